Source: an optimization exercise on an open RTL-to-GDS flow (aim: small area). Production flows keep margins and buffers that such runs may drop. Where RTL was checked, it was by simulation tests only, not by an equivalence proof against the original. The runs stand in the order in which they began. Some may have run side by side, so a run need not build on the results above it, and the first need not be the original design. Not every run is shown, and edits may drop behaviour that the tests do not exercise. The RTL of runs 1 and 23 was laid out without a check of its function. No driver is modelled on the clock port, so clocking that relies on it looks cheaper here than on a real chip.

`flow/config.mk`:
```
export PLATFORM = sky130hd
export DESIGN_NAME = game_core
export DESIGN_NICKNAME = game_core
export VERILOG_FILES = /design/flow/design.v
export SDC_FILE = /design/flow/constraint.sdc
export NUM_CORES = 4
export LEC_CHECK = 0
export CAP_MARGIN = 20
export CORE_MARGIN = 2
export CORE_UTILIZATION = 40
export SLEW_MARGIN = 20
```
`flow/constraint.sdc`:
```
create_clock -name core_clock -period 12.0 [get_ports {clk}]
set_input_delay 2.4000 -clock core_clock [delete_from_list [all_inputs] [get_ports {clk}]]
set_output_delay 2.4000 -clock core_clock [all_outputs]
set_load 0.01 [all_outputs]
```
`flow/design.v`:
```
module bullet(
				input logic Clk, Reset, frame_clk, 
				input logic [15:0] keycode,
				input logic [9:0] Char_X, Char_Y, Monster_X, Monster_Y, Monster2_X, Monster2_Y,
				output logic [9:0] bullet_X, bullet_Y,
				output logic hit,
				output logic hit2
);
	parameter [9:0] bullet_X_Min = 10'd40;        
	parameter [9:0] bullet_X_Max = 10'd599;      
	parameter [9:0] bullet_Y_Min = 10'd40;        
	parameter [9:0] bullet_Y_Max = 10'd439;      
	parameter [9:0] bullet_X_Step = 10'd4;     
	parameter [9:0] bullet_Y_Step = 10'd4;       
	parameter [9:0] bullet_X_Size = 10'd5; 
	parameter [9:0] bullet_Y_Size = 10'd5;
	parameter [9:0] monster_X_Size = 10'd40;
	parameter [9:0] monster_Y_Size = 10'd40;
	parameter [9:0] bullet_start = 10'd20;
    logic frame_clk_delayed, frame_clk_rising_edge;
    always_ff @ (posedge Clk) begin
        frame_clk_delayed <= frame_clk;
        frame_clk_rising_edge <= (frame_clk == 1'b1) && (frame_clk_delayed == 1'b0);
    end
	logic [9:0] bullet_X_Pos, bullet_X_Motion, bullet_Y_Pos, bullet_Y_Motion;
	logic [9:0] bullet_X_Pos_in, bullet_X_Motion_in, bullet_Y_Pos_in, bullet_Y_Motion_in;
	logic proceed, miss;
	enum logic [4:0] {Start, Up, Right, Down, Left} State, Next_state;
	assign bullet_X = bullet_X_Pos;
	assign bullet_Y = bullet_Y_Pos;
	always_ff @(posedge Clk) begin
		if(Reset|(~proceed)|hit|miss|hit2) begin
			bullet_X_Pos <= Char_X + bullet_start;
			bullet_Y_Pos <= Char_Y + bullet_start;
			bullet_X_Motion <= 10'd0;
			bullet_Y_Motion <= 10'd0;
		end
		else begin
			bullet_X_Pos <= bullet_X_Pos_in;
			bullet_Y_Pos <= bullet_Y_Pos_in;
			bullet_X_Motion <= bullet_X_Motion_in;
			bullet_Y_Motion <= bullet_Y_Motion_in;
		end
	end
	always_ff @(posedge Clk) begin
		if(Reset)
			State <= Start;
		else
			State <= Next_state;
	end
	always_comb begin
		bullet_Y_Motion_in = bullet_Y_Motion;
		bullet_X_Motion_in = bullet_X_Motion;
		bullet_X_Pos_in = bullet_X_Pos;
		bullet_Y_Pos_in = bullet_Y_Pos;
		proceed = 1'b1;
		Next_state = State;
		case(State)
			Start:
			begin
			if (keycode[7:0] == 8'h52)
				Next_state = Up;
			else if (keycode[7:0] == 8'h51)
				Next_state = Down;
			else if (keycode[7:0] == 8'h50)
				Next_state = Left;
			else if (keycode[7:0] == 8'h4f)
				Next_state = Right;
			end
			Up, Down, Left, Right:
			begin
				if (hit|miss|hit2)
					Next_state = Start;
			end
			default:Next_state = State;
		endcase
		if (frame_clk_rising_edge) begin
		unique case(State)
			Start:	
				proceed = 1'b0;
			Up: 
			begin
				bullet_Y_Motion_in = (~(bullet_Y_Step) + 1'b1);
			end
			Down: 
			begin
				bullet_Y_Motion_in = bullet_Y_Step;
			end
			Left: 
			begin
				bullet_X_Motion_in = (~(bullet_X_Step) + 1'b1);
			end
			Right: 
			begin
				bullet_X_Motion_in = bullet_X_Step;
			end
		endcase
		bullet_X_Pos_in = bullet_X_Pos + bullet_X_Motion;
		bullet_Y_Pos_in = bullet_Y_Pos + bullet_Y_Motion;
		end
	end
	always_comb begin
		miss = 1'b0;
		hit = 1'b0;
		hit2 = 1'b0;
		if (State != Start) begin
			if (bullet_Y_Pos_in <= bullet_Y_Min || (bullet_Y_Pos_in + bullet_Y_Size) >= bullet_Y_Max)
				miss = 1'b1;
			else if (bullet_X_Pos_in <= bullet_X_Min || (bullet_X_Pos_in + bullet_X_Size) >= bullet_X_Max)
				miss = 1'b1;
			else if (bullet_X_Pos_in <= (Monster_X + monster_X_Size) && bullet_X_Pos_in >= (Monster_X) && bullet_Y_Pos_in <= (Monster_Y + monster_Y_Size) && bullet_Y_Pos_in >= (Monster_Y))
				hit = 1'b1;
			else if (bullet_X_Pos_in <= (Monster2_X + monster_X_Size) && bullet_X_Pos_in >= (Monster2_X) && bullet_Y_Pos_in <= (Monster2_Y + monster_Y_Size) && bullet_Y_Pos_in >= (Monster2_Y))
				hit2 = 1'b1;
		end
	end
endmodule
module monster(
				input logic Clk, Reset, frame_clk, hit,
				input logic [9:0]		Char_X, Char_Y,
				output logic [9:0]	Monster_X, Monster_Y,
				output logic [9:0]	monster_bullet_X_L, monster_bullet_Y_L, 
											monster_bullet_X_R, monster_bullet_Y_R, 
											monster_bullet_X_U, monster_bullet_Y_U,
											monster_bullet_X_D, monster_bullet_Y_D,
				output logic 	hit_char	
);
	parameter [9:0] monster_X_top = 10'd320;   
	parameter [9:0] monster_Y_top = 10'd240; 
	parameter [9:0] monster_X_Min = 10'd40;        
	parameter [9:0] monster_X_Max = 10'd599;      
	parameter [9:0] monster_Y_Min = 10'd40;        
	parameter [9:0] monster_Y_Max = 10'd439;      
	parameter [9:0] monster_X_Step = 10'd1;     
	parameter [9:0] monster_Y_Step = 10'd1;       
	parameter [9:0] monster_X_Size = 10'd20;
	parameter [9:0] monster_Y_Size = 10'd20;
	parameter [1:0] initial_health = 2'b11;
	parameter [9:0] count_Mid = 10'd120;
	parameter [9:0] count_Max = 10'd240;
    logic frame_clk_delayed, frame_clk_rising_edge;
    always_ff @ (posedge Clk) begin
        frame_clk_delayed <= frame_clk;
        frame_clk_rising_edge <= (frame_clk == 1'b1) && (frame_clk_delayed == 1'b0);
    end
	logic [1:0] health;
	logic [9:0] monster_X_Pos, monster_X_Motion, monster_Y_Pos, monster_Y_Motion;
	logic [9:0] monster_X_Pos_in, monster_X_Motion_in, monster_Y_Pos_in, monster_Y_Motion_in;
	logic L_hit, R_hit, U_hit, D_hit;
	logic L_hit2, R_hit2, U_hit2, D_hit2;
	logic [9:0] count, count_in;
	logic [1:0] dir_mon;
	assign hit_char = L_hit | R_hit | U_hit | D_hit;
	always_ff @(posedge Clk) begin
		if (Reset) begin
			health <= initial_health;
			monster_X_Pos <= monster_X_top;
			monster_Y_Pos <= monster_Y_top;
			monster_X_Motion <= 10'd0;
			monster_Y_Motion <= 10'd0;
			count <= 10'd0;
		end
		else begin
			monster_X_Pos <= monster_X_Pos_in;
			monster_Y_Pos <= monster_Y_Pos_in;
			monster_X_Motion <= monster_X_Motion_in;
			monster_Y_Motion <= monster_Y_Motion_in;
			count <= count_in;
		end
		if(count > count_Max) begin
			count <= 10'b0;
		end
		if(monster_X_Pos > Char_X)begin
			dir_mon <= 2'b01;
		end else if (monster_Y_Pos > Char_Y)begin
			dir_mon <= 2'b00;
		end else if (monster_X_Pos <= Char_X)begin
			dir_mon <= 2'b11;
		end else begin
			dir_mon <= 2'b10;
		end
		if (hit)
			health <= health - 1'b1;
		if (health == 2'b00) begin
			monster_X_Pos <= 10'b0;
			monster_Y_Pos <= 10'b0;
		end
	end
	always_comb
    begin
        monster_X_Pos_in = monster_X_Pos;
        monster_Y_Pos_in = monster_Y_Pos;
		  count_in = count;
		  if(count < count_Mid)begin
		  		monster_X_Motion_in = monster_X_Motion;
				monster_Y_Motion_in = monster_Y_Motion;
		  end else begin
				monster_X_Motion_in = 10'b0;
				monster_Y_Motion_in = 10'b0;
		  end
        if (frame_clk_rising_edge)
        begin
				count_in = count + 10'd1;
				if(dir_mon == 2'b00) begin  
					monster_Y_Motion_in = (~(monster_Y_Step) + 1'b1);
					monster_X_Motion_in = 10'b0;
				end else if(dir_mon == 2'b01) begin  
					monster_X_Motion_in = (~(monster_X_Step) + 1'b1);
					monster_Y_Motion_in = 10'b0;
				end else if(dir_mon == 2'b10) begin  
					monster_Y_Motion_in = monster_Y_Step;
					monster_X_Motion_in = 10'b0;
				end else if(dir_mon == 2'b11) begin  
					monster_X_Motion_in = monster_X_Step;
					monster_Y_Motion_in = 10'b0;
				end 
				if( monster_Y_Pos + monster_Y_Size >= monster_Y_Max && dir_mon == 2'b10)  
				begin
                monster_Y_Motion_in = 10'd0;
				end
            if ( monster_Y_Pos <= monster_Y_Min && dir_mon == 2'b00)   
				begin
                monster_Y_Motion_in = 10'd0;
				end
				if( monster_X_Pos + monster_X_Size >= monster_X_Max && dir_mon == 2'b11)   
				begin
                monster_X_Motion_in = 10'd0;
				end
            if ( monster_X_Pos <= monster_X_Min && dir_mon == 2'b10)   
				begin
                monster_X_Motion_in = 10'd0;   
				end
            monster_X_Pos_in = monster_X_Pos + monster_X_Motion;
            monster_Y_Pos_in = monster_Y_Pos + monster_Y_Motion;
        end
	end
	always_comb begin
		Monster_X = monster_X_Pos;
		Monster_Y = monster_Y_Pos;
	end
	bullet bullet_left (
						.keycode(8'h0050),
						.Char_X(monster_X_Pos),
						.Char_Y(monster_Y_Pos),
						.Monster_X(Char_X),
						.Monster_Y(Char_Y),
						.Monster2_X(10'b0),
						.Monster2_Y(10'b0),
						.bullet_X(monster_bullet_X_L),
						.bullet_Y(monster_bullet_Y_L),
						.hit(L_hit),
						.hit2(L_hit2),
						.*
	);
	bullet bullet_right (
						.keycode(8'h004f),
						.Char_X(monster_X_Pos),
						.Char_Y(monster_Y_Pos),
						.Monster_X(Char_X),
						.Monster_Y(Char_Y),
						.Monster2_X(10'b0),
						.Monster2_Y(10'b0),
						.bullet_X(monster_bullet_X_R),
						.bullet_Y(monster_bullet_Y_R),
						.hit(R_hit),
						.hit2(R_hit2),
						.*
	);
	bullet bullet_down (
						.keycode(8'h0051),
						.Char_X(monster_X_Pos),
						.Char_Y(monster_Y_Pos),
						.Monster_X(Char_X),
						.Monster_Y(Char_Y),
						.Monster2_X(10'b0),
						.Monster2_Y(10'b0),
						.bullet_X(monster_bullet_X_D),
						.bullet_Y(monster_bullet_Y_D),
						.hit(D_hit),
						.hit2(D_hit2),
						.*
	);
	bullet bullet_up (
						.keycode(8'h0052),
						.Char_X(monster_X_Pos),
						.Char_Y(monster_Y_Pos),
						.Monster_X(Char_X),
						.Monster_Y(Char_Y),
						.Monster2_X(10'b0),
						.Monster2_Y(10'b0),
						.bullet_X(monster_bullet_X_U),
						.bullet_Y(monster_bullet_Y_U),
						.hit(U_hit),
						.hit2(U_hit2),
						.*
	);
endmodule
module monster2(
				input logic Clk, Reset, frame_clk, hit,
				input logic [9:0]		Char_X, Char_Y,
				output logic [9:0]	Monster_X_2, Monster_Y_2,
				output logic 	hit_char
);
	parameter [9:0] monster_X_top = 10'd200;   
	parameter [9:0] monster_Y_top = 10'd300; 
	parameter [9:0] monster_X_Min = 10'd40;        
	parameter [9:0] monster_X_Max = 10'd599;      
	parameter [9:0] monster_Y_Min = 10'd40;        
	parameter [9:0] monster_Y_Max = 10'd439;      
	parameter [9:0] monster_X_Step = 10'd3;     
	parameter [9:0] monster_Y_Step = 10'd3;       
	parameter [9:0] monster_X_Size = 10'd20;
	parameter [9:0] monster_Y_Size = 10'd20;
	parameter [1:0] initial_health = 2'b11;
	parameter [9:0] count_Mid = 10'd80;
	parameter [9:0] count_Max = 10'd160;
    logic frame_clk_delayed, frame_clk_rising_edge;
    always_ff @ (posedge Clk) begin
        frame_clk_delayed <= frame_clk;
        frame_clk_rising_edge <= (frame_clk == 1'b1) && (frame_clk_delayed == 1'b0);
    end
	logic [1:0] health;
	logic [9:0] monster_X_Pos, monster_X_Motion, monster_Y_Pos, monster_Y_Motion;
	logic [9:0] monster_X_Pos_in, monster_X_Motion_in, monster_Y_Pos_in, monster_Y_Motion_in;
	logic [9:0] count, count_in;
	logic [1:0] dir_mon;
	always_ff @(posedge Clk) begin
		if (Reset) begin
			health <= initial_health;
			monster_X_Pos <= monster_X_top;
			monster_Y_Pos <= monster_Y_top;
			monster_X_Motion <= 10'd0;
			monster_Y_Motion <= 10'd0;
			count <= 10'd0;
		end
		else begin
			monster_X_Pos <= monster_X_Pos_in;
			monster_Y_Pos <= monster_Y_Pos_in;
			monster_X_Motion <= monster_X_Motion_in;
			monster_Y_Motion <= monster_Y_Motion_in;
			count <= count_in;
		end
		if(count > count_Max) begin
			count <= 10'b0;
		end
		if(monster_X_Pos >= Char_X) begin
			if(monster_Y_Pos >= Char_Y) begin
				if((monster_X_Pos - Char_X) >= (monster_Y_Pos - Char_Y)) begin
					dir_mon <= 2'b01; 
				end 
				else begin
					dir_mon <= 2'b00; 
				end
			end
			else begin
				if((monster_X_Pos - Char_X) >= (Char_Y - monster_Y_Pos)) begin
					dir_mon <= 2'b01; 
				end 
				else begin
					dir_mon <= 2'b10; 
				end
			end
		end
		else begin
			if(monster_Y_Pos >= Char_Y) begin
				if((Char_X - monster_X_Pos) >= (monster_Y_Pos - Char_Y)) begin
					dir_mon <= 2'b11; 
				end 
				else begin
					dir_mon <= 2'b00; 
				end
			end
			else begin
				if((Char_X - monster_X_Pos) >= (Char_Y - monster_Y_Pos)) begin
					dir_mon <= 2'b11; 
				end 
				else begin
					dir_mon <= 2'b10; 
				end
			end
		end
		if (hit)
			health <= health - 1'b1;
		if (health == 2'b00) begin
			monster_X_Pos <= 10'b0;
			monster_Y_Pos <= 10'b0;
		end
	end
	always_comb
    begin
        monster_X_Pos_in = monster_X_Pos;
        monster_Y_Pos_in = monster_Y_Pos;
		  count_in = count;
		  if(count > count_Mid)begin
		  		monster_X_Motion_in = monster_X_Motion;
				monster_Y_Motion_in = monster_Y_Motion;
		  end else begin
				monster_X_Motion_in = 10'b0;
				monster_Y_Motion_in = 10'b0;
		  end
        if (frame_clk_rising_edge)
        begin
				count_in = count + 10'd1;
				if(dir_mon == 2'b00) begin  
					monster_Y_Motion_in = (~(monster_Y_Step) + 1'b1);
					monster_X_Motion_in = 10'b0;
				end else if(dir_mon == 2'b01) begin  
					monster_X_Motion_in = (~(monster_X_Step) + 1'b1);
					monster_Y_Motion_in = 10'b0;
				end else if(dir_mon == 2'b10) begin  
					monster_Y_Motion_in = monster_Y_Step;
					monster_X_Motion_in = 10'b0;
				end else if(dir_mon == 2'b11) begin  
					monster_X_Motion_in = monster_X_Step;
					monster_Y_Motion_in = 10'b0;
				end 
				if( monster_Y_Pos + monster_Y_Size >= monster_Y_Max && dir_mon == 2'b10)  
				begin
                monster_Y_Motion_in = 10'd0;
				end
            if ( monster_Y_Pos <= monster_Y_Min && dir_mon == 2'b00)   
				begin
                monster_Y_Motion_in = 10'd0;
				end
				if( monster_X_Pos + monster_X_Size >= monster_X_Max && dir_mon == 2'b11)   
				begin
                monster_X_Motion_in = 10'd0;
				end
            if ( monster_X_Pos <= monster_X_Min && dir_mon == 2'b10)   
				begin
                monster_X_Motion_in = 10'd0;   
				end
            monster_X_Pos_in = monster_X_Pos + monster_X_Motion;
            monster_Y_Pos_in = monster_Y_Pos + monster_Y_Motion;
        end
	end
	always_comb begin
		Monster_X_2 = monster_X_Pos;
		Monster_Y_2 = monster_Y_Pos;
	end
	always_comb begin
		hit_char = 1'b0;
		if (Char_X <= (Monster_X_2 + monster_X_Size) && Char_X >= (Monster_X_2) && Char_Y <= (Monster_Y_2 + monster_Y_Size) && Char_Y >= (Monster_Y_2))begin
			hit_char = 1'b1;
		end
	end
endmodule
module level(
            input logic          Clk, Reset, frame_clk,
            input logic [9:0]    Char_X, Char_Y,
            input logic [15:0]   keycode,
            output logic         finish,
				output logic 			hited,
            output logic [9:0]	Monster_X, Monster_Y,
				output logic [9:0]   Monster_X_2, Monster_Y_2,
				output logic [9:0]	monster_bullet_X_L, monster_bullet_Y_L, 
											monster_bullet_X_R, monster_bullet_Y_R, 
											monster_bullet_X_U, monster_bullet_Y_U,
											monster_bullet_X_D, monster_bullet_Y_D,
            output logic [9:0]   bullet_X, bullet_Y
);
logic hit_by_bullet, hit_by_monster, hit_by_bullet_2, hit_by_monster_2;
assign hited = hit_by_monster| hit_by_monster_2;
always_comb begin
    finish = 1'b0;
    if((Monster_X == 10'b0) && (Monster_Y == 10'b0) && (Monster_X_2 == 10'b0) && (Monster_Y_2 == 10'b0))
        finish = 1'b1;
end
monster monster_1 (
                .hit(hit_by_bullet),
                .hit_char(hit_by_monster),
                .*
);
monster2 monster_2 (.hit(hit_by_bullet_2),
						  .hit_char(hit_by_monster_2),
						  .*);
bullet bullet_1(
                .hit(hit_by_bullet),
					 .hit2(hit_by_bullet_2),
					 .Monster2_X(Monster_X_2),
					 .Monster2_Y(Monster_Y_2),
                .*
);
endmodule
module master_state_controller(
							input Clk, Reset,
							input [15:0] keycode,
							input [9:0] Char_X, Char_Y,
							input finish_1, finish_2, finish_3, Die,
							output logic active_1, active_2, active_3, initial_frame, 
							output logic final_frame, game_over, soft_reset, active_key,
							output logic active_4, active_5, active_6, active_7
);
enum logic [4:0] {Start, L1, Wait1, Wait2, L2, L3, End, Game_Over} State, Next_state;
always_ff @(posedge Clk) begin
	if (Reset)begin
		State <= Start;
		F1 <= 1'b0;
		F2 <= 1'b0;
		F3 <= 1'b0;
		Fkey <= 1'b0;
		N1 <= 1'b0;
		N2 <= 1'b0;
		N3 <= 1'b0;
		active_key <= 1'b0;
   end
	else begin
		State <= Next_state;
		F1 <= F1_in;
		F2 <= F2_in;
		F3 <= F3_in;
		Fkey <= Fkey_in;
		N1 <= N1_in;
		N2 <= N2_in;
		N3 <= N3_in;
		active_key <= active_key_in;
	end
end
logic N1, N2, N3;
logic N1_in, N2_in, N3_in;
logic F1, F2, F3, Fkey;
logic F1_in, F2_in, F3_in, Fkey_in;
logic active_key_in;
always_comb begin
	initial_frame = 1'b0;
	final_frame = 1'b0;
	active_1 = 1'b0;
	active_2 = 1'b0;
	active_3 = 1'b0;
	active_4 = 1'b0;
	active_5 = 1'b0;
	active_6 = 1'b0;
	active_7 = 1'b0;
	game_over = 1'b0;
	soft_reset = 1'b0;
	active_key_in = active_key;
	N1_in = N1;
	N2_in = N2;
	N3_in = N3;
	F1_in = F1;
	F2_in = F2;
	F3_in = F3;
	Fkey_in = Fkey;
	Next_state = State;
		case(State)
			Start:begin
					if(keycode == 16'h0028)begin
						Next_state = L1;
						soft_reset = 1'b1;
						Fkey_in = 1'b0;
						active_key_in = 1'b0;
					end
					end
			L1: begin
					soft_reset = 1'b0;
					if(finish_1)begin
						F1_in = 1'b1;
					end
					else if((F1 == 1'b1 && Char_X >= 10'd540 && Char_Y >= 10'd220 && Char_Y <= 10'd260) || keycode == 16'd0044)begin
						N2_in = 1'b1;
						Next_state = Wait1;
					end else if((F1 == 1'b1 && Char_X >= 10'd300 && Char_X <= 10'd330 && Char_Y <= 10'd60))begin
						N3_in = 1'b1;
						Next_state = Wait1;
					end else if(Die)
						Next_state = Game_Over;	
				 end
			Wait1:begin
						Next_state = Wait2;
						soft_reset = 1'b1;
					end
			Wait2:begin
						if(N2)begin
							Next_state = L2;
							N2_in = 1'b0;
						end else if(N3)begin
							Next_state = L3;
							N3_in = 1'b0;
						end else begin
							Next_state = L1;
							N1_in = 1'b0;
						end
						soft_reset = 1'b1;
					end
			L2: begin
					soft_reset = 1'b0;
					if(finish_2 && F2 == 1'b0)begin
						active_key_in = 1'b1;
						F2_in = 1'b1;
					end else if(active_key == 1'b1 && Char_X >= 10'd300 && Char_X <= 10'd330 && Char_Y >= 10'd210 && Char_Y <= 10'd230)begin
						active_key_in = 1'b0;
						Fkey_in = 1'b1;
					end else if(F2 == 1'b1 && Fkey == 1'b1 && Char_Y >= 10'd210 && Char_Y <= 10'd230 && Char_X <= 10'd60)begin
						N1_in = 1'b1;
						Next_state = Wait1;
					end else if(Die)begin
						Next_state = Game_Over;
					end
				 end
			L3: begin
					soft_reset = 1'b0;
					if(finish_3)begin
						F3_in = 1'b1;
					end
					else if((F3 == 1'b1 && Char_X >= 10'd300 && Char_X <= 10'd330 && Char_Y >= 10'd380))begin
						Next_state = Wait1;
						N1_in = 1'b1;
					end else if(Die)begin
						Next_state = Game_Over;	
					end else if(F3 == 1'b1 && Fkey == 1'b1 && Char_X >= 10'd300 && 
									Char_X <= 10'd330 && Char_Y >= 10'd210 && Char_Y <= 10'd230)begin
						Next_state = End;
					end
				 end
			End, Game_Over: begin
						soft_reset = 1'b1;
						if(keycode == 16'h0029)begin
							F1_in = 1'b0;
							F2_in = 1'b0;
							F3_in = 1'b0;
							Next_state = Start;
						end
					end
			default:;
		endcase
	case(State)
		Start: initial_frame = 1'b1;
		L1:begin
				if(F1 == 1'b0)
					active_1 = 1'b1;
				else
					active_4 = 1'b1;
			end
		L2:begin
				if(F2 == 1'b0)
					active_2 = 1'b1;
				else
					active_5 = 1'b1;
			end
		L3:begin
				if(F3 == 1'b0)
					active_3 = 1'b1;
				else
					active_6 = 1'b1;
			end
		Wait1, Wait2: 
			begin
				active_7 = 1'b1;
			end
		End: final_frame = 1'b1;
		Game_Over: game_over = 1'b1;
	endcase
end
endmodule
module partial_top_level(
                        input logic Clk, Reset, frame_clk,
                        input logic [15:0] keycode,
                        input logic [9:0]     Char_X, Char_Y,
                        output logic [9:0]	Monster_X, Monster_Y,
								output logic [9:0]	Monster_X_2, Monster_Y_2,
 								output logic [9:0]	monster_bullet_X_L, monster_bullet_Y_L, 
															monster_bullet_X_R, monster_bullet_Y_R, 
															monster_bullet_X_U, monster_bullet_Y_U,
															monster_bullet_X_D, monster_bullet_Y_D,
                        output logic [9:0]   bullet_X, bullet_Y,
								output logic [2:0]   Health,
								output logic dungeon_frame1, dungeon_frame2, dungeon_frame3, 
								output logic initial_frame, final_frame, game_over, 
								output logic soft_reset, active_key
);
logic finish_1, finish_2, finish_3, Die, die_1, die_2, die_3;
logic hit1, hit2, hit3;
logic active_1, active_2,active_3, active_4, active_5, active_6, active_7;
logic [2:0] hit_count1, hitcount_2, hit_count3;
logic [2:0] health, health_in;
logic [9:0] Monster_X_1, Monster_Y_1, monster_bullet_X_L_1, monster_bullet_Y_L_1, 
            monster_bullet_X_R_1, monster_bullet_Y_R_1, monster_bullet_X_U_1, monster_bullet_Y_U_1,
				monster_bullet_X_D_1, monster_bullet_Y_D_1, bullet_X_1, bullet_Y_1,
            Monster_X__2, Monster_Y__2, monster_bullet_X_L_2, monster_bullet_Y_L_2, 
            monster_bullet_X_R_2, monster_bullet_Y_R_2, monster_bullet_X_U_2, monster_bullet_Y_U_2,
				monster_bullet_X_D_2, monster_bullet_Y_D_2, bullet_X_2, bullet_Y_2,
				Monster_X_3, Monster_Y_3, monster_bullet_X_L_3, monster_bullet_Y_L_3, 
            monster_bullet_X_R_3, monster_bullet_Y_R_3, monster_bullet_X_U_3, monster_bullet_Y_U_3,
				monster_bullet_X_D_3, monster_bullet_Y_D_3, bullet_X_3, bullet_Y_3;
logic [9:0] Monster_X_1_2, Monster_Y_1_2, Monster_X_2_2, Monster_Y_2_2, Monster_X_3_2, Monster_Y_3_2;
assign dungeon_frame1 = active_1 || active_4;
assign dungeon_frame2 = active_2 || active_5;
assign dungeon_frame3 = active_3 || active_6;
assign Health = health;
always_ff @(posedge Clk) begin
    if(Reset)
        health <= 3'b111;
    else
        health <= health_in;
end
always_comb begin
	 health_in = health;
	 Die = 1'b0;
    if(active_1 == 1'b1) begin
        Monster_X = Monster_X_1; 
        Monster_Y = Monster_Y_1;
		  if(hit1)
			health_in = health - 1'b1;
		  Monster_X_2 = Monster_X_1_2;
		  Monster_Y_2 = Monster_Y_1_2;
        monster_bullet_X_L = monster_bullet_X_L_1;
        monster_bullet_Y_L = monster_bullet_Y_L_1; 
		  monster_bullet_X_R = monster_bullet_X_R_1;
        monster_bullet_Y_R = monster_bullet_Y_R_1;
	     monster_bullet_X_U = monster_bullet_X_U_1; 
        monster_bullet_Y_U = monster_bullet_Y_U_1;
		  monster_bullet_X_D = monster_bullet_X_D_1; 
        monster_bullet_Y_D = monster_bullet_Y_D_1;
        bullet_X = bullet_X_1; 
        bullet_Y = bullet_Y_1;
    end
    else if (active_2 == 1'b1) begin
        Monster_X = Monster_X__2; 
        Monster_Y = Monster_Y__2;
		  if(hit2)
			health_in = health - 1'b1;
		  Monster_X_2 = Monster_X_2_2;
		  Monster_Y_2 = Monster_Y_2_2;
        monster_bullet_X_L = monster_bullet_X_L_2;
        monster_bullet_Y_L = monster_bullet_Y_L_2; 
		  monster_bullet_X_R = monster_bullet_X_R_2;
        monster_bullet_Y_R = monster_bullet_Y_R_2;
	     monster_bullet_X_U = monster_bullet_X_U_2; 
        monster_bullet_Y_U = monster_bullet_Y_U_2;
		  monster_bullet_X_D = monster_bullet_X_D_2; 
        monster_bullet_Y_D = monster_bullet_Y_D_2;
        bullet_X = bullet_X_2; 
        bullet_Y = bullet_Y_2;
    end else if (active_3 == 1'b1) begin
		  Monster_X = Monster_X_3; 
        Monster_Y = Monster_Y_3;
		  Monster_X_2 = Monster_X_3_2;
		  Monster_Y_2 = Monster_Y_3_2;		
		  if(hit3)
			health_in = health - 1'b1;
        monster_bullet_X_L = monster_bullet_X_L_3;
        monster_bullet_Y_L = monster_bullet_Y_L_3; 
		  monster_bullet_X_R = monster_bullet_X_R_3;
        monster_bullet_Y_R = monster_bullet_Y_R_3;
	     monster_bullet_X_U = monster_bullet_X_U_3; 
        monster_bullet_Y_U = monster_bullet_Y_U_3;
		  monster_bullet_X_D = monster_bullet_X_D_3; 
        monster_bullet_Y_D = monster_bullet_Y_D_3;
        bullet_X = bullet_X_3; 
        bullet_Y = bullet_Y_3;
    end else if(active_4 || active_5 || active_6 || active_7)begin
		  Monster_X = 10'b0; 
        Monster_Y = 10'b0;
		  Monster_X_2 = 10'b0;
		  Monster_Y_2 = 10'b0;
        monster_bullet_X_L = 10'b0;
        monster_bullet_Y_L = 10'b0; 
		  monster_bullet_X_R = 10'b0;
        monster_bullet_Y_R = 10'b0;
	     monster_bullet_X_U = 10'b0; 
        monster_bullet_Y_U = 10'b0;
		  monster_bullet_X_D = 10'b0; 
        monster_bullet_Y_D = 10'b0;
        bullet_X = 10'b0; 
        bullet_Y = 10'b0;
	 end else begin
        Monster_X = 10'b0; 
        Monster_Y = 10'b0;
		  Monster_X_2 = 10'b0;
		  Monster_Y_2 = 10'b0;
		  health_in = 3'b111;
        monster_bullet_X_L = 10'b0;
        monster_bullet_Y_L = 10'b0; 
		  monster_bullet_X_R = 10'b0;
        monster_bullet_Y_R = 10'b0;
	     monster_bullet_X_U = 10'b0; 
        monster_bullet_Y_U = 10'b0;
		  monster_bullet_X_D = 10'b0; 
        monster_bullet_Y_D = 10'b0;
        bullet_X = 10'b0; 
        bullet_Y = 10'b0;
    end
	 if(health == 3'b0)
		Die = 1'b1;
end
master_state_controller MSC(.*);
level level_1(
            .Reset(~active_1),
            .finish(finish_1),
				.hited(hit1),
            .Monster_X(Monster_X_1),
            .Monster_Y(Monster_Y_1),
				.Monster_X_2(Monster_X_1_2),
				.Monster_Y_2(Monster_Y_1_2),
				.monster_bullet_X_L(monster_bullet_X_L_1), 
            .monster_bullet_Y_L(monster_bullet_Y_L_1), 
				.monster_bullet_X_R(monster_bullet_X_R_1), 
            .monster_bullet_Y_R(monster_bullet_Y_R_1), 
				.monster_bullet_X_U(monster_bullet_X_U_1), 
            .monster_bullet_Y_U(monster_bullet_Y_U_1),
				.monster_bullet_X_D(monster_bullet_X_D_1), 
            .monster_bullet_Y_D(monster_bullet_Y_D_1),
            .bullet_X(bullet_X_1), 
            .bullet_Y(bullet_Y_1),
            .*
);
level level_2(
            .Reset(~active_2),
            .finish(finish_2),
				.hited(hit2),
            .Monster_X(Monster_X__2),
            .Monster_Y(Monster_Y__2),
				.Monster_X_2(Monster_X_2_2),
				.Monster_Y_2(Monster_Y_2_2),
				.monster_bullet_X_L(monster_bullet_X_L_2), 
            .monster_bullet_Y_L(monster_bullet_Y_L_2), 
				.monster_bullet_X_R(monster_bullet_X_R_2), 
            .monster_bullet_Y_R(monster_bullet_Y_R_2), 
				.monster_bullet_X_U(monster_bullet_X_U_2), 
            .monster_bullet_Y_U(monster_bullet_Y_U_2),
				.monster_bullet_X_D(monster_bullet_X_D_2), 
            .monster_bullet_Y_D(monster_bullet_Y_D_2),
            .bullet_X(bullet_X_2), 
            .bullet_Y(bullet_Y_2),
            .*
);
level level_3(
            .Reset(~active_3),
            .finish(finish_3),
				.hited(hit3),
            .Monster_X(Monster_X_3),
            .Monster_Y(Monster_Y_3),
				.Monster_X_2(Monster_X_3_2),
				.Monster_Y_2(Monster_Y_3_2),
				.monster_bullet_X_L(monster_bullet_X_L_3), 
            .monster_bullet_Y_L(monster_bullet_Y_L_3), 
				.monster_bullet_X_R(monster_bullet_X_R_3), 
            .monster_bullet_Y_R(monster_bullet_Y_R_3), 
				.monster_bullet_X_U(monster_bullet_X_U_3), 
            .monster_bullet_Y_U(monster_bullet_Y_U_3),
				.monster_bullet_X_D(monster_bullet_X_D_3), 
            .monster_bullet_Y_D(monster_bullet_Y_D_3),
            .bullet_X(bullet_X_3), 
            .bullet_Y(bullet_Y_3),
            .*
);
endmodule
module  character( input         Clk,                 
                             Reset,               
                             frame_clk,           
									  soft_reset,
					input logic [15:0] keycode,
               input [9:0]   DrawX, DrawY,        
					input initial_frame, final_frame, game_over,
               output logic  is_character,              
					output logic character_frame,
					output logic [9:0] charX, charY,
					output logic [9:0] char_frame_X, char_frame_Y
              );
    parameter [9:0] char_X_top = 10'd50;   
    parameter [9:0] char_Y_top = 10'd50;   
    parameter [9:0] char_X_Min = 10'd40;        
    parameter [9:0] char_X_Max = 10'd599;      
    parameter [9:0] char_Y_Min = 10'd40;        
    parameter [9:0] char_Y_Max = 10'd439;      
    parameter [9:0] char_X_Step = 10'd2;     
    parameter [9:0] char_Y_Step = 10'd2;       
	 parameter [9:0] char_X_Size = 10'd42; 
	 parameter [9:0] char_Y_Size = 10'd50; 
    logic [9:0] char_X_Pos, char_X_Motion, char_Y_Pos, char_Y_Motion;
    logic [9:0] char_X_Pos_in, char_X_Motion_in, char_Y_Pos_in, char_Y_Motion_in;
    logic char_pic, char_pic_in;
    logic frame_clk_delayed, frame_clk_rising_edge;
    always_ff @ (posedge Clk) begin
        frame_clk_delayed <= frame_clk;
        frame_clk_rising_edge <= (frame_clk == 1'b1) && (frame_clk_delayed == 1'b0);
    end
    always_ff @ (posedge Clk)
    begin
        if (Reset || soft_reset)
        begin
            char_X_Pos <= char_X_top;
            char_Y_Pos <= char_Y_top;
            char_X_Motion <= 10'd0;
            char_Y_Motion <= 10'd0;
				char_pic <= 1'b0;
        end
        else
        begin
            char_X_Pos <= char_X_Pos_in;
            char_Y_Pos <= char_Y_Pos_in;
            char_X_Motion <= char_X_Motion_in;
            char_Y_Motion <= char_Y_Motion_in;
				char_pic <= char_pic_in;
        end
    end
    always_comb
    begin
        char_X_Pos_in = char_X_Pos;
        char_Y_Pos_in = char_Y_Pos;
		  if(keycode == 16'b0)begin
				char_X_Motion_in = 10'd0;
				char_Y_Motion_in = 10'd0;
		  end
		  else begin
				char_X_Motion_in = char_X_Motion;
				char_Y_Motion_in = char_Y_Motion;
		  end
		  char_pic_in = char_pic;
        if (frame_clk_rising_edge)
        begin
				if(keycode == 16'h001a)  
				begin
					char_Y_Motion_in = (~(char_Y_Step) + 1'b1);
					char_X_Motion_in = 10'd0;
				end
				else if(keycode == 16'h0004)  
				begin
					char_X_Motion_in = (~(char_X_Step) + 1'b1);
					char_Y_Motion_in = 10'd0;
					char_pic_in = 1'b1;
				end
				else if(keycode == 16'h0016)  
				begin
					char_Y_Motion_in = char_Y_Step;
					char_X_Motion_in = 10'd0;
				end
				else if(keycode == 16'h0007)  
				begin
					char_X_Motion_in = char_X_Step;
					char_Y_Motion_in = 10'd0;
					char_pic_in = 1'b0;
				end else if(keycode == 16'h1a04 || keycode == 16'h041a)  
				begin
					char_X_Motion_in = (~(char_X_Step) + 1'b1);
					char_Y_Motion_in = (~(char_Y_Step) + 1'b1);
					char_pic_in = 1'b1;
				end else if(keycode == 16'h1a07 || keycode == 16'h071a)  
				begin
					char_X_Motion_in = char_X_Step;;
					char_Y_Motion_in = (~(char_Y_Step) + 1'b1);
					char_pic_in = 1'b0;
				end else if(keycode == 16'h0416 ||keycode == 16'h1604)  
				begin
					char_X_Motion_in = (~(char_X_Step) + 1'b1);
					char_Y_Motion_in = char_Y_Step;
					char_pic_in = 1'b1;
				end else if(keycode == 16'h1607 || keycode == 16'h0716)  
				begin
					char_X_Motion_in = char_X_Step;
					char_Y_Motion_in = char_Y_Step;
					char_pic_in = 1'b0;
				end
				if( char_Y_Pos + char_Y_Size >= char_Y_Max && (keycode[7:0] == 8'h16 || keycode[15:8] == 8'h16))   
				begin
                char_Y_Motion_in = 10'd0;
				end
            else if ( char_Y_Pos <= char_Y_Min && (keycode[7:0] == 8'h1a || keycode[15:8] == 8'h1a))   
				begin
                char_Y_Motion_in = 10'd0;
				end
				if( char_X_Pos + char_X_Size >= char_X_Max && keycode[7:0] == 8'b00000111)   
				begin
                char_X_Motion_in = 10'd0;   
					 if(char_Y_Pos <= char_Y_Min || char_Y_Pos + char_Y_Size >= char_Y_Max)
							char_Y_Motion_in = 10'd0;
				end
            else if ( char_X_Pos <= char_X_Min && keycode[7:0] == 8'b00000100)   
				begin
                char_X_Motion_in = 10'd0;   
					 if(char_Y_Pos <= char_Y_Min || char_Y_Pos + char_Y_Size >= char_Y_Max)
							char_Y_Motion_in = 10'd0;
				end
            char_X_Pos_in = char_X_Pos + char_X_Motion;
            char_Y_Pos_in = char_Y_Pos + char_Y_Motion;
        end
    end
    int DistX, DistY, X, Y, X_size, Y_size, X_start, Y_start;
    assign X_start = char_X_Pos;
	 assign Y_start = char_Y_Pos;
    assign DistX = DrawX;
	 assign DistY = DrawY;
	 assign X_size = char_X_Size;
	 assign Y_size = char_Y_Size;
    always_comb begin
		  character_frame = char_pic;
		  char_frame_X = char_X_Pos;
		  char_frame_Y = char_Y_Pos;
        if ( (DistX >= X_start) && (DistX < X_start + X_size) && (DistY >= Y_start) && (DistY < Y_start + Y_size))
		  begin
				charX = DistX - char_X_Pos_in;
				charY = DistY - char_Y_Pos_in;
				if(initial_frame == 0 && final_frame == 0 && game_over == 0)begin
					is_character = 1'b1;
				end else begin
					is_character = 1'b0;
				end
		  end
        else
		  begin
            is_character = 1'b0;
				charX = 10'b0;
				charY = 10'b0;
		  end
    end
endmodule
module BM_decider
(input logic [9:0] monster_bullet_X_L, monster_bullet_Y_L,
						 monster_bullet_X_R, monster_bullet_Y_R,
						 monster_bullet_X_U, monster_bullet_Y_U,
						 monster_bullet_X_D, monster_bullet_Y_D,
 input logic 		 dungeon_frame1, dungeon_frame2, dungeon_frame3, active_key,
 input logic [9:0] DrawX, DrawY,
 input logic [2:0] Health,
 input logic [9:0] Monster_X, Monster_Y, Monster_X_2, Monster_Y_2, bullet_X, bullet_Y,
 output logic 		 is_bullet, is_bullet_l, is_bullet_r, is_bullet_u, is_bullet_d,  is_monster1, is_monster2, is_monster3,
 output logic 		 is_heart, is_key,
 output logic [9:0] m1_idx_x, m1_idx_y, b_idx_x, b_idx_y, m2_idx_x, m2_idx_y,
						  bl_idx_x, bl_idx_y, br_idx_x, br_idx_y, 
					     bu_idx_x, bu_idx_y, bd_idx_x, bd_idx_y, key_idx_x, key_idx_y
);
parameter [9:0] monster_width = 10'd42;
parameter [9:0] monster_height = 10'd50;
parameter [9:0] bullet_height = 10'd5;
parameter [9:0] bullet_width= 10'd5;
parameter [9:0] heart_width = 10'd20;
parameter [9:0] bullet_start = 10'd20;
parameter [9:0] key_min_x = 10'd300;
parameter [9:0] key_min_y = 10'd210;
logic is_Mons1, is_Mons2, is_Mons3;
int heart_max;
assign is_monster1 = is_Mons1;
assign is_monster2 = is_Mons2;
assign is_monster3 = is_Mons3;
assign heart_max = Health * heart_width;
	always_comb begin
		if(DrawX < heart_max && DrawX >= 10'd0 && DrawY < 10'd20 && DrawY >= 10'd0 && 
										(dungeon_frame1 || dungeon_frame2 || dungeon_frame3))begin
			is_heart = 1'b1;
		end else begin
			is_heart = 1'b0;
		end
		if(active_key && DrawX >= 10'd300 && DrawX < 10'd360 && DrawY >= 10'd210 && DrawY < 10'd245)begin
			is_key = 1'b1;
			key_idx_x = DrawX - key_min_x;
			key_idx_y = DrawY - key_min_y;
		end else begin
			is_key = 1'b0;
			key_idx_x = 10'b0;
			key_idx_y = 10'b0;
		end
		is_Mons1 = 1'b0;
		is_Mons2 = 1'b0;
		is_Mons3 = 1'b0;
		m1_idx_x = 1'b0;
		m1_idx_y = 1'b0;
		m2_idx_x = 1'b0;
		m2_idx_y = 1'b0;
		if(Monster_X > 10'b0 && (DrawX < Monster_X + monster_width) && (DrawX >= Monster_X) 
						  && (DrawY < Monster_Y + monster_height) && (DrawY >= Monster_Y))begin 
			if (dungeon_frame1) begin
				is_Mons1 = 1'b1;
				is_Mons2 = 1'b0;
			end else if (dungeon_frame2 || dungeon_frame3) begin
				is_Mons1 = 1'b0;
				is_Mons2 = 1'b1;
			end else begin
				is_Mons1 = 1'b0;
				is_Mons2 = 1'b0;
			end
			m1_idx_x =  DrawX - Monster_X;
			m1_idx_y = DrawY - Monster_Y;
		end 
		if(Monster_X_2 > 10'b0 && (DrawX < Monster_X_2 + monster_width) && (DrawX >= Monster_X_2) 
						  && (DrawY < Monster_Y_2 + monster_height) && (DrawY >= Monster_Y_2))begin 
			if (dungeon_frame1 || dungeon_frame2 || dungeon_frame3) begin
				is_Mons3 = 1'b1;
			end
			m2_idx_x =  DrawX - Monster_X_2;
			m2_idx_y = DrawY - Monster_Y_2;
		end 
		if(monster_bullet_X_L > bullet_start && monster_bullet_Y_L > bullet_start && (DrawX < monster_bullet_X_L + bullet_width) && (DrawX >= monster_bullet_X_L) 
						  && (DrawY < monster_bullet_Y_L + bullet_height) && (DrawY >= monster_bullet_Y_L) )begin
			is_bullet_l = 1'b1;
			bl_idx_x = DrawX - monster_bullet_X_L;
			bl_idx_y = DrawY - monster_bullet_Y_L;
		end else begin
			is_bullet_l = 1'b0;
			bl_idx_x = 10'b0;
			bl_idx_y = 10'b0;
		end
		if(monster_bullet_X_R > bullet_start && monster_bullet_Y_R > bullet_start && (DrawX < monster_bullet_X_R + bullet_width) && (DrawX >= monster_bullet_X_R) 
						  && (DrawY < monster_bullet_Y_R + bullet_height) && (DrawY >= monster_bullet_Y_R) )begin
			is_bullet_r = 1'b1;
			br_idx_x = DrawX - monster_bullet_X_R;
			br_idx_y = DrawY - monster_bullet_Y_R;
		end else begin
			is_bullet_r = 1'b0;
			br_idx_x = 10'b0;
			br_idx_y = 10'b0;
		end
		if(monster_bullet_X_U > bullet_start && monster_bullet_Y_U > bullet_start && (DrawX < monster_bullet_X_U + bullet_width) && (DrawX >= monster_bullet_X_U) 
						  && (DrawY < monster_bullet_Y_U + bullet_height) && (DrawY >= monster_bullet_Y_U) )begin
			is_bullet_u = 1'b1;
			bu_idx_x = DrawX - monster_bullet_X_U;
			bu_idx_y = DrawY - monster_bullet_Y_U;
		end else begin
			is_bullet_u = 1'b0;
			bu_idx_x = 10'b0;
			bu_idx_y = 10'b0;
		end
		if(monster_bullet_X_D > bullet_start && monster_bullet_Y_D > bullet_start && (DrawX < monster_bullet_X_D + bullet_width) && (DrawX >= monster_bullet_X_D) 
						  && (DrawY < monster_bullet_Y_D + bullet_height) && (DrawY >= monster_bullet_Y_D) )begin
			is_bullet_d = 1'b1;
			bd_idx_x = DrawX - monster_bullet_X_D;
			bd_idx_y = DrawY - monster_bullet_Y_D;
		end else begin
			is_bullet_d = 1'b0;
			bd_idx_x = 10'b0;
			bd_idx_y = 10'b0;
		end
		if(bullet_X != 1'b0 && bullet_Y != 1'b0 && (DrawX < bullet_X + bullet_width) && (DrawX >= bullet_X) 
						  && (DrawY < bullet_Y + bullet_height) && (DrawY >= bullet_Y) )begin
			is_bullet = 1'b1;
			b_idx_x =  DrawX - bullet_X;
			b_idx_y = DrawY - bullet_Y;
		end else begin
			is_bullet = 1'b0;
			b_idx_x = 10'b0;
			b_idx_y = 10'b0;
		end
	end
endmodule
module idx_decider(input logic is_character, is_monster1, is_monster2, is_bullet, is_monster3,
						 input logic is_bullet_l, is_bullet_r, is_bullet_u, is_bullet_d,
						 input logic is_heart, is_key,
						 input logic [9:0] DrawX, DrawY,
						 input logic [9:0] charX, charY,
						 input logic [9:0] m1_idx_x, m1_idx_y, b_idx_x, b_idx_y, m2_idx_x, m2_idx_y,
												 bl_idx_x, bl_idx_y, br_idx_x, br_idx_y, 
												 bu_idx_x, bu_idx_y, bd_idx_x, bd_idx_y, key_idx_x, key_idx_y,
						 output logic [18:0] char_ra, background_ra, monster1_ra, monster2_ra, monster3_ra,
						 output logic [18:0] bullet_ra,
						 output logic [18:0] bullet_l_ra, bullet_r_ra, bullet_u_ra, bullet_d_ra,
						 output logic [18:0] heart_ra, key_ra
						);
	parameter [9:0] char_X_Size = 10'd42;
	parameter [9:0] mon_X_Size = 10'd42;
	parameter [9:0] bul_X_Size = 10'd5;
	parameter [9:0] back_X_Size = 10'd320;
	parameter [9:0] heart_X_Size = 10'd140;
	parameter [9:0] key_X_Size = 10'd60;
	always_comb
	begin
		background_ra = (DrawY >> 1)* back_X_Size + (DrawX >> 1);
	   char_ra= 19'b0;
		bullet_ra = 19'b0;
		monster1_ra = 19'b0;
		monster2_ra = 19'b0;
		monster3_ra = 19'b0;
		bullet_l_ra = 19'b0;			
		bullet_r_ra = 19'b0;
		bullet_u_ra = 19'b0;
		bullet_d_ra = 19'b0;
		heart_ra = 19'b0;
		key_ra = 19'b0;
		if(is_key == 1'b1)begin
			key_ra = key_idx_y * key_X_Size + key_idx_x;
		end
		if(is_heart == 1'b1)begin
			heart_ra = DrawY * heart_X_Size + DrawX;
		end
		if(is_character == 1'b1) begin
			char_ra = charY * char_X_Size + charX;
		end
		if (is_monster1 == 1'b1) begin
			monster1_ra = m1_idx_y * mon_X_Size + m1_idx_x;
		end
		if (is_monster2 == 1'b1) begin
			monster2_ra = m1_idx_y * mon_X_Size + m1_idx_x;
		end
		if (is_monster3 == 1'b1) begin
			monster3_ra = m2_idx_y * mon_X_Size + m2_idx_x;
		end
		if (is_bullet == 1'b1) begin
			bullet_ra = b_idx_y * bul_X_Size + b_idx_x;
		end
		if (is_bullet_l == 1'b1) begin
			bullet_l_ra = bl_idx_y * bul_X_Size + bl_idx_x;
		end
		if (is_bullet_r == 1'b1) begin
			bullet_r_ra = br_idx_y * bul_X_Size + br_idx_x;
		end
		if (is_bullet_u == 1'b1) begin
			bullet_u_ra = bu_idx_y * bul_X_Size + bu_idx_x;
		end
		if (is_bullet_d == 1'b1) begin
			bullet_d_ra = bd_idx_y * bul_X_Size + bd_idx_x;
		end
	end
endmodule
module game_core(
    input  logic        clk,
    input  logic        reset,           
    input  logic        frame_clk,       
    input  logic [15:0] keycode,
    input  logic [9:0]  DrawX, DrawY,    
    output logic [2:0]  Health,
    output logic        active_key,
    output logic        dungeon_frame1, dungeon_frame2, dungeon_frame3,
    output logic        initial_frame, final_frame, game_over,
    output logic [9:0]  Monster_X, Monster_Y, Monster_X_2, Monster_Y_2,
    output logic [9:0]  monster_bullet_X_L, monster_bullet_Y_L,
                        monster_bullet_X_R, monster_bullet_Y_R,
                        monster_bullet_X_U, monster_bullet_Y_U,
                        monster_bullet_X_D, monster_bullet_Y_D,
    output logic [9:0]  bullet_X, bullet_Y,
    output logic [9:0]  char_frame_X, char_frame_Y,
    output logic        character_frame,
    output logic        is_character, is_monster1, is_monster2, is_monster3,
    output logic        is_bullet, is_bullet_l, is_bullet_r, is_bullet_u, is_bullet_d,
    output logic        is_heart, is_key,
    output logic [18:0] char_ra, background_ra, monster1_ra, monster2_ra, monster3_ra,
    output logic [18:0] bullet_ra, bullet_l_ra, bullet_r_ra, bullet_u_ra, bullet_d_ra,
    output logic [18:0] heart_ra, key_ra
);
    logic soft_reset;
    logic [9:0] charX, charY;
    logic [9:0] m1_idx_x, m1_idx_y, b_idx_x, b_idx_y, m2_idx_x, m2_idx_y,
                bl_idx_x, bl_idx_y, br_idx_x, br_idx_y,
                bu_idx_x, bu_idx_y, bd_idx_x, bd_idx_y, key_idx_x, key_idx_y;
    partial_top_level ptl_instance(
        .Clk(clk), .Reset(reset), .frame_clk(frame_clk),
        .keycode(keycode),
        .Char_X(char_frame_X), .Char_Y(char_frame_Y),
        .Monster_X(Monster_X), .Monster_Y(Monster_Y),
        .Monster_X_2(Monster_X_2), .Monster_Y_2(Monster_Y_2),
        .monster_bullet_X_L(monster_bullet_X_L), .monster_bullet_Y_L(monster_bullet_Y_L),
        .monster_bullet_X_R(monster_bullet_X_R), .monster_bullet_Y_R(monster_bullet_Y_R),
        .monster_bullet_X_U(monster_bullet_X_U), .monster_bullet_Y_U(monster_bullet_Y_U),
        .monster_bullet_X_D(monster_bullet_X_D), .monster_bullet_Y_D(monster_bullet_Y_D),
        .bullet_X(bullet_X), .bullet_Y(bullet_Y),
        .Health(Health),
        .dungeon_frame1(dungeon_frame1), .dungeon_frame2(dungeon_frame2),
        .dungeon_frame3(dungeon_frame3),
        .initial_frame(initial_frame), .final_frame(final_frame), .game_over(game_over),
        .soft_reset(soft_reset), .active_key(active_key)
    );
    character character_instance(
        .Clk(clk), .Reset(reset), .frame_clk(frame_clk), .soft_reset(soft_reset),
        .keycode(keycode), .DrawX(DrawX), .DrawY(DrawY),
        .initial_frame(initial_frame), .final_frame(final_frame), .game_over(game_over),
        .is_character(is_character), .character_frame(character_frame),
        .charX(charX), .charY(charY),
        .char_frame_X(char_frame_X), .char_frame_Y(char_frame_Y)
    );
    BM_decider BM_ins(
        .monster_bullet_X_L(monster_bullet_X_L), .monster_bullet_Y_L(monster_bullet_Y_L),
        .monster_bullet_X_R(monster_bullet_X_R), .monster_bullet_Y_R(monster_bullet_Y_R),
        .monster_bullet_X_U(monster_bullet_X_U), .monster_bullet_Y_U(monster_bullet_Y_U),
        .monster_bullet_X_D(monster_bullet_X_D), .monster_bullet_Y_D(monster_bullet_Y_D),
        .dungeon_frame1(dungeon_frame1), .dungeon_frame2(dungeon_frame2),
        .dungeon_frame3(dungeon_frame3), .active_key(active_key),
        .DrawX(DrawX), .DrawY(DrawY), .Health(Health),
        .Monster_X(Monster_X), .Monster_Y(Monster_Y),
        .Monster_X_2(Monster_X_2), .Monster_Y_2(Monster_Y_2),
        .bullet_X(bullet_X), .bullet_Y(bullet_Y),
        .is_bullet(is_bullet), .is_bullet_l(is_bullet_l), .is_bullet_r(is_bullet_r),
        .is_bullet_u(is_bullet_u), .is_bullet_d(is_bullet_d),
        .is_monster1(is_monster1), .is_monster2(is_monster2), .is_monster3(is_monster3),
        .is_heart(is_heart), .is_key(is_key),
        .m1_idx_x(m1_idx_x), .m1_idx_y(m1_idx_y), .b_idx_x(b_idx_x), .b_idx_y(b_idx_y),
        .m2_idx_x(m2_idx_x), .m2_idx_y(m2_idx_y),
        .bl_idx_x(bl_idx_x), .bl_idx_y(bl_idx_y), .br_idx_x(br_idx_x), .br_idx_y(br_idx_y),
        .bu_idx_x(bu_idx_x), .bu_idx_y(bu_idx_y), .bd_idx_x(bd_idx_x), .bd_idx_y(bd_idx_y),
        .key_idx_x(key_idx_x), .key_idx_y(key_idx_y)
    );
    idx_decider idx_des_ins(
        .is_character(is_character), .is_monster1(is_monster1), .is_monster2(is_monster2),
        .is_bullet(is_bullet), .is_monster3(is_monster3),
        .is_bullet_l(is_bullet_l), .is_bullet_r(is_bullet_r),
        .is_bullet_u(is_bullet_u), .is_bullet_d(is_bullet_d),
        .is_heart(is_heart), .is_key(is_key),
        .DrawX(DrawX), .DrawY(DrawY), .charX(charX), .charY(charY),
        .m1_idx_x(m1_idx_x), .m1_idx_y(m1_idx_y), .b_idx_x(b_idx_x), .b_idx_y(b_idx_y),
        .m2_idx_x(m2_idx_x), .m2_idx_y(m2_idx_y),
        .bl_idx_x(bl_idx_x), .bl_idx_y(bl_idx_y), .br_idx_x(br_idx_x), .br_idx_y(br_idx_y),
        .bu_idx_x(bu_idx_x), .bu_idx_y(bu_idx_y), .bd_idx_x(bd_idx_x), .bd_idx_y(bd_idx_y),
        .key_idx_x(key_idx_x), .key_idx_y(key_idx_y),
        .char_ra(char_ra), .background_ra(background_ra), .monster1_ra(monster1_ra),
        .monster2_ra(monster2_ra), .monster3_ra(monster3_ra), .bullet_ra(bullet_ra),
        .bullet_l_ra(bullet_l_ra), .bullet_r_ra(bullet_r_ra),
        .bullet_u_ra(bullet_u_ra), .bullet_d_ra(bullet_d_ra),
        .heart_ra(heart_ra), .key_ra(key_ra)
    );
endmodule
```
`flow/run.sh`:
```
#!/bin/bash
# synth_recipe.tcl (not shown) runs the flow's synth.tcl, then flattens the netlist and writes it again
# the make line also repeats each setting of config.mk as NAME=value (left out here)
make -C /OpenROAD-flow-scripts/flow DESIGN_CONFIG=/design/flow/config.mk WORK_HOME=/design/flow/orfs CLKGATE_MAP_FILE= SYNTH_SCRIPT=/design/flow/synth_recipe.tcl finish
```
==> results.txt, run 1 <==
CTS tree -> built
Layout cells sized above 1 -> 6.29%
First-pass GRT wire length -> 625 mm
Die Y-Extent -> 499 microns
Critical path type -> in2out
GRT Overall Usage -> 33.8%
Status -> finished clean
Vias in the first global route -> 92600
Worst-case clock skew -> 0.0551 ns
Worst-path clk slew -> 0.06 ns
Placed cell area -> 107000 sq um
Syn Inst Count -> 12100
Number of routed nets with antenna violations -> 0
Ports -> 449
Vias -> 97000
Area grow syn2layout -> 13.2%
Final wirelength -> 440 mm
Hold Fails Final Rpt -> 0
Worst-margin pin slew -> 1.33 ns
Routability Congestion -> 1.02
Synth top area share -> 25.3%
Synth top cells by count -> ha_1, inv_1, a21oi_1, nor2_1, nand2_1
Standard-cell rows -> 181
Core ar. -> 243000 sq um
Initial Utilization -> 40.2%
WHS Path Cells -> 1
Area contributors post-synth -> ha_1, dfxtp_1, xnor2_1
DR pass1 iterations -> 7
Final-report setup violation count -> 0
Final Cell Area -> 111000 sq um
Die width -> 499 microns
TritonCTS Sinks -> 733
Register area share after synthesis -> 16.5%
Flops & latches, synth -> 733
Full die area -> 249000 sq um
Reg2reg path depth -> 19
Netlist Area Pre-Place -> 97800 sq um
Met2 Track Usage GR -> 53.1%
Reg-to-reg slack, setup -> 4.76 ns
DP Cell Count -> 15700
Hold Path Origin -> character_instance.frame_clk_delayed$_DFF_P_
# H-tree levels -> 3
Total gr overflow -> 0
Reg2reg end -> ptl_instance.health[2]$_SDFFE_PP1P_
Pin count of the biggest net entering global routing -> 126
Fin crit period -> 11.67 ns
CTS root buf -> clkbuf_16
Final Cycle Share -> 97.2%
Hold_buf cts -> 0
Count leader, synth -> ha_1
Post-synth EDFFs -> 150
Cell variety after synth -> 125
M3 GR Usage -> 6.42%
Max stage delay on crit path -> 0.60 ns
Syn Area/Cell -> 8.07 sq um
Grt met1 use -> 41.6%
Port Buffers -> 407
Vias/cell -> 6.09
Antenna violations before repair -> 39
Max-slew violation count -> 0
Synth Flop Type -> dfxtp_1
Max_slew headroom -> 10.8%
DRC viols -> 0
Nets@finish -> 14800
Crit path capture type -> primary output
Total CTS buffers -> 94
Most Crowded Layer GR -> met2
Synth area leader -> ha_1
Number of DRC markers in iteration 0 -> 9563
Fmax -> 0.0857 GHz
Hold/Removal Path Class -> reg2reg
Critical path data required time -> 9.60 ns
Drt wl/cell -> 27.6 microns
Setup TNS Final -> 0 ns
Clock Path Buffers -> 3
Synth warn -> 9
CP startpoint kind -> input port
WP data arrival -> 9.27 ns
Non-Filler Instances -> 15900
Post-DP HPWL -> 348 mm
Slowest-stage cell, CP -> or4b_2
Asr flop ratio synth -> 0%
# Max-Cap Violations -> 0
Worst skew pair latency -> 0.77 ns
Max Fanout on Critical Path -> 7
-- per-stage QoR --
step                      hold WS [ns]  utilization (%)  setup WS [ns]
after detailed placement         0.378             44.1         -0.102
after global placement           0.366             44.1         -0.130
final                            0.386             45.5          0.331
after global routing             0.412             45.5        -0.0173
after CTS                        0.388             45.4         0.0197
after floorplan                  0.367                -           1.06
-- worst max-delay path, delay by kind of cell --
family	cells	cell delay, ns
AOI/OAI and AO/OA	8	1.25
adders and majority gates	7	2.17
buffers and inverters	10	1.91
and+or+nand+nor	6	1.52
-- logic make-up after synthesis --
family | share of synthesized area, %
fa+ha+maj | 27.9
compound gates | 22.6
xor+xnor | 7.46
buf+inv | 6.12
other cells | 0.00383
flops | 16.5
mux | 2.73
simple gates | 16.7
-- worst max path at each step --
stage	end	start	cells after the start	slack, ns
floorplan	monster3_ra[15]	DrawX[0]	27	1.06
detailed placement	monster3_ra[15]	DrawX[0]	29	-0.10
global placement	monster3_ra[15]	DrawX[0]	29	-0.13
finish	monster3_ra[15]	DrawX[0]	31	0.33
global route	monster3_ra[15]	ptl_instance.MSC.F2$_SDFFE_PP0P_	37	-0.02
CTS	monster1_ra[15]	ptl_instance.MSC.State[2]$_SDFFE_PP0P_	33	0.02
-- placed cells by master, fill, tap and decap left out, types with 327 or more instances in the layout --
| cell type | instances |
|---|---|
| ha_1 | 1980 |
| a21o_1 | 453 |
| o21ai_0 | 624 |
| xnor2_1 | 578 |
| nand2_1 | 744 |
| a21oi_1 | 1047 |
| inv_1 | 1057 |
| dfxtp_1 | 574 |
| clkdlybuf4s50_1 | 389 |
| buf_4 | 327 |
| nor2_1 | 991 |
-- final cells by class --
cell class | instances | area (sq um)
Clock inverter | 55 | 639
Antenna cell | 28 | 70.1
Fill cell | 23900 | 132000
Tap cell | 3202 | 4010
Sequential cell | 733 | 16200
Clock buffer | 119 | 2570
Inverter | 1072 | 4030
Timing Repair Buffer | 762 | 6990
Multi-Input combinational cell | 9952 | 76300
-- repair_timing --
| item | CTS | global route |
|---|---|---|
| pin swaps | 1 | 6 |
| gates cloned | 0 | 2 |
| setup buffers | 2 | 17 |
| setup endpoints to repair | 20 | 47 |
| gates resized for setup | 2 | 49 |
-- routing by layer --
layer | part of all wire (%) | up-vias
met5 | 0.023 | -
met4 | 8.5 | 16
met3 | 8.4 | 1176
met2 | 43 | 4394
met1 | 40 | 46700
li1 | - | 44800
Power of run 1 is not shown: the default activity estimate is doubtful for this run.
==> run 2, diff against run 1 <==
==> flow/design.v (replaced) <==
module mbullet #(parameter int DIR = 0)    
(
    input  logic       clk, rst, hard, fe,
    input  logic [9:0] px, py,             
    input  logic [9:0] cx, cy,             
    output logic [9:0] bx, by,
    output logic       hit
);
    logic st, mv;                          
    logic [9:0] xin, yin;
    logic miss, inbox;
    always_comb begin
        xin = bx;
        yin = by;
        if (fe && mv) begin
            case (DIR)
                0: xin = bx - 10'd4;
                1: xin = bx + 10'd4;
                2: yin = by - 10'd4;
                default: yin = by + 10'd4;
            endcase
        end
    end
    wire [10:0] hx = {1'b0, xin} - {1'b0, cx};
    wire [10:0] hy = {1'b0, yin} - {1'b0, cy};
    assign miss  = (yin <= 10'd40) || (yin >= 10'd434 && yin <= 10'd1018) ||
                   (xin <= 10'd40) || (xin >= 10'd594 && xin <= 10'd1018);
    assign inbox = !hx[10] && hx[9:0] <= 10'd40 && cx <= 10'd983 &&
                   !hy[10] && hy[9:0] <= 10'd40 && cy <= 10'd983;
    assign hit   = !st && !miss && inbox;
    always_ff @(posedge clk) begin
        if (hard) begin
            bx <= 10'd340;
            by <= 10'd260;
            mv <= 1'b0;
        end else if (rst || (fe && st) || (!st && (miss || inbox))) begin
            bx <= px + 10'd20;
            by <= py + 10'd20;
            mv <= 1'b0;
        end else begin
            bx <= xin;
            by <= yin;
            mv <= mv | fe;
        end
        if (rst)
            st <= 1'b1;
        else if (st)
            st <= 1'b0;
        else
            st <= miss || inbox;
    end
endmodule
module game_core(
    input  logic        clk,
    input  logic        reset,           
    input  logic        frame_clk,       
    input  logic [15:0] keycode,
    input  logic [9:0]  DrawX, DrawY,    
    output logic [2:0]  Health,
    output logic        active_key,
    output logic        dungeon_frame1, dungeon_frame2, dungeon_frame3,
    output logic        initial_frame, final_frame, game_over,
    output logic [9:0]  Monster_X, Monster_Y, Monster_X_2, Monster_Y_2,
    output logic [9:0]  monster_bullet_X_L, monster_bullet_Y_L,
                        monster_bullet_X_R, monster_bullet_Y_R,
                        monster_bullet_X_U, monster_bullet_Y_U,
                        monster_bullet_X_D, monster_bullet_Y_D,
    output logic [9:0]  bullet_X, bullet_Y,
    output logic [9:0]  char_frame_X, char_frame_Y,
    output logic        character_frame,
    output logic        is_character, is_monster1, is_monster2, is_monster3,
    output logic        is_bullet, is_bullet_l, is_bullet_r, is_bullet_u, is_bullet_d,
    output logic        is_heart, is_key,
    output logic [18:0] char_ra, background_ra, monster1_ra, monster2_ra, monster3_ra,
    output logic [18:0] bullet_ra, bullet_l_ra, bullet_r_ra, bullet_u_ra, bullet_d_ra,
    output logic [18:0] heart_ra, key_ra
);
    logic fdly, fe;
    always_ff @(posedge clk) begin
        fdly <= frame_clk;
        fe   <= frame_clk & ~fdly;
    end
    localparam logic [2:0] S_START = 3'd0, S_L1 = 3'd1, S_W1 = 3'd2, S_W2 = 3'd3,
                           S_L2 = 3'd4, S_L3 = 3'd5, S_END = 3'd6, S_GO = 3'd7;
    logic [2:0] st, st_n;
    logic F1, F2, F3, Fkey, N2, N3, akey;
    logic F1_n, F2_n, F3_n, Fkey_n, N2_n, N3_n, akey_n;
    logic soft_reset;
    logic [2:0] health;
    logic [9:0] cx, cy;                   
    logic eng_finish, eng_hit;
    logic [1:0] last;                     
    wire inL1 = st == S_L1;
    wire inL2 = st == S_L2;
    wire inL3 = st == S_L3;
    wire act  = (inL1 & ~F1) | (inL2 & ~F2) | (inL3 & ~F3);
    wire [1:0] lvl = inL1 ? 2'd1 : inL2 ? 2'd2 : 2'd3;
    wire fin  = eng_finish & (act | (last == lvl));
    wire die  = health == 3'd0;
    wire k28 = keycode == 16'h0028;
    wire k29 = keycode == 16'h0029;
    wire k44 = keycode == 16'd44;
    wire cx_300_330 = cx >= 10'd300 && cx <= 10'd330;
    wire cy_210_230 = cy >= 10'd210 && cy <= 10'd230;
    always_comb begin
        st_n = st;
        F1_n = F1; F2_n = F2; F3_n = F3;
        Fkey_n = Fkey; N2_n = N2; N3_n = N3; akey_n = akey;
        soft_reset = 1'b0;
        case (st)
            S_START:
                if (k28) begin
                    st_n = S_L1;
                    soft_reset = 1'b1;
                    Fkey_n = 1'b0;
                    akey_n = 1'b0;
                end
            S_L1:
                if (fin)
                    F1_n = 1'b1;
                else if ((F1 && cx >= 10'd540 && cy >= 10'd220 && cy <= 10'd260) || k44) begin
                    N2_n = 1'b1;
                    st_n = S_W1;
                end else if (F1 && cx_300_330 && cy <= 10'd60) begin
                    N3_n = 1'b1;
                    st_n = S_W1;
                end else if (die)
                    st_n = S_GO;
            S_W1: begin
                st_n = S_W2;
                soft_reset = 1'b1;
            end
            S_W2: begin
                soft_reset = 1'b1;
                if (N2) begin
                    st_n = S_L2;
                    N2_n = 1'b0;
                end else if (N3) begin
                    st_n = S_L3;
                    N3_n = 1'b0;
                end else
                    st_n = S_L1;
            end
            S_L2:
                if (fin && !F2) begin
                    akey_n = 1'b1;
                    F2_n = 1'b1;
                end else if (akey && cx_300_330 && cy_210_230) begin
                    akey_n = 1'b0;
                    Fkey_n = 1'b1;
                end else if (F2 && Fkey && cy_210_230 && cx <= 10'd60)
                    st_n = S_W1;
                else if (die)
                    st_n = S_GO;
            S_L3:
                if (fin)
                    F3_n = 1'b1;
                else if (F3 && cx_300_330 && cy >= 10'd380)
                    st_n = S_W1;
                else if (die)
                    st_n = S_GO;
                else if (F3 && Fkey && cx_300_330 && cy_210_230)
                    st_n = S_END;
            default: begin        
                soft_reset = 1'b1;
                if (k29) begin
                    F1_n = 1'b0; F2_n = 1'b0; F3_n = 1'b0;
                    st_n = S_START;
                end
            end
        endcase
    end
    always_ff @(posedge clk) begin
        if (reset) begin
            st <= S_START;
            F1 <= 1'b0; F2 <= 1'b0; F3 <= 1'b0;
            Fkey <= 1'b0; N2 <= 1'b0; N3 <= 1'b0; akey <= 1'b0;
        end else begin
            st <= st_n;
            F1 <= F1_n; F2 <= F2_n; F3 <= F3_n;
            Fkey <= Fkey_n; N2 <= N2_n; N3 <= N3_n; akey <= akey_n;
        end
    end
    always_ff @(posedge clk) begin
        if (reset)
            health <= 3'b111;
        else if (act) begin
            if (eng_hit)
                health <= health - 3'd1;
        end else if (!(inL1 | inL2 | inL3 | st == S_W1 | st == S_W2))
            health <= 3'b111;
    end
    always_ff @(posedge clk)
        if (act)
            last <= lvl;
    logic nact;
    logic [1:0] nlvl;
    always_comb begin
        nact = 1'b0;
        nlvl = 2'd1;
        if (st == S_START)
            nact = k28 & ~F1;
        else if (st == S_W2) begin
            if (N2) begin
                nlvl = 2'd2;
                nact = ~F2;
            end else if (N3) begin
                nlvl = 2'd3;
                nact = ~F3;
            end else
                nact = ~F1;
        end
    end
    wire hard = nact & ~reset & (last != nlvl);
    wire erst = ~act;
    assign Health = health;
    assign active_key = akey;
    assign dungeon_frame1 = inL1;
    assign dungeon_frame2 = inL2;
    assign dungeon_frame3 = inL3;
    assign initial_frame = st == S_START;
    assign final_frame = st == S_END;
    assign game_over = st == S_GO;
    logic [1:0] cxm, cym;      
    logic [1:0] cxm_n, cym_n;
    logic cpic, cpic_n;
    wire [7:0] klo = keycode[7:0];
    wire [7:0] khi = keycode[15:8];
    wire cy_top = cy <= 10'd40;
    wire cy_bot = cy >= 10'd389 && cy <= 10'd973;
    wire cx_rgt = cx >= 10'd557 && cx <= 10'd981;
    wire cx_lft = cx <= 10'd40;
    wire [9:0] cxd = cxm[0] ? 10'h3fe : 10'd2;
    wire [9:0] cyd = cym[0] ? 10'h3fe : 10'd2;
    wire [9:0] cx_in = (fe && cxm[1]) ? cx + cxd : cx;
    wire [9:0] cy_in = (fe && cym[1]) ? cy + cyd : cy;
    always_comb begin
        cxm_n = (keycode == 16'd0) ? 2'b00 : cxm;
        cym_n = (keycode == 16'd0) ? 2'b00 : cym;
        cpic_n = cpic;
        if (fe) begin
            case (keycode)
                16'h001a: begin cym_n = 2'b11; cxm_n = 2'b00; end
                16'h0004: begin cxm_n = 2'b11; cym_n = 2'b00; cpic_n = 1'b1; end
                16'h0016: begin cym_n = 2'b10; cxm_n = 2'b00; end
                16'h0007: begin cxm_n = 2'b10; cym_n = 2'b00; cpic_n = 1'b0; end
                16'h1a04, 16'h041a: begin cxm_n = 2'b11; cym_n = 2'b11; cpic_n = 1'b1; end
                16'h1a07, 16'h071a: begin cxm_n = 2'b10; cym_n = 2'b11; cpic_n = 1'b0; end
                16'h0416, 16'h1604: begin cxm_n = 2'b11; cym_n = 2'b10; cpic_n = 1'b1; end
                16'h1607, 16'h0716: begin cxm_n = 2'b10; cym_n = 2'b10; cpic_n = 1'b0; end
                default: ;
            endcase
            if (cy_bot && (klo == 8'h16 || khi == 8'h16))
                cym_n = 2'b00;
            else if (cy_top && (klo == 8'h1a || khi == 8'h1a))
                cym_n = 2'b00;
            if (cx_rgt && klo == 8'h07) begin
                cxm_n = 2'b00;
                if (cy_top || cy_bot)
                    cym_n = 2'b00;
            end else if (cx_lft && klo == 8'h04) begin
                cxm_n = 2'b00;
                if (cy_top || cy_bot)
                    cym_n = 2'b00;
            end
        end
    end
    always_ff @(posedge clk) begin
        if (reset || soft_reset) begin
            cx <= 10'd50;
            cy <= 10'd50;
            cxm <= 2'b00;
            cym <= 2'b00;
            cpic <= 1'b0;
        end else begin
            cx <= cx_in;
            cy <= cy_in;
            cxm <= cxm_n;
            cym <= cym_n;
            cpic <= cpic_n;
        end
    end
    assign char_frame_X = cx;
    assign char_frame_Y = cy;
    assign character_frame = cpic;
    logic [1:0] h1;
    logic [9:0] p1x, p1y;
    logic [7:0] c1;
    logic [1:0] d1;            
    logic [1:0] m1;            
    logic [1:0] m1_n;
    logic pb_hit1, pb_hit2;    
    wire [9:0] q1x = hard ? 10'd320 : p1x;
    wire [9:0] q1y = hard ? 10'd240 : p1y;
    always_comb begin
        m1_n = (c1 < 8'd120) ? m1 : 2'd0;
        if (fe) begin
            if (d1 == 2'b00)
                m1_n = (p1y <= 10'd40) ? 2'd0 : 2'd3;
            else if (d1 == 2'b01)
                m1_n = 2'd1;
            else
                m1_n = (p1x >= 10'd579 && p1x <= 10'd1003) ? 2'd0 : 2'd2;
        end
    end
    always_ff @(posedge clk) begin
        if (hard) begin
            h1 <= 2'd3;
            p1x <= 10'd320;
            p1y <= 10'd240;
            m1 <= 2'd0;
            c1 <= 8'd0;
        end else begin
            if (pb_hit1)
                h1 <= h1 - 2'd1;
            else if (erst)
                h1 <= 2'd3;
            if (h1 == 2'd0) begin
                p1x <= 10'd0;
                p1y <= 10'd0;
            end else if (erst) begin
                p1x <= 10'd320;
                p1y <= 10'd240;
            end else if (fe) begin
                case (m1)
                    2'd1: p1x <= p1x - 10'd1;
                    2'd2: p1x <= p1x + 10'd1;
                    2'd3: p1y <= p1y - 10'd1;
                    default: ;
                endcase
            end
            m1 <= erst ? 2'd0 : m1_n;
            if (c1 > 8'd240 || erst)
                c1 <= 8'd0;
            else if (fe)
                c1 <= c1 + 8'd1;
        end
        if (q1x > cx)
            d1 <= 2'b01;
        else if (q1y > cy)
            d1 <= 2'b00;
        else
            d1 <= 2'b11;
    end
    logic [1:0] h2;
    logic [9:0] p2x, p2y;
    logic [7:0] c2;
    logic [1:0] d2;            
    logic [2:0] m2;            
    logic [2:0] m2_n;
    wire [9:0] q2x = hard ? 10'd200 : p2x;
    wire [9:0] q2y = hard ? 10'd300 : p2y;
    wire [10:0] ex = {1'b0, q2x} - {1'b0, cx};
    wire [10:0] ey = {1'b0, q2y} - {1'b0, cy};
    wire [9:0] ax = ex[10] ? (10'd0 - ex[9:0]) : ex[9:0];
    wire [9:0] ay = ey[10] ? (10'd0 - ey[9:0]) : ey[9:0];
    wire [1:0] d2_n = (ax >= ay) ? (ex[10] ? 2'b11 : 2'b01) : (ey[10] ? 2'b10 : 2'b00);
    always_comb begin
        m2_n = (c2 > 8'd80) ? m2 : 3'd0;
        if (fe) begin
            case (d2)
                2'b00: m2_n = (p2y <= 10'd40) ? 3'd0 : 3'b100;
                2'b01: m2_n = 3'b101;
                2'b10: m2_n = (p2y >= 10'd419 && p2y <= 10'd1003) ? 3'd0 : 3'b110;
                default: m2_n = (p2x >= 10'd579 && p2x <= 10'd1003) ? 3'd0 : 3'b111;
            endcase
        end
    end
    always_ff @(posedge clk) begin
        if (hard) begin
            h2 <= 2'd3;
            p2x <= 10'd200;
            p2y <= 10'd300;
            m2 <= 3'd0;
            c2 <= 8'd0;
        end else begin
            if (pb_hit2)
                h2 <= h2 - 2'd1;
            else if (erst)
                h2 <= 2'd3;
            if (h2 == 2'd0) begin
                p2x <= 10'd0;
                p2y <= 10'd0;
            end else if (erst) begin
                p2x <= 10'd200;
                p2y <= 10'd300;
            end else if (fe && m2[2]) begin
                case (m2[1:0])
                    2'b00: p2y <= p2y - 10'd3;
                    2'b01: p2x <= p2x - 10'd3;
                    2'b10: p2y <= p2y + 10'd3;
                    default: p2x <= p2x + 10'd3;
                endcase
            end
            m2 <= erst ? 3'd0 : m2_n;
            if (c2 > 8'd160 || erst)
                c2 <= 8'd0;
            else if (fe)
                c2 <= c2 + 8'd1;
        end
        d2 <= d2_n;
    end
    wire [10:0] tx = {1'b0, cx} - {1'b0, p2x};
    wire [10:0] ty = {1'b0, cy} - {1'b0, p2y};
    wire m2_touch = !tx[10] && tx[9:0] <= 10'd20 && p2x <= 10'd1003 &&
                    !ty[10] && ty[9:0] <= 10'd20 && p2y <= 10'd1003;
    logic [9:0] blx, bly, brx, bry, bux, buy, bdx, bdy;
    logic bl_hit, br_hit, bu_hit, bd_hit;
    mbullet #(.DIR(0)) mb_l(.clk(clk), .rst(erst), .hard(hard), .fe(fe), .px(p1x), .py(p1y),
                            .cx(cx), .cy(cy), .bx(blx), .by(bly), .hit(bl_hit));
    mbullet #(.DIR(1)) mb_r(.clk(clk), .rst(erst), .hard(hard), .fe(fe), .px(p1x), .py(p1y),
                            .cx(cx), .cy(cy), .bx(brx), .by(bry), .hit(br_hit));
    mbullet #(.DIR(2)) mb_u(.clk(clk), .rst(erst), .hard(hard), .fe(fe), .px(p1x), .py(p1y),
                            .cx(cx), .cy(cy), .bx(bux), .by(buy), .hit(bu_hit));
    mbullet #(.DIR(3)) mb_d(.clk(clk), .rst(erst), .hard(hard), .fe(fe), .px(p1x), .py(p1y),
                            .cx(cx), .cy(cy), .bx(bdx), .by(bdy), .hit(bd_hit));
    logic pst;                 
    logic [1:0] pdir;          
    logic pmv;
    logic [9:0] pbx, pby;
    logic [9:0] pxin, pyin;
    always_comb begin
        pxin = pbx;
        pyin = pby;
        if (fe && pmv && !pst) begin
            case (pdir)
                2'd0: pyin = pby - 10'd4;
                2'd1: pxin = pbx + 10'd4;
                2'd2: pyin = pby + 10'd4;
                default: pxin = pbx - 10'd4;
            endcase
        end
    end
    wire pmiss = (pyin <= 10'd40) || (pyin >= 10'd434 && pyin <= 10'd1018) ||
                 (pxin <= 10'd40) || (pxin >= 10'd594 && pxin <= 10'd1018);
    wire [10:0] g1x = {1'b0, pxin} - {1'b0, p1x};
    wire [10:0] g1y = {1'b0, pyin} - {1'b0, p1y};
    wire [10:0] g2x = {1'b0, pxin} - {1'b0, p2x};
    wire [10:0] g2y = {1'b0, pyin} - {1'b0, p2y};
    wire pbox1 = !g1x[10] && g1x[9:0] <= 10'd40 && p1x <= 10'd983 &&
                 !g1y[10] && g1y[9:0] <= 10'd40 && p1y <= 10'd983;
    wire pbox2 = !g2x[10] && g2x[9:0] <= 10'd40 && p2x <= 10'd983 &&
                 !g2y[10] && g2y[9:0] <= 10'd40 && p2y <= 10'd983;
    assign pb_hit1 = !pst && !pmiss && pbox1;
    assign pb_hit2 = !pst && !pmiss && !pbox1 && pbox2;
    wire pend = !pst && (pmiss || pbox1 || pbox2);
    always_ff @(posedge clk) begin
        if (erst || (fe && pst) || pend) begin
            pbx <= cx + 10'd20;
            pby <= cy + 10'd20;
            pmv <= 1'b0;
        end else begin
            pbx <= pxin;
            pby <= pyin;
            pmv <= pmv | fe;
        end
        if (erst)
            pst <= 1'b1;
        else if (pst) begin
            if (klo == 8'h52) begin
                pst <= 1'b0; pdir <= 2'd0;
            end else if (klo == 8'h51) begin
                pst <= 1'b0; pdir <= 2'd2;
            end else if (klo == 8'h50) begin
                pst <= 1'b0; pdir <= 2'd3;
            end else if (klo == 8'h4f) begin
                pst <= 1'b0; pdir <= 2'd1;
            end
        end else if (pend)
            pst <= 1'b1;
    end
    assign eng_finish = p1x == 10'd0 && p1y == 10'd0 && p2x == 10'd0 && p2y == 10'd0;
    assign eng_hit = bl_hit | br_hit | bu_hit | bd_hit | m2_touch;
    assign Monster_X = act ? p1x : 10'd0;
    assign Monster_Y = act ? p1y : 10'd0;
    assign Monster_X_2 = act ? p2x : 10'd0;
    assign Monster_Y_2 = act ? p2y : 10'd0;
    assign monster_bullet_X_L = act ? blx : 10'd0;
    assign monster_bullet_Y_L = act ? bly : 10'd0;
    assign monster_bullet_X_R = act ? brx : 10'd0;
    assign monster_bullet_Y_R = act ? bry : 10'd0;
    assign monster_bullet_X_U = act ? bux : 10'd0;
    assign monster_bullet_Y_U = act ? buy : 10'd0;
    assign monster_bullet_X_D = act ? bdx : 10'd0;
    assign monster_bullet_Y_D = act ? bdy : 10'd0;
    assign bullet_X = act ? pbx : 10'd0;
    assign bullet_Y = act ? pby : 10'd0;
    wire anydf = inL1 | inL2 | inL3;
    wire [10:0] chx = {1'b0, DrawX} - {1'b0, cx};
    wire [10:0] chy = {1'b0, DrawY} - {1'b0, cy};
    wire cbox = !chx[10] && chx[9:0] < 10'd42 && !chy[10] && chy[9:0] < 10'd50;
    assign is_character = cbox && !(initial_frame || final_frame || game_over);
    wire [9:0] charX = chx[9:0] - ((fe && cxm[1]) ? cxd : 10'd0);
    wire [9:0] charY = chy[9:0] - ((fe && cym[1]) ? cyd : 10'd0);
    assign char_ra = is_character ? (19'(charY) * 19'd42 + 19'(charX)) : 19'd0;
    wire [10:0] s1x = {1'b0, DrawX} - {1'b0, Monster_X};
    wire [10:0] s1y = {1'b0, DrawY} - {1'b0, Monster_Y};
    wire mbox1 = Monster_X != 10'd0 && !s1x[10] && s1x[9:0] < 10'd42 && Monster_X <= 10'd981 &&
                 !s1y[10] && s1y[9:0] < 10'd50 && Monster_Y <= 10'd973;
    assign is_monster1 = mbox1 && dungeon_frame1;
    assign is_monster2 = mbox1 && !dungeon_frame1 && (dungeon_frame2 || dungeon_frame3);
    wire [18:0] m1ra = 19'(s1y[5:0]) * 19'd42 + 19'(s1x[5:0]);
    assign monster1_ra = is_monster1 ? m1ra : 19'd0;
    assign monster2_ra = is_monster2 ? m1ra : 19'd0;
    wire [10:0] s2x = {1'b0, DrawX} - {1'b0, Monster_X_2};
    wire [10:0] s2y = {1'b0, DrawY} - {1'b0, Monster_Y_2};
    wire mbox2 = Monster_X_2 != 10'd0 && !s2x[10] && s2x[9:0] < 10'd42 && Monster_X_2 <= 10'd981 &&
                 !s2y[10] && s2y[9:0] < 10'd50 && Monster_Y_2 <= 10'd973;
    assign is_monster3 = mbox2 && anydf;
    assign monster3_ra = is_monster3 ? (19'(s2y[5:0]) * 19'd42 + 19'(s2x[5:0])) : 19'd0;
    function automatic logic [5:0] bbox(input logic [9:0] dx, input logic [9:0] dy,
                                        input logic [9:0] bx, input logic [9:0] by);
        logic [10:0] sx, sy;
        sx = {1'b0, dx} - {1'b0, bx};
        sy = {1'b0, dy} - {1'b0, by};
        bbox[0] = !sx[10] && sx[9:0] < 10'd5 && bx <= 10'd1018 &&
                  !sy[10] && sy[9:0] < 10'd5 && by <= 10'd1018;
        bbox[5:1] = 5'(sy[2:0]) * 5'd5 + 5'(sx[2:0]);
    endfunction
    wire [5:0] bl = bbox(DrawX, DrawY, monster_bullet_X_L, monster_bullet_Y_L);
    wire [5:0] br = bbox(DrawX, DrawY, monster_bullet_X_R, monster_bullet_Y_R);
    wire [5:0] bu = bbox(DrawX, DrawY, monster_bullet_X_U, monster_bullet_Y_U);
    wire [5:0] bd = bbox(DrawX, DrawY, monster_bullet_X_D, monster_bullet_Y_D);
    wire [5:0] bp = bbox(DrawX, DrawY, bullet_X, bullet_Y);
    assign is_bullet_l = bl[0] && monster_bullet_X_L > 10'd20 && monster_bullet_Y_L > 10'd20;
    assign is_bullet_r = br[0] && monster_bullet_X_R > 10'd20 && monster_bullet_Y_R > 10'd20;
    assign is_bullet_u = bu[0] && monster_bullet_X_U > 10'd20 && monster_bullet_Y_U > 10'd20;
    assign is_bullet_d = bd[0] && monster_bullet_X_D > 10'd20 && monster_bullet_Y_D > 10'd20;
    assign is_bullet   = bp[0] && bullet_X != 10'd0 && bullet_Y != 10'd0;
    assign bullet_l_ra = is_bullet_l ? 19'(bl[5:1]) : 19'd0;
    assign bullet_r_ra = is_bullet_r ? 19'(br[5:1]) : 19'd0;
    assign bullet_u_ra = is_bullet_u ? 19'(bu[5:1]) : 19'd0;
    assign bullet_d_ra = is_bullet_d ? 19'(bd[5:1]) : 19'd0;
    assign bullet_ra   = is_bullet   ? 19'(bp[5:1]) : 19'd0;
    wire [7:0] hmax = {health, 4'b0} + {health, 2'b0};
    assign is_heart = DrawX < {2'b0, hmax} && DrawY < 10'd20 && anydf;
    assign heart_ra = is_heart ? (19'(DrawY[4:0]) * 19'd140 + 19'(DrawX[7:0])) : 19'd0;
    assign is_key = akey && DrawX >= 10'd300 && DrawX < 10'd360 && DrawY >= 10'd210 && DrawY < 10'd245;
    wire [5:0] kx = DrawX[5:0] - 6'd44;       
    wire [5:0] ky = DrawY[5:0] - 6'd18;       
    assign key_ra = is_key ? (19'(ky) * 19'd60 + 19'(kx)) : 19'd0;
    assign background_ra = 19'(DrawY[9:1]) * 19'd320 + 19'(DrawX[9:1]);
endmodule
==> results.txt, run 2 <==
Status -> finished clean
Area grow syn2layout -> 14.9%
Cell variety after synth -> 106 (-15%)
Full die area -> 95200 sq um (-62%)
Grt met1 use -> 41.5% (-0.097 points)
Netlist Area Pre-Place -> 37100 sq um (-62%)
Vias -> 37500 (-61%)
Crit path capture type -> primary output
Worst-path clk slew -> 0.06 ns (about the same)
Count leader, synth -> ha_1
Unrepaired setup endpoints after global routing -> false
Synth Flop Type -> dfxtp_1
Most Crowded Layer GR -> met2
M3 GR Usage -> 4.37% (-2.0 points)
Hold_buf cts -> 0 (unchanged)
Die width -> 309 microns (-38%)
GRT Overall Usage -> 29.7% (-4.1 points)
Fin crit period -> 11.28 ns (-0.389 ns)
CTS root buf -> clkbuf_16
Pin count of the biggest net entering global routing -> 65 (-48%)
Port Buffers -> 342 (-16%)
Clock Path Buffers -> 3 (unchanged)
Hold Fails Final Rpt -> 0 (unchanged)
CTS resizes -> 0 (-2)
Standard-cell rows -> 111 (-39%)
Post-synthesis compound-gate area fraction -> 21.4% (-1.2 points)
Final Cycle Share -> 94.0% (-3.2 points)
Setup TNS Final -> 0 ns (unchanged)
Register area share after synthesis -> 12.0% (-4.6 points)
Post-synthesis mux area share -> 3.41% (+0.69 points)
Number of fill cells in the layout -> 9295 (-61%)
Routability Congestion -> 0.952 (-6.3%)
Number of routed nets with antenna violations -> 0 (unchanged)
Initial Utilization -> 40.4% (+0.18 points)
Ports -> 449 (unchanged)
Max-slew violation count -> 0 (unchanged)
Max stage delay on crit path -> 0.55 ns (-0.05 ns)
Fmax -> 0.0887 GHz (+3.5%)
WP data arrival -> 8.88 ns (-0.39 ns)
Total gr overflow -> 0 (unchanged)
Syn Inst Count -> 4965 (-59%)
CTS tree -> built
Post-Synth Simple-Gate Area -> 20.7% (+4.1 points)
Max_slew headroom -> 18.3% (+7.4 points)
Layout cells sized above 1 -> 4.03% (-2.3 points)
Asr flop ratio synth -> 0% (unchanged)
# H-tree levels -> 1 (-2)
DRC viols -> 0 (unchanged)
Worst-margin pin slew -> 1.22 ns (-0.114 ns)
Synth warn -> 5 (-4)
Critical path's top delay family -> compound AO/OA/AOI/OAI gates
Synth area leader -> ha_1
# Max-Cap Violations -> 0 (unchanged)
Slowest-stage cell, CP -> clkdlybuf4s50_1
Commonest non-fill, non-tap cell in the layout -> ha_1
Post-CTS setup buffers -> 0 (-2)
Worst skew pair latency -> 0.62 ns (-0.15 ns)
Synth top cells by count -> ha_1, inv_1, nor2_1, nand2_1, a21oi_1
Final-report setup violation count -> 0 (unchanged)
Total CTS buffers -> 30 (-68%)
Nets@finish -> 5995 (-59%)
Critical path data required time -> 9.60 ns (about the same)
Commonest cells after routing, fill and taps aside -> ha_1, inv_1, nor2_1, nand2_1, clkdlybuf4s50_1
First-pass GRT wire length -> 215 mm (-66%)
Syn Area/Cell -> 7.47 sq um (-7.4%)
Final wirelength -> 146 mm (-67%)
Die Y-Extent -> 309 microns (-38%)
Post-synth EDFFs -> 6 (-96%)
Post-Synth XOR/XNOR Area -> 8.62% (+1.2 points)
Hold/Removal Path Class -> reg2reg
Buf+Inv Stages, Crit Path -> 5 (-5)
Vias/cell -> 5.74 (-5.8%)
CP most frequent cell -> ha_1
Number of DRC markers in iteration 0 -> 3379 (-65%)
Flops & latches, synth -> 219 (-70%)
Core ar. -> 91800 sq um (-62%)
Area contributors post-synth -> ha_1, dfxtp_1, xnor2_1
Largest family of logic cells by synthesized area -> adder cells
Adder-cell share of the synthesized area -> 24.5% (-3.4 points)
CP startpoint kind -> input port
Synth top area share -> 21.1% (-4.2 points)
Max Fanout on Critical Path -> 3 (-4)
Vias in the first global route -> 34400 (-63%)
TritonCTS Sinks -> 219 (-70%)
Met2 Track Usage GR -> 45.6% (-7.5 points)
Critical path type -> in2out
Post-DP HPWL -> 113 mm (-68%)
Worst-case clock skew -> 0.0174 ns (-0.0378 ns)
Drt wl/cell -> 22.3 microns (-19%)
Antenna violations before repair -> 11 (-72%)
DR pass1 iterations -> 5 (-2)
-- run 2: cell types whose count changed after synthesis, moves of 106 or more --
cell / previous run / this run
o21ai_0: 639 / 236
inv_1: 1061 / 536
clkbuf_1: 236 / 111
ha_1: 1980 / 627
nor2_1: 994 / 426
nor3_1: 257 / 128
a21oi_1: 1052 / 331
nand2_1: 747 / 383
xnor2_1: 604 / 241
a21o_1: 453 / 116
nand2b_1: 167 / 61
edfxtp_1: 150 / 6
dfxtp_1: 583 / 213
nor2b_1: 208 / 86
-- run 2: kinds of logic after synthesis --
family / Yosys count
xor+xnor: 365
flops: 219
buf+inv: 794
fa+ha+maj: 689
simple gates: 1564
compound gates: 1211
other cells: 1
mux: 122
-- run 2: worst reg2reg max path, cell delays in order, from the launching register on --
cell	delay, ns
dfxtp_1	0.59
clkinv_1	0.42
nor3_1	0.55
nand3_1	0.14
a21oi_1	0.16
o21ai_0	0.14
nand3_2	0.41
buf_4	0.63
nand2_1	0.14
ha_1	0.36
o21ai_0	0.15
a21boi_0	0.29
o21a_1	0.15
nor2_1	0.06
o21ai_0	0.31
buf_2	0.27
nand2_1	0.08
o21ai_0	0.10
ha_1	0.28
a21o_1	0.16
a21o_1	0.18
a21o_1	0.18
a21oi_1	0.14
nor2b_1	0.06
o21ai_0	0.14
o2bb2ai_1	0.13
o21ai_0	0.20
mux2i_1	0.18
-- run 2: worst paths after layout --
| kind | from | end | slack (ns) | cells past startpoint |
|---|---|---|---|---|
| hold reg to reg | fdly$_DFF_P_ | fe$_DFF_P_ | 0.38 | 1 |
| setup / recovery | DrawY[3] | char_ra[15] | 0.72 | 26 |
| hold / removal | fdly$_DFF_P_ | fe$_DFF_P_ | 0.38 | 1 |
| setup reg to reg | st[0]$_SDFFE_PP0P_ | d2[1]$_DFF_P_ | 5.30 | 27 |
-- run 2: layer usage --
layer,vias up,routed length (microns),part of all wire (%)
met5,-,47,0.032
met1,17700,64500,44
met3,255,13200,9.1
met2,1599,61900,42
li1,18000,-,-
met4,8,6300,4.3
-- run 2: layout make-up --
| class | count | area [sq um] | share of cell area (%) |
|---|---|---|---|
| clock inverter | 14 | 180 | 0.423 |
| antenna | 4 | 10.0 | 0.0235 |
| sequential | 219 | 4450 | 10.4 |
| clock buffer | 41 | 842 | 1.98 |
| tap | 1243 | 1560 | 3.65 |
| timing repair buffer | 417 | 3960 | 9.29 |
| multi-input combinational | 4057 | 29600 | 69.4 |
| inverter | 542 | 2040 | 4.78 |
-- run 2: metrics by stage --
| stage | hold slack [ns] | cells | util (%) | setup WS, ns | cell area [sq um] |
|---|---|---|---|---|---|
| finish | 0.382 | 6537 | 46.4 | 0.721 | 42600 |
| CTS | 0.387 | 6531 | 46.4 | 0.788 | 42600 |
| floorplan | 0.367 | 5070 | - | 2.14 | 37500 |
| global route | 0.396 | 6533 | 46.4 | 0.249 | 42600 |
| global placement | 0.375 | 6476 | 45.3 | 0.873 | 41600 |
| detailed placement | 0.377 | 6476 | 45.3 | 0.827 | 41600 |
Power of run 2 is not shown: the default activity estimate is doubtful for this run.
==> run 3, diff against run 2 <==
--- a/flow/design.v
+++ b/flow/design.v
@@ -8,2 +8,25 @@
 );
+    function automatic logic [10:0] sub10(input logic [9:0] a, input logic [9:0] b);
+        logic c;
+        c = 1'b1;
+        for (int i = 0; i < 10; i++) begin
+            sub10[i] = a[i] ^ ~b[i] ^ c;
+            c = (a[i] & ~b[i]) | (a[i] & c) | (~b[i] & c);
+        end
+        sub10[10] = ~c;
+    endfunction
+    function automatic logic ge10(input logic [9:0] a, input logic [9:0] b);
+        logic g;
+        g = 1'b1;
+        for (int i = 0; i < 10; i++)
+            g = (a[i] & ~b[i]) | (a[i] & g) | (~b[i] & g);
+        ge10 = g;
+    endfunction
+    function automatic logic ge8(input logic [7:0] a, input logic [7:0] b);
+        logic g;
+        g = 1'b1;
+        for (int i = 0; i < 8; i++)
+            g = (a[i] & ~b[i]) | (a[i] & g) | (~b[i] & g);
+        ge8 = g;
+    endfunction
     logic st, mv;                          
@@ -23,8 +46,8 @@
     end
-    wire [10:0] hx = {1'b0, xin} - {1'b0, cx};
-    wire [10:0] hy = {1'b0, yin} - {1'b0, cy};
-    assign miss  = (yin <= 10'd40) || (yin >= 10'd434 && yin <= 10'd1018) ||
-                   (xin <= 10'd40) || (xin >= 10'd594 && xin <= 10'd1018);
-    assign inbox = !hx[10] && hx[9:0] <= 10'd40 && cx <= 10'd983 &&
-                   !hy[10] && hy[9:0] <= 10'd40 && cy <= 10'd983;
+    wire [10:0] hx = sub10(xin, cx);
+    wire [10:0] hy = sub10(yin, cy);
+    assign miss  = (ge10(10'd40, yin)) || (ge10(yin, 10'd434) && ge10(10'd1018, yin)) ||
+                   (ge10(10'd40, xin)) || (ge10(xin, 10'd594) && ge10(10'd1018, xin));
+    assign inbox = !hx[10] && ge10(10'd40, hx[9:0]) && ge10(10'd983, cx) &&
+                   !hy[10] && ge10(10'd40, hy[9:0]) && cy <= 10'd983;
     assign hit   = !st && !miss && inbox;
@@ -77,2 +100,25 @@
 );
+    function automatic logic [10:0] sub10(input logic [9:0] a, input logic [9:0] b);
+        logic c;
+        c = 1'b1;
+        for (int i = 0; i < 10; i++) begin
+            sub10[i] = a[i] ^ ~b[i] ^ c;
+            c = (a[i] & ~b[i]) | (a[i] & c) | (~b[i] & c);
+        end
+        sub10[10] = ~c;
+    endfunction
+    function automatic logic ge10(input logic [9:0] a, input logic [9:0] b);
+        logic g;
+        g = 1'b1;
+        for (int i = 0; i < 10; i++)
+            g = (a[i] & ~b[i]) | (a[i] & g) | (~b[i] & g);
+        ge10 = g;
+    endfunction
+    function automatic logic ge8(input logic [7:0] a, input logic [7:0] b);
+        logic g;
+        g = 1'b1;
+        for (int i = 0; i < 8; i++)
+            g = (a[i] & ~b[i]) | (a[i] & g) | (~b[i] & g);
+        ge8 = g;
+    endfunction
     logic fdly, fe;
@@ -102,4 +148,4 @@
     wire k44 = keycode == 16'd44;
-    wire cx_300_330 = cx >= 10'd300 && cx <= 10'd330;
-    wire cy_210_230 = cy >= 10'd210 && cy <= 10'd230;
+    wire cx_300_330 = ge10(cx, 10'd300) && cx <= 10'd330;
+    wire cy_210_230 = ge10(cy, 10'd210) && cy <= 10'd230;
     always_comb begin
@@ -120,6 +166,6 @@
                     F1_n = 1'b1;
-                else if ((F1 && cx >= 10'd540 && cy >= 10'd220 && cy <= 10'd260) || k44) begin
+                else if ((F1 && ge10(cx, 10'd540) && ge10(cy, 10'd220) && ge10(10'd260, cy)) || k44) begin
                     N2_n = 1'b1;
                     st_n = S_W1;
-                end else if (F1 && cx_300_330 && cy <= 10'd60) begin
+                end else if (F1 && cx_300_330 && ge10(10'd60, cy)) begin
                     N3_n = 1'b1;
@@ -150,3 +196,3 @@
                     Fkey_n = 1'b1;
-                end else if (F2 && Fkey && cy_210_230 && cx <= 10'd60)
+                end else if (F2 && Fkey && cy_210_230 && ge10(10'd60, cx))
                     st_n = S_W1;
@@ -157,3 +203,3 @@
                     F3_n = 1'b1;
-                else if (F3 && cx_300_330 && cy >= 10'd380)
+                else if (F3 && cx_300_330 && ge10(cy, 10'd380))
                     st_n = S_W1;
@@ -229,4 +275,4 @@
     wire cy_top = cy <= 10'd40;
-    wire cy_bot = cy >= 10'd389 && cy <= 10'd973;
-    wire cx_rgt = cx >= 10'd557 && cx <= 10'd981;
+    wire cy_bot = ge10(cy, 10'd389) && cy <= 10'd973;
+    wire cx_rgt = ge10(cx, 10'd557) && cx <= 10'd981;
     wire cx_lft = cx <= 10'd40;
@@ -295,6 +341,6 @@
     always_comb begin
-        m1_n = (c1 < 8'd120) ? m1 : 2'd0;
+        m1_n = (!ge8(c1, 8'd120)) ? m1 : 2'd0;
         if (fe) begin
             if (d1 == 2'b00)
-                m1_n = (p1y <= 10'd40) ? 2'd0 : 2'd3;
+                m1_n = (ge10(10'd40, p1y)) ? 2'd0 : 2'd3;
             else if (d1 == 2'b01)
@@ -302,3 +348,3 @@
             else
-                m1_n = (p1x >= 10'd579 && p1x <= 10'd1003) ? 2'd0 : 2'd2;
+                m1_n = (ge10(p1x, 10'd579) && ge10(10'd1003, p1x)) ? 2'd0 : 2'd2;
         end
@@ -332,3 +378,3 @@
             m1 <= erst ? 2'd0 : m1_n;
-            if (c1 > 8'd240 || erst)
+            if (!ge8(8'd240, c1) || erst)
                 c1 <= 8'd0;
@@ -337,5 +383,5 @@
         end
-        if (q1x > cx)
+        if (!ge10(cx, q1x))
             d1 <= 2'b01;
-        else if (q1y > cy)
+        else if (!ge10(cy, q1y))
             d1 <= 2'b00;
@@ -352,15 +398,15 @@
     wire [9:0] q2y = hard ? 10'd300 : p2y;
-    wire [10:0] ex = {1'b0, q2x} - {1'b0, cx};
-    wire [10:0] ey = {1'b0, q2y} - {1'b0, cy};
+    wire [10:0] ex = sub10(q2x, cx);
+    wire [10:0] ey = sub10(q2y, cy);
     wire [9:0] ax = ex[10] ? (10'd0 - ex[9:0]) : ex[9:0];
     wire [9:0] ay = ey[10] ? (10'd0 - ey[9:0]) : ey[9:0];
-    wire [1:0] d2_n = (ax >= ay) ? (ex[10] ? 2'b11 : 2'b01) : (ey[10] ? 2'b10 : 2'b00);
+    wire [1:0] d2_n = ge10(ax, ay) ? (ex[10] ? 2'b11 : 2'b01) : (ey[10] ? 2'b10 : 2'b00);
     always_comb begin
-        m2_n = (c2 > 8'd80) ? m2 : 3'd0;
+        m2_n = (!ge8(8'd80, c2)) ? m2 : 3'd0;
         if (fe) begin
             case (d2)
-                2'b00: m2_n = (p2y <= 10'd40) ? 3'd0 : 3'b100;
+                2'b00: m2_n = (ge10(10'd40, p2y)) ? 3'd0 : 3'b100;
                 2'b01: m2_n = 3'b101;
-                2'b10: m2_n = (p2y >= 10'd419 && p2y <= 10'd1003) ? 3'd0 : 3'b110;
-                default: m2_n = (p2x >= 10'd579 && p2x <= 10'd1003) ? 3'd0 : 3'b111;
+                2'b10: m2_n = (ge10(p2y, 10'd419) && ge10(10'd1003, p2y)) ? 3'd0 : 3'b110;
+                default: m2_n = (ge10(p2x, 10'd579) && ge10(10'd1003, p2x)) ? 3'd0 : 3'b111;
             endcase
@@ -395,3 +441,3 @@
             m2 <= erst ? 3'd0 : m2_n;
-            if (c2 > 8'd160 || erst)
+            if (!ge8(8'd160, c2) || erst)
                 c2 <= 8'd0;
@@ -402,6 +448,6 @@
     end
-    wire [10:0] tx = {1'b0, cx} - {1'b0, p2x};
-    wire [10:0] ty = {1'b0, cy} - {1'b0, p2y};
-    wire m2_touch = !tx[10] && tx[9:0] <= 10'd20 && p2x <= 10'd1003 &&
-                    !ty[10] && ty[9:0] <= 10'd20 && p2y <= 10'd1003;
+    wire [10:0] tx = sub10(cx, p2x);
+    wire [10:0] ty = sub10(cy, p2y);
+    wire m2_touch = !tx[10] && ge10(10'd20, tx[9:0]) && ge10(10'd1003, p2x) &&
+                    !ty[10] && ge10(10'd20, ty[9:0]) && p2y <= 10'd1003;
     logic [9:0] blx, bly, brx, bry, bux, buy, bdx, bdy;
@@ -433,12 +479,12 @@
     end
-    wire pmiss = (pyin <= 10'd40) || (pyin >= 10'd434 && pyin <= 10'd1018) ||
-                 (pxin <= 10'd40) || (pxin >= 10'd594 && pxin <= 10'd1018);
-    wire [10:0] g1x = {1'b0, pxin} - {1'b0, p1x};
-    wire [10:0] g1y = {1'b0, pyin} - {1'b0, p1y};
-    wire [10:0] g2x = {1'b0, pxin} - {1'b0, p2x};
-    wire [10:0] g2y = {1'b0, pyin} - {1'b0, p2y};
-    wire pbox1 = !g1x[10] && g1x[9:0] <= 10'd40 && p1x <= 10'd983 &&
-                 !g1y[10] && g1y[9:0] <= 10'd40 && p1y <= 10'd983;
-    wire pbox2 = !g2x[10] && g2x[9:0] <= 10'd40 && p2x <= 10'd983 &&
-                 !g2y[10] && g2y[9:0] <= 10'd40 && p2y <= 10'd983;
+    wire pmiss = (ge10(10'd40, pyin)) || (ge10(pyin, 10'd434) && ge10(10'd1018, pyin)) ||
+                 (ge10(10'd40, pxin)) || (ge10(pxin, 10'd594) && ge10(10'd1018, pxin));
+    wire [10:0] g1x = sub10(pxin, p1x);
+    wire [10:0] g1y = sub10(pyin, p1y);
+    wire [10:0] g2x = sub10(pxin, p2x);
+    wire [10:0] g2y = sub10(pyin, p2y);
+    wire pbox1 = !g1x[10] && ge10(10'd40, g1x[9:0]) && ge10(10'd983, p1x) &&
+                 !g1y[10] && ge10(10'd40, g1y[9:0]) && p1y <= 10'd983;
+    wire pbox2 = !g2x[10] && ge10(10'd40, g2x[9:0]) && ge10(10'd983, p2x) &&
+                 !g2y[10] && ge10(10'd40, g2y[9:0]) && p2y <= 10'd983;
     assign pb_hit1 = !pst && !pmiss && pbox1;
@@ -488,5 +534,5 @@
     wire anydf = inL1 | inL2 | inL3;
-    wire [10:0] chx = {1'b0, DrawX} - {1'b0, cx};
-    wire [10:0] chy = {1'b0, DrawY} - {1'b0, cy};
-    wire cbox = !chx[10] && chx[9:0] < 10'd42 && !chy[10] && chy[9:0] < 10'd50;
+    wire [10:0] chx = sub10(DrawX, cx);
+    wire [10:0] chy = sub10(DrawY, cy);
+    wire cbox = !chx[10] && !ge10(chx[9:0], 10'd42) && !chy[10] && chy[9:0] < 10'd50;
     assign is_character = cbox && !(initial_frame || final_frame || game_over);
@@ -495,6 +541,6 @@
     assign char_ra = is_character ? (19'(charY) * 19'd42 + 19'(charX)) : 19'd0;
-    wire [10:0] s1x = {1'b0, DrawX} - {1'b0, Monster_X};
-    wire [10:0] s1y = {1'b0, DrawY} - {1'b0, Monster_Y};
-    wire mbox1 = Monster_X != 10'd0 && !s1x[10] && s1x[9:0] < 10'd42 && Monster_X <= 10'd981 &&
-                 !s1y[10] && s1y[9:0] < 10'd50 && Monster_Y <= 10'd973;
+    wire [10:0] s1x = sub10(DrawX, Monster_X);
+    wire [10:0] s1y = sub10(DrawY, Monster_Y);
+    wire mbox1 = Monster_X != 10'd0 && !s1x[10] && !ge10(s1x[9:0], 10'd42) && ge10(10'd981, Monster_X) &&
+                 !s1y[10] && !ge10(s1y[9:0], 10'd50) && Monster_Y <= 10'd973;
     assign is_monster1 = mbox1 && dungeon_frame1;
@@ -504,6 +550,6 @@
     assign monster2_ra = is_monster2 ? m1ra : 19'd0;
-    wire [10:0] s2x = {1'b0, DrawX} - {1'b0, Monster_X_2};
-    wire [10:0] s2y = {1'b0, DrawY} - {1'b0, Monster_Y_2};
-    wire mbox2 = Monster_X_2 != 10'd0 && !s2x[10] && s2x[9:0] < 10'd42 && Monster_X_2 <= 10'd981 &&
-                 !s2y[10] && s2y[9:0] < 10'd50 && Monster_Y_2 <= 10'd973;
+    wire [10:0] s2x = sub10(DrawX, Monster_X_2);
+    wire [10:0] s2y = sub10(DrawY, Monster_Y_2);
+    wire mbox2 = Monster_X_2 != 10'd0 && !s2x[10] && !ge10(s2x[9:0], 10'd42) && ge10(10'd981, Monster_X_2) &&
+                 !s2y[10] && !ge10(s2y[9:0], 10'd50) && Monster_Y_2 <= 10'd973;
     assign is_monster3 = mbox2 && anydf;
@@ -513,6 +559,6 @@
         logic [10:0] sx, sy;
-        sx = {1'b0, dx} - {1'b0, bx};
-        sy = {1'b0, dy} - {1'b0, by};
-        bbox[0] = !sx[10] && sx[9:0] < 10'd5 && bx <= 10'd1018 &&
-                  !sy[10] && sy[9:0] < 10'd5 && by <= 10'd1018;
+        sx = sub10(dx, bx);
+        sy = sub10(dy, by);
+        bbox[0] = !sx[10] && !ge10(sx[9:0], 10'd5) && ge10(10'd1018, bx) &&
+                  !sy[10] && !ge10(sy[9:0], 10'd5) && by <= 10'd1018;
         bbox[5:1] = 5'(sy[2:0]) * 5'd5 + 5'(sx[2:0]);
@@ -524,6 +570,6 @@
     wire [5:0] bp = bbox(DrawX, DrawY, bullet_X, bullet_Y);
-    assign is_bullet_l = bl[0] && monster_bullet_X_L > 10'd20 && monster_bullet_Y_L > 10'd20;
-    assign is_bullet_r = br[0] && monster_bullet_X_R > 10'd20 && monster_bullet_Y_R > 10'd20;
-    assign is_bullet_u = bu[0] && monster_bullet_X_U > 10'd20 && monster_bullet_Y_U > 10'd20;
-    assign is_bullet_d = bd[0] && monster_bullet_X_D > 10'd20 && monster_bullet_Y_D > 10'd20;
+    assign is_bullet_l = bl[0] && !ge10(10'd20, monster_bullet_X_L) && monster_bullet_Y_L > 10'd20;
+    assign is_bullet_r = br[0] && !ge10(10'd20, monster_bullet_X_R) && monster_bullet_Y_R > 10'd20;
+    assign is_bullet_u = bu[0] && !ge10(10'd20, monster_bullet_X_U) && monster_bullet_Y_U > 10'd20;
+    assign is_bullet_d = bd[0] && !ge10(10'd20, monster_bullet_X_D) && monster_bullet_Y_D > 10'd20;
     assign is_bullet   = bp[0] && bullet_X != 10'd0 && bullet_Y != 10'd0;
@@ -535,5 +581,5 @@
     wire [7:0] hmax = {health, 4'b0} + {health, 2'b0};
-    assign is_heart = DrawX < {2'b0, hmax} && DrawY < 10'd20 && anydf;
+    assign is_heart = !ge10(DrawX, {2'b0, hmax}) && !ge10(DrawY, 10'd20) && anydf;
     assign heart_ra = is_heart ? (19'(DrawY[4:0]) * 19'd140 + 19'(DrawX[7:0])) : 19'd0;
-    assign is_key = akey && DrawX >= 10'd300 && DrawX < 10'd360 && DrawY >= 10'd210 && DrawY < 10'd245;
+    assign is_key = akey && ge10(DrawX, 10'd300) && !ge10(DrawX, 10'd360) && ge10(DrawY, 10'd210) && DrawY < 10'd245;
     wire [5:0] kx = DrawX[5:0] - 6'd44;       
==> results.txt, run 3 <==
Max_slew headroom -> 13.2% (-5.0 points)
Vias/cell -> 5.50 (-4.2%)
Post-synth EDFFs -> 6 (unchanged)
Die width -> 282 microns (-8.5%)
Worst-path clk slew -> 0.06 ns (about the same)
First-pass GRT wire length -> 174 mm (-19%)
CP startpoint kind -> input port
WP data arrival -> 9.12 ns (+0.24 ns)
Hold Fails Final Rpt -> 0 (unchanged)
Layout Utilization -> 47.5% (+1.0 points)
Hold/Removal Path Class -> reg2reg
DRC viols -> 0 (unchanged)
Area grow syn2layout -> 18.0%
Clock Path Buffers -> 3 (unchanged)
Ports -> 449 (unchanged)
Number of DRC markers in iteration 0 -> 2652 (-22%)
Asr flop ratio synth -> 0% (unchanged)
Count leader, synth -> nor2_1
Final wirelength -> 119 mm (-18%)
Full die area -> 79700 sq um (-16%)
Max Fanout on Critical Path -> 3 (unchanged)
Commonest non-fill, non-tap cell in the layout -> nor2_1
Standard-cell rows -> 102 (-8.1%)
Critical path type -> in2out
Worst-margin pin slew -> 1.29 ns (+0.0748 ns)
Reg-to-reg slack, setup -> 4.13 ns (-1.17 ns)
# H-tree levels -> 1 (unchanged)
Port Buffers -> 342 (unchanged)
Synth top area share -> 19.6% (-1.5 points)
Fin crit period -> 11.52 ns (+0.240 ns)
Synth Flop Type -> dfxtp_1
Syn Area/Cell -> 8.22 sq um (+10%)
Worst skew pair latency -> 0.61 ns (about the same)
Final-report setup violation count -> 0 (unchanged)
Drt wl/cell -> 23.0 microns (+3.1%)
Vias in the first global route -> 26600 (-23%)
DR pass1 iterations -> 5 (unchanged)
Register area share after synthesis -> 14.3% (+2.4 points)
Pin count of the biggest net entering global routing -> 73 (+12%)
Fmax -> 0.0868 GHz (-2.1%)
Area contributors post-synth -> fa_1, dfxtp_1, ha_1
Non-Filler Instances -> 5185 (-21%)
Routability Congestion -> 0.987 (+3.7%)
Total CTS buffers -> 28 (-6.7%)
# Max-Cap Violations -> 0 (unchanged)
CTS root buf -> clkbuf_16
Critical path data required time -> 9.60 ns (about the same)
Max-slew violation count -> 0 (unchanged)
Flops & latches, synth -> 219 (unchanged)
Layout cells sized above 1 -> 4.83% (+0.80 points)
Crit path capture type -> primary output
Initial Utilization -> 40.2% (-0.19 points)
Status -> finished clean
Nets@finish -> 4790 (-20%)
GRT Overall Usage -> 29.4% (-0.25 points)
Unrepaired setup endpoints after global routing -> false
Vias -> 28500 (-24%)
CTS tree -> built
Commonest cells after routing, fill and taps aside -> nor2_1, inv_1, clkdlybuf4s50_1, ha_1, fa_1
Hold_buf cts -> 0 (unchanged)
Final Cycle Share -> 96.0% (+2.0 points)
Netlist Area Pre-Place -> 31000 sq um (-16%)
Total gr overflow -> 0 (unchanged)
Cell variety after synth -> 85 (-20%)
Syn Inst Count -> 3773 (-24%)
Post-DP HPWL -> 95.8 mm (-15%)
Number of routed nets with antenna violations -> 0 (unchanged)
DP Cell Count -> 5130 (-21%)
Synth warn -> 5 (unchanged)
Die Y-Extent -> 282 microns (-8.5%)
Worst-case clock skew -> 0.0422 ns (+0.0248 ns)
Antenna violations before repair -> 2 (-9)
Core ar. -> 77100 sq um (-16%)
Synth area leader -> fa_1
TritonCTS Sinks -> 219 (unchanged)
Synth top cells by count -> nor2_1, inv_1, ha_1, fa_1, nand2_1
-- run 3: cell types whose count changed after synthesis, sizes merged, moves of 46 or more --
| cell | before | now |
|---|---|---|
| nor3 | 129 | 68 |
| nand2 | 384 | 241 |
| xnor2 | 241 | 176 |
| a21o | 116 | 51 |
| ha | 627 | 325 |
| nor2b | 86 | 36 |
| o21a | 63 | 16 |
| inv | 539 | 436 |
| fa | 62 | 304 |
| xor2 | 124 | 77 |
| o21ai | 253 | 149 |
| a21oi | 333 | 215 |
| nor4 | 83 | 37 |
-- run 3: logic make-up after synthesis --
family,count (synthesis),share of synthesized area [%]
XOR/XNOR,253,7.15
adder cells (fa/ha/maj),642,33.2
buffers and inverters,671,9.59
multiplexers,86,2.82
flip-flops,219,14.3
AND/OR/NAND/NOR,1220,19.1
other,1,0.0121
AO/OA/AOI/OAI,681,13.9
-- run 3: critical path: stages --
cell             delay, ns
clkdlybuf4s50_1       0.47
fa_2                  0.46
fa_2                  0.45
fa_1                  0.39
fa_2                  0.35
fa_2                  0.34
fa_1                  0.39
fa_2                  0.36
fa_2                  0.59
xnor2_2               0.09
xnor2_2               0.15
ha_1                  0.30
ha_1                  0.30
ha_1                  0.32
ha_2                  0.19
inv_1                 0.06
nand2_1               0.07
a2111o_1              0.38
o211ai_1              0.14
nand4_1               0.17
nand3b_1              0.23
nor4_1                0.21
dlygate4sd2_1         0.31
-- run 3: path summary, 6_finish.rpt --
check                           start              to  depth (start not counted)
setup / recovery             DrawY[2]     char_ra[16]                         23
hold / removal           fdly$_DFF_P_      fe$_DFF_P_                          1
setup reg to reg  p1y[0]$_SDFFE_PP0P_  pbx[3]$_DFF_P_                         25
hold reg to reg          fdly$_DFF_P_      fe$_DFF_P_                          1
-- run 3: final cells by class --
class                           instances  area [sq um]
Fill cell                            7666         40500
Multi-Input combinational cell       2988         24000
Sequential cell                       219          4450
Timing Repair Buffer                  444          4190
Inverter                              441          1660
Tap cell                             1040          1300
Clock buffer                           38           788
Clock inverter                         13           175
Antenna cell                            2          5.00
-- run 3: timing repair --
item	4_1_cts	5_1_grt
pin swaps	1	6
endpoints found under the setup margin	4	4
gates resized for setup	7	9
gates cloned	0	0
setup buffers	0	1
-- run 3: stage by stage --
step | hold WS (ns) | setup WS [ns] | cell area (sq um) | TNS, ns
finish | 0.378 | 0.480 | 36600 | 0
global route | 0.424 | 0.229 | 36600 | 0
CTS | 0.385 | -0.0538 | 36500 | -0.0538
detailed placement | 0.368 | -0.349 | 35600 | -1.24
global placement | 0.363 | -0.292 | 35600 | -1.01
floorplan | 0.367 | 0.905 | 31400 | 0
-- run 3: metal layers --
layer	track usage [%]	share of wire (%)
met2	45.7	44
met1	40.0	42
met4	10.4	3.9
met5	0	0
met3	6.86	9.9
Power of run 3 is not shown: the default activity estimate is doubtful for this run.
==> run 4, diff against run 3 <==
--- a/flow/design.v
+++ b/flow/design.v
@@ -3,4 +3,6 @@
     input  logic       clk, rst, hard, fe,
-    input  logic [9:0] px, py,             
+    input  logic [9:0] px20, py20,         
     input  logic [9:0] cx, cy,             
+    input  logic [9:0] cx40, cy40,         
+    input  logic       cxok, cyok,         
     output logic [9:0] bx, by,
@@ -8,11 +10,2 @@
 );
-    function automatic logic [10:0] sub10(input logic [9:0] a, input logic [9:0] b);
-        logic c;
-        c = 1'b1;
-        for (int i = 0; i < 10; i++) begin
-            sub10[i] = a[i] ^ ~b[i] ^ c;
-            c = (a[i] & ~b[i]) | (a[i] & c) | (~b[i] & c);
-        end
-        sub10[10] = ~c;
-    endfunction
     function automatic logic ge10(input logic [9:0] a, input logic [9:0] b);
@@ -24,8 +17,9 @@
     endfunction
-    function automatic logic ge8(input logic [7:0] a, input logic [7:0] b);
-        logic g;
-        g = 1'b1;
-        for (int i = 0; i < 8; i++)
-            g = (a[i] & ~b[i]) | (a[i] & g) | (~b[i] & g);
-        ge8 = g;
+    function automatic logic [9:0] add10(input logic [9:0] a, input logic [9:0] b);
+        logic c;
+        c = 1'b0;
+        for (int i = 0; i < 10; i++) begin
+            add10[i] = a[i] ^ b[i] ^ c;
+            c = (a[i] & b[i]) | (a[i] & c) | (b[i] & c);
+        end
     endfunction
@@ -34,2 +28,3 @@
     logic miss, inbox;
+    wire m = fe & mv;
     always_comb begin
@@ -37,17 +32,13 @@
         yin = by;
-        if (fe && mv) begin
-            case (DIR)
-                0: xin = bx - 10'd4;
-                1: xin = bx + 10'd4;
-                2: yin = by - 10'd4;
-                default: yin = by + 10'd4;
-            endcase
-        end
+        case (DIR)
+            0: xin = add10(bx, {{8{m}}, 2'b00});
+            1: xin = add10(bx, {7'd0, m, 2'b00});
+            2: yin = add10(by, {{8{m}}, 2'b00});
+            default: yin = add10(by, {7'd0, m, 2'b00});
+        endcase
     end
-    wire [10:0] hx = sub10(xin, cx);
-    wire [10:0] hy = sub10(yin, cy);
-    assign miss  = (ge10(10'd40, yin)) || (ge10(yin, 10'd434) && ge10(10'd1018, yin)) ||
-                   (ge10(10'd40, xin)) || (ge10(xin, 10'd594) && ge10(10'd1018, xin));
-    assign inbox = !hx[10] && ge10(10'd40, hx[9:0]) && ge10(10'd983, cx) &&
-                   !hy[10] && ge10(10'd40, hy[9:0]) && cy <= 10'd983;
+    assign miss  = ge10(10'd40, yin) || (ge10(yin, 10'd434) && ge10(10'd1018, yin)) ||
+                   ge10(10'd40, xin) || (ge10(xin, 10'd594) && ge10(10'd1018, xin));
+    assign inbox = ge10(xin, cx) && ge10(cx40, xin) && cxok &&
+                   ge10(yin, cy) && ge10(cy40, yin) && cyok;
     assign hit   = !st && !miss && inbox;
@@ -59,4 +50,4 @@
         end else if (rst || (fe && st) || (!st && (miss || inbox))) begin
-            bx <= px + 10'd20;
-            by <= py + 10'd20;
+            bx <= px20;
+            by <= py20;
             mv <= 1'b0;
@@ -123,2 +114,26 @@
     endfunction
+    function automatic logic [9:0] add10(input logic [9:0] a, input logic [9:0] b);
+        logic c;
+        c = 1'b0;
+        for (int i = 0; i < 10; i++) begin
+            add10[i] = a[i] ^ b[i] ^ c;
+            c = (a[i] & b[i]) | (a[i] & c) | (b[i] & c);
+        end
+    endfunction
+    function automatic logic [15:0] add16(input logic [15:0] a, input logic [15:0] b,
+                                          input logic cin);
+        logic c;
+        c = cin;
+        for (int i = 0; i < 16; i++) begin
+            add16[i] = a[i] ^ b[i] ^ c;
+            c = (a[i] & b[i]) | (a[i] & c) | (b[i] & c);
+        end
+    endfunction
+    function automatic logic [11:0] mul42(input logic [5:0] y, input logic [5:0] x);
+        logic [15:0] y5, s;
+        y5 = add16({8'd0, y, 2'b00}, {10'd0, y}, 1'b0);                    
+        s  = add16({5'd0, y, 5'd0}, {10'd0, x}, 1'b0);                     
+        s  = add16(s, {y5[14:0], 1'b0}, 1'b0);                             
+        mul42 = s[11:0];
+    endfunction
     logic fdly, fe;
@@ -148,4 +163,4 @@
     wire k44 = keycode == 16'd44;
-    wire cx_300_330 = ge10(cx, 10'd300) && cx <= 10'd330;
-    wire cy_210_230 = ge10(cy, 10'd210) && cy <= 10'd230;
+    wire cx_300_330 = ge10(cx, 10'd300) && ge10(10'd330, cx);
+    wire cy_210_230 = ge10(cy, 10'd210) && ge10(10'd230, cy);
     always_comb begin
@@ -274,10 +289,10 @@
     wire [7:0] khi = keycode[15:8];
-    wire cy_top = cy <= 10'd40;
-    wire cy_bot = ge10(cy, 10'd389) && cy <= 10'd973;
-    wire cx_rgt = ge10(cx, 10'd557) && cx <= 10'd981;
-    wire cx_lft = cx <= 10'd40;
-    wire [9:0] cxd = cxm[0] ? 10'h3fe : 10'd2;
-    wire [9:0] cyd = cym[0] ? 10'h3fe : 10'd2;
-    wire [9:0] cx_in = (fe && cxm[1]) ? cx + cxd : cx;
-    wire [9:0] cy_in = (fe && cym[1]) ? cy + cyd : cy;
+    wire cy_top = ge10(10'd40, cy);
+    wire cy_bot = ge10(cy, 10'd389) && ge10(10'd973, cy);
+    wire cx_rgt = ge10(cx, 10'd557) && ge10(10'd981, cx);
+    wire cx_lft = ge10(10'd40, cx);
+    wire xmv = fe & cxm[1];
+    wire ymv = fe & cym[1];
+    wire [9:0] cx_in = add10(cx, {{8{xmv & cxm[0]}}, xmv, 1'b0});
+    wire [9:0] cy_in = add10(cy, {{8{ymv & cym[0]}}, ymv, 1'b0});
     always_comb begin
@@ -341,6 +356,6 @@
     always_comb begin
-        m1_n = (!ge8(c1, 8'd120)) ? m1 : 2'd0;
+        m1_n = ge8(c1, 8'd120) ? 2'd0 : m1;
         if (fe) begin
             if (d1 == 2'b00)
-                m1_n = (ge10(10'd40, p1y)) ? 2'd0 : 2'd3;
+                m1_n = ge10(10'd40, p1y) ? 2'd0 : 2'd3;
             else if (d1 == 2'b01)
@@ -351,2 +366,8 @@
     end
+    wire m1l = fe & (m1 == 2'd1);
+    wire m1r = fe & (m1 == 2'd2);
+    wire m1u = fe & (m1 == 2'd3);
+    wire [9:0] p1x_mv = add10(p1x, {{9{m1l}}, m1l | m1r});
+    wire [9:0] p1y_mv = add10(p1y, {10{m1u}});
+    wire [7:0] c1_inc = 8'(add10({2'b0, c1}, {9'd0, fe}));
     always_ff @(posedge clk) begin
@@ -369,9 +390,5 @@
                 p1y <= 10'd240;
-            end else if (fe) begin
-                case (m1)
-                    2'd1: p1x <= p1x - 10'd1;
-                    2'd2: p1x <= p1x + 10'd1;
-                    2'd3: p1y <= p1y - 10'd1;
-                    default: ;
-                endcase
+            end else begin
+                p1x <= p1x_mv;
+                p1y <= p1y_mv;
             end
@@ -380,4 +397,4 @@
                 c1 <= 8'd0;
-            else if (fe)
-                c1 <= c1 + 8'd1;
+            else
+                c1 <= c1_inc;
         end
@@ -400,10 +417,12 @@
     wire [10:0] ey = sub10(q2y, cy);
-    wire [9:0] ax = ex[10] ? (10'd0 - ex[9:0]) : ex[9:0];
-    wire [9:0] ay = ey[10] ? (10'd0 - ey[9:0]) : ey[9:0];
-    wire [1:0] d2_n = ge10(ax, ay) ? (ex[10] ? 2'b11 : 2'b01) : (ey[10] ? 2'b10 : 2'b00);
+    wire sx = ex[10];
+    wire sy = ey[10];
+    wire [15:0] es = add16({{5{sx}}, ex}, {{5{sy}}, ey} ^ {16{sx ~^ sy}}, sx ~^ sy);
+    wire ahor = sx ? (es[15] | (es == 16'd0)) : !es[15];
+    wire [1:0] d2_n = ahor ? (sx ? 2'b11 : 2'b01) : (sy ? 2'b10 : 2'b00);
     always_comb begin
-        m2_n = (!ge8(8'd80, c2)) ? m2 : 3'd0;
+        m2_n = ge8(8'd80, c2) ? 3'd0 : m2;
         if (fe) begin
             case (d2)
-                2'b00: m2_n = (ge10(10'd40, p2y)) ? 3'd0 : 3'b100;
+                2'b00: m2_n = ge10(10'd40, p2y) ? 3'd0 : 3'b100;
                 2'b01: m2_n = 3'b101;
@@ -414,2 +433,9 @@
     end
+    wire m2u = fe & (m2 == 3'b100);
+    wire m2l = fe & (m2 == 3'b101);
+    wire m2d = fe & (m2 == 3'b110);
+    wire m2r = fe & (m2 == 3'b111);
+    wire [9:0] p2x_mv = add10(p2x, {{8{m2l}}, m2r, m2l | m2r});
+    wire [9:0] p2y_mv = add10(p2y, {{8{m2u}}, m2d, m2u | m2d});
+    wire [7:0] c2_inc = 8'(add10({2'b0, c2}, {9'd0, fe}));
     always_ff @(posedge clk) begin
@@ -432,9 +458,5 @@
                 p2y <= 10'd300;
-            end else if (fe && m2[2]) begin
-                case (m2[1:0])
-                    2'b00: p2y <= p2y - 10'd3;
-                    2'b01: p2x <= p2x - 10'd3;
-                    2'b10: p2y <= p2y + 10'd3;
-                    default: p2x <= p2x + 10'd3;
-                endcase
+            end else begin
+                p2x <= p2x_mv;
+                p2y <= p2y_mv;
             end
@@ -443,4 +465,4 @@
                 c2 <= 8'd0;
-            else if (fe)
-                c2 <= c2 + 8'd1;
+            else
+                c2 <= c2_inc;
         end
@@ -451,13 +473,23 @@
     wire m2_touch = !tx[10] && ge10(10'd20, tx[9:0]) && ge10(10'd1003, p2x) &&
-                    !ty[10] && ge10(10'd20, ty[9:0]) && p2y <= 10'd1003;
+                    !ty[10] && ge10(10'd20, ty[9:0]) && ge10(10'd1003, p2y);
+    wire [9:0] p1x20 = add10(p1x, 10'd20);
+    wire [9:0] p1y20 = add10(p1y, 10'd20);
+    wire [9:0] cx40 = add10(cx, 10'd40);
+    wire [9:0] cy40 = add10(cy, 10'd40);
+    wire cxok = ge10(10'd983, cx);
+    wire cyok = ge10(10'd983, cy);
     logic [9:0] blx, bly, brx, bry, bux, buy, bdx, bdy;
     logic bl_hit, br_hit, bu_hit, bd_hit;
-    mbullet #(.DIR(0)) mb_l(.clk(clk), .rst(erst), .hard(hard), .fe(fe), .px(p1x), .py(p1y),
-                            .cx(cx), .cy(cy), .bx(blx), .by(bly), .hit(bl_hit));
-    mbullet #(.DIR(1)) mb_r(.clk(clk), .rst(erst), .hard(hard), .fe(fe), .px(p1x), .py(p1y),
-                            .cx(cx), .cy(cy), .bx(brx), .by(bry), .hit(br_hit));
-    mbullet #(.DIR(2)) mb_u(.clk(clk), .rst(erst), .hard(hard), .fe(fe), .px(p1x), .py(p1y),
-                            .cx(cx), .cy(cy), .bx(bux), .by(buy), .hit(bu_hit));
-    mbullet #(.DIR(3)) mb_d(.clk(clk), .rst(erst), .hard(hard), .fe(fe), .px(p1x), .py(p1y),
-                            .cx(cx), .cy(cy), .bx(bdx), .by(bdy), .hit(bd_hit));
+    mbullet #(.DIR(0)) mb_l(.clk(clk), .rst(erst), .hard(hard), .fe(fe), .px20(p1x20), .py20(p1y20),
+                            .cx(cx), .cy(cy), .cx40(cx40), .cy40(cy40), .cxok(cxok), .cyok(cyok),
+                            .bx(blx), .by(bly), .hit(bl_hit));
+    mbullet #(.DIR(1)) mb_r(.clk(clk), .rst(erst), .hard(hard), .fe(fe), .px20(p1x20), .py20(p1y20),
+                            .cx(cx), .cy(cy), .cx40(cx40), .cy40(cy40), .cxok(cxok), .cyok(cyok),
+                            .bx(brx), .by(bry), .hit(br_hit));
+    mbullet #(.DIR(2)) mb_u(.clk(clk), .rst(erst), .hard(hard), .fe(fe), .px20(p1x20), .py20(p1y20),
+                            .cx(cx), .cy(cy), .cx40(cx40), .cy40(cy40), .cxok(cxok), .cyok(cyok),
+                            .bx(bux), .by(buy), .hit(bu_hit));
+    mbullet #(.DIR(3)) mb_d(.clk(clk), .rst(erst), .hard(hard), .fe(fe), .px20(p1x20), .py20(p1y20),
+                            .cx(cx), .cy(cy), .cx40(cx40), .cy40(cy40), .cxok(cxok), .cyok(cyok),
+                            .bx(bdx), .by(bdy), .hit(bd_hit));
     logic pst;                 
@@ -466,17 +498,11 @@
     logic [9:0] pbx, pby;
-    logic [9:0] pxin, pyin;
-    always_comb begin
-        pxin = pbx;
-        pyin = pby;
-        if (fe && pmv && !pst) begin
-            case (pdir)
-                2'd0: pyin = pby - 10'd4;
-                2'd1: pxin = pbx + 10'd4;
-                2'd2: pyin = pby + 10'd4;
-                default: pxin = pbx - 10'd4;
-            endcase
-        end
-    end
-    wire pmiss = (ge10(10'd40, pyin)) || (ge10(pyin, 10'd434) && ge10(10'd1018, pyin)) ||
-                 (ge10(10'd40, pxin)) || (ge10(pxin, 10'd594) && ge10(10'd1018, pxin));
+    wire pm = fe & pmv & ~pst;
+    wire pmu = pm & (pdir == 2'd0);
+    wire pmr = pm & (pdir == 2'd1);
+    wire pmd = pm & (pdir == 2'd2);
+    wire pml = pm & (pdir == 2'd3);
+    wire [9:0] pxin = add10(pbx, {{7{pml}}, pml | pmr, 2'b00});
+    wire [9:0] pyin = add10(pby, {{7{pmu}}, pmu | pmd, 2'b00});
+    wire pmiss = ge10(10'd40, pyin) || (ge10(pyin, 10'd434) && ge10(10'd1018, pyin)) ||
+                 ge10(10'd40, pxin) || (ge10(pxin, 10'd594) && ge10(10'd1018, pxin));
     wire [10:0] g1x = sub10(pxin, p1x);
@@ -486,5 +512,5 @@
     wire pbox1 = !g1x[10] && ge10(10'd40, g1x[9:0]) && ge10(10'd983, p1x) &&
-                 !g1y[10] && ge10(10'd40, g1y[9:0]) && p1y <= 10'd983;
+                 !g1y[10] && ge10(10'd40, g1y[9:0]) && ge10(10'd983, p1y);
     wire pbox2 = !g2x[10] && ge10(10'd40, g2x[9:0]) && ge10(10'd983, p2x) &&
-                 !g2y[10] && ge10(10'd40, g2y[9:0]) && p2y <= 10'd983;
+                 !g2y[10] && ge10(10'd40, g2y[9:0]) && ge10(10'd983, p2y);
     assign pb_hit1 = !pst && !pmiss && pbox1;
@@ -494,4 +520,4 @@
         if (erst || (fe && pst) || pend) begin
-            pbx <= cx + 10'd20;
-            pby <= cy + 10'd20;
+            pbx <= add10(cx, 10'd20);
+            pby <= add10(cy, 10'd20);
             pmv <= 1'b0;
@@ -536,7 +562,14 @@
     wire [10:0] chy = sub10(DrawY, cy);
-    wire cbox = !chx[10] && !ge10(chx[9:0], 10'd42) && !chy[10] && chy[9:0] < 10'd50;
+    wire cbox = !chx[10] && !ge10(chx[9:0], 10'd42) && !chy[10] && !ge10(chy[9:0], 10'd50);
     assign is_character = cbox && !(initial_frame || final_frame || game_over);
-    wire [9:0] charX = chx[9:0] - ((fe && cxm[1]) ? cxd : 10'd0);
-    wire [9:0] charY = chy[9:0] - ((fe && cym[1]) ? cyd : 10'd0);
-    assign char_ra = is_character ? (19'(charY) * 19'd42 + 19'(charX)) : 19'd0;
+    wire xpos = xmv & ~cxm[0];
+    wire ypos = ymv & ~cym[0];
+    wire [5:0] lx = 6'(add10({4'd0, chx[5:0]}, {4'd0, {4{xpos}}, xmv, 1'b0}));
+    wire [5:0] ly = 6'(add10({4'd0, chy[5:0]}, {4'd0, {4{ypos}}, ymv, 1'b0}));
+    wire wx = xpos & (chx[5:1] == 5'd0);
+    wire wy = ypos & (chy[5:1] == 5'd0);
+    wire [11:0] cra = mul42(ly, lx);
+    wire [9:0] kcr = wy ? (wx ? 10'd645 : 10'd630) : (wx ? 10'd15 : 10'd0);
+    wire [9:0] cra_hi = add10({4'd0, cra[11:6]}, kcr);
+    assign char_ra = is_character ? {3'd0, cra_hi, cra[5:0]} : 19'd0;
     wire [10:0] s1x = sub10(DrawX, Monster_X);
@@ -544,8 +577,8 @@
     wire mbox1 = Monster_X != 10'd0 && !s1x[10] && !ge10(s1x[9:0], 10'd42) && ge10(10'd981, Monster_X) &&
-                 !s1y[10] && !ge10(s1y[9:0], 10'd50) && Monster_Y <= 10'd973;
+                 !s1y[10] && !ge10(s1y[9:0], 10'd50) && ge10(10'd973, Monster_Y);
     assign is_monster1 = mbox1 && dungeon_frame1;
     assign is_monster2 = mbox1 && !dungeon_frame1 && (dungeon_frame2 || dungeon_frame3);
-    wire [18:0] m1ra = 19'(s1y[5:0]) * 19'd42 + 19'(s1x[5:0]);
-    assign monster1_ra = is_monster1 ? m1ra : 19'd0;
-    assign monster2_ra = is_monster2 ? m1ra : 19'd0;
+    wire [11:0] m1ra = mul42(s1y[5:0], s1x[5:0]);
+    assign monster1_ra = is_monster1 ? {7'd0, m1ra} : 19'd0;
+    assign monster2_ra = is_monster2 ? {7'd0, m1ra} : 19'd0;
     wire [10:0] s2x = sub10(DrawX, Monster_X_2);
@@ -553,5 +586,6 @@
     wire mbox2 = Monster_X_2 != 10'd0 && !s2x[10] && !ge10(s2x[9:0], 10'd42) && ge10(10'd981, Monster_X_2) &&
-                 !s2y[10] && !ge10(s2y[9:0], 10'd50) && Monster_Y_2 <= 10'd973;
+                 !s2y[10] && !ge10(s2y[9:0], 10'd50) && ge10(10'd973, Monster_Y_2);
     assign is_monster3 = mbox2 && anydf;
-    assign monster3_ra = is_monster3 ? (19'(s2y[5:0]) * 19'd42 + 19'(s2x[5:0])) : 19'd0;
+    wire [11:0] m3ra = mul42(s2y[5:0], s2x[5:0]);
+    assign monster3_ra = is_monster3 ? {7'd0, m3ra} : 19'd0;
     function automatic logic [5:0] bbox(input logic [9:0] dx, input logic [9:0] dy,
@@ -559,7 +593,10 @@
         logic [10:0] sx, sy;
+        logic [15:0] t;
         sx = sub10(dx, bx);
         sy = sub10(dy, by);
-        bbox[0] = !sx[10] && !ge10(sx[9:0], 10'd5) && ge10(10'd1018, bx) &&
-                  !sy[10] && !ge10(sy[9:0], 10'd5) && by <= 10'd1018;
-        bbox[5:1] = 5'(sy[2:0]) * 5'd5 + 5'(sx[2:0]);
+        bbox[0] = !sx[10] && sx[9:3] == 7'd0 && !ge10({7'd0, sx[2:0]}, 10'd5) && ge10(10'd1018, bx) &&
+                  !sy[10] && sy[9:3] == 7'd0 && !ge10({7'd0, sy[2:0]}, 10'd5) && ge10(10'd1018, by);
+        t = add16({11'd0, sy[2:0], 2'b00}, {13'd0, sy[2:0]}, 1'b0);
+        t = add16(t, {13'd0, sx[2:0]}, 1'b0);
+        bbox[5:1] = t[4:0];
     endfunction
@@ -570,6 +607,6 @@
     wire [5:0] bp = bbox(DrawX, DrawY, bullet_X, bullet_Y);
-    assign is_bullet_l = bl[0] && !ge10(10'd20, monster_bullet_X_L) && monster_bullet_Y_L > 10'd20;
-    assign is_bullet_r = br[0] && !ge10(10'd20, monster_bullet_X_R) && monster_bullet_Y_R > 10'd20;
-    assign is_bullet_u = bu[0] && !ge10(10'd20, monster_bullet_X_U) && monster_bullet_Y_U > 10'd20;
-    assign is_bullet_d = bd[0] && !ge10(10'd20, monster_bullet_X_D) && monster_bullet_Y_D > 10'd20;
+    assign is_bullet_l = bl[0] && !ge10(10'd20, monster_bullet_X_L) && !ge10(10'd20, monster_bullet_Y_L);
+    assign is_bullet_r = br[0] && !ge10(10'd20, monster_bullet_X_R) && !ge10(10'd20, monster_bullet_Y_R);
+    assign is_bullet_u = bu[0] && !ge10(10'd20, monster_bullet_X_U) && !ge10(10'd20, monster_bullet_Y_U);
+    assign is_bullet_d = bd[0] && !ge10(10'd20, monster_bullet_X_D) && !ge10(10'd20, monster_bullet_Y_D);
     assign is_bullet   = bp[0] && bullet_X != 10'd0 && bullet_Y != 10'd0;
@@ -580,10 +617,17 @@
     assign bullet_ra   = is_bullet   ? 19'(bp[5:1]) : 19'd0;
-    wire [7:0] hmax = {health, 4'b0} + {health, 2'b0};
-    assign is_heart = !ge10(DrawX, {2'b0, hmax}) && !ge10(DrawY, 10'd20) && anydf;
-    assign heart_ra = is_heart ? (19'(DrawY[4:0]) * 19'd140 + 19'(DrawX[7:0])) : 19'd0;
-    assign is_key = akey && ge10(DrawX, 10'd300) && !ge10(DrawX, 10'd360) && ge10(DrawY, 10'd210) && DrawY < 10'd245;
-    wire [5:0] kx = DrawX[5:0] - 6'd44;       
-    wire [5:0] ky = DrawY[5:0] - 6'd18;       
-    assign key_ra = is_key ? (19'(ky) * 19'd60 + 19'(kx)) : 19'd0;
-    assign background_ra = 19'(DrawY[9:1]) * 19'd320 + 19'(DrawX[9:1]);
+    wire [15:0] hmax = add16({9'd0, health, 4'b0}, {11'd0, health, 2'b0}, 1'b0);
+    assign is_heart = !ge10(DrawX, hmax[9:0]) && !ge10(DrawY, 10'd20) && anydf;
+    wire [15:0] h3 = add16({10'd0, DrawY[4:0], 1'b0}, {11'd0, DrawY[4:0]}, 1'b0);
+    wire [15:0] hx4 = add16({h3[13:0], 2'b00}, {8'd0, DrawX[7:0]}, 1'b0);
+    wire [15:0] hra = add16(hx4, {4'd0, DrawY[4:0], 7'd0}, 1'b0);
+    assign heart_ra = is_heart ? {7'd0, hra[11:0]} : 19'd0;
+    assign is_key = akey && ge10(DrawX, 10'd300) && !ge10(DrawX, 10'd360) &&
+                    ge10(DrawY, 10'd210) && !ge10(DrawY, 10'd245);
+    wire [5:0] kx = 6'(add10({4'd0, DrawX[5:0]}, 10'd20));    
+    wire [5:0] ky = 6'(add10({4'd0, DrawY[5:0]}, 10'd46));    
+    wire [15:0] kra = add16({4'd0, ky, kx}, ~{8'd0, ky, 2'b00}, 1'b1);
+    assign key_ra = is_key ? {7'd0, kra[11:0]} : 19'd0;
+    wire [15:0] bg5 = add16({5'd0, DrawY[9:1], 2'b00}, {7'd0, DrawY[9:1]}, 1'b0);
+    wire [15:0] bgh = add16(bg5, {13'd0, DrawX[9:7]}, 1'b0);
+    assign background_ra = {bgh[12:0], DrawX[6:1]};
 endmodule
==> results.txt, run 4 <==
Status -> finished clean
Final Cycle Share -> 98.2% (+2.2 points)
Synth top cells by count -> inv_1, fa_1, nor2_1, dfxtp_1, ha_1
Diode count -> 0 (-2)
Hold_buf cts -> 0 (unchanged)
Post-synth EDFFs -> 6 (unchanged)
Most Crowded Layer GR -> met2
Worst skew pair latency -> 0.58 ns (-0.03 ns)
Synth area leader -> fa_1
M3 GR Usage -> 8.41% (+1.5 points)
# Max-Cap Violations -> 0 (unchanged)
Grt met1 use -> 39.7% (-0.32 points)
Final wirelength -> 106 mm (-11%)
Die width -> 265 microns (-6.2%)
Met2 Track Usage GR -> 45.8% (+0.12 points)
Critical path data required time -> 9.60 ns (about the same)
Commonest cells after routing, fill and taps aside -> inv_1, fa_1, clkdlybuf4s50_1, nor2_1, dfxtp_1
Full die area -> 70100 sq um (-12%)
Vias in the first global route -> 23400 (-12%)
TritonCTS Sinks -> 219 (unchanged)
Drt wl/cell -> 24.3 microns (+5.6%)
Worst-margin pin slew -> 1.14 ns (-0.150 ns)
Cell variety after synth -> 85 (unchanged)
Synth Flop Type -> dfxtp_1
GRT Overall Usage -> 29.8% (+0.38 points)
Count leader, synth -> inv_1
Area grow syn2layout -> 19.0%
Asr flop ratio synth -> 0% (unchanged)
Fmax -> 0.0849 GHz (-2.2%)
Worst path cell trace -> dlygate4sd2_1 > inv_4 > ha_1 > inv_1 > fa_1 > fa_2 > fa_1 > fa_1 > inv_1 > fa_1 > fa_1 > fa_1 > inv_1 > fa_1 > fa_2 > fa_1 > fa_1 > fa_2 > fa_1 > ha_1 > ha_1 > and2_1 > dlygate4sd2_1
Hold Fails Final Rpt -> 0 (unchanged)
Syn Area/Cell -> 8.66 sq um (+5.4%)
Worst-case clock skew -> 0.0279 ns (-0.0143 ns)
Core ar. -> 67300 sq um (-13%)
Max-slew violation count -> 0 (unchanged)
Post-DP HPWL -> 86.7 mm (-9.5%)
CP startpoint kind -> input port
Buf+Inv Stages, Crit Path -> 6 (+3)
Critical path type -> in2out
Vias/cell -> 5.59 (+1.6%)
# H-tree levels -> 1 (unchanged)
Worst-path clk slew -> 0.06 ns (about the same)
Final hold slack -> 0.381 ns (+0.00230 ns)
Fin crit period -> 11.78 ns (+0.260 ns)
Final-report setup violation count -> 0 (unchanged)
DRC viols -> 0 (unchanged)
Pin count of the biggest net entering global routing -> 61 (-16%)
Antenna violations before repair -> 0 (-2)
WP data arrival -> 9.38 ns (+0.26 ns)
Area contributors post-synth -> fa_1, dfxtp_1, ha_1
First-pass GRT wire length -> 156 mm (-11%)
Final Cell Area -> 32400 sq um (-12%)
Vias -> 24400 (-15%)
Total CTS buffers -> 27 (-3.6%)
Ports -> 449 (unchanged)
Layout cells sized above 1 -> 5.19% (+0.36 points)
Layout Utilization -> 48.1% (+0.66 points)
Syn Inst Count -> 3144 (-17%)
Commonest non-fill, non-tap cell in the layout -> inv_1
Flops & latches, synth -> 219 (unchanged)
Critical path's top delay family -> adder cells
Initial Utilization -> 40.5% (+0.24 points)
Max stage delay on crit path -> 0.58 ns (about the same)
Clock Path Buffers -> 3 (unchanged)
CTS tree -> built
Number of routed nets with antenna violations -> 0 (unchanged)
Setup TNS Final -> 0 ns (unchanged)
Slowest-stage cell, CP -> fa_1
Max_slew headroom -> 23.7% (+11 points)
Hold/Removal Path Class -> reg2reg
CTS root buf -> clkbuf_16
Synth warn -> 5 (unchanged)
Number of DRC markers in iteration 0 -> 2480 (-6.5%)
Die Y-Extent -> 265 microns (-6.2%)
Nets@finish -> 4076 (-15%)
Register area share after synthesis -> 16.3% (+2.0 points)
Netlist Area Pre-Place -> 27200 sq um (-12%)
Standard-cell rows -> 95 (-6.9%)
Max Fanout on Critical Path -> 2 (-1)
Port Buffers -> 336 (-1.8%)
DR pass1 iterations -> 6 (+1)
Unrepaired setup endpoints after global routing -> false
Crit path capture type -> primary output
Placed cell area -> 31400 sq um (-12%)
Total gr overflow -> 0 (unchanged)
CP most frequent cell -> fa_1
Routability Congestion -> 0.971 (-1.6%)
Synth top area share -> 26.6% (+7.0 points)
[run 4: cell types whose count changed in the layout (fill, tap and decap cells not counted), sizes merged, moves of 18 or more]
cell    change
and2       +51
inv        +18
a211oi     -21
nor2      -160
mux2i      -25
nand2      -41
ha        -119
a21o       -39
xnor2     -135
maj3       +20
a21oi     -117
o21bai     -31
fa         +58
xor2       -47
[run 4: area by class of cell]
cell class	count	area [sq um]
Clock buffer	37	806
Inverter	453	1700
Tap cell	873	1090
Timing Repair Buffer	420	4010
Fill cell	6539	34900
Sequential cell	219	4440
Multi-Input combinational cell	2348	20200
Clock inverter	12	101
[run 4: final timing paths]
path / start / end / slack [ns] / cells after the start
worst max register to register: st[1]$_SDFFE_PP0P_ / d2[0]$_DFF_P_ / 2.32 / 34
worst min-delay path: fdly$_DFF_P_ / fe$_DFF_P_ / 0.38 / 1
worst max-delay path: DrawY[1] / char_ra[13] / 0.22 / 23
worst min register to register: fdly$_DFF_P_ / fe$_DFF_P_ / 0.38 / 1
[run 4: stage by stage]
| stage | instances | setup WS [ns] |
|---|---|---|
| CTS | 4360 | -0.00120 |
| global route | 4362 | 0.00846 |
| detailed placement | 4311 | -0.420 |
| finish | 4362 | 0.221 |
| floorplan | 3255 | 0.00190 |
| global placement | 4311 | -0.423 |
[run 4: logic make-up after synthesis]
kind of cell             Yosys count  share of synthesized area, %
AO/OA/AOI/OAI                    486                          11.8
XOR/XNOR                          71                          2.29
adder cells (fa/ha/maj)          601                          37.3
buffers and inverters            688                          11.3
flip-flops                       219                          16.3
multiplexers                      57                          2.12
other                              1                        0.0138
AND/OR/NAND/NOR                 1021                          18.9
[run 4: worst reg2reg max path, delay by kind of cell, from the launching register on]
family / cells / cell delay (ns)
compound gates: 4 / 0.76
flops: 1 / 0.78
fa+ha+maj: 20 / 6.76
xor+xnor: 2 / 0.34
buf+inv: 5 / 0.33
simple gates: 3 / 0.61
[run 4: metal layers]
metal  routed length (microns)  vias up
li1                          -    10900
met1                     43200    11900
met2                     46800     1332
met3                     11200      219
met4                      4830        0
met5                         0        -
[run 4: timing repair]
action	CTS	global route
endpoints found under the setup margin	4	4
pin swaps	0	6
buffers inserted	0	1
gates resized for setup	7	11
Power of run 4 is not shown: the default activity estimate is doubtful for this run.
==> run 5, diff against run 4 <==
--- a/flow/config.mk
+++ b/flow/config.mk
@@ -10,2 +10,3 @@
 export CORE_UTILIZATION = 40
+export CTS_BUF_LIST = sky130_fd_sc_hd__clkbuf_2 sky130_fd_sc_hd__clkbuf_4
 export SLEW_MARGIN = 20
==> results.txt, run 5 <==
Worst flop-to-flop path startpoint -> st[1]$_SDFFE_PP0P_
Number of fill cells in the layout -> 6582 (+0.66%)
Max-slew violation count -> 0 (unchanged)
# H-tree levels -> 2 (+1)
Cell variety after synth -> 85 (unchanged)
Met2 Track Usage GR -> 46.1% (+0.26 points)
Final wirelength -> 106 mm (+0.34%)
Synth warn -> 5 (unchanged)
Vias/cell -> 5.56 (-0.40%)
WP data arrival -> 9.37 ns (about the same)
Standard-cell rows -> 95 (unchanged)
Worst-margin pin slew -> 1.07 ns (-0.0762 ns)
Total gr overflow -> 0 (unchanged)
Final-report setup violation count -> 0 (unchanged)
CTS root buf -> clkbuf_4
Die width -> 265 microns (unchanged)
M3 GR Usage -> 7.74% (-0.67 points)
Count leader, synth -> inv_1
First-pass GRT wire length -> 157 mm (+0.48%)
DR pass1 iterations -> 6 (unchanged)
Syn Inst Count -> 3144 (unchanged)
Max_slew headroom -> 28.8% (+5.1 points)
Core ar. -> 67300 sq um (unchanged)
Reg-to-reg slack, setup -> 2.25 ns (-0.07 ns)
Post-synth EDFFs -> 6 (unchanged)
Hold/Removal Path Class -> reg2reg
Antenna violations before repair -> 2 (+2)
Hold Path Origin -> fdly$_DFF_P_
Worst-path clk slew -> 0.06 ns (about the same)
Routability Congestion -> 0.971 (unchanged)
Area contributors post-synth -> fa_1, dfxtp_1, ha_1
Fin worst setup slack -> 0.225 ns (+0.00442 ns)
DRC viols -> 0 (unchanged)
# Max-Cap Violations -> 0 (unchanged)
GRT Overall Usage -> 30.1% (+0.24 points)
Number of DRC markers in iteration 0 -> 2629 (+6.0%)
Syn Area/Cell -> 8.66 sq um (unchanged)
Nets@finish -> 4109 (+0.81%)
Asr flop ratio synth -> 0% (unchanged)
Hold EP -> fe$_DFF_P_
Slowest-stage cell, CP -> fa_1
Pin count of the biggest net entering global routing -> 61 (unchanged)
Hold_buf cts -> 0 (unchanged)
Synth Flop Type -> dfxtp_1
Full die area -> 70100 sq um (unchanged)
Fin crit period -> 11.77 ns (-0.00442 ns)
Register area share after synthesis -> 16.3% (unchanged)
Area grow syn2layout -> 18.5%
Layout cells sized above 1 -> 6.40% (+1.2 points)
Max stage delay on crit path -> 0.58 ns (about the same)
Placed cell area -> 31400 sq um (unchanged)
Grt met1 use -> 40.2% (+0.54 points)
Ports -> 449 (unchanged)
WHS Path Cells -> 1 (unchanged)
Final hold slack -> 0.382 ns (+0.00118 ns)
Final Cell Area -> 32300 sq um (-0.38%)
Most Crowded Layer GR -> met2
Final Cycle Share -> 98.1% (about the same)
Worst-case clock skew -> 0.0985 ns (+0.0706 ns)
Initial Utilization -> 40.5% (unchanged)
Commonest cells after routing, fill and taps aside -> inv_1, fa_1, clkdlybuf4s50_1, nor2_1, dfxtp_1
Unrepaired setup endpoints after global routing -> false
Place WS -> -0.420 ns (unchanged)
Die Y-Extent -> 265 microns (unchanged)
Drt wl/cell -> 24.1 microns (-1.0%)
Synth top cells by count -> inv_1, fa_1, nor2_1, dfxtp_1, ha_1
Total CTS buffers -> 60 (+120%)
Clock Path Buffers -> 3 (unchanged)
TritonCTS Sinks -> 219 (unchanged)
Port Buffers -> 336 (unchanged)
Synth top area share -> 26.6% (unchanged)
Max Fanout on Critical Path -> 2 (unchanged)
Worst skew pair latency -> 0.90 ns (+0.32 ns)
Crit path launch -> DrawY[1]
Number of routed nets with antenna violations -> 0 (unchanged)
Hold Fails Final Rpt -> 0 (unchanged)
Crit path capture type -> primary output
CTS tree -> built
Vias -> 24600 (+0.99%)
CP most frequent cell -> fa_1
Vias in the first global route -> 23600 (+0.90%)
Worst path cell trace -> dlygate4sd2_1 > inv_4 > ha_1 > inv_1 > fa_1 > fa_2 > fa_1 > fa_1 > inv_1 > fa_1 > fa_1 > fa_1 > inv_1 > fa_1 > fa_2 > fa_1 > fa_2 > fa_2 > fa_1 > ha_1 > ha_1 > and2_1 > dlygate4sd2_1
CP startpoint kind -> input port
Reg2reg path depth -> 34 (unchanged)
Reg2reg end -> d2[0]$_DFF_P_
Flops & latches, synth -> 219 (unchanged)
Synth area leader -> fa_1
Post-DP HPWL -> 86.7 mm (unchanged)
Fmax -> 0.0849 GHz (about the same)
Critical path type -> in2out
Status -> finished clean
Critical path data required time -> 9.60 ns (about the same)
Commonest non-fill, non-tap cell in the layout -> inv_1
Netlist Area Pre-Place -> 27200 sq um (unchanged)
## run 5: changes by cell type in the layout (fill, tap and decap cells not counted), moves of 3 or more
cell and delta:
clkbuf_1 -3, clkbuf_16 -29, clkbuf_4 +83, clkbuf_8 -5, clkinv_1 +16, diode_2 +3, inv_6 -3
## run 5: through the flow
step / TNS (ns) / instances / util, %
4_1_cts: -0.00120 / 4418 / 47.8
6_report: 0 / 4423 / 47.9
3_5_place_dp: -1.11 / 4311 / 46.7
3_3_place_gp: -1.14 / 4311 / 46.7
5_1_grt: 0 / 4423 / 47.9
2_1_floorplan: 0 / 3255 / -
## run 5: worst max path at each step
| stage | end | slack, ns | cells after the start |
|---|---|---|---|
| floorplan | d2[0]$_DFF_P_ | 0.002 | 38 |
| finish | char_ra[13] | 0.23 | 23 |
| CTS | char_ra[13] | -0.001 | 27 |
| global route | char_ra[13] | 0.009 | 27 |
| detailed placement | char_ra[13] | -0.42 | 27 |
| global placement | char_ra[13] | -0.42 | 27 |
## run 5: kinds of logic (layout without fill, tap and decap cells)
logic type	count (synthesis)	after routing	share of synthesized area [%]
xor+xnor	71	71	2.29
fa+ha+maj	601	601	37.3
simple gates	1021	1021	18.9
mux	57	57	2.12
other cells	1	115	0.0138
flops	219	219	16.3
compound gates	486	486	11.8
buf+inv	688	980	11.3
## run 5: timing repair
action | CTS | global route
buffers inserted | 0 | 1
pin swaps | 0 | 6
setup endpoints to repair | 4 | 4
gates resized for setup | 7 | 11
endpoints found under the hold margin | 0 | 0
gates cloned | 0 | 0
## run 5: routing by layer
layer  part of all wire (%)  wire length (microns)  vias to the layer above
li1                       -                      -                    11000
met1                     41                  43400                    12100
met2                     44                  47100                     1335
met3                     10                  11000                      228
met4                    4.6                   4900                        0
met5                      0                      0                        -
## run 5: critical path, delay by kind of cell
family,cells,cell delay [ns]
and+or+nand+nor,1,0.13
adders and majority gates,16,5.99
buffers and inverters,6,0.82
## run 5: area by class of cell
class,count,area [sq um],share of cell area [%]
inverter,453,1700,5.28
timing repair buffer,420,4010,12.4
multi-input combinational,2348,20200,62.7
tap,873,1090,3.39
antenna,3,7.51,0.0233
clock buffer,83,623,1.93
sequential,219,4440,13.8
clock inverter,24,153,0.473
Power of run 5 is not shown: the default activity estimate is doubtful for this run.
==> run 6, diff against run 5 <==
--- a/flow/design.v
+++ b/flow/design.v
@@ -2,6 +2,6 @@
 (
-    input  logic       clk, rst, hard, fe,
+    input  logic       clk, rst, fe,
+    input  logic       keep,               
     input  logic [9:0] px20, py20,         
     input  logic [9:0] cx, cy,             
-    input  logic [9:0] cx40, cy40,         
     input  logic       cxok, cyok,         
@@ -41,11 +41,18 @@
                    ge10(10'd40, xin) || (ge10(xin, 10'd594) && ge10(10'd1018, xin));
-    assign inbox = ge10(xin, cx) && ge10(cx40, xin) && cxok &&
-                   ge10(yin, cy) && ge10(cy40, yin) && cyok;
+    function automatic logic [10:0] sub10(input logic [9:0] a, input logic [9:0] b);
+        logic c;
+        c = 1'b1;
+        for (int i = 0; i < 10; i++) begin
+            sub10[i] = a[i] ^ ~b[i] ^ c;
+            c = (a[i] & ~b[i]) | (a[i] & c) | (~b[i] & c);
+        end
+        sub10[10] = ~c;
+    endfunction
+    wire [10:0] hx = sub10(xin, cx);
+    wire [10:0] hy = sub10(yin, cy);
+    assign inbox = !hx[10] && ge10(10'd40, hx[9:0]) && cxok &&
+                   !hy[10] && ge10(10'd40, hy[9:0]) && cyok;
     assign hit   = !st && !miss && inbox;
     always_ff @(posedge clk) begin
-        if (hard) begin
-            bx <= 10'd340;
-            by <= 10'd260;
-            mv <= 1'b0;
-        end else if (rst || (fe && st) || (!st && (miss || inbox))) begin
+        if (rst || !keep || (fe && st) || (!st && (miss || inbox))) begin
             bx <= px20;
@@ -276,2 +283,3 @@
     wire erst = ~act;
+    wire keep = ~reset & ((st_n == S_L1 & ~F1_n) | (st_n == S_L2 & ~F2_n) | (st_n == S_L3 & ~F3_n));
     assign Health = health;
@@ -373,10 +381,4 @@
     always_ff @(posedge clk) begin
-        if (hard) begin
-            h1 <= 2'd3;
-            p1x <= 10'd320;
-            p1y <= 10'd240;
-            m1 <= 2'd0;
-            c1 <= 8'd0;
-        end else begin
-            if (pb_hit1)
+        begin
+            if (pb_hit1 && !hard)
                 h1 <= h1 - 2'd1;
@@ -384,3 +386,3 @@
                 h1 <= 2'd3;
-            if (h1 == 2'd0) begin
+            if (h1 == 2'd0 && !hard) begin
                 p1x <= 10'd0;
@@ -441,10 +443,4 @@
     always_ff @(posedge clk) begin
-        if (hard) begin
-            h2 <= 2'd3;
-            p2x <= 10'd200;
-            p2y <= 10'd300;
-            m2 <= 3'd0;
-            c2 <= 8'd0;
-        end else begin
-            if (pb_hit2)
+        begin
+            if (pb_hit2 && !hard)
                 h2 <= h2 - 2'd1;
@@ -452,3 +448,3 @@
                 h2 <= 2'd3;
-            if (h2 == 2'd0) begin
+            if (h2 == 2'd0 && !hard) begin
                 p2x <= 10'd0;
@@ -474,6 +470,4 @@
                     !ty[10] && ge10(10'd20, ty[9:0]) && ge10(10'd1003, p2y);
-    wire [9:0] p1x20 = add10(p1x, 10'd20);
-    wire [9:0] p1y20 = add10(p1y, 10'd20);
-    wire [9:0] cx40 = add10(cx, 10'd40);
-    wire [9:0] cy40 = add10(cy, 10'd40);
+    wire [9:0] p1x20 = keep ? (hard ? 10'd340 : add10(p1x, 10'd20)) : 10'd0;
+    wire [9:0] p1y20 = keep ? (hard ? 10'd260 : add10(p1y, 10'd20)) : 10'd0;
     wire cxok = ge10(10'd983, cx);
@@ -482,13 +476,13 @@
     logic bl_hit, br_hit, bu_hit, bd_hit;
-    mbullet #(.DIR(0)) mb_l(.clk(clk), .rst(erst), .hard(hard), .fe(fe), .px20(p1x20), .py20(p1y20),
-                            .cx(cx), .cy(cy), .cx40(cx40), .cy40(cy40), .cxok(cxok), .cyok(cyok),
+    mbullet #(.DIR(0)) mb_l(.clk(clk), .rst(erst), .fe(fe), .keep(keep), .px20(p1x20), .py20(p1y20),
+                            .cx(cx), .cy(cy), .cxok(cxok), .cyok(cyok),
                             .bx(blx), .by(bly), .hit(bl_hit));
-    mbullet #(.DIR(1)) mb_r(.clk(clk), .rst(erst), .hard(hard), .fe(fe), .px20(p1x20), .py20(p1y20),
-                            .cx(cx), .cy(cy), .cx40(cx40), .cy40(cy40), .cxok(cxok), .cyok(cyok),
+    mbullet #(.DIR(1)) mb_r(.clk(clk), .rst(erst), .fe(fe), .keep(keep), .px20(p1x20), .py20(p1y20),
+                            .cx(cx), .cy(cy), .cxok(cxok), .cyok(cyok),
                             .bx(brx), .by(bry), .hit(br_hit));
-    mbullet #(.DIR(2)) mb_u(.clk(clk), .rst(erst), .hard(hard), .fe(fe), .px20(p1x20), .py20(p1y20),
-                            .cx(cx), .cy(cy), .cx40(cx40), .cy40(cy40), .cxok(cxok), .cyok(cyok),
+    mbullet #(.DIR(2)) mb_u(.clk(clk), .rst(erst), .fe(fe), .keep(keep), .px20(p1x20), .py20(p1y20),
+                            .cx(cx), .cy(cy), .cxok(cxok), .cyok(cyok),
                             .bx(bux), .by(buy), .hit(bu_hit));
-    mbullet #(.DIR(3)) mb_d(.clk(clk), .rst(erst), .hard(hard), .fe(fe), .px20(p1x20), .py20(p1y20),
-                            .cx(cx), .cy(cy), .cx40(cx40), .cy40(cy40), .cxok(cxok), .cyok(cyok),
+    mbullet #(.DIR(3)) mb_d(.clk(clk), .rst(erst), .fe(fe), .keep(keep), .px20(p1x20), .py20(p1y20),
+                            .cx(cx), .cy(cy), .cxok(cxok), .cyok(cyok),
                             .bx(bdx), .by(bdy), .hit(bd_hit));
@@ -549,10 +543,10 @@
     assign Monster_Y_2 = act ? p2y : 10'd0;
-    assign monster_bullet_X_L = act ? blx : 10'd0;
-    assign monster_bullet_Y_L = act ? bly : 10'd0;
-    assign monster_bullet_X_R = act ? brx : 10'd0;
-    assign monster_bullet_Y_R = act ? bry : 10'd0;
-    assign monster_bullet_X_U = act ? bux : 10'd0;
-    assign monster_bullet_Y_U = act ? buy : 10'd0;
-    assign monster_bullet_X_D = act ? bdx : 10'd0;
-    assign monster_bullet_Y_D = act ? bdy : 10'd0;
+    assign monster_bullet_X_L = blx;
+    assign monster_bullet_Y_L = bly;
+    assign monster_bullet_X_R = brx;
+    assign monster_bullet_Y_R = bry;
+    assign monster_bullet_X_U = bux;
+    assign monster_bullet_Y_U = buy;
+    assign monster_bullet_X_D = bdx;
+    assign monster_bullet_Y_D = bdy;
     assign bullet_X = act ? pbx : 10'd0;
==> flow/flow/run.sh (new file) <==
#!/bin/bash
# Standard layout, except that the port buffers are the platform's smallest
# buffer (buf_1) instead of the default pick. Every tool's output is kept in
# a log file in the work folder.
set -euo pipefail
bash standard.sh BUFFER_PORTS_ARGS="-buffer_cell sky130_fd_sc_hd__buf_1" finish > standard_flow.log 2>&1
==> flow/standard.sh (new file) <==
#!/bin/bash
# synth_recipe.tcl (not shown) runs the flow's synth.tcl, then flattens the netlist and writes it again
# the make line also repeats each setting of config.mk as NAME=value (left out here)
make -C /OpenROAD-flow-scripts/flow DESIGN_CONFIG=/design/flow/config.mk WORK_HOME=/design/flow/orfs CLKGATE_MAP_FILE= SYNTH_SCRIPT=/design/flow/synth_recipe.tcl "${@:-finish}"
--- a/flow/config.mk
+++ b/flow/config.mk
@@ -10,3 +10,2 @@
 export CORE_UTILIZATION = 40
-export CTS_BUF_LIST = sky130_fd_sc_hd__clkbuf_2 sky130_fd_sc_hd__clkbuf_4
 export SLEW_MARGIN = 20
removed: flow/run.sh
==> results.txt, run 6 <==
Number of DRC markers in iteration 0 -> 1885 (-28%)
Syn Inst Count -> 2793 (-11%)
Status -> finished clean
Hold EP -> fe$_DFF_P_
Layout cells sized above 1 -> 5.25% (-1.1 points)
Final wirelength -> 103 mm (-3.2%)
Layout Utilization -> 45.3% (-2.7 points)
Worst-path clk slew -> 0.06 ns (about the same)
Max Fanout on Critical Path -> 3 (+1)
Number of fill cells in the layout -> 6595 (+0.20%)
Vias in the first global route -> 21700 (-7.9%)
Area grow syn2layout -> 11.5%
Crit path capture type -> primary output
DRC viols -> 0 (unchanged)
Diode count -> 0 (-3)
TritonCTS Sinks -> 219 (unchanged)
Total CTS buffers -> 27 (-55%)
Worst skew pair latency -> 0.57 ns (-0.33 ns)
Drt wl/cell -> 25.5 microns (+5.9%)
Reg2reg path depth -> 36 (+5.9%)
Post-synth EDFFs -> 58 (+52)
Count leader, synth -> inv_1
Die Y-Extent -> 263 microns (-0.78%)
CP startpoint kind -> input port
DP Cell Count -> 3996 (-7.3%)
Synth top cells by count -> inv_1, fa_1, ha_1, nor2_1, dfxtp_1
GRT Overall Usage -> 29.5% (-0.54 points)
Adder-cell share of the synthesized area -> 41.5% (+4.2 points)
Fin crit period -> 11.67 ns (-0.105 ns)
Commonest non-fill, non-tap cell in the layout -> inv_1
Standard-cell rows -> 94 (-1.1%)
Full die area -> 69100 sq um (-1.5%)
Reg area -> 4960 sq um (+12%)
Routability Congestion -> 1.02 (+5.1%)
Hold Path Origin -> fdly$_DFF_P_
First-pass GRT wire length -> 148 mm (-5.2%)
Area contributors post-synth -> fa_1, dfxtp_1, ha_1
Antenna violations before repair -> 2 (unchanged)
WP data arrival -> 9.27 ns (-0.10 ns)
Max-slew violation count -> 0 (unchanged)
# Max-Cap Violations -> 0 (unchanged)
Flops & latches, synth -> 219 (unchanged)
Die width -> 263 microns (-0.78%)
Fmax -> 0.0857 GHz (+0.90%)
Post-synthesis compound-gate area fraction -> 9.58% (-2.2 points)
Hold/Removal Path Class -> reg2reg
Register area share after synthesis -> 18.5% (+2.2 points)
Core ar. -> 66000 sq um (-1.9%)
Synth Flop Type -> dfxtp_1
Post-synthesis mux area share -> 2.16% (+0.039 points)
Reg2reg end -> d2[0]$_DFF_P_
Final-report setup violation count -> 0 (unchanged)
# H-tree levels -> 1 (-1)
Unrepaired setup endpoints after global routing -> false
Multi-input gate area -> 19300 sq um (-4.4%)
Clock Path Buffers -> 3 (unchanged)
Post-Synth Simple-Gate Area -> 15.2% (-3.7 points)
Netlist Area Pre-Place -> 26800 sq um (-1.6%)
Port Buffers -> 336 (unchanged)
Critical path data required time -> 9.60 ns (about the same)
Cell variety after synth -> 83 (-2.4%)
Non-Filler Instances -> 4044 (-8.6%)
Vias -> 22300 (-9.5%)
Initial Utilization -> 40.6% (+0.15 points)
Max_slew headroom -> 23.3% (-5.5 points)
Vias/cell -> 5.51 (-1.0%)
Post-DP HPWL -> 82.8 mm (-4.5%)
CTS root buf -> clkbuf_16
DR pass1 iterations -> 5 (-1)
Pin count of the biggest net entering global routing -> 61 (unchanged)
Worst flop-to-flop path startpoint -> st[2]$_SDFF_PP0_
Ports -> 449 (unchanged)
WHS Path Cells -> 1 (unchanged)
Final Cycle Share -> 97.2% (-0.88 points)
Number of routed nets with antenna violations -> 0 (unchanged)
Worst-case clock skew -> 0.0172 ns (-0.0813 ns)
Post-Synth XOR/XNOR Area -> 1.99% (-0.29 points)
Asr flop ratio synth -> 0% (unchanged)
Synth area leader -> fa_1
Nets@finish -> 3827 (-6.9%)
Total gr overflow -> 0 (unchanged)
Commonest cells after routing, fill and taps aside -> inv_1, fa_1, buf_1, ha_1, nor2_1
Largest family of logic cells by synthesized area -> adder cells
Reg-to-reg slack, setup -> 2.16 ns (-0.09 ns)
Synth top area share -> 31.8% (+5.2 points)
CTS tree -> built
Syn Area/Cell -> 9.59 sq um (+11%)
Post-CTS setup buffers -> 0 (unchanged)
Critical path type -> in2out
Hold Fails Final Rpt -> 0 (unchanged)
Synth warn -> 5 (unchanged)
Worst-margin pin slew -> 1.15 ns (+0.0818 ns)
-- run 6: cells by family after synthesis --
kind of cell | count (synthesis)
other | 1
flip-flops | 219
adder cells (fa/ha/maj) | 635
buffers and inverters | 662
XOR/XNOR | 61
AND/OR/NAND/NOR | 767
AO/OA/AOI/OAI | 393
multiplexers | 55
-- run 6: stage by stage --
| stage | setup TNS [ns] | area [sq um] | setup slack (ns) | hold WS, ns |
|---|---|---|---|---|
| floorplan | 0 | 27200 | 0.0625 | 0.367 |
| global placement | 0 | 29000 | 0.0979 | 0.373 |
| detailed placement | -0.0856 | 29000 | -0.0429 | 0.380 |
| CTS | 0 | 29800 | 0.296 | 0.389 |
| global route | 0 | 29900 | 0.0309 | 0.415 |
| finish | 0 | 29900 | 0.330 | 0.386 |
-- run 6: routing by layer --
metal	wire length, microns	vias to the layer above	track usage (%)	share of wire [%]
li1	-	9749	-	-
met4	4820	2	12.3	4.7
met2	45200	1191	44.8	44
met1	40000	11100	37.5	39
met5	12	-	0	0.012
met3	12900	196	11.5	13
-- run 6: critical path: stages --
cell and delay, ns:
buf_1 0.22, inv_1 0.16, ha_1 0.15, inv_1 0.05
fa_1 0.49, inv_1 0.06, fa_1 0.41, inv_1 0.07
fa_1 0.47, fa_1 0.56, inv_1 0.06, fa_1 0.40
fa_1 0.41, fa_1 0.37, inv_1 0.07, fa_1 0.40
inv_1 0.09, fa_1 0.16, inv_1 0.05, fa_1 0.37
fa_1 0.38, fa_1 0.38, fa_1 0.37, ha_1 0.19
ha_1 0.26, and2_1 0.10, buf_1 0.15
-- run 6: what timing repair did --
item / in CTS / in global routing
resized for setup: 0 / 2
setup endpoints to repair: 0 / 2
endpoints found under the hold margin: 0 / 0
hold buffers: 0 / 0
-- run 6: cell type report --
cell class,count,area share (%)
inverter,475,5.97
sequential,219,16.6
clock inverter,7,0.218
clock buffer,41,2.64
multi-input combinational,2023,64.7
timing repair buffer,415,6.22
tap,864,3.62
-- run 6: worst max path at each step --
stage	startpoint	to	slack, ns	cells past startpoint
after global placement	keycode[4]	d2[0]$_DFF_P_	0.1	37
after detailed placement	keycode[4]	d2[1]$_DFF_P_	-0.04	37
after global routing	DrawY[1]	char_ra[13]	0.03	27
after floorplan	keycode[13]	d2[0]$_DFF_P_	0.06	38
final	DrawY[1]	char_ra[13]	0.33	27
after CTS	DrawY[1]	char_ra[13]	0.30	27
Power of run 6 is not shown: the default activity estimate is doubtful for this run.
==> run 7, diff against run 6 <==
==> flow/run.sh (new file) <==
#!/bin/bash
# synth_recipe.tcl (not shown) runs the flow's synth.tcl, then flattens the netlist and writes it again
# the make line also repeats each setting of config.mk as NAME=value (left out here)
make -C /OpenROAD-flow-scripts/flow DESIGN_CONFIG=/design/flow/config.mk WORK_HOME=/design/flow/orfs CLKGATE_MAP_FILE= SYNTH_SCRIPT=/design/flow/synth_recipe.tcl finish
removed: flow/flow/run.sh
removed: flow/standard.sh
==> results.txt, run 7 <==
CTS tree -> built
CTS root buf -> clkbuf_16
Final wirelength -> 111 mm (+7.9%)
Crit path capture type -> primary output
Layout cells sized above 1 -> 6.73% (+1.5 points)
Die width -> 263 microns (unchanged)
Initial Utilization -> 40.6% (unchanged)
DRC viols -> 0 (unchanged)
Final Cell Area -> 32400 sq um (+8.6%)
CP startpoint kind -> input port
Count leader, synth -> inv_1
Vias -> 22700 (+2.1%)
Final Cycle Share -> 98.1% (+0.88 points)
Max-slew violation count -> 0 (unchanged)
Full die area -> 69100 sq um (unchanged)
Commonest cells after routing, fill and taps aside -> inv_1, fa_1, clkdlybuf4s50_1, ha_1, nor2_1
Syn Area/Cell -> 9.59 sq um (unchanged)
Hold/Removal Path Class -> reg2reg
Drt wl/cell -> 27.3 microns (+7.1%)
Fmax -> 0.0849 GHz (-0.89%)
Die Y-Extent -> 263 microns (unchanged)
Clock Path Buffers -> 3 (unchanged)
Multi-input gate area -> 19300 sq um (about the same)
WP data arrival -> 9.37 ns (+0.10 ns)
Cell variety after synth -> 83 (unchanged)
Max Fanout on Critical Path -> 2 (-1)
DR pass1 iterations -> 6 (+1)
Area grow syn2layout -> 21.1%
Vias in the first global route -> 23200 (+6.8%)
Antenna violations before repair -> 4 (+2)
Routability Congestion -> 1.02 (+0.38%)
Worst skew pair latency -> 0.61 ns (+0.04 ns)
# H-tree levels -> 1 (unchanged)
Final-report setup violation count -> 0 (unchanged)
Pin count of the biggest net entering global routing -> 61 (unchanged)
# Max-Cap Violations -> 0 (unchanged)
Syn Inst Count -> 2793 (unchanged)
Synth top cells by count -> inv_1, fa_1, ha_1, nor2_1, dfxtp_1
Max_slew headroom -> 22.2% (-1.1 points)
Asr flop ratio synth -> 0% (unchanged)
Number of fill cells in the layout -> 6138 (-6.9%)
Post-synth EDFFs -> 58 (unchanged)
Netlist Area Pre-Place -> 26800 sq um (unchanged)
Worst-margin pin slew -> 1.15 ns (+0.00475 ns)
Standard-cell rows -> 94 (unchanged)
Worst-path clk slew -> 0.06 ns (about the same)
Port Buffers -> 336 (unchanged)
Fin crit period -> 11.77 ns (+0.105 ns)
Synth Flop Type -> dfxtp_1
Vias/cell -> 5.58 (+1.4%)
Number of routed nets with antenna violations -> 0 (unchanged)
Total CTS buffers -> 29 (+7.4%)
TritonCTS Sinks -> 219 (unchanged)
Number of DRC markers in iteration 0 -> 1985 (+5.3%)
Nets@finish -> 3852 (+0.65%)
Final hold slack -> 0.406 ns (+0.0196 ns)
Flops & latches, synth -> 219 (unchanged)
Total gr overflow -> 0 (unchanged)
Reg area -> 4960 sq um (unchanged)
Commonest non-fill, non-tap cell in the layout -> inv_1
Critical path data required time -> 9.60 ns (about the same)
First-pass GRT wire length -> 161 mm (+8.7%)
Synth top area share -> 31.8% (unchanged)
GRT Overall Usage -> 32.0% (+2.5 points)
Area contributors post-synth -> fa_1, dfxtp_1, ha_1
Placed cell area -> 31300 sq um (+7.8%)
Post-DP HPWL -> 89.4 mm (+8.0%)
Core ar. -> 66000 sq um (unchanged)
Worst-case clock skew -> 0.0233 ns (+0.00610 ns)
Synth area leader -> fa_1
Critical path type -> in2out
Status -> finished clean
Ports -> 449 (unchanged)
Hold Fails Final Rpt -> 0 (unchanged)
Synth warn -> 5 (unchanged)
Register area share after synthesis -> 18.5% (unchanged)
[run 7: cell counts after synthesis]
Identical to the previous run, type by type.
[run 7: critical path: stages]
cell and delay (ns):
clkdlybuf4s50_1 0.42, buf_6 0.15, inv_1 0.07, ha_1 0.14
inv_1 0.06, fa_2 0.39, fa_2 0.49, fa_2 0.41
fa_1 0.58, inv_1 0.07, fa_2 0.39, fa_1 0.54
fa_2 0.20, inv_2 0.03, fa_1 0.39, fa_2 0.44
fa_2 0.40, fa_2 0.38, fa_2 0.37, fa_2 0.33
ha_1 0.19, ha_1 0.17, and2_1 0.13, clkdlybuf4s15_1 0.22
[run 7: worst paths after layout]
path | startpoint | to | slack, ns | cells past startpoint
worst max-delay path | DrawY[1] | char_ra[14] | 0.23 | 24
worst min-delay path | fdly$_DFF_P_ | fe$_DFF_P_ | 0.41 | 1
worst min register to register | fdly$_DFF_P_ | fe$_DFF_P_ | 0.41 | 1
worst max register to register | st[2]$_SDFF_PP0_ | d2[0]$_DFF_P_ | 2.43 | 37
[run 7: cell type report]
cell class,count,share of cell area [%]
multi-input cells,2023,59.6
flip-flops and latches,219,15.3
repair buffers,438,12.8
inverters,475,5.50
well taps,864,3.33
clock buffers,34,2.39
clock inverters,20,1.01
diodes,1,0.00772
[run 7: logic make-up (layout without fill, tap and decap cells)]
family | after synthesis | after routing | synth area share, %
and+or+nand+nor | 767 | 767 | 15.2
buffers and inverters | 662 | 967 | 11.0
adders and majority gates | 635 | 635 | 41.5
AOI/OAI and AO/OA | 393 | 393 | 9.58
DFF | 219 | 219 | 18.5
xor gates and xnor gates | 61 | 61 | 1.99
muxes | 55 | 55 | 2.16
other | 1 | 113 | 0.0140
[run 7: per-layer routing]
metal  GRT usage [%]  routed length, microns
met1            42.2                   45400
met2            49.5                   49300
met3            9.25                   11400
met5           0.762                      89
met4            12.5                    4980
[run 7: metrics by stage]
stage	utilization, %	setup WS (ns)	setup TNS (ns)	std cells
after floorplan	-	0.0625	0	2904
after global placement	47.4	-0.350	-0.767	4016
after detailed placement	47.4	-0.382	-0.896	4017
after CTS	49.0	0.00103	0	4071
after global routing	49.1	-0.0118	-0.0167	4073
final	49.1	0.225	0	4074
[run 7: repair_timing]
action                                  CTS  global route
pin swaps                                 2            12
hold buffers                              0             0
gates resized for setup                   7            18
endpoints found under the setup margin    4             4
setup buffers                             0             1
Power of run 7 is not shown: the default activity estimate is doubtful for this run.
==> run 8, diff against run 7 <==
==> flow/flow/run.sh (new file) <==
#!/bin/bash
# Standard layout, except that the port buffers are the platform's smallest
# buffer (buf_1) instead of the default pick. Every tool's output is kept in
# a log file in the work folder.
set -euo pipefail
bash standard.sh BUFFER_PORTS_ARGS="-buffer_cell sky130_fd_sc_hd__buf_1" finish > standard_flow.log 2>&1
==> flow/standard.sh (new file) <==
#!/bin/bash
# synth_recipe.tcl (not shown) runs the flow's synth.tcl, then flattens the netlist and writes it again
# the make line also repeats each setting of config.mk as NAME=value (left out here)
make -C /OpenROAD-flow-scripts/flow DESIGN_CONFIG=/design/flow/config.mk WORK_HOME=/design/flow/orfs CLKGATE_MAP_FILE= SYNTH_SCRIPT=/design/flow/synth_recipe.tcl "${@:-finish}"
--- a/flow/config.mk
+++ b/flow/config.mk
@@ -10,2 +10,4 @@
 export CORE_UTILIZATION = 40
+export CTS_BUF_LIST = sky130_fd_sc_hd__clkbuf_2 sky130_fd_sc_hd__clkbuf_4
+export GPL_TIMING_DRIVEN = 0
 export SLEW_MARGIN = 20
removed: flow/run.sh
==> results.txt, run 8 <==
Unrepaired setup endpoints after global routing -> true
# H-tree levels -> 3 (+2)
Commonest cells after routing, fill and taps aside -> inv_1, fa_1, buf_1, ha_1, nor2_1
Synth warn -> 5 (unchanged)
Area grow syn2layout -> 14.4%
Number of routed nets with antenna violations -> 0 (unchanged)
Syn Inst Count -> 2793 (unchanged)
Number of DRC markers in iteration 0 -> 2150 (+8.3%)
Status -> finished clean
Synth area leader -> fa_1
Hold/Removal Path Class -> reg2reg
Reg-to-reg slack, setup -> 1.25 ns (-1.18 ns)
Clock Path Buffers -> 3 (unchanged)
Critical path type -> in2out
Reg2reg path depth -> 39 (+5.4%)
Standard-cell rows -> 94 (unchanged)
Register area share after synthesis -> 18.5% (unchanged)
Count leader, synth -> inv_1
Synth top cells by count -> inv_1, fa_1, ha_1, nor2_1, dfxtp_1
Max Fanout on Critical Path -> 10 (+8)
Final-report setup violation count -> 0 (unchanged)
DRC viols -> 0 (unchanged)
Layout cells sized above 1 -> 9.31% (+2.6 points)
GRT Overall Usage -> 30.3% (-1.7 points)
Flops & latches, synth -> 219 (unchanged)
Area contributors post-synth -> fa_1, dfxtp_1, ha_1
Fmax -> 0.0852 GHz (+0.31%)
Final Cycle Share -> 97.8% (-0.30 points)
Crit path capture type -> primary output
Ports -> 449 (unchanged)
Total CTS buffers -> 66 (+130%)
Max_slew headroom -> 17.6% (-4.6 points)
Synth Flop Type -> dfxtp_1
Fin crit period -> 11.74 ns (-0.0360 ns)
Vias/cell -> 5.45 (-2.4%)
Reg2reg end -> d2[1]$_DFF_P_
Netlist Area Pre-Place -> 26800 sq um (unchanged)
Core ar. -> 66000 sq um (unchanged)
Initial Utilization -> 40.6% (unchanged)
Hold EP -> fe$_DFF_P_
Reg area -> 4970 sq um (about the same)
First-pass GRT wire length -> 152 mm (-5.6%)
Worst skew pair latency -> 0.86 ns (+0.25 ns)
Drt wl/cell -> 24.9 microns (-8.7%)
Cell variety after synth -> 83 (unchanged)
Worst-margin pin slew -> 1.23 ns (+0.0817 ns)
TritonCTS Sinks -> 219 (unchanged)
Post-DP HPWL -> 83.7 mm (-6.3%)
Routability Congestion -> 1.01 (-1.1%)
Die width -> 263 microns (unchanged)
Vias -> 23000 (+1.3%)
Synth top area share -> 31.8% (unchanged)
Total gr overflow -> 0 (unchanged)
Vias in the first global route -> 22700 (-2.3%)
Post-synth EDFFs -> 58 (unchanged)
Hold Fails Final Rpt -> 0 (unchanged)
DR pass1 iterations -> 7 (+1)
Nets@finish -> 3982 (+3.4%)
WP data arrival -> 9.34 ns (-0.03 ns)
Place WS -> -1.40 ns (-1.01 ns)
Final wirelength -> 105 mm (-5.2%)
CTS tree -> built
Pin count of the biggest net entering global routing -> 16 (-74%)
Die Y-Extent -> 263 microns (unchanged)
Fin worst setup slack -> 0.261 ns (+0.0360 ns)
Worst-case clock skew -> 0.0766 ns (+0.0533 ns)
Full die area -> 69100 sq um (unchanged)
Port Buffers -> 336 (unchanged)
Antenna violations before repair -> 3 (-1)
CTS root buf -> clkbuf_4
WHS Path Cells -> 1 (unchanged)
Multi-input gate area -> 19400 sq um (+0.19%)
Hold Path Origin -> fdly$_DFF_P_
CP startpoint kind -> input port
Number of fill cells in the layout -> 6489 (+5.7%)
Syn Area/Cell -> 9.59 sq um (unchanged)
Worst flop-to-flop path startpoint -> st[0]$_SDFF_PP0_
# Max-Cap Violations -> 0 (unchanged)
Max-slew violation count -> 0 (unchanged)
Setup TNS Final -> 0 ns (unchanged)
Asr flop ratio synth -> 0% (unchanged)
Commonest non-fill, non-tap cell in the layout -> inv_1
Worst-path clk slew -> 0.05 ns (about the same)
Critical path data required time -> 9.60 ns (about the same)
-- run 8: repair_timing --
action / CTS / global route
endpoints found under the setup margin: 29 / 42
setup buffers: 0 / 4
hold buffers: 0 / 0
gates resized for setup: 12 / 16
pin swaps: 0 / 1
-- run 8: final cells by class --
class / instances / share of cell area, %
Tap cell: 864 / 3.53
Sequential cell: 219 / 16.2
Inverter: 475 / 5.86
Multi-Input combinational cell: 2023 / 63.3
Clock buffer: 89 / 2.18
Clock inverter: 24 / 0.519
Timing Repair Buffer: 346 / 4.56
Buffer: 185 / 3.84
Antenna cell: 4 / 0.0327
-- run 8: how the worst max path moves through the flow --
stage | start | to | slack [ns] | cells after the start
detailed placement | keycode[4] | d2[0]$_DFF_P_ | -1.40 | 40
CTS | DrawX[1] | char_ra[13] | 0.02 | 27
finish | DrawY[0] | monster1_ra[2] | 0.26 | 21
global route | keycode[4] | d2[1]$_DFF_P_ | -0.04 | 38
floorplan | keycode[13] | d2[0]$_DFF_P_ | 0.06 | 38
global placement | DrawY[1] | char_ra[13] | -1.33 | 25
-- run 8: worst max-delay path, cell delays in order --
cell       delay [ns]
buf_1            0.63
inv_1            0.64
ha_1             0.41
inv_1            0.07
fa_1             0.17
fa_1             0.21
fa_1             0.20
fa_1             0.18
fa_1             0.16
inv_1            0.15
fa_1             0.42
fa_1             0.39
fa_1             0.39
fa_1             0.49
nand4_1          0.11
nor4_2           0.48
o211ai_1         0.30
a2111oi_2        0.73
clkbuf_1         0.40
and3_1           0.21
buf_1            0.16
-- run 8: kinds of logic (layout without fill, tap and decap cells) --
logic type / count (synthesis) / in the layout / share of synthesized area, %
adder cells (fa/ha/maj): 635 / 635 / 41.5
buffers and inverters: 662 / 1119 / 11.0
AO/OA/AOI/OAI: 393 / 393 / 9.58
other: 1 / 116 / 0.0140
AND/OR/NAND/NOR: 767 / 767 / 15.2
multiplexers: 55 / 55 / 2.16
flip-flops: 219 / 219 / 18.5
XOR/XNOR: 61 / 61 / 1.99
-- run 8: routing by layer --
layer | global-route usage (%) | wire length (microns) | vias up
li1 | - | - | 10100
met1 | 38.6 | 41200 | 11400
met2 | 47.0 | 46400 | 1299
met3 | 10.1 | 12300 | 271
met4 | 13.5 | 5410 | 2
met5 | 0 | 13 | -
-- run 8: per-stage QoR --
stage	utilization (%)	instances	instance area [sq um]	hold WS, ns
5_1_grt	46.4	4226	30600	0.391
3_3_place_gp	44.8	4104	29600	0.372
6_report	46.4	4229	30600	0.384
3_5_place_dp	44.9	4107	29600	0.377
4_1_cts	46.2	4219	30500	0.386
2_1_floorplan	-	2904	27200	0.367
Power of run 8 is not shown: the default activity estimate is doubtful for this run.
==> run 9, diff against run 8 <==
--- a/flow/design.v
+++ b/flow/design.v
@@ -107,2 +107,12 @@
     endfunction
+    function automatic logic [10:0] nsub10(input logic [9:0] na, input logic [9:0] b);
+        logic c;
+        logic [9:0] t;
+        c = 1'b0;
+        for (int i = 0; i < 10; i++) begin
+            t[i] = na[i] ^ b[i] ^ c;
+            c = (na[i] & b[i]) | (na[i] & c) | (b[i] & c);
+        end
+        nsub10 = {c, ~t};
+    endfunction
     function automatic logic ge10(input logic [9:0] a, input logic [9:0] b);
@@ -138,8 +148,183 @@
     endfunction
+    function automatic logic [15:0] mul42w(input logic [5:0] y, input logic [5:0] x, input logic wx, input logic wy);
+        logic s0, k0, s1, k1, s2, k2, s3, k3, s4, k4, s5, k5, s6, k6, s7, k7, s8, k8, s9, k9, s10, k10, s11, k11, s12, k12, s13, k13, s14, k14, s15, k15, s16, k16, s17, k17, s18, k18, s19, k19, s20, k20, s21, k21, s22, k22, s23, k23;
+        s0 = x[1] ^ y[0];
+        k0 = x[1] & y[0];
+        s1 = x[2] ^ y[1] ^ k0;
+        k1 = (x[2] & y[1]) | (x[2] & k0) | (y[1] & k0);
+        s2 = x[3] ^ y[2] ^ y[0];
+        k2 = (x[3] & y[2]) | (x[3] & y[0]) | (y[2] & y[0]);
+        s3 = k1 ^ s2;
+        k3 = k1 & s2;
+        s4 = x[4] ^ y[3] ^ y[1];
+        k4 = (x[4] & y[3]) | (x[4] & y[1]) | (y[3] & y[1]);
+        s5 = k2 ^ k3 ^ s4;
+        k5 = (k2 & k3) | (k2 & s4) | (k3 & s4);
+        s6 = x[5] ^ y[4] ^ y[2];
+        k6 = (x[5] & y[4]) | (x[5] & y[2]) | (y[4] & y[2]);
+        s7 = y[0] ^ k4 ^ k5;
+        k7 = (y[0] & k4) | (y[0] & k5) | (k4 & k5);
+        s8 = s6 ^ s7;
+        k8 = s6 & s7;
+        s9 = y[5] ^ y[3] ^ y[1];
+        k9 = (y[5] & y[3]) | (y[5] & y[1]) | (y[3] & y[1]);
+        s10 = wx ^ k6 ^ k7;
+        k10 = (wx & k6) | (wx & k7) | (k6 & k7);
+        s11 = k8 ^ s9 ^ s10;
+        k11 = (k8 & s9) | (k8 & s10) | (s9 & s10);
+        s12 = y[4] ^ y[2] ^ wx;
+        k12 = (y[4] & y[2]) | (y[4] & wx) | (y[2] & wx);
+        s13 = wy ^ k9 ^ k10;
+        k13 = (wy & k9) | (wy & k10) | (k9 & k10);
+        s14 = k11 ^ s12 ^ s13;
+        k14 = (k11 & s12) | (k11 & s13) | (s12 & s13);
+        s15 = y[5] ^ y[3] ^ wx;
+        k15 = (y[5] & y[3]) | (y[5] & wx) | (y[3] & wx);
+        s16 = wy ^ k12 ^ k13;
+        k16 = (wy & k12) | (wy & k13) | (k12 & k13);
+        s17 = k14 ^ s15 ^ s16;
+        k17 = (k14 & s15) | (k14 & s16) | (s15 & s16);
+        s18 = y[4] ^ wx ^ k15;
+        k18 = (y[4] & wx) | (y[4] & k15) | (wx & k15);
+        s19 = k16 ^ k17 ^ s18;
+        k19 = (k16 & k17) | (k16 & s18) | (k17 & s18);
+        s20 = y[5] ^ wy ^ k18;
+        k20 = (y[5] & wy) | (y[5] & k18) | (wy & k18);
+        s21 = k19 ^ s20;
+        k21 = k19 & s20;
+        s22 = wy ^ k20 ^ k21;
+        k22 = (wy & k20) | (wy & k21) | (k20 & k21);
+        s23 = wy ^ k22;
+        k23 = wy & k22;
+        mul42w = {wy, 1'b0, k23, s23, s22, s21, s19, s17, s14, s11, s8, s5, s3, s1, s0, x[0]};
+    endfunction
     function automatic logic [11:0] mul42(input logic [5:0] y, input logic [5:0] x);
-        logic [15:0] y5, s;
-        y5 = add16({8'd0, y, 2'b00}, {10'd0, y}, 1'b0);                    
-        s  = add16({5'd0, y, 5'd0}, {10'd0, x}, 1'b0);                     
-        s  = add16(s, {y5[14:0], 1'b0}, 1'b0);                             
-        mul42 = s[11:0];
+        logic s0, k0, s1, k1, s2, k2, s3, k3, s4, k4, s5, k5, s6, k6, s7, k7, s8, k8, s9, k9, s10, k10, s11, k11, s12, k12, s13, k13, s14, k14, s15, k15, s16, k16, s17, k17;
+        s0 = x[1] ^ y[0];
+        k0 = x[1] & y[0];
+        s1 = x[2] ^ y[1] ^ k0;
+        k1 = (x[2] & y[1]) | (x[2] & k0) | (y[1] & k0);
+        s2 = x[3] ^ y[2] ^ y[0];
+        k2 = (x[3] & y[2]) | (x[3] & y[0]) | (y[2] & y[0]);
+        s3 = k1 ^ s2;
+        k3 = k1 & s2;
+        s4 = x[4] ^ y[3] ^ y[1];
+        k4 = (x[4] & y[3]) | (x[4] & y[1]) | (y[3] & y[1]);
+        s5 = k2 ^ k3 ^ s4;
+        k5 = (k2 & k3) | (k2 & s4) | (k3 & s4);
+        s6 = x[5] ^ y[4] ^ y[2];
+        k6 = (x[5] & y[4]) | (x[5] & y[2]) | (y[4] & y[2]);
+        s7 = y[0] ^ k4 ^ k5;
+        k7 = (y[0] & k4) | (y[0] & k5) | (k4 & k5);
+        s8 = s6 ^ s7;
+        k8 = s6 & s7;
+        s9 = y[5] ^ y[3] ^ y[1];
+        k9 = (y[5] & y[3]) | (y[5] & y[1]) | (y[3] & y[1]);
+        s10 = k6 ^ k7 ^ k8;
+        k10 = (k6 & k7) | (k6 & k8) | (k7 & k8);
+        s11 = s9 ^ s10;
+        k11 = s9 & s10;
+        s12 = y[4] ^ y[2] ^ k9;
+        k12 = (y[4] & y[2]) | (y[4] & k9) | (y[2] & k9);
+        s13 = k10 ^ k11 ^ s12;
+        k13 = (k10 & k11) | (k10 & s12) | (k11 & s12);
+        s14 = y[5] ^ y[3] ^ k12;
+        k14 = (y[5] & y[3]) | (y[5] & k12) | (y[3] & k12);
+        s15 = k13 ^ s14;
+        k15 = k13 & s14;
+        s16 = y[4] ^ k14 ^ k15;
+        k16 = (y[4] & k14) | (y[4] & k15) | (k14 & k15);
+        s17 = y[5] ^ k16;
+        k17 = y[5] & k16;
+        mul42 = {k17, s17, s16, s15, s13, s11, s8, s5, s3, s1, s0, x[0]};
+    endfunction
+    function automatic logic [11:0] mul140(input logic [4:0] y, input logic [7:0] x);
+        logic s0, k0, s1, k1, s2, k2, s3, k3, s4, k4, s5, k5, s6, k6, s7, k7, s8, k8, s9, k9, s10, k10, s11, k11, s12, k12, s13, k13, s14, k14;
+        s0 = x[2] ^ y[0];
+        k0 = x[2] & y[0];
+        s1 = x[3] ^ y[1] ^ y[0];
+        k1 = (x[3] & y[1]) | (x[3] & y[0]) | (y[1] & y[0]);
+        s2 = k0 ^ s1;
+        k2 = k0 & s1;
+        s3 = x[4] ^ y[2] ^ y[1];
+        k3 = (x[4] & y[2]) | (x[4] & y[1]) | (y[2] & y[1]);
+        s4 = k1 ^ k2 ^ s3;
+        k4 = (k1 & k2) | (k1 & s3) | (k2 & s3);
+        s5 = x[5] ^ y[3] ^ y[2];
+        k5 = (x[5] & y[3]) | (x[5] & y[2]) | (y[3] & y[2]);
+        s6 = k3 ^ k4 ^ s5;
+        k6 = (k3 & k4) | (k3 & s5) | (k4 & s5);
+        s7 = x[6] ^ y[4] ^ y[3];
+        k7 = (x[6] & y[4]) | (x[6] & y[3]) | (y[4] & y[3]);
+        s8 = k5 ^ k6 ^ s7;
+        k8 = (k5 & k6) | (k5 & s7) | (k6 & s7);
+        s9 = x[7] ^ y[4] ^ y[0];
+        k9 = (x[7] & y[4]) | (x[7] & y[0]) | (y[4] & y[0]);
+        s10 = k7 ^ k8 ^ s9;
+        k10 = (k7 & k8) | (k7 & s9) | (k8 & s9);
+        s11 = y[1] ^ k9 ^ k10;
+        k11 = (y[1] & k9) | (y[1] & k10) | (k9 & k10);
+        s12 = y[2] ^ k11;
+        k12 = y[2] & k11;
+        s13 = y[3] ^ k12;
+        k13 = y[3] & k12;
+        s14 = y[4] ^ k13;
+        k14 = y[4] & k13;
+        mul140 = {s14, s13, s12, s11, s10, s8, s6, s4, s2, s0, x[1], x[0]};
+    endfunction
+    function automatic logic [4:0] mul5(input logic [2:0] y, input logic [2:0] x);
+        logic s0, k0, s1, k1, s2, k2, s3, k3, s4, k4, s5, k5;
+        s0 = x[0] ^ y[0];
+        k0 = x[0] & y[0];
+        s1 = x[1] ^ y[1] ^ k0;
+        k1 = (x[1] & y[1]) | (x[1] & k0) | (y[1] & k0);
+        s2 = x[2] ^ y[2] ^ y[0];
+        k2 = (x[2] & y[2]) | (x[2] & y[0]) | (y[2] & y[0]);
+        s3 = k1 ^ s2;
+        k3 = k1 & s2;
+        s4 = y[1] ^ k2 ^ k3;
+        k4 = (y[1] & k2) | (y[1] & k3) | (k2 & k3);
+        s5 = y[2] ^ k4;
+        k5 = y[2] & k4;
+        mul5 = {s5, s4, s3, s1, s0};
+    endfunction
+    function automatic logic [12:0] bg5(input logic [8:0] y, input logic [2:0] x);
+        logic s0, k0, s1, k1, s2, k2, s3, k3, s4, k4, s5, k5, s6, k6, s7, k7, s8, k8, s9, k9, s10, k10, s11, k11, s12, k12, s13, k13, s14, k14, s15, k15, s16, k16, s17, k17;
+        s0 = x[0] ^ y[0];
+        k0 = x[0] & y[0];
+        s1 = x[1] ^ y[1] ^ k0;
+        k1 = (x[1] & y[1]) | (x[1] & k0) | (y[1] & k0);
+        s2 = x[2] ^ y[2] ^ y[0];
+        k2 = (x[2] & y[2]) | (x[2] & y[0]) | (y[2] & y[0]);
+        s3 = k1 ^ s2;
+        k3 = k1 & s2;
+        s4 = y[3] ^ y[1] ^ k2;
+        k4 = (y[3] & y[1]) | (y[3] & k2) | (y[1] & k2);
+        s5 = k3 ^ s4;
+        k5 = k3 & s4;
+        s6 = y[4] ^ y[2] ^ k4;
+        k6 = (y[4] & y[2]) | (y[4] & k4) | (y[2] & k4);
+        s7 = k5 ^ s6;
+        k7 = k5 & s6;
+        s8 = y[5] ^ y[3] ^ k6;
+        k8 = (y[5] & y[3]) | (y[5] & k6) | (y[3] & k6);
+        s9 = k7 ^ s8;
+        k9 = k7 & s8;
+        s10 = y[6] ^ y[4] ^ k8;
+        k10 = (y[6] & y[4]) | (y[6] & k8) | (y[4] & k8);
+        s11 = k9 ^ s10;
+        k11 = k9 & s10;
+        s12 = y[7] ^ y[5] ^ k10;
+        k12 = (y[7] & y[5]) | (y[7] & k10) | (y[5] & k10);
+        s13 = k11 ^ s12;
+        k13 = k11 & s12;
+        s14 = y[8] ^ y[6] ^ k12;
+        k14 = (y[8] & y[6]) | (y[8] & k12) | (y[6] & k12);
+        s15 = k13 ^ s14;
+        k15 = k13 & s14;
+        s16 = y[7] ^ k14 ^ k15;
+        k16 = (y[7] & k14) | (y[7] & k15) | (k14 & k15);
+        s17 = y[8] ^ k16;
+        k17 = y[8] & k16;
+        bg5 = {1'b0, k17, s17, s16, s15, s13, s11, s9, s7, s5, s3, s1, s0};
     endfunction
@@ -554,4 +739,6 @@
     wire anydf = inL1 | inL2 | inL3;
-    wire [10:0] chx = sub10(DrawX, cx);
-    wire [10:0] chy = sub10(DrawY, cy);
+    wire [9:0] nDrawX = ~DrawX;
+    wire [9:0] nDrawY = ~DrawY;
+    wire [10:0] chx = nsub10(nDrawX, cx);
+    wire [10:0] chy = nsub10(nDrawY, cy);
     wire cbox = !chx[10] && !ge10(chx[9:0], 10'd42) && !chy[10] && !ge10(chy[9:0], 10'd50);
@@ -560,12 +747,10 @@
     wire ypos = ymv & ~cym[0];
-    wire [5:0] lx = 6'(add10({4'd0, chx[5:0]}, {4'd0, {4{xpos}}, xmv, 1'b0}));
-    wire [5:0] ly = 6'(add10({4'd0, chy[5:0]}, {4'd0, {4{ypos}}, ymv, 1'b0}));
+    wire [5:0] lx = 6'(nsub10({4'd0, nDrawX[5:0]}, {4'd0, cx_in[5:0]}));
+    wire [5:0] ly = 6'(nsub10({4'd0, nDrawY[5:0]}, {4'd0, cy_in[5:0]}));
     wire wx = xpos & (chx[5:1] == 5'd0);
     wire wy = ypos & (chy[5:1] == 5'd0);
-    wire [11:0] cra = mul42(ly, lx);
-    wire [9:0] kcr = wy ? (wx ? 10'd645 : 10'd630) : (wx ? 10'd15 : 10'd0);
-    wire [9:0] cra_hi = add10({4'd0, cra[11:6]}, kcr);
-    assign char_ra = is_character ? {3'd0, cra_hi, cra[5:0]} : 19'd0;
-    wire [10:0] s1x = sub10(DrawX, Monster_X);
-    wire [10:0] s1y = sub10(DrawY, Monster_Y);
+    wire [15:0] cra = mul42w(ly, lx, wx, wy);
+    assign char_ra = is_character ? {3'd0, cra} : 19'd0;
+    wire [10:0] s1x = nsub10(nDrawX, Monster_X);
+    wire [10:0] s1y = nsub10(nDrawY, Monster_Y);
     wire mbox1 = Monster_X != 10'd0 && !s1x[10] && !ge10(s1x[9:0], 10'd42) && ge10(10'd981, Monster_X) &&
@@ -577,4 +762,4 @@
     assign monster2_ra = is_monster2 ? {7'd0, m1ra} : 19'd0;
-    wire [10:0] s2x = sub10(DrawX, Monster_X_2);
-    wire [10:0] s2y = sub10(DrawY, Monster_Y_2);
+    wire [10:0] s2x = nsub10(nDrawX, Monster_X_2);
+    wire [10:0] s2y = nsub10(nDrawY, Monster_Y_2);
     wire mbox2 = Monster_X_2 != 10'd0 && !s2x[10] && !ge10(s2x[9:0], 10'd42) && ge10(10'd981, Monster_X_2) &&
@@ -587,16 +772,13 @@
         logic [10:0] sx, sy;
-        logic [15:0] t;
-        sx = sub10(dx, bx);
-        sy = sub10(dy, by);
+        sx = nsub10(dx, bx);
+        sy = nsub10(dy, by);
         bbox[0] = !sx[10] && sx[9:3] == 7'd0 && !ge10({7'd0, sx[2:0]}, 10'd5) && ge10(10'd1018, bx) &&
                   !sy[10] && sy[9:3] == 7'd0 && !ge10({7'd0, sy[2:0]}, 10'd5) && ge10(10'd1018, by);
-        t = add16({11'd0, sy[2:0], 2'b00}, {13'd0, sy[2:0]}, 1'b0);
-        t = add16(t, {13'd0, sx[2:0]}, 1'b0);
-        bbox[5:1] = t[4:0];
-    endfunction
-    wire [5:0] bl = bbox(DrawX, DrawY, monster_bullet_X_L, monster_bullet_Y_L);
-    wire [5:0] br = bbox(DrawX, DrawY, monster_bullet_X_R, monster_bullet_Y_R);
-    wire [5:0] bu = bbox(DrawX, DrawY, monster_bullet_X_U, monster_bullet_Y_U);
-    wire [5:0] bd = bbox(DrawX, DrawY, monster_bullet_X_D, monster_bullet_Y_D);
-    wire [5:0] bp = bbox(DrawX, DrawY, bullet_X, bullet_Y);
+        bbox[5:1] = mul5(sy[2:0], sx[2:0]);
+    endfunction
+    wire [5:0] bl = bbox(nDrawX, nDrawY, monster_bullet_X_L, monster_bullet_Y_L);
+    wire [5:0] br = bbox(nDrawX, nDrawY, monster_bullet_X_R, monster_bullet_Y_R);
+    wire [5:0] bu = bbox(nDrawX, nDrawY, monster_bullet_X_U, monster_bullet_Y_U);
+    wire [5:0] bd = bbox(nDrawX, nDrawY, monster_bullet_X_D, monster_bullet_Y_D);
+    wire [5:0] bp = bbox(nDrawX, nDrawY, bullet_X, bullet_Y);
     assign is_bullet_l = bl[0] && !ge10(10'd20, monster_bullet_X_L) && !ge10(10'd20, monster_bullet_Y_L);
@@ -613,5 +795,3 @@
     assign is_heart = !ge10(DrawX, hmax[9:0]) && !ge10(DrawY, 10'd20) && anydf;
-    wire [15:0] h3 = add16({10'd0, DrawY[4:0], 1'b0}, {11'd0, DrawY[4:0]}, 1'b0);
-    wire [15:0] hx4 = add16({h3[13:0], 2'b00}, {8'd0, DrawX[7:0]}, 1'b0);
-    wire [15:0] hra = add16(hx4, {4'd0, DrawY[4:0], 7'd0}, 1'b0);
+    wire [11:0] hra = mul140(DrawY[4:0], DrawX[7:0]);
     assign heart_ra = is_heart ? {7'd0, hra[11:0]} : 19'd0;
@@ -623,5 +803,4 @@
     assign key_ra = is_key ? {7'd0, kra[11:0]} : 19'd0;
-    wire [15:0] bg5 = add16({5'd0, DrawY[9:1], 2'b00}, {7'd0, DrawY[9:1]}, 1'b0);
-    wire [15:0] bgh = add16(bg5, {13'd0, DrawX[9:7]}, 1'b0);
-    assign background_ra = {bgh[12:0], DrawX[6:1]};
+    wire [12:0] bgh = bg5(DrawY[9:1], DrawX[9:7]);
+    assign background_ra = {bgh, DrawX[6:1]};
 endmodule
--- a/flow/config.mk
+++ b/flow/config.mk
@@ -10,4 +10,2 @@
 export CORE_UTILIZATION = 40
-export CTS_BUF_LIST = sky130_fd_sc_hd__clkbuf_2 sky130_fd_sc_hd__clkbuf_4
-export GPL_TIMING_DRIVEN = 0
 export SLEW_MARGIN = 20
==> results.txt, run 9 <==
Status -> finished clean
Reg area -> 4960 sq um (about the same)
Clock Path Buffers -> 3 (unchanged)
Standard-cell rows -> 94 (unchanged)
CTS root buf -> clkbuf_16
Number of fill cells in the layout -> 6484 (-0.077%)
Vias in the first global route -> 21200 (-6.4%)
Fmax -> 0.0881 GHz (+3.4%)
Asr flop ratio synth -> 0% (unchanged)
Total CTS buffers -> 28 (-58%)
Flops & latches, synth -> 219 (unchanged)
DRC viols -> 0 (unchanged)
Slowest-stage cell, CP -> nor4_1
Buf+Inv Stages, Crit Path -> 4 (-2)
Synth top cells by count -> inv_1, fa_1, nor2_1, ha_1, dfxtp_1
Multi-input gate area -> 19300 sq um (-0.51%)
Vias -> 22100 (-3.9%)
Post-CTS setup buffers -> 0 (unchanged)
WP data arrival -> 8.95 ns (-0.39 ns)
Worst path cell trace -> buf_1 > inv_1 > fa_1 > fa_1 > fa_1 > fa_1 > fa_1 > fa_1 > fa_1 > inv_1 > fa_1 > nor2_1 > nand3_1 > nor4_1 > o21ai_0 > nor4_2 > and2_1 > nor2b_1 > buf_1
Worst-case clock skew -> 0.0177 ns (-0.0589 ns)
M3 GR Usage -> 6.50% (-3.6 points)
Register area share after synthesis -> 18.6% (+0.056 points)
Critical path's top delay family -> adder cells
DR pass1 iterations -> 7 (unchanged)
Cell variety after synth -> 88 (+6.0%)
Commonest cells after routing, fill and taps aside -> inv_1, fa_1, buf_1, nor2_1, ha_1
Die width -> 262 microns (-0.15%)
Total gr overflow -> 0 (unchanged)
Worst-margin pin slew -> 1.12 ns (-0.111 ns)
Area grow syn2layout -> 11.7%
Number of routed nets with antenna violations -> 0 (unchanged)
Commonest non-fill, non-tap cell in the layout -> inv_1
TritonCTS Sinks -> 219 (unchanged)
Max_slew headroom -> 25.0% (+7.4 points)
Antenna violations before repair -> 2 (-1)
Vias/cell -> 5.53 (+1.5%)
Crit path capture type -> primary output
Met2 Track Usage GR -> 45.6% (-1.4 points)
Hold_buf cts -> 0 (unchanged)
Setup TNS Final -> 0 ns (unchanged)
Fin crit period -> 11.35 ns (-0.390 ns)
# H-tree levels -> 1 (-2)
Synth warn -> 5 (unchanged)
Hold/Removal Path Class -> reg2reg
Core ar. -> 66000 sq um (unchanged)
Grt met1 use -> 38.2% (-0.31 points)
Post-DP HPWL -> 79.9 mm (-4.6%)
Syn Area/Cell -> 9.70 sq um (+1.1%)
Worst-path clk slew -> 0.06 ns (about the same)
Full die area -> 68900 sq um (-0.29%)
Hold Fails Final Rpt -> 0 (unchanged)
CTS tree -> built
Syn Inst Count -> 2753 (-1.4%)
Netlist Area Pre-Place -> 26700 sq um (-0.30%)
Unrepaired setup endpoints after global routing -> false
Max Fanout on Critical Path -> 7 (-3)
Number of DRC markers in iteration 0 -> 2083 (-3.1%)
Worst skew pair latency -> 0.60 ns (-0.26 ns)
Max stage delay on crit path -> 0.68 ns (-0.05 ns)
Critical path data required time -> 9.60 ns (about the same)
Post-synth EDFFs -> 58 (unchanged)
Routability Congestion -> 0.982 (-3.1%)
Drt wl/cell -> 25.2 microns (+0.99%)
Nets@finish -> 3754 (-5.7%)
CTS resizes -> 0 (-12)
GRT Overall Usage -> 28.8% (-1.6 points)
Final Cycle Share -> 94.6% (-3.3 points)
Pin count of the biggest net entering global routing -> 58 (+42)
Max-slew violation count -> 0 (unchanged)
First-pass GRT wire length -> 145 mm (-4.5%)
Count leader, synth -> inv_1
Layout cells sized above 1 -> 6.92% (-2.4 points)
# Max-Cap Violations -> 0 (unchanged)
CP most frequent cell -> fa_1
Final-report setup violation count -> 0 (unchanged)
Final wirelength -> 101 mm (-4.4%)
CP startpoint kind -> input port
Synth top area share -> 32.5% (+0.70 points)
Synth area leader -> fa_1
Die Y-Extent -> 262 microns (-0.15%)
Synth Flop Type -> dfxtp_1
Port Buffers -> 334 (-0.60%)
Most Crowded Layer GR -> met2
Critical path type -> in2out
Initial Utilization -> 40.5% (-0.12 points)
Ports -> 449 (unchanged)
Area contributors post-synth -> fa_1, dfxtp_1, ha_1
[run 9: cell families (layout without fill, tap and decap cells)]
group	after synthesis	in the layout	synth area share [%]
and+or+nand+nor	814	814	17.0
adders and majority gates	604	604	40.4
muxes	45	45	1.78
DFF	219	219	18.6
xor gates and xnor gates	57	57	1.87
other	1	115	0.0140
buffers and inverters	653	925	11.2
AOI/OAI and AO/OA	360	360	9.10
[run 9: path summary, 6_finish.rpt]
path | startpoint | end | slack (ns) | depth (start not counted)
setup / recovery | DrawX[2] | monster2_ra[0] | 0.65 | 19
hold / removal | fdly$_DFF_P_ | fe$_DFF_P_ | 0.39 | 1
setup reg to reg | st[0]$_SDFF_PP0_ | d2[0]$_DFF_P_ | 2.30 | 35
hold reg to reg | fdly$_DFF_P_ | fe$_DFF_P_ | 0.39 | 1
[run 9: per-layer routing]
layer,wire length (microns),part of all wire [%],up-vias
met4,4410,4.4,0
met5,0,0,-
met2,45700,45,1213
met3,9990,9.9,198
met1,40600,40,11100
li1,-,-,9645
[run 9: layout make-up]
type	count	area share [%]
Multi-Input combinational cell	1994	64.6
Sequential cell	219	16.6
Timing Repair Buffer	407	6.05
Inverter	466	5.86
Tap cell	864	3.62
Clock buffer	32	2.43
Clock inverter	20	0.738
Antenna cell	1	0.00839
[run 9: per-stage QoR]
stage | instance area (sq um) | worst slack (ns) | hold WS (ns) | utilization, % | std cells
global placement | 28900 | 0.431 | 0.373 | 43.8 | 3950
global route | 29800 | 0.367 | 0.399 | 45.2 | 4003
detailed placement | 28900 | 0.280 | 0.381 | 43.8 | 3950
CTS | 29800 | 0.619 | 0.390 | 45.2 | 4002
finish | 29800 | 0.651 | 0.393 | 45.2 | 4003
floorplan | 27200 | 0.0325 | 0.367 | - | 2866
[run 9: worst register-to-register path: cells and delay by family, from the launching register on]
kind | cells | cell delay, ns
flip-flops | 1 | 0.75
multiplexers | 1 | 0.08
AND/OR/NAND/NOR | 4 | 1.17
buffers and inverters | 5 | 0.30
AO/OA/AOI/OAI | 4 | 0.58
adder cells (fa/ha/maj) | 20 | 6.42
XOR/XNOR | 1 | 0.26
Power of run 9 is not shown: the default activity estimate is doubtful for this run.
==> run 10, diff against run 9 <==
--- a/flow/config.mk
+++ b/flow/config.mk
@@ -7,5 +7,5 @@
 export LEC_CHECK = 0
-export CAP_MARGIN = 20
+export CAP_MARGIN = 0
 export CORE_MARGIN = 2
 export CORE_UTILIZATION = 40
-export SLEW_MARGIN = 20
+export SLEW_MARGIN = 0
==> results.txt, run 10 <==
Status -> finished clean
Number of DRC markers in iteration 0 -> 2083 (unchanged)
Total gr overflow -> 0 (unchanged)
DR pass1 iterations -> 7 (unchanged)
Vias -> 22100 (unchanged)
Synth top area share -> 32.5% (unchanged)
Slowest-stage cell, CP -> nor4_1
Syn Area/Cell -> 9.70 sq um (unchanged)
Hold/Removal Path Class -> reg2reg
WHS Path Cells -> 1 (unchanged)
Final Cycle Share -> 94.6% (unchanged)
Final wirelength -> 101 mm (unchanged)
Synth top cells by count -> inv_1, fa_1, nor2_1, ha_1, dfxtp_1
Worst-margin pin slew -> 1.12 ns (unchanged)
Post-synth EDFFs -> 58 (unchanged)
DP Cell Count -> 3950 (unchanged)
Setup TNS Final -> 0 ns (unchanged)
CTS root buf -> clkbuf_16
Max Fanout on Critical Path -> 7 (unchanged)
Layout cells sized above 1 -> 6.92% (unchanged)
Syn Inst Count -> 2753 (unchanged)
Synth area leader -> fa_1
Total CTS buffers -> 28 (unchanged)
Vias/cell -> 5.53 (unchanged)
Full die area -> 68900 sq um (unchanged)
Vias in the first global route -> 21200 (unchanged)
First-pass GRT wire length -> 145 mm (unchanged)
Place WS -> 0.280 ns (unchanged)
Worst skew pair latency -> 0.60 ns (about the same)
Fin crit period -> 11.35 ns (unchanged)
Nets@finish -> 3754 (unchanged)
Initial Utilization -> 40.5% (unchanged)
Area grow syn2layout -> 11.7% (unchanged)
GRT Overall Usage -> 28.8% (unchanged)
Critical path data required time -> 9.60 ns (about the same)
Buf+Inv Stages, Crit Path -> 4 (unchanged)
Fin worst setup slack -> 0.651 ns (unchanged)
Critical path's top delay family -> adder cells
Port Buffers -> 334 (unchanged)
Commonest cells after routing, fill and taps aside -> inv_1, fa_1, buf_1, nor2_1, ha_1
Worst path cell trace -> buf_1 > inv_1 > fa_1 > fa_1 > fa_1 > fa_1 > fa_1 > fa_1 > fa_1 > inv_1 > fa_1 > nor2_1 > nand3_1 > nor4_1 > o21ai_0 > nor4_2 > and2_1 > nor2b_1 > buf_1
DRC viols -> 0 (unchanged)
Final-report setup violation count -> 0 (unchanged)
CTS tree -> built
Drt wl/cell -> 25.2 microns (unchanged)
Unrepaired setup endpoints after global routing -> false
Fmax -> 0.0881 GHz (unchanged)
# Max-Cap Violations -> 0 (unchanged)
Synth Flop Type -> dfxtp_1
Cell variety after synth -> 88 (unchanged)
Post-CTS setup buffers -> 0 (unchanged)
Layout Utilization -> 45.2% (unchanged)
Area contributors post-synth -> fa_1, dfxtp_1, ha_1
Reg-to-reg slack, setup -> 2.30 ns (about the same)
# H-tree levels -> 1 (unchanged)
Hold Fails Final Rpt -> 0 (unchanged)
Max-slew violation count -> 0 (unchanged)
Hold_buf cts -> 0 (unchanged)
Reg2reg path depth -> 35 (unchanged)
CP most frequent cell -> fa_1
Netlist Area Pre-Place -> 26700 sq um (unchanged)
Register area share after synthesis -> 18.6% (unchanged)
Routability Congestion -> 0.982 (unchanged)
Max_slew headroom -> 25.0% (unchanged)
Critical path type -> in2out
Die Y-Extent -> 262 microns (unchanged)
Count leader, synth -> inv_1
Hold EP -> fe$_DFF_P_
Commonest non-fill, non-tap cell in the layout -> inv_1
Core ar. -> 66000 sq um (unchanged)
TritonCTS Sinks -> 219 (unchanged)
Post-DP HPWL -> 79.9 mm (unchanged)
Standard-cell rows -> 94 (unchanged)
Die width -> 262 microns (unchanged)
Synth warn -> 5 (unchanged)
Max stage delay on crit path -> 0.68 ns (about the same)
Clock Path Buffers -> 3 (unchanged)
Pin count of the biggest net entering global routing -> 58 (unchanged)
Ports -> 449 (unchanged)
CP startpoint kind -> input port
Worst-case clock skew -> 0.0177 ns (unchanged)
Asr flop ratio synth -> 0% (unchanged)
WP data arrival -> 8.95 ns (about the same)
Antenna violations before repair -> 2 (unchanged)
Hold Path Origin -> fdly$_DFF_P_
CTS resizes -> 0 (unchanged)
Flops & latches, synth -> 219 (unchanged)
Reg2reg end -> d2[0]$_DFF_P_
Crit path capture type -> primary output
Worst flop-to-flop path startpoint -> st[0]$_SDFF_PP0_
Number of routed nets with antenna violations -> 0 (unchanged)
Non-Filler Instances -> 4003 (unchanged)
Worst-path clk slew -> 0.06 ns (about the same)
-- run 10: cell counts in the layout (fill, tap and decap cells not counted) --
Identical to the previous run, type by type.
-- run 10: layer usage --
layer	track usage [%]	vias up	routed length [microns]
met5	0	-	0
li1	-	9645	-
met3	6.50	198	9990
met4	11.4	0	4410
met2	45.6	1213	45700
met1	38.2	11100	40600
-- run 10: area by class of cell --
| type | count | area [sq um] |
|---|---|---|
| Inverter | 466 | 1750 |
| Fill cell | 6484 | 36200 |
| Timing Repair Buffer | 407 | 1800 |
| Sequential cell | 219 | 4960 |
| Antenna cell | 1 | 2.50 |
| Multi-Input combinational cell | 1994 | 19300 |
| Tap cell | 864 | 1080 |
| Clock inverter | 20 | 220 |
| Clock buffer | 32 | 726 |
-- run 10: how the worst max path moves through the flow --
| stage | start | end | slack, ns | depth (start not counted) |
|---|---|---|---|---|
| after floorplan | keycode[10] | d2[0]$_DFF_P_ | 0.03 | 39 |
| after global placement | keycode[5] | d2[0]$_DFF_P_ | 0.43 | 36 |
| after detailed placement | keycode[8] | d2[0]$_DFF_P_ | 0.28 | 36 |
| after CTS | DrawX[1] | char_ra[12] | 0.62 | 26 |
| after global routing | DrawX[1] | char_ra[12] | 0.37 | 26 |
| final | DrawX[2] | monster2_ra[0] | 0.65 | 19 |
-- run 10: worst register-to-register path, delay by kind of cell (launching register included) --
| kind | cells | cell delay (ns) |
|---|---|---|
| fa+ha+maj | 20 | 6.42 |
| simple gates | 4 | 1.17 |
| buf+inv | 5 | 0.30 |
| compound gates | 4 | 0.58 |
| mux | 1 | 0.08 |
| flops | 1 | 0.75 |
| xor+xnor | 1 | 0.26 |
-- run 10: cell families (layout without fill, tap and decap cells) --
group,count (synthesis),in the layout,share of synthesized area [%]
AND/OR/NAND/NOR,814,814,17.0
multiplexers,45,45,1.78
AO/OA/AOI/OAI,360,360,9.10
other,1,115,0.0140
buffers and inverters,653,925,11.2
flip-flops,219,219,18.6
XOR/XNOR,57,57,1.87
adder cells (fa/ha/maj),604,604,40.4
-- run 10: metrics by stage --
| stage | instance area (sq um) | hold WS, ns |
|---|---|---|
| detailed placement | 28900 | 0.381 |
| global placement | 28900 | 0.373 |
| floorplan | 27200 | 0.367 |
| finish | 29800 | 0.393 |
| global route | 29800 | 0.399 |
| CTS | 29800 | 0.390 |
Power of run 10 is not shown: the default activity estimate is doubtful for this run.
==> run 11, diff against run 10 <==
--- a/flow/config.mk
+++ b/flow/config.mk
@@ -7,5 +7,5 @@
 export LEC_CHECK = 0
-export CAP_MARGIN = 0
+export CAP_MARGIN = 20
 export CORE_MARGIN = 2
-export CORE_UTILIZATION = 40
-export SLEW_MARGIN = 0
+export CORE_UTILIZATION = 65
+export SLEW_MARGIN = 20
==> results.txt, run 11 <==
Status -> finished clean
Max_slew headroom -> 20.0% (-5.0 points)
Max Fanout on Critical Path -> 10 (+3)
Synth top area share -> 32.5% (unchanged)
Final wirelength -> 99.3 mm (-1.4%)
Area contributors post-synth -> fa_1, dfxtp_1, ha_1
Critical path's top delay family -> adder cells
GRT Overall Usage -> 46.9% (+18 points)
Synth top cells by count -> inv_1, fa_1, nor2_1, ha_1, dfxtp_1
DP Cell Count -> 3612 (-8.6%)
Critical path type -> in2reg
DR pass1 iterations -> 7 (unchanged)
Vias -> 23300 (+5.2%)
Vias/cell -> 6.35 (+15%)
Fmax -> 0.0873 GHz (-0.94%)
Placed cell area -> 28400 sq um (-1.6%)
Syn Area/Cell -> 9.70 sq um (unchanged)
Die width -> 207 microns (-21%)
Synth warn -> 5 (unchanged)
Ports -> 449 (unchanged)
CP most frequent cell -> fa_1
Asr flop ratio synth -> 0% (unchanged)
Routability Congestion -> 1.04 (+5.5%)
Synth area leader -> fa_1
Final Cell Area -> 29400 sq um (-1.5%)
First-pass GRT wire length -> 144 mm (-0.87%)
Standard-cell rows -> 74 (-21%)
Cell variety after synth -> 88 (unchanged)
CP startpoint kind -> input port
Worst-path clk slew -> 0.06 ns (about the same)
Initial Utilization -> 65.6% (+25 points)
DRC viols -> 0 (unchanged)
Vias in the first global route -> 23000 (+8.6%)
# Max-Cap Violations -> 0 (unchanged)
Unrepaired setup endpoints after global routing -> false
Die Y-Extent -> 207 microns (-21%)
Syn Inst Count -> 2753 (unchanged)
Final Cycle Share -> 95.5% (+0.89 points)
Area grow syn2layout -> 9.96%
CTS root buf -> clkbuf_16
Number of DRC markers in iteration 0 -> 2685 (+29%)
Fin crit period -> 11.46 ns (+0.107 ns)
# H-tree levels -> 1 (unchanged)
Buf+Inv Stages, Crit Path -> 7 (+3)
Total gr overflow -> 0 (unchanged)
Commonest non-fill, non-tap cell in the layout -> inv_1
Port Buffers -> 334 (unchanged)
Worst skew pair latency -> 0.58 ns (-0.02 ns)
Layout cells sized above 1 -> 6.68% (-0.24 points)
Slowest-stage cell, CP -> or4_4
Worst-case clock skew -> 0.0186 ns (+0.000828 ns)
WP data arrival -> 11.93 ns (+2.98 ns)
Number of routed nets with antenna violations -> 0 (unchanged)
Antenna violations before repair -> 3 (+1)
Full die area -> 42700 sq um (-38%)
TritonCTS Sinks -> 219 (unchanged)
Synth Flop Type -> dfxtp_1
Max-slew violation count -> 0 (unchanged)
Post-synth EDFFs -> 58 (unchanged)
Flops & latches, synth -> 219 (unchanged)
Clock Path Buffers -> 3 (unchanged)
CTS tree -> built
Max stage delay on crit path -> 0.49 ns (-0.19 ns)
Register area share after synthesis -> 18.6% (unchanged)
Final-report setup violation count -> 0 (unchanged)
Worst-margin pin slew -> 1.19 ns (+0.0662 ns)
Post-CTS setup buffers -> 0 (unchanged)
CTS resizes -> 0 (unchanged)
Non-Filler Instances -> 3663 (-8.5%)
Total CTS buffers -> 27 (-3.6%)
Count leader, synth -> inv_1
Core ar. -> 40700 sq um (-38%)
Hold_buf cts -> 0 (unchanged)
Post-DP HPWL -> 77.2 mm (-3.3%)
Commonest cells after routing, fill and taps aside -> inv_1, fa_1, buf_1, nor2_1, ha_1
Hold/Removal Path Class -> reg2reg
Hold Fails Final Rpt -> 0 (unchanged)
Nets@finish -> 3747 (-0.19%)
Pin count of the biggest net entering global routing -> 61 (+5.2%)
Crit path capture type -> register
Critical path data required time -> 12.47 ns (+2.87 ns)
Netlist Area Pre-Place -> 26700 sq um (unchanged)
Drt wl/cell -> 27.1 microns (+7.8%)
-- run 11: changes by cell type in the layout (fill, tap and decap cells not counted), sizes merged --
cell / before / now
buf: 405 / 400
bufinv: 3 / 2
clkbuf: 34 / 39
clkinv: 11 / 1
diode: 1 / 2
inv: 470 / 472
-- run 11: final timing paths --
| check | startpoint | endpoint | slack [ns] | cells after the start |
|---|---|---|---|---|
| max | keycode[5] | d2[0]$_DFF_P_ | 0.54 | 36 |
| min | fdly$_DFF_P_ | fe$_DFF_P_ | 0.40 | 1 |
| max reg2reg | st[0]$_SDFF_PP0_ | d2[0]$_DFF_P_ | 1.88 | 35 |
| min reg2reg | fdly$_DFF_P_ | fe$_DFF_P_ | 0.40 | 1 |
-- run 11: area by class of cell --
cell class | instances | area [sq um]
Inverter | 466 | 1750
Multi-Input combinational cell | 1994 | 19300
Clock buffer | 38 | 800
Tap cell | 532 | 666
Clock inverter | 11 | 141
Timing Repair Buffer | 401 | 1760
Fill cell | 3049 | 11400
Antenna cell | 2 | 5.00
Sequential cell | 219 | 4960
-- run 11: worst reg2reg max path, delay by kind of cell, from the launching register on --
family / cells / cell delay, ns
DFF: 1 / 0.76
muxes: 1 / 0.09
and+or+nand+nor: 4 / 1.29
adders and majority gates: 20 / 6.52
xor gates and xnor gates: 2 / 0.51
buffers and inverters: 6 / 0.41
AOI/OAI and AO/OA: 2 / 0.46
-- run 11: routing by layer --
layer / track usage (%) / vias up / share of wire, %
met2: 68.9 / 1831 / 43
met5: 0.806 / - / 0.051
li1: - / 9634 / -
met4: 31.4 / 4 / 8.1
met1: 59.7 / 11300 / 35
met3: 14.8 / 458 / 14
-- run 11: cell families after synthesis --
logic type	Yosys count	share of synthesized area (%)
AOI/OAI and AO/OA	360	9.10
xor gates and xnor gates	57	1.87
adders and majority gates	604	40.4
buffers and inverters	653	11.2
DFF	219	18.6
muxes	45	1.78
other	1	0.0140
and+or+nand+nor	814	17.0
-- run 11: through the flow --
stage                     util [%]  setup TNS (ns)  hold WS (ns)  setup slack, ns
final                         72.1               0         0.398            0.544
after global placement        69.7               0         0.375            0.240
after floorplan                  -               0         0.367           0.0325
after CTS                     72.1               0         0.402            0.560
after detailed placement      69.7         -0.0748         0.387          -0.0427
after global routing          72.1               0         0.417            0.155
Power of run 11 is not shown: the default activity estimate is doubtful for this run.
==> run 12, diff against run 11 <==
--- a/flow/config.mk
+++ b/flow/config.mk
@@ -10,2 +10,3 @@
 export CORE_UTILIZATION = 65
+export CTS_BUF_LIST = sky130_fd_sc_hd__clkbuf_2 sky130_fd_sc_hd__clkbuf_4
 export SLEW_MARGIN = 20
==> results.txt, run 12 <==
Place WS -> -0.0427 ns (unchanged)
Register area share after synthesis -> 18.6% (unchanged)
Synth top area share -> 32.5% (unchanged)
Pin count of the biggest net entering global routing -> 61 (unchanged)
Worst-path clk slew -> 0.07 ns (about the same)
Die Y-Extent -> 207 microns (unchanged)
Nets@finish -> 3787 (+1.1%)
Final Cell Area -> 29300 sq um (-0.35%)
Worst-case clock skew -> 0.0681 ns (+0.0496 ns)
First-pass GRT wire length -> 145 mm (+0.23%)
Worst skew pair latency -> 0.81 ns (+0.23 ns)
Synth Flop Type -> dfxtp_1
Post-synth EDFFs -> 58 (unchanged)
Area grow syn2layout -> 9.58%
Commonest cells after routing, fill and taps aside -> inv_1, fa_1, buf_1, nor2_1, ha_1
Fin crit period -> 11.30 ns (-0.155 ns)
GRT Overall Usage -> 47.2% (+0.32 points)
Vias/cell -> 6.32 (-0.57%)
Worst-margin pin slew -> 1.29 ns (+0.0962 ns)
Reg2reg path depth -> 35 (unchanged)
Initial Utilization -> 65.6% (unchanged)
Standard-cell rows -> 74 (unchanged)
Hold_buf cts -> 0 (unchanged)
DR pass1 iterations -> 8 (+1)
Drt wl/cell -> 26.7 microns (-1.6%)
Flops & latches, synth -> 219 (unchanged)
Antenna violations before repair -> 3 (unchanged)
Fin worst setup slack -> 0.699 ns (+0.155 ns)
Hold/Removal Path Class -> reg2reg
Syn Inst Count -> 2753 (unchanged)
Crit path capture type -> primary output
Hold Fails Final Rpt -> 0 (unchanged)
CTS tree -> built
Critical path type -> reg2out
Cell variety after synth -> 88 (unchanged)
Fmax -> 0.0885 GHz (+1.4%)
Synth area leader -> fa_1
CTS resizes -> 0 (unchanged)
CTS root buf -> clkbuf_4
WP data arrival -> 8.90 ns (-3.03 ns)
Setup TNS Final -> 0 ns (unchanged)
Count leader, synth -> inv_1
Number of DRC markers in iteration 0 -> 2531 (-5.7%)
Commonest non-fill, non-tap cell in the layout -> inv_1
Final-report setup violation count -> 0 (unchanged)
Post-CTS setup buffers -> 0 (unchanged)
Vias in the first global route -> 23300 (+1.3%)
Max Fanout on Critical Path -> 28 (+18)
Max-slew violation count -> 0 (unchanged)
DRC viols -> 0 (unchanged)
Final hold slack -> 0.415 ns (+0.0166 ns)
# Max-Cap Violations -> 0 (unchanged)
Area contributors post-synth -> fa_1, dfxtp_1, ha_1
Asr flop ratio synth -> 0% (unchanged)
Number of fill cells in the layout -> 3057 (+0.26%)
Final Cycle Share -> 94.2% (-1.3 points)
Critical path data required time -> 9.60 ns (-2.87 ns)
CP startpoint kind -> register
Full die area -> 42700 sq um (unchanged)
Layout cells sized above 1 -> 8.35% (+1.7 points)
Total gr overflow -> 0 (unchanged)
TritonCTS Sinks -> 219 (unchanged)
Port Buffers -> 334 (unchanged)
Vias -> 23600 (+1.4%)
# H-tree levels -> 3 (+2)
Placed cell area -> 28400 sq um (unchanged)
Synth warn -> 5 (unchanged)
Die width -> 207 microns (unchanged)
Ports -> 449 (unchanged)
Synth top cells by count -> inv_1, fa_1, nor2_1, ha_1, dfxtp_1
Status -> finished clean
Max_slew headroom -> 14.0% (-6.0 points)
Core ar. -> 40700 sq um (unchanged)
Clock Path Buffers -> 3 (unchanged)
WHS Path Cells -> 1 (unchanged)
Netlist Area Pre-Place -> 26700 sq um (unchanged)
Total CTS buffers -> 67 (+150%)
Syn Area/Cell -> 9.70 sq um (unchanged)
Final wirelength -> 99.7 mm (+0.32%)
Post-DP HPWL -> 77.2 mm (unchanged)
Routability Congestion -> 1.04 (unchanged)
Unrepaired setup endpoints after global routing -> false
Number of routed nets with antenna violations -> 0 (unchanged)
[run 12: routing by layer]
metal | vias up | track usage [%] | wire, microns
li1 | 9747 | - | -
met1 | 11500 | 58.9 | 34600
met2 | 1857 | 69.3 | 42300
met3 | 487 | 16.4 | 14400
met4 | 0 | 32.2 | 8340
met5 | - | 0.691 | 0
[run 12: final timing paths]
| kind | startpoint | endpoint | slack [ns] |
|---|---|---|---|
| max | st[0]$_SDFF_PP0_ | monster2_ra[9] | 0.70 |
| min | fdly$_DFF_P_ | fe$_DFF_P_ | 0.42 |
| max reg2reg | st[0]$_SDFF_PP0_ | d2[1]$_DFF_P_ | 1.91 |
| min reg2reg | fdly$_DFF_P_ | fe$_DFF_P_ | 0.42 |
[run 12: cells by family (layout without fill, tap and decap cells)]
group | Yosys count | in the layout | synth area share, %
other | 1 | 120 | 0.0140
AOI/OAI and AO/OA | 360 | 360 | 9.10
adders and majority gates | 604 | 604 | 40.4
buffers and inverters | 653 | 985 | 11.2
xor gates and xnor gates | 57 | 57 | 1.87
muxes | 45 | 45 | 1.78
DFF | 219 | 219 | 18.6
and+or+nand+nor | 814 | 814 | 17.0
[run 12: metrics by stage]
stage,instances,util [%]
3_3_place_gp,3612,69.7
4_1_cts,3730,71.8
2_1_floorplan,2866,-
3_5_place_dp,3612,69.7
6_report,3736,71.8
5_1_grt,3734,71.8
[run 12: layout make-up]
| cell class | instances | area, sq um | area share, % |
|---|---|---|---|
| Multi-Input combinational cell | 1994 | 19300 | 65.9 |
| Inverter | 466 | 1750 | 5.98 |
| Antenna cell | 6 | 15.0 | 0.0513 |
| Timing Repair Buffer | 401 | 1760 | 6.01 |
| Sequential cell | 219 | 4960 | 17.0 |
| Clock inverter | 25 | 140 | 0.479 |
| Clock buffer | 93 | 698 | 2.39 |
| Tap cell | 532 | 666 | 2.27 |
[run 12: worst max-delay path: stages, from the launching register on]
cell	delay [ns]
dfxtp_1	0.76
nor2b_1	0.36
nand2b_1	0.09
a21o_2	0.23
inv_1	0.78
buf_4	0.30
nand2_1	0.22
fa_1	0.46
inv_1	0.07
fa_1	0.18
fa_1	0.41
inv_1	0.10
fa_1	0.41
ha_1	0.22
fa_1	0.41
fa_1	0.50
ha_1	0.14
inv_1	0.05
fa_1	0.47
inv_1	0.04
ha_1	0.19
fa_1	0.39
ha_1	0.20
inv_1	0.07
fa_1	0.50
nor2b_1	0.33
buf_1	0.20
Power of run 12 is not shown: the default activity estimate is doubtful for this run.
==> run 13, diff against run 12 <==
==> flow/flow/run.sh (replaced) <==
#!/bin/bash
# Standard layout, except that the port buffers are the platform's smallest
# buffer (buf_1) instead of the default pick, and that after CTS the cells on
# paths with spare slack are downsized (flow/recover.tcl, run as the CTS
# step's POST hook). Every tool's output is kept in a log file in the work
# folder (ORFS's own logs under orfs/logs, make's output in standard_flow.log).
set -euo pipefail
bash standard.sh BUFFER_PORTS_ARGS="-buffer_cell sky130_fd_sc_hd__buf_1" \
    POST_CTS_TCL="$PWD/flow/recover.tcl" finish > standard_flow.log 2>&1
==> flow/flow/recover.tcl (new file) <==
# After CTS: downsize cells on paths with spare slack to recover area, then
# legalize the placement again.
log_cmd estimate_parasitics -placement
log_cmd repair_timing -recover_power 100 -setup_margin 0.1 -verbose
log_cmd detailed_placement
check_placement -verbose
log_cmd estimate_parasitics -placement
report_worst_slack -max
report_design_area
--- a/flow/config.mk
+++ b/flow/config.mk
@@ -10,3 +10,2 @@
 export CORE_UTILIZATION = 65
-export CTS_BUF_LIST = sky130_fd_sc_hd__clkbuf_2 sky130_fd_sc_hd__clkbuf_4
 export SLEW_MARGIN = 20
==> results.txt, run 13 <==
Status -> finished clean
Standard-cell rows -> 74 (unchanged)
Routability Congestion -> 1.04 (unchanged)
GRT Overall Usage -> 47.0% (-0.26 points)
Max_slew headroom -> 16.5% (+2.5 points)
Post-synthesis compound-gate area fraction -> 9.10% (unchanged)
Critical path data required time -> 9.60 ns (about the same)
Max stage delay on crit path -> 0.67 ns (-0.11 ns)
Layout cells sized above 1 -> 5.73% (-2.6 points)
Fmax -> 0.0852 GHz (-3.8%)
Area grow syn2layout -> 9.53% (about the same)
Die width -> 207 microns (unchanged)
Cell variety after synth -> 88 (unchanged)
Port Buffers -> 334 (unchanged)
Synth top area share -> 32.5% (unchanged)
WHS Path Cells -> 1 (unchanged)
Synth Flop Type -> dfxtp_1
Pin count of the biggest net entering global routing -> 61 (unchanged)
Drt wl/cell -> 27.2 microns (+2.0%)
Nets@finish -> 3757 (-0.79%)
Antenna violations before repair -> 3 (unchanged)
Post-synth EDFFs -> 58 (unchanged)
Worst path depth -> 25 (-3.8%)
# Max-Cap Violations -> 0 (unchanged)
Vias/cell -> 6.37 (+0.79%)
Place WS -> -0.0427 ns (unchanged)
Flops & latches, synth -> 219 (unchanged)
Syn Inst Count -> 2753 (unchanged)
CP startpoint kind -> input port
Commonest cells after routing, fill and taps aside -> inv_1, fa_1, buf_1, nor2_1, ha_1
Buf+Inv Stages, Crit Path -> 8 (unchanged)
Vias in the first global route -> 23000 (-1.5%)
Ports -> 449 (unchanged)
Fin worst setup slack -> 0.256 ns (-0.442 ns)
Area contributors post-synth -> fa_1, dfxtp_1, ha_1
Syn Area/Cell -> 9.70 sq um (unchanged)
Commonest non-fill, non-tap cell in the layout -> inv_1
Final-report setup violation count -> 0 (unchanged)
Worst-path clk slew -> 0.06 ns (about the same)
Synth area leader -> fa_1
Post-DP HPWL -> 77.2 mm (unchanged)
Max-slew violation count -> 0 (unchanged)
CTS tree -> built
WP data arrival -> 9.34 ns (+0.44 ns)
Critical path's top delay family -> adder cells
Synth warn -> 5 (unchanged)
Number of routed nets with antenna violations -> 0 (unchanged)
Final Cell Area -> 29300 sq um (about the same)
Worst skew pair latency -> 0.58 ns (-0.23 ns)
Core ar. -> 40700 sq um (unchanged)
DR pass1 iterations -> 8 (unchanged)
Asr flop ratio synth -> 0% (unchanged)
Worst-margin pin slew -> 1.24 ns (-0.0425 ns)
Adder-cell share of the synthesized area -> 40.4% (unchanged)
Hold/Removal Path Class -> reg2reg
Register area share after synthesis -> 18.6% (unchanged)
Multi-input gate area -> 19200 sq um (-0.62%)
Total gr overflow -> 0 (unchanged)
Crit path capture type -> primary output
Post-Synth XOR/XNOR Area -> 1.87% (unchanged)
Post-synthesis mux area share -> 1.78% (unchanged)
Synth top cells by count -> inv_1, fa_1, nor2_1, ha_1, dfxtp_1
CP most frequent cell -> fa_1
DRC viols -> 0 (unchanged)
Slowest-stage cell, CP -> clkbuf_1
Hold Fails Final Rpt -> 0 (unchanged)
Worst-case clock skew -> 0.0166 ns (-0.0515 ns)
Final wirelength -> 99.9 mm (+0.21%)
Netlist Area Pre-Place -> 26700 sq um (unchanged)
Count leader, synth -> inv_1
Final Cycle Share -> 97.9% (+3.7 points)
Largest family of logic cells by synthesized area -> adder cells
TritonCTS Sinks -> 219 (unchanged)
Die Y-Extent -> 207 microns (unchanged)
Reg2reg path depth -> 35 (unchanged)
Unrepaired setup endpoints after global routing -> false
First-pass GRT wire length -> 144 mm (-0.20%)
Number of DRC markers in iteration 0 -> 2394 (-5.4%)
Setup TNS Final -> 0 ns (unchanged)
Vias -> 23400 (-0.94%)
Reg area -> 4960 sq um (unchanged)
Full die area -> 42700 sq um (unchanged)
Post-Synth Simple-Gate Area -> 17.0% (unchanged)
Number of fill cells in the layout -> 3073 (+0.52%)
Max Fanout on Critical Path -> 21 (-25%)
Placed cell area -> 28400 sq um (unchanged)
Fin crit period -> 11.74 ns (+0.442 ns)
Critical path type -> in2out
Final hold slack -> 0.398 ns (-0.0166 ns)
Initial Utilization -> 65.6% (unchanged)
## run 13: cell counts after synthesis
Identical to the previous run, type by type.
## run 13: cell type report
class                           count  share of cell area, %
Clock buffer                       38                   2.73
Timing Repair Buffer              411                   6.06
Inverter                          466                   5.98
Multi-Input combinational cell   1994                   65.5
Antenna cell                        1                0.00855
Tap cell                          532                   2.28
Sequential cell                   219                   17.0
Clock inverter                     11                  0.483
## run 13: cell families (layout without fill, tap and decap cells)
group,Yosys count,in the layout
and+or+nand+nor,814,814
other,1,115
adders and majority gates,604,604
xor gates and xnor gates,57,57
buffers and inverters,653,926
AOI/OAI and AO/OA,360,360
DFF,219,219
muxes,45,45
## run 13: metal layers
metal / GRT usage [%] / up-vias / share of wire, %
met5: 0.806 / - / 0.025
met4: 31.4 / 4 / 8.1
met3: 15.3 / 468 / 14
met2: 69.0 / 1776 / 43
met1: 59.5 / 11500 / 35
li1: - / 9631 / -
## run 13: metrics by stage
step                      util (%)  std cells
after floorplan                  -       2866
after global placement        69.7       3612
after detailed placement      69.7       3612
after global routing          71.8       3671
final                         71.8       3672
## run 13: path summary, 6_finish.rpt
kind                                       start        endpoint  slack (ns)
worst max register to register  st[0]$_SDFF_PP0_   d2[0]$_DFF_P_        1.90
worst min-delay path                fdly$_DFF_P_      fe$_DFF_P_        0.40
worst max-delay path                    DrawX[0]  monster1_ra[0]        0.26
worst min register to register      fdly$_DFF_P_      fe$_DFF_P_        0.40
Power of run 13 is not shown: the default activity estimate is doubtful for this run.
==> run 14, diff against run 13 <==
--- a/flow/design.v
+++ b/flow/design.v
@@ -651,6 +651,4 @@
     end
-    wire [10:0] tx = sub10(cx, p2x);
-    wire [10:0] ty = sub10(cy, p2y);
-    wire m2_touch = !tx[10] && ge10(10'd20, tx[9:0]) && ge10(10'd1003, p2x) &&
-                    !ty[10] && ge10(10'd20, ty[9:0]) && ge10(10'd1003, p2y);
+    wire m2_touch = ((ex[10] && ge10(ex[9:0], 10'd1004)) || ex == 11'd0) && ge10(10'd1003, p2x) &&
+                    ((ey[10] && ge10(ey[9:0], 10'd1004)) || ey == 11'd0) && ge10(10'd1003, p2y);
     wire [9:0] p1x20 = keep ? (hard ? 10'd340 : add10(p1x, 10'd20)) : 10'd0;
==> flow/flow/run.sh (replaced) <==
#!/bin/bash
# Standard layout, except that the port buffers are the platform's smallest
# buffer (buf_1) instead of the default pick. Every tool's output is kept in
# a log file in the work folder.
set -euo pipefail
bash standard.sh BUFFER_PORTS_ARGS="-buffer_cell sky130_fd_sc_hd__buf_1" finish > standard_flow.log 2>&1
--- a/flow/config.mk
+++ b/flow/config.mk
@@ -10,2 +10,3 @@
 export CORE_UTILIZATION = 65
+export CTS_BUF_LIST = sky130_fd_sc_hd__clkbuf_2 sky130_fd_sc_hd__clkbuf_4
 export SLEW_MARGIN = 20
removed: flow/flow/recover.tcl
==> results.txt, run 14 <==
Fmax -> 0.0887 GHz (+4.2%)
Asr flop ratio synth -> 0% (unchanged)
Max Fanout on Critical Path -> 7 (-67%)
Netlist Area Pre-Place -> 26400 sq um (-1.1%)
Post-CTS setup buffers -> 0
Reg2reg end -> d2[0]$_DFF_P_
Ports -> 449 (unchanged)
Unrepaired setup endpoints after global routing -> false
Final Cycle Share -> 93.9% (-4.0 points)
CTS root buf -> clkbuf_4
Nets@finish -> 3753 (-0.11%)
Final-report setup violation count -> 0 (unchanged)
Routability Congestion -> 1.06 (+2.2%)
Fin crit period -> 11.27 ns (-0.476 ns)
Slowest-stage cell, CP -> or4_4
Hold Fails Final Rpt -> 0 (unchanged)
Register area share after synthesis -> 18.8% (+0.21 points)
Synth warn -> 5 (unchanged)
Count leader, synth -> inv_1
Worst-path clk slew -> 0.06 ns (about the same)
Hold_buf cts -> 0
Core ar. -> 39900 sq um (-2.0%)
Synth top area share -> 31.7% (-0.84 points)
Synth Flop Type -> dfxtp_1
Setup TNS Final -> 0 ns (unchanged)
Initial Utilization -> 66.2% (+0.61 points)
Synth area leader -> fa_1
Crit path capture type -> register
Worst-case clock skew -> 0.0730 ns (+0.0564 ns)
Flops & latches, synth -> 219 (unchanged)
DR pass1 iterations -> 8 (unchanged)
Cell variety after synth -> 94 (+6.8%)
Layout cells sized above 1 -> 8.79% (+3.1 points)
Synth top cells by count -> inv_1, fa_1, nor2_1, ha_1, dfxtp_1
Die Y-Extent -> 206 microns (-0.55%)
WP data arrival -> 11.88 ns (+2.54 ns)
Area contributors post-synth -> fa_1, dfxtp_1, ha_1
# H-tree levels -> 3
Max-slew violation count -> 0 (unchanged)
CTS resizes -> 0
WHS Path Cells -> 1 (unchanged)
Critical path type -> in2reg
Critical path data required time -> 12.62 ns (+3.02 ns)
Area grow syn2layout -> 10.0%
Total gr overflow -> 0 (unchanged)
Number of fill cells in the layout -> 3107 (+1.1%)
Full die area -> 42300 sq um (-1.1%)
First-pass GRT wire length -> 140 mm (-2.9%)
CP most frequent cell -> fa_1
Total CTS buffers -> 67
CP startpoint kind -> input port
CTS tree -> built
Worst flop-to-flop path startpoint -> st[1]$_SDFF_PP0_
Hold EP -> fe$_DFF_P_
Commonest cells after routing, fill and taps aside -> inv_1, fa_1, buf_1, nor2_1, ha_1
Hold/Removal Path Class -> reg2reg
Pin count of the biggest net entering global routing -> 59 (-3.3%)
TritonCTS Sinks -> 219 (unchanged)
Clock Path Buffers -> 3
Post-synth EDFFs -> 58 (unchanged)
Max_slew headroom -> 13.2% (-3.3 points)
Vias in the first global route -> 22900 (-0.30%)
Layout Utilization -> 72.8% (+0.97 points)
Status -> finished clean
Number of DRC markers in iteration 0 -> 2476 (+3.4%)
Final wirelength -> 96.7 mm (-3.1%)
Die width -> 206 microns (-0.55%)
Port Buffers -> 334 (unchanged)
Worst-margin pin slew -> 1.29 ns (+0.0477 ns)
Worst skew pair latency -> 0.80 ns (+0.22 ns)
# Max-Cap Violations -> 0 (unchanged)
Syn Inst Count -> 2731 (-0.80%)
Antenna violations before repair -> 8 (+5)
Standard-cell rows -> 73 (-1.4%)
Vias/cell -> 6.27 (-1.5%)
GRT Overall Usage -> 46.2% (-0.76 points)
DRC viols -> 0 (unchanged)
Syn Area/Cell -> 9.67 sq um (-0.32%)
Number of routed nets with antenna violations -> 0 (unchanged)
Reg2reg path depth -> 36 (+2.9%)
Hold Path Origin -> fdly$_DFF_P_
Reg-to-reg slack, setup -> 1.67 ns (-0.23 ns)
Drt wl/cell -> 26.0 microns (-4.3%)
Vias -> 23300 (-0.22%)
Max stage delay on crit path -> 0.58 ns (-0.09 ns)
Post-DP HPWL -> 75.7 mm (-2.0%)
Commonest non-fill, non-tap cell in the layout -> inv_1
-- run 14: worst max path at each step --
| stage | from | cells past startpoint | to |
|---|---|---|---|
| 2_1_floorplan | keycode[13] | 38 | d2[0]$_DFF_P_ |
| 5_1_grt | keycode[13] | 36 | d2[0]$_DFF_P_ |
| 3_3_place_gp | keycode[13] | 35 | d2[0]$_DFF_P_ |
| 3_5_place_dp | keycode[13] | 35 | d2[0]$_DFF_P_ |
| 4_1_cts | keycode[13] | 35 | d2[0]$_DFF_P_ |
| 6_report | keycode[13] | 35 | d2[0]$_DFF_P_ |
-- run 14: metrics by stage --
stage	worst slack, ns	area, sq um	instances	hold WS, ns
floorplan	0.0314	26900	2844	0.367
global placement	0.202	28100	3588	0.376
detailed placement	0.112	28100	3589	0.383
CTS	0.862	29000	3709	0.390
global route	0.425	29000	3710	0.412
finish	0.732	29000	3718	0.387
-- run 14: layout make-up --
class,count,area [sq um],area share [%]
Antenna cell,9,22.5,0.0775
Clock buffer,99,743,2.56
Clock inverter,21,149,0.513
Inverter,454,1700,5.87
Multi-Input combinational cell,1981,19000,65.4
Sequential cell,219,4960,17.1
Tap cell,525,657,2.26
Timing Repair Buffer,410,1820,6.28
-- run 14: metal layers --
layer / global-route usage (%) / vias up / wire length (microns)
li1: - / 9709 / -
met1: 56.3 / 11300 / 32800
met2: 68.3 / 1831 / 42000
met3: 18.2 / 443 / 14600
met4: 30.0 / 6 / 7250
met5: 0 / - / 90
-- run 14: critical path, delay by kind of cell --
kind | cells | cell delay (ns)
and+or+nand+nor | 5 | 1.30
AOI/OAI and AO/OA | 2 | 0.45
muxes | 1 | 0.29
adders and majority gates | 20 | 6.81
xor gates and xnor gates | 1 | 0.23
buffers and inverters | 6 | 0.39
-- run 14: logic make-up after synthesis --
| kind of cell | count (synthesis) | synth area share (%) |
|---|---|---|
| AOI/OAI and AO/OA | 344 | 8.77 |
| xor gates and xnor gates | 55 | 1.82 |
| adders and majority gates | 590 | 39.8 |
| buffers and inverters | 644 | 11.1 |
| DFF | 219 | 18.8 |
| muxes | 51 | 2.05 |
| other | 1 | 0.0142 |
| and+or+nand+nor | 827 | 17.7 |
Power of run 14 is not shown: the default activity estimate is doubtful for this run.
==> run 15, diff against run 14 <==
==> flow/flow/run.sh (replaced) <==
#!/bin/bash
# Standard layout, except that the port buffers are the platform's smallest
# buffer (buf_1) instead of the default pick, and that after CTS the cells on
# paths with spare slack are downsized (flow/recover.tcl, run as the CTS
# step's POST hook). Every tool's output is kept in a log file in the work
# folder (ORFS's own logs under orfs/logs, make's output in standard_flow.log).
set -euo pipefail
bash standard.sh BUFFER_PORTS_ARGS="-buffer_cell sky130_fd_sc_hd__buf_1" \
    POST_CTS_TCL="$PWD/flow/recover.tcl" finish > standard_flow.log 2>&1
==> flow/flow/recover.tcl (new file) <==
# After CTS: downsize cells on paths with spare slack to recover area, then
# legalize the placement again.
log_cmd estimate_parasitics -placement
log_cmd repair_timing -recover_power 100 -setup_margin 0.1 -verbose
log_cmd detailed_placement
check_placement -verbose
log_cmd estimate_parasitics -placement
report_worst_slack -max
report_design_area
==> results.txt, run 15 <==
Commonest cells after routing, fill and taps aside -> inv_1, fa_1, buf_1, nor2_1, ha_1
Hold Fails Final Rpt -> 0 (unchanged)
Final Cell Area -> 28900 sq um (-0.62%)
Worst flop-to-flop path startpoint -> st[1]$_SDFF_PP0_
Initial Utilization -> 66.2% (unchanged)
Post-Synth XOR/XNOR Area -> 1.82% (unchanged)
Fmax -> 0.0854 GHz (-3.8%)
CP most frequent cell -> fa_1
Hold Path Origin -> fdly$_DFF_P_
Area grow syn2layout -> 9.31%
Worst path cell trace -> nor2_1 > a22oi_1 > inv_2 > buf_4 > nand2_1 > fa_1 > inv_1 > fa_1 > fa_1 > fa_1 > fa_1 > fa_1 > fa_1 > fa_1 > inv_1 > fa_1 > nor2_1 > nand3_1 > nor4_1 > o2111a_1 > buf_4 > and2_0 > nor2b_1 > buf_1
Unrepaired setup endpoints after global routing -> false
Max-slew violation count -> 0 (unchanged)
Full die area -> 42300 sq um (unchanged)
Placed cell area -> 28100 sq um (unchanged)
Setup TNS Final -> 0 ns (unchanged)
Buf+Inv Stages, Crit Path -> 6 (unchanged)
WP data arrival -> 9.31 ns (-2.57 ns)
Flops & latches, synth -> 219 (unchanged)
Worst-margin pin slew -> 1.22 ns (-0.0732 ns)
Synth Flop Type -> dfxtp_1
Standard-cell rows -> 73 (unchanged)
Layout cells sized above 1 -> 7.72% (-1.1 points)
Port Buffers -> 334 (unchanged)
Synth warn -> 5 (unchanged)
Post-DP HPWL -> 75.7 mm (unchanged)
WHS Path Cells -> 1 (unchanged)
Hold/Removal Path Class -> reg2reg
Synth top area share -> 31.7% (unchanged)
Nets@finish -> 3757 (+0.11%)
Netlist Area Pre-Place -> 26400 sq um (unchanged)
Routability Congestion -> 1.06 (unchanged)
Total gr overflow -> 0 (unchanged)
CTS tree -> built
Hold EP -> fe$_DFF_P_
Number of DRC markers in iteration 0 -> 2585 (+4.4%)
Largest family of logic cells by synthesized area -> adder cells
Syn Inst Count -> 2731 (unchanged)
Reg2reg path depth -> 31 (-14%)
Asr flop ratio synth -> 0% (unchanged)
Worst-case clock skew -> 0.0709 ns (-0.00215 ns)
Ports -> 449 (unchanged)
Post-synth EDFFs -> 58 (unchanged)
Vias -> 23200 (-0.60%)
Vias/cell -> 6.24 (-0.52%)
Synth top cells by count -> inv_1, fa_1, nor2_1, ha_1, dfxtp_1
Antenna violations before repair -> 8 (unchanged)
Critical path's top delay family -> adder cells
Max stage delay on crit path -> 0.97 ns (+0.39 ns)
Post-synthesis compound-gate area fraction -> 8.77% (unchanged)
Drt wl/cell -> 26.0 microns (about the same)
Final Cycle Share -> 97.6% (+3.7 points)
Worst-path clk slew -> 0.06 ns (about the same)
Die Y-Extent -> 206 microns (unchanged)
CP startpoint kind -> register
DR pass1 iterations -> 7 (-1)
Max Fanout on Critical Path -> 19 (+12)
TritonCTS Sinks -> 219 (unchanged)
Syn Area/Cell -> 9.67 sq um (unchanged)
Number of routed nets with antenna violations -> 0 (unchanged)
Adder-cell share of the synthesized area -> 39.8% (unchanged)
First-pass GRT wire length -> 140 mm (+0.19%)
Synth area leader -> fa_1
Critical path data required time -> 9.60 ns (-3.02 ns)
DRC viols -> 0 (unchanged)
Worst skew pair latency -> 0.81 ns (about the same)
Die width -> 206 microns (unchanged)
Register area share after synthesis -> 18.8% (unchanged)
Status -> finished clean
Vias in the first global route -> 22900 (+0.022%)
Slowest-stage cell, CP -> a22oi_1
Critical path type -> reg2out
Max_slew headroom -> 18.8% (+5.6 points)
Cell variety after synth -> 94 (unchanged)
Commonest non-fill, non-tap cell in the layout -> inv_1
Pin count of the biggest net entering global routing -> 59 (unchanged)
Fin crit period -> 11.71 ns (+0.439 ns)
Area contributors post-synth -> fa_1, dfxtp_1, ha_1
GRT Overall Usage -> 46.2% (about the same)
Number of fill cells in the layout -> 3139 (+1.0%)
Reg2reg end -> d2[0]$_DFF_P_
Reg-to-reg slack, setup -> 1.47 ns (-0.20 ns)
Core ar. -> 39900 sq um (unchanged)
Post-synthesis mux area share -> 2.05% (unchanged)
# Max-Cap Violations -> 0 (unchanged)
Post-Synth Simple-Gate Area -> 17.7% (unchanged)
Crit path capture type -> primary output
Count leader, synth -> inv_1
Final wirelength -> 96.7 mm (about the same)
Final-report setup violation count -> 0 (unchanged)
[run 15: cell types whose count changed in the layout (fill, tap and decap cells not counted), sizes merged]
cell    before  now
buf        409  379
clkbuf     100  134
diode        9    2
[run 15: worst max-delay path by stage]
stage,startpoint,to,slack (ns),cells after the start
floorplan,keycode[13],d2[0]$_DFF_P_,0.03,38
global placement,keycode[13],d2[0]$_DFF_P_,0.20,35
detailed placement,keycode[13],d2[0]$_DFF_P_,0.11,35
global route,st[2]$_SDFF_PP0_,monster2_ra[0],0.09,25
finish,st[1]$_SDFF_PP0_,monster2_ra[9],0.29,24
[run 15: worst register-to-register path: cells and delay by family, from the launching register on]
kind / cells / cell delay (ns)
mux: 1 / 0.29
fa+ha+maj: 17 / 6.34
flops: 1 / 0.49
xor+xnor: 1 / 0.23
buf+inv: 6 / 0.95
compound gates: 2 / 0.48
simple gates: 4 / 1.62
[run 15: final cells by class]
| type | count | area, sq um | area share (%) |
|---|---|---|---|
| repair buffers | 414 | 1790 | 6.19 |
| inverters | 454 | 1700 | 5.90 |
| diodes | 2 | 5.00 | 0.0173 |
| multi-input cells | 1981 | 18900 | 65.3 |
| flip-flops and latches | 219 | 4960 | 17.2 |
| well taps | 525 | 657 | 2.28 |
| clock inverters | 21 | 149 | 0.516 |
| clock buffers | 99 | 743 | 2.57 |
[run 15: through the flow]
step,instances,hold WS (ns),util (%),worst slack (ns)
floorplan,2844,0.367,-,0.0314
detailed placement,3589,0.383,70.5,0.112
global placement,3588,0.376,70.5,0.202
finish,3715,0.387,72.3,0.293
global route,3715,0.412,72.3,0.0913
[run 15: kinds of logic after synthesis]
logic type | count (synthesis)
AND/OR/NAND/NOR | 827
flip-flops | 219
AO/OA/AOI/OAI | 344
adder cells (fa/ha/maj) | 590
other | 1
XOR/XNOR | 55
multiplexers | 51
buffers and inverters | 644
[run 15: per-layer routing]
metal  vias to the layer above  global-route usage [%]  share of wire [%]
met2                      1704                    69.0                 44
met5                         -                       0              0.059
met1                     11300                    55.9                 34
met4                         8                    28.6                7.4
li1                       9724                       -                  -
met3                       458                    18.9                 15
Power of run 15 is not shown: the default activity estimate is doubtful for this run.
==> run 16, diff against run 15 <==
--- a/flow/flow/run.sh
+++ b/flow/flow/run.sh
@@ -8,2 +8,2 @@
 bash standard.sh BUFFER_PORTS_ARGS="-buffer_cell sky130_fd_sc_hd__buf_1" \
-    POST_CTS_TCL="$PWD/flow/recover.tcl" finish > standard_flow.log 2>&1
+    POST_CTS_TCL="$PWD/flow/recover.tcl" SKIP_REPAIR_TIE_FANOUT=1 finish > standard_flow.log 2>&1
==> results.txt, run 16 <==
Hold Fails Final Rpt -> 0 (unchanged)
Final Cell Area -> 28400 sq um (-1.7%)
Critical Path Sink -> monster1_ra[9]
Cell variety after synth -> 94 (unchanged)
Nets@finish -> 3638 (-3.2%)
Commonest non-fill, non-tap cell in the layout -> inv_1
Vias -> 23100 (-0.56%)
Crit path capture type -> primary output
Syn Inst Count -> 2731 (unchanged)
Critical path type -> reg2out
Area grow syn2layout -> 7.50%
Netlist Area Pre-Place -> 26400 sq um (unchanged)
Flops & latches, synth -> 219 (unchanged)
Synth area leader -> fa_1
Count leader, synth -> inv_1
Reg2reg end -> d2[1]$_DFF_P_
GRT Overall Usage -> 47.1% (+0.83 points)
Vias/cell -> 6.41 (+2.6%)
Reg-to-reg slack, setup -> 1.29 ns (-0.18 ns)
Final Cycle Share -> 96.9% (-0.64 points)
Die width -> 206 microns (unchanged)
Max_slew headroom -> 12.9% (-5.9 points)
Vias in the first global route -> 22700 (-0.88%)
Routability Congestion -> 1.03 (-2.7%)
# Max-Cap Violations -> 0 (unchanged)
Max Fanout on Critical Path -> 29 (+10)
Placed cell area -> 27600 sq um (-1.7%)
Critical path data required time -> 9.60 ns (about the same)
Drt wl/cell -> 27.1 microns (+4.1%)
Synth top area share -> 31.7% (unchanged)
Worst skew pair latency -> 0.81 ns (about the same)
DR pass1 iterations -> 6 (-1)
Post-DP HPWL -> 76.4 mm (+1.0%)
Layout cells sized above 1 -> 7.26% (-0.45 points)
Full die area -> 42300 sq um (unchanged)
Initial Utilization -> 66.2% (unchanged)
Die Y-Extent -> 206 microns (unchanged)
Max-slew violation count -> 0 (unchanged)
Crit path launch -> st[0]$_SDFF_PP0_
Ports -> 449 (unchanged)
Final wirelength -> 97.5 mm (+0.89%)
Register area share after synthesis -> 18.8% (unchanged)
Synth top cells by count -> inv_1, fa_1, nor2_1, ha_1, dfxtp_1
Worst flop-to-flop path startpoint -> st[1]$_SDFF_PP0_
DP Cell Count -> 3469 (-3.3%)
Core ar. -> 39900 sq um (unchanged)
Fin crit period -> 11.63 ns (-0.0768 ns)
Post-synth EDFFs -> 58 (unchanged)
Syn Area/Cell -> 9.67 sq um (unchanged)
Status -> finished clean
First-pass GRT wire length -> 143 mm (+2.0%)
Worst-path clk slew -> 0.08 ns (+0.02 ns)
Final hold slack -> 0.402 ns (+0.0150 ns)
Hold/Removal Path Class -> reg2reg
Final-report setup violation count -> 0 (unchanged)
Number of routed nets with antenna violations -> 0 (unchanged)
TritonCTS Sinks -> 219 (unchanged)
Number of DRC markers in iteration 0 -> 2967 (+15%)
CP most frequent cell -> fa_1
Setup TNS Final -> 0 ns (unchanged)
Antenna violations before repair -> 6 (-2)
Standard-cell rows -> 73 (unchanged)
Total gr overflow -> 0 (unchanged)
CP startpoint kind -> register
Reg2reg path depth -> 31 (unchanged)
DRC viols -> 0 (unchanged)
WP data arrival -> 9.23 ns (-0.08 ns)
Slowest-stage cell, CP -> o2111a_1
Unrepaired setup endpoints after global routing -> false
Synth Flop Type -> dfxtp_1
Port Buffers -> 334 (unchanged)
Max stage delay on crit path -> 0.82 ns (-0.15 ns)
Pin count of the biggest net entering global routing -> 115 (+95%)
Area contributors post-synth -> fa_1, dfxtp_1, ha_1
WHS Path Cells -> 1 (unchanged)
Synth warn -> 5 (unchanged)
CTS tree -> built
Asr flop ratio synth -> 0% (unchanged)
Worst-case clock skew -> 0.0711 ns (+0.000273 ns)
Commonest cells after routing, fill and taps aside -> inv_1, fa_1, buf_1, nor2_1, ha_1
Fmax -> 0.0860 GHz (+0.66%)
Worst-margin pin slew -> 1.29 ns (+0.0765 ns)
Non-Filler Instances -> 3600 (-3.1%)
==> run 16: cell counts after synthesis <==
No cell type changed its count.
==> run 16: metrics by stage <==
| step | worst slack (ns) | utilization [%] |
|---|---|---|
| global placement | 0.282 | 69.3 |
| floorplan | 0.0314 | - |
| global route | 0.0266 | 71.1 |
| finish | 0.370 | 71.1 |
| detailed placement | 0.0969 | 69.3 |
==> run 16: final cells by class <==
class,count,area (sq um)
multi-input combinational,1868,18400
fill,3199,11500
inverter,454,1710
antenna,4,10.0
clock buffer,90,676
tap,525,657
sequential,219,4960
clock inverter,33,218
timing repair buffer,407,1740
==> run 16: per-layer routing <==
| metal | vias to the layer above | track usage, % | wire, microns |
|---|---|---|---|
| met5 | - | 0 | 15 |
| met4 | 2 | 27.9 | 6830 |
| met3 | 414 | 19.1 | 15000 |
| met2 | 1701 | 68.0 | 41400 |
| met1 | 11300 | 59.5 | 34300 |
| li1 | 9611 | - | - |
==> run 16: worst max-delay path, delay by kind of cell (launching register included) <==
family                     cells  cell delay [ns]
adders and majority gates     10             3.59
buffers and inverters          6             1.53
DFF                            1             0.68
AOI/OAI and AO/OA              2             1.01
and+or+nand+nor                7             1.61
==> run 16: worst min-delay path by stage <==
stage | from | slack [ns] | to
2_1_floorplan | fdly$_DFF_P_ | 0.37 | fe$_DFF_P_
3_3_place_gp | fdly$_DFF_P_ | 0.39 | fe$_DFF_P_
3_5_place_dp | fdly$_DFF_P_ | 0.40 | fe$_DFF_P_
5_1_grt | fdly$_DFF_P_ | 0.41 | fe$_DFF_P_
6_report | fdly$_DFF_P_ | 0.40 | fe$_DFF_P_
==> run 16: cells by family (layout without fill, tap and decap cells) <==
| group | count (synthesis) | in the layout | share of synthesized area, % |
|---|---|---|---|
| AO/OA/AOI/OAI | 344 | 344 | 8.77 |
| XOR/XNOR | 55 | 55 | 1.82 |
| flip-flops | 219 | 219 | 18.8 |
| AND/OR/NAND/NOR | 827 | 827 | 17.7 |
| buffers and inverters | 644 | 984 | 11.1 |
| adder cells (fa/ha/maj) | 590 | 590 | 39.8 |
| other | 1 | 5 | 0.0142 |
| multiplexers | 51 | 51 | 2.05 |
Power of run 16 is not shown: the default activity estimate is doubtful for this run.
==> run 17, diff against run 16 <==
==> flow/flow/run.sh (replaced) <==
#!/bin/bash
# Standard layout, except that: the port buffers are the platform's smallest
# buffer (buf_1) instead of the default pick; the constant outputs share one
# tie cell (repair_design buffers its net) instead of one tie cell each; and
# after CTS the cells on paths with spare slack are downsized
# (flow/recover.tcl, run as the CTS step's POST hook). Every tool's output is kept in a log file in the work
# folder (ORFS's own logs under orfs/logs, make's output in standard_flow.log).
set -euo pipefail
bash standard.sh BUFFER_PORTS_ARGS="-buffer_cell sky130_fd_sc_hd__buf_1" \
    POST_CTS_TCL="$PWD/flow/recover.tcl" SKIP_REPAIR_TIE_FANOUT=1 finish > standard_flow.log 2>&1
==> results.txt, run 17 <==
Status -> finished clean
Critical path's top delay family -> adder cells
Flops & latches, synth -> 219 (unchanged)
Worst-case clock skew -> 0.0711 ns (unchanged)
Commonest non-fill, non-tap cell in the layout -> inv_1
Vias in the first global route -> 22700 (unchanged)
Hold Fails Final Rpt -> 0 (unchanged)
CP most frequent cell -> fa_1
Synth warn -> 5 (unchanged)
DR pass1 iterations -> 6 (unchanged)
Max-slew violation count -> 0 (unchanged)
Crit path capture type -> primary output
Post-synth EDFFs -> 58 (unchanged)
Count leader, synth -> inv_1
Fmax -> 0.0860 GHz (unchanged)
Synth area leader -> fa_1
Fin crit period -> 11.63 ns (unchanged)
Number of DRC markers in iteration 0 -> 2967 (unchanged)
Non-Filler Instances -> 3600 (unchanged)
Syn Area/Cell -> 9.67 sq um (unchanged)
Routability Congestion -> 1.03 (unchanged)
Full die area -> 42300 sq um (unchanged)
Max_slew headroom -> 12.9% (unchanged)
Synth Flop Type -> dfxtp_1
Buf+Inv Stages, Crit Path -> 6 (unchanged)
Worst skew pair latency -> 0.81 ns (about the same)
Worst-margin pin slew -> 1.29 ns (unchanged)
First-pass GRT wire length -> 143 mm (unchanged)
Worst-path clk slew -> 0.08 ns (about the same)
Initial Utilization -> 66.2% (unchanged)
Critical path type -> reg2out
Die Y-Extent -> 206 microns (unchanged)
Place WS -> 0.0969 ns (unchanged)
Die width -> 206 microns (unchanged)
Standard-cell rows -> 73 (unchanged)
CTS tree -> built
Final-report setup violation count -> 0 (unchanged)
Netlist Area Pre-Place -> 26400 sq um (unchanged)
Unrepaired setup endpoints after global routing -> false
Register area share after synthesis -> 18.8% (unchanged)
# Max-Cap Violations -> 0 (unchanged)
Total gr overflow -> 0 (unchanged)
Core ar. -> 39900 sq um (unchanged)
Synth top cells by count -> inv_1, fa_1, nor2_1, ha_1, dfxtp_1
Critical path data required time -> 9.60 ns (about the same)
DRC viols -> 0 (unchanged)
Vias -> 23100 (unchanged)
Antenna violations before repair -> 6 (unchanged)
Post-DP HPWL -> 76.4 mm (unchanged)
Number of routed nets with antenna violations -> 0 (unchanged)
DP Cell Count -> 3469 (unchanged)
Commonest cells after routing, fill and taps aside -> inv_1, fa_1, buf_1, nor2_1, ha_1
Fin worst setup slack -> 0.370 ns (unchanged)
Drt wl/cell -> 27.1 microns (unchanged)
Final wirelength -> 97.5 mm (unchanged)
CP startpoint kind -> register
Setup TNS Final -> 0 ns (unchanged)
Max Fanout on Critical Path -> 29 (unchanged)
Ports -> 449 (unchanged)
Max stage delay on crit path -> 0.82 ns (about the same)
Synth top area share -> 31.7% (unchanged)
Syn Inst Count -> 2731 (unchanged)
GRT Overall Usage -> 47.1% (unchanged)
Final Cycle Share -> 96.9% (unchanged)
Vias/cell -> 6.41 (unchanged)
Layout Utilization -> 71.1% (unchanged)
Hold/Removal Path Class -> reg2reg
WP data arrival -> 9.23 ns (about the same)
Cell variety after synth -> 94 (unchanged)
Layout cells sized above 1 -> 7.26% (unchanged)
Pin count of the biggest net entering global routing -> 115 (unchanged)
Nets@finish -> 3638 (unchanged)
Area contributors post-synth -> fa_1, dfxtp_1, ha_1
TritonCTS Sinks -> 219 (unchanged)
Port Buffers -> 334 (unchanged)
Asr flop ratio synth -> 0% (unchanged)
Area grow syn2layout -> 7.50% (unchanged)
Slowest-stage cell, CP -> o2111a_1
## run 17: worst register-to-register path: cells and delay by family (launching register included)
kind,cells,cell delay [ns]
xor+xnor,1,0.24
mux,1,0.29
buf+inv,6,0.97
compound gates,2,0.51
simple gates,4,1.74
fa+ha+maj,17,6.36
flops,1,0.50
## run 17: kinds of logic after synthesis
| group | after synthesis | synth area share (%) |
|---|---|---|
| flops | 219 | 18.8 |
| compound gates | 344 | 8.77 |
| buf+inv | 644 | 11.1 |
| fa+ha+maj | 590 | 39.8 |
| simple gates | 827 | 17.7 |
| other cells | 1 | 0.0142 |
| mux | 51 | 2.05 |
| xor+xnor | 55 | 1.82 |
## run 17: layout make-up
cell class,instances,area [sq um]
fill,3199,11500
sequential,219,4960
antenna,4,10.0
timing repair buffer,407,1740
multi-input combinational,1868,18400
inverter,454,1710
clock inverter,33,218
tap,525,657
clock buffer,90,676
## run 17: layer usage
layer / track usage, % / vias up / wire, microns
met3: 19.1 / 414 / 15000
met1: 59.5 / 11300 / 34300
li1: - / 9611 / -
met4: 27.9 / 2 / 6830
met2: 68.0 / 1701 / 41400
met5: 0 / - / 15
## run 17: path summary, 6_finish.rpt
path / startpoint / to / slack [ns] / depth (start not counted)
worst min-delay path: fdly$_DFF_P_ / fe$_DFF_P_ / 0.40 / 1
worst max register to register: st[1]$_SDFF_PP0_ / d2[1]$_DFF_P_ / 1.29 / 31
worst max-delay path: st[0]$_SDFF_PP0_ / monster1_ra[9] / 0.37 / 25
worst min register to register: fdly$_DFF_P_ / fe$_DFF_P_ / 0.40 / 1
## run 17: through the flow
| step | hold slack [ns] | cell area (sq um) |
|---|---|---|
| final | 0.402 | 28400 |
| after global placement | 0.386 | 27600 |
| after detailed placement | 0.396 | 27600 |
| after floorplan | 0.367 | 26400 |
| after global routing | 0.414 | 28400 |
Power of run 17 is not shown: the default activity estimate is doubtful for this run.
==> run 18, diff against run 17 <==
==> flow/flow/run.sh (replaced) <==
#!/bin/bash
# Standard layout, except that the port buffers are the platform's smallest
# buffer (buf_1) instead of the default pick, and that after CTS the cells on
# paths with spare slack are downsized (flow/recover.tcl, run as the CTS
# step's POST hook). Every tool's output is kept in a log file in the work
# folder (ORFS's own logs under orfs/logs, make's output in standard_flow.log).
set -euo pipefail
bash standard.sh BUFFER_PORTS_ARGS="-buffer_cell sky130_fd_sc_hd__buf_1" \
    POST_CTS_TCL="$PWD/flow/recover.tcl" SKIP_REPAIR_TIE_FANOUT=1 finish > standard_flow.log 2>&1
--- a/flow/config.mk
+++ b/flow/config.mk
@@ -10,3 +10,5 @@
 export CORE_UTILIZATION = 65
-export CTS_BUF_LIST = sky130_fd_sc_hd__clkbuf_2 sky130_fd_sc_hd__clkbuf_4
+export CTS_BUF_LIST = sky130_fd_sc_hd__clkbuf_4 sky130_fd_sc_hd__clkbuf_8
+export CTS_CLUSTER_DIAMETER = 75
+export CTS_CLUSTER_SIZE = 8
 export SLEW_MARGIN = 20
==> results.txt, run 18 <==
TritonCTS Sinks -> 219 (unchanged)
Commonest non-fill, non-tap cell in the layout -> inv_1
GRT Overall Usage -> 46.8% (-0.25 points)
Number of fill cells in the layout -> 3221 (+0.69%)
WP data arrival -> 12.22 ns (+2.99 ns)
Netlist Area Pre-Place -> 26400 sq um (unchanged)
Syn Area/Cell -> 9.67 sq um (unchanged)
Layout cells sized above 1 -> 5.79% (-1.5 points)
Setup TNS Final -> 0 ns (unchanged)
Port Buffers -> 334 (unchanged)
Hold/Removal Path Class -> reg2reg
Final-report setup violation count -> 0 (unchanged)
Synth warn -> 5 (unchanged)
Flops & latches, synth -> 219 (unchanged)
Final Cycle Share -> 97.4% (+0.50 points)
Number of DRC markers in iteration 0 -> 2832 (-4.6%)
Final hold slack -> 0.417 ns (+0.0145 ns)
Max_slew headroom -> 8.43% (-4.5 points)
Antenna violations before repair -> 7 (+1)
Die width -> 206 microns (unchanged)
Worst skew pair latency -> 0.63 ns (-0.18 ns)
Fin crit period -> 11.69 ns (+0.0602 ns)
Post-DP HPWL -> 76.4 mm (unchanged)
Register area share after synthesis -> 18.8% (unchanged)
Count leader, synth -> inv_1
Status -> finished clean
Pin count of the biggest net entering global routing -> 115 (unchanged)
Number of routed nets with antenna violations -> 0 (unchanged)
Synth top area share -> 31.7% (unchanged)
Die Y-Extent -> 206 microns (unchanged)
Vias -> 22900 (-0.76%)
Asr flop ratio synth -> 0% (unchanged)
Fmax -> 0.0855 GHz (-0.51%)
Syn Inst Count -> 2731 (unchanged)
Worst-case clock skew -> 0.0380 ns (-0.0331 ns)
First-pass GRT wire length -> 142 mm (-0.56%)
Worst-path clk slew -> 0.06 ns (-0.02 ns)
Standard-cell rows -> 73 (unchanged)
Final Cell Area -> 28200 sq um (-0.69%)
Max-slew violation count -> 0 (unchanged)
# Max-Cap Violations -> 0 (unchanged)
Vias in the first global route -> 22400 (-1.4%)
Hold Fails Final Rpt -> 0 (unchanged)
DRC viols -> 0 (unchanged)
Total gr overflow -> 0 (unchanged)
Synth area leader -> fa_1
Slowest-stage cell, CP -> clkdlybuf4s15_1
Critical path type -> in2reg
Routability Congestion -> 1.03 (unchanged)
Layout Utilization -> 70.6% (-0.49 points)
Crit path capture type -> register
Placed cell area -> 27600 sq um (unchanged)
Final wirelength -> 97.3 mm (-0.21%)
Drt wl/cell -> 27.5 microns (+1.7%)
CTS tree -> built
CP startpoint kind -> input port
Post-synth EDFFs -> 58 (unchanged)
Worst-margin pin slew -> 1.36 ns (+0.0667 ns)
Max Fanout on Critical Path -> 18 (-38%)
Vias/cell -> 6.48 (+1.1%)
Area contributors post-synth -> fa_1, dfxtp_1, ha_1
DR pass1 iterations -> 6 (unchanged)
Cell variety after synth -> 94 (unchanged)
Full die area -> 42300 sq um (unchanged)
Synth top cells by count -> inv_1, fa_1, nor2_1, ha_1, dfxtp_1
Ports -> 449 (unchanged)
Critical path data required time -> 12.53 ns (+2.93 ns)
Nets@finish -> 3606 (-0.88%)
Unrepaired setup endpoints after global routing -> false
Core ar. -> 39900 sq um (unchanged)
Synth Flop Type -> dfxtp_1
Initial Utilization -> 66.2% (unchanged)
Area grow syn2layout -> 6.76%
CP most frequent cell -> fa_1
Max stage delay on crit path -> 0.90 ns (+0.08 ns)
Commonest cells after routing, fill and taps aside -> inv_1, fa_1, buf_1, nor2_1, ha_1
run 18: cell families (layout without fill, tap and decap cells):
logic type,after synthesis,after routing,synth area share (%)
other cells,1,4,0.0142
mux,51,51,2.05
flops,219,219,18.8
xor+xnor,55,55,1.82
buf+inv,644,918,11.1
fa+ha+maj,590,590,39.8
compound gates,344,344,8.77
simple gates,827,827,17.7
run 18: layer usage:
metal | share of wire [%] | wire length (microns) | GRT usage, % | vias up
met5 | 0.024 | 23 | 0 | -
met4 | 6.5 | 6370 | 26.5 | 4
met3 | 15 | 14400 | 18.3 | 407
met2 | 43 | 41800 | 68.6 | 1696
met1 | 36 | 34800 | 59.3 | 11300
li1 | - | - | - | 9501
run 18: path summary, 6_finish.rpt:
path,endpoint,depth (start not counted),from,slack (ns)
setup / recovery,d2[1]$_DFF_P_,29,keycode[7],0.31
hold / removal,fe$_DFF_P_,1,fdly$_DFF_P_,0.42
setup reg to reg,d2[1]$_DFF_P_,28,st[1]$_SDFF_PP0_,1.18
hold reg to reg,fe$_DFF_P_,1,fdly$_DFF_P_,0.42
run 18: cell type report:
cell class                      instances  area [sq um]  share of cell area [%]
Timing Repair Buffer                  408          1750                    6.21
Clock inverter                          3          42.5                   0.151
Clock buffer                           53           654                    2.32
Sequential cell                       219          4960                    17.6
Multi-Input combinational cell       1868         18400                    65.3
Inverter                              454          1710                    6.06
Antenna cell                            3          7.51                  0.0266
Tap cell                              525           657                    2.33
run 18: metrics by stage:
stage / setup slack [ns] / cells
after detailed placement: 0.0969 / 3469
after floorplan: 0.0314 / 2731
after global routing: 0.00925 / 3531
after global placement: 0.282 / 3468
final: 0.309 / 3533
run 18: critical path: cells and delay by family:
kind	cells	cell delay (ns)
AO/OA/AOI/OAI	2	0.43
AND/OR/NAND/NOR	5	1.39
multiplexers	1	0.29
buffers and inverters	5	1.57
adder cells (fa/ha/maj)	15	5.86
XOR/XNOR	1	0.24
Power of run 18 is not shown: the default activity estimate is doubtful for this run.
==> run 19, diff against run 18 <==
--- a/flow/config.mk
+++ b/flow/config.mk
@@ -10,5 +10,5 @@
 export CORE_UTILIZATION = 65
-export CTS_BUF_LIST = sky130_fd_sc_hd__clkbuf_4 sky130_fd_sc_hd__clkbuf_8
-export CTS_CLUSTER_DIAMETER = 75
-export CTS_CLUSTER_SIZE = 8
+export CTS_BUF_LIST = sky130_fd_sc_hd__clkbuf_8
+export CTS_CLUSTER_DIAMETER = 60
+export CTS_CLUSTER_SIZE = 10
 export SLEW_MARGIN = 20
==> results.txt, run 19 <==
Status -> finished clean
# Max-Cap Violations -> 0 (unchanged)
Crit path capture type -> primary output
Count leader, synth -> inv_1
DRC viols -> 0 (unchanged)
Port Buffers -> 334 (unchanged)
Initial Utilization -> 66.2% (unchanged)
Area grow syn2layout -> 6.56%
Pin count of the biggest net entering global routing -> 115 (unchanged)
First-pass GRT wire length -> 142 mm (-0.25%)
Critical path data required time -> 9.60 ns (-2.93 ns)
TritonCTS Sinks -> 219 (unchanged)
DR pass1 iterations -> 6 (unchanged)
Drt wl/cell -> 27.4 microns (-0.36%)
CP startpoint kind -> register
M3 GR Usage -> 18.5% (+0.22 points)
Number of fill cells in the layout -> 3221 (unchanged)
Max Fanout on Critical Path -> 29 (+11)
Vias/cell -> 6.47 (-0.10%)
Core ar. -> 39900 sq um (unchanged)
Cell variety after synth -> 94 (unchanged)
Synth Flop Type -> dfxtp_1
Syn Inst Count -> 2731 (unchanged)
Final wirelength -> 97.0 mm (-0.36%)
Synth area leader -> fa_1
Register area share after synthesis -> 18.8% (unchanged)
WP data arrival -> 9.20 ns (-3.02 ns)
Ports -> 449 (unchanged)
Post-DP HPWL -> 76.4 mm (unchanged)
Synth top cells by count -> inv_1, fa_1, nor2_1, ha_1, dfxtp_1
Number of routed nets with antenna violations -> 0 (unchanged)
Max_slew headroom -> 12.2% (+3.8 points)
Commonest non-fill, non-tap cell in the layout -> inv_1
Final Cycle Share -> 96.7% (-0.73 points)
Fin crit period -> 11.60 ns (-0.0880 ns)
Synth warn -> 5 (unchanged)
Commonest cells after routing, fill and taps aside -> inv_1, fa_1, buf_1, nor2_1, ha_1
GRT Overall Usage -> 46.5% (-0.34 points)
Vias -> 22900 (-0.10%)
Full die area -> 42300 sq um (unchanged)
Area contributors post-synth -> fa_1, dfxtp_1, ha_1
Worst skew pair latency -> 0.71 ns (+0.08 ns)
Worst-margin pin slew -> 1.31 ns (-0.0561 ns)
Flops & latches, synth -> 219 (unchanged)
Hold/Removal Path Class -> reg2reg
Routability Congestion -> 1.03 (unchanged)
CTS tree -> built
Asr flop ratio synth -> 0% (unchanged)
Netlist Area Pre-Place -> 26400 sq um (unchanged)
Fmax -> 0.0862 GHz (+0.76%)
Worst-case clock skew -> 0.0574 ns (+0.0194 ns)
Post-synth EDFFs -> 58 (unchanged)
Max-slew violation count -> 0 (unchanged)
Unrepaired setup endpoints after global routing -> false
Setup TNS Final -> 0 ns (unchanged)
Die width -> 206 microns (unchanged)
Total gr overflow -> 0 (unchanged)
Syn Area/Cell -> 9.67 sq um (unchanged)
Final-report setup violation count -> 0 (unchanged)
Layout cells sized above 1 -> 5.59% (-0.20 points)
Worst-path clk slew -> 0.07 ns (about the same)
Layout Utilization -> 70.5% (-0.13 points)
Nets@finish -> 3602 (-0.11%)
Die Y-Extent -> 206 microns (unchanged)
Antenna violations before repair -> 6 (-1)
Critical path type -> reg2out
Hold Fails Final Rpt -> 0 (unchanged)
Most Crowded Layer GR -> met2
Met2 Track Usage GR -> 68.0% (-0.55 points)
Standard-cell rows -> 73 (unchanged)
Synth top area share -> 31.7% (unchanged)
Number of DRC markers in iteration 0 -> 2820 (-0.42%)
Grt met1 use -> 59.0% (-0.33 points)
Vias in the first global route -> 22400 (-0.10%)
==> run 19: cell count changes in the layout (fill, tap and decap cells not counted), sizes merged <==
cell           before  now
buf               370  371
clkbuf             90   71
clkdlybuf4s15       1    0
clkinv              2    8
clkinvlp            2    1
diode               3    4
inv               452  465
==> run 19: worst max-delay path: stages, from the launching register on <==
cell and delay, ns:
dfxtp_1 0.72, mux2i_1 0.19, a22oi_2 0.18, buf_4 0.40
clkinvlp_4 0.70, and2_0 0.42, ha_1 0.19, inv_1 0.06
fa_1 0.15, inv_1 0.05, fa_1 0.38, fa_1 0.39
fa_1 0.39, fa_1 0.39, fa_1 0.41, fa_1 0.40
fa_1 0.37, inv_1 0.07, fa_1 0.40, and4b_1 0.24
nand3_1 0.08, nor4_1 0.32, o21ai_0 0.29, nor3_1 0.88
and2_0 0.22, buf_1 0.22
==> run 19: path summary, 6_finish.rpt <==
kind / start / to / slack [ns] / cells after the start
worst max-delay path: F1$_SDFF_PP0_ / monster3_ra[10] / 0.40 / 25
worst min-delay path: fdly$_DFF_P_ / fe$_DFF_P_ / 0.40 / 1
worst max register to register: st[1]$_SDFF_PP0_ / d2[1]$_DFF_P_ / 1.30 / 31
worst min register to register: fdly$_DFF_P_ / fe$_DFF_P_ / 0.40 / 1
==> run 19: through the flow <==
step | hold slack [ns] | worst slack (ns) | instances | area [sq um]
6_report | 0.404 | 0.397 | 3533 | 28100
3_5_place_dp | 0.396 | 0.0969 | 3469 | 27600
3_3_place_gp | 0.386 | 0.282 | 3468 | 27600
5_1_grt | 0.412 | 0.0439 | 3530 | 28100
2_1_floorplan | 0.367 | 0.0314 | 2731 | 26400
==> run 19: kinds of logic (layout without fill, tap and decap cells) <==
kind of cell	count (synthesis)	in the layout	synth area share, %
AND/OR/NAND/NOR	827	827	17.7
buffers and inverters	644	917	11.1
adder cells (fa/ha/maj)	590	590	39.8
AO/OA/AOI/OAI	344	344	8.77
flip-flops	219	219	18.8
XOR/XNOR	55	55	1.82
multiplexers	51	51	2.05
other	1	5	0.0142
==> run 19: final cells by class <==
cell class / count / area, sq um / share of cell area (%)
Antenna cell: 4 / 10.0 / 0.0356
Timing Repair Buffer: 408 / 1770 / 6.28
Clock buffer: 34 / 468 / 1.66
Multi-Input combinational cell: 1868 / 18400 / 65.4
Tap cell: 525 / 657 / 2.33
Sequential cell: 219 / 4960 / 17.6
Clock inverter: 21 / 148 / 0.525
Inverter: 454 / 1710 / 6.07
==> run 19: layer usage <==
metal  wire length, microns  vias up
met5                     18        -
met4                   6930        2
met3                  14900      425
met2                  41000     1723
met1                  34100    11200
li1                       -     9497
Power of run 19 is not shown: the default activity estimate is doubtful for this run.
==> run 20, diff against run 19 <==
--- a/flow/config.mk
+++ b/flow/config.mk
@@ -12,3 +12,3 @@
 export CTS_CLUSTER_DIAMETER = 60
-export CTS_CLUSTER_SIZE = 10
+export CTS_CLUSTER_SIZE = 14
 export SLEW_MARGIN = 20
==> results.txt, run 20 <==
Status -> finished clean
Die Y-Extent -> 206 microns (unchanged)
Area grow syn2layout -> 6.72%
Synth area leader -> fa_1
Number of fill cells in the layout -> 3230 (+0.28%)
Final Cycle Share -> 96.3% (-0.37 points)
Max Fanout on Critical Path -> 7 (-76%)
CP startpoint kind -> input port
Worst-margin pin slew -> 1.36 ns (+0.0550 ns)
CP most frequent cell -> fa_1
Fmax -> 0.0865 GHz (+0.38%)
Number of routed nets with antenna violations -> 0 (unchanged)
Asr flop ratio synth -> 0% (unchanged)
Max_slew headroom -> 8.50% (-3.7 points)
Critical path data required time -> 9.60 ns (about the same)
Vias in the first global route -> 22400 (+0.071%)
Layout Utilization -> 70.6% (+0.10 points)
Non-Filler Instances -> 3532 (-0.028%)
Syn Inst Count -> 2731 (unchanged)
Ports -> 449 (unchanged)
Drt wl/cell -> 27.5 microns (about the same)
Synth warn -> 5 (unchanged)
First-pass GRT wire length -> 142 mm (+0.25%)
Worst skew pair latency -> 0.69 ns (-0.02 ns)
Final wirelength -> 97.0 mm (about the same)
Unrepaired setup endpoints after global routing -> false
Pin count of the biggest net entering global routing -> 115 (unchanged)
GRT Overall Usage -> 46.6% (+0.11 points)
Post-DP HPWL -> 76.4 mm (unchanged)
Vias/cell -> 6.41 (-0.89%)
Commonest cells after routing, fill and taps aside -> inv_1, fa_1, buf_1, nor2_1, ha_1
Standard-cell rows -> 73 (unchanged)
Synth top cells by count -> inv_1, fa_1, nor2_1, ha_1, dfxtp_1
Critical path type -> in2out
CTS tree -> built
Worst-path clk slew -> 0.09 ns (+0.02 ns)
Synth Flop Type -> dfxtp_1
Layout cells sized above 1 -> 5.76% (+0.17 points)
Syn Area/Cell -> 9.67 sq um (unchanged)
Synth top area share -> 31.7% (unchanged)
DP Cell Count -> 3469 (unchanged)
Die width -> 206 microns (unchanged)
Worst-case clock skew -> 0.0550 ns (-0.00242 ns)
Cell variety after synth -> 94 (unchanged)
Number of DRC markers in iteration 0 -> 2789 (-1.1%)
Crit path capture type -> primary output
Vias -> 22600 (-0.92%)
Max-slew violation count -> 0 (unchanged)
Flops & latches, synth -> 219 (unchanged)
Routability Congestion -> 1.03 (unchanged)
Total gr overflow -> 0 (unchanged)
Max stage delay on crit path -> 0.58 ns (-0.30 ns)
Slowest-stage cell, CP -> clkbuf_1
Core ar. -> 39900 sq um (unchanged)
Setup TNS Final -> 0 ns (unchanged)
Nets@finish -> 3601 (-0.028%)
Hold/Removal Path Class -> reg2reg
Full die area -> 42300 sq um (unchanged)
WP data arrival -> 9.16 ns (-0.04 ns)
Commonest non-fill, non-tap cell in the layout -> inv_1
# Max-Cap Violations -> 0 (unchanged)
Initial Utilization -> 66.2% (unchanged)
Register area share after synthesis -> 18.8% (unchanged)
Area contributors post-synth -> fa_1, dfxtp_1, ha_1
Count leader, synth -> inv_1
TritonCTS Sinks -> 219 (unchanged)
DRC viols -> 0 (unchanged)
DR pass1 iterations -> 6 (unchanged)
Post-synth EDFFs -> 58 (unchanged)
Netlist Area Pre-Place -> 26400 sq um (unchanged)
Port Buffers -> 334 (unchanged)
Final-report setup violation count -> 0 (unchanged)
Hold Fails Final Rpt -> 0 (unchanged)
Fin crit period -> 11.56 ns (-0.0441 ns)
Antenna violations before repair -> 3 (-3)
-- run 20: cell counts after synthesis --
No cell type changed its count.
-- run 20: final timing paths --
kind	start	end	depth (start not counted)	slack [ns]
max	DrawY[2]	char_ra[12]	25	0.44
min	fdly$_DFF_P_	fe$_DFF_P_	1	0.41
max reg2reg	st[0]$_SDFF_PP0_	d2[1]$_DFF_P_	34	1.36
min reg2reg	fdly$_DFF_P_	fe$_DFF_P_	1	0.41
-- run 20: layer usage --
metal | up-vias | global-route usage (%) | routed length (microns)
li1 | 9485 | - | -
met1 | 11200 | 59.4 | 34600
met2 | 1580 | 67.5 | 41300
met3 | 397 | 18.7 | 14500
met4 | 2 | 26.2 | 6680
met5 | - | 0 | 16
-- run 20: cell type report --
type,count,area [sq um],share of cell area [%]
diodes,3,7.51,0.0266
clock buffers,29,399,1.42
clock inverters,25,273,0.968
inverters,454,1710,6.06
multi-input cells,1868,18400,65.4
flip-flops and latches,219,4960,17.6
well taps,525,657,2.33
repair buffers,409,1750,6.21
-- run 20: worst max-delay path, delay by kind of cell --
family	cells	cell delay, ns
adder cells (fa/ha/maj)	13	4.92
buffers and inverters	11	1.70
AND/OR/NAND/NOR	1	0.13
-- run 20: stage by stage --
| step | setup WS (ns) | hold slack, ns | instance area [sq um] |
|---|---|---|---|
| 6_report | 0.441 | 0.407 | 28200 |
| 5_1_grt | 0.140 | 0.417 | 28200 |
| 3_5_place_dp | 0.0969 | 0.396 | 27600 |
| 3_3_place_gp | 0.282 | 0.386 | 27600 |
| 2_1_floorplan | 0.0314 | 0.367 | 26400 |
-- run 20: cell families after synthesis --
group | Yosys count | share of synthesized area, %
mux | 51 | 2.05
compound gates | 344 | 8.77
buf+inv | 644 | 11.1
xor+xnor | 55 | 1.82
fa+ha+maj | 590 | 39.8
flops | 219 | 18.8
simple gates | 827 | 17.7
other cells | 1 | 0.0142
Power of run 20 is not shown: the default activity estimate is doubtful for this run.
==> run 21, diff against run 20 <==
==> flow/flow/run.sh (replaced) <==
#!/bin/bash
# Standard layout, except that: the port buffers are the platform's smallest
# buffer (buf_1) instead of the default pick; the constant outputs share one
# tie cell (repair_design buffers its net) instead of one tie cell each; and
# after CTS the cells on paths with spare slack are downsized
# (flow/recover.tcl, run as the CTS step's POST hook). Every tool's output is kept in a log file in the work
# folder (ORFS's own logs under orfs/logs, make's output in standard_flow.log).
set -euo pipefail
bash standard.sh BUFFER_PORTS_ARGS="-buffer_cell sky130_fd_sc_hd__buf_1" \
    POST_CTS_TCL="$PWD/flow/recover.tcl" SKIP_REPAIR_TIE_FANOUT=1 finish > standard_flow.log 2>&1
--- a/flow/config.mk
+++ b/flow/config.mk
@@ -12,3 +12,3 @@
 export CTS_CLUSTER_DIAMETER = 60
-export CTS_CLUSTER_SIZE = 14
+export CTS_CLUSTER_SIZE = 10
 export SLEW_MARGIN = 20
==> results.txt, run 21 <==
Status -> finished clean
Worst-path clk slew -> 0.07 ns (-0.02 ns)
Count leader, synth -> inv_1
Worst skew pair latency -> 0.71 ns (+0.02 ns)
Slowest-stage cell, CP -> nor3_1
Area contributors post-synth -> fa_1, dfxtp_1, ha_1
Critical path type -> reg2out
DRC viols -> 0 (unchanged)
Worst-case clock skew -> 0.0574 ns (+0.00242 ns)
Flops & latches, synth -> 219 (unchanged)
Max Fanout on Critical Path -> 29 (+22)
Vias in the first global route -> 22400 (-0.071%)
WHS Path Cells -> 1 (unchanged)
Vias -> 22900 (+0.93%)
Syn Area/Cell -> 9.67 sq um (unchanged)
CTS tree -> built
Total gr overflow -> 0 (unchanged)
Max stage delay on crit path -> 0.88 ns (+0.30 ns)
DR pass1 iterations -> 6 (unchanged)
Synth area leader -> fa_1
Number of DRC markers in iteration 0 -> 2820 (+1.1%)
First-pass GRT wire length -> 142 mm (-0.25%)
Netlist Area Pre-Place -> 26400 sq um (unchanged)
Vias/cell -> 6.47 (+0.90%)
Ports -> 449 (unchanged)
Port Buffers -> 334 (unchanged)
Critical path's top delay family -> adder cells
Syn Inst Count -> 2731 (unchanged)
Max-slew violation count -> 0 (unchanged)
TritonCTS Sinks -> 219 (unchanged)
Core ar. -> 39900 sq um (unchanged)
Synth top area share -> 31.7% (unchanged)
Post-synth EDFFs -> 58 (unchanged)
Commonest cells after routing, fill and taps aside -> inv_1, fa_1, buf_1, nor2_1, ha_1
Pin count of the biggest net entering global routing -> 115 (unchanged)
WP data arrival -> 9.20 ns (+0.04 ns)
Critical path data required time -> 9.60 ns (about the same)
GRT Overall Usage -> 46.5% (-0.11 points)
Worst path depth -> 25 (unchanged)
Nets@finish -> 3602 (+0.028%)
Post-DP HPWL -> 76.4 mm (unchanged)
Die Y-Extent -> 206 microns (unchanged)
Hold/Removal Path Class -> reg2reg
Cell variety after synth -> 94 (unchanged)
Unrepaired setup endpoints after global routing -> false
Synth top cells by count -> inv_1, fa_1, nor2_1, ha_1, dfxtp_1
Worst-margin pin slew -> 1.31 ns (-0.0550 ns)
Reg2reg path depth -> 31 (-8.8%)
Crit path capture type -> primary output
CP most frequent cell -> fa_1
Final Cycle Share -> 96.7% (+0.37 points)
Setup TNS Final -> 0 ns (unchanged)
Full die area -> 42300 sq um (unchanged)
Final-report setup violation count -> 0 (unchanged)
Hold Fails Final Rpt -> 0 (unchanged)
Register area share after synthesis -> 18.8% (unchanged)
Asr flop ratio synth -> 0% (unchanged)
Area grow syn2layout -> 6.56%
Fin crit period -> 11.60 ns (+0.0441 ns)
Layout cells sized above 1 -> 5.59% (-0.17 points)
Number of routed nets with antenna violations -> 0 (unchanged)
CP startpoint kind -> register
Antenna violations before repair -> 6 (+3)
Synth warn -> 5 (unchanged)
Routability Congestion -> 1.03 (unchanged)
Standard-cell rows -> 73 (unchanged)
Die width -> 206 microns (unchanged)
Synth Flop Type -> dfxtp_1
Drt wl/cell -> 27.4 microns (about the same)
Final wirelength -> 97.0 mm (about the same)
Fmax -> 0.0862 GHz (-0.38%)
Commonest non-fill, non-tap cell in the layout -> inv_1
Max_slew headroom -> 12.2% (+3.7 points)
# Max-Cap Violations -> 0 (unchanged)
Buf+Inv Stages, Crit Path -> 6 (-5)
Initial Utilization -> 66.2% (unchanged)
[run 21: per-layer routing]
layer  vias to the layer above  global-route usage [%]  part of all wire (%)
li1                       9497                       -                     -
met5                         -                   0.357                 0.019
met1                     11200                    59.0                    35
met2                      1723                    68.0                    42
met4                         2                    25.6                   7.1
met3                       425                    18.5                    15
[run 21: logic make-up (layout without fill, tap and decap cells)]
group,after synthesis,in the layout,synth area share [%]
AND/OR/NAND/NOR,827,827,17.7
AO/OA/AOI/OAI,344,344,8.77
XOR/XNOR,55,55,1.82
other,1,5,0.0142
multiplexers,51,51,2.05
buffers and inverters,644,917,11.1
flip-flops,219,219,18.8
adder cells (fa/ha/maj),590,590,39.8
[run 21: cell type report]
cell class	instances	area [sq um]
multi-input cells	1868	18400
fillers	3221	11800
flip-flops and latches	219	4960
repair buffers	408	1770
inverters	454	1710
well taps	525	657
clock buffers	34	468
clock inverters	21	148
diodes	4	10.0
[run 21: through the flow]
| stage | hold WS (ns) | std cells | instance area [sq um] | worst slack (ns) | utilization [%] |
|---|---|---|---|---|---|
| global placement | 0.386 | 3468 | 27600 | 0.282 | 69.3 |
| global route | 0.412 | 3530 | 28100 | 0.0439 | 70.5 |
| finish | 0.404 | 3533 | 28100 | 0.397 | 70.5 |
| detailed placement | 0.396 | 3469 | 27600 | 0.0969 | 69.3 |
| floorplan | 0.367 | 2731 | 26400 | 0.0314 | - |
[run 21: worst paths after layout]
| path | start | to | slack [ns] |
|---|---|---|---|
| setup / recovery | F1$_SDFF_PP0_ | monster3_ra[10] | 0.40 |
| hold / removal | fdly$_DFF_P_ | fe$_DFF_P_ | 0.40 |
| hold reg to reg | fdly$_DFF_P_ | fe$_DFF_P_ | 0.40 |
| setup reg to reg | st[1]$_SDFF_PP0_ | d2[1]$_DFF_P_ | 1.30 |
Power of run 21 is not shown: the default activity estimate is doubtful for this run.
==> run 22, diff against run 21 <==
--- a/flow/design.v
+++ b/flow/design.v
@@ -751,6 +751,6 @@
     assign char_ra = is_character ? {3'd0, cra} : 19'd0;
-    wire [10:0] s1x = nsub10(nDrawX, Monster_X);
-    wire [10:0] s1y = nsub10(nDrawY, Monster_Y);
-    wire mbox1 = Monster_X != 10'd0 && !s1x[10] && !ge10(s1x[9:0], 10'd42) && ge10(10'd981, Monster_X) &&
-                 !s1y[10] && !ge10(s1y[9:0], 10'd50) && ge10(10'd973, Monster_Y);
+    wire [10:0] s1x = nsub10(nDrawX, p1x);
+    wire [10:0] s1y = nsub10(nDrawY, p1y);
+    wire mbox1 = p1x != 10'd0 && !s1x[10] && !ge10(s1x[9:0], 10'd42) && ge10(10'd981, p1x) &&
+                 !s1y[10] && !ge10(s1y[9:0], 10'd50) && ge10(10'd973, p1y) && act;
     assign is_monster1 = mbox1 && dungeon_frame1;
@@ -760,6 +760,6 @@
     assign monster2_ra = is_monster2 ? {7'd0, m1ra} : 19'd0;
-    wire [10:0] s2x = nsub10(nDrawX, Monster_X_2);
-    wire [10:0] s2y = nsub10(nDrawY, Monster_Y_2);
-    wire mbox2 = Monster_X_2 != 10'd0 && !s2x[10] && !ge10(s2x[9:0], 10'd42) && ge10(10'd981, Monster_X_2) &&
-                 !s2y[10] && !ge10(s2y[9:0], 10'd50) && ge10(10'd973, Monster_Y_2);
+    wire [10:0] s2x = nsub10(nDrawX, p2x);
+    wire [10:0] s2y = nsub10(nDrawY, p2y);
+    wire mbox2 = p2x != 10'd0 && !s2x[10] && !ge10(s2x[9:0], 10'd42) && ge10(10'd981, p2x) &&
+                 !s2y[10] && !ge10(s2y[9:0], 10'd50) && ge10(10'd973, p2y) && act;
     assign is_monster3 = mbox2 && anydf;
@@ -780,3 +780,3 @@
     wire [5:0] bd = bbox(nDrawX, nDrawY, monster_bullet_X_D, monster_bullet_Y_D);
-    wire [5:0] bp = bbox(nDrawX, nDrawY, bullet_X, bullet_Y);
+    wire [5:0] bp = bbox(nDrawX, nDrawY, pbx, pby);
     assign is_bullet_l = bl[0] && !ge10(10'd20, monster_bullet_X_L) && !ge10(10'd20, monster_bullet_Y_L);
@@ -785,3 +785,3 @@
     assign is_bullet_d = bd[0] && !ge10(10'd20, monster_bullet_X_D) && !ge10(10'd20, monster_bullet_Y_D);
-    assign is_bullet   = bp[0] && bullet_X != 10'd0 && bullet_Y != 10'd0;
+    assign is_bullet   = bp[0] && pbx != 10'd0 && pby != 10'd0 && act;
     assign bullet_l_ra = is_bullet_l ? 19'(bl[5:1]) : 19'd0;
==> results.txt, run 22 <==
Synth top area share -> 32.1% (+0.42 points)
Commonest cells after routing, fill and taps aside -> inv_1, fa_1, buf_1, nor2_1, ha_1
Number of routed nets with antenna violations -> 0 (unchanged)
Port Buffers -> 334 (unchanged)
Vias/cell -> 6.29 (-2.8%)
Synth area leader -> fa_1
Worst-case clock skew -> 0.0314 ns (-0.0259 ns)
Setup TNS Final -> 0 ns (unchanged)
Commonest non-fill, non-tap cell in the layout -> inv_1
Number of DRC markers in iteration 0 -> 2640 (-6.4%)
DRC viols -> 0 (unchanged)
Reg-to-reg slack, setup -> 1.68 ns (+0.38 ns)
Area contributors post-synth -> fa_1, dfxtp_1, ha_1
Core ar. -> 39600 sq um (-0.69%)
Flops & latches, synth -> 219 (unchanged)
CP startpoint kind -> input port
Fmax -> 0.0874 GHz (+1.5%)
Number of fill cells in the layout -> 3138 (-2.6%)
Final Cycle Share -> 95.3% (-1.4 points)
Post-DP HPWL -> 72.1 mm (-5.7%)
Crit path capture type -> register
Netlist Area Pre-Place -> 26100 sq um (-1.3%)
CP most frequent cell -> fa_1
Synth Flop Type -> dfxtp_1
Critical Path Sink -> d2[0]$_DFF_P_
Die width -> 204 microns (-0.64%)
Asr flop ratio synth -> 0% (unchanged)
Max_slew headroom -> 16.1% (+3.9 points)
Worst skew pair latency -> 0.64 ns (-0.07 ns)
Drt wl/cell -> 26.4 microns (-3.7%)
TritonCTS Sinks -> 219 (unchanged)
Vias -> 22200 (-2.9%)
Final wirelength -> 93.4 mm (-3.7%)
Slowest-stage cell, CP -> or4b_1
DR pass1 iterations -> 7 (+1)
Full die area -> 41700 sq um (-1.3%)
Nets@finish -> 3606 (+0.11%)
Final-report setup violation count -> 0 (unchanged)
Standard-cell rows -> 73 (unchanged)
Fin crit period -> 11.44 ns (-0.167 ns)
Max-slew violation count -> 0 (unchanged)
Pin count of the biggest net entering global routing -> 115 (unchanged)
Worst path depth -> 35 (+40%)
Routability Congestion -> 1.01 (-1.8%)
Total gr overflow -> 0 (unchanged)
Initial Utilization -> 65.8% (-0.41 points)
Critical path data required time -> 12.53 ns (+2.93 ns)
Syn Area/Cell -> 9.55 sq um (-1.2%)
Reg2reg path depth -> 34 (+9.7%)
Antenna violations before repair -> 6 (unchanged)
CTS tree -> built
Synth warn -> 5 (unchanged)
Area grow syn2layout -> 6.84%
Die Y-Extent -> 204 microns (-0.64%)
Ports -> 449 (unchanged)
Worst-margin pin slew -> 1.26 ns (-0.0468 ns)
# Max-Cap Violations -> 0 (unchanged)
Layout cells sized above 1 -> 4.90% (-0.70 points)
Post-synth EDFFs -> 58 (unchanged)
Reg2reg end -> d2[0]$_DFF_P_
Critical path's top delay family -> adder cells
Max stage delay on crit path -> 0.60 ns (-0.28 ns)
Critical path type -> in2reg
Register area share after synthesis -> 19.0% (+0.25 points)
Layout Utilization -> 70.2% (-0.26 points)
Max Fanout on Critical Path -> 10 (-66%)
Cell variety after synth -> 106 (+13%)
Syn Inst Count -> 2728 (-0.11%)
Hold Fails Final Rpt -> 0 (unchanged)
Count leader, synth -> inv_1
Worst flop-to-flop path startpoint -> st[2]$_SDFF_PP0_
First-pass GRT wire length -> 138 mm (-2.6%)
Vias in the first global route -> 22000 (-1.6%)
Hold/Removal Path Class -> reg2reg
Unrepaired setup endpoints after global routing -> false
Crit path launch -> keycode[4]
Buf+Inv Stages, Crit Path -> 6 (unchanged)
Worst-path clk slew -> 0.08 ns (about the same)
Synth top cells by count -> inv_1, fa_1, nor2_1, ha_1, dfxtp_1
Status -> finished clean
GRT Overall Usage -> 45.5% (-0.95 points)
WP data arrival -> 11.97 ns (+2.77 ns)
[run 22: changes by cell type in the layout (fill, tap and decap cells not counted), sizes merged, moves of 7 or more]
cell / delta
a21oi: +9
inv: -7
mux2: -10
nor3b: -9
nor4: -9
nor2: +71
and3: -17
nor2b: +9
a211oi: +11
nor3: -28
a31oi: -8
[run 22: final cells by class]
class	count	area (sq um)	area share, %
clock inverters	17	135	0.485
inverters	448	1680	6.04
diodes	4	10.0	0.0359
repair buffers	409	1740	6.23
flip-flops and latches	219	4960	17.8
clock buffers	31	427	1.53
multi-input cells	1879	18200	65.5
well taps	525	657	2.36
[run 22: layer usage]
metal	wire, microns	GRT usage (%)	up-vias
li1	-	-	9427
met2	39500	65.7	1602
met4	7220	29.8	6
met1	34300	60.4	10800
met3	12200	12.7	361
met5	35	0	-
[run 22: kinds of logic after synthesis]
| family | Yosys count | synth area share (%) |
|---|---|---|
| buf+inv | 630 | 11.1 |
| flops | 219 | 19.0 |
| xor+xnor | 56 | 1.88 |
| compound gates | 342 | 8.84 |
| mux | 38 | 1.52 |
| other cells | 1 | 0.0144 |
| simple gates | 853 | 17.4 |
| fa+ha+maj | 589 | 40.2 |
[run 22: worst min-delay path by stage]
| stage | slack (ns) | cells after the start | end | startpoint |
|---|---|---|---|---|
| final | 0.49 | 2 | mb_d.mv$_SDFF_PP0_ | mb_d.mv$_SDFF_PP0_ |
| after global routing | 0.51 | 2 | mb_d.mv$_SDFF_PP0_ | mb_d.mv$_SDFF_PP0_ |
| after detailed placement | 0.47 | 2 | mb_d.mv$_SDFF_PP0_ | mb_d.mv$_SDFF_PP0_ |
| after global placement | 0.46 | 2 | mb_r.mv$_SDFF_PN0_ | mb_r.mv$_SDFF_PN0_ |
| after floorplan | 0.37 | 1 | fe$_DFF_P_ | fdly$_DFF_P_ |
[run 22: worst reg2reg max path, delay by kind of cell (launching register included)]
family / cells / cell delay [ns]
buffers and inverters: 6 / 0.66
multiplexers: 1 / 0.33
adder cells (fa/ha/maj): 20 / 6.71
flip-flops: 1 / 0.30
AO/OA/AOI/OAI: 2 / 0.41
AND/OR/NAND/NOR: 4 / 1.53
XOR/XNOR: 1 / 0.29
[run 22: stage by stage]
stage	cell area, sq um	setup WS, ns	hold slack (ns)	cells
2_1_floorplan	26100	0.0110	0.367	2728
3_3_place_gp	27400	0.178	0.460	3479
3_5_place_dp	27400	0.0178	0.468	3479
5_1_grt	27800	0.115	0.507	3529
6_report	27800	0.565	0.485	3532
Power of run 22 is not shown: the default activity estimate is doubtful for this run.
==> run 23, diff against run 22 <==
--- a/flow/design.v
+++ b/flow/design.v
@@ -606,4 +606,4 @@
     wire sy = ey[10];
-    wire [15:0] es = add16({{5{sx}}, ex}, {{5{sy}}, ey} ^ {16{sx ~^ sy}}, sx ~^ sy);
-    wire ahor = sx ? (es[15] | (es == 16'd0)) : !es[15];
+    wire [11:0] es = 12'(add16({5'd0, sx, ex}, {4'd0, {{sy, ey} ^ {12{sx ~^ sy}}}}, sx ~^ sy));
+    wire ahor = sx ? (es[11] | (es == 12'd0)) : !es[11];
     wire [1:0] d2_n = ahor ? (sx ? 2'b11 : 2'b01) : (sy ? 2'b10 : 2'b00);
==> results.txt, run 23 <==
Area contributors post-synth -> fa_1, dfxtp_1, ha_1
Final Cycle Share -> 94.3% (-0.96 points)
First-pass GRT wire length -> 140 mm (+1.1%)
Worst-case clock skew -> 0.0220 ns (-0.00944 ns)
Drt wl/cell -> 27.2 microns (+2.8%)
Synth Flop Type -> dfxtp_1
Netlist Area Pre-Place -> 26400 sq um (+1.4%)
WP data arrival -> 11.92 ns (-0.05 ns)
Reg2reg path depth -> 33 (-2.9%)
Placed cell area -> 27600 sq um (+0.95%)
Number of fill cells in the layout -> 3128 (-0.32%)
Crit path capture type -> register
Reg area -> 4960 sq um (unchanged)
Vias -> 22800 (+2.6%)
Pin count of the biggest net entering global routing -> 115 (unchanged)
DR pass1 iterations -> 8 (+1)
DP Cell Count -> 3464 (-0.43%)
Post-synth EDFFs -> 58 (unchanged)
Port Buffers -> 334 (unchanged)
Core ar. -> 39900 sq um (+0.69%)
Nets@finish -> 3594 (-0.33%)
Total gr overflow -> 0 (unchanged)
Flops & latches, synth -> 219 (unchanged)
Commonest cells after routing, fill and taps aside -> inv_1, fa_1, buf_1, nor2_1, ha_1
CP most frequent cell -> fa_1
Worst-path clk slew -> 0.07 ns (about the same)
Critical path type -> in2reg
Count leader, synth -> inv_1
Synth top cells by count -> inv_1, fa_1, nor2_1, ha_1, dfxtp_1
Vias in the first global route -> 22300 (+1.3%)
# Max-Cap Violations -> 0 (unchanged)
GRT Overall Usage -> 45.7% (+0.19 points)
Max_slew headroom -> 18.7% (+2.6 points)
Final wirelength -> 95.8 mm (+2.6%)
Ports -> 449 (unchanged)
Non-Filler Instances -> 3525 (-0.20%)
Initial Utilization -> 66.2% (+0.47 points)
Slowest-stage cell, CP -> nor4_1
Worst skew pair latency -> 0.66 ns (+0.02 ns)
Die width -> 206 microns (+0.69%)
Fmax -> 0.0883 GHz (+1.0%)
Syn Area/Cell -> 9.70 sq um (+1.5%)
Number of DRC markers in iteration 0 -> 3005 (+14%)
Unrepaired setup endpoints after global routing -> false
Number of routed nets with antenna violations -> 0 (unchanged)
Asr flop ratio synth -> 0% (unchanged)
Multi-input gate area -> 18500 sq um (+1.2%)
Max-slew violation count -> 0 (unchanged)
Final-report setup violation count -> 0 (unchanged)
Commonest non-fill, non-tap cell in the layout -> inv_1
TritonCTS Sinks -> 219 (unchanged)
DRC viols -> 0 (unchanged)
Antenna violations before repair -> 6 (unchanged)
Syn Inst Count -> 2726 (-0.073%)
Area grow syn2layout -> 6.57%
Post-DP HPWL -> 74.1 mm (+2.8%)
Full die area -> 42300 sq um (+1.4%)
Standard-cell rows -> 73 (unchanged)
CP startpoint kind -> input port
Max stage delay on crit path -> 0.54 ns (-0.06 ns)
Max Fanout on Critical Path -> 34 (+24)
Fin crit period -> 11.32 ns (-0.115 ns)
Setup TNS Final -> 0 ns (unchanged)
Layout cells sized above 1 -> 5.27% (+0.38 points)
WHS Path Cells -> 1 (-1)
Cell variety after synth -> 95 (-10%)
Hold Fails Final Rpt -> 0 (unchanged)
Register area share after synthesis -> 18.8% (-0.26 points)
Status -> finished clean
Critical path data required time -> 12.60 ns (+0.07 ns)
Synth warn -> 5 (unchanged)
Vias/cell -> 6.46 (+2.8%)
Worst-margin pin slew -> 1.22 ns (-0.0386 ns)
Hold/Removal Path Class -> reg2reg
Synth area leader -> fa_1
CTS tree -> built
Final Cell Area -> 28200 sq um (+1.2%)
Synth top area share -> 31.4% (-0.67 points)
Die Y-Extent -> 206 microns (+0.69%)
Routability Congestion -> 1.02 (+0.52%)
==> run 23: cell types whose count changed in the layout (fill, tap and decap cells not counted), sizes merged, moves of 6 or more <==
cell     previous run  this run
a211oi             22        11
nor4               46        89
mux2i              26        37
o21ai              70        64
o211ai             10        17
and4                3        11
a21oi             103        87
o2111ai             4        12
mux2               12        22
nand3              34        27
nor2b              36        24
nor2              251       195
==> run 23: routing by layer <==
| metal | GRT usage [%] | routed length [microns] |
|---|---|---|
| met1 | 59.0 | 34100 |
| met2 | 67.1 | 41300 |
| met3 | 16.9 | 14300 |
| met4 | 24.7 | 6130 |
| met5 | 0 | 27 |
==> run 23: cells by family (layout without fill, tap and decap cells) <==
| logic type | Yosys count | count (layout) | synth area share [%] |
|---|---|---|---|
| and+or+nand+nor | 832 | 832 | 17.8 |
| buffers and inverters | 641 | 911 | 11.1 |
| adders and majority gates | 585 | 585 | 39.4 |
| AOI/OAI and AO/OA | 333 | 333 | 8.69 |
| DFF | 219 | 219 | 18.8 |
| muxes | 59 | 59 | 2.34 |
| xor gates and xnor gates | 56 | 56 | 1.86 |
| other | 1 | 5 | 0.0142 |
==> run 23: final cells by class <==
type	count	share of cell area, %
flip-flops and latches	219	17.6
clock buffers	32	1.56
repair buffers	408	6.16
multi-input cells	1866	65.5
inverters	451	6.01
well taps	525	2.33
clock inverters	20	0.755
diodes	4	0.0355
==> run 23: through the flow <==
stage | util [%] | worst slack, ns | hold slack [ns]
after floorplan | - | 0.262 | 0.367
after global placement | 69.2 | 0.509 | 0.373
after detailed placement | 69.3 | 0.350 | 0.381
after global routing | 70.6 | 0.0497 | 0.407
final | 70.6 | 0.680 | 0.395
==> run 23: path summary, 6_finish.rpt <==
path	slack, ns	startpoint	endpoint
hold reg to reg	0.40	fdly$_DFF_P_	fe$_DFF_P_
hold / removal	0.40	fdly$_DFF_P_	fe$_DFF_P_
setup / recovery	0.68	keycode[10]	d2[1]$_DFF_P_
setup reg to reg	2.12	st[2]$_SDFF_PP0_	d2[1]$_DFF_P_
==> run 23: critical path: cells and delay by family <==
kind            cells  cell delay [ns]
fa+ha+maj          15             5.41
xor+xnor            1             0.21
simple gates        6             1.75
buf+inv             8             1.26
compound gates      3             0.58
mux                 1             0.30
Power of run 23 is not shown: the default activity estimate is doubtful for this run.
==> run 24, diff against run 23 <==
--- a/flow/design.v
+++ b/flow/design.v
@@ -606,4 +606,4 @@
     wire sy = ey[10];
-    wire [11:0] es = 12'(add16({5'd0, sx, ex}, {4'd0, {{sy, ey} ^ {12{sx ~^ sy}}}}, sx ~^ sy));
-    wire ahor = sx ? (es[11] | (es == 12'd0)) : !es[11];
+    wire [15:0] es = add16({{5{sx}}, ex}, {{5{sy}}, ey} ^ {16{sx ~^ sy}}, sx ~^ sy);
+    wire ahor = sx ? (es[15] | (es == 16'd0)) : !es[15];
     wire [1:0] d2_n = ahor ? (sx ? 2'b11 : 2'b01) : (sy ? 2'b10 : 2'b00);
--- a/flow/config.mk
+++ b/flow/config.mk
@@ -13,2 +13,3 @@
 export CTS_CLUSTER_SIZE = 10
+export GPL_TIMING_DRIVEN = 0
 export SLEW_MARGIN = 20
==> results.txt, run 24 <==
Routability Congestion -> 1.10 (+7.6%)
WHS Path Cells -> 1 (unchanged)
Adder-cell share of the synthesized area -> 40.2% (+0.83 points)
Post-DP HPWL -> 73.8 mm (-0.39%)
Met2 Track Usage GR -> 67.7% (+0.67 points)
Drt wl/cell -> 26.2 microns (-3.6%)
Fin worst setup slack -> 0.323 ns (-0.357 ns)
Asr flop ratio synth -> 0% (unchanged)
Ports -> 449 (unchanged)
Worst-path clk slew -> 0.07 ns (about the same)
Reg2reg end -> d2[0]$_DFF_P_
Worst flop-to-flop path startpoint -> st[2]$_SDFF_PP0_
Reg-to-reg slack, setup -> 1.40 ns (-0.72 ns)
Most Crowded Layer GR -> met2
Worst-case clock skew -> 0.0567 ns (+0.0347 ns)
Fin crit period -> 11.68 ns (+0.357 ns)
Port Buffers -> 332 (-0.60%)
Hold Path Origin -> fdly$_DFF_P_
Vias/cell -> 6.31 (-2.4%)
Syn Inst Count -> 2728 (+0.073%)
Post-synth EDFFs -> 58 (unchanged)
Number of routed nets with antenna violations -> 0 (unchanged)
Register area share after synthesis -> 19.0% (+0.26 points)
Crit path capture type -> primary output
Nets@finish -> 3728 (+3.7%)
Cell variety after synth -> 106 (+12%)
Hold EP -> fe$_DFF_P_
Synth warn -> 5 (unchanged)
Unrepaired setup endpoints after global routing -> false
Synth top area share -> 32.1% (+0.67 points)
Hold/Removal Path Class -> reg2reg
Initial Utilization -> 65.8% (-0.47 points)
Synth top cells by count -> inv_1, fa_1, nor2_1, ha_1, dfxtp_1
Hold Fails Final Rpt -> 0 (unchanged)
TritonCTS Sinks -> 219 (unchanged)
Die Y-Extent -> 204 microns (-0.68%)
# Max-Cap Violations -> 0 (unchanged)
First-pass GRT wire length -> 141 mm (+0.85%)
Max Fanout on Critical Path -> 10 (-71%)
Syn Area/Cell -> 9.55 sq um (-1.5%)
Layout cells sized above 1 -> 8.35% (+3.1 points)
CP startpoint kind -> input port
Worst-margin pin slew -> 1.28 ns (+0.0643 ns)
Flops & latches, synth -> 219 (unchanged)
Worst skew pair latency -> 0.67 ns (about the same)
Synth area leader -> fa_1
Standard-cell rows -> 73 (unchanged)
Final wirelength -> 95.8 mm (about the same)
Largest family of logic cells by synthesized area -> adder cells
Count leader, synth -> inv_1
Area contributors post-synth -> fa_1, dfxtp_1, ha_1
WP data arrival -> 9.28 ns (-2.64 ns)
Grt met1 use -> 58.7% (-0.39 points)
Fmax -> 0.0856 GHz (-3.1%)
Synth Flop Type -> dfxtp_1
Vias in the first global route -> 22700 (+1.8%)
M3 GR Usage -> 15.7% (-1.2 points)
Commonest non-fill, non-tap cell in the layout -> inv_1
DRC viols -> 0 (unchanged)
Critical path type -> in2out
DR pass1 iterations -> 8 (unchanged)
Final-report setup violation count -> 0 (unchanged)
Vias -> 23100 (+1.3%)
Reg2reg path depth -> 35 (+6.1%)
Commonest cells after routing, fill and taps aside -> inv_1, fa_1, buf_1, nor2_1, ha_1
Full die area -> 41700 sq um (-1.4%)
Pin count of the biggest net entering global routing -> 115 (unchanged)
Post-synthesis compound-gate area fraction -> 8.84% (+0.15 points)
Post-Synth Simple-Gate Area -> 17.4% (-0.42 points)
Max-slew violation count -> 0 (unchanged)
Netlist Area Pre-Place -> 26100 sq um (-1.4%)
Final Cycle Share -> 97.3% (+3.0 points)
Number of fill cells in the layout -> 3010 (-3.8%)
Place WS -> -1.14 ns (-1.49 ns)
Status -> finished clean
Setup TNS Final -> 0 ns (unchanged)
Post-Synth XOR/XNOR Area -> 1.88% (+0.026 points)
Critical path data required time -> 9.60 ns (-3.00 ns)
Total gr overflow -> 0 (unchanged)
Area grow syn2layout -> 10.5%
CTS tree -> built
Core ar. -> 39600 sq um (-0.69%)
Die width -> 204 microns (-0.68%)
Post-synthesis mux area share -> 1.52% (-0.82 points)
GRT Overall Usage -> 46.4% (+0.70 points)
Antenna violations before repair -> 8 (+2)
Number of DRC markers in iteration 0 -> 2722 (-9.4%)
Max_slew headroom -> 13.7% (-4.9 points)
[run 24: per-stage QoR]
stage	area (sq um)	util [%]	instances	hold slack, ns
final	28800	72.6	3658	0.391
after global routing	28800	72.6	3653	0.418
after detailed placement	28100	70.9	3587	0.387
after global placement	28000	70.7	3585	0.374
after floorplan	26100	-	2728	0.367
[run 24: final cells by class]
type | count | area (sq um) | share of cell area [%]
Antenna cell | 7 | 17.5 | 0.0608
Buffer | 179 | 1200 | 4.17
Clock buffer | 31 | 427 | 1.48
Clock inverter | 18 | 123 | 0.426
Inverter | 448 | 1690 | 5.86
Multi-Input combinational cell | 1879 | 18300 | 63.4
Sequential cell | 219 | 4970 | 17.3
Tap cell | 525 | 657 | 2.28
Timing Repair Buffer | 352 | 1450 | 5.04
[run 24: worst max-delay path by stage]
| stage | from | endpoint | slack (ns) | cells after the start |
|---|---|---|---|---|
| 3_5_place_dp | keycode[4] | d2[1]$_DFF_P_ | -1.14 | 38 |
| 2_1_floorplan | keycode[14] | d2[0]$_DFF_P_ | 0.01 | 39 |
| 3_3_place_gp | keycode[4] | d2[1]$_DFF_P_ | -1.02 | 38 |
| 6_report | DrawY[0] | monster2_ra[1] | 0.32 | 26 |
| 5_1_grt | keycode[6] | d2[0]$_DFF_P_ | 0.07 | 38 |
[run 24: logic make-up (layout without fill, tap and decap cells)]
family	count (synthesis)	in the layout
AO/OA/AOI/OAI	342	342
multiplexers	38	38
buffers and inverters	630	1028
adder cells (fa/ha/maj)	589	589
other	1	8
AND/OR/NAND/NOR	853	853
flip-flops	219	219
XOR/XNOR	56	56
[run 24: metal layers]
metal	share of wire (%)	routed length [microns]
met1	36	34100
met2	43	40900
met5	0.034	33
met3	14	13100
met4	8.0	7670
[run 24: worst max-delay path: stages]
cell and delay, ns:
clkdlybuf4s18_2 0.47, clkinvlp_2 0.22, buf_4 0.23, ha_1 0.20, inv_1 0.06, fa_1 0.15
inv_1 0.05, fa_1 0.38, fa_1 0.39, fa_1 0.39, fa_1 0.42, fa_1 0.40
fa_1 0.39, fa_1 0.37, inv_1 0.08, fa_1 0.41, nor2_1 0.10, nand3_1 0.08
nor4_1 0.28, o21ai_0 0.21, nor4_4 0.29, buf_4 0.19, and3b_1 0.43, clkbuf_2 0.27
and2_1 0.18, buf_1 0.19
Power of run 24 is not shown: the default activity estimate is doubtful for this run.
==> run 25, diff against run 24 <==
--- a/flow/config.mk
+++ b/flow/config.mk
@@ -13,2 +13,3 @@
 export CTS_CLUSTER_SIZE = 10
+export GPL_ROUTABILITY_DRIVEN = 0
 export GPL_TIMING_DRIVEN = 0
==> results.txt, run 25 <==
Worst-case clock skew -> 0.0265 ns (-0.0302 ns)
Synth warn -> 5 (unchanged)
GRT Overall Usage -> 44.8% (-1.7 points)
Critical path data required time -> 9.60 ns (about the same)
Synth top area share -> 32.1% (unchanged)
Standard-cell rows -> 73 (unchanged)
Flops & latches, synth -> 219 (unchanged)
Worst-path clk slew -> 0.07 ns (about the same)
Nets@finish -> 3731 (+0.080%)
Setup TNS Final -> 0 ns (unchanged)
Placed cell area -> 28100 sq um (about the same)
Count leader, synth -> inv_1
Commonest cells after routing, fill and taps aside -> inv_1, fa_1, buf_1, nor2_1, ha_1
Drt wl/cell -> 25.3 microns (-3.5%)
Number of fill cells in the layout -> 3041 (+1.0%)
Fmax -> 0.0852 GHz (-0.52%)
Number of routed nets with antenna violations -> 0 (unchanged)
Worst skew pair latency -> 0.65 ns (-0.02 ns)
Max_slew headroom -> 19.4% (+5.6 points)
Hold/Removal Path Class -> reg2reg
# Max-Cap Violations -> 0 (unchanged)
Register area share after synthesis -> 19.0% (unchanged)
Initial Utilization -> 65.8% (unchanged)
WP data arrival -> 9.34 ns (+0.06 ns)
Vias in the first global route -> 22600 (-0.72%)
Ports -> 449 (unchanged)
Area contributors post-synth -> fa_1, dfxtp_1, ha_1
Synth top cells by count -> inv_1, fa_1, nor2_1, ha_1, dfxtp_1
Vias/cell -> 6.26 (-0.74%)
Post-DP HPWL -> 71.7 mm (-2.9%)
Syn Inst Count -> 2728 (unchanged)
Max-slew violation count -> 0 (unchanged)
Core ar. -> 39600 sq um (unchanged)
Final Cell Area -> 29000 sq um (+0.58%)
CTS tree -> built
DR pass1 iterations -> 7 (-1)
Antenna violations before repair -> 2 (-6)
Status -> finished clean
Netlist Area Pre-Place -> 26100 sq um (unchanged)
Post-synth EDFFs -> 58 (unchanged)
Max Fanout on Critical Path -> 10 (unchanged)
Synth Flop Type -> dfxtp_1
Vias -> 22900 (-0.82%)
Full die area -> 41700 sq um (unchanged)
Cell variety after synth -> 106 (unchanged)
Asr flop ratio synth -> 0% (unchanged)
Die width -> 204 microns (unchanged)
Syn Area/Cell -> 9.55 sq um (unchanged)
Hold Fails Final Rpt -> 0 (unchanged)
DRC viols -> 0 (unchanged)
Worst-margin pin slew -> 1.21 ns (-0.0747 ns)
Final hold slack -> 0.396 ns (+0.00522 ns)
Final-report setup violation count -> 0 (unchanged)
Critical path type -> in2out
Fin worst setup slack -> 0.262 ns (-0.0609 ns)
TritonCTS Sinks -> 219 (unchanged)
Area grow syn2layout -> 11.1%
Port Buffers -> 332 (unchanged)
Fin crit period -> 11.74 ns (+0.0609 ns)
Metal2 WL -> 39.4 mm (-3.7%)
Final wirelength -> 92.4 mm (-3.6%)
Final Cycle Share -> 97.8% (+0.51 points)
Crit path capture type -> primary output
Pin count of the biggest net entering global routing -> 115 (unchanged)
Top Layer Used -> met4
Total gr overflow -> 0 (unchanged)
First-pass GRT wire length -> 137 mm (-2.7%)
Synth area leader -> fa_1
Number of DRC markers in iteration 0 -> 2959 (+8.7%)
Layout cells sized above 1 -> 8.79% (+0.45 points)
Die Y-Extent -> 204 microns (unchanged)
Place WS -> -1.12 ns (+0.0179 ns)
M1 WL -> 32.7 mm (-4.2%)
Commonest non-fill, non-tap cell in the layout -> inv_1
Met3 wire length -> 12.6 mm (-4.2%)
CP startpoint kind -> input port
[run 25: cell counts after synthesis]
No cell type changed its count.
[run 25: per-stage QoR]
step                      cells  util, %
after global placement     3585     70.7
after global routing       3653     73.0
after floorplan            2728        -
after detailed placement   3588     70.9
final                      3655     73.1
[run 25: critical path: stages]
cell and delay, ns:
buf_1 0.13, inv_1 0.46, ha_1 0.41, inv_1 0.06
fa_1 0.17, inv_1 0.05, fa_1 0.39, fa_1 0.41
fa_1 0.40, fa_1 0.39, fa_1 0.40, fa_1 0.39
fa_1 0.37, inv_1 0.08, fa_1 0.42, nor2_1 0.11
nand3_1 0.10, nor4_1 0.22, o21ai_0 0.15, nor4_2 0.65
and3b_1 0.49, clkbuf_1 0.34, and2_1 0.19, buf_1 0.15
[run 25: metal layers]
metal  up-vias  GRT usage (%)
met4         0           32.1
met3       449           14.1
met5         -              0
met1     11000           56.5
li1       9668              -
met2      1794           65.3
[run 25: layout make-up]
type / instances / area (sq um) / area share [%]
Sequential cell: 219 / 4970 / 17.1
Inverter: 448 / 1690 / 5.85
Clock buffer: 32 / 440 / 1.52
Multi-Input combinational cell: 1879 / 18300 / 63.2
Tap cell: 525 / 657 / 2.27
Antenna cell: 3 / 7.51 / 0.0259
Buffer: 179 / 1210 / 4.18
Timing Repair Buffer: 355 / 1510 / 5.22
Clock inverter: 15 / 179 / 0.618
[run 25: path summary, 6_finish.rpt]
| kind | from | endpoint | slack (ns) | cells past startpoint |
|---|---|---|---|---|
| hold reg to reg | fdly$_DFF_P_ | fe$_DFF_P_ | 0.40 | 1 |
| hold / removal | fdly$_DFF_P_ | fe$_DFF_P_ | 0.40 | 1 |
| setup reg to reg | st[2]$_SDFF_PP0_ | d2[1]$_DFF_P_ | 1.54 | 38 |
| setup / recovery | DrawX[0] | monster2_ra[1] | 0.26 | 24 |
[run 25: kinds of logic (layout without fill, tap and decap cells)]
group           after synthesis  count (layout)  share of synthesized area, %
compound gates              342             342                          8.84
xor+xnor                     56              56                          1.88
fa+ha+maj                   589             589                          40.2
buf+inv                     630            1029                          11.1
flops                       219             219                          19.0
mux                          38              38                          1.52
other cells                   1               4                        0.0144
simple gates                853             853                          17.4
Power of run 25 is not shown: the default activity estimate is doubtful for this run.
==> run 26, diff against run 25 <==
--- a/flow/flow/recover.tcl
+++ b/flow/flow/recover.tcl
@@ -3,3 +3,3 @@
 log_cmd estimate_parasitics -placement
-log_cmd repair_timing -recover_power 100 -setup_margin 0.1 -verbose
+log_cmd repair_timing -recover_power 100 -setup_margin 0.05 -verbose
 log_cmd detailed_placement
--- a/flow/config.mk
+++ b/flow/config.mk
@@ -13,4 +13,2 @@
 export CTS_CLUSTER_SIZE = 10
-export GPL_ROUTABILITY_DRIVEN = 0
-export GPL_TIMING_DRIVEN = 0
 export SLEW_MARGIN = 20
==> results.txt, run 26 <==
Asr flop ratio synth -> 0% (unchanged)
Worst skew pair latency -> 0.64 ns (about the same)
Synth warn -> 5 (unchanged)
Synth top cells by count -> inv_1, fa_1, nor2_1, ha_1, dfxtp_1
Critical path type -> in2reg
Worst-case clock skew -> 0.0314 ns (+0.00494 ns)
Area grow syn2layout -> 6.84%
Final-report setup violation count -> 0 (unchanged)
GRT Overall Usage -> 45.5% (+0.77 points)
Max stage delay on crit path -> 0.60 ns (-0.05 ns)
Fmax -> 0.0874 GHz (+2.7%)
Synth Flop Type -> dfxtp_1
Flops & latches, synth -> 219 (unchanged)
CTS tree -> built
Worst-path clk slew -> 0.08 ns (about the same)
Die Y-Extent -> 204 microns (unchanged)
Syn Inst Count -> 2728 (unchanged)
Pin count of the biggest net entering global routing -> 115 (unchanged)
Antenna violations before repair -> 6 (+4)
Layout cells sized above 1 -> 4.90% (-3.9 points)
Nets@finish -> 3606 (-3.4%)
DRC viols -> 0 (unchanged)
Syn Area/Cell -> 9.55 sq um (unchanged)
# Max-Cap Violations -> 0 (unchanged)
Critical path data required time -> 12.53 ns (+2.93 ns)
Max Fanout on Critical Path -> 10 (unchanged)
Netlist Area Pre-Place -> 26100 sq um (unchanged)
WP data arrival -> 11.97 ns (+2.63 ns)
Count leader, synth -> inv_1
DR pass1 iterations -> 7 (unchanged)
Post-DP HPWL -> 72.1 mm (+0.53%)
Register area share after synthesis -> 19.0% (unchanged)
Slowest-stage cell, CP -> or4b_1
Number of routed nets with antenna violations -> 0 (unchanged)
Synth area leader -> fa_1
Ports -> 449 (unchanged)
Core ar. -> 39600 sq um (unchanged)
Area contributors post-synth -> fa_1, dfxtp_1, ha_1
TritonCTS Sinks -> 219 (unchanged)
Die width -> 204 microns (unchanged)
Commonest cells after routing, fill and taps aside -> inv_1, fa_1, buf_1, nor2_1, ha_1
Max-slew violation count -> 0 (unchanged)
Crit path capture type -> register
Hold/Removal Path Class -> reg2reg
Worst-margin pin slew -> 1.26 ns (+0.0490 ns)
Final Cycle Share -> 95.3% (-2.5 points)
Cell variety after synth -> 106 (unchanged)
Max_slew headroom -> 16.1% (-3.3 points)
First-pass GRT wire length -> 138 mm (+0.77%)
Full die area -> 41700 sq um (unchanged)
Total gr overflow -> 0 (unchanged)
Routability Congestion -> 1.01
Setup TNS Final -> 0 ns (unchanged)
Hold Fails Final Rpt -> 0 (unchanged)
Drt wl/cell -> 26.4 microns (+4.5%)
Standard-cell rows -> 73 (unchanged)
CP startpoint kind -> input port
Post-synth EDFFs -> 58 (unchanged)
Final wirelength -> 93.4 mm (+1.0%)
Fin crit period -> 11.44 ns (-0.303 ns)
Status -> finished clean
Port Buffers -> 334 (+0.60%)
CP most frequent cell -> fa_1
Synth top area share -> 32.1% (unchanged)
Vias in the first global route -> 22000 (-2.3%)
Unrepaired setup endpoints after global routing -> false
Vias -> 22200 (-3.0%)
Vias/cell -> 6.29 (+0.39%)
Initial Utilization -> 65.8% (unchanged)
Commonest non-fill, non-tap cell in the layout -> inv_1
Number of DRC markers in iteration 0 -> 2640 (-11%)
-- run 26: changes by cell type in the layout (fill, tap and decap cells not counted), moves of 4 or more --
| cell | previous run | this run |
|---|---|---|
| and2_0 | 0 | 34 |
| and2_1 | 117 | 83 |
| clkbuf_1 | 34 | 20 |
| buf_6 | 4 | 0 |
| buf_2 | 15 | 0 |
| buf_4 | 138 | 41 |
| inv_1 | 443 | 455 |
| clkbuf_2 | 3 | 18 |
| inv_2 | 5 | 0 |
-- run 26: layout make-up --
type,instances,area (sq um)
fill,3138,11800
sequential,219,4960
tap,525,657
clock buffer,31,427
antenna,4,10.0
inverter,448,1680
multi-input combinational,1879,18200
clock inverter,17,135
timing repair buffer,409,1740
-- run 26: cell families after synthesis --
family	synth area share, %
simple gates	17.4
buf+inv	11.1
fa+ha+maj	40.2
compound gates	8.84
flops	19.0
xor+xnor	1.88
mux	1.52
other cells	0.0144
-- run 26: final timing paths --
check / startpoint / end / slack (ns) / depth (start not counted)
min: mb_d.mv$_SDFF_PP0_ / mb_d.mv$_SDFF_PP0_ / 0.49 / 2
max: keycode[4] / d2[0]$_DFF_P_ / 0.56 / 35
min reg2reg: mb_d.mv$_SDFF_PP0_ / mb_d.mv$_SDFF_PP0_ / 0.49 / 2
max reg2reg: st[2]$_SDFF_PP0_ / d2[0]$_DFF_P_ / 1.68 / 34
-- run 26: critical path, delay by kind of cell --
family          cells  cell delay (ns)
fa+ha+maj          20             6.70
simple gates        5             1.44
compound gates      2             0.41
buf+inv             6             0.38
mux                 1             0.33
xor+xnor            1             0.29
-- run 26: stage by stage --
| step | utilization [%] | hold WS [ns] | area [sq um] | setup WS [ns] | std cells |
|---|---|---|---|---|---|
| after global placement | 69.1 | 0.460 | 27400 | 0.178 | 3479 |
| final | 70.2 | 0.485 | 27800 | 0.565 | 3532 |
| after detailed placement | 69.1 | 0.468 | 27400 | 0.0178 | 3479 |
| after floorplan | - | 0.367 | 26100 | 0.0110 | 2728 |
| after global routing | 70.2 | 0.507 | 27800 | 0.115 | 3529 |
-- run 26: layer usage --
layer	GRT usage, %	vias to the layer above	wire length (microns)
met2	65.7	1602	39500
met4	29.8	6	7220
met5	0	-	35
li1	-	9427	-
met1	60.4	10800	34300
met3	12.7	361	12200
Power of run 26 is not shown: the default activity estimate is doubtful for this run.
==> run 27, diff against run 26 <==
--- a/flow/flow/recover.tcl
+++ b/flow/flow/recover.tcl
@@ -3,3 +3,3 @@
 log_cmd estimate_parasitics -placement
-log_cmd repair_timing -recover_power 100 -setup_margin 0.05 -verbose
+log_cmd repair_timing -recover_power 100 -setup_margin 0.1 -verbose
 log_cmd detailed_placement
--- a/flow/config.mk
+++ b/flow/config.mk
@@ -9,3 +9,3 @@
 export CORE_MARGIN = 2
-export CORE_UTILIZATION = 65
+export CORE_UTILIZATION = 75
 export CTS_BUF_LIST = sky130_fd_sc_hd__clkbuf_8
==> results.txt, run 27 <==
Status -> finished clean
Crit path launch -> keycode[10]
Antenna violations before repair -> 9 (+3)
Reg area -> 4960 sq um (unchanged)
Worst-path clk slew -> 0.09 ns (about the same)
TritonCTS Sinks -> 219 (unchanged)
Max_slew headroom -> 12.9% (-3.2 points)
Layout cells sized above 1 -> 4.73% (-0.16 points)
Vias in the first global route -> 23700 (+7.5%)
CP startpoint kind -> input port
Full die area -> 36300 sq um (-13%)
First-pass GRT wire length -> 143 mm (+3.5%)
Pin count of the biggest net entering global routing -> 115 (unchanged)
Synth warn -> 5 (unchanged)
Post-DP HPWL -> 73.4 mm (+1.9%)
Die Y-Extent -> 190 microns (-6.8%)
Hold Fails Final Rpt -> 0 (unchanged)
Worst-case clock skew -> 0.0477 ns (+0.0163 ns)
Cell variety after synth -> 106 (unchanged)
DR pass1 iterations -> 6 (-1)
Commonest non-fill, non-tap cell in the layout -> inv_1
# Max-Cap Violations -> 0 (unchanged)
Area grow syn2layout -> 6.63%
Area contributors post-synth -> fa_1, dfxtp_1, ha_1
Asr flop ratio synth -> 0% (unchanged)
Number of fill cells in the layout -> 2132 (-32%)
Total gr overflow -> 0 (unchanged)
Synth Flop Type -> dfxtp_1
Vias/cell -> 6.74 (+7.3%)
DRC viols -> 0 (unchanged)
Vias -> 23400 (+5.3%)
Max-slew violation count -> 0 (unchanged)
CTS tree -> built
Max stage delay on crit path -> 0.62 ns (+0.02 ns)
CP most frequent cell -> fa_1
Syn Area/Cell -> 9.55 sq um (unchanged)
Critical path data required time -> 12.56 ns (+0.03 ns)
Drt wl/cell -> 27.9 microns (+5.7%)
Register area share after synthesis -> 19.0% (unchanged)
Core ar. -> 34400 sq um (-13%)
Flops & latches, synth -> 219 (unchanged)
Fin crit period -> 11.47 ns (+0.0355 ns)
Fmax -> 0.0872 GHz (-0.31%)
Final Cycle Share -> 95.6% (+0.30 points)
Synth top area share -> 32.1% (unchanged)
WP data arrival -> 12.03 ns (+0.06 ns)
Max Fanout on Critical Path -> 35 (+25)
Syn Inst Count -> 2728 (unchanged)
Standard-cell rows -> 68 (-6.8%)
Die width -> 190 microns (-6.8%)
Final wirelength -> 96.8 mm (+3.7%)
GRT Overall Usage -> 54.3% (+8.8 points)
Nets@finish -> 3604 (-0.055%)
Slowest-stage cell, CP -> or4b_1
Multi-input gate area -> 18200 sq um (about the same)
Setup TNS Final -> 0 ns (unchanged)
Critical path type -> in2reg
Synth area leader -> fa_1
Number of DRC markers in iteration 0 -> 3291 (+25%)
Ports -> 449 (unchanged)
Worst flop-to-flop path startpoint -> st[1]$_SDFF_PP0_
Routability Congestion -> 1.06 (+4.6%)
Commonest cells after routing, fill and taps aside -> inv_1, fa_1, buf_1, nor2_1, ha_1
Post-synth EDFFs -> 58 (unchanged)
Count leader, synth -> inv_1
Final-report setup violation count -> 0 (unchanged)
Initial Utilization -> 75.8% (+10 points)
Hold Path Origin -> mb_d.mv$_SDFF_PP0_
Worst-margin pin slew -> 1.30 ns (+0.0461 ns)
Crit path capture type -> register
Port Buffers -> 334 (unchanged)
Hold/Removal Path Class -> reg2reg
Synth top cells by count -> inv_1, fa_1, nor2_1, ha_1, dfxtp_1
Worst skew pair latency -> 0.66 ns (+0.02 ns)
Unrepaired setup endpoints after global routing -> false
Netlist Area Pre-Place -> 26100 sq um (unchanged)
Number of routed nets with antenna violations -> 0 (unchanged)
-- run 27: logic make-up (layout without fill, tap and decap cells) --
| family | Yosys count | after routing | synth area share, % |
|---|---|---|---|
| buf+inv | 630 | 904 | 11.1 |
| simple gates | 853 | 853 | 17.4 |
| xor+xnor | 56 | 56 | 1.88 |
| flops | 219 | 219 | 19.0 |
| fa+ha+maj | 589 | 589 | 40.2 |
| other cells | 1 | 10 | 0.0144 |
| mux | 38 | 38 | 1.52 |
| compound gates | 342 | 342 | 8.84 |
-- run 27: worst paths after layout --
check                                           to  depth (start not counted)  slack, ns
worst max-delay path                 d2[1]$_DFF_P_                         35       0.53
worst min register to register  mb_d.mv$_SDFF_PP0_                          2       0.48
worst max register to register       d2[1]$_DFF_P_                         33       1.48
worst min-delay path            mb_d.mv$_SDFF_PP0_                          2       0.48
-- run 27: layout make-up --
cell class / instances / area share [%]
multi-input cells: 1879 / 65.6
flip-flops and latches: 219 / 17.9
repair buffers: 408 / 6.32
inverters: 448 / 6.05
well taps: 455 / 2.05
clock buffers: 31 / 1.54
clock inverters: 17 / 0.500
diodes: 9 / 0.0810
-- run 27: through the flow --
step | setup slack [ns] | cell area [sq um] | hold WS (ns) | util, % | std cells
floorplan | 0.0110 | 26100 | 0.367 | - | 2728
global placement | 0.187 | 27300 | 0.459 | 79.3 | 3406
detailed placement | -0.0597 | 27300 | 0.463 | 79.3 | 3406
global route | 0.111 | 27800 | 0.523 | 80.8 | 3461
finish | 0.529 | 27800 | 0.477 | 80.9 | 3466
-- run 27: layer usage --
layer | vias to the layer above | track usage (%) | wire length (microns)
met5 | - | 0 | 32
met4 | 6 | 40.0 | 8860
met3 | 622 | 23.4 | 16400
met2 | 2107 | 78.6 | 41200
met1 | 11200 | 64.6 | 30300
li1 | 9419 | - | -
-- run 27: critical path, delay by kind of cell --
kind / cells / cell delay (ns)
compound gates: 3 / 0.57
xor+xnor: 1 / 0.25
fa+ha+maj: 17 / 6.03
buf+inv: 6 / 0.83
mux: 1 / 0.33
simple gates: 7 / 1.63
Power of run 27 is not shown: the default activity estimate is doubtful for this run.

## static timing again, ports no longer ideal
How much do the figures lean on ideal ports? The routed layouts below were timed once more, with nothing changed but the port constraints.
Step 1 sets driving cells, clkbuf_16 on the clock port and buf_2 on the other inputs (assumed; they add their load-dependent delay and slew).
Step 2 times the ports against the registers' clock, not the clock port: input delays grow and output delays shrink by t, the midpoint of the rising clock arrivals with the driver on.
a / b / c = ideal ports / drivers / drivers and shift; a / b = the first two.
| run | t, ns | setup WS [ns] | clock arrival spread, ns | worst register clock-pin slew, ns | pins driven straight from the clock port |
|---|---|---|---|---|---|
| run 1 | 0.833 | 0.331 / 0.135 / 0.135 | 0.068 / 0.068 | 0.07 / 0.07 | 1 |
| run 2 | 0.675 | 0.721 / 0.694 / 0.694 | 0.018 / 0.018 | 0.07 / 0.07 | 1 |
| run 3 | 0.655 | 0.480 / 0.451 / 0.451 | 0.042 / 0.042 | 0.07 / 0.07 | 1 |
| run 4 | 0.629 | 0.221 / 0.189 / 0.080 | 0.030 / 0.031 | 0.07 / 0.07 | 1 |
| run 5 | 0.904 | 0.225 / 0.194 / 0.026 | 0.098 / 0.098 | 0.08 / 0.08 | 1 |
| run 6 | 0.627 | 0.330 / 0.304 / 0.129 | 0.018 / 0.018 | 0.06 / 0.06 | 1 |
| run 7 | 0.661 | 0.225 / 0.197 / 0.017 | 0.023 / 0.023 | 0.07 / 0.07 | 1 |
| run 8 | 0.877 | 0.261 / 0.214 / -0.402 | 0.076 / 0.077 | 0.08 / 0.08 | 1 |
| run 9 | 0.649 | 0.651 / 0.619 / 0.283 | 0.018 / 0.018 | 0.07 / 0.07 | 1 |
| run 10 | 0.649 | 0.651 / 0.619 / 0.283 | 0.018 / 0.018 | 0.07 / 0.07 | 1 |
| run 11 | 0.625 | 0.544 / 0.576 / -0.050 | 0.021 / 0.021 | 0.07 / 0.07 | 1 |
| run 12 | 0.828 | 0.699 / 0.645 / -0.001 | 0.068 / 0.068 | 0.08 / 0.08 | 1 |
| run 13 | 0.631 | 0.256 / 0.225 / -0.176 | 0.018 / 0.019 | 0.07 / 0.07 | 1 |
| run 14 | 0.809 | 0.732 / 0.762 / -0.047 | 0.079 / 0.078 | 0.08 / 0.08 | 1 |
| run 15 | 0.826 | 0.293 / 0.242 / -0.266 | 0.077 / 0.077 | 0.08 / 0.08 | 1 |
| run 16 | 0.825 | 0.370 / 0.315 / -0.238 | 0.071 / 0.071 | 0.09 / 0.09 | 1 |
| run 17 | 0.825 | 0.370 / 0.315 / -0.238 | 0.071 / 0.071 | 0.09 / 0.09 | 1 |
| run 18 | 0.667 | 0.309 / 0.273 / -0.321 | 0.038 / 0.039 | 0.08 / 0.08 | 1 |
| run 19 | 0.734 | 0.397 / 0.341 / -0.262 | 0.058 / 0.058 | 0.09 / 0.09 | 1 |
| run 20 | 0.714 | 0.441 / 0.408 / -0.177 | 0.056 / 0.055 | 0.10 / 0.10 | 1 |
| run 21 | 0.734 | 0.397 / 0.341 / -0.262 | 0.058 / 0.058 | 0.09 / 0.09 | 1 |
| run 22 | 0.679 | 0.565 / 0.594 / -0.083 | 0.031 / 0.032 | 0.08 / 0.08 | 1 |
| run 23 | 0.701 | 0.680 / 0.665 / 0.007 | 0.022 / 0.022 | 0.09 / 0.09 | 1 |
| run 24 | 0.697 | 0.323 / 0.274 / -0.255 | 0.057 / 0.057 | 0.09 / 0.09 | 1 |
| run 25 | 0.696 | 0.262 / 0.238 / -0.285 | 0.027 / 0.026 | 0.08 / 0.08 | 1 |
| run 26 | 0.679 | 0.565 / 0.594 / -0.083 | 0.031 / 0.032 | 0.08 / 0.08 | 1 |
| run 27 | 0.697 | 0.529 / 0.554 / -0.132 | 0.048 / 0.048 | 0.09 / 0.09 | 1 |
Met with ideal ports but missed after step 2: setup timing in 17 of these runs. For run 14, which loses most, drivers alone change the setup slack by +0.030 ns; drivers and shift together by -0.779 ns.
